This is an optimization exercise on Yosys and OpenROAD, whose aim is small area and a short achievable clock period, not a production implementation.
RTL that was checked went through simulation tests only; none was proved equivalent to the original.
Runs are listed by start time; runs that overlapped did not see each other's results, and the first one shown may already differ from the original design.
Not every run is shown, and edits may drop behaviour that the tests do not exercise.
No functional check of the RTL was part of runs 3, 4, 6 to 8 and 10 to 12.
No activity file was given, so power comes from the tool's default toggle rates.

==> design/flow/config.mk <==
export PLATFORM = sky130hd
export DESIGN_NAME = game_top
export DESIGN_NICKNAME = game_top
export VERILOG_FILES = /design/flow/design.v
export SDC_FILE = /design/flow/constraint.sdc
export NUM_CORES = 4
export LEC_CHECK = 0
export CAP_MARGIN = 20
export CORE_MARGIN = 2
export CORE_UTILIZATION = 40
export PLACE_DENSITY = 0.6
export SLEW_MARGIN = 20
==> design/flow/constraint.sdc <==
create_clock -name core_clock -period 30.0 [get_ports {clk}]
set_input_delay 6.0000 -clock core_clock [delete_from_list [all_inputs] [get_ports {clk}]]
set_output_delay 6.0000 -clock core_clock [all_outputs]
set_load 0.01 [all_outputs]
==> design/flow/design.v <==
module seven_segment_array_driver (
    input wire clk,
    input wire rst_n,
    input wire [31:0] display_data,  
    input wire [7:0] dot_point,      
    output reg [7:0] seg_com,        
    output reg [7:0] seg_data        
);
    parameter SCAN_DIV = 5000;  
    reg [15:0] scan_cnt;
    reg [2:0] digit_sel;
    reg [3:0] hex_val;
    reg dp_val;
    always @(posedge clk or negedge rst_n) begin
        if (!rst_n) begin
            scan_cnt <= 0;
            digit_sel <= 0;
        end else begin
            if (scan_cnt >= SCAN_DIV) begin
                scan_cnt <= 0;
                digit_sel <= digit_sel + 1;
            end else begin
                scan_cnt <= scan_cnt + 1;
            end
        end
    end
    always @(*) begin
        case (digit_sel)
            3'd0: begin seg_com = 8'b11111110; hex_val = display_data[3:0];   dp_val = dot_point[0]; end
            3'd1: begin seg_com = 8'b11111101; hex_val = display_data[7:4];   dp_val = dot_point[1]; end
            3'd2: begin seg_com = 8'b11111011; hex_val = display_data[11:8];  dp_val = dot_point[2]; end
            3'd3: begin seg_com = 8'b11110111; hex_val = display_data[15:12]; dp_val = dot_point[3]; end
            3'd4: begin seg_com = 8'b11101111; hex_val = display_data[19:16]; dp_val = dot_point[4]; end
            3'd5: begin seg_com = 8'b11011111; hex_val = display_data[23:20]; dp_val = dot_point[5]; end
            3'd6: begin seg_com = 8'b10111111; hex_val = display_data[27:24]; dp_val = dot_point[6]; end
            3'd7: begin seg_com = 8'b01111111; hex_val = display_data[31:28]; dp_val = dot_point[7]; end
            default: begin seg_com = 8'b11111111; hex_val = 4'h0; dp_val = 0; end
        endcase
    end
    always @(*) begin
        case (hex_val)
            4'h0: seg_data = 8'b11111100;  
            4'h1: seg_data = 8'b01100000;  
            4'h2: seg_data = 8'b11011010;  
            4'h3: seg_data = 8'b11110010;  
            4'h4: seg_data = 8'b01100110;  
            4'h5: seg_data = 8'b10110110;  
            4'h6: seg_data = 8'b10111110;  
            4'h7: seg_data = 8'b11100000;  
            4'h8: seg_data = 8'b11111110;  
            4'h9: seg_data = 8'b11110110;  
            4'hA: seg_data = 8'b11101110;  
            4'hB: seg_data = 8'b00010000;  
            4'hC: seg_data = 8'b10011100;  
            4'hD: seg_data = 8'b01111010;  
            4'hE: seg_data = 8'b10011110;  
            4'hF: seg_data = 8'b10001110;  
            default: seg_data = 8'b00000000;
        endcase
        if (dp_val) begin
            seg_data[0] = 1'b1;
        end
    end
endmodule
module adc_interface (
    input  wire clk,
    input  wire rst,          
    input  wire adc_data_in,  
    output reg  adc_cs_n,     
    output reg  adc_sclk,     
    output reg  adc_din,      
    output reg [7:0] dial_value,  
    output reg [7:0] cds_value    
);
    parameter integer CLK_DIV = 2500;
    reg [15:0] clk_cnt;
    reg sck_rise_en;  
    reg sck_fall_en;  
    always @(posedge clk or posedge rst) begin
        if (rst) begin
            clk_cnt     <= 0;
            adc_sclk    <= 0;
            sck_rise_en <= 0;
            sck_fall_en <= 0;
        end else begin
            sck_rise_en <= 0;
            sck_fall_en <= 0;
            if (clk_cnt >= (CLK_DIV - 1)) begin
                clk_cnt  <= 0;
                adc_sclk <= ~adc_sclk;
                if (adc_sclk == 0) sck_rise_en <= 1;  
                else               sck_fall_en <= 1;  
            end else begin
                clk_cnt <= clk_cnt + 1;
            end
        end
    end
    localparam S_IDLE  = 2'd0;
    localparam S_TRANS = 2'd1;
    localparam S_DONE  = 2'd2;
    reg [1:0] state;
    reg [4:0] bit_cnt;
    reg [2:0] channel_addr;
    reg [2:0] prev_addr;
    reg [15:0] shift_in;
    always @(posedge clk or posedge rst) begin
        if (rst) begin
            state        <= S_IDLE;
            adc_cs_n     <= 1;
            adc_din      <= 0;
            bit_cnt      <= 0;
            channel_addr <= 0;
            prev_addr    <= 0;
            shift_in     <= 0;
            dial_value   <= 0;
            cds_value    <= 0;
        end else begin
            case (state)
                S_IDLE: begin
                    adc_cs_n <= 1;
                    if (sck_fall_en) begin  
                        adc_cs_n <= 0;
                        bit_cnt  <= 0;
                        state    <= S_TRANS;
                    end
                end
                S_TRANS: begin
                    if (sck_rise_en) begin  
                        if (bit_cnt >= 1 && bit_cnt <= 16) begin
                            shift_in <= {shift_in[14:0], adc_data_in};
                        end
                        case (bit_cnt)
                            0:  adc_din <= 1'b1;             
                            1:  adc_din <= 1'b0;             
                            2:  adc_din <= 1'b0;             
                            3:  adc_din <= channel_addr[2];  
                            4:  adc_din <= channel_addr[1];  
                            5:  adc_din <= channel_addr[0];  
                            6:  adc_din <= 1'b1;             
                            7:  adc_din <= 1'b1;             
                            8:  adc_din <= 1'b0;             
                            9:  adc_din <= 1'b0;             
                            10: adc_din <= 1'b1;             
                            11: adc_din <= 1'b1;             
                            default: adc_din <= 1'b0;
                        endcase
                        bit_cnt <= bit_cnt + 1;
                        if (bit_cnt == 16) begin
                            state    <= S_DONE;
                            adc_cs_n <= 1;
                        end
                    end
                end
                S_DONE: begin
                    if (prev_addr == 0)      cds_value  <= shift_in[11:4];  
                    else if (prev_addr == 1) dial_value <= shift_in[11:4];  
                    prev_addr <= channel_addr;
                    channel_addr <= (channel_addr == 0) ? 1 : 0;
                    state <= S_IDLE;
                end
            endcase
        end
    end
endmodule
module dip_switch_driver (
    input wire clk,
    input wire rst_n,
    input wire [7:0] dip_in,
    output reg [7:0] dip_out
);
    parameter CNTR_WIDTH = 20; 
    reg [7:0] dip_sync_0;
    reg [7:0] dip_sync_1;
    always @(posedge clk or negedge rst_n) begin
        if (!rst_n) begin
            dip_sync_0 <= 8'h00;
            dip_sync_1 <= 8'h00;
        end else begin
            dip_sync_0 <= dip_in;
            dip_sync_1 <= dip_sync_0;
        end
    end
    reg [CNTR_WIDTH-1:0] debounce_cnt;
    wire sample_tick;
    always @(posedge clk or negedge rst_n) begin
        if (!rst_n) begin
            debounce_cnt <= 0;
        end else begin
            debounce_cnt <= debounce_cnt + 1;
        end
    end
    assign sample_tick = (debounce_cnt == 0);
    always @(posedge clk or negedge rst_n) begin
        if (!rst_n) begin
            dip_out <= 8'h00;
        end else if (sample_tick) begin
            dip_out <= dip_sync_1;
        end
    end
endmodule
module led_array_driver (
    input  wire rst_n,         
    input  wire [7:0] led_data,  
    output wire [7:0] led_out    
);
    assign led_out = (!rst_n) ? 8'hFF : ~led_data;
endmodule
module keypad_parallel_driver (
    input wire clk,
    input wire rst_n,
    input wire [11:0] key_in,    
    output reg [3:0] key_value,  
    output reg key_valid         
);
    parameter CNT_MAX = 1000000; 
    wire [11:0] key_in_inv;
    wire [11:0] key_clean;
    reg [11:0] key_prev;
    assign key_in_inv = ~key_in; 
    genvar i;
    generate
        for (i = 0; i < 12; i = i + 1) begin : key_debounce
            reg [19:0] cnt;
            reg sync_0, sync_1;
            reg clean_reg;
            always @(posedge clk or negedge rst_n) begin
                if (!rst_n) begin
                    cnt <= 0; clean_reg <= 0; sync_0 <= 0; sync_1 <= 0;
                end else begin
                    sync_0 <= key_in_inv[i];
                    sync_1 <= sync_0;
                    if (sync_1 != clean_reg) begin
                        cnt <= cnt + 1;
                        if (cnt >= CNT_MAX) begin
                            clean_reg <= sync_1;
                            cnt <= 0;
                        end
                    end else begin
                        cnt <= 0;
                    end
                end
            end
            assign key_clean[i] = clean_reg;
        end
    endgenerate
    always @(posedge clk or negedge rst_n) begin
        if (!rst_n) begin
            key_prev <= 0; key_valid <= 0; key_value <= 0;
        end else begin
            key_prev <= key_clean; 
            key_valid <= 0;        
            if (key_clean[0] && !key_prev[0]) begin
                key_value <= 4'd1; key_valid <= 1;
            end else if (key_clean[1] && !key_prev[1]) begin
                key_value <= 4'd2; key_valid <= 1;
            end else if (key_clean[2] && !key_prev[2]) begin
                key_value <= 4'd3; key_valid <= 1;
            end else if (key_clean[3] && !key_prev[3]) begin
                key_value <= 4'd4; key_valid <= 1;
            end else if (key_clean[4] && !key_prev[4]) begin
                key_value <= 4'd5; key_valid <= 1;
            end else if (key_clean[5] && !key_prev[5]) begin
                key_value <= 4'd6; key_valid <= 1;
            end else if (key_clean[6] && !key_prev[6]) begin
                key_value <= 4'd7; key_valid <= 1;
            end else if (key_clean[7] && !key_prev[7]) begin
                key_value <= 4'd8; key_valid <= 1;
            end
            else if (key_clean[9] && !key_prev[9]) begin
                key_value <= 4'd10; key_valid <= 1;  
            end else if (key_clean[10] && !key_prev[10]) begin
                key_value <= 4'd0; key_valid <= 1;   
            end else if (key_clean[11] && !key_prev[11]) begin
                key_value <= 4'd11; key_valid <= 1;  
            end
        end
    end
endmodule
module rgb_led_driver (
    input  wire       clk,
    input  wire       rst_n,
    input  wire [2:0] color_sel,  
    input  wire       blink_en,   
    output wire [3:0] r_out,
    output wire [3:0] g_out,
    output wire [3:0] b_out
);
    parameter BLINK_MAX = 25000000; 
    reg [24:0] cnt;
    reg blink_state;
    reg mask; 
    always @(posedge clk or negedge rst_n) begin
        if(!rst_n) begin
            cnt <= 0;
            blink_state <= 1'b1;  
        end else begin
            if(cnt >= BLINK_MAX) begin
                cnt <= 0;
                blink_state <= ~blink_state;
            end else begin
                cnt <= cnt + 1;
            end
        end
    end
    always @(*) begin
        if (blink_en) mask = blink_state;
        else          mask = 1'b1;  
    end
    assign r_out = {4{ ~(color_sel[2] & mask) }};
    assign g_out = {4{ ~(color_sel[1] & mask) }};
    assign b_out = {4{ ~(color_sel[0] & mask) }};
endmodule
module servo_motor_driver (
    input wire clk,
    input wire rst_n,
    input wire [7:0] angle_val,  
    output reg servo_pwm
);
    parameter PWM_PERIOD = 1000000;  
    parameter MIN_WIDTH = 30000;
    parameter MAX_WIDTH = 120000;
    parameter ANGLE_STEP = 500;
    reg [19:0] cnt;
    reg [19:0] target_width;   
    reg [19:0] current_width;  
    always @(*) begin
        if (angle_val > 180) 
            target_width = MAX_WIDTH;
        else 
            target_width = MIN_WIDTH + (angle_val * ANGLE_STEP);
    end
    always @(posedge clk or negedge rst_n) begin
        if (!rst_n) begin
            cnt <= 0;
            servo_pwm <= 0;
            current_width <= MIN_WIDTH;  
        end else begin
            if (cnt >= PWM_PERIOD - 1) begin
                cnt <= 0;
                servo_pwm <= 1;  
                current_width <= target_width; 
            end else begin
                cnt <= cnt + 1;
                if (cnt < current_width) 
                    servo_pwm <= 1;
                else 
                    servo_pwm <= 0;
            end
        end
    end
endmodule
module single_seven_segment_driver (
    input  wire [3:0] hex_value,  
    input  wire       dp_in,      
    output reg  [7:0] seg_out     
);
    parameter ACTIVE_LOW = 1;
    reg [7:0] seg_decode;  
    always @(*) begin
        case(hex_value)
            4'h0: seg_decode = 8'b11111100;
            4'h1: seg_decode = 8'b01100000;
            4'h2: seg_decode = 8'b11011010;
            4'h3: seg_decode = 8'b11110010;
            4'h4: seg_decode = 8'b01100110;
            4'h5: seg_decode = 8'b10110110;
            4'h6: seg_decode = 8'b10111110;
            4'h7: seg_decode = 8'b11100000;
            4'h8: seg_decode = 8'b11111110;
            4'h9: seg_decode = 8'b11110110;
            4'hA: seg_decode = 8'b11101110;
            4'hB: seg_decode = 8'b00111110;
            4'hC: seg_decode = 8'b10011100;
            4'hD: seg_decode = 8'b01111010;
            4'hE: seg_decode = 8'b10011110;
            4'hF: seg_decode = 8'b10001110;
            default: seg_decode = 8'b00000000;
        endcase
        if(dp_in) seg_decode[0] = 1'b1;
        else      seg_decode[0] = 1'b0;
    end
    always @(*) begin
        if (ACTIVE_LOW) begin
            seg_out = ~seg_decode;
        end else begin
            seg_out = seg_decode;
        end
    end
endmodule
module step_motor_driver (
    input wire clk,
    input wire rst_n,
    input wire step_pulse,       
    input wire dir,              
    output reg [3:0] motor_phase  
);
    reg [1:0] step_idx;
    always @(posedge clk or negedge rst_n) begin
        if (!rst_n) begin
            step_idx <= 0;
            motor_phase <= 4'b0000;  
        end else begin
            if (step_pulse) begin
                if (dir == 0) step_idx <= step_idx + 1;
                else          step_idx <= step_idx - 1;
            end
            case (step_idx)
                2'b00: motor_phase <= 4'b1100;
                2'b01: motor_phase <= 4'b0110;
                2'b10: motor_phase <= 4'b0011;
                2'b11: motor_phase <= 4'b1001;
                default: motor_phase <= 4'b0000;
            endcase
        end
    end
endmodule
module text_lcd_driver (
    input  wire         clk,
    input  wire         rst_n,
    input  wire [127:0] line1_buffer,
    input  wire [127:0] line2_buffer,
    output reg          lcd_rs,
    output reg          lcd_rw,
    output reg          lcd_en,
    output reg  [7:0]   lcd_data
);
    parameter CNT_INIT  = 100000;
    parameter CNT_PULSE = 50;
    parameter CNT_EXEC  = 2500;
    reg [19:0] delay_cnt;
    reg [5:0]  char_idx;
    reg [3:0]  state;
    localparam S_INIT_WAIT = 0;
    localparam S_SET_DATA  = 1;
    localparam S_EN_HIGH   = 2;
    localparam S_EN_LOW    = 3;
    localparam S_WAIT_EXEC = 4;
    reg [3:0]  cmd_step;
    reg [7:0]  target_data;
    reg        target_rs;
    reg [19:0] wait_limit;
    wire [7:0] char_data [0:31];
    genvar i;
    generate
        for(i=0; i<16; i=i+1) begin : parsing
            assign char_data[i]    = line1_buffer[8*(15-i) +: 8];
            assign char_data[16+i] = line2_buffer[8*(15-i) +: 8];
        end
    endgenerate
    always @(posedge clk or negedge rst_n) begin
        if(!rst_n) begin
            state <= S_INIT_WAIT;
            cmd_step <= 0;
            char_idx <= 0;
            lcd_en <= 0;
            delay_cnt <= 0;
            lcd_rs <= 0; lcd_rw <= 0; lcd_data <= 0;
            target_rs <= 0; target_data <= 0;
        end else begin
            case(state)
                S_INIT_WAIT: begin
                    if(delay_cnt < CNT_INIT) delay_cnt <= delay_cnt + 1;
                    else begin
                        delay_cnt <= 0;
                        state <= S_SET_DATA;
                        cmd_step <= 0; 
                    end
                end
                S_SET_DATA: begin
                    lcd_rw <= 0;
                    case(cmd_step)
                        0: begin target_rs<=0; target_data<=8'h38; end
                        1: begin target_rs<=0; target_data<=8'h0C; end
                        2: begin target_rs<=0; target_data<=8'h01; end
                        3: begin target_rs<=0; target_data<=8'h06; end
                        4: begin
                            target_rs <= 0;
                            if(char_idx < 16) target_data <= 8'h80 + char_idx;
                            else              target_data <= 8'hC0 + (char_idx-16);
                        end
                        5: begin
                            target_rs <= 1;
                            target_data <= char_data[char_idx];
                        end
                    endcase
                    lcd_rs <= target_rs;
                    lcd_data <= target_data;
                    state <= S_EN_HIGH;
                    delay_cnt <= 0;
                end
                S_EN_HIGH: begin
                    lcd_en <= 1;
                    if(delay_cnt < CNT_PULSE) delay_cnt <= delay_cnt + 1;
                    else begin
                        delay_cnt <= 0;
                        state <= S_EN_LOW;
                    end
                end
                S_EN_LOW: begin
                    lcd_en <= 0;
                    state <= S_WAIT_EXEC;
                end
                S_WAIT_EXEC: begin
                    wait_limit = (cmd_step == 2) ? CNT_INIT : CNT_EXEC;
                    if(delay_cnt < wait_limit) delay_cnt <= delay_cnt + 1;
                    else begin
                        delay_cnt <= 0;
                        state <= S_SET_DATA;
                        if(cmd_step < 4) cmd_step <= cmd_step + 1;
                        else if(cmd_step == 4) cmd_step <= 5;
                        else begin
                            if(char_idx == 31) begin
                                char_idx <= 0;
                                cmd_step <= 4;
                            end else begin
                                char_idx <= char_idx + 1;
                                cmd_step <= 4;
                            end
                        end
                    end
                end
            endcase
        end
    end
endmodule
module game_timer (
    input wire clk,
    input wire rst_n,
    input wire game_enable,      
    input wire timer_reset,      
    input wire [3:0] stability,  
    output reg [15:0] time_bcd,  
    output reg time_out          
);
    parameter CLK_FREQ      = 50_000_000;
    parameter START_TIME_MM = 8'h05;  
    parameter START_TIME_SS = 8'h00;  
    parameter SIM_MODE      = 0; 
    reg [31:0] tick_cnt;
    reg [31:0] tick_limit;
    reg [7:0] min_val;  
    reg [7:0] sec_val;  
    parameter DIVIDER = (SIM_MODE) ? 1000 : 1;
    always @(*) begin
        case (stability)
            4'd9: tick_limit = 50_000_000 / DIVIDER;  
            4'd8: tick_limit = 47_222_222 / DIVIDER;
            4'd7: tick_limit = 44_444_444 / DIVIDER;
            4'd6: tick_limit = 41_666_666 / DIVIDER;
            4'd5: tick_limit = 38_888_888 / DIVIDER;
            4'd4: tick_limit = 36_111_111 / DIVIDER;
            4'd3: tick_limit = 33_333_333 / DIVIDER;  
            4'd2: tick_limit = 30_555_555 / DIVIDER;
            4'd1: tick_limit = 27_777_777 / DIVIDER;
            4'd0: tick_limit = 25_000_000 / DIVIDER;  
            default: tick_limit = 50_000_000 / DIVIDER;
        endcase
    end
    always @(posedge clk or negedge rst_n) begin
        if (!rst_n) begin
            min_val <= START_TIME_MM;
            sec_val <= START_TIME_SS;
            tick_cnt <= 0;
            time_out <= 0;
        end else begin
            time_out <= 0;  
            if (timer_reset) begin
                min_val <= START_TIME_MM;
                sec_val <= START_TIME_SS;
                tick_cnt <= 0;
            end 
            else if (game_enable) begin
                if (min_val != 0 || sec_val != 0) begin
                    if (tick_cnt >= tick_limit) begin
                        tick_cnt <= 0;
                        if (sec_val == 0) begin
                            sec_val <= 8'h59;
                            if (min_val != 0) begin
                                if (min_val[3:0] == 0) min_val <= min_val - 8'h07; 
                                else                   min_val <= min_val - 8'h01;
                            end
                        end else begin
                            if (sec_val[3:0] == 0) sec_val <= sec_val - 8'h07;
                            else                   sec_val <= sec_val - 8'h01;
                        end
                    end else begin
                        tick_cnt <= tick_cnt + 1;
                    end
                end else begin
                    time_out <= 1; 
                end
            end
        end
    end
    always @(*) begin
        time_bcd = {min_val, sec_val};
    end
endmodule
module main_fsm (
    input wire clk,
    input wire rst_n,
    input wire game_start_btn,
    input wire phase_clear,
    input wire time_out,
    input wire puzzle_fail,
    input wire event_fail,
    input wire puzzle_correct,
    output reg [2:0] current_state,
    output reg [3:0] stability,
    output reg game_enable,
    output reg timer_reset,
    output reg game_clear,
    output reg game_over
);
    localparam IDLE    = 3'd0;
    localparam PHASE1  = 3'd1;
    localparam PHASE2  = 3'd2;
    localparam PHASE3  = 3'd3;
    localparam PHASE4  = 3'd4;
    localparam SUCCESS = 3'd5;
    localparam FAIL    = 3'd6;
    reg [2:0] next_state;
    reg p_fail_prev, e_fail_prev, p_corr_prev;
    wire p_fail_edge, e_fail_edge, p_corr_edge;
    assign p_fail_edge = puzzle_fail & ~p_fail_prev;
    assign e_fail_edge = event_fail & ~e_fail_prev;
    assign p_corr_edge = puzzle_correct & ~p_corr_prev;
    always @(posedge clk or negedge rst_n) begin
        if (!rst_n) begin
            current_state <= IDLE;
            p_fail_prev <= 0; e_fail_prev <= 0; p_corr_prev <= 0;
        end else begin
            current_state <= next_state;
            p_fail_prev <= puzzle_fail;
            e_fail_prev <= event_fail;
            p_corr_prev <= puzzle_correct;
        end
    end
    always @(*) begin
        next_state = current_state;
        case (current_state)
            IDLE: if (game_start_btn) next_state = PHASE1;
            PHASE1: begin
                if (time_out) next_state = FAIL;  
                else if (phase_clear) next_state = PHASE2;
            end
            PHASE2: begin
                if (time_out) next_state = FAIL;
                else if (phase_clear) next_state = PHASE3;
            end
            PHASE3: begin
                if (time_out) next_state = FAIL;
                else if (phase_clear) next_state = PHASE4;
            end
            PHASE4: begin
                if (time_out) next_state = FAIL;
                else if (phase_clear) next_state = SUCCESS;
            end
            SUCCESS: begin end
            FAIL: begin end
            default: next_state = IDLE;
        endcase
    end
    always @(posedge clk or negedge rst_n) begin
        if (!rst_n) begin
            stability <= 4'd9;
        end else begin
            if (current_state == IDLE) begin
                stability <= 4'd9;
            end else if (game_enable) begin
                if ((p_fail_edge || e_fail_edge) && stability > 0)
                    stability <= stability - 1;  
                else if (p_corr_edge && stability < 9)
                    stability <= stability + 1;
            end
        end
    end
    always @(*) begin
        game_enable = 0;
        game_clear = 0;
        game_over = 0;
        timer_reset = 0;
        case (current_state)
            IDLE: timer_reset = 1;
            PHASE1, PHASE2, PHASE3, PHASE4: game_enable = 1;
            SUCCESS: game_clear = 1;
            FAIL:    game_over = 1;
        endcase
    end
endmodule
module random_event_generator (
    input wire clk,
    input wire rst_n,
    input wire [2:0] current_state,  
    input wire event_active,         
    output reg trig_ev1,             
    output reg trig_ev2              
);
    parameter MIN_TIME = 32'd250_000_000;  
    parameter MAX_TIME = 32'd750_000_000;  
    reg [31:0] timer_cnt;
    reg [31:0] target_time;
    reg [31:0] lfsr;
    wire feedback = lfsr[31] ^ lfsr[21] ^ lfsr[1] ^ lfsr[0];
    always @(posedge clk or negedge rst_n) begin
        if (!rst_n) begin
            lfsr <= 32'h1234_5678;  
            target_time <= MIN_TIME;
        end else begin
            lfsr <= {lfsr[30:0], feedback};
            if (trig_ev1 || trig_ev2) begin
                target_time <= MIN_TIME + (lfsr % (MAX_TIME - MIN_TIME));
            end
        end
    end
    always @(posedge clk or negedge rst_n) begin
        if (!rst_n) begin
            timer_cnt <= 0;
            trig_ev1 <= 0;
            trig_ev2 <= 0;
        end else begin
            trig_ev1 <= 0;  
            trig_ev2 <= 0;
            if ((current_state == 3'd1 || current_state == 3'd3 || current_state == 3'd4) 
                && !event_active) begin
                if (timer_cnt >= target_time) begin
                    timer_cnt <= 0;
                    if (lfsr[0]) trig_ev1 <= 1;
                    else         trig_ev2 <= 1;
                end else begin
                    timer_cnt <= timer_cnt + 1;
                end
            end else begin
            end
        end
    end
endmodule
module phase1_puzzle1 (
    input wire clk,
    input wire rst_n,
    input wire enable,
    input wire [7:0] dip_sw,      
    input wire key_valid,         
    input wire [3:0] key_value,   
    input wire [15:0] timer_data, 
    output reg [31:0] seg_data,   
    output reg [7:0] led_out,     
    output reg clear,             
    output reg fail,              
    output reg correct            
);
    localparam KEY_SUBMIT = 4'd0;   
    localparam KEY_STAR   = 4'd10;  
    localparam KEY_HASH   = 4'd11;  
    localparam TARGET_RESULT = 8'hFF;
    reg edit_mode; 
    reg [7:0] nums [0:8]; 
    reg [1:0] ops  [0:7];  
    reg [7:0] calc_result;
    integer i;
    always @(posedge clk or negedge rst_n) begin
        if (!rst_n) begin
            clear <= 0; fail <= 0; correct <= 0;
            edit_mode <= 0; 
            led_out <= 8'hFF; 
            nums[0] <= 8'h12; nums[1] <= 8'h34; nums[2] <= 8'h56; 
            nums[3] <= 8'h78; nums[4] <= 8'h9A; nums[5] <= 8'hBC;
            nums[6] <= 8'hDE; nums[7] <= 8'hF0; nums[8] <= 8'hAA;
            for (i=0; i<8; i=i+1) ops[i] <= 0; 
        end else if (enable) begin
            clear <= 0; fail <= 0; correct <= 0;
            if (key_valid) begin
                case (key_value)
                    KEY_SUBMIT: begin
                        if (calc_result == TARGET_RESULT) begin
                            clear <= 1; correct <= 1;
                        end else begin
                            fail <= 1; 
                        end
                        edit_mode <= 0; 
                        led_out <= 8'hFF;
                    end
                    KEY_STAR: begin
                        edit_mode <= ~edit_mode;
                        if (edit_mode == 0) led_out <= 8'h00; 
                        else                led_out <= 8'hFF; 
                    end
                    KEY_HASH: begin
                    end
                    default: begin
                        if (key_value >= 1 && key_value <= 8) begin
                            if (edit_mode == 0) begin
                                nums[key_value - 1] <= ~nums[key_value - 1];
                            end 
                        end
                    end
                endcase
            end
        end else begin
             clear <= 0; fail <= 0; correct <= 0;
        end
    end
    always @(*) begin
        calc_result = nums[0]; 
        for (i = 0; i < 8; i = i + 1) begin
            if (dip_sw[i]) begin 
                calc_result = calc_result | nums[i+1];
            end
        end
    end
    always @(*) begin
        seg_data = {
            3'd0, calc_result[7], 
            3'd0, calc_result[6],
            3'd0, calc_result[5],
            3'd0, calc_result[4],
            3'd0, calc_result[3],
            3'd0, calc_result[2],
            3'd0, calc_result[1],
            3'd0, calc_result[0]
        };
    end
endmodule
module phase1_puzzle2_dial (
    input wire clk,
    input wire rst_n,
    input wire enable,
    input wire [7:0] adc_dial_val,   
    input wire btn_click,            
    output reg [31:0] target_seg_data,  
    output reg [7:0] cursor_led,        
    output reg [7:0] servo_angle,       
    output reg clear,
    output reg fail
);
    parameter TIME_LIMIT_SEC = 3;       
    parameter CLK_FREQ = 50_000_000;    
    parameter MAX_TICK = TIME_LIMIT_SEC * CLK_FREQ; 
    localparam S_INIT = 0;
    localparam S_PLAY = 1;
    localparam S_DONE = 2;
    reg [1:0] state;
    reg [2:0] target_pos;    
    reg [2:0] current_pos;   
    reg [31:0] timer_cnt;    
    reg [15:0] lfsr_reg;
    wire feedback = lfsr_reg[15] ^ lfsr_reg[13] ^ lfsr_reg[12] ^ lfsr_reg[10];
    always @(posedge clk or negedge rst_n) begin
        if (!rst_n) begin
            lfsr_reg <= 16'hACE1;
            target_pos <= 0;
            state <= S_INIT;
            timer_cnt <= 0;
            clear <= 0; fail <= 0;
        end else begin
            lfsr_reg <= {lfsr_reg[14:0], feedback};
            clear <= 0; 
            fail <= 0;
            if (enable) begin
                case (state)
                    S_INIT: begin
                        target_pos <= lfsr_reg[2:0]; 
                        timer_cnt <= MAX_TICK;
                        state <= S_PLAY;
                    end
                    S_PLAY: begin
                        if (timer_cnt > 0) begin
                            timer_cnt <= timer_cnt - 1;
                            if (btn_click) begin
                                if (current_pos == target_pos) begin
                                    clear <= 1;
                                    state <= S_DONE; 
                                end else begin
                                    fail <= 1; 
                                    state <= S_INIT; 
                                end
                            end
                        end else begin
                            fail <= 1;
                            state <= S_INIT;
                        end
                    end
                    S_DONE: begin
                    end
                endcase
            end else begin
                state <= S_INIT;
            end
        end
    end
    always @(*) begin
        current_pos = adc_dial_val[7:5];  
        case (current_pos)
            3'd0: cursor_led = 8'b00000001;
            3'd1: cursor_led = 8'b00000010;
            3'd2: cursor_led = 8'b00000100;
            3'd3: cursor_led = 8'b00001000;
            3'd4: cursor_led = 8'b00010000;
            3'd5: cursor_led = 8'b00100000;
            3'd6: cursor_led = 8'b01000000;
            3'd7: cursor_led = 8'b10000000;
            default: cursor_led = 8'b00000000;
        endcase
        servo_angle = current_pos * 8'd25; 
    end
    always @(*) begin
        if (enable && state != S_DONE) begin
            target_seg_data = {8{4'hB}}; 
            case (target_pos)
                3'd0: target_seg_data[3:0]   = 4'h0;  
                3'd1: target_seg_data[7:4]   = 4'h0; 
                3'd2: target_seg_data[11:8]  = 4'h0; 
                3'd3: target_seg_data[15:12] = 4'h0; 
                3'd4: target_seg_data[19:16] = 4'h0; 
                3'd5: target_seg_data[23:20] = 4'h0; 
                3'd6: target_seg_data[27:24] = 4'h0; 
                3'd7: target_seg_data[31:28] = 4'h0;  
            endcase
        end else begin
            target_seg_data = 32'h00000000;
        end
    end
endmodule
module phase1_puzzle3 (
    input wire clk,
    input wire rst_n,
    input wire enable,
    input wire [7:0] dip_sw,         
    input wire btn_submit,           
    input wire [15:0] timer_data,    
    output reg [31:0] seg_data,      
    output reg [7:0] led_out,        
    output reg clear,                
    output reg fail                  
);
    localparam INITIAL_PATTERN = 8'h2B; 
    reg [7:0] dip_prev;
    reg puzzle_active;
    reg [7:0] next_led_out; 
    reg [7:0] switch_masks [0:7];
    integer i;
    always @(posedge clk or negedge rst_n) begin
        if (!rst_n) begin
            led_out <= INITIAL_PATTERN;
            dip_prev <= 0;
            clear <= 0; fail <= 0;
            puzzle_active <= 0;
            switch_masks[0] <= 8'b01001011;  
            switch_masks[1] <= 8'b00010110;  
            switch_masks[2] <= 8'b10101101;  
            switch_masks[3] <= 8'b01011010;  
            switch_masks[4] <= 8'b10110101;  
            switch_masks[5] <= 8'b11101101;  
            switch_masks[6] <= 8'b11010010;  
            switch_masks[7] <= 8'b10100100;  
        end else begin
            if (enable) begin
                clear <= 0; fail <= 0; 
                if (!puzzle_active) begin
                    led_out <= INITIAL_PATTERN;
                    dip_prev <= dip_sw; 
                    puzzle_active <= 1;
                end else begin
                    next_led_out = led_out; 
                    for (i = 0; i < 8; i = i + 1) begin
                        if (dip_sw[i] != dip_prev[i]) begin
                            next_led_out = next_led_out ^ switch_masks[i];
                        end
                    end
                    led_out <= next_led_out;
                    dip_prev <= dip_sw; 
                    if (btn_submit) begin
                        if (led_out == 8'h00) clear <= 1;
                        else                  fail <= 1;
                    end
                end
            end else begin
                puzzle_active <= 0;
                clear <= 0; fail <= 0;
            end
        end
    end
    always @(*) begin
        if (enable) begin
            seg_data = {timer_data, 16'hCAFE}; 
        end else begin
            seg_data = 32'h00000000;
        end
    end
endmodule
module phase1_final_click (
    input wire clk,
    input wire rst_n,
    input wire enable,
    input wire btn_click,
    output reg [31:0] seg_display,
    output reg motor_pulse,
    output reg clear
);
    reg [7:0] current_cnt;
    reg [7:0] target_cnt;
    reg target_set_flag;
    reg [15:0] lfsr_reg;
    wire feedback = lfsr_reg[15] ^ lfsr_reg[13] ^ lfsr_reg[12] ^ lfsr_reg[10];
    always @(posedge clk or negedge rst_n) begin
        if (!rst_n) begin
            lfsr_reg <= 16'hCAFE;
            target_cnt <= 8'd30;
            target_set_flag <= 0;
        end else begin
            lfsr_reg <= {lfsr_reg[14:0], feedback};
            if (enable) begin
                if (!target_set_flag) begin
                    target_cnt <= {3'b0, lfsr_reg[4:0]} + 8'd20;
                    target_set_flag <= 1;
                end
            end else begin
                target_set_flag <= 0;
            end
        end
    end
    always @(posedge clk or negedge rst_n) begin
        if (!rst_n) begin
            current_cnt <= 0; motor_pulse <= 0; clear <= 0;
        end else begin
            motor_pulse <= 0;
            if (enable) begin
                if (btn_click) begin
                    if (current_cnt < target_cnt) begin
                        current_cnt <= current_cnt + 1;
                        motor_pulse <= 1; 
                    end
                end
                if (current_cnt >= target_cnt) clear <= 1;
                else clear <= 0;
            end else begin
                current_cnt <= 0; clear <= 0;
            end
        end
    end
    function [11:0] bin2bcd(input [7:0] bin);
        integer i;
        begin
            bin2bcd = 0;
            for (i = 7; i >= 0; i = i - 1) begin
                if (bin2bcd[3:0] >= 5) bin2bcd[3:0] = bin2bcd[3:0] + 3;
                if (bin2bcd[7:4] >= 5) bin2bcd[7:4] = bin2bcd[7:4] + 3;
                if (bin2bcd[11:8] >= 5) bin2bcd[11:8] = bin2bcd[11:8] + 3;
                bin2bcd = {bin2bcd[10:0], bin[i]};
            end
        end
    endfunction
    reg [11:0] current_bcd;
    reg [11:0] target_bcd;
    always @(*) begin
        current_bcd = bin2bcd(current_cnt);
        target_bcd = bin2bcd(target_cnt);
        seg_display = 32'hFFFF_FFFF;
        seg_display[23:16] = 8'hFF;
        seg_display[15:8]  = 8'hFF;
        seg_display[31:28] = current_bcd[3:0];
        seg_display[27:24] = current_bcd[7:4];
        seg_display[7:4] = target_bcd[3:0];
        seg_display[3:0] = target_bcd[7:4];
    end
endmodule
module event1_overload (
    input wire clk,
    input wire rst_n,
    input wire event_start,          
    input wire [7:0] cds_value,      
    output reg [7:0] servo_angle,    
    output reg piezo_warn,           
    output reg event_success,        
    output reg event_fail,           
    output reg event_active          
);
    parameter DROP_MARGIN   = 8'd3;     
    parameter integer SERVO_STEP_PERIOD = 200_000;  
    parameter OVERLOAD_ANGLE = 8'd180;  
    parameter IDLE_ANGLE     = 8'd0;
    parameter BEEP_PERIOD = 12500000;
    localparam IDLE    = 2'b00;
    localparam WARNING = 2'b01; 
    localparam RESULT  = 2'b10;
    reg [1:0] state;
    reg [31:0] servo_step_cnt;        
    reg [24:0] beep_cnt;
    reg [7:0] ambient_level;          
    reg [7:0] live_cds_value;         
    wire drop_success;
    wire servo_reach_next;
    assign drop_success = (ambient_level > live_cds_value) &&
                          ((ambient_level - live_cds_value) >= DROP_MARGIN);
    assign servo_reach_next = (servo_angle >= OVERLOAD_ANGLE) ||
                              ((servo_angle == OVERLOAD_ANGLE - 1) && (servo_step_cnt >= SERVO_STEP_PERIOD));
    always @(posedge clk or negedge rst_n) begin
        if (!rst_n) begin
            state <= IDLE;
            event_success <= 0; event_fail <= 0; event_active <= 0;
            servo_angle <= IDLE_ANGLE; piezo_warn <= 0; beep_cnt <= 0;
            ambient_level <= 0; live_cds_value <= 0;
            servo_step_cnt <= 0;
        end else begin
            case (state)
                IDLE: begin
                    event_success <= 0; event_fail <= 0; event_active <= 0;
                    piezo_warn <= 0; beep_cnt <= 0;
                    servo_angle <= IDLE_ANGLE;
                    servo_step_cnt <= 0;
                    if (event_start) begin
                        state <= WARNING;
                        event_active <= 1;
                        ambient_level <= cds_value;
                        live_cds_value <= cds_value;
                        piezo_warn <= 1; 
                    end
                end
                WARNING: begin
                    live_cds_value <= cds_value;
                    if (beep_cnt >= BEEP_PERIOD) begin
                        beep_cnt <= 0;
                        piezo_warn <= ~piezo_warn;  
                    end else begin
                        beep_cnt <= beep_cnt + 1;
                    end
                    if (drop_success) begin
                        event_success <= 1;
                        state <= RESULT;
                    end else if (servo_reach_next) begin
                        servo_angle <= OVERLOAD_ANGLE;
                        servo_step_cnt <= 0;
                        event_fail <= 1;
                        state <= RESULT;
                    end else begin
                        if (servo_step_cnt >= SERVO_STEP_PERIOD) begin
                            servo_step_cnt <= 0;
                            servo_angle <= servo_angle + 1;
                        end else begin
                            servo_step_cnt <= servo_step_cnt + 1;
                        end
                    end
                end
                RESULT: begin
                    event_active <= 0; 
                    piezo_warn <= 0; 
                    servo_angle <= IDLE_ANGLE;
                    servo_step_cnt <= 0;
                    state <= IDLE;      
                end
                default: state <= IDLE;
            endcase
        end
    end
endmodule
module event2_danger (
    input wire clk,
    input wire rst_n,
    input wire event_start,           
    input wire btn_pressed,
    output reg [7:0] servo_angle,
    output reg [2:0] rgb_led,
    output reg event_success,
    output reg event_fail,
    output reg event_active
);
    parameter SWEEP_SPEED = 200_000; 
    parameter TIME_LIMIT = 250_000_000; 
    localparam SERVO_MAX   = 8'd180;
    localparam GRN_WIDTH   = 8'd40;    
    localparam YEL_MARGIN  = 8'd40;    
    localparam BASE_MIN    = YEL_MARGIN;
    localparam BASE_MAX    = SERVO_MAX - GRN_WIDTH - YEL_MARGIN;
    localparam RAND_SPAN   = BASE_MAX - BASE_MIN + 1;
    localparam COLOR_RED = 3'b110;   
    localparam COLOR_YEL = 3'b010;
    localparam COLOR_GRN = 3'b011;
    localparam COLOR_OFF = 3'b000;
    localparam IDLE   = 2'b00;
    localparam SCAN   = 2'b01; 
    localparam FINISH = 2'b10;
    reg [1:0] state;
    reg [31:0] move_cnt;
    reg [31:0] timer_cnt;
    reg direction;
    reg [7:0] rand_state;
    reg [7:0] green_start, green_end;
    reg [7:0] yel_low_start, yel_low_end;
    reg [7:0] yel_high_start, yel_high_end;
    wire [7:0] rand_next = {rand_state[6:0], rand_state[7] ^ rand_state[5] ^ rand_state[4] ^ rand_state[3]};
    wire [7:0] next_green_start = BASE_MIN + (rand_next % RAND_SPAN);
    wire [7:0] next_green_end   = next_green_start + GRN_WIDTH;
    wire [7:0] next_yel_low_start  = (next_green_start >= YEL_MARGIN) ? (next_green_start - YEL_MARGIN) : 8'd0;
    wire [7:0] next_yel_low_end    = next_green_start;
    wire [7:0] next_yel_high_start = next_green_end;
    wire [7:0] next_yel_high_end   = (next_green_end + YEL_MARGIN <= SERVO_MAX) ? (next_green_end + YEL_MARGIN) : SERVO_MAX;
    always @(posedge clk or negedge rst_n) begin
        if (!rst_n) begin
            state <= IDLE;
            servo_angle <= 0; rgb_led <= COLOR_OFF;
            event_success <= 0; event_fail <= 0; event_active <= 0;
            move_cnt <= 0; timer_cnt <= 0; direction <= 0;
            rand_state <= 8'hA5;
            green_start <= BASE_MIN;
            green_end <= BASE_MIN + GRN_WIDTH;
            yel_low_start <= (BASE_MIN >= YEL_MARGIN) ? (BASE_MIN - YEL_MARGIN) : 8'd0;
            yel_low_end <= BASE_MIN;
            yel_high_start <= BASE_MIN + GRN_WIDTH;
            yel_high_end <= ((BASE_MIN + GRN_WIDTH + YEL_MARGIN) <= SERVO_MAX) ? (BASE_MIN + GRN_WIDTH + YEL_MARGIN) : SERVO_MAX;
        end else begin
            case (state)
                IDLE: begin
                    event_success <= 0; event_fail <= 0; event_active <= 0;
                    rgb_led <= COLOR_OFF; move_cnt <= 0; timer_cnt <= 0;
                    if (event_start) begin
                        state <= SCAN;
                        event_active <= 1;
                        servo_angle <= 0;
                        direction <= 0;
                        rand_state <= rand_next;
                        green_start <= next_green_start;
                        green_end <= next_green_end;
                        yel_low_start <= next_yel_low_start;
                        yel_low_end <= next_yel_low_end;
                        yel_high_start <= next_yel_high_start;
                        yel_high_end <= next_yel_high_end;
                    end
                end
                SCAN: begin
                    if (move_cnt >= SWEEP_SPEED) begin
                        move_cnt <= 0;
                        if (direction == 0) begin 
                            if (servo_angle >= 180) direction <= 1;
                            else servo_angle <= servo_angle + 1;
                        end else begin
                            if (servo_angle <= 0) direction <= 0;
                            else servo_angle <= servo_angle - 1;
                        end
                    end else begin
                        move_cnt <= move_cnt + 1;
                    end
                    if (servo_angle < yel_low_start) rgb_led <= COLOR_RED;
                    else if (servo_angle < yel_low_end) rgb_led <= COLOR_YEL;
                    else if (servo_angle < green_end) rgb_led <= COLOR_GRN;
                    else if (servo_angle < yel_high_end) rgb_led <= COLOR_YEL;
                    else rgb_led <= COLOR_RED;
                    timer_cnt <= timer_cnt + 1;
                    if (timer_cnt >= TIME_LIMIT) begin
                        event_fail <= 1; 
                        state <= FINISH;
                    end else if (btn_pressed) begin
                        if ((servo_angle >= green_start) && (servo_angle < green_end)) event_success <= 1; 
                        else event_fail <= 1;
                        state <= FINISH;
                    end
                end
                FINISH: begin
                    event_active <= 0; rgb_led <= COLOR_OFF;
                    state <= IDLE;
                end
                default: state <= IDLE;
            endcase
        end
    end
endmodule
module game_top (
    input wire clk,              
    input wire [11:0] keypad_in, 
    input wire [7:0] dip_in,     
    input wire adc_data_in,      
    output wire [7:0] seg_com,   
    output wire [7:0] seg_data,  
    output wire [7:0] seg_single_data,
    output wire [7:0] led_out,   
    output wire [2:0] f_led1, f_led2, f_led3, f_led4,
    output wire lcd_rs, lcd_rw, lcd_en,
    output wire [7:0] lcd_data,
    output wire servo_pwm,        
    output wire [3:0] step_motor_phase, 
    output wire piezo_out,
    output wire adc_cs_n, adc_sclk, adc_din         
);
    wire sys_rst; 
    assign sys_rst = ~keypad_in[8];  
    wire [3:0] key_val;        
    wire key_pulse;            
    wire btn_main_action;
    assign btn_main_action = key_pulse && (key_val == 4'd0);
    wire btn_p4_action;
    assign btn_p4_action = key_pulse && (key_val == 4'd1);
    wire btn_event_action;
    assign btn_event_action = key_pulse && (key_val == 4'd11);
    wire [7:0] dip_sync;       
    wire [7:0] adc_dial_val;   
    wire [7:0] adc_cds_val;   
    wire [2:0] current_state;  
    wire [3:0] stability;      
    wire game_enable;          
    wire timer_reset_sig;      
    wire game_clear_sig;       
    wire game_over_sig;        
    wire time_out_sig;         
    wire [15:0] time_bcd;      
    wire p1_clear, p2_clear, p3_clear, p4_clear;
    wire p1_fail, p2_fail, p3_fail; 
    wire ev1_fail, ev2_fail;
    wire p_fail_sig, e_fail_sig;
    assign p_fail_sig = p1_fail | p2_fail | p3_fail;
    assign e_fail_sig = ev1_fail | ev2_fail;
    wire p_correct_sig;
    wire ev1_success, ev2_success;
    wire stability_recover_sig;
    assign stability_recover_sig = p_correct_sig | ev1_success | ev2_success;
    wire ev1_active, ev2_active; 
    wire is_event_running;
    assign is_event_running = ev1_active | ev2_active;
    wire auto_trig_ev1, auto_trig_ev2;
    reg [31:0] seg_display_data;
    reg [7:0] led_display_data;
    reg [7:0] servo_target_angle;
    reg [2:0] rgb_target_color;
    reg [127:0] lcd_line1; 
    reg [127:0] lcd_line2;
    wire [7:0] p1_led, p2_led, p3_led;
    wire [31:0] p1_seg, p2_seg, p3_seg, p4_seg;
    wire [7:0] p2_servo, ev1_servo, ev2_servo;
    wire p4_motor_pulse; 
    wire ev1_piezo;
    wire [2:0] ev2_rgb;
    wire [3:0] rgb_r_vec, rgb_g_vec, rgb_b_vec;
    dip_switch_driver #(.CNTR_WIDTH(4)) u_dip_driver (
        .clk(clk), .rst_n(~sys_rst), .dip_in(dip_in), .dip_out(dip_sync)
    );
    adc_interface #(.CLK_DIV(3)) u_adc_driver (
        .clk(clk), .rst(sys_rst),
        .adc_data_in(adc_data_in), .adc_cs_n(adc_cs_n), .adc_sclk(adc_sclk), .adc_din(adc_din),
        .dial_value(adc_dial_val), .cds_value(adc_cds_val)
    );
    keypad_parallel_driver #(.CNT_MAX(8)) u_keypad_driver (
        .clk(clk), .rst_n(~sys_rst), .key_in(keypad_in), .key_value(key_val), .key_valid(key_pulse)
    );
    random_event_generator #(.MIN_TIME(32'd1250), .MAX_TIME(32'd3750)) u_rand_gen (
        .clk(clk), .rst_n(~sys_rst),
        .current_state(current_state),
        .event_active(is_event_running),
        .trig_ev1(auto_trig_ev1),
        .trig_ev2(auto_trig_ev2)
    );
    main_fsm u_fsm (
        .clk(clk), .rst_n(~sys_rst),
        .game_start_btn(btn_main_action),
        .phase_clear(p1_clear | p2_clear | p3_clear | p4_clear),
        .time_out(time_out_sig),
        .puzzle_fail(p_fail_sig), .event_fail(e_fail_sig), .puzzle_correct(stability_recover_sig),
        .current_state(current_state), .stability(stability), .game_enable(game_enable),
        .timer_reset(timer_reset_sig), .game_clear(game_clear_sig), .game_over(game_over_sig)
    );
    game_timer #(.DIVIDER(200000)) u_timer (
        .clk(clk), .rst_n(~sys_rst),
        .game_enable(game_enable), .timer_reset(timer_reset_sig), .stability(stability),
        .time_bcd(time_bcd), .time_out(time_out_sig)
    );
    phase1_puzzle1 u_puzzle1 (
        .clk(clk), .rst_n(~sys_rst), 
        .enable(current_state == 3'd1),
        .dip_sw(dip_sync), .key_valid(key_pulse), .key_value(key_val),
        .timer_data(time_bcd),
        .led_out(p1_led), .seg_data(p1_seg), .clear(p1_clear), 
        .fail(p1_fail), 
        .correct(p_correct_sig)
    );
    phase1_puzzle2_dial #(.CLK_FREQ(250)) u_puzzle2 (
        .clk(clk), .rst_n(~sys_rst), 
        .enable(current_state == 3'd2),
        .adc_dial_val(adc_dial_val), 
        .btn_click(btn_main_action),     
        .target_seg_data(p2_seg), .cursor_led(p2_led), .servo_angle(p2_servo),
        .clear(p2_clear), 
        .fail(p2_fail) 
    );
    phase1_puzzle3 u_puzzle3 (
        .clk(clk), .rst_n(~sys_rst), 
        .enable(current_state == 3'd3),
        .dip_sw(dip_sync), 
        .btn_submit(btn_main_action), 
        .timer_data(time_bcd),    
        .seg_data(p3_seg), .led_out(p3_led), .clear(p3_clear), 
        .fail(p3_fail) 
    );
    phase1_final_click u_puzzle4 (
        .clk(clk), .rst_n(~sys_rst), 
        .enable(current_state == 3'd4),
        .btn_click(btn_p4_action),     
        .seg_display(p4_seg), .motor_pulse(p4_motor_pulse), .clear(p4_clear)
    );
    event1_overload #(.SERVO_STEP_PERIOD(1), .BEEP_PERIOD(62)) u_event1 (
        .clk(clk), .rst_n(~sys_rst), 
        .event_start(auto_trig_ev1), 
        .cds_value(adc_cds_val),
        .servo_angle(ev1_servo), .piezo_warn(ev1_piezo),
        .event_success(ev1_success), 
        .event_fail(ev1_fail), 
        .event_active(ev1_active)
    );
    event2_danger #(.SWEEP_SPEED(1), .TIME_LIMIT(1250)) u_event2 (
        .clk(clk), .rst_n(~sys_rst), 
        .event_start(auto_trig_ev2), 
        .btn_pressed(btn_event_action), 
        .servo_angle(ev2_servo), .rgb_led(ev2_rgb),
        .event_success(ev2_success), 
        .event_fail(ev2_fail), 
        .event_active(ev2_active)
    );
    always @(*) begin
        case (current_state)
            3'd1: seg_display_data = p1_seg; 
            3'd2: seg_display_data = p2_seg;
            3'd3: seg_display_data = p3_seg; 
            3'd4: seg_display_data = p4_seg;
            3'd5: seg_display_data = 32'h8888_8888;  
            3'd6: seg_display_data = 32'hDEAD_DEAD;  
            default: seg_display_data = 32'hFFFF_1d1E; 
        endcase
    end
    always @(*) begin
        case (current_state)
            3'd1: led_display_data = p1_led;
            3'd2: led_display_data = p2_led;
            3'd3: led_display_data = p3_led;
            default: led_display_data = 8'h00;
        endcase
    end
    always @(*) begin
        if (ev1_active)      servo_target_angle = ev1_servo;
        else if (ev2_active) servo_target_angle = ev2_servo;
        else if (current_state == 3'd2) servo_target_angle = p2_servo;
        else servo_target_angle = 8'd90;
    end
    always @(*) begin
        if (ev2_active) 
            rgb_target_color = ev2_rgb;
        else 
            rgb_target_color = 3'b000;
    end
    reg [127:0] lcd_timer_str;
    always @(*) begin
        lcd_timer_str = {
            8'h54, 8'h49, 8'h4D, 8'h45, 8'h3A, 8'h20,  
            (8'h30 + {4'b0, time_bcd[15:12]}),         
            (8'h30 + {4'b0, time_bcd[11:8]}),          
            8'h3A,                                     
            (8'h30 + {4'b0, time_bcd[7:4]}),           
            (8'h30 + {4'b0, time_bcd[3:0]}),           
            8'h20, 8'h20, 8'h20, 8'h20, 8'h20          
        };
    end
    always @(*) begin
        case (current_state)
            3'd0: begin lcd_line1 = "READY TO PLAY   "; lcd_line2 = lcd_timer_str; end
            3'd1: begin lcd_line1 = "PHASE 1: NUMBER "; lcd_line2 = lcd_timer_str; end
            3'd2: begin lcd_line1 = "PHASE 2: DIAL   "; lcd_line2 = lcd_timer_str; end
            3'd3: begin lcd_line1 = "PHASE 3: LOGIC  "; lcd_line2 = lcd_timer_str; end
            3'd4: begin lcd_line1 = "PHASE 4: CLICK  "; lcd_line2 = lcd_timer_str; end
            3'd5: begin lcd_line1 = "BOMB DEFUSED!   "; lcd_line2 = "YOU ARE SAFE :) "; end
            3'd6: begin lcd_line1 = "EXPLOSION !!!   "; lcd_line2 = "GAME OVER :(    "; end
            default: begin lcd_line1 = "FPGA BOMB GAME  "; lcd_line2 = "initializing... "; end
        endcase
    end
    seven_segment_array_driver #(.SCAN_DIV(4)) u_seg_driver (
        .clk(clk), .rst_n(~sys_rst),
        .display_data(seg_display_data), .dot_point(8'h00),
        .seg_com(seg_com), .seg_data(seg_data)
    );
    single_seven_segment_driver #(
        .ACTIVE_LOW(1'b0)
    ) u_single_seg (
        .hex_value(stability), .dp_in(1'b0), .seg_out(seg_single_data)
    );
    servo_motor_driver #(.PWM_PERIOD(2000), .MIN_WIDTH(60), .MAX_WIDTH(240), .ANGLE_STEP(1)) u_servo_driver (
        .clk(clk), .rst_n(~sys_rst),
        .angle_val(servo_target_angle), .servo_pwm(servo_pwm)
    );
    step_motor_driver u_step_driver (
        .clk(clk), .rst_n(~sys_rst),
        .step_pulse(p4_motor_pulse), .dir(1'b0), .motor_phase(step_motor_phase)
    );
    rgb_led_driver u_rgb_driver (
        .clk(clk), .rst_n(~sys_rst),
        .color_sel(rgb_target_color), .blink_en(1'b0), 
        .r_out(rgb_r_vec), .g_out(rgb_g_vec), .b_out(rgb_b_vec)
    );
    assign f_led1 = {rgb_b_vec[0], rgb_r_vec[0], rgb_g_vec[0]};
    assign f_led2 = {rgb_b_vec[1], rgb_r_vec[1], rgb_g_vec[1]};
    assign f_led3 = {rgb_b_vec[2], rgb_r_vec[2], rgb_g_vec[2]};
    assign f_led4 = {rgb_b_vec[3], rgb_r_vec[3], rgb_g_vec[3]};
    assign piezo_out = ev1_piezo; 
    led_array_driver u_led_driver (
        .rst_n(~sys_rst), .led_data(led_display_data), .led_out(led_out)
    );
    text_lcd_driver #(.CNT_INIT(200), .CNT_PULSE(2), .CNT_EXEC(8)) u_lcd_driver (
        .clk(clk), .rst_n(~sys_rst),
        .line1_buffer(lcd_line1), .line2_buffer(lcd_line2),
        .lcd_rs(lcd_rs), .lcd_rw(lcd_rw), .lcd_en(lcd_en), .lcd_data(lcd_data)
    );
endmodule
==> design/flow/run.sh <==
#!/bin/bash
# synth_recipe.tcl (not shown) runs the flow's synth.tcl, then flattens the netlist and writes it again
# the make line also repeats each setting of config.mk as NAME=value (left out here)
make -C /OpenROAD-flow-scripts/flow DESIGN_CONFIG=/design/flow/config.mk WORK_HOME=/design/flow/orfs CLKGATE_MAP_FILE= SYNTH_SCRIPT=/design/flow/synth_recipe.tcl finish
==> results.toml, run 1 <==
[min_path]
hold_class = "reg -> reg"
min-delay-start = "u_puzzle2.lfsr_reg[3]$_DFF_PN0_"

[clocking]
cts.clk_slew.worst_paths_ns = 0.06
cts_buffers = 110
h-tree-depth = 3
holdBufCountCts = 0
clockBufferDepth = 3
cts_tree = "done"
cts_setup_buffers = 0
clk-insertion-delay-late_ns = 0.74
cts_sinks = 1002
cts_resized = 0
cts_root_buffer = "clkbuf_16"

[global_routing]
grt_pass1_wl_mm = 228
grt_usage_pct = 18.5
grt_pass1_vias = 44118
grt_max_degree = 178
antenna_found_initial = 1
globalRouteOverflowTotal = 0

[floorplan]
rows = 138
dieArea_sq_mm = 0.146
start_util_pct = 40.3
die_y_um = 382
ios = 86
fp.dieW_um = 382
core_sq_mm = 0.142

[place]
io_buffers = 82
place_area_sq_mm = 0.0604
dp_hpwl_mm = 95.4
gp_congestion = 0.942
place_inst = 8047

[timing]
rsz0062_at_grt = "false"
fin_skew_ns = 0.0458
timing.fmax_mhz = 40.8
fin_setup_tns_ns = 0
hold_viol_final = 0
max_slew_margin_pct = 24.4
fin_crit_ns = 24.50
finalCritPeriodShare_pct = 81.7
drv_slew = 0
worst-slew-pin-transition_ns = 1.13
finalSetupViolations = 0

[final_layout]
layout_commonest_cell = "dfrtp_1"
antenna_cells = 0
ff_latch_area_sq_mm = 0.0252
top_regs = "u_keypad_driver.key_debounce.cnt: 220 flops, u_puzzle1.nums: 72 flops"
final_layout_size_suffix_gt1_share_pct = 9.98
fin_cells = 8255
syn_to_final_growth_pct = 12.6
nFillCells = 13520
top_register = "u_keypad_driver.key_debounce.cnt"
multi_input_area_sq_mm = 0.0306
layout_common_cells = "897 x dfrtp_1, 638 x nor2_1, 478 x nand2_1"
final_nets = 6530
final_area_sq_mm = 0.0644
largest_reg_flops = 220

[logic_synthesis]
ys_seq_area_share_pct = 44.1
syn_area_sq_mm = 0.0572
ys_async_sr_fraction_pct = 100
syn-mean-instance-area_sq_um = 9.40
ys_warn_count = 22
ys.flop_type = "dfrtp_1"
ys_types = 136
synth_edf_count = 0
netlist_instances = 6081
ys_seq_elements = 1002

[route]
viasPerCell = 5.48
drc = 0
drtPass1Iterations = 6
wl_mm = 137
post_drt_wl_per_cell_um = 16.5
drt-initial-drc-count = 3384
antenna_left = 0
num_vias = 45269

[critical_path]
startpoint = "u_rand_gen.lfsr[23]$_DFF_PN0_"
crit_fanout = 18
timing.rr.start = "u_rand_gen.lfsr[23]$_DFF_PN0_"
slowest_delay_ns = 0.85
critPathKind = "reg -> reg"
slowest_stage = "a41oi_1"
cp_common_cell = "o21ai_1"
start_kind = "flip-flop"
critPathArrivalTime_ns = 25.07
endpoint_kind = "flip-flop"
required_ns = 30.58

[power_and_ir_drop]
ir_drop_v = 0.0000520
leakage_nw = 27.8
p_total_w = 0.00410
powerDensity_mw_per_mm2 = 63.6

[outcome]
status = "complete, no violations"

[job]
drv_cap = 0
==> through the flow <==
step	setup slack, ns	hold slack, ns	util, %
CTS	5.41	0.317	45.4
floorplan	10.38	0.331	-
detailed placement	5.52	0.335	42.6
finish	5.50	0.335	45.4
global placement	6.12	0.332	42.6
global route	3.29	0.333	45.4
==> power by group <==
part	leakage [nW]	switching (W)	internal, W
combinational	13.2	0.000584	0.000402
clock	1.90	0.000579	0.000855
sequential	12.7	0.000145	0.00153
total	27.8	0.00131	0.00279
==> logic make-up (layout without fill, tap and decap cells) <==
family	Yosys count	count (layout)	synth area share, %
AO/OA/AOI/OAI	1530	1530	18.5
XOR/XNOR	344	344	5.40
adder cells (fa/ha/maj)	254	254	5.54
buffers and inverters	545	616	3.76
flip-flops	1002	1002	44.1
multiplexers	204	204	3.96
other	1	214	0.00656
AND/OR/NAND/NOR	2201	2201	18.8
==> cell type report <==
cell class | instances | area share [%]
clock buffers | 163 | 4.94
clock inverters | 45 | 1.17
inverters | 291 | 1.70
multi-input cells | 4747 | 47.6
flip-flops and latches | 1002 | 39.2
well taps | 1890 | 3.67
repair buffers | 117 | 1.73
==> synth_stat cells, types with 16 or more instances <==
library cell	count	area [sq um]
or3_1	46	288
a21boi_0	19	143
a211oi_1	64	480
nor3_1	158	791
buf_2	19	95.1
xor2_1	129	1130
a21oi_1	341	1710
nand3_1	198	991
o21a_1	45	338
o221ai_1	18	158
o31ai_1	29	218
dfstp_2	103	2710
and4_1	18	158
mux2_2	156	1760
nand2b_1	72	450
a21o_1	51	383
or4_1	30	225
nand4_1	82	513
nand2_1	478	1790
o22ai_1	57	357
a22o_1	22	193
a211o_1	22	193
buf_1	19	71.3
o21ai_1	32	160
o21ai_0	333	1670
and2_1	93	582
a31oi_1	75	469
a221oi_1	22	193
inv_1	287	1080
dfrtp_1	899	22500
or2_2	38	238
nor2_1	638	2390
and3_1	81	507
buf_4	16	120
a22oi_1	52	390
clkbuf_1	197	739
mux2i_1	43	430
nor2b_1	75	469
o211ai_1	48	360
nor4_1	129	807
xnor2_1	207	1810
ha_1	236	2950
==> per-layer routing <==
layer  wire [um]  GRT usage, %  part of all wire [%]
met5           0             0                     0
met4        3640          6.01                   2.7
met2       61500          29.3                    45
met1       64100          25.9                    47
met3        7350          2.83                   5.4
==> final timing paths <==
| path | endpoint | depth (start not counted) | slack, ns |
|---|---|---|---|
| max | u_rand_gen.target_time[9]$_DFFE_PN0P_ | 66 | 5.50 |
| min | u_puzzle2.lfsr_reg[4]$_DFF_PN0_ | 0 | 0.33 |
| max reg2reg | u_rand_gen.target_time[9]$_DFFE_PN0P_ | 66 | 5.50 |
| min reg2reg | u_puzzle2.lfsr_reg[4]$_DFF_PN0_ | 0 | 0.33 |
| max in group asynchronous | u_event1.ambient_level[7]$_DFFE_PN0P_ | 4 | 21.64 |
| min in group asynchronous | u_timer.tick_cnt[17]$_DFFE_PN0P_ | 1 | 5.23 |
==> worst max-delay path, delay by kind of cell (launching register included) <==
kind | cells | cell delay, ns
adders and majority gates | 2 | 0.71
AOI/OAI and AO/OA | 42 | 14.69
DFF | 1 | 0.60
and+or+nand+nor | 15 | 5.93
xor gates and xnor gates | 4 | 1.29
muxes | 3 | 1.10
==> run 2: changes to the inputs <==
==> design/flow/design.v (replaced) <==
module game_top (
    input wire clk,
    input wire [11:0] keypad_in,
    input wire [7:0] dip_in,
    input wire adc_data_in,
    output wire [7:0] seg_com,
    output wire [7:0] seg_data,
    output wire [7:0] seg_single_data,
    output wire [7:0] led_out,
    output wire [2:0] f_led1, f_led2, f_led3, f_led4,
    output wire lcd_rs, lcd_rw, lcd_en,
    output wire [7:0] lcd_data,
    output wire servo_pwm,
    output wire [3:0] step_motor_phase,
    output wire piezo_out,
    output wire adc_cs_n, adc_sclk, adc_din
);
    wire rst_n = keypad_in[8];    
    reg  [10:0] fc;
    wire        fc_end = (fc == 11'd1999);
    wire [10:0] fc_d   = fc_end ? 11'd0 : fc + 11'd1;
    wire [3:0]  f4     = fc[3:0];
    wire [3:0]  f4_d   = fc_d[3:0];
    reg  [7:0] dA, dD;
    wire [7:0] dA_d = (f4 == 4'd14) ? dip_in : dA;
    wire [7:0] dD_d = (f4 == 4'd1)  ? dA : dD;
    wire [7:0] dip_sw   = ((f4 == 4'd15) || (f4 == 4'd0)) ? dD : dA;
    wire [7:0] dip_sw_d = ((f4_d == 4'd15) || (f4_d == 4'd0)) ? dD_d : dA_d;
    wire [7:0] dip_tog  = (f4 == 4'd1) ? (dA ^ dD) : 8'd0;    
    localparam [3:0] KM1 = 4'd9, KM2A = 4'd10, KM2B = 4'd11;
    wire [10:0] kp;    
    genvar gi;
    generate
        for (gi = 0; gi < 11; gi = gi + 1) begin : kd
            localparam integer PIN = (gi < 8) ? gi : gi + 1;
            reg s0, s1, cl;
            reg [3:0] c;
            reg [3:0] c_d;
            reg cl_d;
            wire m = s1 ^ cl;
            always @(*) begin
                cl_d = cl;
                case (c)
                    4'd8: begin
                        if (m) begin c_d = KM1; cl_d = s1; end
                        else c_d = 4'd0;
                    end
                    KM1:  c_d = m ? KM2B : KM2A;
                    KM2A: c_d = m ? 4'd1 : 4'd0;
                    KM2B: c_d = m ? 4'd2 : 4'd0;
                    default: c_d = m ? c + 4'd1 : 4'd0;
                endcase
            end
            always @(posedge clk or negedge rst_n) begin
                if (!rst_n) begin
                    s0 <= 1'b0; s1 <= 1'b0; cl <= 1'b0; c <= 4'd0;
                end else begin
                    s0 <= ~keypad_in[PIN];
                    s1 <= s0;
                    cl <= cl_d;
                    c  <= c_d;
                end
            end
            assign kp[gi] = cl & ((c == KM2A) || (c == KM2B));
        end
    endgenerate
    wire [7:0] numk;
    assign numk[0] = kp[0];
    generate
        for (gi = 1; gi < 8; gi = gi + 1) begin : kpri
            assign numk[gi] = kp[gi] & ~(|kp[gi-1:0]);
        end
    endgenerate
    wire any_num = |kp[7:0];
    wire k_star  = kp[8] & ~any_num;
    wire k_zero  = kp[9] & ~any_num & ~kp[8];
    wire k_hash  = kp[10] & ~any_num & ~kp[8] & ~kp[9];
    wire k_one   = kp[0];
    reg [2:0] st;
    reg [3:0] stab;
    reg pfp, efp, pcp;
    reg [2:0] st_d;
    reg [3:0] stab_d;
    wire p1c, p2c, p3c, p4c, p1f, p2f, p3f, evs, evf, tout;
    wire phase_clear = p1c | p2c | p3c | p4c;
    wire p_fail = p1f | p2f | p3f;
    wire p_corr = p1c | evs;
    wire pfe = p_fail & ~pfp;
    wire efe = evf & ~efp;
    wire pce = p_corr & ~pcp;
    wire ge  = (st == 3'd1) || (st == 3'd2) || (st == 3'd3) || (st == 3'd4);
    always @(*) begin
        st_d = st;
        case (st)
            3'd0: if (k_zero) st_d = 3'd1;
            3'd1, 3'd2, 3'd3, 3'd4: begin
                if (tout) st_d = 3'd6;
                else if (phase_clear) st_d = st + 3'd1;
            end
            3'd5, 3'd6: st_d = st;
            default: st_d = 3'd0;
        endcase
        stab_d = stab;
        if (st == 3'd0) stab_d = 4'd9;
        else if (ge) begin
            if ((pfe || efe) && stab != 4'd0) stab_d = stab - 4'd1;
            else if (pce && stab < 4'd9) stab_d = stab + 4'd1;
        end
    end
    reg [7:0] tick;
    reg [2:0] mn, sh10;
    reg [3:0] so;
    reg       tout_r;
    reg [7:0] tick_d;
    reg [2:0] mn_d, sh10_d;
    reg [3:0] so_d;
    reg       tout_d;
    reg [7:0] tlim;
    assign tout = tout_r;
    always @(*) begin
        case (stab)
            4'd8: tlim = 8'd236;
            4'd7: tlim = 8'd222;
            4'd6: tlim = 8'd208;
            4'd5: tlim = 8'd194;
            4'd4: tlim = 8'd180;
            4'd3: tlim = 8'd166;
            4'd2: tlim = 8'd152;
            4'd1: tlim = 8'd138;
            4'd0: tlim = 8'd125;
            default: tlim = 8'd250;
        endcase
        tick_d = tick; mn_d = mn; sh10_d = sh10; so_d = so; tout_d = 1'b0;
        if (st == 3'd0) begin
            mn_d = 3'd5; sh10_d = 3'd0; so_d = 4'd0; tick_d = 8'd0;
        end else if (ge) begin
            if (mn != 3'd0 || sh10 != 3'd0 || so != 4'd0) begin
                if (tick >= tlim) begin
                    tick_d = 8'd0;
                    if (sh10 == 3'd0 && so == 4'd0) begin
                        sh10_d = 3'd5; so_d = 4'd9;
                        if (mn != 3'd0) mn_d = mn - 3'd1;
                    end else if (so == 4'd0) begin
                        sh10_d = sh10 - 3'd1; so_d = 4'd9;
                    end else begin
                        so_d = so - 4'd1;
                    end
                end else begin
                    tick_d = tick + 8'd1;
                end
            end else begin
                tout_d = 1'b1;
            end
        end
    end
    reg [7:0] inv;      
    reg edit, p1c_r, p1f_r;
    reg [7:0] inv_d;
    reg edit_d, p1c_d, p1f_d;
    assign p1c = p1c_r;
    assign p1f = p1f_r;
    wire en1 = (st == 3'd1);
    function [7:0] p1_calc(input [7:0] iv, input [7:0] dsw);
        reg [7:0] n0, n1, n2, n3, n4, n5, n6, n7;
        begin
            n0 = 8'h12 ^ {8{iv[0]}}; n1 = 8'h34 ^ {8{iv[1]}};
            n2 = 8'h56 ^ {8{iv[2]}}; n3 = 8'h78 ^ {8{iv[3]}};
            n4 = 8'h9A ^ {8{iv[4]}}; n5 = 8'hBC ^ {8{iv[5]}};
            n6 = 8'hDE ^ {8{iv[6]}}; n7 = 8'hF0 ^ {8{iv[7]}};
            p1_calc = n0 | (n1 & {8{dsw[0]}}) | (n2 & {8{dsw[1]}}) | (n3 & {8{dsw[2]}})
                         | (n4 & {8{dsw[3]}}) | (n5 & {8{dsw[4]}}) | (n6 & {8{dsw[5]}})
                         | (n7 & {8{dsw[6]}}) | (8'hAA & {8{dsw[7]}});
        end
    endfunction
    wire [7:0] calc = p1_calc(inv, dip_sw);
    always @(*) begin
        inv_d = inv; edit_d = edit; p1c_d = 1'b0; p1f_d = 1'b0;
        if (en1) begin
            if (k_zero) begin
                if (calc == 8'hFF) p1c_d = 1'b1;
                else p1f_d = 1'b1;
                edit_d = 1'b0;
            end else if (k_star) begin
                edit_d = ~edit;
            end else if (!edit) begin
                inv_d = inv ^ numk;
            end
        end
    end
    reg [15:0] l2;
    reg [2:0]  tpos;
    reg [1:0]  p2s;
    reg [9:0]  p2t;
    reg        p2c_r, p2f_r;
    reg [2:0]  tpos_d;
    reg [1:0]  p2s_d;
    reg [9:0]  p2t_d;
    reg        p2c_d, p2f_d;
    assign p2c = p2c_r;
    assign p2f = p2f_r;
    wire [15:0] l2_d = {l2[14:0], l2[15] ^ l2[13] ^ l2[12] ^ l2[10]};
    wire en2 = (st == 3'd2);
    reg  [2:0] dial;
    wire [2:0] pos = dial;
    always @(*) begin
        tpos_d = tpos; p2s_d = p2s; p2t_d = p2t; p2c_d = 1'b0; p2f_d = 1'b0;
        if (en2) begin
            case (p2s)
                2'd0: begin
                    tpos_d = l2[2:0];
                    p2t_d = 10'd750;
                    p2s_d = 2'd1;
                end
                2'd1: begin
                    if (p2t != 10'd0) begin
                        p2t_d = p2t - 10'd1;
                        if (k_zero) begin
                            if (pos == tpos) begin p2c_d = 1'b1; p2s_d = 2'd2; end
                            else begin p2f_d = 1'b1; p2s_d = 2'd0; end
                        end
                    end else begin
                        p2f_d = 1'b1; p2s_d = 2'd0;
                    end
                end
                default: ;
            endcase
        end else begin
            p2s_d = 2'd0;
        end
    end
    reg [7:0] p3l;
    reg p3a, p3c_r, p3f_r;
    reg [7:0] p3l_d;
    reg p3a_d, p3c_d, p3f_d;
    assign p3c = p3c_r;
    assign p3f = p3f_r;
    wire en3 = (st == 3'd3);
    wire [7:0] p3mask = ({8{dip_tog[0]}} & 8'b01001011) ^ ({8{dip_tog[1]}} & 8'b00010110)
                      ^ ({8{dip_tog[2]}} & 8'b10101101) ^ ({8{dip_tog[3]}} & 8'b01011010)
                      ^ ({8{dip_tog[4]}} & 8'b10110101) ^ ({8{dip_tog[5]}} & 8'b11101101)
                      ^ ({8{dip_tog[6]}} & 8'b11010010) ^ ({8{dip_tog[7]}} & 8'b10100100);
    always @(*) begin
        p3l_d = p3l; p3a_d = p3a; p3c_d = 1'b0; p3f_d = 1'b0;
        if (en3) begin
            if (!p3a) begin
                p3l_d = 8'h2B; p3a_d = 1'b1;
            end else begin
                p3l_d = p3l ^ p3mask;
                if (k_zero) begin
                    if (p3l == 8'h00) p3c_d = 1'b1;
                    else p3f_d = 1'b1;
                end
            end
        end else begin
            p3a_d = 1'b0;
        end
    end
    reg [3:0] l4d;               
    wire s4 = l2[0] ^ l2[2] ^ l2[3] ^ l2[4] ^ l2[5] ^ l2[8] ^ l2[11] ^ l2[12] ^ l2[14] ^ l2[15];
    wire [4:0] l4lo = {l4d, s4};
    reg [2:0] tt;  reg [3:0] to;        
    reg tflag;
    reg [2:0] ct;  reg [3:0] co;        
    reg mp, p4c_r;
    reg [2:0] tt_d; reg [3:0] to_d; reg tflag_d;
    reg [2:0] ct_d; reg [3:0] co_d; reg mp_d, p4c_d;
    assign p4c = p4c_r;
    wire en4 = (st == 3'd4);
    function [6:0] tgt_bcd(input [4:0] v);    
        begin
            if (v >= 5'd30)      begin tgt_bcd[6:4] = 3'd5; tgt_bcd[3:0] = v[3:0] - 4'd14; end
            else if (v >= 5'd20) begin tgt_bcd[6:4] = 3'd4; tgt_bcd[3:0] = v[3:0] - 4'd4; end
            else if (v >= 5'd10) begin tgt_bcd[6:4] = 3'd3; tgt_bcd[3:0] = v[3:0] - 4'd10; end
            else                 begin tgt_bcd[6:4] = 3'd2; tgt_bcd[3:0] = v[3:0]; end
        end
    endfunction
    wire cur_lt_tgt = (ct < tt) || ((ct == tt) && (co < to));
    always @(*) begin
        tt_d = tt; to_d = to; tflag_d = tflag;
        if (en4) begin
            if (!tflag) begin
                {tt_d, to_d} = tgt_bcd(l4lo);
                tflag_d = 1'b1;
            end
        end else begin
            tflag_d = 1'b0;
        end
        ct_d = ct; co_d = co; mp_d = 1'b0; p4c_d = 1'b0;
        if (en4) begin
            if (k_one && cur_lt_tgt) begin
                if (co == 4'd9) begin co_d = 4'd0; ct_d = ct + 3'd1; end
                else co_d = co + 4'd1;
                mp_d = 1'b1;
            end
            p4c_d = ~cur_lt_tgt;
        end else begin
            ct_d = 3'd0; co_d = 4'd0;
        end
    end
    reg [1:0] sidx;
    reg [3:0] mph;
    assign step_motor_phase = mph;
    reg [31:0] lf;
    reg [11:0] tc;
    reg [11:0] tg;        
    reg [4:0]  sc;
    reg tr1, tr2;
    wire [31:0] lf_d = {lf[30:0], lf[31] ^ lf[21] ^ lf[1] ^ lf[0]};
    wire trig = tr1 | tr2;
    wire [11:0] tg_in = trig ? 12'd1250 : tg;
    wire [12:0] ty = {tg_in, lf[31]};
    wire [12:0] tg_sub  = (ty >= 13'd5000) ? (ty - 13'd3750) : (ty - 13'd1250);
    wire [11:0] tg_step = tg_sub[11:0];
    wire [11:0] tg_d = (trig || sc != 5'd0) ? tg_step : tg;
    wire [4:0]  sc_d = trig ? 5'd1 : ((sc != 5'd0) ? sc + 5'd1 : 5'd0);
    reg  [2:0]  es;
    wire ev_act = (es != 3'd0);
    wire rq = ((st == 3'd1) || (st == 3'd3) || (st == 3'd4)) && !ev_act;
    wire tc_hit = (tc >= tg);
    wire [11:0] tc_d = rq ? (tc_hit ? 12'd0 : tc + 12'd1) : tc;
    wire tr1_d = rq & tc_hit & lf[0];
    wire tr2_d = rq & tc_hit & ~lf[0];
    localparam [2:0] E_IDLE = 3'd0, E_W1 = 3'd1, E_R1 = 3'd2, E_S2 = 3'd3, E_F2 = 3'd4;
    reg [10:0] T;
    reg [7:0]  sv;
    reg        dir;
    reg [7:0]  amb;
    reg [7:0]  rnd;
    reg        gok;
    reg        nR, nG, nB;      
    reg        pz;
    reg        evs_r, evf_r;
    reg [7:0]  cdsL;            
    assign evs = evs_r;
    assign evf = evf_r;
    reg [2:0]  es_d;
    reg [10:0] T_d;
    reg [7:0]  sv_d;
    reg        dir_d;
    reg [7:0]  amb_d;
    reg [7:0]  rnd_d;
    reg        gok_d;
    reg        nR_d, nG_d, nB_d;
    reg        pz_d;
    reg        evs_d, evf_d;
    wire [7:0] rnd_next = {rnd[6:0], rnd[7] ^ rnd[5] ^ rnd[4] ^ rnd[3]};
    wire [7:0] rmod = rnd % 8'd61;
    wire [5:0] gofs = gok ? rmod[5:0] : 6'd0;      
    wire [8:0] dz = {1'b0, sv} - {3'b000, gofs};
    wire z_red = dz[8] || (dz >= 9'd120);
    wire z_grn = !dz[8] && (dz >= 9'd40) && (dz < 9'd80);
    wire drop = (T != 11'd0) && ({1'b0, amb} >= ({1'b0, cdsL} + 9'd3));
    wire beep = (T == 11'd62) || (T == 11'd125) || (T == 11'd188) || (T == 11'd251) || (T == 11'd314);
    always @(*) begin
        es_d = es; T_d = T; sv_d = sv; dir_d = dir; amb_d = amb; rnd_d = rnd; gok_d = gok;
        nR_d = 1'b1; nG_d = 1'b1; nB_d = 1'b1; pz_d = pz; evs_d = evs_r; evf_d = evf_r;
        case (es)
            E_IDLE: begin
                evs_d = 1'b0; evf_d = 1'b0; pz_d = 1'b0; T_d = 11'd0; sv_d = 8'd0;
                if (tr1) begin
                    es_d = E_W1; pz_d = 1'b1;
                end else if (tr2) begin
                    es_d = E_S2; dir_d = 1'b0; rnd_d = rnd_next; gok_d = 1'b1;
                end
            end
            E_W1: begin
                T_d = T + 11'd1;
                if (beep) pz_d = ~pz;
                if (T == 11'd0) amb_d = cdsL;
                if (drop) begin
                    evs_d = 1'b1; es_d = E_R1;
                end else if ((sv == 8'd179) && T[0]) begin
                    sv_d = 8'd180; evf_d = 1'b1; es_d = E_R1;
                end else if (T[0]) begin
                    sv_d = sv + 8'd1;
                end
            end
            E_R1: begin
                es_d = E_IDLE; pz_d = 1'b0; sv_d = 8'd0;
            end
            E_S2: begin
                if (T[0]) begin
                    if (!dir) begin
                        if (sv >= 8'd180) dir_d = 1'b1;
                        else sv_d = sv + 8'd1;
                    end else begin
                        if (sv == 8'd0) dir_d = 1'b0;
                        else sv_d = sv - 8'd1;
                    end
                end
                nR_d = ~z_red;
                nG_d = 1'b0;
                nB_d = ~z_grn;
                T_d = T + 11'd1;
                if (T >= 11'd1250) begin
                    evf_d = 1'b1; es_d = E_F2;
                end else if (k_hash) begin
                    if (z_grn) evs_d = 1'b1;
                    else evf_d = 1'b1;
                    es_d = E_F2;
                end
            end
            E_F2: begin
                es_d = E_IDLE;
            end
            default: es_d = E_IDLE;
        endcase
    end
    assign f_led1 = {nB, nR, nG};
    assign f_led2 = {nB, nR, nG};
    assign f_led3 = {nB, nR, nG};
    assign f_led4 = {nB, nR, nG};
    assign piezo_out = pz;
    reg [1:0] ac;
    reg       sclk_r;
    reg [4:0] bc;
    reg       chan, prv, csn, din_r;
    reg [7:0] shr;
    reg [4:0] bc_d;
    reg       din_d;
    wire rise = (ac == 2'd0) && sclk_r;
    wire fall = (ac == 2'd0) && !sclk_r;
    wire [1:0] ac_d = (ac == 2'd2) ? 2'd0 : ac + 2'd1;
    wire sclk_d = (ac == 2'd2) ? ~sclk_r : sclk_r;
    wire in_tr = (bc <= 5'd16);
    always @(*) begin
        bc_d = bc;
        if (bc == 5'd20) bc_d = 5'd19;
        else if (bc == 5'd19) begin if (fall) bc_d = 5'd0; end
        else if (bc == 5'd17) bc_d = 5'd18;
        else if (bc == 5'd18) bc_d = 5'd19;
        else if (in_tr && rise) bc_d = bc + 5'd1;
        din_d = din_r;
        if (in_tr && rise) begin
            case (bc)
                5'd0: din_d = 1'b1;
                5'd5: din_d = chan;
                5'd6, 5'd7, 5'd10, 5'd11: din_d = 1'b1;
                default: din_d = 1'b0;
            endcase
        end
    end
    wire csn_d = !(bc_d <= 5'd16);
    wire sh_en = rise && (bc >= 5'd5) && (bc <= 5'd12);
    assign adc_cs_n = csn;
    assign adc_sclk = sclk_r;
    assign adc_din  = din_r;
    reg [7:0] sang;
    reg       pwm;
    wire [7:0] p2_servo = {pos, 4'b0} + {1'b0, pos, 3'b0} + {5'b0, pos};
    wire [7:0] servo_tgt = ev_act ? sv : (en2 ? p2_servo : 8'd90);
    wire pwm_d = fc_end ? 1'b1 : ({1'b0, fc} < ({4'b0, sang} + 12'd60));
    assign servo_pwm = pwm;
    reg [2:0] s5;
    reg [7:0] scom;
    wire s5_adv = (s5 >= 3'd4);
    wire [2:0] s5_d = s5_adv ? 3'd0 : s5 + 3'd1;
    wire [7:0] scom_d = s5_adv ? {scom[6:0], scom[7]} : scom;
    assign seg_com = scom;
    function [7:0] hex7(input [3:0] h);
        case (h)
            4'h0: hex7 = 8'hFC; 4'h1: hex7 = 8'h60; 4'h2: hex7 = 8'hDA; 4'h3: hex7 = 8'hF2;
            4'h4: hex7 = 8'h66; 4'h5: hex7 = 8'hB6; 4'h6: hex7 = 8'hBE; 4'h7: hex7 = 8'hE0;
            4'h8: hex7 = 8'hFE; 4'h9: hex7 = 8'hF6; 4'hA: hex7 = 8'hEE; 4'hB: hex7 = 8'h10;
            4'hC: hex7 = 8'h9C; 4'hD: hex7 = 8'h7A; 4'hE: hex7 = 8'h9E; default: hex7 = 8'h8E;
        endcase
    endfunction
    wire [7:0] calc_d = p1_calc(inv_d, dip_sw_d);
    reg  [31:0] disp_d;
    always @(*) begin
        case (st_d)
            3'd1: disp_d = {3'd0, calc_d[7], 3'd0, calc_d[6], 3'd0, calc_d[5], 3'd0, calc_d[4],
                            3'd0, calc_d[3], 3'd0, calc_d[2], 3'd0, calc_d[1], 3'd0, calc_d[0]};
            3'd2: begin
                if (p2s_d == 2'd2) disp_d = 32'h0000_0000;
                else begin
                    disp_d = 32'hBBBB_BBBB;
                    disp_d[tpos_d*4 +: 4] = 4'h0;
                end
            end
            3'd3: disp_d = {4'h0, 1'b0, mn_d, 1'b0, sh10_d, so_d, 16'hCAFE};
            3'd4: disp_d = {co_d, 1'b0, ct_d, 16'hFFFF, to_d, 1'b0, tt_d};
            3'd5: disp_d = 32'h8888_8888;
            3'd6: disp_d = 32'hDEAD_DEAD;
            default: disp_d = 32'hFFFF_1D1E;
        endcase
    end
    reg [3:0] hex_d;
    integer di;
    always @(*) begin
        hex_d = 4'h0;
        for (di = 0; di < 8; di = di + 1)
            if (!scom_d[di]) hex_d = hex_d | disp_d[di*4 +: 4];
    end
    wire [7:0] segd_d = hex7(hex_d);
    reg  [7:0] segd;
    assign seg_data = segd;
    reg [6:0] ssd;
    wire [7:0] ssd_full = hex7(stab_d);
    assign seg_single_data = {ssd, 1'b0};
    reg [7:0] ledr;
    reg [7:0] led_d;
    always @(*) begin
        case (st_d)
            3'd1: led_d = edit_d ? 8'hFF : 8'h00;
            3'd2: led_d = ~(8'd1 << dial_d);
            3'd3: led_d = ~p3l_d;
            default: led_d = 8'hFF;
        endcase
    end
    assign led_out = ledr;
    reg [2:0] ls;
    reg [7:0] dcnt;
    reg [2:0] cmd;
    reg [4:0] cidx;
    reg       trs, lrs, len;
    reg [7:0] tdat, ldat;
    reg [2:0] ls_d;
    reg [7:0] dcnt_d;
    reg [2:0] cmd_d;
    reg [4:0] cidx_d;
    reg       trs_d, lrs_d, len_d;
    reg [7:0] tdat_d, ldat_d;
    assign lcd_rs = lrs;
    assign lcd_rw = 1'b0;
    assign lcd_en = len;
    assign lcd_data = ldat;
    function [7:0] lcd_char(input [2:0] s, input [4:0] idx, input [2:0] m1, input [2:0] s10, input [3:0] s1);
        begin
            lcd_char = 8'h20;
            case ({s, idx})
                {3'd0, 5'd0}: lcd_char = 8'h52;
                {3'd0, 5'd1}: lcd_char = 8'h45;
                {3'd0, 5'd2}: lcd_char = 8'h41;
                {3'd0, 5'd3}: lcd_char = 8'h44;
                {3'd0, 5'd4}: lcd_char = 8'h59;
                {3'd0, 5'd6}: lcd_char = 8'h54;
                {3'd0, 5'd7}: lcd_char = 8'h4F;
                {3'd0, 5'd9}: lcd_char = 8'h50;
                {3'd0, 5'd10}: lcd_char = 8'h4C;
                {3'd0, 5'd11}: lcd_char = 8'h41;
                {3'd0, 5'd12}: lcd_char = 8'h59;
                {3'd0, 5'd16}: lcd_char = 8'h54;
                {3'd0, 5'd17}: lcd_char = 8'h49;
                {3'd0, 5'd18}: lcd_char = 8'h4D;
                {3'd0, 5'd19}: lcd_char = 8'h45;
                {3'd0, 5'd20}: lcd_char = 8'h3A;
                {3'd0, 5'd22}: lcd_char = 8'h30;
                {3'd0, 5'd23}: lcd_char = {5'b00110, m1};
                {3'd0, 5'd24}: lcd_char = 8'h3A;
                {3'd0, 5'd25}: lcd_char = {5'b00110, s10};
                {3'd0, 5'd26}: lcd_char = {4'h3, s1};
                {3'd1, 5'd0}: lcd_char = 8'h50;
                {3'd1, 5'd1}: lcd_char = 8'h48;
                {3'd1, 5'd2}: lcd_char = 8'h41;
                {3'd1, 5'd3}: lcd_char = 8'h53;
                {3'd1, 5'd4}: lcd_char = 8'h45;
                {3'd1, 5'd6}: lcd_char = 8'h31;
                {3'd1, 5'd7}: lcd_char = 8'h3A;
                {3'd1, 5'd9}: lcd_char = 8'h4E;
                {3'd1, 5'd10}: lcd_char = 8'h55;
                {3'd1, 5'd11}: lcd_char = 8'h4D;
                {3'd1, 5'd12}: lcd_char = 8'h42;
                {3'd1, 5'd13}: lcd_char = 8'h45;
                {3'd1, 5'd14}: lcd_char = 8'h52;
                {3'd1, 5'd16}: lcd_char = 8'h54;
                {3'd1, 5'd17}: lcd_char = 8'h49;
                {3'd1, 5'd18}: lcd_char = 8'h4D;
                {3'd1, 5'd19}: lcd_char = 8'h45;
                {3'd1, 5'd20}: lcd_char = 8'h3A;
                {3'd1, 5'd22}: lcd_char = 8'h30;
                {3'd1, 5'd23}: lcd_char = {5'b00110, m1};
                {3'd1, 5'd24}: lcd_char = 8'h3A;
                {3'd1, 5'd25}: lcd_char = {5'b00110, s10};
                {3'd1, 5'd26}: lcd_char = {4'h3, s1};
                {3'd2, 5'd0}: lcd_char = 8'h50;
                {3'd2, 5'd1}: lcd_char = 8'h48;
                {3'd2, 5'd2}: lcd_char = 8'h41;
                {3'd2, 5'd3}: lcd_char = 8'h53;
                {3'd2, 5'd4}: lcd_char = 8'h45;
                {3'd2, 5'd6}: lcd_char = 8'h32;
                {3'd2, 5'd7}: lcd_char = 8'h3A;
                {3'd2, 5'd9}: lcd_char = 8'h44;
                {3'd2, 5'd10}: lcd_char = 8'h49;
                {3'd2, 5'd11}: lcd_char = 8'h41;
                {3'd2, 5'd12}: lcd_char = 8'h4C;
                {3'd2, 5'd16}: lcd_char = 8'h54;
                {3'd2, 5'd17}: lcd_char = 8'h49;
                {3'd2, 5'd18}: lcd_char = 8'h4D;
                {3'd2, 5'd19}: lcd_char = 8'h45;
                {3'd2, 5'd20}: lcd_char = 8'h3A;
                {3'd2, 5'd22}: lcd_char = 8'h30;
                {3'd2, 5'd23}: lcd_char = {5'b00110, m1};
                {3'd2, 5'd24}: lcd_char = 8'h3A;
                {3'd2, 5'd25}: lcd_char = {5'b00110, s10};
                {3'd2, 5'd26}: lcd_char = {4'h3, s1};
                {3'd3, 5'd0}: lcd_char = 8'h50;
                {3'd3, 5'd1}: lcd_char = 8'h48;
                {3'd3, 5'd2}: lcd_char = 8'h41;
                {3'd3, 5'd3}: lcd_char = 8'h53;
                {3'd3, 5'd4}: lcd_char = 8'h45;
                {3'd3, 5'd6}: lcd_char = 8'h33;
                {3'd3, 5'd7}: lcd_char = 8'h3A;
                {3'd3, 5'd9}: lcd_char = 8'h4C;
                {3'd3, 5'd10}: lcd_char = 8'h4F;
                {3'd3, 5'd11}: lcd_char = 8'h47;
                {3'd3, 5'd12}: lcd_char = 8'h49;
                {3'd3, 5'd13}: lcd_char = 8'h43;
                {3'd3, 5'd16}: lcd_char = 8'h54;
                {3'd3, 5'd17}: lcd_char = 8'h49;
                {3'd3, 5'd18}: lcd_char = 8'h4D;
                {3'd3, 5'd19}: lcd_char = 8'h45;
                {3'd3, 5'd20}: lcd_char = 8'h3A;
                {3'd3, 5'd22}: lcd_char = 8'h30;
                {3'd3, 5'd23}: lcd_char = {5'b00110, m1};
                {3'd3, 5'd24}: lcd_char = 8'h3A;
                {3'd3, 5'd25}: lcd_char = {5'b00110, s10};
                {3'd3, 5'd26}: lcd_char = {4'h3, s1};
                {3'd4, 5'd0}: lcd_char = 8'h50;
                {3'd4, 5'd1}: lcd_char = 8'h48;
                {3'd4, 5'd2}: lcd_char = 8'h41;
                {3'd4, 5'd3}: lcd_char = 8'h53;
                {3'd4, 5'd4}: lcd_char = 8'h45;
                {3'd4, 5'd6}: lcd_char = 8'h34;
                {3'd4, 5'd7}: lcd_char = 8'h3A;
                {3'd4, 5'd9}: lcd_char = 8'h43;
                {3'd4, 5'd10}: lcd_char = 8'h4C;
                {3'd4, 5'd11}: lcd_char = 8'h49;
                {3'd4, 5'd12}: lcd_char = 8'h43;
                {3'd4, 5'd13}: lcd_char = 8'h4B;
                {3'd4, 5'd16}: lcd_char = 8'h54;
                {3'd4, 5'd17}: lcd_char = 8'h49;
                {3'd4, 5'd18}: lcd_char = 8'h4D;
                {3'd4, 5'd19}: lcd_char = 8'h45;
                {3'd4, 5'd20}: lcd_char = 8'h3A;
                {3'd4, 5'd22}: lcd_char = 8'h30;
                {3'd4, 5'd23}: lcd_char = {5'b00110, m1};
                {3'd4, 5'd24}: lcd_char = 8'h3A;
                {3'd4, 5'd25}: lcd_char = {5'b00110, s10};
                {3'd4, 5'd26}: lcd_char = {4'h3, s1};
                {3'd5, 5'd0}: lcd_char = 8'h42;
                {3'd5, 5'd1}: lcd_char = 8'h4F;
                {3'd5, 5'd2}: lcd_char = 8'h4D;
                {3'd5, 5'd3}: lcd_char = 8'h42;
                {3'd5, 5'd5}: lcd_char = 8'h44;
                {3'd5, 5'd6}: lcd_char = 8'h45;
                {3'd5, 5'd7}: lcd_char = 8'h46;
                {3'd5, 5'd8}: lcd_char = 8'h55;
                {3'd5, 5'd9}: lcd_char = 8'h53;
                {3'd5, 5'd10}: lcd_char = 8'h45;
                {3'd5, 5'd11}: lcd_char = 8'h44;
                {3'd5, 5'd12}: lcd_char = 8'h21;
                {3'd5, 5'd16}: lcd_char = 8'h59;
                {3'd5, 5'd17}: lcd_char = 8'h4F;
                {3'd5, 5'd18}: lcd_char = 8'h55;
                {3'd5, 5'd20}: lcd_char = 8'h41;
                {3'd5, 5'd21}: lcd_char = 8'h52;
                {3'd5, 5'd22}: lcd_char = 8'h45;
                {3'd5, 5'd24}: lcd_char = 8'h53;
                {3'd5, 5'd25}: lcd_char = 8'h41;
                {3'd5, 5'd26}: lcd_char = 8'h46;
                {3'd5, 5'd27}: lcd_char = 8'h45;
                {3'd5, 5'd29}: lcd_char = 8'h3A;
                {3'd5, 5'd30}: lcd_char = 8'h29;
                {3'd6, 5'd0}: lcd_char = 8'h45;
                {3'd6, 5'd1}: lcd_char = 8'h58;
                {3'd6, 5'd2}: lcd_char = 8'h50;
                {3'd6, 5'd3}: lcd_char = 8'h4C;
                {3'd6, 5'd4}: lcd_char = 8'h4F;
                {3'd6, 5'd5}: lcd_char = 8'h53;
                {3'd6, 5'd6}: lcd_char = 8'h49;
                {3'd6, 5'd7}: lcd_char = 8'h4F;
                {3'd6, 5'd8}: lcd_char = 8'h4E;
                {3'd6, 5'd10}: lcd_char = 8'h21;
                {3'd6, 5'd11}: lcd_char = 8'h21;
                {3'd6, 5'd12}: lcd_char = 8'h21;
                {3'd6, 5'd16}: lcd_char = 8'h47;
                {3'd6, 5'd17}: lcd_char = 8'h41;
                {3'd6, 5'd18}: lcd_char = 8'h4D;
                {3'd6, 5'd19}: lcd_char = 8'h45;
                {3'd6, 5'd21}: lcd_char = 8'h4F;
                {3'd6, 5'd22}: lcd_char = 8'h56;
                {3'd6, 5'd23}: lcd_char = 8'h45;
                {3'd6, 5'd24}: lcd_char = 8'h52;
                {3'd6, 5'd26}: lcd_char = 8'h3A;
                {3'd6, 5'd27}: lcd_char = 8'h28;
                {3'd7, 5'd0}: lcd_char = 8'h46;
                {3'd7, 5'd1}: lcd_char = 8'h50;
                {3'd7, 5'd2}: lcd_char = 8'h47;
                {3'd7, 5'd3}: lcd_char = 8'h41;
                {3'd7, 5'd5}: lcd_char = 8'h42;
                {3'd7, 5'd6}: lcd_char = 8'h4F;
                {3'd7, 5'd7}: lcd_char = 8'h4D;
                {3'd7, 5'd8}: lcd_char = 8'h42;
                {3'd7, 5'd10}: lcd_char = 8'h47;
                {3'd7, 5'd11}: lcd_char = 8'h41;
                {3'd7, 5'd12}: lcd_char = 8'h4D;
                {3'd7, 5'd13}: lcd_char = 8'h45;
                {3'd7, 5'd16}: lcd_char = 8'h69;
                {3'd7, 5'd17}: lcd_char = 8'h6E;
                {3'd7, 5'd18}: lcd_char = 8'h69;
                {3'd7, 5'd19}: lcd_char = 8'h74;
                {3'd7, 5'd20}: lcd_char = 8'h69;
                {3'd7, 5'd21}: lcd_char = 8'h61;
                {3'd7, 5'd22}: lcd_char = 8'h6C;
                {3'd7, 5'd23}: lcd_char = 8'h69;
                {3'd7, 5'd24}: lcd_char = 8'h7A;
                {3'd7, 5'd25}: lcd_char = 8'h69;
                {3'd7, 5'd26}: lcd_char = 8'h6E;
                {3'd7, 5'd27}: lcd_char = 8'h67;
                {3'd7, 5'd28}: lcd_char = 8'h2E;
                {3'd7, 5'd29}: lcd_char = 8'h2E;
                {3'd7, 5'd30}: lcd_char = 8'h2E;
                default: lcd_char = 8'h20;
            endcase
        end
    endfunction
    always @(*) begin
        ls_d = ls; dcnt_d = dcnt; cmd_d = cmd; cidx_d = cidx;
        trs_d = trs; lrs_d = lrs; len_d = len; tdat_d = tdat; ldat_d = ldat;
        case (ls)
            3'd0: begin
                if (dcnt < 8'd200) dcnt_d = dcnt + 8'd1;
                else begin dcnt_d = 8'd0; ls_d = 3'd1; cmd_d = 3'd0; end
            end
            3'd1: begin
                case (cmd)
                    3'd0: begin trs_d = 1'b0; tdat_d = 8'h38; end
                    3'd1: begin trs_d = 1'b0; tdat_d = 8'h0C; end
                    3'd2: begin trs_d = 1'b0; tdat_d = 8'h01; end
                    3'd3: begin trs_d = 1'b0; tdat_d = 8'h06; end
                    3'd4: begin trs_d = 1'b0; tdat_d = {1'b1, cidx[4], 2'b00, cidx[3:0]}; end
                    3'd5: begin trs_d = 1'b1; tdat_d = lcd_char(st, cidx, mn, sh10, so); end
                    default: ;
                endcase
                lrs_d = trs; ldat_d = tdat;
                ls_d = 3'd2; dcnt_d = 8'd0;
            end
            3'd2: begin
                len_d = 1'b1;
                if (dcnt < 8'd2) dcnt_d = dcnt + 8'd1;
                else begin dcnt_d = 8'd0; ls_d = 3'd3; end
            end
            3'd3: begin
                len_d = 1'b0; ls_d = 3'd4;
            end
            3'd4: begin
                if (dcnt < ((cmd == 3'd2) ? 8'd200 : 8'd8)) dcnt_d = dcnt + 8'd1;
                else begin
                    dcnt_d = 8'd0; ls_d = 3'd1;
                    if (cmd < 3'd4) cmd_d = cmd + 3'd1;
                    else if (cmd == 3'd4) cmd_d = 3'd5;
                    else begin cidx_d = cidx + 5'd1; cmd_d = 3'd4; end
                end
            end
            default: ;
        endcase
    end
    wire [2:0] dial_d = (bc == 5'd17 && prv) ? shr[7:5] : dial;
    always @(posedge clk or negedge rst_n) begin
        if (!rst_n) begin
            fc <= 11'd0;
            dA <= 8'd0; dD <= 8'd0;
            st <= 3'd0; stab <= 4'd9; pfp <= 1'b0; efp <= 1'b0; pcp <= 1'b0;
            tick <= 8'd0; mn <= 3'd5; sh10 <= 3'd0; so <= 4'd0; tout_r <= 1'b0;
            inv <= 8'd0; edit <= 1'b0; p1c_r <= 1'b0; p1f_r <= 1'b0;
            l2 <= 16'hACE1; tpos <= 3'd0; p2s <= 2'd0; p2t <= 10'd0; p2c_r <= 1'b0; p2f_r <= 1'b0;
            p3l <= 8'h2B; p3a <= 1'b0; p3c_r <= 1'b0; p3f_r <= 1'b0;
            l4d <= 4'b1111; tt <= 3'd3; to <= 4'd0; tflag <= 1'b0; ct <= 3'd0; co <= 4'd0;
            mp <= 1'b0; p4c_r <= 1'b0;
            sidx <= 2'd0; mph <= 4'b0000;
            lf <= 32'h1234_5678; tc <= 12'd0; tg <= 12'd1250; sc <= 5'd0; tr1 <= 1'b0; tr2 <= 1'b0;
            es <= E_IDLE; T <= 11'd0; sv <= 8'd0; dir <= 1'b0; amb <= 8'd0; rnd <= 8'hA5; gok <= 1'b0;
            nR <= 1'b1; nG <= 1'b1; nB <= 1'b1; pz <= 1'b0; evs_r <= 1'b0; evf_r <= 1'b0;
            ac <= 2'd0; sclk_r <= 1'b0; bc <= 5'd20; chan <= 1'b0; prv <= 1'b0; csn <= 1'b1; din_r <= 1'b0;
            dial <= 3'd0; cdsL <= 8'd0;
            sang <= 8'd0; pwm <= 1'b0;
            s5 <= 3'd0; scom <= 8'hFE; segd <= 8'h9E; ssd <= 7'h7B; ledr <= 8'hFF;
            ls <= 3'd0; dcnt <= 8'd0; cmd <= 3'd0; cidx <= 5'd0;
            trs <= 1'b0; lrs <= 1'b0; len <= 1'b0; tdat <= 8'd0; ldat <= 8'd0;
        end else begin
            fc <= fc_d;
            dA <= dA_d; dD <= dD_d;
            st <= st_d; stab <= stab_d; pfp <= p_fail; efp <= evf; pcp <= p_corr;
            tick <= tick_d; mn <= mn_d; sh10 <= sh10_d; so <= so_d; tout_r <= tout_d;
            inv <= inv_d; edit <= edit_d; p1c_r <= p1c_d; p1f_r <= p1f_d;
            l2 <= l2_d; tpos <= tpos_d; p2s <= p2s_d; p2t <= p2t_d; p2c_r <= p2c_d; p2f_r <= p2f_d;
            p3l <= p3l_d; p3a <= p3a_d; p3c_r <= p3c_d; p3f_r <= p3f_d;
            l4d <= {l4d[2:0], s4}; tt <= tt_d; to <= to_d; tflag <= tflag_d; ct <= ct_d; co <= co_d;
            mp <= mp_d; p4c_r <= p4c_d;
            if (mp) sidx <= sidx + 2'd1;
            case (sidx)
                2'b00: mph <= 4'b1100;
                2'b01: mph <= 4'b0110;
                2'b10: mph <= 4'b0011;
                default: mph <= 4'b1001;
            endcase
            lf <= lf_d; tc <= tc_d; tg <= tg_d; sc <= sc_d; tr1 <= tr1_d; tr2 <= tr2_d;
            es <= es_d; T <= T_d; sv <= sv_d; dir <= dir_d; amb <= amb_d; rnd <= rnd_d; gok <= gok_d;
            nR <= nR_d; nG <= nG_d; nB <= nB_d; pz <= pz_d; evs_r <= evs_d; evf_r <= evf_d;
            ac <= ac_d; sclk_r <= sclk_d; bc <= bc_d; csn <= csn_d; din_r <= din_d;
            if (bc == 5'd18) begin
                chan <= ~chan; prv <= chan;
                if (!prv) cdsL <= shr;
            end
            dial <= dial_d;
            if (fc_end) sang <= servo_tgt;
            pwm <= pwm_d;
            s5 <= s5_d; scom <= scom_d; segd <= segd_d; ssd <= ssd_full[7:1]; ledr <= led_d;
            ls <= ls_d; dcnt <= dcnt_d; cmd <= cmd_d; cidx <= cidx_d;
            trs <= trs_d; lrs <= lrs_d; len <= len_d; tdat <= tdat_d; ldat <= ldat_d;
        end
    end
    always @(posedge clk) begin
        if (sh_en) shr <= {shr[6:0], adc_data_in};
    end
endmodule
==> run 2 against run 1 <==
  * Total power is 59% lower
  * Combinational power is 67% lower
  * Largest power group unchanged
  * Synthesized area is 54% lower
  * Design area is 53% lower
  * Register-to-register slack better by 18 ns
  * Critical path depth fell by 52
  * Die area is 53% lower
==> results.toml, run 2 <==
[place]
gp_congestion = 0.912
place_area_sq_mm = 0.0281
dp_hpwl_mm = 50.3
place_inst = 3730
io_buffers = 82

[critical_path]
critPathArrivalTime_ns = 9.88
endpoint_kind = "flip-flop"
required_ns = 30.51
start_kind = "input pin"
crit_fanout = 5
critPathKind = "in -> reg"

[global_routing]
grt_max_degree = 119
grt_pass1_vias = 21436
globalRouteOverflowTotal = 0
grt_usage_pct = 20.2
grt_pass1_wl_mm = 113
antenna_found_initial = 0

[logic_synthesis]
ys_warn_count = 1
syn-mean-instance-area_sq_um = 9.26
synth_top_cell_area_share_pct = 33.1
netlist_top_cells_count = "351 x dfrtp_1, 305 x nand2_1, 233 x nor2_1, 202 x o21ai_0, 185 x ha_1"
synth_compound_area_share_pct = 17.3
synth_xor_area_share_pct = 4.61
ys_types = 108
yosysMostFrequentCell = "dfrtp_1"
ys.flop_type = "dfrtp_1"
synth_adder_area_share_pct = 8.96
netlist_instances = 2863
muxShareOfSynthArea_pct = 4.74
synth_top_family_by_area = "simple AND/OR/NAND/NOR gates"
ys_seq_elements = 435
synth-simple-area-share_pct = 18.6
yosysTopAreaCell = "dfrtp_1"
synth_edf_count = 8
ys_seq_area_share_pct = 41.6
ys_async_sr_fraction_pct = 98.2
ys_top_cells_by_area = "dfrtp_1 33%, ha_1 8.7%, dfstp_2 7.5%"
syn_area_sq_mm = 0.0265

[route]
post_drt_wl_per_cell_um = 17.9
num_vias = 21673
drtPass1Iterations = 6
drc = 0
antenna_left = 0
viasPerCell = 5.66
drt-initial-drc-count = 1766
wl_mm = 68.7

[timing]
fin_setup_tns_ns = 0
worst-slew-pin-transition_ns = 1.04
fin_skew_ns = 0.0224
finalCritPeriodShare_pct = 31.2
timing.fmax_mhz = 107
finalSetupViolations = 0
max_slew_margin_pct = 30.9
rsz0062_at_grt = "false"
hold_viol_final = 0
fin_crit_ns = 9.37
drv_slew = 0

[job]
drv_cap = 0

[clocking]
cts_resized = 0
clk-insertion-delay-late_ns = 0.61
holdBufCountCts = 0
cts_sinks = 435
clockBufferDepth = 3
cts_tree = "done"
cts.clk_slew.worst_paths_ns = 0.06
cts_setup_buffers = 0
cts_buffers = 52
h-tree-depth = 2
cts_root_buffer = "clkbuf_16"

[floorplan]
ios = 86
fp.dieW_um = 261
die_y_um = 261
rows = 94
dieArea_sq_mm = 0.0683
core_sq_mm = 0.0656
start_util_pct = 40.4

[final_layout]
top_register = "kd.c"
layout_common_cells = "351 x dfrtp_1, 305 x nand2_1, 233 x nor2_1"
layout_commonest_cell = "dfrtp_1"
largest_reg_flops = 44
antenna_cells = 0
final_area_sq_mm = 0.0300
final_layout_size_suffix_gt1_share_pct = 10.5
final_nets = 3131
syn_to_final_growth_pct = 13.0
fin_cells = 3829
top_regs = "kd.c: 44 flops, lf: 32 flops, l2: 16 flops"

[outcome]
status = "complete, no violations"

[power_and_ir_drop]
leakage_nw = 13.3
ir_drop_v = 0.0000451
p_total_w = 0.00167
powerDensity_mw_per_mm2 = 55.8

[min_path]
hold_class = "reg -> reg"
run 2: changes by cell type in the layout (fill, tap and decap cells not counted), moves of 82 or more:
cell,delta
inv_1,-118
nor3_1,-99
nand3_1,-108
xor2_1,-82
nor2_1,-405
o21ai_0,-131
nor4_1,-90
a21oi_1,-180
conb_1,-211
xnor2_1,-119
dfrtp_1,-546
mux2_2,-88
nand2_1,-173
run 2: report_power, final:
| group | switching (W) | internal (W) | total [W] |
|---|---|---|---|
| combinational | 0.000195 | 0.000126 | 0.000321 |
| sequential | 0.0000511 | 0.000631 | 0.000682 |
| clock | 0.000258 | 0.000410 | 0.000668 |
run 2: worst paths after layout:
check / startpoint / endpoint / slack (ns) / depth (start not counted)
hold reg to reg: lf[5]$_DFF_PN1_ / lf[6]$_DFF_PN1_ / 0.34 / 0
setup / recovery: dip_in[3] / segd[4]$_DFF_PN1_ / 20.63 / 14
min in group asynchronous: keypad_in[8] / din_r$_DFFE_PN0P_ / 5.46 / 1
max in group asynchronous: keypad_in[8] / ldat[3]$_DFFE_PN0P_ / 22.38 / 3
setup reg to reg: st[2]$_DFF_PN0_ / segd[4]$_DFF_PN1_ / 23.26 / 17
hold / removal: lf[5]$_DFF_PN1_ / lf[6]$_DFF_PN1_ / 0.34 / 0
run 2: stage by stage:
step	hold WS, ns	utilization [%]	setup slack (ns)
5_1_grt	0.343	45.6	20.44
2_1_floorplan	0.331	-	21.45
6_report	0.344	45.6	20.63
3_5_place_dp	0.336	42.8	20.08
3_3_place_gp	0.333	42.8	20.34
4_1_cts	0.338	45.6	20.70
run 2: layout make-up:
class / instances / area, sq um
Sequential cell: 435 / 11000
Clock inverter: 25 / 328
Fill cell: 6300 / 35700
Tap cell: 864 / 1080
Clock buffer: 73 / 1500
Inverter: 176 / 661
Multi-Input combinational cell: 2154 / 14400
Timing Repair Buffer: 102 / 973
run 2: cell families after synthesis:
kind of cell / count (synthesis)
buffers and inverters: 276
AOI/OAI and AO/OA: 706
xor gates and xnor gates: 137
DFF: 435
other: 1
and+or+nand+nor: 1003
muxes: 117
adders and majority gates: 188
run 2: per-layer routing:
layer | part of all wire [%] | track usage, % | routed length (um)
met5 | 0 | 0 | 0
met1 | 46 | 27.6 | 31400
met4 | 2.7 | 6.11 | 1850
met2 | 46 | 32.9 | 31900
met3 | 5.1 | 3.25 | 3510
run 2: critical path, stage by stage:
cell	delay, ns
clkdlybuf4s50_1	0.44
mux2_2	0.29
o221a_2	0.25
a31oi_1	0.24
or3_1	0.20
nand4_1	0.14
o311ai_0	0.46
o2111ai_1	0.21
nor4_1	0.36
nand3_1	0.39
ha_1	0.44
inv_1	0.05
mux2_2	0.26
o21ai_0	0.14
==> run 3: changes to the inputs <==
--- a/design/flow/design.v
+++ b/design/flow/design.v
@@ -25,43 +25,53 @@
     wire [7:0] dA_d = (f4 == 4'd14) ? dip_in : dA;
     wire [7:0] dD_d = (f4 == 4'd1)  ? dA : dD;
     wire [7:0] dip_sw   = ((f4 == 4'd15) || (f4 == 4'd0)) ? dD : dA;
-    wire [7:0] dip_sw_d = ((f4_d == 4'd15) || (f4_d == 4'd0)) ? dD_d : dA_d;
+    wire [7:0] dip_sw_d = ((f4_d == 4'd15) || (f4_d == 4'd0)) ? dD_d : dA;
     wire [7:0] dip_tog  = (f4 == 4'd1) ? (dA ^ dD) : 8'd0;    
-    localparam [3:0] KM1 = 4'd9, KM2A = 4'd10, KM2B = 4'd11;
+    localparam [3:0] KM1 = 4'd9, KM20 = 4'd10, KM21 = 4'd11, KM30 = 4'd12, KM31 = 4'd13, KM32 = 4'd14;
     wire [10:0] kp;    
     genvar gi;
     generate
         for (gi = 0; gi < 11; gi = gi + 1) begin : kd
             localparam integer PIN = (gi < 8) ? gi : gi + 1;
-            reg s0, s1, cl;
+            reg s0, cl;
             reg [3:0] c;
             reg [3:0] c_d;
             reg cl_d;
-            wire m = s1 ^ cl;
+            wire m = s0 ^ cl;
             always @(*) begin
                 cl_d = cl;
                 case (c)
+                    4'd0: c_d = m ? 4'd1 : 4'd0;
+                    4'd1: c_d = m ? 4'd2 : 4'd0;
+                    4'd2: c_d = m ? 4'd3 : 4'd0;
+                    4'd3: c_d = m ? 4'd4 : 4'd0;
+                    4'd4: c_d = m ? 4'd5 : 4'd0;
+                    4'd5: c_d = m ? 4'd6 : 4'd0;
+                    4'd6: c_d = m ? 4'd7 : 4'd0;
+                    4'd7: c_d = m ? 4'd8 : 4'd0;
                     4'd8: begin
-                        if (m) begin c_d = KM1; cl_d = s1; end
+                        if (m) begin c_d = KM1; cl_d = s0; end
                         else c_d = 4'd0;
                     end
-                    KM1:  c_d = m ? KM2B : KM2A;
-                    KM2A: c_d = m ? 4'd1 : 4'd0;
-                    KM2B: c_d = m ? 4'd2 : 4'd0;
-                    default: c_d = m ? c + 4'd1 : 4'd0;
+                    KM1:  c_d = m ? KM21 : KM20;
+                    KM20: c_d = m ? KM31 : KM30;
+                    KM21: c_d = m ? KM32 : KM30;
+                    KM30: c_d = m ? 4'd1 : 4'd0;
+                    KM31: c_d = m ? 4'd2 : 4'd0;
+                    KM32: c_d = m ? 4'd3 : 4'd0;
+                    default: c_d = 4'd0;
                 endcase
             end
             always @(posedge clk or negedge rst_n) begin
                 if (!rst_n) begin
-                    s0 <= 1'b0; s1 <= 1'b0; cl <= 1'b0; c <= 4'd0;
+                    s0 <= 1'b0; cl <= 1'b0; c <= 4'd0;
                 end else begin
                     s0 <= ~keypad_in[PIN];
-                    s1 <= s0;
                     cl <= cl_d;
                     c  <= c_d;
                 end
             end
-            assign kp[gi] = cl & ((c == KM2A) || (c == KM2B));
+            assign kp[gi] = cl & ((c == KM30) || (c == KM31) || (c == KM32));
         end
     endgenerate
     wire [7:0] numk;
@@ -449,7 +459,10 @@
     reg       pwm;
     wire [7:0] p2_servo = {pos, 4'b0} + {1'b0, pos, 3'b0} + {5'b0, pos};
     wire [7:0] servo_tgt = ev_act ? sv : (en2 ? p2_servo : 8'd90);
-    wire pwm_d = fc_end ? 1'b1 : ({1'b0, fc} < ({4'b0, sang} + 12'd60));
+    wire fc_lt60 = (fc < 11'd60);
+    wire sang_nz = (sang != 8'd0);
+    wire [7:0] sang_d = fc_end ? servo_tgt : ((!fc_lt60 && sang_nz) ? sang - 8'd1 : sang);
+    wire pwm_d = fc_end | fc_lt60 | sang_nz;
     assign servo_pwm = pwm;
     reg [2:0] s5;
     reg [7:0] scom;
@@ -457,46 +470,55 @@
     wire [2:0] s5_d = s5_adv ? 3'd0 : s5 + 3'd1;
     wire [7:0] scom_d = s5_adv ? {scom[6:0], scom[7]} : scom;
     assign seg_com = scom;
-    function [7:0] hex7(input [3:0] h);
-        case (h)
-            4'h0: hex7 = 8'hFC; 4'h1: hex7 = 8'h60; 4'h2: hex7 = 8'hDA; 4'h3: hex7 = 8'hF2;
-            4'h4: hex7 = 8'h66; 4'h5: hex7 = 8'hB6; 4'h6: hex7 = 8'hBE; 4'h7: hex7 = 8'hE0;
-            4'h8: hex7 = 8'hFE; 4'h9: hex7 = 8'hF6; 4'hA: hex7 = 8'hEE; 4'hB: hex7 = 8'h10;
-            4'hC: hex7 = 8'h9C; 4'hD: hex7 = 8'h7A; 4'hE: hex7 = 8'h9E; default: hex7 = 8'h8E;
-        endcase
+    function [7:0] bcd7(input [3:0] v);
+        reg A, B, C, D;
+        begin
+            {A, B, C, D} = v;
+            bcd7[7] = A | C | (B & D) | (~B & ~D);
+            bcd7[6] = ~B | (~C & ~D) | (C & D);
+            bcd7[5] = B | ~C | D;
+            bcd7[4] = A | (~B & ~D) | (C & ~D) | (B & ~C & D) | (~B & C);
+            bcd7[3] = (~B & ~D) | (C & ~D);
+            bcd7[2] = A | (~C & ~D) | (B & ~C) | (B & ~D);
+            bcd7[1] = A | (B & ~C) | (~B & C) | (C & ~D);
+            bcd7[0] = 1'b0;
+        end
     endfunction
     wire [7:0] calc_d = p1_calc(inv_d, dip_sw_d);
-    reg  [31:0] disp_d;
+    wire [7:0] dsel = ~scom_d;           
+    reg  [3:0] bcd_in;
+    reg        use_bcd;
+    reg  [7:0] seg_const;
+    wire       p2_zero = (p2s_d == 2'd2) || dsel[tpos_d];
     always @(*) begin
+        bcd_in = 4'd0; use_bcd = 1'b0;
         case (st_d)
-            3'd1: disp_d = {3'd0, calc_d[7], 3'd0, calc_d[6], 3'd0, calc_d[5], 3'd0, calc_d[4],
-                            3'd0, calc_d[3], 3'd0, calc_d[2], 3'd0, calc_d[1], 3'd0, calc_d[0]};
-            3'd2: begin
-                if (p2s_d == 2'd2) disp_d = 32'h0000_0000;
-                else begin
-                    disp_d = 32'hBBBB_BBBB;
-                    disp_d[tpos_d*4 +: 4] = 4'h0;
-                end
+            3'd3: begin
+                use_bcd = |dsel[6:4];
+                bcd_in = ({4{dsel[6]}} & {1'b0, mn_d}) | ({4{dsel[5]}} & {1'b0, sh10_d}) | ({4{dsel[4]}} & so_d);
             end
-            3'd3: disp_d = {4'h0, 1'b0, mn_d, 1'b0, sh10_d, so_d, 16'hCAFE};
-            3'd4: disp_d = {co_d, 1'b0, ct_d, 16'hFFFF, to_d, 1'b0, tt_d};
-            3'd5: disp_d = 32'h8888_8888;
-            3'd6: disp_d = 32'hDEAD_DEAD;
-            default: disp_d = 32'hFFFF_1D1E;
+            3'd4: begin
+                use_bcd = dsel[7] | dsel[6] | dsel[1] | dsel[0];
+                bcd_in = ({4{dsel[7]}} & co_d) | ({4{dsel[6]}} & {1'b0, ct_d})
+                       | ({4{dsel[1]}} & to_d) | ({4{dsel[0]}} & {1'b0, tt_d});
+            end
+            default: ;
+        endcase
+        case (st_d)
+            3'd1: seg_const = (|(calc_d & dsel)) ? 8'h60 : 8'hFC;
+            3'd2: seg_const = p2_zero ? 8'hFC : 8'h10;
+            3'd3: seg_const = dsel[7] ? 8'hFC : dsel[3] ? 8'h9C : dsel[2] ? 8'hEE : dsel[1] ? 8'h8E : 8'h9E;
+            3'd4: seg_const = 8'h8E;
+            3'd5: seg_const = 8'hFE;
+            3'd6: seg_const = (dsel[6] | dsel[2]) ? 8'h9E : (dsel[5] | dsel[1]) ? 8'hEE : 8'h7A;
+            default: seg_const = (|dsel[7:4]) ? 8'h8E : (dsel[3] | dsel[1]) ? 8'h60 : dsel[2] ? 8'h7A : 8'h9E;
         endcase
     end
-    reg [3:0] hex_d;
-    integer di;
-    always @(*) begin
-        hex_d = 4'h0;
-        for (di = 0; di < 8; di = di + 1)
-            if (!scom_d[di]) hex_d = hex_d | disp_d[di*4 +: 4];
-    end
-    wire [7:0] segd_d = hex7(hex_d);
+    wire [7:0] segd_d = use_bcd ? bcd7(bcd_in) : seg_const;
     reg  [7:0] segd;
     assign seg_data = segd;
     reg [6:0] ssd;
-    wire [7:0] ssd_full = hex7(stab_d);
+    wire [7:0] ssd_full = bcd7(stab_d);
     assign seg_single_data = {ssd, 1'b0};
     reg [7:0] ledr;
     reg [7:0] led_d;
@@ -762,18 +784,17 @@
             fc <= 11'd0;
             dA <= 8'd0; dD <= 8'd0;
             st <= 3'd0; stab <= 4'd9; pfp <= 1'b0; efp <= 1'b0; pcp <= 1'b0;
-            tick <= 8'd0; mn <= 3'd5; sh10 <= 3'd0; so <= 4'd0; tout_r <= 1'b0;
             inv <= 8'd0; edit <= 1'b0; p1c_r <= 1'b0; p1f_r <= 1'b0;
-            l2 <= 16'hACE1; tpos <= 3'd0; p2s <= 2'd0; p2t <= 10'd0; p2c_r <= 1'b0; p2f_r <= 1'b0;
+            l2 <= 16'hACE1; tpos <= 3'd0; p2s <= 2'd0; p2c_r <= 1'b0; p2f_r <= 1'b0;
             p3l <= 8'h2B; p3a <= 1'b0; p3c_r <= 1'b0; p3f_r <= 1'b0;
             l4d <= 4'b1111; tt <= 3'd3; to <= 4'd0; tflag <= 1'b0; ct <= 3'd0; co <= 4'd0;
             mp <= 1'b0; p4c_r <= 1'b0;
             sidx <= 2'd0; mph <= 4'b0000;
             lf <= 32'h1234_5678; tc <= 12'd0; tg <= 12'd1250; sc <= 5'd0; tr1 <= 1'b0; tr2 <= 1'b0;
-            es <= E_IDLE; T <= 11'd0; sv <= 8'd0; dir <= 1'b0; amb <= 8'd0; rnd <= 8'hA5; gok <= 1'b0;
+            es <= E_IDLE; rnd <= 8'hA5; gok <= 1'b0;
             nR <= 1'b1; nG <= 1'b1; nB <= 1'b1; pz <= 1'b0; evs_r <= 1'b0; evf_r <= 1'b0;
             ac <= 2'd0; sclk_r <= 1'b0; bc <= 5'd20; chan <= 1'b0; prv <= 1'b0; csn <= 1'b1; din_r <= 1'b0;
-            dial <= 3'd0; cdsL <= 8'd0;
+            dial <= 3'd0;
             sang <= 8'd0; pwm <= 1'b0;
             s5 <= 3'd0; scom <= 8'hFE; segd <= 8'h9E; ssd <= 7'h7B; ledr <= 8'hFF;
             ls <= 3'd0; dcnt <= 8'd0; cmd <= 3'd0; cidx <= 5'd0;
@@ -782,9 +803,8 @@
             fc <= fc_d;
             dA <= dA_d; dD <= dD_d;
             st <= st_d; stab <= stab_d; pfp <= p_fail; efp <= evf; pcp <= p_corr;
-            tick <= tick_d; mn <= mn_d; sh10 <= sh10_d; so <= so_d; tout_r <= tout_d;
             inv <= inv_d; edit <= edit_d; p1c_r <= p1c_d; p1f_r <= p1f_d;
-            l2 <= l2_d; tpos <= tpos_d; p2s <= p2s_d; p2t <= p2t_d; p2c_r <= p2c_d; p2f_r <= p2f_d;
+            l2 <= l2_d; tpos <= tpos_d; p2s <= p2s_d; p2c_r <= p2c_d; p2f_r <= p2f_d;
             p3l <= p3l_d; p3a <= p3a_d; p3c_r <= p3c_d; p3f_r <= p3f_d;
             l4d <= {l4d[2:0], s4}; tt <= tt_d; to <= to_d; tflag <= tflag_d; ct <= ct_d; co <= co_d;
             mp <= mp_d; p4c_r <= p4c_d;
@@ -796,15 +816,14 @@
                 default: mph <= 4'b1001;
             endcase
             lf <= lf_d; tc <= tc_d; tg <= tg_d; sc <= sc_d; tr1 <= tr1_d; tr2 <= tr2_d;
-            es <= es_d; T <= T_d; sv <= sv_d; dir <= dir_d; amb <= amb_d; rnd <= rnd_d; gok <= gok_d;
+            es <= es_d; rnd <= rnd_d; gok <= gok_d;
             nR <= nR_d; nG <= nG_d; nB <= nB_d; pz <= pz_d; evs_r <= evs_d; evf_r <= evf_d;
             ac <= ac_d; sclk_r <= sclk_d; bc <= bc_d; csn <= csn_d; din_r <= din_d;
             if (bc == 5'd18) begin
                 chan <= ~chan; prv <= chan;
-                if (!prv) cdsL <= shr;
             end
             dial <= dial_d;
-            if (fc_end) sang <= servo_tgt;
+            sang <= sang_d;
             pwm <= pwm_d;
             s5 <= s5_d; scom <= scom_d; segd <= segd_d; ssd <= ssd_full[7:1]; ledr <= led_d;
             ls <= ls_d; dcnt <= dcnt_d; cmd <= cmd_d; cidx <= cidx_d;
@@ -813,5 +832,9 @@
     end
     always @(posedge clk) begin
         if (sh_en) shr <= {shr[6:0], adc_data_in};
+        if (bc == 5'd18 && !prv) cdsL <= shr;
+        tick <= tick_d; mn <= mn_d; sh10 <= sh10_d; so <= so_d; tout_r <= tout_d;
+        p2t <= p2t_d;
+        T <= T_d; sv <= sv_d; dir <= dir_d; amb <= amb_d;
     end
 endmodule
--- a/design/flow/config.mk
+++ b/design/flow/config.mk
@@ -5,6 +5,7 @@
 export SDC_FILE = /design/flow/constraint.sdc
 export NUM_CORES = 4
 export LEC_CHECK = 0
+export ABC_AREA = 1
 export CAP_MARGIN = 20
 export CORE_MARGIN = 2
 export CORE_UTILIZATION = 40
==> run 3 against run 2 <==
  * Sequential power rose by 2%
  * Die area fell by 6.0%
  * Maximum frequency rose by 21%
  * Setup slack improved by 1.6 ns
  * Critical path depth fell by 11
  * Register-to-register slack improved by 1.5 ns
  * Utilization rose by 0.17 points
  * Sequential cell count fell by 11
  * Routed wire length fell by 15%
  * Critical endpoint is now fc[5]$_DFF_PN0_
  * Largest cell class unchanged
  * Largest power group unchanged
==> results.toml, run 3 <==
[critical_path]
crit_family = "buffers and inverters"
cp_cell_sequence = "buf_8 > buf_4 > buf_12"
required_ns = 30.56
crit_fanout = 175
critPathArrivalTime_ns = 8.33
critPathKind = "in -> async"
endpoint_kind = "asynchronous set/reset pin"
cp_num_buf_inv = 3
slowest_stage = "buf_4"
slowest_delay_ns = 0.74
start_kind = "input pin"

[power_and_ir_drop]
p_comb_share_pct = 20.1
p_int_w = 0.00111
seqPwrFrac_pct = 43.1
switching_share_pct = 31.2
leakage_nw = 13.2
p_switching_w = 0.000505
powerDensity_mw_per_mm2 = 57.3
power.share.clock_pct = 36.8
ir_drop_v = 0.0000408

[clocking]
cts.clk_slew.worst_paths_ns = 0.06
cts_tree = "done"
cts_root_buffer = "clkbuf_16"
cts_buffers = 50
cts_sinks = 424
cts_resized = 0
cts_setup_buffers = 0
clockBufferDepth = 3
h-tree-depth = 2
clk-insertion-delay-late_ns = 0.60
holdBufCountCts = 0

[global_routing]
busiest_layer = "met2"
grt_pass1_wl_mm = 97.5
grt_max_degree = 176
globalRouteOverflowTotal = 0
antenna_found_initial = 0
use_met2_pct = 29.3
met3_usage_pct = 2.26
grt_usage_pct = 18.5
grt_pass1_vias = 19279
grt.met1_usage_pct = 26.1

[floorplan]
rows = 91
core_sq_mm = 0.0616
ios = 86
fp.dieW_um = 253
start_util_pct = 40.4
dieArea_sq_mm = 0.0643
die_y_um = 253

[logic_synthesis]
ys_top_cells_by_area = "dfrtp_1 28%, nand2_1 8.7%, inv_1 8.1%"
ys.flop_type = "dfrtp_1"
synth_top_cell_area_share_pct = 27.8
ys_seq_area_share_pct = 43.7
yosysTopAreaCell = "dfrtp_1"
ys_types = 77
ys_async_sr_fraction_pct = 82.8
syn_area_sq_mm = 0.0249
ys_warn_count = 1
synth_edf_count = 54
netlist_top_cells_count = "577 x nand2_1, 535 x inv_1, 365 x nor2_1, 277 x dfrtp_1, 200 x o21ai_0"
ys_seq_elements = 424
netlist_instances = 3137
syn-mean-instance-area_sq_um = 7.94
yosysMostFrequentCell = "nand2_1"

[timing]
drv_slew = 0
fin_setup_tns_ns = 0
hold_viol_final = 0
fin_crit_ns = 7.77
rsz0062_at_grt = "false"
hold_slack_ns = 0.345
worst-slew-pin-transition_ns = 1.05
finalCritPeriodShare_pct = 25.9
max_slew_margin_pct = 29.0
fin_skew_ns = 0.0162
timing.fmax_mhz = 129
finalSetupViolations = 0

[final_layout]
nFillCells = 6011
largest_reg_flops = 44
layout_common_cells = "577 x nand2_1, 535 x inv_1, 365 x nor2_1"
layout_commonest_cell = "nand2_1"
final_layout_size_suffix_gt1_share_pct = 7.47
final_area_sq_mm = 0.0282
top_register = "kd.c"
final_nets = 3377
top_regs = "kd.c: 44 flops, lf: 32 flops, l2: 16 flops"
final_util_pct = 45.8
antenna_cells = 0
syn_to_final_growth_pct = 13.3
fin_cells = 4117

[route]
drtPass1Iterations = 6
viasPerCell = 5.00
drt-initial-drc-count = 1344
post_drt_wl_per_cell_um = 14.2
antenna_left = 0
drc = 0
num_vias = 20589
wl_mm = 58.6

[place]
io_buffers = 82
gp_congestion = 0.976
dp_hpwl_mm = 43.8
place_area_sq_mm = 0.0266
place_inst = 4023

[outcome]
status = "complete, no violations"

[job]
drv_cap = 0

[min_path]
hold_class = "reg -> reg"
[run 3: changes by cell type in the layout (fill, tap and decap cells not counted), sizes merged, moves of 71 or more]
cell	change
inv	+370
nand3	+80
nor2	+143
nand2	+292
ha	-71
dfrtp	-74
[run 3: power groups by stage]
stage | registers [W] | logic [W] | clock network, W
after floorplan | 0.000688 | 0.000247 | 0
after global placement | 0.000705 | 0.000323 | 0
after detailed placement | 0.000705 | 0.000326 | 0
after CTS | 0.000696 | 0.000327 | 0.000617
after global routing | 0.000705 | 0.000374 | 0.000639
final | 0.000696 | 0.000324 | 0.000595
[run 3: cells by family after synthesis]
family	share of synthesized area, %
compound gates	13.2
xor+xnor	3.96
fa+ha+maj	5.97
buf+inv	9.29
flops	43.7
mux	0.357
other cells	0.0151
simple gates	23.5
[run 3: worst reg2reg max path: cells and delay by family (launching register included)]
kind,cells,cell delay (ns)
adders and majority gates,4,0.93
and+or+nand+nor,13,1.50
xor gates and xnor gates,1,0.22
AOI/OAI and AO/OA,9,1.76
DFF,1,0.59
buffers and inverters,2,0.15
[run 3: area by class of cell]
cell class | instances | area, sq um | area share (%)
clock buffers | 70 | 1430 | 5.06
clock inverters | 24 | 189 | 0.669
repair buffers | 91 | 906 | 3.21
well taps | 837 | 1050 | 3.71
multi-input cells | 2123 | 11700 | 41.5
flip-flops and latches | 424 | 10900 | 38.5
inverters | 548 | 2060 | 7.30
[run 3: metrics by stage]
step                      setup WS (ns)  power [W]
final                             22.23    0.00162
after global routing              21.78    0.00172
after CTS                         22.16    0.00164
after detailed placement          21.51    0.00103
after global placement            21.51    0.00103
after floorplan                   23.36   0.000935
[run 3: path summary, 6_finish.rpt]
check	start	depth (start not counted)	to	slack, ns
worst max-delay path	keypad_in[8]	3	fc[5]$_DFF_PN0_	22.23
worst min-delay path	lf[15]$_DFF_PN0_	0	lf[16]$_DFF_PN0_	0.34
worst max register to register	rnd[5]$_DFFE_PN1P_	29	evf_r$_DFFE_PN0P_	24.73
worst min register to register	lf[15]$_DFF_PN0_	0	lf[16]$_DFF_PN0_	0.34
max in group core_clock	scom[6]$_DFF_PN1_	1	seg_com[6]	22.32
min in group asynchronous	keypad_in[8]	1	ssd[2]$_DFF_PN0_	5.50
[run 3: metal layers]
metal,routed length (um),vias to the layer above
met4,1720,0
met5,0,-
met1,28200,9535
li1,-,10492
met2,26100,449
met3,2630,113
==> run 4: changes to the inputs <==
--- a/design/flow/config.mk
+++ b/design/flow/config.mk
@@ -9,5 +9,7 @@
 export CAP_MARGIN = 20
 export CORE_MARGIN = 2
 export CORE_UTILIZATION = 40
+export CTS_BUF_LIST = sky130_fd_sc_hd__clkbuf_4
+export CTS_CLUSTER_SIZE = 30
 export PLACE_DENSITY = 0.6
 export SLEW_MARGIN = 20
==> run 4 against run 3 <==
  * Still clean on timing, DRC and antenna
  * Clock skew is 0.067 ns higher
  * First-iteration DRC count shrank 5.2%
  * Sequential share of layout area up 0.060 points
  * Register-to-register slack is essentially flat
  * Cell count is 3.3% higher
  * Maximum frequency shrank 2.7%
==> results.toml, run 4 <==
[route]
num_vias = 21079
antenna_left = 0
viasPerCell = 4.96
drt-initial-drc-count = 1274
post_drt_wl_per_cell_um = 14.0
drtPass1Iterations = 6
wl_met1_mm = 28.3
drc = 0
wl_mm = 59.4
top_layer = "met4"
dr_wl_met3_mm = 3.03
routed-wl-met2_mm = 26.3

[critical_path]
endpoint_kind = "primary output"
critPathArrivalTime_ns = 1.98
critPathKind = "reg -> out"
crit_fanout = 4
slowest_stage = "dfstp_2"
slowest_delay_ns = 0.55
start_kind = "flip-flop"
crit_family = "flip-flops"
required_ns = 24.00
cp_num_buf_inv = 1
cp_cell_sequence = "clkdlybuf4s50_1"

[logic_synthesis]
syn-mean-instance-area_sq_um = 7.94
netlist_instances = 3137
ys_seq_area_share_pct = 43.7
syn_area_sq_mm = 0.0249
ys_async_sr_fraction_pct = 82.8
synth_edf_count = 54
synth_top_cell_area_share_pct = 27.8
netlist_top_cells_count = "577 x nand2_1, 535 x inv_1, 365 x nor2_1, 277 x dfrtp_1, 200 x o21ai_0"
ys_top_cells_by_area = "dfrtp_1 28%, nand2_1 8.7%, inv_1 8.1%"
ys_types = 77
ys_warn_count = 1
yosysMostFrequentCell = "nand2_1"
ys.flop_type = "dfrtp_1"
yosysTopAreaCell = "dfrtp_1"
ys_seq_elements = 424

[power_and_ir_drop]
p_comb_share_pct = 20.8
p_switching_w = 0.000516
seqPwrFrac_pct = 44.6
powerDensity_mw_per_mm2 = 55.4
power.share.clock_pct = 34.6
p_int_w = 0.00105
switching_share_pct = 33.0
ir_drop_v = 0.0000301
leakage_nw = 13.4

[clocking]
cts_tree = "done"
cts.clk_slew.worst_paths_ns = 0.06
cts_sinks = 424
cts_resized = 0
cts_buffers = 119
h-tree-depth = 3
cts_setup_buffers = 0
clockBufferDepth = 3
holdBufCountCts = 0
clk-insertion-delay-late_ns = 0.90
cts_root_buffer = "clkbuf_4"

[timing]
fin_skew_ns = 0.0834
timing.fmax_mhz = 125
finalCritPeriodShare_pct = 26.6
hold_viol_final = 0
finalSetupViolations = 0
fin_crit_ns = 7.98
rsz0062_at_grt = "false"
max_slew_margin_pct = 24.8
worst-slew-pin-transition_ns = 1.12
fin_setup_tns_ns = 0
drv_slew = 0

[floorplan]
start_util_pct = 40.4
dieArea_sq_mm = 0.0643
fp.dieW_um = 253
ios = 86
die_y_um = 253
core_sq_mm = 0.0616
rows = 91

[final_layout]
fin_cells = 4252
final_nets = 3446
syn_to_final_growth_pct = 13.2
layout_common_cells = "577 x nand2_1, 535 x inv_1, 365 x nor2_1"
largest_reg_flops = 44
top_register = "kd.c"
top_regs = "kd.c: 44 flops, lf: 32 flops, l2: 16 flops"
layout_commonest_cell = "nand2_1"
final_layout_size_suffix_gt1_share_pct = 10.6

[place]
dp_hpwl_mm = 43.8
place_inst = 4023
gp_congestion = 0.976
io_buffers = 82

[outcome]
status = "complete, no violations"

[global_routing]
grt_max_degree = 176
antenna_found_initial = 2
grt_pass1_vias = 19941
globalRouteOverflowTotal = 0
grt_usage_pct = 18.8
grt_pass1_wl_mm = 98.8

[job]
drv_cap = 0

[min_path]
hold_class = "reg -> reg"
-- run 4: cell types whose count changed in the layout (fill, tap and decap cells not counted), sizes merged --
cell,change
clkbuf,+111
clkinvlp,-3
inv,+3
bufinv,-1
diode,+4
clkinv,+21
-- run 4: metrics by stage --
step	hold WS, ns	cell area (sq um)	setup slack (ns)	utilization (%)	total power, W
finish	0.315	28200	22.02	45.7	0.00156
detailed placement	0.336	26600	21.51	43.2	0.00103
CTS	0.321	28200	21.91	45.7	0.00159
floorplan	0.331	24900	23.36	-	0.000935
global route	0.328	28200	21.87	45.7	0.00167
global placement	0.334	26600	21.51	43.2	0.00103
-- run 4: cells by family (layout without fill, tap and decap cells) --
family / Yosys count / in the layout / share of synthesized area (%)
AND/OR/NAND/NOR: 1334 / 1334 / 23.5
buffers and inverters: 592 / 864 / 9.29
other: 1 / 7 / 0.0151
multiplexers: 8 / 8 / 0.357
XOR/XNOR: 110 / 110 / 3.96
adder cells (fa/ha/maj): 117 / 117 / 5.97
AO/OA/AOI/OAI: 551 / 551 / 13.2
flip-flops: 424 / 424 / 43.7
-- run 4: cell type report --
cell class | count | area [sq um]
Sequential cell | 424 | 10900
Fill cell | 6131 | 33400
Multi-Input combinational cell | 2123 | 11700
Tap cell | 837 | 1050
Clock buffer | 181 | 1360
Antenna cell | 4 | 10.0
Inverter | 548 | 2060
Timing Repair Buffer | 91 | 906
Clock inverter | 44 | 204
-- run 4: worst paths after layout --
kind / start / slack (ns) / endpoint / cells past startpoint
min: l2[10]$_DFF_PN1_ / 0.32 / l2[11]$_DFF_PN1_ / 0
min reg2reg: l2[10]$_DFF_PN1_ / 0.32 / l2[11]$_DFF_PN1_ / 0
min in group asynchronous: keypad_in[8] / 5.20 / ssd[2]$_DFF_PN0_ / 1
max reg2reg: rnd[7]$_DFFE_PN1P_ / 24.72 / evf_r$_DFFE_PN0P_ / 29
max in group asynchronous: keypad_in[8] / 22.38 / kd[0].cl$_DFFE_PN0P_ / 3
max: nB$_DFF_PN1_ / 22.02 / f_led3[2] / 1
-- run 4: metal layers --
metal / global-route usage, % / vias to the layer above
met5: 0 / -
met4: 7.44 / 0
met2: 29.4 / 509
li1: - / 10717
met3: 3.68 / 132
met1: 25.6 / 9721
-- run 4: power by group through the flow --
stage / logic [W] / clock network (W) / registers, W
final: 0.000325 / 0.000540 / 0.000696
after floorplan: 0.000247 / 0 / 0.000688
after detailed placement: 0.000326 / 0 / 0.000705
after global placement: 0.000323 / 0 / 0.000705
after CTS: 0.000327 / 0.000565 / 0.000695
after global routing: 0.000374 / 0.000595 / 0.000705
==> run 5: changes to the inputs <==
--- a/design/flow/design.v
+++ b/design/flow/design.v
@@ -182,12 +182,13 @@
                          | (n7 & {8{dsw[6]}}) | (8'hAA & {8{dsw[7]}});
         end
     endfunction
-    wire [7:0] calc = p1_calc(inv, dip_sw);
+    reg  calc_ok;       
+    wire [7:0] calc_d;
     always @(*) begin
         inv_d = inv; edit_d = edit; p1c_d = 1'b0; p1f_d = 1'b0;
         if (en1) begin
             if (k_zero) begin
-                if (calc == 8'hFF) p1c_d = 1'b1;
+                if (calc_ok) p1c_d = 1'b1;
                 else p1f_d = 1'b1;
                 edit_d = 1'b0;
             end else if (k_star) begin
@@ -311,23 +312,22 @@
     reg [3:0] mph;
     assign step_motor_phase = mph;
     reg [31:0] lf;
-    reg [11:0] tc;
-    reg [11:0] tg;        
+    reg [12:0] tcm;
+    reg [11:0] tg;
     reg [4:0]  sc;
     reg tr1, tr2;
     wire [31:0] lf_d = {lf[30:0], lf[31] ^ lf[21] ^ lf[1] ^ lf[0]};
     wire trig = tr1 | tr2;
-    wire [11:0] tg_in = trig ? 12'd1250 : tg;
-    wire [12:0] ty = {tg_in, lf[31]};
-    wire [12:0] tg_sub  = (ty >= 13'd5000) ? (ty - 13'd3750) : (ty - 13'd1250);
-    wire [11:0] tg_step = tg_sub[11:0];
+    wire [12:0] ty = {tg & {12{~trig}}, lf[31]};       
+    wire [13:0] ty_sub = {1'b0, ty} - 14'd2500;
+    wire [11:0] tg_step = ty_sub[13] ? ty[11:0] : ty_sub[11:0];
     wire [11:0] tg_d = (trig || sc != 5'd0) ? tg_step : tg;
     wire [4:0]  sc_d = trig ? 5'd1 : ((sc != 5'd0) ? sc + 5'd1 : 5'd0);
     reg  [2:0]  es;
     wire ev_act = (es != 3'd0);
     wire rq = ((st == 3'd1) || (st == 3'd3) || (st == 3'd4)) && !ev_act;
-    wire tc_hit = (tc >= tg);
-    wire [11:0] tc_d = rq ? (tc_hit ? 12'd0 : tc + 12'd1) : tc;
+    wire tc_hit = !tcm[12] && (tcm[11:0] >= tg);
+    wire [12:0] tcm_d = rq ? (tc_hit ? 13'h1B1E : tcm + 13'd1) : tcm;
     wire tr1_d = rq & tc_hit & lf[0];
     wire tr2_d = rq & tc_hit & ~lf[0];
     localparam [2:0] E_IDLE = 3'd0, E_W1 = 3'd1, E_R1 = 3'd2, E_S2 = 3'd3, E_F2 = 3'd4;
@@ -354,7 +354,9 @@
     reg        pz_d;
     reg        evs_d, evf_d;
     wire [7:0] rnd_next = {rnd[6:0], rnd[7] ^ rnd[5] ^ rnd[4] ^ rnd[3]};
-    wire [7:0] rmod = rnd % 8'd61;
+    wire [6:0] rm_s = {1'b0, rnd[5:0]} + {3'b0, rnd[7:6], 1'b0} + {5'b0, rnd[7:6]};
+    wire [6:0] rm_t = rm_s - 7'd61;
+    wire [7:0] rmod = {1'b0, (rm_s >= 7'd61) ? rm_t : rm_s};
     wire [5:0] gofs = gok ? rmod[5:0] : 6'd0;      
     wire [8:0] dz = {1'b0, sv} - {3'b000, gofs};
     wire z_red = dz[8] || (dz >= 9'd120);
@@ -402,7 +404,7 @@
                 nG_d = 1'b0;
                 nB_d = ~z_grn;
                 T_d = T + 11'd1;
-                if (T >= 11'd1250) begin
+                if (T == 11'd1250) begin
                     evf_d = 1'b1; es_d = E_F2;
                 end else if (k_hash) begin
                     if (z_grn) evs_d = 1'b1;
@@ -484,7 +486,7 @@
             bcd7[0] = 1'b0;
         end
     endfunction
-    wire [7:0] calc_d = p1_calc(inv_d, dip_sw_d);
+    assign calc_d = p1_calc(inv_d, dip_sw_d);
     wire [7:0] dsel = ~scom_d;           
     reg  [3:0] bcd_in;
     reg        use_bcd;
@@ -706,33 +708,28 @@
                 {3'd6, 5'd24}: lcd_char = 8'h52;
                 {3'd6, 5'd26}: lcd_char = 8'h3A;
                 {3'd6, 5'd27}: lcd_char = 8'h28;
-                {3'd7, 5'd0}: lcd_char = 8'h46;
-                {3'd7, 5'd1}: lcd_char = 8'h50;
-                {3'd7, 5'd2}: lcd_char = 8'h47;
-                {3'd7, 5'd3}: lcd_char = 8'h41;
-                {3'd7, 5'd5}: lcd_char = 8'h42;
-                {3'd7, 5'd6}: lcd_char = 8'h4F;
-                {3'd7, 5'd7}: lcd_char = 8'h4D;
-                {3'd7, 5'd8}: lcd_char = 8'h42;
-                {3'd7, 5'd10}: lcd_char = 8'h47;
-                {3'd7, 5'd11}: lcd_char = 8'h41;
-                {3'd7, 5'd12}: lcd_char = 8'h4D;
-                {3'd7, 5'd13}: lcd_char = 8'h45;
-                {3'd7, 5'd16}: lcd_char = 8'h69;
-                {3'd7, 5'd17}: lcd_char = 8'h6E;
-                {3'd7, 5'd18}: lcd_char = 8'h69;
-                {3'd7, 5'd19}: lcd_char = 8'h74;
-                {3'd7, 5'd20}: lcd_char = 8'h69;
-                {3'd7, 5'd21}: lcd_char = 8'h61;
-                {3'd7, 5'd22}: lcd_char = 8'h6C;
-                {3'd7, 5'd23}: lcd_char = 8'h69;
-                {3'd7, 5'd24}: lcd_char = 8'h7A;
-                {3'd7, 5'd25}: lcd_char = 8'h69;
-                {3'd7, 5'd26}: lcd_char = 8'h6E;
-                {3'd7, 5'd27}: lcd_char = 8'h67;
-                {3'd7, 5'd28}: lcd_char = 8'h2E;
-                {3'd7, 5'd29}: lcd_char = 8'h2E;
-                {3'd7, 5'd30}: lcd_char = 8'h2E;
+                {3'd7, 5'd0}: lcd_char = 8'h50;
+                {3'd7, 5'd1}: lcd_char = 8'h48;
+                {3'd7, 5'd2}: lcd_char = 8'h41;
+                {3'd7, 5'd3}: lcd_char = 8'h53;
+                {3'd7, 5'd4}: lcd_char = 8'h45;
+                {3'd7, 5'd6}: lcd_char = 8'h33;
+                {3'd7, 5'd7}: lcd_char = 8'h3A;
+                {3'd7, 5'd9}: lcd_char = 8'h4C;
+                {3'd7, 5'd10}: lcd_char = 8'h4F;
+                {3'd7, 5'd11}: lcd_char = 8'h47;
+                {3'd7, 5'd12}: lcd_char = 8'h49;
+                {3'd7, 5'd13}: lcd_char = 8'h43;
+                {3'd7, 5'd16}: lcd_char = 8'h54;
+                {3'd7, 5'd17}: lcd_char = 8'h49;
+                {3'd7, 5'd18}: lcd_char = 8'h4D;
+                {3'd7, 5'd19}: lcd_char = 8'h45;
+                {3'd7, 5'd20}: lcd_char = 8'h3A;
+                {3'd7, 5'd22}: lcd_char = 8'h30;
+                {3'd7, 5'd23}: lcd_char = {5'b00110, m1};
+                {3'd7, 5'd24}: lcd_char = 8'h3A;
+                {3'd7, 5'd25}: lcd_char = {5'b00110, s10};
+                {3'd7, 5'd26}: lcd_char = {4'h3, s1};
                 default: lcd_char = 8'h20;
             endcase
         end
@@ -784,13 +781,13 @@
             fc <= 11'd0;
             dA <= 8'd0; dD <= 8'd0;
             st <= 3'd0; stab <= 4'd9; pfp <= 1'b0; efp <= 1'b0; pcp <= 1'b0;
-            inv <= 8'd0; edit <= 1'b0; p1c_r <= 1'b0; p1f_r <= 1'b0;
+            inv <= 8'd0; calc_ok <= 1'b0; edit <= 1'b0; p1c_r <= 1'b0; p1f_r <= 1'b0;
             l2 <= 16'hACE1; tpos <= 3'd0; p2s <= 2'd0; p2c_r <= 1'b0; p2f_r <= 1'b0;
             p3l <= 8'h2B; p3a <= 1'b0; p3c_r <= 1'b0; p3f_r <= 1'b0;
             l4d <= 4'b1111; tt <= 3'd3; to <= 4'd0; tflag <= 1'b0; ct <= 3'd0; co <= 4'd0;
             mp <= 1'b0; p4c_r <= 1'b0;
             sidx <= 2'd0; mph <= 4'b0000;
-            lf <= 32'h1234_5678; tc <= 12'd0; tg <= 12'd1250; sc <= 5'd0; tr1 <= 1'b0; tr2 <= 1'b0;
+            lf <= 32'h1234_5678; tcm <= 13'h1B1E; tg <= 12'd0; sc <= 5'd0; tr1 <= 1'b0; tr2 <= 1'b0;
             es <= E_IDLE; rnd <= 8'hA5; gok <= 1'b0;
             nR <= 1'b1; nG <= 1'b1; nB <= 1'b1; pz <= 1'b0; evs_r <= 1'b0; evf_r <= 1'b0;
             ac <= 2'd0; sclk_r <= 1'b0; bc <= 5'd20; chan <= 1'b0; prv <= 1'b0; csn <= 1'b1; din_r <= 1'b0;
@@ -803,7 +800,7 @@
             fc <= fc_d;
             dA <= dA_d; dD <= dD_d;
             st <= st_d; stab <= stab_d; pfp <= p_fail; efp <= evf; pcp <= p_corr;
-            inv <= inv_d; edit <= edit_d; p1c_r <= p1c_d; p1f_r <= p1f_d;
+            inv <= inv_d; calc_ok <= &calc_d; edit <= edit_d; p1c_r <= p1c_d; p1f_r <= p1f_d;
             l2 <= l2_d; tpos <= tpos_d; p2s <= p2s_d; p2c_r <= p2c_d; p2f_r <= p2f_d;
             p3l <= p3l_d; p3a <= p3a_d; p3c_r <= p3c_d; p3f_r <= p3f_d;
             l4d <= {l4d[2:0], s4}; tt <= tt_d; to <= to_d; tflag <= tflag_d; ct <= ct_d; co <= co_d;
@@ -815,7 +812,7 @@
                 2'b10: mph <= 4'b0011;
                 default: mph <= 4'b1001;
             endcase
-            lf <= lf_d; tc <= tc_d; tg <= tg_d; sc <= sc_d; tr1 <= tr1_d; tr2 <= tr2_d;
+            lf <= lf_d; tcm <= tcm_d; tg <= tg_d; sc <= sc_d; tr1 <= tr1_d; tr2 <= tr2_d;
             es <= es_d; rnd <= rnd_d; gok <= gok_d;
             nR <= nR_d; nG <= nG_d; nB <= nB_d; pz <= pz_d; evs_r <= evs_d; evf_r <= evf_d;
             ac <= ac_d; sclk_r <= sclk_d; bc <= bc_d; csn <= csn_d; din_r <= din_d;
==> design/flow/config.mk (replaced) <==
export PLATFORM = sky130hd
export DESIGN_NAME = game_top
export DESIGN_NICKNAME = game_top
export VERILOG_FILES = /design/flow/design.v
export SDC_FILE = /design/flow/constraint.sdc
export NUM_CORES = 4
export LEC_CHECK = 0
export CAP_MARGIN = 20
export CORE_MARGIN = 2
export CORE_UTILIZATION = 40
export PLACE_DENSITY = 0.6
export SLEW_MARGIN = 20
==> run 5 against run 4 <==
  * Hold slack improved by 0.029 ns
  * Maximum frequency increased by 2.6%
  * Total power rose by 4.1%
  * Clock skew fell by 0.053 ns
  * Critical path type unchanged
==> results.toml, run 5 <==
[global_routing]
grt_pass1_vias = 18191
grt_pass1_wl_mm = 94.6
globalRouteOverflowTotal = 0
antenna_found_initial = 1
grt_usage_pct = 18.4
grt_max_degree = 182

[logic_synthesis]
synth_edf_count = 54
yosysMostFrequentCell = "dfrtp_1"
ys_types = 103
netlist_instances = 2522
ys_seq_elements = 426
syn-mean-instance-area_sq_um = 9.52
ys.flop_type = "dfrtp_1"
ys_top_cells_by_area = "dfrtp_1 29%, dfstp_2 8.4%, edfxtp_1 6.8%"
yosysTopAreaCell = "dfrtp_1"
netlist_top_cells_count = "276 x dfrtp_1, 245 x nor2_1, 240 x nand2_1, 165 x o21ai_0, 150 x inv_1"
ys_seq_area_share_pct = 45.5
synth_top_cell_area_share_pct = 28.8
ys_async_sr_fraction_pct = 82.9
ys_warn_count = 1
syn_area_sq_mm = 0.0240

[critical_path]
r2r_slack_ns = 24.08
required_ns = 24.00
timing.rr.start = "rnd[7]$_DFFE_PN1P_"
ff2ff_path_depth = 25
slowest_delay_ns = 0.63
endpoint_kind = "primary output"
critPathArrivalTime_ns = 1.78
crit_fanout = 3
slowest_stage = "clkdlybuf4s50_1"
critPathKind = "reg -> out"
start_kind = "flip-flop"
cp_cell_sequence = "clkdlybuf4s50_1"
r2r-end = "evs_r$_DFFE_PN0P_"
cp_num_buf_inv = 1
crit_family = "buffers and inverters"

[floorplan]
die_y_um = 249
rows = 89
dieArea_sq_mm = 0.0620
fp.dieW_um = 249
ios = 86
core_sq_mm = 0.0591
start_util_pct = 40.6

[job]
drv_cap = 0

[place]
io_buffers = 82
dp_hpwl_mm = 41.3
place_area_sq_mm = 0.0255
gp_congestion = 0.907

[timing]
max_slew_margin_pct = 34.9
fin_crit_ns = 7.78
finalSetupViolations = 0
worst-slew-pin-transition_ns = 0.973
timing.fmax_mhz = 129
rsz0062_at_grt = "false"
hold_slack_ns = 0.344
fin_setup_tns_ns = 0
drv_slew = 0
hold_viol_final = 0
finalCritPeriodShare_pct = 25.9
fin_skew_ns = 0.0308

[final_layout]
ff_latch_area_sq_mm = 0.0109
final_area_sq_mm = 0.0272
layout_common_cells = "276 x dfrtp_1, 245 x nor2_1, 240 x nand2_1"
top_register = "kd.c"
final_nets = 2720
antenna_cells = 0
syn_to_final_growth_pct = 13.5
top_regs = "kd.c: 44 flops, lf: 32 flops, l2: 16 flops"
largest_reg_flops = 44
final_layout_size_suffix_gt1_share_pct = 10.8
layout_commonest_cell = "dfrtp_1"
nFillCells = 5486
multi_input_area_sq_mm = 0.0121

[clocking]
clk-insertion-delay-late_ns = 0.61
holdBufCountCts = 0
cts_buffers = 51
h-tree-depth = 2
cts_setup_buffers = 0
cts_root_buffer = "clkbuf_16"
cts.clk_slew.worst_paths_ns = 0.06
cts_resized = 0
cts_tree = "done"
cts_sinks = 426
clockBufferDepth = 3

[route]
drtPass1Iterations = 5
drc = 0
viasPerCell = 5.54
num_vias = 18797
antenna_left = 0
post_drt_wl_per_cell_um = 16.9
drt-initial-drc-count = 1373
wl_mm = 57.5

[power_and_ir_drop]
p_total_w = 0.00163
leakage_nw = 11.6
powerDensity_mw_per_mm2 = 59.7
ir_drop_v = 0.0000426

[min_path]
whs_path_depth = 0
min_to = "lf[16]$_DFF_PN0_"
hold_class = "reg -> reg"
min-delay-start = "lf[15]$_DFF_PN0_"

[outcome]
status = "complete, no violations"
[run 5: cell types whose count changed in the layout (fill, tap and decap cells not counted), moves of 25 or more]
| cell | delta |
|---|---|
| clkinv_1 | -33 |
| nand2_1 | -337 |
| mux2_2 | +46 |
| nor2b_1 | +49 |
| nor2_1 | -120 |
| o21ai_0 | -35 |
| nand3_1 | -90 |
| nand2b_1 | +37 |
| o211ai_1 | -25 |
| xnor2_1 | +54 |
| inv_1 | -385 |
| clkbuf_4 | -181 |
| mux2i_1 | +35 |
| clkbuf_16 | +52 |
[run 5: worst max path at each step]
stage | cells after the start | startpoint | to | slack [ns]
floorplan | 1 | nG$_DFF_PN1_ | f_led1[0] | 23.36
global placement | 2 | keypad_in[8] | lf[11]$_DFF_PN0_ | 22.39
detailed placement | 2 | keypad_in[8] | lf[11]$_DFF_PN0_ | 22.34
CTS | 1 | scom[1]$_DFF_PN1_ | seg_com[1] | 22.16
global route | 1 | scom[2]$_DFF_PN1_ | seg_com[2] | 22.15
finish | 1 | scom[2]$_DFF_PN1_ | seg_com[2] | 22.22
[run 5: layout make-up]
| cell class | count | area share, % |
|---|---|---|
| Inverter | 153 | 2.11 |
| Sequential cell | 426 | 40.1 |
| Tap cell | 773 | 3.55 |
| Multi-Input combinational cell | 1846 | 44.3 |
| Clock buffer | 74 | 5.59 |
| Clock inverter | 22 | 0.716 |
| Timing Repair Buffer | 102 | 3.63 |
[run 5: layer usage]
metal	global-route usage (%)	wire length (um)	vias up
li1	-	-	9065
met1	25.3	26600	9133
met2	28.9	25800	473
met3	2.94	2940	126
met4	7.84	2110	0
met5	0	0	-
[run 5: kinds of logic (layout without fill, tap and decap cells)]
family                   Yosys count  in the layout  synth area share, %
other                              1              3               0.0156
AND/OR/NAND/NOR                  908            908                 18.7
multiplexers                      90             90                 4.08
AO/OA/AOI/OAI                    566            566                 15.2
XOR/XNOR                         156            156                 5.75
flip-flops                       426            426                 45.5
buffers and inverters            252            351                 4.25
adder cells (fa/ha/maj)          123            123                 6.49
[run 5: metrics by stage]
stage               util, %  setup WS (ns)  cells
global route           46.1          22.15   3396
finish                 46.1          22.22   3396
detailed placement     43.2          22.34   3300
global placement       43.2          22.39   3300
CTS                    46.1          22.16   3396
floorplan                 -          23.36   2524
[run 5: where the power goes]
group	internal, W	switching (W)
Sequential	0.000643	0.0000643
Clock	0.000370	0.000249
Combinational	0.000123	0.000175
## Run 6: large edit since run 5, in outline
design/flow/design.v: 837 -> 19149 lines; modules unchanged: 0
  game_top: edited, 837 -> 19149 lines, shown in part
==> module game_top as of run 6, first 86 of 19149 lines <==
module game_top(clk, keypad_in, dip_in, adc_data_in, seg_com, seg_data, seg_single_data, led_out, f_led1, f_led2, f_led3, f_led4, lcd_rs, lcd_rw, lcd_en, lcd_data, servo_pwm, step_motor_phase, piezo_out, adc_cs_n, adc_sclk
, adc_din);
  input clk;
  wire clk;
  input [11:0] keypad_in;
  wire [11:0] keypad_in;
  input [7:0] dip_in;
  wire [7:0] dip_in;
  input adc_data_in;
  wire adc_data_in;
  output [7:0] seg_com;
  reg [7:0] seg_com;
  output [7:0] seg_data;
  wire [7:0] seg_data;
  output [7:0] seg_single_data;
  wire [7:0] seg_single_data;
  output [7:0] led_out;
  reg [7:0] led_out;
  output [2:0] f_led1;
  wire [2:0] f_led1;
  output [2:0] f_led2;
  wire [2:0] f_led2;
  output [2:0] f_led3;
  wire [2:0] f_led3;
  output [2:0] f_led4;
  wire [2:0] f_led4;
  output lcd_rs;
  reg lcd_rs;
  output lcd_rw;
  wire lcd_rw;
  output lcd_en;
  reg lcd_en;
  output [7:0] lcd_data;
  reg [7:0] lcd_data;
  output servo_pwm;
  reg servo_pwm;
  output [3:0] step_motor_phase;
  reg [3:0] step_motor_phase;
  output piezo_out;
  reg piezo_out;
  output adc_cs_n;
  reg adc_cs_n;
  output adc_sclk;
  reg adc_sclk;
  output adc_din;
  reg adc_din;
  wire _00000_;
  wire _00001_;
  wire _00002_;
  wire _00003_;
  wire _00004_;
  wire _00005_;
  wire _00006_;
  wire _00007_;
  wire _00008_;
  wire _00009_;
  wire _00010_;
  wire _00011_;
  wire _00012_;
  wire _00013_;
  wire _00014_;
  wire _00015_;
  wire _00016_;
  wire _00017_;
  wire _00018_;
  wire _00019_;
  wire _00020_;
  wire _00021_;
  wire _00022_;
  wire _00023_;
  wire _00024_;
  wire _00025_;
  wire _00026_;
  wire _00027_;
  wire _00028_;
  wire _00029_;
  wire _00030_;
  wire _00031_;
  wire _00032_;
  wire _00033_;
  wire _00034_;
  wire _00035_;
  wire _00036_;
  wire _00037_;
  wire _00038_;
  wire _00039_;
removed: design/flow/run.sh
==> design/flow/flow/run.sh (new file) <==
#!/bin/bash
# Layout flow: the standard ORFS flow (standard.sh, unchanged synthesis, floorplan,
# power grid, placement, CTS, routing), with three settings passed to make:
#  - port buffers are buf_2 cells;
#  - clock tree synthesis inserts no dummy loads;
#  - repair_timing aims for a setup slack of 22.5 ns at the design's 30 ns clock,
#    so that the paths that set the achieved period are sized and buffered.
# All tool output goes to flow_standard.log here (ORFS's per-step logs are in orfs/logs).
set -uo pipefail
bash standard.sh finish \
  "BUFFER_PORTS_ARGS=-buffer_cell sky130_fd_sc_hd__buf_2" \
  "CTS_ARGS=-sink_clustering_enable -repair_clock_nets -dont_use_dummy_load" \
  "SETUP_SLACK_MARGIN=22.5" > flow_standard.log 2>&1
==> design/flow/standard.sh (new file) <==
#!/bin/bash
# synth_recipe.tcl (not shown) runs the flow's synth.tcl, then flattens the netlist and writes it again
# the make line also repeats each setting of config.mk as NAME=value (left out here)
make -C /OpenROAD-flow-scripts/flow DESIGN_CONFIG=/design/flow/config.mk WORK_HOME=/design/flow/orfs CLKGATE_MAP_FILE= SYNTH_SCRIPT=/design/flow/synth_recipe.tcl "${@:-finish}"
--- a/design/flow/config.mk
+++ b/design/flow/config.mk
@@ -5,6 +5,7 @@
 export SDC_FILE = /design/flow/constraint.sdc
 export NUM_CORES = 4
 export LEC_CHECK = 0
+export ABC_AREA = 1
 export CAP_MARGIN = 20
 export CORE_MARGIN = 2
 export CORE_UTILIZATION = 40
==> run 6 against run 5 <==
  * Still clean on timing, DRC and antenna
  * Clock power down about 20%
  * Design area fell by 9.2%
  * Setup slack improved by 0.53 ns
  * Synthesized area shrank 6.5%
  * Register-to-register slack improved by 0.10 ns
  * Clock skew is 0.052 ns higher
  * Maximum frequency is 7.3% higher
  * Critical path type unchanged
==> results.toml, run 6 <==
[outcome]
status = "complete, no violations"

[logic_synthesis]
synth_top_family_by_area = "simple AND/OR/NAND/NOR gates"
ys.flop_type = "dfrtp_1"
synth_compound_area_share_pct = 13.0
muxShareOfSynthArea_pct = 0.240
ys_seq_area_share_pct = 48.7
ys_seq_elements = 426
synth_edf_count = 54
ys_top_cells_by_area = "dfrtp_1 31%, dfstp_2 9.0%, nand2_1 8.3%"
netlist_top_cells_count = "497 x nand2_1, 466 x inv_1, 316 x nor2_1, 276 x dfrtp_1, 177 x o21ai_0"
synth-simple-area-share_pct = 21.4
yosysMostFrequentCell = "nand2_1"
syn-mean-instance-area_sq_um = 8.25
synth_xor_area_share_pct = 2.58
ys_warn_count = 1
yosysTopAreaCell = "dfrtp_1"
ys_async_sr_fraction_pct = 82.9
ys_types = 76
syn_area_sq_mm = 0.0224
synth_top_cell_area_share_pct = 30.8
synth_adder_area_share_pct = 4.28
netlist_instances = 2718

[clocking]
clk-insertion-delay-late_ns = 0.61
clockBufferDepth = 3
cts_setup_buffers = 0
cts_buffers = 48
h-tree-depth = 2
cts.clk_slew.worst_paths_ns = 0.06
cts_sinks = 426
cts_resized = 0
holdBufCountCts = 0
cts_root_buffer = "clkbuf_16"
cts_tree = "done"

[critical_path]
required_ns = 24.00
crit_fanout = 4
slowest_stage = "dfstp_2"
endpoint_kind = "primary output"
critPathKind = "reg -> out"
slowest_delay_ns = 0.54
crit_family = "flip-flops"
start_kind = "flip-flop"
cp_cell_sequence = "buf_2"
critPathArrivalTime_ns = 1.25
cp_num_buf_inv = 1

[final_layout]
antenna_cells = 0
syn_to_final_growth_pct = 10.3
final_nets = 2897
layout_common_cells = "497 x nand2_1, 466 x inv_1, 315 x nor2_1"
layout_commonest_cell = "nand2_1"
final_layout_size_suffix_gt1_share_pct = 10.8

[timing]
fin_setup_tns_ns = 0
setup_ws_ns = 22.75
drv_slew = 0
max_slew_margin_pct = 34.1
fin_crit_ns = 7.25
fin_skew_ns = 0.0832
timing.fmax_mhz = 138
finalSetupViolations = 0
worst-slew-pin-transition_ns = 0.985
rsz0062_at_grt = "false"
hold_viol_final = 0
finalCritPeriodShare_pct = 24.2

[route]
num_vias = 17872
viasPerCell = 5.04
drt-initial-drc-count = 1215
drc = 0
wl_mm = 52.8
antenna_left = 0
post_drt_wl_per_cell_um = 14.9
drtPass1Iterations = 7

[place]
io_buffers = 82
gp_congestion = 0.914
dp_hpwl_mm = 39.4
place_ws_ns = 22.04

[global_routing]
globalRouteOverflowTotal = 0
grt_pass1_vias = 17580
grt_max_degree = 136
grt_usage_pct = 18.6
grt_pass1_wl_mm = 87.8
antenna_found_initial = 0

[floorplan]
ios = 86
start_util_pct = 40.6
die_y_um = 241
fp.dieW_um = 241
dieArea_sq_mm = 0.0580
core_sq_mm = 0.0553
rows = 86

[power_and_ir_drop]
p_total_w = 0.00140
leakage_nw = 11.8
powerDensity_mw_per_mm2 = 56.8
ir_drop_v = 0.0000506

[min_path]
hold_class = "reg -> reg"

[job]
drv_cap = 0
==> run 6: per-stage QoR <==
stage | cell area, sq um | hold slack [ns] | util [%] | std cells
global route | 24700 | 0.350 | 44.7 | 3548
global placement | 23500 | 0.332 | 42.5 | 3499
finish | 24700 | 0.347 | 44.7 | 3548
floorplan | 22400 | 0.331 | - | 2720
CTS | 24700 | 0.348 | 44.6 | 3547
detailed placement | 23500 | 0.336 | 42.5 | 3499
==> run 6: cell families (layout without fill, tap and decap cells) <==
group,Yosys count,after routing
xor+xnor,66,66
other cells,1,3
flops,426,426
mux,5,5
compound gates,499,499
buf+inv,545,625
simple gates,1102,1102
fa+ha+maj,74,74
==> run 6: report_power, final <==
part	total, W	internal (W)	switching (W)
logic	0.000216	0.0000792	0.000136
registers	0.000695	0.000643	0.0000520
clock network	0.000493	0.000279	0.000215
==> run 6: cell type report <==
| cell class | instances | area [sq um] |
|---|---|---|
| flip-flops and latches | 426 | 10900 |
| fillers | 5411 | 30600 |
| multi-input cells | 1749 | 9330 |
| clock buffers | 48 | 1200 |
| well taps | 748 | 936 |
| inverters | 487 | 1830 |
| repair buffers | 90 | 504 |
==> run 6: path summary, 6_finish.rpt <==
check,startpoint,to,slack [ns],cells past startpoint
setup / recovery,nG$_DFF_PN1_,f_led2[0],22.75,1
hold / removal,lf[30]$_DFF_PN0_,lf[31]$_DFF_PN0_,0.35,0
setup reg to reg,flip-flop,evs$_DFF_PN0_,24.18,29
hold reg to reg,lf[30]$_DFF_PN0_,lf[31]$_DFF_PN0_,0.35,0
max in group asynchronous,keypad_in[8],seg_data_reg[6]$_DFF_PN0_,22.94,3
min in group asynchronous,keypad_in[8],kd[8].s0$_DFF_PN0_,5.30,1
==> run 6: per-layer routing <==
| layer | GRT usage (%) | up-vias | routed length (um) | part of all wire (%) |
|---|---|---|---|---|
| li1 | - | 8969 | - | - |
| met1 | 25.0 | 8433 | 24700 | 47 |
| met2 | 30.8 | 370 | 24400 | 46 |
| met3 | 2.69 | 100 | 2220 | 4.2 |
| met4 | 6.58 | 0 | 1510 | 2.8 |
| met5 | 0 | - | 0 | 0 |
==> run 7: changes to the inputs <==
==> design/flow/run.sh (new file) <==
#!/bin/bash
# synth_recipe.tcl (not shown) runs the flow's synth.tcl, then flattens the netlist and writes it again
# the make line also repeats each setting of config.mk as NAME=value (left out here)
make -C /OpenROAD-flow-scripts/flow DESIGN_CONFIG=/design/flow/config.mk WORK_HOME=/design/flow/orfs CLKGATE_MAP_FILE= SYNTH_SCRIPT=/design/flow/synth_recipe.tcl finish
removed: design/flow/flow/run.sh
removed: design/flow/standard.sh
==> run 7 against run 6 <==
  * Still clean
  * Design area is 3.8% higher
  * Sequential cell count stayed put
  * Register-to-register slack worse by 0.04 ns
  * Maximum frequency is 6.4% lower
  * Synthesized cell count stayed put
  * Sequential share of layout area is 1.6 points lower
  * Synthesized area stayed put
  * Largest power group unchanged
==> results.toml, run 7 <==
[route]
drtPass1Iterations = 6
num_vias = 18037
drc = 0
drt-initial-drc-count = 1381
antenna_left = 0
wl_mm = 54.0
post_drt_wl_per_cell_um = 15.0
viasPerCell = 5.02

[logic_synthesis]
synth_edf_count = 54
syn_area_sq_mm = 0.0224
synth_top_cell_area_share_pct = 30.8
netlist_top_cells_count = "497 x nand2_1, 466 x inv_1, 316 x nor2_1, 276 x dfrtp_1, 177 x o21ai_0"
ys_types = 76
ys_seq_area_share_pct = 48.7
ys_warn_count = 1
syn-mean-instance-area_sq_um = 8.25
yosysTopAreaCell = "dfrtp_1"
netlist_instances = 2718
ys_top_cells_by_area = "dfrtp_1 31%, dfstp_2 9.0%, nand2_1 8.3%"
ys_async_sr_fraction_pct = 82.9
yosysMostFrequentCell = "nand2_1"
ys.flop_type = "dfrtp_1"
ys_seq_elements = 426

[global_routing]
globalRouteOverflowTotal = 0
grt_max_degree = 76
grt_pass1_wl_mm = 89.0
antenna_found_initial = 3
grt_pass1_vias = 17621
grt_usage_pct = 19.0

[clocking]
cts_buffers = 48
clk-insertion-delay-late_ns = 0.61
cts_resized = 0
clockBufferDepth = 3
cts_tree = "done"
cts_setup_buffers = 0
cts_sinks = 426
holdBufCountCts = 0
cts.clk_slew.worst_paths_ns = 0.06
h-tree-depth = 2
cts_root_buffer = "clkbuf_16"

[critical_path]
cp_num_buf_inv = 1
slowest_stage = "dfstp_2"
slowest_delay_ns = 0.57
critPathKind = "reg -> out"
cp_cell_sequence = "clkdlybuf4s50_1"
start_kind = "flip-flop"
required_ns = 24.00
crit_family = "flip-flops"
crit_fanout = 3
endpoint_kind = "primary output"
critPathArrivalTime_ns = 1.74

[final_layout]
multi_input_area_sq_mm = 0.00933
layout_commonest_cell = "nand2_1"
nFillCells = 5394
antenna_cells = 0
syn_to_final_growth_pct = 14.5
fin_cells = 3590
final_nets = 2897
ff_latch_area_sq_mm = 0.0109
layout_common_cells = "497 x nand2_1, 466 x inv_1, 315 x nor2_1"
final_layout_size_suffix_gt1_share_pct = 8.90

[floorplan]
ios = 86
dieArea_sq_mm = 0.0580
die_y_um = 241
rows = 86
fp.dieW_um = 241
start_util_pct = 40.6
core_sq_mm = 0.0553

[timing]
worst-slew-pin-transition_ns = 0.984
setup_ws_ns = 22.26
hold_viol_final = 0
hold_slack_ns = 0.349
max_slew_margin_pct = 33.7
timing.fmax_mhz = 129
drv_slew = 0
rsz0062_at_grt = "false"
finalCritPeriodShare_pct = 25.8
finalSetupViolations = 0
fin_setup_tns_ns = 0
fin_skew_ns = 0.0184
fin_crit_ns = 7.74

[place]
gp_congestion = 0.921
dp_hpwl_mm = 40.2
io_buffers = 82
place_ws_ns = 21.60
place_inst = 3500

[outcome]
status = "complete, no violations"

[power_and_ir_drop]
ir_drop_v = 0.0000453
leakage_nw = 12.1
powerDensity_mw_per_mm2 = 60.6

[job]
drv_cap = 0

[min_path]
hold_class = "reg -> reg"
## run 7: final timing paths
path	cells past startpoint	slack, ns	endpoint	start
hold / removal	0	0.35	lf[31]$_DFF_PN0_	lf[30]$_DFF_PN0_
min in group asynchronous	1	5.32	adc_sclk$_DFF_PN0_	keypad_in[8]
hold reg to reg	0	0.35	lf[31]$_DFF_PN0_	lf[30]$_DFF_PN0_
max in group asynchronous	3	22.41	ls[2]$_DFF_PN0_	keypad_in[8]
setup / recovery	1	22.26	seg_com[1]	seg_com[1]$_DFF_PN1_
setup reg to reg	29	24.14	evs$_DFF_PN0_	flip-flop
## run 7: kinds of logic after synthesis
family	count (synthesis)	synth area share, %
compound gates	499	13.0
xor+xnor	66	2.58
fa+ha+maj	74	4.28
buf+inv	545	9.75
flops	426	48.7
mux	5	0.240
other cells	1	0.0167
simple gates	1102	21.4
## run 7: area by class of cell
class                           count  area share (%)
Clock inverter                     27            1.43
Tap cell                          748            3.65
Timing Repair Buffer               90            3.45
Multi-Input combinational cell   1749            36.3
Inverter                          487            7.13
Sequential cell                   426            42.6
Clock buffer                       63            5.42
## run 7: metrics by stage
step	total power, W	util [%]	instance area [sq um]
finish	0.00156	46.4	25700
CTS	0.00157	46.4	25700
floorplan	0.000853	-	22400
detailed placement	0.000922	43.2	23900
global route	0.00165	46.4	25700
global placement	0.000908	43.2	23900
## run 7: metal layers
layer  up-vias  global-route usage [%]  wire length [um]
met2       400                    31.9             25300
met3        70                    3.53              2690
met5         -                       0                 0
li1       8992                       -                 -
met4         0                    4.92              1140
met1      8575                    25.4             24900
## run 7: report_power, final
group	total (W)	internal, W	switching (W)
Clock	0.000642	0.000390	0.000252
Sequential	0.000695	0.000643	0.0000518
Combinational	0.000219	0.0000811	0.000138
## Run 8: large edit since run 7, in outline
design/flow/design.v: 19149 -> 18652 lines; modules unchanged: 0
  game_top: edited, 19149 -> 18652 lines, shown in part
==> module game_top as of run 8, first 86 of 18652 lines <==
module game_top(clk, keypad_in, dip_in, adc_data_in, seg_com, seg_data, seg_single_data, led_out, f_led1, f_led2, f_led3, f_led4, lcd_rs, lcd_rw, lcd_en, lcd_data, servo_pwm, step_motor_phase, piezo_out, adc_cs_n, adc_sclk
, adc_din);
  input clk;
  wire clk;
  input [11:0] keypad_in;
  wire [11:0] keypad_in;
  input [7:0] dip_in;
  wire [7:0] dip_in;
  input adc_data_in;
  wire adc_data_in;
  output [7:0] seg_com;
  reg [7:0] seg_com;
  output [7:0] seg_data;
  wire [7:0] seg_data;
  output [7:0] seg_single_data;
  wire [7:0] seg_single_data;
  output [7:0] led_out;
  reg [7:0] led_out;
  output [2:0] f_led1;
  wire [2:0] f_led1;
  output [2:0] f_led2;
  wire [2:0] f_led2;
  output [2:0] f_led3;
  wire [2:0] f_led3;
  output [2:0] f_led4;
  wire [2:0] f_led4;
  output lcd_rs;
  reg lcd_rs;
  output lcd_rw;
  wire lcd_rw;
  output lcd_en;
  reg lcd_en;
  output [7:0] lcd_data;
  reg [7:0] lcd_data;
  output servo_pwm;
  reg servo_pwm;
  output [3:0] step_motor_phase;
  reg [3:0] step_motor_phase;
  output piezo_out;
  reg piezo_out;
  output adc_cs_n;
  reg adc_cs_n;
  output adc_sclk;
  reg adc_sclk;
  output adc_din;
  reg adc_din;
  wire _00000_;
  wire _00001_;
  wire _00002_;
  wire _00003_;
  wire _00004_;
  wire _00005_;
  wire _00006_;
  wire _00007_;
  wire _00008_;
  wire _00009_;
  wire _00010_;
  wire _00011_;
  wire _00012_;
  wire _00013_;
  wire _00014_;
  wire _00015_;
  wire _00016_;
  wire _00017_;
  wire _00018_;
  wire _00019_;
  wire _00020_;
  wire _00021_;
  wire _00022_;
  wire _00023_;
  wire _00024_;
  wire _00025_;
  wire _00026_;
  wire _00027_;
  wire _00028_;
  wire _00029_;
  wire _00030_;
  wire _00031_;
  wire _00032_;
  wire _00033_;
  wire _00034_;
  wire _00035_;
  wire _00036_;
  wire _00037_;
  wire _00038_;
  wire _00039_;
removed: design/flow/run.sh
==> design/flow/flow/run.sh (new file) <==
#!/bin/bash
# Layout flow: the standard ORFS flow (standard.sh, unchanged synthesis, floorplan,
# power grid, placement, CTS, routing), with three settings passed to make:
#  - port buffers are buf_2 cells;
#  - clock tree synthesis inserts no dummy loads;
#  - repair_timing aims for a setup slack of 24 ns at the design's 30 ns clock,
#    so that the paths that set the achieved period are sized and buffered.
# All tool output goes to flow_standard.log here (ORFS's per-step logs are in orfs/logs).
set -uo pipefail
bash standard.sh finish \
  "BUFFER_PORTS_ARGS=-buffer_cell sky130_fd_sc_hd__buf_2" \
  "CTS_ARGS=-sink_clustering_enable -repair_clock_nets -dont_use_dummy_load" \
  "SETUP_SLACK_MARGIN=24" > flow_standard.log 2>&1
==> design/flow/standard.sh (new file) <==
#!/bin/bash
# synth_recipe.tcl (not shown) runs the flow's synth.tcl, then flattens the netlist and writes it again
# the make line also repeats each setting of config.mk as NAME=value (left out here)
make -C /OpenROAD-flow-scripts/flow DESIGN_CONFIG=/design/flow/config.mk WORK_HOME=/design/flow/orfs CLKGATE_MAP_FILE= SYNTH_SCRIPT=/design/flow/synth_recipe.tcl "${@:-finish}"
==> run 8 against run 7 <==
  * Total power grew 4.8%
  * Hold slack lost 0.024 ns
  * Combinational power grew 77%
  * Critical endpoint is now f_led4[0]
  * Non-clock buffer count grew 25
  * Sequential cell count grew 1
  * Maximum frequency grew 7.0%
  * Design area shrank 1.5%
  * Setup slack gained 0.50 ns
  * Critical path depth is the same
  * Clock power shrank 21%
  * First-iteration DRC count shrank 6.8%
  * Via count shrank 0.92%
==> results.toml, run 8 <==
[outcome]
status = "complete, no violations"

[clocking]
clk-insertion-delay-late_ns = 0.58
cts_root_buffer = "clkbuf_16"
clockBufferDepth = 3
holdBufCountCts = 0
cts_buffers = 50
cts.clk_slew.worst_paths_ns = 0.05
cts_sinks = 427
h-tree-depth = 2
cts_tree = "done"

[critical_path]
required_ns = 24.00
critPathArrivalTime_ns = 1.24
endpoint_kind = "primary output"
cp_cell_sequence = "buf_2"
cp_num_buf_inv = 1
crit_fanout = 4
critPathKind = "reg -> out"
cp.depth = 1
slowest_stage = "dfstp_2"
slowest_delay_ns = 0.53
crit_family = "flip-flops"
ff2ff_path_depth = 33
start_kind = "flip-flop"

[route]
drt-initial-drc-count = 1287
post_drt_wl_per_cell_um = 15.8
viasPerCell = 5.15
drc = 0
num_vias = 17871
antenna_left = 0
wl_mm = 54.7
drtPass1Iterations = 5

[final_layout]
antenna_cells = 0
final_nets = 2859
final_area_sq_mm = 0.0253
final_layout_size_suffix_gt1_share_pct = 13.2
layout_common_cells = "467 x inv_1, 457 x nand2_1, 310 x nor2_1"
layout_commonest_cell = "inv_1"
syn_to_final_growth_pct = 14.2

[timing]
fin_crit_ns = 7.24
rsz0062_at_grt = "true"
drv_slew = 0
worst-slew-pin-transition_ns = 0.988
fin_setup_tns_ns = 0
setup_ws_ns = 22.76
finalSetupViolations = 0
hold_viol_final = 0
max_slew_margin_pct = 33.4
finalCritPeriodShare_pct = 24.1
timing.fmax_mhz = 138
fin_skew_ns = 0.0408

[global_routing]
grt_pass1_vias = 17621
use_met2_pct = 32.5
globalRouteOverflowTotal = 0
grt.met1_usage_pct = 26.3
grt_max_degree = 39
busiest_layer = "met2"
antenna_found_initial = 0
met3_usage_pct = 2.75
grt_usage_pct = 19.5
grt_pass1_wl_mm = 90.4

[place]
io_buffers = 82
place_area_sq_mm = 0.0233
place_ws_ns = 21.62
gp_congestion = 0.907
dp_hpwl_mm = 39.2

[logic_synthesis]
syn-mean-instance-area_sq_um = 8.35
synth_edf_count = 55
yosysMostFrequentCell = "inv_1"
ys_top_cells_by_area = "dfrtp_1 31%, dfstp_2 9.4%, inv_1 8.1%"
syn_area_sq_mm = 0.0221
synth_top_family_by_area = "simple AND/OR/NAND/NOR gates"
ys_warn_count = 1
ys_seq_elements = 427
ys_seq_area_share_pct = 49.5
netlist_instances = 2652
synth_top_cell_area_share_pct = 31.0
ys_types = 63
synth_adder_area_share_pct = 4.07
synth-simple-area-share_pct = 20.9
ys.flop_type = "dfrtp_1"
ys_async_sr_fraction_pct = 82.7
netlist_top_cells_count = "478 x inv_1, 457 x nand2_1, 317 x nor2_1, 274 x dfrtp_1, 159 x o21ai_0"
synth_compound_area_share_pct = 12.8
synth_xor_area_share_pct = 2.37
yosysTopAreaCell = "dfrtp_1"
muxShareOfSynthArea_pct = 0.407

[job]
drv_cap = 0

[power_and_ir_drop]
leakage_nw = 12.0
ir_drop_v = 0.0000621
powerDensity_mw_per_mm2 = 64.5

[floorplan]
dieArea_sq_mm = 0.0572
die_y_um = 239
rows = 86
ios = 86
start_util_pct = 40.3
core_sq_mm = 0.0549
fp.dieW_um = 239

[min_path]
whs_path_depth = 0
hold_class = "reg -> reg"
==> run 8: cell count changes after synthesis, moves of 6 or more <==
cell / before / now
o22ai_1: 40 / 48
nand2_1: 497 / 457
nor3_1: 62 / 44
o21ai_1: 18 / 12
nor4_1: 14 / 21
nand3_2: 3 / 10
nand2_2: 7 / 13
inv_1: 466 / 478
o21ai_0: 177 / 159
nand4_1: 46 / 28
nand3_1: 95 / 110
o211ai_1: 13 / 20
inv_2: 15 / 21
a21oi_1: 146 / 126
==> run 8: metrics by stage <==
stage	util [%]	instances	hold WS, ns	power, W
2_1_floorplan	-	2654	0.331	0.00101
3_3_place_gp	42.4	3395	0.336	0.00110
3_5_place_dp	42.4	3395	0.336	0.00112
4_1_cts	45.9	3465	0.317	0.00165
5_1_grt	46.1	3470	0.318	0.00174
6_report	46.1	3470	0.325	0.00163
==> run 8: logic make-up (layout without fill, tap and decap cells) <==
family,Yosys count,after routing
muxes,8,8
adders and majority gates,69,69
DFF,427,427
xor gates and xnor gates,60,60
other,1,3
AOI/OAI and AO/OA,476,476
and+or+nand+nor,1057,1057
buffers and inverters,554,666
==> run 8: final cells by class <==
| type | instances | area [sq um] |
|---|---|---|
| fillers | 5178 | 29600 |
| flip-flops and latches | 427 | 11000 |
| multi-input cells | 1673 | 9040 |
| inverters | 501 | 1910 |
| clock buffers | 50 | 1250 |
| repair buffers | 115 | 1240 |
| well taps | 704 | 881 |
==> run 8: final timing paths <==
check	slack, ns	start	end
max	22.76	nG$_DFF_PN1_	f_led4[0]
min	0.32	lf[30]$_DFF_PN0_	lf[31]$_DFF_PN0_
max reg2reg	24.63	flip-flop	evf$_DFF_PN0_
min reg2reg	0.32	lf[30]$_DFF_PN0_	lf[31]$_DFF_PN0_
max in group asynchronous	24.06	keypad_in[8]	tcm[0]$_DFF_PN0_
min in group asynchronous	5.39	keypad_in[8]	p3l[7]$_DFF_PN0_
==> run 8: worst reg2reg max path: cells and delay by family, from the launching register on <==
family | cells | cell delay [ns]
simple gates | 14 | 1.51
flops | 1 | 0.42
xor+xnor | 1 | 0.31
compound gates | 4 | 0.54
buf+inv | 6 | 0.35
fa+ha+maj | 8 | 2.13
==> run 8: repair_timing <==
item                                    4_1_cts  5_1_grt
endpoints found under the setup margin      341       81
gates resized for setup                      52        9
gates cloned                                  9        2
setup buffers                                11        3
endpoints found under the hold margin         0        0
==> run 8: report_power, final <==
group / switching [W] / leakage [nW] / internal (W)
sequential: 0.0000652 / 5.15 / 0.000672
combinational: 0.000245 / 6.28 / 0.000142
clock: 0.000216 / 0.616 / 0.000290
total: 0.000527 / 12.0 / 0.00110
==> run 8: per-layer routing <==
| metal | share of wire [%] | vias up |
|---|---|---|
| li1 | - | 8799 |
| met1 | 46 | 8528 |
| met2 | 47 | 440 |
| met3 | 4.5 | 104 |
| met4 | 2.6 | 0 |
| met5 | 0 | - |
## Run 9: large edit since run 8, in outline
design/flow/design.v: 18652 -> 18046 lines; modules unchanged: 0
  game_top: edited, 18652 -> 18046 lines, shown in part
==> module game_top as of run 9, first 86 of 18046 lines <==
module game_top(clk, keypad_in, dip_in, adc_data_in, seg_com, seg_data, seg_single_data, led_out, f_led1, f_led2, f_led3, f_led4, lcd_rs, lcd_rw, lcd_en, lcd_data, servo_pwm, step_motor_phase, piezo_out, adc_cs_n, adc_sclk
, adc_din);
  input clk;
  wire clk;
  input [11:0] keypad_in;
  wire [11:0] keypad_in;
  input [7:0] dip_in;
  wire [7:0] dip_in;
  input adc_data_in;
  wire adc_data_in;
  output [7:0] seg_com;
  reg [7:0] seg_com;
  output [7:0] seg_data;
  wire [7:0] seg_data;
  output [7:0] seg_single_data;
  wire [7:0] seg_single_data;
  output [7:0] led_out;
  reg [7:0] led_out;
  output [2:0] f_led1;
  wire [2:0] f_led1;
  output [2:0] f_led2;
  wire [2:0] f_led2;
  output [2:0] f_led3;
  wire [2:0] f_led3;
  output [2:0] f_led4;
  wire [2:0] f_led4;
  output lcd_rs;
  reg lcd_rs;
  output lcd_rw;
  wire lcd_rw;
  output lcd_en;
  reg lcd_en;
  output [7:0] lcd_data;
  reg [7:0] lcd_data;
  output servo_pwm;
  reg servo_pwm;
  output [3:0] step_motor_phase;
  reg [3:0] step_motor_phase;
  output piezo_out;
  reg piezo_out;
  output adc_cs_n;
  reg adc_cs_n;
  output adc_sclk;
  reg adc_sclk;
  output adc_din;
  reg adc_din;
  wire _00000_;
  wire _00001_;
  wire _00002_;
  wire _00003_;
  wire _00004_;
  wire _00005_;
  wire _00006_;
  wire _00007_;
  wire _00008_;
  wire _00009_;
  wire _00010_;
  wire _00011_;
  wire _00012_;
  wire _00013_;
  wire _00014_;
  wire _00015_;
  wire _00016_;
  wire _00017_;
  wire _00018_;
  wire _00019_;
  wire _00020_;
  wire _00021_;
  wire _00022_;
  wire _00023_;
  wire _00024_;
  wire _00025_;
  wire _00026_;
  wire _00027_;
  wire _00028_;
  wire _00029_;
  wire _00030_;
  wire _00031_;
  wire _00032_;
  wire _00033_;
  wire _00034_;
  wire _00035_;
  wire _00036_;
  wire _00037_;
  wire _00038_;
  wire _00039_;
==> design/flow/flow/run.sh (replaced) <==
#!/bin/bash
# Layout flow: the standard ORFS flow (standard.sh, unchanged synthesis, floorplan,
# power grid, placement, CTS, routing), with three settings passed to make:
#  - port buffers are buf_2 cells;
#  - clock tree synthesis inserts no dummy loads;
#  - repair_timing aims for a setup slack of 22.5 ns at the design's 30 ns clock,
#    so that the paths that set the achieved period are sized and buffered.
# All tool output goes to flow_standard.log here (ORFS's per-step logs are in orfs/logs).
set -uo pipefail
bash standard.sh finish \
  "BUFFER_PORTS_ARGS=-buffer_cell sky130_fd_sc_hd__buf_2" \
  "CTS_ARGS=-sink_clustering_enable -repair_clock_nets -dont_use_dummy_load" \
  "SETUP_SLACK_MARGIN=22.5" > flow_standard.log 2>&1
==> run 9 against run 8 <==
  * Die area shrank 1.1%
  * Synthesized area shrank 1.1%
  * Clock skew grew 0.030 ns
  * Via count shrank 2.7%
  * Setup slack lost 0.0051 ns
  * Utilization shrank 1.3 points
  * Largest cell class unchanged
  * Synthesized cell count shrank 0.94%
  * Sequential power grew 4.2%
  * Critical path type unchanged
  * Highest routed layer unchanged
  * Clock power shrank 1%
  * Still clean
  * Design area shrank 4.5%
==> results.toml, run 9 <==
[logic_synthesis]
netlist_top_cells_count = "516 x nand2_1, 430 x inv_1, 291 x nor2_1, 274 x dfrtp_1, 164 x o21ai_0"
yosysTopAreaCell = "dfrtp_1"
ys_async_sr_fraction_pct = 82.7
ys_types = 74
synth_edf_count = 55
yosysMostFrequentCell = "nand2_1"
ys.flop_type = "dfrtp_1"
netlist_instances = 2627
ys_seq_area_share_pct = 50.1
ys_warn_count = 1
synth_top_cell_area_share_pct = 31.3
syn_area_sq_mm = 0.0219
syn-mean-instance-area_sq_um = 8.33
ys_seq_elements = 427
ys_top_cells_by_area = "dfrtp_1 31%, dfstp_2 9.5%, nand2_1 8.8%"

[floorplan]
rows = 85
ios = 86
dieArea_sq_mm = 0.0566
fp.dieW_um = 238
core_sq_mm = 0.0539
die_y_um = 238
start_util_pct = 40.6

[timing]
finalSetupViolations = 0
finalCritPeriodShare_pct = 24.2
fin_setup_tns_ns = 0
drv_slew = 0
fin_crit_ns = 7.25
hold_viol_final = 0
worst-slew-pin-transition_ns = 0.972
setup_ws_ns = 22.75
fin_skew_ns = 0.0705
rsz0062_at_grt = "false"
max_slew_margin_pct = 34.7
timing.fmax_mhz = 138

[final_layout]
layout_common_cells = "516 x nand2_1, 430 x inv_1, 291 x nor2_1"
final_layout_size_suffix_gt1_share_pct = 12.0
antenna_cells = 0
final_nets = 2787
layout_commonest_cell = "nand2_1"
syn_to_final_growth_pct = 10.2

[clocking]
cts_sinks = 427
clockBufferDepth = 3
clk-insertion-delay-late_ns = 0.59
cts_setup_buffers = 0
cts_tree = "done"
h-tree-depth = 2
holdBufCountCts = 0
cts.clk_slew.worst_paths_ns = 0.05
cts_buffers = 49
cts_root_buffer = "clkbuf_16"

[route]
routed-wl-met2_mm = 23.2
post_drt_wl_per_cell_um = 15.2
wl_mm = 51.8
top_layer = "met4"
num_vias = 17387
drt-initial-drc-count = 1197
drc = 0
viasPerCell = 5.11
drtPass1Iterations = 5
wl_met1_mm = 24.5
dr_wl_met3_mm = 2.61
antenna_left = 0

[critical_path]
r2r-end = "tcm[11]$_DFF_PN1_"
cp_num_buf_inv = 1
critPathKind = "reg -> out"
startpoint = "seg_com[2]$_DFF_PN1_"
critPathCapture = "seg_com[2]"
r2r_slack_ns = 25.50
timing.rr.start = "st[1]$_DFF_PN0_"
crit_fanout = 3
start_kind = "flip-flop"
cp_cell_sequence = "buf_2"
crit_family = "flip-flops"
required_ns = 24.00
critPathArrivalTime_ns = 1.25
cp.depth = 1
slowest_delay_ns = 0.53
slowest_stage = "dfstp_2"
endpoint_kind = "primary output"
ff2ff_path_depth = 20

[power_and_ir_drop]
p_int_w = 0.00117
switching_share_pct = 37.2
power.share.clock_pct = 26.8
seqPwrFrac_pct = 41.1
p_comb_share_pct = 32.1
powerDensity_mw_per_mm2 = 77.4
ir_drop_v = 0.0000473
p_switching_w = 0.000696
leakage_nw = 11.9

[place]
gp_congestion = 0.914
place_ws_ns = 21.37
dp_hpwl_mm = 38.2
io_buffers = 82

[job]
drv_cap = 0

[global_routing]
globalRouteOverflowTotal = 0
grt_max_degree = 156
grt_pass1_vias = 16832
grt_usage_pct = 18.5
grt_pass1_wl_mm = 85.2
antenna_found_initial = 0

[min_path]
hold_class = "reg -> reg"

[outcome]
status = "complete, no violations"
## run 9: cell types whose count changed in the layout (fill, tap and decap cells not counted), sizes merged, moves of 19 or more
cell | before | now
a21oi | 130 | 111
buf | 106 | 86
inv | 499 | 447
nand2 | 471 | 529
nand3 | 120 | 150
nor2 | 335 | 308
## run 9: worst min-delay path by stage
stage | to | startpoint | cells past startpoint | slack (ns)
global route | lf[6]$_DFF_PN1_ | lf[5]$_DFF_PN1_ | 0 | 0.29
global placement | lf[31]$_DFF_PN0_ | lf[30]$_DFF_PN0_ | 0 | 0.34
floorplan | lf[16]$_DFF_PN0_ | lf[15]$_DFF_PN0_ | 0 | 0.33
detailed placement | lf[16]$_DFF_PN0_ | lf[15]$_DFF_PN0_ | 0 | 0.34
CTS | lf[6]$_DFF_PN1_ | lf[5]$_DFF_PN1_ | 0 | 0.31
finish | lf[6]$_DFF_PN1_ | lf[5]$_DFF_PN1_ | 0 | 0.30
## run 9: final cells by class
type	instances	area [sq um]
multi-input cells	1691	8880
inverters	454	1710
clock buffers	49	1230
fillers	5224	29800
flip-flops and latches	427	11000
repair buffers	86	483
well taps	696	871
## run 9: power groups by stage
stage / Clock [W] / Sequential [W] / Combinational [W]
3_3_place_gp: 0 / 0.000773 / 0.000588
5_1_grt: 0.000539 / 0.000780 / 0.000684
2_1_floorplan: 0 / 0.000757 / 0.000442
3_5_place_dp: 0 / 0.000777 / 0.000598
6_report: 0.000500 / 0.000768 / 0.000601
4_1_cts: 0.000516 / 0.000768 / 0.000603
## run 9: logic make-up after synthesis
group,synth area share [%]
simple gates,22.2
buf+inv,9.41
compound gates,11.8
xor+xnor,2.67
other cells,0.0171
mux,0.606
flops,50.1
fa+ha+maj,3.20
## run 9: timing repair
action	in CTS	in global routing
resized for setup	3	1
setup endpoints to repair	83	83
endpoints found under the hold margin	0	0
## run 9: per-layer routing
layer  vias to the layer above  global-route usage [%]
li1                       8623                       -
met1                      8262                    25.4
met2                       399                    29.7
met3                       103                    3.11
met4                         0                    6.23
met5                         -                       0
## run 9: stage by stage
| step | power, W | instance area [sq um] | hold slack (ns) | util (%) | std cells |
|---|---|---|---|---|---|
| 3_5_place_dp | 0.00137 | 22900 | 0.336 | 42.4 | 3354 |
| 5_1_grt | 0.00200 | 24100 | 0.294 | 44.8 | 3403 |
| 4_1_cts | 0.00189 | 24100 | 0.306 | 44.7 | 3403 |
| 3_3_place_gp | 0.00136 | 22900 | 0.335 | 42.4 | 3354 |
| 2_1_floorplan | 0.00120 | 21900 | 0.331 | - | 2629 |
| 6_report | 0.00187 | 24100 | 0.305 | 44.8 | 3403 |
==> run 10: too many edits to list; what changed since run 9 <==
design/flow/design.v: 18046 -> 18621 lines; modules unchanged: 0
  game_top: edited, 18046 -> 18621 lines, shown in part
==> module game_top, changes in run 10, first 96 of 18459 lines <==
@@ -9,13 +9,13 @@
   input adc_data_in;
   wire adc_data_in;
   output [7:0] seg_com;
-  reg [7:0] seg_com;
+  wire [7:0] seg_com;
   output [7:0] seg_data;
   wire [7:0] seg_data;
   output [7:0] seg_single_data;
   wire [7:0] seg_single_data;
   output [7:0] led_out;
-  reg [7:0] led_out;
+  wire [7:0] led_out;
   output [2:0] f_led1;
   wire [2:0] f_led1;
   output [2:0] f_led2;
@@ -39,7 +39,7 @@
   output piezo_out;
   reg piezo_out;
   output adc_cs_n;
-  reg adc_cs_n;
+  wire adc_cs_n;
   output adc_sclk;
   reg adc_sclk;
   output adc_din;
@@ -1816,7 +1816,7 @@
   wire _01769_;
   wire _01770_;
   wire _01771_;
-  wire [7:0] _01772_;
+  wire _01772_;
   wire _01773_;
   wire _01774_;
   wire _01775_;
@@ -1941,7 +1941,7 @@
   wire _01894_;
   wire _01895_;
   wire _01896_;
-  wire _01897_;
+  wire [7:0] _01897_;
   wire _01898_;
   wire _01899_;
   wire _01900_;
@@ -8244,6 +8244,285 @@
   wire _08197_;
   wire _08198_;
   wire _08199_;
+  wire _08200_;
+  wire _08201_;
+  wire _08202_;
+  wire _08203_;
+  wire _08204_;
+  wire _08205_;
+  wire _08206_;
+  wire _08207_;
+  wire _08208_;
+  wire _08209_;
+  wire _08210_;
+  wire _08211_;
+  wire _08212_;
+  wire _08213_;
+  wire _08214_;
+  wire _08215_;
+  wire _08216_;
+  wire _08217_;
+  wire _08218_;
+  wire _08219_;
+  wire _08220_;
+  wire _08221_;
+  wire _08222_;
+  wire _08223_;
+  wire _08224_;
+  wire _08225_;
+  wire _08226_;
+  wire _08227_;
+  wire _08228_;
+  wire _08229_;
+  wire _08230_;
+  wire _08231_;
+  wire _08232_;
+  wire _08233_;
+  wire _08234_;
+  wire _08235_;
+  wire _08236_;
+  wire _08237_;
+  wire _08238_;
+  wire _08239_;
+  wire _08240_;
+  wire _08241_;
+  wire _08242_;
+  wire _08243_;
+  wire _08244_;
+  wire _08245_;
+  wire _08246_;
+  wire _08247_;
+  wire _08248_;
==> run 10 against run 9 <==
  * Clock power fell by 2%
  * Register-to-register slack got worse by 1.2 ns
  * Total power fell by 25%
  * Sequential cell count did not move
  * Critical endpoint is now seg_com[0]
==> results.toml, run 10 <==
[logic_synthesis]
netlist_top_cells_count = "487 x inv_1, 459 x nand2_1, 303 x dfrtp_1, 301 x nor2_1, 178 x o21ai_0"
synth_edf_count = 55
ys_seq_elements = 427
ys.flop_type = "dfrtp_1"
ys_warn_count = 1
ys_top_cells_by_area = "dfrtp_1 35%, inv_1 8.3%, nand2_1 7.8%"
synth_top_cell_area_share_pct = 34.5
netlist_instances = 2662
syn-mean-instance-area_sq_um = 8.25
ys_seq_area_share_pct = 49.8
yosysTopAreaCell = "dfrtp_1"
yosysMostFrequentCell = "inv_1"
ys_async_sr_fraction_pct = 82.7
syn_area_sq_mm = 0.0220
ys_types = 71

[critical_path]
critPathArrivalTime_ns = 1.27
crit_family = "flip-flops"
critPathKind = "reg -> out"
cp_cell_sequence = "inv_1 > buf_2"
slowest_delay_ns = 0.53
crit_fanout = 3
endpoint_kind = "primary output"
start_kind = "flip-flop"
slowest_stage = "dfstp_2"
required_ns = 24.00
cp_num_buf_inv = 2

[clocking]
h-tree-depth = 2
cts_sinks = 427
clockBufferDepth = 3
cts_buffers = 48
clk-insertion-delay-late_ns = 0.58
holdBufCountCts = 0
cts.clk_slew.worst_paths_ns = 0.06
cts_root_buffer = "clkbuf_16"
cts_tree = "done"

[power_and_ir_drop]
p_switching_w = 0.000400
leakage_nw = 11.7
switching_share_pct = 28.6
p_comb_share_pct = 15.8
seqPwrFrac_pct = 49.2
p_int_w = 0.000999
ir_drop_v = 0.0000469
powerDensity_mw_per_mm2 = 57.7
power.share.clock_pct = 35.0

[route]
antenna_left = 0
wl_mm = 50.9
drc = 0
drt-initial-drc-count = 1159
drtPass1Iterations = 5
post_drt_wl_per_cell_um = 14.8
num_vias = 17525
viasPerCell = 5.09

[final_layout]
syn_to_final_growth_pct = 10.5
final_nets = 2841
antenna_cells = 0
layout_common_cells = "487 x inv_1, 459 x nand2_1, 303 x dfrtp_1"
final_layout_size_suffix_gt1_share_pct = 9.42
nFillCells = 5271
layout_commonest_cell = "inv_1"

[global_routing]
grt_max_degree = 160
antenna_found_initial = 4
grt_pass1_wl_mm = 84.8
grt_usage_pct = 18.3
globalRouteOverflowTotal = 0
grt_pass1_vias = 16975

[outcome]
status = "complete, no violations"

[timing]
timing.fmax_mhz = 138
fin_setup_tns_ns = 0
fin_crit_ns = 7.27
max_slew_margin_pct = 35.2
finalCritPeriodShare_pct = 24.2
drv_slew = 0
worst-slew-pin-transition_ns = 0.970
hold_viol_final = 0
finalSetupViolations = 0
fin_skew_ns = 0.0318
hold_slack_ns = 0.345
rsz0062_at_grt = "false"

[floorplan]
dieArea_sq_mm = 0.0568
ios = 86
die_y_um = 238
rows = 85
start_util_pct = 40.6
core_sq_mm = 0.0540
fp.dieW_um = 238

[job]
drv_cap = 0

[place]
dp_hpwl_mm = 37.7
io_buffers = 82
gp_congestion = 0.945

[min_path]
hold_class = "reg -> reg"
==> run 10: changes by cell type in the layout (fill, tap and decap cells not counted), sizes merged, moves of 16 or more <==
cell,delta
xnor2,+18
or2,-16
nand3,-37
dfrtp,+29
xor2,-21
nand2,-63
dfstp,-29
nor3,+17
o22ai,+22
a21oi,+22
inv,+63
==> run 10: per-stage QoR <==
stage / setup slack (ns) / util, % / instance area (sq um) / cells / power (W)
after floorplan: 23.33 / - / 22000 / 2664 / 0.000849
after global placement: 21.60 / 42.6 / 23000 / 3396 / 0.000907
after detailed placement: 21.53 / 42.6 / 23000 / 3396 / 0.000918
after CTS: 22.51 / 44.8 / 24200 / 3444 / 0.00142
after global routing: 22.66 / 44.9 / 24300 / 3445 / 0.00149
final: 22.73 / 44.9 / 24300 / 3445 / 0.00140
==> run 10: cell families (layout without fill, tap and decap cells) <==
logic type / Yosys count / count (layout) / synth area share, %
AOI/OAI and AO/OA: 491 / 491 / 13.0
muxes: 3 / 3 / 0.148
DFF: 427 / 427 / 49.8
buffers and inverters: 563 / 648 / 10.1
xor gates and xnor gates: 63 / 63 / 2.51
and+or+nand+nor: 1045 / 1045 / 20.4
adders and majority gates: 69 / 69 / 4.09
other: 1 / 3 / 0.0171
==> run 10: area by class of cell <==
class / count / area (sq um) / area share [%]
sequential: 427 / 10900 / 45.1
tap: 696 / 871 / 3.59
inverter: 513 / 1930 / 7.94
multi-input combinational: 1674 / 8830 / 36.4
timing repair buffer: 87 / 502 / 2.07
clock buffer: 48 / 1200 / 4.95
==> run 10: what timing repair did <==
item | in CTS | in global routing
resized for setup | 2 | 0
setup buffers | 0 | 0
endpoints found under the setup margin | 69 | 0
==> run 10: worst paths after layout <==
path	start	to	slack (ns)	cells past startpoint
worst max-delay path	sdig[0]$_DFF_PN1_	seg_com[0]	22.73	2
worst min-delay path	lf[22]$_DFF_PN0_	lf[23]$_DFF_PN0_	0.34	0
worst max register to register	flip-flop	evf$_DFF_PN0_	24.30	29
worst min register to register	lf[22]$_DFF_PN0_	lf[23]$_DFF_PN0_	0.34	0
max in group asynchronous	keypad_in[8]	ls[0]$_DFF_PN0_	22.95	3
min in group asynchronous	keypad_in[8]	kd[7].c[3]$_DFF_PN0_	5.33	1
==> run 10: routing by layer <==
metal | vias up | global-route usage, % | routed length (um)
met5 | - | 0 | 21
li1 | 8774 | - | -
met2 | 383 | 29.3 | 23100
met4 | 4 | 6.02 | 1400
met3 | 89 | 3.69 | 2670
met1 | 8275 | 24.7 | 23800
==> run 10: worst reg2reg max path: cells and delay by family (launching register included) <==
family / cells / cell delay (ns)
adders and majority gates: 9 / 2.93
and+or+nand+nor: 13 / 1.45
AOI/OAI and AO/OA: 4 / 0.58
DFF: 1 / 0.43
buffers and inverters: 3 / 0.19
==> run 10: power by group through the flow <==
stage / Clock [W] / Sequential [W] / Combinational [W]
6_report: 0.000490 / 0.000688 / 0.000221
5_1_grt: 0.000533 / 0.000695 / 0.000258
4_1_cts: 0.000510 / 0.000687 / 0.000222
3_5_place_dp: 0 / 0.000697 / 0.000221
3_3_place_gp: 0 / 0.000695 / 0.000212
2_1_floorplan: 0 / 0.000684 / 0.000165
==> run 11: too many edits to list; what changed since run 10 <==
design/flow/design.v: 18621 -> 18901 lines; modules unchanged: 0
  game_top: edited, 18621 -> 18901 lines, shown in part
==> module game_top, changes in run 11, first 104 of 18896 lines <==
@@ -1941,7 +1941,7 @@
   wire _01894_;
   wire _01895_;
   wire _01896_;
-  wire [7:0] _01897_;
+  wire _01897_;
   wire _01898_;
   wire _01899_;
   wire _01900_;
@@ -1992,7 +1992,7 @@
   wire _01945_;
   wire _01946_;
   wire _01947_;
-  wire _01948_;
+  wire [7:0] _01948_;
   wire _01949_;
   wire _01950_;
   wire _01951_;
@@ -8523,6 +8523,150 @@
   wire _08476_;
   wire _08477_;
   wire _08478_;
+  wire _08479_;
+  wire _08480_;
+  wire _08481_;
+  wire _08482_;
+  wire _08483_;
+  wire _08484_;
+  wire _08485_;
+  wire _08486_;
+  wire _08487_;
+  wire _08488_;
+  wire _08489_;
+  wire _08490_;
+  wire _08491_;
+  wire _08492_;
+  wire _08493_;
+  wire _08494_;
+  wire _08495_;
+  wire _08496_;
+  wire _08497_;
+  wire _08498_;
+  wire _08499_;
+  wire _08500_;
+  wire _08501_;
+  wire _08502_;
+  wire _08503_;
+  wire _08504_;
+  wire _08505_;
+  wire _08506_;
+  wire _08507_;
+  wire _08508_;
+  wire _08509_;
+  wire _08510_;
+  wire _08511_;
+  wire _08512_;
+  wire _08513_;
+  wire _08514_;
+  wire _08515_;
+  wire _08516_;
+  wire _08517_;
+  wire _08518_;
+  wire _08519_;
+  wire _08520_;
+  wire _08521_;
+  wire _08522_;
+  wire _08523_;
+  wire _08524_;
+  wire _08525_;
+  wire _08526_;
+  wire _08527_;
+  wire _08528_;
+  wire _08529_;
+  wire _08530_;
+  wire _08531_;
+  wire _08532_;
+  wire _08533_;
+  wire _08534_;
+  wire _08535_;
+  wire _08536_;
+  wire _08537_;
+  wire _08538_;
+  wire _08539_;
+  wire _08540_;
+  wire _08541_;
+  wire _08542_;
+  wire _08543_;
+  wire _08544_;
+  wire _08545_;
+  wire _08546_;
+  wire _08547_;
+  wire _08548_;
+  wire _08549_;
+  wire _08550_;
+  wire _08551_;
+  wire _08552_;
+  wire _08553_;
+  wire _08554_;
+  wire _08555_;
+  wire _08556_;
+  wire _08557_;
+  wire _08558_;
+  wire _08559_;
+  wire _08560_;
==> run 11 against run 10 <==
  * Highest routed layer is now met4
  * Still clean on timing, DRC and antenna
  * Critical path type unchanged
  * Via count grew 0.65%
  * Cell count is 2.4% higher
  * First-iteration DRC count is the same
  * Maximum frequency rose by 1.3%
  * Synthesized area increased by 1.9%
  * Count of clock-buffer cells in the layout rose by 1
  * Global-route usage fell by 0.35 points
  * Sequential share of layout area fell by 0.71 points
  * Setup slack better by 0.092 ns
  * Non-clock buffer count grew 1
  * Synthesized cell count is 0.86% higher
==> results.toml, run 11 <==
[outcome]
status = "complete, no violations"

[logic_synthesis]
ys_seq_elements = 435
ys_top_cells_by_area = "dfrtp_1 31%, edfxtp_1 8.1%, inv_1 8.0%"
syn-mean-instance-area_sq_um = 8.33
synth_top_cell_area_share_pct = 31.0
netlist_top_cells_count = "474 x inv_1, 440 x nand2_1, 316 x nor2_1, 277 x dfrtp_1, 155 x o21ai_0"
ys_types = 82
ys_async_sr_fraction_pct = 74.5
ys_seq_area_share_pct = 49.1
synth_edf_count = 60
yosysTopAreaCell = "dfrtp_1"
syn_area_sq_mm = 0.0224
ys.flop_type = "dfrtp_1"
yosysMostFrequentCell = "inv_1"
ys_warn_count = 1
netlist_instances = 2685

[final_layout]
layout_common_cells = "474 x inv_1, 440 x nand2_1, 316 x nor2_1"
final_layout_size_suffix_gt1_share_pct = 11.8
layout_commonest_cell = "inv_1"
final_nets = 2863
final_area_sq_mm = 0.0248
antenna_cells = 0
syn_to_final_growth_pct = 10.8

[place]
gp_congestion = 0.924
dp_hpwl_mm = 38.2
io_buffers = 82
place_area_sq_mm = 0.0235
place_ws_ns = 21.64

[power_and_ir_drop]
powerDensity_mw_per_mm2 = 51.9
ir_drop_v = 0.0000453
p_int_w = 0.000958
power.share.clock_pct = 38.9
p_comb_share_pct = 10.0
switching_share_pct = 25.6
leakage_nw = 11.9
p_total_w = 0.00129
seqPwrFrac_pct = 51.1
p_switching_w = 0.000329

[timing]
fin_setup_tns_ns = 0
rsz0062_at_grt = "false"
finalSetupViolations = 0
finalCritPeriodShare_pct = 23.9
drv_slew = 0
fin_crit_ns = 7.18
setup_ws_ns = 22.82
hold_viol_final = 0
timing.fmax_mhz = 139
fin_skew_ns = 0.0413
hold_slack_ns = 0.340
max_slew_margin_pct = 34.2
worst-slew-pin-transition_ns = 0.983

[job]
drv_cap = 0

[critical_path]
r2r_slack_ns = 24.43
endpoint_kind = "primary output"
crit_fanout = 2
ff2ff_path_depth = 30
start_kind = "flip-flop"
critPathArrivalTime_ns = 1.18
critPathKind = "reg -> out"
startpoint = "sdig_reg[5]$_DFF_PN0_"
required_ns = 24.00

[route]
num_vias = 17639
drtPass1Iterations = 5
drt-initial-drc-count = 1159
antenna_left = 0
post_drt_wl_per_cell_um = 14.5
drc = 0
wl_mm = 51.2
viasPerCell = 5.00

[floorplan]
dieArea_sq_mm = 0.0578
ios = 86
die_y_um = 241
fp.dieW_um = 241
start_util_pct = 40.5
rows = 86
core_sq_mm = 0.0552

[clocking]
cts.clk_slew.worst_paths_ns = 0.06
cts_sinks = 435
holdBufCountCts = 0
cts_buffers = 49
clockBufferDepth = 3
cts_tree = "done"
cts_root_buffer = "clkbuf_16"
cts_setup_buffers = 0
clk-insertion-delay-late_ns = 0.60
h-tree-depth = 2

[min_path]
min-delay-start = "lf[9]$_DFF_PN1_"
hold_class = "reg -> reg"
whs_path_depth = 0
min_to = "lf[10]$_DFF_PN1_"

[global_routing]
globalRouteOverflowTotal = 0
antenna_found_initial = 0
grt_pass1_vias = 17142
grt_pass1_wl_mm = 84.3
grt_max_degree = 163
grt_usage_pct = 17.9
run 11: changes by cell type after synthesis, sizes merged, moves of 9 or more:
cell / before / now
a21oi: 133 / 116
dfrtp: 303 / 277
xor2: 30 / 40
nand3: 113 / 124
nor2: 318 / 339
clkbuf: 23 / 14
dfxtp: 19 / 51
o22ai: 59 / 50
ha: 63 / 54
run 11: worst max-delay path, cell delays in order (launching register included):
cell	delay (ns)
dfrtp_1	0.37
inv_1	0.08
buf_2	0.13
run 11: how the worst max path moves through the flow:
stage                                 end  slack (ns)  cells after the start
2_1_floorplan                   f_led2[0]       23.39                      2
3_3_place_gp   asynchronous set/reset pin       21.67                      3
3_5_place_dp   asynchronous set/reset pin       21.64                      3
4_1_cts                   f4[0]$_DFF_PN0_       22.55                      3
5_1_grt        asynchronous set/reset pin       22.68                      3
6_report                       seg_com[5]       22.82                      2
run 11: cell families after synthesis:
logic type               after synthesis  share of synthesized area, %
AND/OR/NAND/NOR                     1083                          22.0
buffers and inverters                560                          9.90
AO/OA/AOI/OAI                        474                          12.5
flip-flops                           435                          49.1
XOR/XNOR                              66                          2.62
adder cells (fa/ha/maj)               61                          3.60
multiplexers                           5                         0.240
other                                  1                        0.0168
run 11: power groups by stage:
stage	registers, W	logic [W]	clock network, W
after floorplan	0.000661	0.0000964	0
after global placement	0.000665	0.000122	0
after detailed placement	0.000668	0.000128	0
after CTS	0.000657	0.000129	0.000519
after global routing	0.000662	0.000149	0.000542
final	0.000658	0.000128	0.000501
run 11: metal layers:
layer	GRT usage (%)	wire length, um	up-vias
met5	0	0	-
met1	23.0	22900	8273
met3	2.51	2220	118
met2	30.0	24000	402
li1	-	-	8846
met4	8.19	2090	0
run 11: area by class of cell:
type | instances | area [sq um]
fillers | 5300 | 30400
flip-flops and latches | 435 | 11000
multi-input cells | 1692 | 9180
inverters | 515 | 1940
clock buffers | 49 | 1230
well taps | 748 | 936
repair buffers | 88 | 507
run 11: per-stage QoR:
step	utilization (%)	cells
after floorplan	-	2687
after global placement	42.6	3477
after detailed placement	42.6	3477
after CTS	44.8	3526
after global routing	44.9	3527
final	44.9	3527
run 11: repair_timing:
item                                    CTS  global route
cloned                                    0             1
endpoints found under the setup margin   71            71
resized for setup                         1             1
==> run 12: changes to the inputs <==
==> design/flow/flow/run.sh (replaced) <==
#!/bin/bash
# Layout flow: the standard ORFS flow (standard.sh, unchanged synthesis, floorplan,
# power grid, placement, CTS, routing), with three settings passed to make:
#  - port buffers are buf_2 cells;
#  - clock tree synthesis inserts no dummy loads;
#  - repair_timing aims for a setup slack of 23.1 ns at the design's 30 ns clock,
#    so that the paths that set the achieved period are sized and buffered.
# All tool output goes to flow_standard.log here (ORFS's per-step logs are in orfs/logs).
set -uo pipefail
bash standard.sh finish \
  "BUFFER_PORTS_ARGS=-buffer_cell sky130_fd_sc_hd__buf_2" \
  "CTS_ARGS=-sink_clustering_enable -repair_clock_nets -dont_use_dummy_load" \
  "SETUP_SLACK_MARGIN=23.1" > flow_standard.log 2>&1
==> run 12 against run 11 <==
  * Cell count rose by 0.51%
  * Non-clock buffer count rose by 18
  * Via count rose by 0.23%
  * Utilization rose by 0.52 points
  * Design area rose by 1.2%
  * Sequential cell count did not move
  * Critical path depth did not move
  * Critical path type unchanged
  * Critical endpoint is now seg_com[2]
==> results.toml, run 12 <==
[power_and_ir_drop]
leakage_nw = 12.1
seqPwrFrac_pct = 51.1
power.share.clock_pct = 38.9
p_int_w = 0.000959
p_comb_share_pct = 10.0
switching_share_pct = 25.6
p_switching_w = 0.000329
powerDensity_mw_per_mm2 = 51.4
p_total_w = 0.00129
ir_drop_v = 0.0000451

[final_layout]
antenna_cells = 0
final_layout_size_suffix_gt1_share_pct = 12.6
ff_latch_area_sq_mm = 0.0110
nFillCells = 5281
layout_common_cells = "467 x inv_1, 440 x nand2_1, 316 x nor2_1"
multi_input_area_sq_mm = 0.00918
layout_commonest_cell = "inv_1"
final_nets = 2881
syn_to_final_growth_pct = 12.0

[logic_synthesis]
synth_edf_count = 60
synth-simple-area-share_pct = 22.0
syn-mean-instance-area_sq_um = 8.33
ys.flop_type = "dfrtp_1"
netlist_instances = 2685
ys_async_sr_fraction_pct = 74.5
ys_warn_count = 1
synth_xor_area_share_pct = 2.62
ys_types = 82
yosysTopAreaCell = "dfrtp_1"
synth_adder_area_share_pct = 3.60
synth_compound_area_share_pct = 12.5
muxShareOfSynthArea_pct = 0.240
synth_top_cell_area_share_pct = 31.0
yosysMostFrequentCell = "inv_1"
synth_top_family_by_area = "simple AND/OR/NAND/NOR gates"
syn_area_sq_mm = 0.0224
ys_top_cells_by_area = "dfrtp_1 31%, edfxtp_1 8.1%, inv_1 8.0%"
ys_seq_area_share_pct = 49.1
netlist_top_cells_count = "474 x inv_1, 440 x nand2_1, 316 x nor2_1, 277 x dfrtp_1, 155 x o21ai_0"
ys_seq_elements = 435

[clocking]
clk-insertion-delay-late_ns = 0.60
cts_sinks = 435
clockBufferDepth = 3
cts_root_buffer = "clkbuf_16"
cts.clk_slew.worst_paths_ns = 0.06
cts_tree = "done"
holdBufCountCts = 0
h-tree-depth = 2
cts_buffers = 49

[timing]
finalCritPeriodShare_pct = 23.9
hold_viol_final = 0
fin_setup_tns_ns = 0
drv_slew = 0
worst-slew-pin-transition_ns = 1.02
finalSetupViolations = 0
fin_skew_ns = 0.0384
rsz0062_at_grt = "true"
fin_crit_ns = 7.16
max_slew_margin_pct = 31.9
timing.fmax_mhz = 140

[global_routing]
grt_max_degree = 95
grt_pass1_vias = 17301
grt_usage_pct = 18.1
globalRouteOverflowTotal = 0
grt_pass1_wl_mm = 85.2
antenna_found_initial = 0

[route]
wl_mm = 51.5
antenna_left = 0
drc = 0
drt-initial-drc-count = 1065
post_drt_wl_per_cell_um = 14.5
num_vias = 17679
drtPass1Iterations = 5
viasPerCell = 4.99

[critical_path]
crit_fanout = 3
start_kind = "flip-flop"
cp_num_buf_inv = 2
critPathKind = "reg -> out"
crit_family = "flip-flops"
cp_cell_sequence = "inv_1 > buf_2"
critPathArrivalTime_ns = 1.16
slowest_delay_ns = 0.39
endpoint_kind = "primary output"
required_ns = 24.00
slowest_stage = "dfrtp_1"

[place]
gp_congestion = 0.924
io_buffers = 82
dp_hpwl_mm = 38.2

[job]
drv_cap = 0

[floorplan]
rows = 86
ios = 86
core_sq_mm = 0.0552
start_util_pct = 40.5
fp.dieW_um = 241
die_y_um = 241
dieArea_sq_mm = 0.0578

[outcome]
status = "complete, no violations"

[min_path]
hold_class = "reg -> reg"
run 12: cell counts after synthesis:
Identical to the previous run, type by type.
run 12: final timing paths:
path                                  startpoint               end  slack, ns  depth (start not counted)
max in group asynchronous           keypad_in[8]  fch[0]$_DFF_PN1_      23.37                          3
min reg2reg                      lf[9]$_DFF_PN1_  lf[10]$_DFF_PN1_       0.34                          0
max reg2reg                            flip-flop         flip-flop      24.46                         29
min in group asynchronous           keypad_in[8]      cB$_DFF_PN0_       5.38                          1
max                        sdig_reg[2]$_DFF_PN0_        seg_com[2]      22.84                          2
min                              lf[9]$_DFF_PN1_  lf[10]$_DFF_PN1_       0.34                          0
run 12: kinds of logic (layout without fill, tap and decap cells):
| kind of cell | Yosys count | in the layout |
|---|---|---|
| AOI/OAI and AO/OA | 474 | 474 |
| xor gates and xnor gates | 66 | 66 |
| buffers and inverters | 560 | 670 |
| other | 1 | 3 |
| muxes | 5 | 5 |
| adders and majority gates | 61 | 61 |
| and+or+nand+nor | 1083 | 1083 |
| DFF | 435 | 435 |
run 12: repair_timing:
| item | 4_1_cts | 5_1_grt |
|---|---|---|
| setup endpoints to repair | 132 | 129 |
| gates cloned | 1 | 0 |
| resized for setup | 18 | 15 |
| setup buffers | 13 | 5 |
run 12: metal layers:
metal	track usage (%)	share of wire [%]	vias up
met3	2.49	3.7	116
met1	23.1	45	8338
li1	-	-	8884
met2	30.5	47	341
met5	0	0	-
met4	8.41	4.0	0
run 12: layout make-up:
cell class	count	share of cell area, %
clock buffer	49	4.89
inverter	515	7.74
multi-input combinational	1692	36.6
sequential	435	43.8
tap	748	3.73
timing repair buffer	106	3.17
run 12: worst register-to-register path: cells and delay by family, from the launching register on:
kind                     cells  cell delay (ns)
buffers and inverters        7             0.43
adder cells (fa/ha/maj)      9             2.63
XOR/XNOR                     1             0.15
AND/OR/NAND/NOR              8             0.78
AO/OA/AOI/OAI                4             0.87
flip-flops                   1             0.41
run 12: stage by stage:
stage                     setup WS, ns  hold WS (ns)  cells  area (sq um)  util (%)
after floorplan                  23.39         0.331   2687         22400         -
after global placement           21.67         0.337   3477         23500      42.6
after detailed placement         21.64         0.335   3477         23500      42.6
after CTS                        22.81         0.338   3540         24900      45.2
after global routing             22.77         0.340   3545         25100      45.4
final                            22.84         0.339   3545         25100      45.4
run 12: power groups by stage:
stage | clock network (W) | logic, W | registers [W]
floorplan | 0 | 0.0000964 | 0.000661
global placement | 0 | 0.000122 | 0.000665
detailed placement | 0 | 0.000128 | 0.000668
CTS | 0.000519 | 0.000130 | 0.000657
global route | 0.000542 | 0.000150 | 0.000662
finish | 0.000501 | 0.000129 | 0.000658
==> run 13: too many edits to list; what changed since run 12 <==
design/flow/design.v: 18901 -> 17887 lines; modules unchanged: 0
  game_top: edited, 18901 -> 17887 lines, shown in part
==> module game_top as of run 13, first 86 of 17887 lines <==
module game_top(clk, keypad_in, dip_in, adc_data_in, seg_com, seg_data, seg_single_data, led_out, f_led1, f_led2, f_led3, f_led4, lcd_rs, lcd_rw, lcd_en, lcd_data, servo_pwm, step_motor_phase, piezo_out, adc_cs_n, adc_sclk
, adc_din);
  input clk;
  wire clk;
  input [11:0] keypad_in;
  wire [11:0] keypad_in;
  input [7:0] dip_in;
  wire [7:0] dip_in;
  input adc_data_in;
  wire adc_data_in;
  output [7:0] seg_com;
  wire [7:0] seg_com;
  output [7:0] seg_data;
  wire [7:0] seg_data;
  output [7:0] seg_single_data;
  wire [7:0] seg_single_data;
  output [7:0] led_out;
  wire [7:0] led_out;
  output [2:0] f_led1;
  wire [2:0] f_led1;
  output [2:0] f_led2;
  wire [2:0] f_led2;
  output [2:0] f_led3;
  wire [2:0] f_led3;
  output [2:0] f_led4;
  wire [2:0] f_led4;
  output lcd_rs;
  reg lcd_rs;
  output lcd_rw;
  wire lcd_rw;
  output lcd_en;
  reg lcd_en;
  output [7:0] lcd_data;
  reg [7:0] lcd_data;
  output servo_pwm;
  reg servo_pwm;
  output [3:0] step_motor_phase;
  reg [3:0] step_motor_phase;
  output piezo_out;
  reg piezo_out;
  output adc_cs_n;
  wire adc_cs_n;
  output adc_sclk;
  reg adc_sclk;
  output adc_din;
  reg adc_din;
  wire _00000_;
  wire _00001_;
  wire _00002_;
  wire _00003_;
  wire _00004_;
  wire _00005_;
  wire _00006_;
  wire _00007_;
  wire _00008_;
  wire _00009_;
  wire _00010_;
  wire _00011_;
  wire _00012_;
  wire _00013_;
  wire _00014_;
  wire _00015_;
  wire _00016_;
  wire _00017_;
  wire _00018_;
  wire _00019_;
  wire _00020_;
  wire _00021_;
  wire _00022_;
  wire _00023_;
  wire _00024_;
  wire _00025_;
  wire _00026_;
  wire _00027_;
  wire _00028_;
  wire _00029_;
  wire _00030_;
  wire _00031_;
  wire _00032_;
  wire _00033_;
  wire _00034_;
  wire _00035_;
  wire _00036_;
  wire _00037_;
  wire _00038_;
  wire _00039_;
==> design/flow/flow/run.sh (replaced) <==
#!/bin/bash
# Layout flow: the standard ORFS flow (standard.sh, unchanged synthesis, floorplan,
# power grid, placement, CTS, routing), with three settings passed to make:
#  - port buffers are buf_2 cells;
#  - clock tree synthesis inserts no dummy loads and uses clkbuf_4/clkbuf_8 cells;
#  - repair_timing aims for a setup slack of 22.5 ns at the design's 30 ns clock,
#    so that the paths that set the achieved period are sized and buffered.
# All tool output goes to flow_standard.log here (ORFS's per-step logs are in orfs/logs).
set -uo pipefail
bash standard.sh finish \
  "BUFFER_PORTS_ARGS=-buffer_cell sky130_fd_sc_hd__buf_2" \
  "CTS_ARGS=-sink_clustering_enable -repair_clock_nets -dont_use_dummy_load -buf_list {sky130_fd_sc_hd__clkbuf_4 sky130_fd_sc_hd__clkbuf_8}" \
  "SETUP_SLACK_MARGIN=22.5" > flow_standard.log 2>&1
==> run 13 against run 12 <==
  * Combinational power grew to 2.9 times the previous value
  * Cell count shrank 4.3%
  * Total power grew 22%
  * Utilization shrank 0.93 points
  * Die area shrank 3.0%
  * Sequential share of layout area grew 2.2 points
  * Still clean
  * Global-route usage is essentially flat
  * Count of clock-buffer cells in the layout grew 31
  * Synthesized cell count shrank 4.2%
  * Largest power group unchanged
  * Sequential cell count is the same
  * Synthesized area shrank 3.1%
  * Sequential power grew 13%
  * Largest cell class unchanged
==> results.toml, run 13 <==
[logic_synthesis]
synth_edf_count = 60
ys_seq_area_share_pct = 50.7
ys_seq_elements = 435
synth-simple-area-share_pct = 19.9
syn_area_sq_mm = 0.0217
ys_warn_count = 1
ys_async_sr_fraction_pct = 74.5
synth_xor_area_share_pct = 2.86
syn-mean-instance-area_sq_um = 8.43
synth_compound_area_share_pct = 12.3
synth_adder_area_share_pct = 3.91
ys_types = 75
synth_top_family_by_area = "simple AND/OR/NAND/NOR gates"
ys_top_cells_by_area = "dfrtp_1 32%, edfxtp_1 8.3%, inv_1 8.3%"
netlist_instances = 2573
muxShareOfSynthArea_pct = 0.519
yosysMostFrequentCell = "inv_1"
synth_top_cell_area_share_pct = 32.0
netlist_top_cells_count = "478 x inv_1, 433 x nand2_1, 298 x nor2_1, 277 x dfrtp_1, 174 x o21ai_0"
ys.flop_type = "dfrtp_1"
yosysTopAreaCell = "dfrtp_1"

[critical_path]
required_ns = 24.00
critPathArrivalTime_ns = 1.26
endpoint_kind = "primary output"
slowest_stage = "dfrtp_1"
start_kind = "flip-flop"
cp_num_buf_inv = 2
slowest_delay_ns = 0.39
crit_fanout = 2
crit_family = "flip-flops"
cp_cell_sequence = "inv_1 > buf_2"
critPathKind = "reg -> out"

[outcome]
status = "complete, no violations"

[power_and_ir_drop]
p_total_w = 0.00156
switching_share_pct = 33.4
p_switching_w = 0.000522
power.share.clock_pct = 28.9
ir_drop_v = 0.0000391
seqPwrFrac_pct = 47.3
powerDensity_mw_per_mm2 = 65.5
p_comb_share_pct = 23.8
leakage_nw = 11.4
p_int_w = 0.00104

[route]
antenna_left = 0
drtPass1Iterations = 7
post_drt_wl_per_cell_um = 14.7
drc = 0
viasPerCell = 5.03
drt-initial-drc-count = 867
wl_mm = 50.0
num_vias = 17075

[global_routing]
grt_max_degree = 165
antenna_found_initial = 1
grt_pass1_wl_mm = 82.8
globalRouteOverflowTotal = 0
grt_usage_pct = 18.1
grt_pass1_vias = 16667

[clocking]
holdBufCountCts = 0
cts_buffers = 80
cts_root_buffer = "clkbuf_8"
clockBufferDepth = 3
cts.clk_slew.worst_paths_ns = 0.06
clk-insertion-delay-late_ns = 0.67
h-tree-depth = 3
cts_tree = "done"
cts_sinks = 435

[floorplan]
ios = 86
dieArea_sq_mm = 0.0561
die_y_um = 237
fp.dieW_um = 237
rows = 85
start_util_pct = 40.4
core_sq_mm = 0.0537

[timing]
finalSetupViolations = 0
rsz0062_at_grt = "false"
timing.fmax_mhz = 138
hold_viol_final = 0
setup_ws_ns = 22.74
hold_slack_ns = 0.302
fin_skew_ns = 0.0863
worst-slew-pin-transition_ns = 0.881
fin_setup_tns_ns = 0
finalCritPeriodShare_pct = 24.2
drv_slew = 0
max_slew_margin_pct = 40.7
fin_crit_ns = 7.26

[place]
io_buffers = 82
place_inst = 3313
gp_congestion = 0.903
dp_hpwl_mm = 36.9
place_ws_ns = 21.63

[final_layout]
nFillCells = 5180
final_nets = 2787
multi_input_area_sq_mm = 0.00857
layout_commonest_cell = "inv_1"
fin_cells = 3394
final_layout_size_suffix_gt1_share_pct = 11.3
layout_common_cells = "478 x inv_1, 433 x nand2_1, 298 x nor2_1"
ff_latch_area_sq_mm = 0.0110
syn_to_final_growth_pct = 10.2

[min_path]
hold_class = "reg -> reg"

[job]
drv_cap = 0
[run 13: changes by cell type in the layout (fill, tap and decap cells not counted), moves of 19 or more]
cell,delta
clkbuf_8,+80
clkbuf_16,-49
nand3_1,-34
inv_2,-24
o21ai_1,-24
buf_2,+21
buf_6,-20
nand2_2,-19
o21ai_0,+19
[run 13: layer usage]
layer / vias up / share of wire (%) / global-route usage, %
li1: 8510 / - / -
met1: 8058 / 45 / 23.4
met2: 408 / 47 / 30.1
met3: 99 / 4.9 / 3.66
met4: 0 / 2.7 / 6.81
met5: - / 0 / 0
[run 13: worst reg2reg max path: cells and delay by family, from the launching register on]
family,cells,cell delay [ns]
AOI/OAI and AO/OA,6,0.89
adders and majority gates,6,1.54
buffers and inverters,6,0.45
DFF,1,0.56
and+or+nand+nor,12,1.42
[run 13: cell families after synthesis]
| kind of cell | after synthesis |
|---|---|
| flip-flops | 435 |
| adder cells (fa/ha/maj) | 66 |
| buffers and inverters | 545 |
| AND/OR/NAND/NOR | 987 |
| multiplexers | 10 |
| other | 1 |
| AO/OA/AOI/OAI | 460 |
| XOR/XNOR | 69 |
[run 13: timing repair]
action	in CTS	in global routing
cloned	0	0
resized for setup	1	1
setup endpoints to repair	64	14
pin swaps	0	0
buffers inserted	0	0
[run 13: path summary, 6_finish.rpt]
kind	start	end	slack (ns)	depth (start not counted)
min in group asynchronous	keypad_in[8]	asynchronous set/reset pin	5.38	1
max in group asynchronous	keypad_in[8]	kd[7].s0$_DFF_PN0_	22.92	3
setup / recovery	sdig_reg[1]$_DFF_PN0_	seg_com[1]	22.74	2
setup reg to reg	flip-flop	flip-flop	24.83	30
hold / removal	l2[6]$_DFF_PN1_	l2[7]$_DFF_PN1_	0.30	0
hold reg to reg	l2[6]$_DFF_PN1_	l2[7]$_DFF_PN1_	0.30	0
[run 13: final cells by class]
type / count / area share [%]
Sequential cell: 435 / 46.0
Multi-Input combinational cell: 1595 / 35.9
Timing Repair Buffer: 87 / 2.02
Antenna cell: 1 / 0.0105
Inverter: 500 / 7.87
Tap cell: 696 / 3.64
Clock buffer: 80 / 4.61
[run 13: through the flow]
step	area [sq um]	utilization, %
after detailed placement	22800	42.4
after CTS	23900	44.5
after global placement	22800	42.4
final	23900	44.5
after global routing	23900	44.5
after floorplan	21700	-
[run 13: power by group through the flow]
stage / clock network [W] / logic, W / registers [W]
floorplan: 0 / 0.000280 / 0.000734
CTS: 0.000473 / 0.000376 / 0.000741
global route: 0.000499 / 0.000427 / 0.000752
detailed placement: 0 / 0.000375 / 0.000751
finish: 0.000452 / 0.000372 / 0.000741
global placement: 0 / 0.000364 / 0.000748
==> run 14: changes to the inputs <==
==> design/flow/flow/run.sh (replaced) <==
#!/bin/bash
# Layout flow: the standard ORFS flow (standard.sh, unchanged synthesis, floorplan,
# power grid, placement, CTS, routing), with three settings passed to make:
#  - port buffers are buf_2 cells;
#  - clock tree synthesis inserts no dummy loads and uses sink clusters of up to 20;
#  - repair_timing aims for a setup slack of 22.5 ns at the design's 30 ns clock,
#    so that the paths that set the achieved period are sized and buffered.
# All tool output goes to flow_standard.log here (ORFS's per-step logs are in orfs/logs).
set -uo pipefail
bash standard.sh finish \
  "BUFFER_PORTS_ARGS=-buffer_cell sky130_fd_sc_hd__buf_2" \
  "CTS_ARGS=-sink_clustering_enable -repair_clock_nets -dont_use_dummy_load -sink_clustering_size 20 -sink_clustering_max_diameter 120" \
  "SETUP_SLACK_MARGIN=22.5" > flow_standard.log 2>&1
==> run 14 against run 13 <==
  * Still clean on timing, DRC and antenna
  * Sequential cell count unchanged
  * Maximum frequency increased by 0.97%
  * Sequential share of layout area increased by 0.89 points
  * Die area unchanged
  * Cell count shrank 1.6%
  * Routed wire length fell by 1.7%
  * Non-clock buffer count did not move
  * Design area shrank 1.9%
  * Critical path type unchanged
  * Critical endpoint is now f_led3[0]
  * Highest routed layer unchanged
==> results.toml, run 14 <==
[logic_synthesis]
netlist_top_cells_count = "478 x inv_1, 433 x nand2_1, 298 x nor2_1, 277 x dfrtp_1, 174 x o21ai_0"
synth_top_cell_area_share_pct = 32.0
ys_seq_elements = 435
ys.flop_type = "dfrtp_1"
ys_types = 75
yosysTopAreaCell = "dfrtp_1"
netlist_instances = 2573
ys_warn_count = 1
yosysMostFrequentCell = "inv_1"
syn-mean-instance-area_sq_um = 8.43
syn_area_sq_mm = 0.0217
ys_seq_area_share_pct = 50.7
ys_top_cells_by_area = "dfrtp_1 32%, edfxtp_1 8.3%, inv_1 8.3%"
ys_async_sr_fraction_pct = 74.5
synth_edf_count = 60

[route]
post_drt_wl_per_cell_um = 14.7
drt-initial-drc-count = 934
drc = 0
num_vias = 16819
wl_mm = 49.2
viasPerCell = 5.04
drtPass1Iterations = 5
antenna_left = 0

[clocking]
clk-insertion-delay-late_ns = 0.60
h-tree-depth = 1
holdBufCountCts = 0
clockBufferDepth = 3
cts_root_buffer = "clkbuf_16"
cts_buffers = 26
cts_sinks = 435
cts_tree = "done"
cts.clk_slew.worst_paths_ns = 0.09

[critical_path]
critPathArrivalTime_ns = 1.19
ff2ff_path_depth = 30
start_kind = "flip-flop"
endpoint_kind = "primary output"
critPathKind = "reg -> out"
required_ns = 24.00
crit_fanout = 4
r2r_slack_ns = 24.84

[global_routing]
antenna_found_initial = 0
globalRouteOverflowTotal = 0
grt_pass1_wl_mm = 81.6
grt_usage_pct = 17.6
grt_pass1_vias = 16285
grt_max_degree = 165

[timing]
finalSetupViolations = 0
fin_setup_tns_ns = 0
fin_skew_ns = 0.0617
finalCritPeriodShare_pct = 24.0
timing.fmax_mhz = 139
fin_crit_ns = 7.19
drv_slew = 0
max_slew_margin_pct = 38.9
rsz0062_at_grt = "false"
hold_viol_final = 0
worst-slew-pin-transition_ns = 0.908

[final_layout]
layout_commonest_cell = "inv_1"
final_area_sq_mm = 0.0234
final_nets = 2733
syn_to_final_growth_pct = 8.08
layout_common_cells = "478 x inv_1, 433 x nand2_1, 298 x nor2_1"
antenna_cells = 0
final_layout_size_suffix_gt1_share_pct = 9.46
nFillCells = 5213

[place]
dp_hpwl_mm = 36.9
io_buffers = 82
gp_congestion = 0.903
place_area_sq_mm = 0.0228

[floorplan]
core_sq_mm = 0.0537
dieArea_sq_mm = 0.0561
start_util_pct = 40.4
die_y_um = 237
ios = 86
fp.dieW_um = 237
rows = 85

[min_path]
min-delay-start = "lf[30]$_DFF_PN0_"
whs_path_depth = 0
min_to = "lf[31]$_DFF_PN0_"
hold_class = "reg -> reg"

[power_and_ir_drop]
powerDensity_mw_per_mm2 = 62.0
leakage_nw = 11.1
ir_drop_v = 0.0000336

[outcome]
status = "complete, no violations"

[job]
drv_cap = 0
[run 14: cell counts after synthesis]
Identical to the previous run, type by type.
[run 14: worst max-delay path by stage]
stage | endpoint | cells past startpoint | from | slack (ns)
3_5_place_dp | asynchronous set/reset pin | 3 | keypad_in[8] | 21.63
2_1_floorplan | f_led2[0] | 2 | cG$_DFF_PN0_ | 23.39
3_3_place_gp | kd[1].s0$_DFF_PN0_ | 3 | keypad_in[8] | 21.70
4_1_cts | kd[7].c[0]$_DFF_PN0_ | 3 | keypad_in[8] | 22.59
5_1_grt | kd[7].c[0]$_DFF_PN0_ | 3 | keypad_in[8] | 22.51
6_report | f_led3[0] | 2 | cG$_DFF_PN0_ | 22.81
[run 14: timing repair]
item	in CTS	in global routing
endpoints found under the setup margin	68	64
gates cloned	0	0
resized for setup	1	1
setup buffers	0	0
[run 14: through the flow]
step / total power [W] / std cells / setup slack [ns] / utilization (%) / hold slack [ns]
2_1_floorplan: 0.00101 / 2575 / 23.39 / - / 0.331
3_3_place_gp: 0.00111 / 3313 / 21.70 / 42.4 / 0.333
3_5_place_dp: 0.00113 / 3313 / 21.63 / 42.4 / 0.336
4_1_cts: 0.00148 / 3339 / 22.59 / 43.6 / 0.336
5_1_grt: 0.00156 / 3339 / 22.51 / 43.6 / 0.340
6_report: 0.00145 / 3339 / 22.81 / 43.6 / 0.344
[run 14: cell type report]
type	count	area, sq um	share of cell area [%]
clock buffer	26	651	2.78
inverter	500	1880	8.02
multi-input combinational	1595	8570	36.6
sequential	435	11000	46.9
tap	696	871	3.71
timing repair buffer	87	482	2.05
[run 14: per-layer routing]
layer,global-route usage (%),share of wire (%),up-vias
met5,0,0,-
met4,5.43,2.8,0
met3,1.92,3.5,87
met2,30.1,47,323
met1,23.6,47,7997
li1,-,-,8412
[run 14: kinds of logic after synthesis]
kind of cell / after synthesis / share of synthesized area (%)
AO/OA/AOI/OAI: 460 / 12.3
AND/OR/NAND/NOR: 987 / 19.9
multiplexers: 10 / 0.519
XOR/XNOR: 69 / 2.86
buffers and inverters: 545 / 9.86
flip-flops: 435 / 50.7
other: 1 / 0.0173
adder cells (fa/ha/maj): 66 / 3.91
[run 14: critical path, stage by stage (launching register included)]
cell	delay [ns]
dfrtp_1	0.36
inv_1	0.09
buf_2	0.14
[run 14: report_power, final]
part,internal (W),total [W],switching (W)
Combinational,0.000127,0.000372,0.000245
Sequential,0.000680,0.000739,0.0000587
Clock,0.000153,0.000343,0.000190
==> run 15: changes to the inputs <==
==> design/flow/flow/run.sh (replaced) <==
#!/bin/bash
# Layout flow: the standard ORFS flow (standard.sh, unchanged synthesis, floorplan,
# power grid, placement, CTS, routing), with three settings passed to make:
#  - port buffers are buf_2 cells;
#  - clock tree synthesis inserts no dummy loads and uses sink clusters of up to 25;
#  - repair_timing aims for a setup slack of 22.5 ns at the design's 30 ns clock,
#    so that the paths that set the achieved period are sized and buffered.
# All tool output goes to flow_standard.log here (ORFS's per-step logs are in orfs/logs).
set -uo pipefail
bash standard.sh finish \
  "BUFFER_PORTS_ARGS=-buffer_cell sky130_fd_sc_hd__buf_2" \
  "CTS_ARGS=-sink_clustering_enable -repair_clock_nets -dont_use_dummy_load -sink_clustering_size 25 -sink_clustering_max_diameter 150" \
  "SETUP_SLACK_MARGIN=22.5" > flow_standard.log 2>&1
==> run 15 against run 14 <==
  * Still clean on timing, DRC and antenna
  * Sequential cell count unchanged
  * Hold slack improved by 0.0017 ns
  * Combinational power hardly changed
  * Utilization shrank 0.19 points
  * First-iteration DRC count up 1.1%
  * Global-route usage decreased by 0.11 points
  * Clock power decreased by 9.3%
  * Non-clock buffer count up 1
  * Design area fell by 0.43%
  * Count of clock-buffer cells in the layout decreased by 5
  * Clock skew is 0.025 ns lower
  * Largest power group unchanged
==> results.toml, run 15 <==
[clocking]
cts_setup_buffers = 0
clockBufferDepth = 3
cts_tree = "done"
h-tree-depth = 1
cts.clk_slew.worst_paths_ns = 0.10
cts_buffers = 21
clk-insertion-delay-late_ns = 0.57
cts_sinks = 435
cts_root_buffer = "clkbuf_16"

[timing]
fin_skew_ns = 0.0368
worst-slew-pin-transition_ns = 0.883
finalCritPeriodShare_pct = 23.9
max_slew_margin_pct = 40.6
timing.fmax_mhz = 140
rsz0062_at_grt = "false"
fin_crit_ns = 7.16
drv_slew = 0
fin_setup_tns_ns = 0
finalSetupViolations = 0
hold_viol_final = 0

[logic_synthesis]
netlist_instances = 2573
ys_async_sr_fraction_pct = 74.5
ys_types = 75
synth_edf_count = 60
yosysTopAreaCell = "dfrtp_1"
ys_top_cells_by_area = "dfrtp_1 32%, edfxtp_1 8.3%, inv_1 8.3%"
synth_top_cell_area_share_pct = 32.0
yosysMostFrequentCell = "inv_1"
netlist_top_cells_count = "478 x inv_1, 433 x nand2_1, 298 x nor2_1, 277 x dfrtp_1, 174 x o21ai_0"
syn_area_sq_mm = 0.0217
syn-mean-instance-area_sq_um = 8.43
ys_seq_elements = 435
ys.flop_type = "dfrtp_1"
ys_warn_count = 1
ys_seq_area_share_pct = 50.7

[route]
post_drt_wl_per_cell_um = 14.8
viasPerCell = 5.02
drtPass1Iterations = 5
num_vias = 16749
antenna_left = 0
wl_mm = 49.2
drt-initial-drc-count = 944
drc = 0

[final_layout]
syn_to_final_growth_pct = 7.61
final_nets = 2729
layout_commonest_cell = "inv_1"
final_layout_size_suffix_gt1_share_pct = 9.32
layout_common_cells = "478 x inv_1, 433 x nand2_1, 298 x nor2_1"
final_util_pct = 43.5
antenna_cells = 0

[global_routing]
antenna_found_initial = 0
globalRouteOverflowTotal = 0
grt_pass1_vias = 16256
grt_max_degree = 165
grt_pass1_wl_mm = 81.2
grt_usage_pct = 17.5

[critical_path]
critPathKind = "reg -> out"
crit_fanout = 4
required_ns = 24.00
endpoint_kind = "primary output"
start_kind = "flip-flop"
critPathArrivalTime_ns = 1.16

[floorplan]
start_util_pct = 40.4
die_y_um = 237
fp.dieW_um = 237
dieArea_sq_mm = 0.0561
rows = 85
core_sq_mm = 0.0537
ios = 86

[power_and_ir_drop]
powerDensity_mw_per_mm2 = 61.0
leakage_nw = 11.1
p_total_w = 0.00142
ir_drop_v = 0.0000317

[place]
gp_congestion = 0.903
dp_hpwl_mm = 36.9
io_buffers = 82

[min_path]
hold_class = "reg -> reg"

[outcome]
status = "complete, no violations"

[job]
drv_cap = 0
==> run 15: cell count changes in the layout (fill, tap and decap cells not counted), sizes merged <==
| cell | delta |
|---|---|
| clkbuf | -4 |
==> run 15: critical path: stages, from the launching register on <==
cell and delay, ns:
dfrtp_1 0.37, inv_1 0.09, buf_2 0.14
==> run 15: what timing repair did <==
item,in CTS,in global routing
hold buffers,0,0
gates cloned,0,1
resized for setup,1,1
setup endpoints to repair,68,64
==> run 15: where the power goes <==
part	leakage (nW)	internal (W)	switching (W)
clock	0.259	0.000126	0.000185
sequential	5.16	0.000680	0.0000587
combinational	5.64	0.000128	0.000246
total	11.1	0.000933	0.000489
==> run 15: kinds of logic (layout without fill, tap and decap cells) <==
kind of cell,count (synthesis),after routing,synth area share (%)
muxes,10,10,0.519
DFF,435,435,50.7
adders and majority gates,66,66,3.91
buffers and inverters,545,609,9.86
AOI/OAI and AO/OA,460,460,12.3
and+or+nand+nor,987,987,19.9
other,1,3,0.0173
xor gates and xnor gates,69,69,2.86
==> run 15: stage by stage <==
| step | setup WS (ns) | std cells | area [sq um] | hold WS, ns |
|---|---|---|---|---|
| 2_1_floorplan | 23.39 | 2575 | 21700 | 0.331 |
| 3_3_place_gp | 21.70 | 3313 | 22800 | 0.333 |
| 3_5_place_dp | 21.63 | 3313 | 22800 | 0.336 |
| 4_1_cts | 22.56 | 3334 | 23300 | 0.342 |
| 5_1_grt | 22.75 | 3335 | 23300 | 0.350 |
| 6_report | 22.84 | 3335 | 23300 | 0.345 |
==> run 15: cell type report <==
class	instances	area, sq um
Inverter	500	1880
Timing Repair Buffer	88	507
Fill cell	5222	30400
Multi-Input combinational cell	1595	8570
Clock buffer	21	526
Sequential cell	435	11000
Tap cell	696	871
==> run 15: routing by layer <==
layer,vias to the layer above,global-route usage [%],wire [um]
li1,8404,-,-
met1,7914,23.5,22800
met2,347,29.9,23200
met3,84,1.99,1920
met4,0,4.95,1280
met5,-,0,0
==> run 15: final timing paths <==
check                           slack [ns]             start                    endpoint  cells past startpoint
min in group asynchronous             5.44      keypad_in[8]  asynchronous set/reset pin                      1
worst min register to register        0.35  lf[20]$_DFF_PN1_            lf[21]$_DFF_PN1_                      0
worst max register to register       24.83         flip-flop                   flip-flop                     30
max in group asynchronous            23.07      keypad_in[8]        kd[7].c[0]$_DFF_PN0_                      3
worst max-delay path                 22.84      cG$_DFF_PN0_                   f_led3[0]                      2
worst min-delay path                  0.35  lf[20]$_DFF_PN1_            lf[21]$_DFF_PN1_                      0
==> run 16: changes to the inputs <==
--- a/design/flow/config.mk
+++ b/design/flow/config.mk
@@ -8,6 +8,6 @@
 export ABC_AREA = 1
 export CAP_MARGIN = 20
 export CORE_MARGIN = 2
-export CORE_UTILIZATION = 40
-export PLACE_DENSITY = 0.6
+export CORE_UTILIZATION = 65
+export PLACE_DENSITY = 0.8
 export SLEW_MARGIN = 20
==> run 16 against run 15 <==
  * Non-clock buffer count fell by 1
  * Count of clock-buffer cells in the layout stayed put
  * Synthesized cell count unchanged
  * Synthesized area did not move
  * Still clean
  * Clock power is 3% lower
  * Critical path depth unchanged
  * Maximum frequency fell by 0.37%
  * Critical endpoint is now seg_com[3]
  * First-iteration DRC count is 31% higher
  * Critical path type unchanged
  * Die area is 38% lower
==> results.toml, run 16 <==
[clocking]
h-tree-depth = 1
cts_tree = "done"
cts_buffers = 21
cts_root_buffer = "clkbuf_16"
cts_resized = 0
cts_setup_buffers = 0
clk-insertion-delay-late_ns = 0.56
holdBufCountCts = 0
clockBufferDepth = 3
cts_sinks = 435
cts.clk_slew.worst_paths_ns = 0.11

[timing]
hold_viol_final = 0
fin_crit_ns = 7.19
max_slew_margin_pct = 34.8
fin_setup_tns_ns = 0
rsz0062_at_grt = "false"
finalSetupViolations = 0
fin_skew_ns = 0.0457
hold_slack_ns = 0.352
finalCritPeriodShare_pct = 24.0
drv_slew = 0
timing.fmax_mhz = 139
worst-slew-pin-transition_ns = 0.978

[power_and_ir_drop]
leakage_nw = 11.0
powerDensity_mw_per_mm2 = 61.9
switching_share_pct = 34.4
p_switching_w = 0.000488
p_total_w = 0.00142
p_int_w = 0.000933
p_comb_share_pct = 26.7
power.share.clock_pct = 21.2
ir_drop_v = 0.0000712
seqPwrFrac_pct = 52.1

[global_routing]
globalRouteOverflowTotal = 0
grt_pass1_wl_mm = 81.3
antenna_found_initial = 0
grt_max_degree = 105
grt_pass1_vias = 16920
grt_usage_pct = 28.2

[route]
antenna_left = 0
drc = 0
routed-wl-met2_mm = 23.7
dr_wl_met3_mm = 2.26
viasPerCell = 5.59
drt-initial-drc-count = 1235
wl_mm = 48.7
drtPass1Iterations = 6
post_drt_wl_per_cell_um = 15.8
top_layer = "met4"
wl_met1_mm = 20.8
num_vias = 17205

[floorplan]
core_sq_mm = 0.0327
die_y_um = 187
fp.dieW_um = 187
ios = 86
dieArea_sq_mm = 0.0348
rows = 66
start_util_pct = 66.3

[logic_synthesis]
synth_adder_area_share_pct = 3.91
synth_compound_area_share_pct = 12.3
muxShareOfSynthArea_pct = 0.519
ys_seq_elements = 435
synth-simple-area-share_pct = 19.9
ys_types = 75
yosysMostFrequentCell = "inv_1"
synth_xor_area_share_pct = 2.86
ys_seq_area_share_pct = 50.7
ys_top_cells_by_area = "dfrtp_1 32%, edfxtp_1 8.3%, inv_1 8.3%"
synth_edf_count = 60
yosysTopAreaCell = "dfrtp_1"
synth_top_family_by_area = "simple AND/OR/NAND/NOR gates"
ys_async_sr_fraction_pct = 74.5
netlist_instances = 2573
ys.flop_type = "dfrtp_1"
syn-mean-instance-area_sq_um = 8.43
synth_top_cell_area_share_pct = 32.0
ys_warn_count = 1
netlist_top_cells_count = "478 x inv_1, 433 x nand2_1, 298 x nor2_1, 277 x dfrtp_1, 174 x o21ai_0"
syn_area_sq_mm = 0.0217

[job]
drv_cap = 0

[critical_path]
ff2ff_path_depth = 30
start_kind = "flip-flop"
required_ns = 24.00
critPathArrivalTime_ns = 1.19
endpoint_kind = "primary output"
crit_fanout = 2
critPathKind = "reg -> out"

[final_layout]
layout_common_cells = "478 x inv_1, 433 x nand2_1, 298 x nor2_1"
layout_commonest_cell = "inv_1"
final_layout_size_suffix_gt1_share_pct = 9.33
antenna_cells = 0
final_util_pct = 70.3
final_nets = 2728
fin_cells = 3080
nFillCells = 2664
syn_to_final_growth_pct = 5.95

[place]
place_inst = 3059
io_buffers = 82
dp_hpwl_mm = 36.9
gp_congestion = 0.934

[min_path]
hold_class = "reg -> reg"
whs_path_depth = 0

[outcome]
status = "complete, no violations"
## run 16: cell counts after synthesis
Identical to the previous run, type by type.
## run 16: power groups by stage
stage,logic [W],registers (W),clock network [W]
after floorplan,0.000280,0.000734,0
after global placement,0.000354,0.000747,0
after detailed placement,0.000375,0.000751,0
after CTS,0.000377,0.000740,0.000309
after global routing,0.000428,0.000751,0.000328
final,0.000380,0.000741,0.000301
## run 16: critical path, stage by stage, from the launching register on
cell	delay [ns]
dfrtp_1	0.40
inv_1	0.09
buf_2	0.14
## run 16: area by class of cell
type	instances	area [sq um]	area share, %
flip-flops and latches	435	11000	47.8
multi-input cells	1595	8570	37.3
inverters	500	1880	8.18
well taps	442	553	2.41
clock buffers	21	526	2.29
repair buffers	87	458	1.99
## run 16: per-stage QoR
stage | setup WS [ns] | instance area, sq um
floorplan | 23.39 | 21700
global placement | 22.37 | 22400
detailed placement | 22.33 | 22400
CTS | 22.81 | 23000
global route | 22.68 | 23000
finish | 22.81 | 23000
## run 16: routing by layer
layer,global-route usage (%),vias up
li1,-,8396
met1,36.5,8183
met2,49.1,512
met3,3.05,114
met4,10.7,0
met5,0,-
## run 16: final timing paths
| check | from | slack [ns] | to |
|---|---|---|---|
| min reg2reg | lf[30]$_DFF_PN0_ | 0.35 | lf[31]$_DFF_PN0_ |
| min in group asynchronous | keypad_in[8] | 5.45 | asynchronous set/reset pin |
| max reg2reg | flip-flop | 24.70 | flip-flop |
| min | lf[30]$_DFF_PN0_ | 0.35 | lf[31]$_DFF_PN0_ |
| max | sdig_reg[3]$_DFF_PN0_ | 22.81 | seg_com[3] |
| max in group asynchronous | keypad_in[8] | 22.97 | lf[11]$_DFF_PN0_ |
## run 16: cells by family (layout without fill, tap and decap cells)
family / after synthesis / in the layout
simple gates: 987 / 987
buf+inv: 545 / 608
fa+ha+maj: 66 / 66
flops: 435 / 435
other cells: 1 / 3
compound gates: 460 / 460
xor+xnor: 69 / 69
mux: 10 / 10
--- run 17: outline of the changes from run 16 ---
design/flow/design.v: 17887 -> 17463 lines; modules unchanged: 0
  game_top: edited, 17887 -> 17463 lines, shown in part
==> module game_top as of run 17, first 86 of 17463 lines <==
module game_top(clk, keypad_in, dip_in, adc_data_in, seg_com, seg_data, seg_single_data, led_out, f_led1, f_led2, f_led3, f_led4, lcd_rs, lcd_rw, lcd_en, lcd_data, servo_pwm, step_motor_phase, piezo_out, adc_cs_n, adc_sclk
, adc_din);
  input clk;
  wire clk;
  input [11:0] keypad_in;
  wire [11:0] keypad_in;
  input [7:0] dip_in;
  wire [7:0] dip_in;
  input adc_data_in;
  wire adc_data_in;
  output [7:0] seg_com;
  wire [7:0] seg_com;
  output [7:0] seg_data;
  wire [7:0] seg_data;
  output [7:0] seg_single_data;
  wire [7:0] seg_single_data;
  output [7:0] led_out;
  wire [7:0] led_out;
  output [2:0] f_led1;
  wire [2:0] f_led1;
  output [2:0] f_led2;
  wire [2:0] f_led2;
  output [2:0] f_led3;
  wire [2:0] f_led3;
  output [2:0] f_led4;
  wire [2:0] f_led4;
  output lcd_rs;
  reg lcd_rs;
  output lcd_rw;
  wire lcd_rw;
  output lcd_en;
  reg lcd_en;
  output [7:0] lcd_data;
  reg [7:0] lcd_data;
  output servo_pwm;
  reg servo_pwm;
  output [3:0] step_motor_phase;
  reg [3:0] step_motor_phase;
  output piezo_out;
  reg piezo_out;
  output adc_cs_n;
  wire adc_cs_n;
  output adc_sclk;
  reg adc_sclk;
  output adc_din;
  reg adc_din;
  wire _00000_;
  wire _00001_;
  wire _00002_;
  wire _00003_;
  wire _00004_;
  wire _00005_;
  wire _00006_;
  wire _00007_;
  wire _00008_;
  wire _00009_;
  wire _00010_;
  wire _00011_;
  wire _00012_;
  wire _00013_;
  wire _00014_;
  wire _00015_;
  wire _00016_;
  wire _00017_;
  wire _00018_;
  wire _00019_;
  wire _00020_;
  wire _00021_;
  wire _00022_;
  wire _00023_;
  wire _00024_;
  wire _00025_;
  wire _00026_;
  wire _00027_;
  wire _00028_;
  wire _00029_;
  wire _00030_;
  wire _00031_;
  wire _00032_;
  wire _00033_;
  wire _00034_;
  wire _00035_;
  wire _00036_;
  wire _00037_;
  wire _00038_;
  wire _00039_;
--- a/design/flow/config.mk
+++ b/design/flow/config.mk
@@ -8,6 +8,6 @@
 export ABC_AREA = 1
 export CAP_MARGIN = 20
 export CORE_MARGIN = 2
-export CORE_UTILIZATION = 65
-export PLACE_DENSITY = 0.8
+export CORE_UTILIZATION = 40
+export PLACE_DENSITY = 0.6
 export SLEW_MARGIN = 20
==> run 17 against run 16 <==
  * Total power increased by 7.0%
  * Clock skew increased by 0.030 ns
  * Combinational power increased by 22%
  * Still clean on timing, DRC and antenna
  * Register-to-register slack improved by 0.74 ns
==> results.toml, run 17 <==
[critical_path]
crit_family = "flip-flops"
slowest_stage = "dfrtp_1"
critPathKind = "reg -> out"
endpoint_kind = "primary output"
start_kind = "flip-flop"
slowest_delay_ns = 0.38
critPathArrivalTime_ns = 1.15
r2r_slack_ns = 25.44
crit_fanout = 4
cp_num_buf_inv = 2
cp.depth = 2
required_ns = 24.00
cp_cell_sequence = "inv_1 > buf_2"
ff2ff_path_depth = 31
startpoint = "cG$_DFF_PN0_"

[final_layout]
final_area_sq_mm = 0.0230
final_layout_size_suffix_gt1_share_pct = 8.09
layout_common_cells = "505 x nand2_1, 485 x inv_1, 275 x nor2_1"
final_nets = 2765
layout_commonest_cell = "nand2_1"
syn_to_final_growth_pct = 7.52

[logic_synthesis]
syn_area_sq_mm = 0.0214
ys_warn_count = 1
ys_top_cells_by_area = "dfrtp_1 31%, nand2_1 8.9%, inv_1 8.5%"
synth-simple-area-share_pct = 20.9
synth_xor_area_share_pct = 2.70
synth_compound_area_share_pct = 12.6
ys.flop_type = "dfrtp_1"
yosysMostFrequentCell = "nand2_1"
netlist_instances = 2616
synth_top_cell_area_share_pct = 31.2
ys_async_sr_fraction_pct = 74.4
synth_edf_count = 54
synth_top_family_by_area = "simple AND/OR/NAND/NOR gates"
netlist_top_cells_count = "505 x nand2_1, 485 x inv_1, 275 x nor2_1, 267 x dfrtp_1, 186 x o21ai_0"
yosysTopAreaCell = "dfrtp_1"
ys_types = 66
muxShareOfSynthArea_pct = 0.368
ys_seq_elements = 425
synth_adder_area_share_pct = 3.45
ys_seq_area_share_pct = 49.9
syn-mean-instance-area_sq_um = 8.18

[clocking]
cts_setup_buffers = 0
cts_sinks = 425
h-tree-depth = 1
clk-insertion-delay-late_ns = 0.56
cts_resized = 0
cts_root_buffer = "clkbuf_16"
clockBufferDepth = 3
cts.clk_slew.worst_paths_ns = 0.10
holdBufCountCts = 0
cts_buffers = 21
cts_tree = "done"

[min_path]
min-delay-start = "l2[9]$_DFF_PN0_"
min_to = "l2[10]$_DFF_PN1_"
hold_class = "reg -> reg"
whs_path_depth = 0

[floorplan]
start_util_pct = 40.6
fp.dieW_um = 235
dieArea_sq_mm = 0.0554
core_sq_mm = 0.0528
die_y_um = 235
ios = 86
rows = 84

[power_and_ir_drop]
seqPwrFrac_pct = 49.7
switching_share_pct = 36.2
p_comb_share_pct = 30.5
powerDensity_mw_per_mm2 = 66.1
p_switching_w = 0.000551
leakage_nw = 11.2
ir_drop_v = 0.0000388
p_int_w = 0.000970
power.share.clock_pct = 19.8

[timing]
finalSetupViolations = 0
rsz0062_at_grt = "false"
fin_setup_tns_ns = 0
fin_skew_ns = 0.0761
finalCritPeriodShare_pct = 23.8
worst-slew-pin-transition_ns = 1.05
fin_crit_ns = 7.15
hold_viol_final = 0
drv_slew = 0
timing.fmax_mhz = 140
max_slew_margin_pct = 29.0

[route]
drtPass1Iterations = 5
num_vias = 17098
antenna_left = 0
wl_mm = 49.9
drt-initial-drc-count = 1470
post_drt_wl_per_cell_um = 14.8
drc = 0
viasPerCell = 5.07

[place]
io_buffers = 82
gp_congestion = 0.906
place_area_sq_mm = 0.0225
dp_hpwl_mm = 38.0

[global_routing]
globalRouteOverflowTotal = 0
grt_pass1_wl_mm = 82.3
antenna_found_initial = 2
grt_pass1_vias = 16186
grt_max_degree = 123
grt_usage_pct = 17.9

[job]
drv_cap = 0

[outcome]
status = "complete, no violations"
-- run 17: power by group through the flow --
stage,sequential [W],combinational (W),clock (W)
2_1_floorplan,0.000746,0.000348,0
3_3_place_gp,0.000765,0.000454,0
3_5_place_dp,0.000768,0.000465,0
4_1_cts,0.000757,0.000467,0.000318
5_1_grt,0.000771,0.000534,0.000337
6_report,0.000757,0.000464,0.000301
-- run 17: final cells by class --
cell class	count	area [sq um]
Sequential cell	425	10700
Multi-Input combinational cell	1649	8580
Timing Repair Buffer	91	488
Clock buffer	21	526
Inverter	496	1860
Tap cell	688	861
Fill cell	5212	29700
Antenna cell	1	2.50
-- run 17: logic make-up (layout without fill, tap and decap cells) --
family          after synthesis  after routing
simple gates               1054           1054
buf+inv                     544            608
compound gates              460            460
flops                       425            425
xor+xnor                     66             66
fa+ha+maj                    59             59
mux                           7              7
other cells                   1              4
-- run 17: worst max path at each step --
stage | endpoint
floorplan | f_led2[0]
global placement | lq[2]$_DFF_PN0_
detailed placement | asynchronous set/reset pin
CTS | f_led1[2]
global route | asynchronous set/reset pin
finish | f_led4[0]
-- run 17: per-stage QoR --
| step | total power [W] | setup slack [ns] | hold WS, ns | utilization (%) | instances |
|---|---|---|---|---|---|
| 2_1_floorplan | 0.00109 | 23.39 | 0.331 | - | 2618 |
| 3_3_place_gp | 0.00122 | 22.34 | 0.335 | 42.6 | 3349 |
| 3_5_place_dp | 0.00123 | 22.27 | 0.337 | 42.6 | 3349 |
| 4_1_cts | 0.00154 | 22.81 | 0.354 | 43.6 | 3370 |
| 5_1_grt | 0.00164 | 22.68 | 0.356 | 43.6 | 3370 |
| 6_report | 0.00152 | 22.85 | 0.350 | 43.6 | 3371 |
-- run 17: routing by layer --
| layer | up-vias | global-route usage, % | wire length [um] |
|---|---|---|---|
| met4 | 2 | 3.92 | 1020 |
| met2 | 421 | 28.7 | 22400 |
| met3 | 62 | 1.92 | 2260 |
| li1 | 8523 | - | - |
| met5 | - | 0 | 13 |
| met1 | 8090 | 26.1 | 24200 |
==> run 18: changes to the inputs <==
==> design/flow/flow/run.sh (replaced) <==
#!/bin/bash
# Layout flow: the standard ORFS flow (standard.sh, unchanged synthesis, floorplan,
# power grid, placement, CTS, routing), with three settings passed to make:
#  - port buffers are buf_2 cells;
#  - clock tree synthesis inserts no dummy loads and uses sink clusters of up to 20;
#  - repair_timing aims for a setup slack of 22.5 ns at the design's 30 ns clock,
#    so that the paths that set the achieved period are sized and buffered.
# All tool output goes to flow_standard.log here (ORFS's per-step logs are in orfs/logs).
set -uo pipefail
bash standard.sh finish \
  "BUFFER_PORTS_ARGS=-buffer_cell sky130_fd_sc_hd__buf_2" \
  "CTS_ARGS=-sink_clustering_enable -repair_clock_nets -dont_use_dummy_load -sink_clustering_size 20 -sink_clustering_max_diameter 120" \
  "SETUP_SLACK_MARGIN=22.5" > flow_standard.log 2>&1
==> run 18 against run 17 <==
  * Design area is 0.43% higher
  * Count of clock-buffer cells in the layout increased by 4
  * Sequential share of layout area is 0.20 points lower
  * Clock skew decreased by 0.027 ns
==> results.toml, run 18 <==
[global_routing]
grt_pass1_vias = 16270
grt_max_degree = 123
globalRouteOverflowTotal = 0
antenna_found_initial = 2
grt.met1_usage_pct = 26.0
met3_usage_pct = 2.08
grt_pass1_wl_mm = 82.4
use_met2_pct = 28.7
busiest_layer = "met2"
grt_usage_pct = 17.9

[place]
place_inst = 3349
gp_congestion = 0.906
io_buffers = 82
place_area_sq_mm = 0.0225
dp_hpwl_mm = 38.0

[critical_path]
slowest_delay_ns = 0.36
crit_family = "flip-flops"
critPathKind = "reg -> out"
critPathArrivalTime_ns = 1.17
required_ns = 24.00
crit_fanout = 4
cp_cell_sequence = "inv_1 > buf_2"
cp_num_buf_inv = 2
slowest_stage = "dfrtp_1"
endpoint_kind = "primary output"
start_kind = "flip-flop"

[power_and_ir_drop]
seqPwrFrac_pct = 48.8
switching_share_pct = 36.1
p_comb_share_pct = 29.9
powerDensity_mw_per_mm2 = 67.1
power.share.clock_pct = 21.3
ir_drop_v = 0.0000413
p_int_w = 0.000992
p_switching_w = 0.000559
leakage_nw = 11.2

[logic_synthesis]
yosysMostFrequentCell = "nand2_1"
syn_area_sq_mm = 0.0214
netlist_instances = 2616
netlist_top_cells_count = "505 x nand2_1, 485 x inv_1, 275 x nor2_1, 267 x dfrtp_1, 186 x o21ai_0"
muxShareOfSynthArea_pct = 0.368
ys_types = 66
ys_async_sr_fraction_pct = 74.4
synth_top_family_by_area = "simple AND/OR/NAND/NOR gates"
ys_warn_count = 1
ys_top_cells_by_area = "dfrtp_1 31%, nand2_1 8.9%, inv_1 8.5%"
synth-simple-area-share_pct = 20.9
ys.flop_type = "dfrtp_1"
synth_edf_count = 54
synth_xor_area_share_pct = 2.70
syn-mean-instance-area_sq_um = 8.18
ys_seq_elements = 425
synth_compound_area_share_pct = 12.6
synth_adder_area_share_pct = 3.45
yosysTopAreaCell = "dfrtp_1"
ys_seq_area_share_pct = 49.9
synth_top_cell_area_share_pct = 31.2

[route]
drc = 0
post_drt_wl_per_cell_um = 14.9
drt-initial-drc-count = 1494
num_vias = 17110
antenna_left = 0
wl_mm = 50.2
viasPerCell = 5.07
drtPass1Iterations = 6

[job]
drv_cap = 0

[clocking]
cts_root_buffer = "clkbuf_16"
cts.clk_slew.worst_paths_ns = 0.08
cts_sinks = 425
holdBufCountCts = 0
cts_tree = "done"
h-tree-depth = 1
clk-insertion-delay-late_ns = 0.57
cts_resized = 0
cts_buffers = 25
clockBufferDepth = 3
cts_setup_buffers = 0

[timing]
finalSetupViolations = 0
timing.fmax_mhz = 139
worst-slew-pin-transition_ns = 0.993
drv_slew = 0
rsz0062_at_grt = "false"
fin_setup_tns_ns = 0
hold_viol_final = 0
finalCritPeriodShare_pct = 23.9
max_slew_margin_pct = 33.1
fin_skew_ns = 0.0487
fin_crit_ns = 7.17

[floorplan]
rows = 84
dieArea_sq_mm = 0.0554
ios = 86
core_sq_mm = 0.0528
die_y_um = 235
fp.dieW_um = 235
start_util_pct = 40.6

[final_layout]
layout_common_cells = "505 x nand2_1, 485 x inv_1, 275 x nor2_1"
final_nets = 2769
final_area_sq_mm = 0.0231
layout_commonest_cell = "nand2_1"
final_layout_size_suffix_gt1_share_pct = 8.23
syn_to_final_growth_pct = 7.98
final_util_pct = 43.8
fin_cells = 3375

[min_path]
hold_class = "reg -> reg"

[outcome]
status = "complete, no violations"
[run 18: per-layer routing]
| metal | share of wire [%] | vias up |
|---|---|---|
| li1 | - | 8538 |
| met1 | 48 | 8089 |
| met2 | 45 | 422 |
| met3 | 5.0 | 59 |
| met4 | 1.8 | 2 |
| met5 | 0.026 | - |
[run 18: kinds of logic after synthesis]
| kind of cell | count (synthesis) |
|---|---|
| AND/OR/NAND/NOR | 1054 |
| buffers and inverters | 544 |
| AO/OA/AOI/OAI | 460 |
| flip-flops | 425 |
| XOR/XNOR | 66 |
| adder cells (fa/ha/maj) | 59 |
| multiplexers | 7 |
| other | 1 |
[run 18: area by class of cell]
| class | instances | area, sq um |
|---|---|---|
| clock buffers | 25 | 626 |
| fillers | 5193 | 29600 |
| multi-input cells | 1649 | 8580 |
| repair buffers | 91 | 488 |
| inverters | 496 | 1860 |
| flip-flops and latches | 425 | 10700 |
| diodes | 1 | 2.50 |
| well taps | 688 | 861 |
[run 18: path summary, 6_finish.rpt]
check	start	end	slack, ns	cells past startpoint
hold / removal	lf[15]$_DFF_PN0_	lf[16]$_DFF_PN0_	0.35	0
setup / recovery	cB$_DFF_PN0_	f_led1[2]	22.83	2
min in group asynchronous	keypad_in[8]	kd[6].c[1]$_DFF_PN0_	5.50	1
hold reg to reg	lf[15]$_DFF_PN0_	lf[16]$_DFF_PN0_	0.35	0
setup reg to reg	flip-flop	flip-flop	25.44	31
max in group asynchronous	keypad_in[8]	asynchronous set/reset pin	22.97	2
[run 18: power groups by stage]
stage	Sequential (W)	Clock, W	Combinational, W
after floorplan	0.000746	0	0.000348
after global placement	0.000765	0	0.000454
after detailed placement	0.000768	0	0.000465
after CTS	0.000757	0.000344	0.000467
after global routing	0.000771	0.000365	0.000534
final	0.000757	0.000331	0.000464
[run 18: worst reg2reg max path: cells and delay by family, from the launching register on]
family / cells / cell delay [ns]
fa+ha+maj: 3 / 0.59
xor+xnor: 1 / 0.21
compound gates: 4 / 0.64
flops: 1 / 0.61
simple gates: 19 / 1.98
buf+inv: 4 / 0.26
[run 18: stage by stage]
step / hold WS [ns] / setup WS, ns / total power, W
after floorplan: 0.331 / 23.39 / 0.00109
after global placement: 0.335 / 22.34 / 0.00122
after detailed placement: 0.337 / 22.27 / 0.00123
after CTS: 0.356 / 22.79 / 0.00157
after global routing: 0.367 / 22.67 / 0.00167
final: 0.354 / 22.83 / 0.00155
--- run 19: outline of the changes from run 18 ---
design/flow/design.v: 17463 -> 17553 lines; modules unchanged: 0
  game_top: edited, 17463 -> 17553 lines, shown in part
==> module game_top, changes in run 19, first 99 of 17234 lines <==
@@ -1803,7 +1803,7 @@
   wire _01756_;
   wire _01757_;
   wire _01758_;
-  wire _01759_;
+  wire [7:0] _01759_;
   wire _01760_;
   wire _01761_;
   wire _01762_;
@@ -1814,7 +1814,7 @@
   wire _01767_;
   wire _01768_;
   wire _01769_;
-  wire [7:0] _01770_;
+  wire _01770_;
   wire _01771_;
   wire _01772_;
   wire _01773_;
@@ -7958,7 +7958,61 @@
   wire _07911_;
   wire _07912_;
   wire _07913_;
-  reg [10:0] T;
+  wire _07914_;
+  wire _07915_;
+  wire _07916_;
+  wire _07917_;
+  wire _07918_;
+  wire _07919_;
+  wire _07920_;
+  wire _07921_;
+  wire _07922_;
+  wire _07923_;
+  wire _07924_;
+  wire _07925_;
+  wire _07926_;
+  wire _07927_;
+  wire _07928_;
+  wire _07929_;
+  wire _07930_;
+  wire _07931_;
+  wire _07932_;
+  wire _07933_;
+  wire _07934_;
+  wire _07935_;
+  wire _07936_;
+  wire _07937_;
+  wire _07938_;
+  wire _07939_;
+  wire _07940_;
+  wire _07941_;
+  wire _07942_;
+  wire _07943_;
+  wire _07944_;
+  wire _07945_;
+  wire _07946_;
+  wire _07947_;
+  wire _07948_;
+  wire _07949_;
+  wire _07950_;
+  wire _07951_;
+  wire _07952_;
+  wire _07953_;
+  wire _07954_;
+  wire _07955_;
+  wire _07956_;
+  wire _07957_;
+  wire _07958_;
+  wire _07959_;
+  wire _07960_;
+  wire _07961_;
+  wire _07962_;
+  wire _07963_;
+  wire _07964_;
+  wire _07965_;
+  wire _07966_;
+  wire _07967_;
+  wire _07968_;
   reg Tp;
   wire Tp_d;
   reg [1:0] ac;
@@ -8049,6 +8103,7 @@
   reg [15:0] l2;
   wire [15:0] l2_d;
   reg [3:0] l4d;
+  reg lap;
   reg [2:0] lcmd;
   reg [7:0] ledx;
   wire len_d;
@@ -8122,2753 +8177,2687 @@
   reg trs;
   reg [2:0] tt;
   wire [2:0] tt_d;
-  assign _00001_ = ~T[9];
-  assign _00000_ = ~es[0];
-  assign evf_d = _01771_ & _01772_;
-  assign _01771_ = ~es[2];
-  assign _01772_ = ~_00000_;
-  assign _00002_ = ~evf_d;
==> run 19 against run 18 <==
  * Sequential share of layout area rose by 0.28 points
  * Largest cell class unchanged
  * Highest routed layer unchanged
  * Design area shrank 3.2%
  * Still clean
  * Register-to-register slack gained 0.56 ns
  * Utilization shrank 0.11 points
  * Hold slack got worse by 0.069 ns
  * Synthesized cell count fell by 5.0%
  * First-iteration DRC count shrank 27%
==> results.toml, run 19 <==
[outcome]
status = "complete, no violations"

[clocking]
clk-insertion-delay-late_ns = 0.59
cts_buffers = 25
cts_root_buffer = "clkbuf_16"
holdBufCountCts = 0
cts_tree = "done"
h-tree-depth = 1
cts_setup_buffers = 0
clockBufferDepth = 3
cts.clk_slew.worst_paths_ns = 0.09
cts_sinks = 415

[critical_path]
required_ns = 24.00
critPathCapture = "f_led2[1]"
start_kind = "flip-flop"
r2r-end = "segx_reg[3]$_DFF_PN0_"
ff2ff_path_depth = 13
critPathKind = "reg -> out"
r2r_slack_ns = 26.00
endpoint_kind = "primary output"
crit_fanout = 4
critPathArrivalTime_ns = 1.17
startpoint = "cR$_DFF_PN0_"
timing.rr.start = "st[1]$_DFF_PN0_"

[logic_synthesis]
synth_top_cell_area_share_pct = 32.4
ys_top_cells_by_area = "dfrtp_1 32%, nand2_1 8.4%, inv_1 7.9%"
ys.flop_type = "dfrtp_1"
syn_area_sq_mm = 0.0206
ys_seq_area_share_pct = 50.4
ys_async_sr_fraction_pct = 76.1
ys_warn_count = 1
ys_types = 74
syn-mean-instance-area_sq_um = 8.31
yosysMostFrequentCell = "nand2_1"
synth_edf_count = 46
ys_seq_elements = 415
netlist_instances = 2485
yosysTopAreaCell = "dfrtp_1"
netlist_top_cells_count = "462 x nand2_1, 437 x inv_1, 282 x nor2_1, 267 x dfrtp_1, 183 x o21ai_0"

[place]
dp_hpwl_mm = 37.1
place_area_sq_mm = 0.0217
place_inst = 3211
io_buffers = 82
gp_congestion = 0.938

[global_routing]
grt_pass1_wl_mm = 81.1
globalRouteOverflowTotal = 0
grt_max_degree = 167
antenna_found_initial = 1
grt_usage_pct = 18.6
grt_pass1_vias = 16068

[final_layout]
final_area_sq_mm = 0.0224
final_nets = 2633
layout_common_cells = "462 x nand2_1, 437 x inv_1, 282 x nor2_1"
final_util_pct = 43.7
ff_latch_area_sq_mm = 0.0104
multi_input_area_sq_mm = 0.00832
nFillCells = 4986
layout_commonest_cell = "nand2_1"
final_layout_size_suffix_gt1_share_pct = 8.29
syn_to_final_growth_pct = 8.35
fin_cells = 3238

[route]
drt-initial-drc-count = 1097
drtPass1Iterations = 7
wl_mm = 49.0
antenna_left = 0
num_vias = 16499
drc = 0
viasPerCell = 5.10
post_drt_wl_per_cell_um = 15.1

[timing]
fin_skew_ns = 0.0679
hold_viol_final = 0
fin_setup_tns_ns = 0
max_slew_margin_pct = 40.3
finalCritPeriodShare_pct = 23.9
worst-slew-pin-transition_ns = 0.886
timing.fmax_mhz = 140
finalSetupViolations = 0
fin_crit_ns = 7.17
rsz0062_at_grt = "false"
drv_slew = 0

[power_and_ir_drop]
ir_drop_v = 0.0000360
powerDensity_mw_per_mm2 = 66.6
p_total_w = 0.00149
leakage_nw = 10.9

[floorplan]
core_sq_mm = 0.0512
start_util_pct = 40.3
rows = 83
ios = 86
die_y_um = 231
dieArea_sq_mm = 0.0535
fp.dieW_um = 231

[job]
drv_cap = 0

[min_path]
hold_class = "reg -> reg"
## run 19: cell types whose count changed in the layout (fill, tap and decap cells not counted), sizes merged, moves of 8 or more
| cell | change |
|---|---|
| edfxtp | -8 |
| inv | -48 |
| nand2 | -43 |
| nand3 | -18 |
| nand4 | -10 |
## run 19: cells by family (layout without fill, tap and decap cells)
group	Yosys count	in the layout	share of synthesized area [%]
mux	11	11	0.594
compound gates	463	463	13.2
buf+inv	488	557	9.34
flops	415	415	50.4
fa+ha+maj	53	53	3.25
simple gates	988	988	20.4
xor+xnor	66	66	2.80
other cells	1	5	0.0182
## run 19: layer usage
metal	wire [um]	vias up	share of wire (%)	track usage, %
li1	-	8186	-	-
met5	13	-	0.027	0
met4	1190	2	2.4	5.40
met1	23000	7821	47	26.0
met3	2550	80	5.2	2.28
met2	22200	410	45	30.3
## run 19: layout make-up
class | instances | area share (%)
sequential | 415 | 46.5
multi-input combinational | 1584 | 37.2
inverter | 445 | 7.48
tap | 680 | 3.80
clock buffer | 25 | 2.80
timing repair buffer | 87 | 2.17
antenna | 2 | 0.0224
## run 19: metrics by stage
stage | hold WS [ns] | setup WS [ns]
after CTS | 0.291 | 22.60
after detailed placement | 0.336 | 21.67
after floorplan | 0.331 | 23.39
after global placement | 0.333 | 21.71
final | 0.285 | 22.83
after global routing | 0.296 | 22.58
## run 19: worst max-delay path, cell delays in order (launching register included)
cell,delay (ns)
dfrtp_1,0.36
inv_1,0.08
buf_2,0.13
## run 19: worst min path at each step
| stage | to | start | slack, ns | cells past startpoint |
|---|---|---|---|---|
| floorplan | lf[16]$_DFF_PN0_ | lf[15]$_DFF_PN0_ | 0.33 | 0 |
| global placement | lf[17]$_DFF_PN0_ | lf[16]$_DFF_PN0_ | 0.33 | 0 |
| detailed placement | lf[31]$_DFF_PN0_ | lf[30]$_DFF_PN0_ | 0.34 | 0 |
| CTS | lf[27]$_DFF_PN0_ | lf[26]$_DFF_PN0_ | 0.29 | 0 |
| global route | lf[27]$_DFF_PN0_ | lf[26]$_DFF_PN0_ | 0.30 | 0 |
| finish | lf[27]$_DFF_PN0_ | lf[26]$_DFF_PN0_ | 0.29 | 0 |
## run 19: report_power, final
part / internal [W] / total (W) / switching, W
clock: 0.000148 / 0.000329 / 0.000181
combinational: 0.000145 / 0.000423 / 0.000278
sequential: 0.000670 / 0.000738 / 0.0000685
total: 0.000962 / 0.00149 / 0.000527
## run 19: timing repair
item | in CTS | in global routing
cloned | 0 | 0
gates resized for setup | 1 | 3
endpoints found under the setup margin | 79 | 79
--- run 20: outline of the changes from run 19 ---
design/flow/design.v: 17553 -> 17312 lines; modules unchanged: 0
  game_top: edited, 17553 -> 17312 lines, shown in part
==> module game_top as of run 20, first 86 of 17312 lines <==
module game_top(clk, keypad_in, dip_in, adc_data_in, seg_com, seg_data, seg_single_data, led_out, f_led1, f_led2, f_led3, f_led4, lcd_rs, lcd_rw, lcd_en, lcd_data, servo_pwm, step_motor_phase, piezo_out, adc_cs_n, adc_sclk
, adc_din);
  input clk;
  wire clk;
  input [11:0] keypad_in;
  wire [11:0] keypad_in;
  input [7:0] dip_in;
  wire [7:0] dip_in;
  input adc_data_in;
  wire adc_data_in;
  output [7:0] seg_com;
  wire [7:0] seg_com;
  output [7:0] seg_data;
  wire [7:0] seg_data;
  output [7:0] seg_single_data;
  wire [7:0] seg_single_data;
  output [7:0] led_out;
  wire [7:0] led_out;
  output [2:0] f_led1;
  wire [2:0] f_led1;
  output [2:0] f_led2;
  wire [2:0] f_led2;
  output [2:0] f_led3;
  wire [2:0] f_led3;
  output [2:0] f_led4;
  wire [2:0] f_led4;
  output lcd_rs;
  reg lcd_rs;
  output lcd_rw;
  wire lcd_rw;
  output lcd_en;
  reg lcd_en;
  output [7:0] lcd_data;
  reg [7:0] lcd_data;
  output servo_pwm;
  reg servo_pwm;
  output [3:0] step_motor_phase;
  reg [3:0] step_motor_phase;
  output piezo_out;
  reg piezo_out;
  output adc_cs_n;
  wire adc_cs_n;
  output adc_sclk;
  reg adc_sclk;
  output adc_din;
  reg adc_din;
  wire _00000_;
  wire _00001_;
  wire _00002_;
  wire _00003_;
  wire _00004_;
  wire _00005_;
  wire _00006_;
  wire _00007_;
  wire _00008_;
  wire _00009_;
  wire _00010_;
  wire _00011_;
  wire _00012_;
  wire _00013_;
  wire _00014_;
  wire _00015_;
  wire _00016_;
  wire _00017_;
  wire _00018_;
  wire _00019_;
  wire _00020_;
  wire _00021_;
  wire _00022_;
  wire _00023_;
  wire _00024_;
  wire _00025_;
  wire _00026_;
  wire _00027_;
  wire _00028_;
  wire _00029_;
  wire _00030_;
  wire _00031_;
  wire _00032_;
  wire _00033_;
  wire _00034_;
  wire _00035_;
  wire _00036_;
  wire _00037_;
  wire _00038_;
  wire _00039_;
==> run 20 against run 19 <==
  * Still clean
  * Die area fell by 1.2%
  * Critical path depth stayed put
  * Design area down 1.4%
  * Synthesized cell count fell by 1.3%
  * Setup slack better by 0.012 ns
  * Utilization rose by 0.16 points
  * Largest power group unchanged
==> results.toml, run 20 <==
[clocking]
cts.clk_slew.worst_paths_ns = 0.08
clockBufferDepth = 3
cts_resized = 2
cts_root_buffer = "clkbuf_16"
h-tree-depth = 1
clk-insertion-delay-late_ns = 0.56
holdBufCountCts = 0
cts_sinks = 410
cts_tree = "done"
cts_setup_buffers = 0
cts_buffers = 24

[critical_path]
critPathKind = "reg -> out"
slowest_stage = "dfrtp_1"
start_kind = "flip-flop"
crit_fanout = 4
critPathArrivalTime_ns = 1.16
cp_cell_sequence = "inv_1 > buf_2"
slowest_delay_ns = 0.36
required_ns = 24.00
endpoint_kind = "primary output"

[logic_synthesis]
ys_seq_area_share_pct = 50.4
ys_top_cells_by_area = "dfrtp_1 32%, nand2_1 8.0%, inv_1 7.8%"
yosysTopAreaCell = "dfrtp_1"
netlist_top_cells_count = "435 x nand2_1, 423 x inv_1, 277 x nor2_1, 264 x dfrtp_1, 183 x o21ai_0"
ys.flop_type = "dfrtp_1"
synth_top_cell_area_share_pct = 32.4
syn-mean-instance-area_sq_um = 8.32
netlist_instances = 2452
syn_area_sq_mm = 0.0204
synth_edf_count = 45
ys_warn_count = 1
yosysMostFrequentCell = "nand2_1"
ys_types = 63
ys_seq_elements = 410
ys_async_sr_fraction_pct = 76.1

[power_and_ir_drop]
ir_drop_v = 0.0000389
leakage_nw = 10.5
powerDensity_mw_per_mm2 = 67.9

[place]
place_ws_ns = 21.56
dp_hpwl_mm = 36.1
gp_congestion = 0.948
io_buffers = 82
place_inst = 3166
place_area_sq_mm = 0.0214

[global_routing]
grt_max_degree = 116
globalRouteOverflowTotal = 0
grt_usage_pct = 18.2
grt_pass1_vias = 15757
grt_pass1_wl_mm = 79.5
antenna_found_initial = 2

[timing]
worst-slew-pin-transition_ns = 1.03
setup_ws_ns = 22.84
fin_skew_ns = 0.0192
fin_setup_tns_ns = 0
drv_slew = 0
fin_crit_ns = 7.16
hold_viol_final = 0
timing.fmax_mhz = 140
finalCritPeriodShare_pct = 23.9
max_slew_margin_pct = 30.4
rsz0062_at_grt = "false"
finalSetupViolations = 0

[final_layout]
syn_to_final_growth_pct = 8.14
nFillCells = 4960
final_nets = 2591
final_layout_size_suffix_gt1_share_pct = 8.74
layout_commonest_cell = "nand2_1"
layout_common_cells = "435 x nand2_1, 423 x inv_1, 277 x nor2_1"
final_area_sq_mm = 0.0221
fin_cells = 3191

[route]
num_vias = 16232
post_drt_wl_per_cell_um = 15.0
drc = 0
drt-initial-drc-count = 1322
viasPerCell = 5.09
wl_mm = 47.9
antenna_left = 0
drtPass1Iterations = 5

[floorplan]
dieArea_sq_mm = 0.0528
start_util_pct = 40.6
core_sq_mm = 0.0503
rows = 82
die_y_um = 230
fp.dieW_um = 230
ios = 86

[min_path]
hold_class = "reg -> reg"

[job]
drv_cap = 0

[outcome]
status = "complete, no violations"
run 20: kinds of logic (layout without fill, tap and decap cells):
kind of cell | Yosys count | in the layout | share of synthesized area, %
simple gates | 939 | 939 | 19.5
buf+inv | 484 | 548 | 9.36
compound gates | 483 | 483 | 13.9
flops | 410 | 410 | 50.4
xor+xnor | 74 | 74 | 3.18
fa+ha+maj | 49 | 49 | 3.01
mux | 12 | 12 | 0.650
other cells | 1 | 4 | 0.0184
run 20: final timing paths:
check                                     start                   end  slack [ns]  cells past startpoint
setup / recovery                   cB$_DFF_PN0_             f_led3[2]       22.84                      2
hold / removal                 lf[15]$_DFF_PN0_      lf[16]$_DFF_PN0_        0.36                      0
setup reg to reg           kd[5].c[2]$_DFF_PN0_     ledx[2]$_DFF_PN0_       25.95                     17
hold reg to reg                lf[15]$_DFF_PN0_      lf[16]$_DFF_PN0_        0.36                      0
max in group asynchronous          keypad_in[8]  ssx_reg[5]$_DFF_PN0_       23.00                      3
min in group asynchronous          keypad_in[8]     adc_din$_DFF_PN0_        5.42                      1
run 20: power by group:
group	internal (W)	total [W]	switching, W	leakage [nW]
combinational	0.000148	0.000460	0.000312	5.32
sequential	0.000651	0.000715	0.0000635	4.86
clock	0.000142	0.000322	0.000180	0.296
total	0.000941	0.00150	0.000556	10.5
run 20: per-layer routing:
| layer | vias to the layer above | track usage [%] | wire length, um |
|---|---|---|---|
| met1 | 7663 | 25.7 | 23200 |
| met4 | 0 | 4.62 | 993 |
| met2 | 404 | 29.5 | 21300 |
| met5 | - | 0 | 0 |
| li1 | 8093 | - | - |
| met3 | 72 | 2.38 | 2350 |
run 20: critical path, delay by kind of cell (launching register included):
kind | cells | cell delay [ns]
DFF | 1 | 0.36
buffers and inverters | 2 | 0.23
run 20: metrics by stage:
stage               util [%]  hold slack (ns)  power [W]
floorplan                  -            0.331    0.00104
global placement        42.6            0.336    0.00117
detailed placement      42.6            0.337    0.00118
CTS                     43.8            0.357    0.00151
global route            43.9            0.360    0.00161
finish                  43.9            0.357    0.00150
run 20: cell type report:
| cell class | count | area [sq um] | area share, % |
|---|---|---|---|
| clock buffer | 24 | 601 | 2.72 |
| inverter | 437 | 1640 | 7.44 |
| timing repair buffer | 87 | 470 | 2.13 |
| tap | 672 | 841 | 3.81 |
| antenna | 1 | 2.50 | 0.0113 |
| multi-input combinational | 1560 | 8220 | 37.3 |
| sequential | 410 | 10300 | 46.6 |
==> run 21: changes to the inputs <==
==> design/flow/flow/run.sh (replaced) <==
#!/bin/bash
# Layout flow: the standard ORFS flow (standard.sh, unchanged synthesis, floorplan,
# power grid, placement, CTS, routing), with three settings passed to make:
#  - port buffers are buf_2 cells;
#  - clock tree synthesis inserts no dummy loads and uses sink clusters of up to 25;
#  - repair_timing aims for a setup slack of 22.5 ns at the design's 30 ns clock,
#    so that the paths that set the achieved period are sized and buffered.
# All tool output goes to flow_standard.log here (ORFS's per-step logs are in orfs/logs).
set -uo pipefail
bash standard.sh finish \
  "BUFFER_PORTS_ARGS=-buffer_cell sky130_fd_sc_hd__buf_2" \
  "CTS_ARGS=-sink_clustering_enable -repair_clock_nets -dont_use_dummy_load -sink_clustering_size 25 -sink_clustering_max_diameter 150" \
  "SETUP_SLACK_MARGIN=22.5" > flow_standard.log 2>&1
==> run 21 against run 20 <==
  * First-iteration DRC count down 0.98%
  * Clock skew up 0.0021 ns
  * Routed wire length down 0.15%
  * Largest power group unchanged
  * Design area down 0.46%
  * Critical endpoint unchanged
  * Total power down 1.9%
==> results.toml, run 21 <==
[outcome]
status = "complete, no violations"

[place]
dp_hpwl_mm = 36.1
place_inst = 3166
io_buffers = 82
gp_congestion = 0.948

[final_layout]
fin_cells = 3186
nFillCells = 4955
syn_to_final_growth_pct = 7.63
layout_common_cells = "435 x nand2_1, 423 x inv_1, 277 x nor2_1"
antenna_cells = 0
layout_commonest_cell = "nand2_1"
final_nets = 2587
final_layout_size_suffix_gt1_share_pct = 8.59

[route]
post_drt_wl_per_cell_um = 15.0
drtPass1Iterations = 5
drc = 0
viasPerCell = 5.10
antenna_left = 0
num_vias = 16248
drt-initial-drc-count = 1309
wl_mm = 47.8

[logic_synthesis]
ys_warn_count = 1
synth_edf_count = 45
ys_seq_area_share_pct = 50.4
syn_area_sq_mm = 0.0204
syn-mean-instance-area_sq_um = 8.32
synth_top_cell_area_share_pct = 32.4
ys_types = 63
netlist_top_cells_count = "435 x nand2_1, 423 x inv_1, 277 x nor2_1, 264 x dfrtp_1, 183 x o21ai_0"
ys_top_cells_by_area = "dfrtp_1 32%, nand2_1 8.0%, inv_1 7.8%"
netlist_instances = 2452
yosysMostFrequentCell = "nand2_1"
yosysTopAreaCell = "dfrtp_1"
ys_async_sr_fraction_pct = 76.1
ys_seq_elements = 410
ys.flop_type = "dfrtp_1"

[global_routing]
grt_usage_pct = 18.2
grt_max_degree = 116
antenna_found_initial = 2
globalRouteOverflowTotal = 0
grt_pass1_wl_mm = 79.5
grt_pass1_vias = 15776

[critical_path]
required_ns = 24.00
timing.rr.start = "kd[5].c[2]$_DFF_PN0_"
cp.depth = 2
crit_family = "flip-flops"
cp_num_buf_inv = 2
crit_fanout = 4
start_kind = "flip-flop"
slowest_stage = "dfrtp_1"
critPathArrivalTime_ns = 1.14
critPathKind = "reg -> out"
cp_cell_sequence = "inv_1 > buf_2"
r2r-end = "ledx[3]$_DFF_PN0_"
endpoint_kind = "primary output"
r2r_slack_ns = 25.90
slowest_delay_ns = 0.37
ff2ff_path_depth = 15

[floorplan]
die_y_um = 230
core_sq_mm = 0.0503
rows = 82
fp.dieW_um = 230
dieArea_sq_mm = 0.0528
start_util_pct = 40.6
ios = 86

[clocking]
cts.clk_slew.worst_paths_ns = 0.09
clockBufferDepth = 3
cts_buffers = 20
cts_root_buffer = "clkbuf_16"
cts_tree = "done"
h-tree-depth = 1
cts_setup_buffers = 0
cts_sinks = 410
clk-insertion-delay-late_ns = 0.55
holdBufCountCts = 0

[power_and_ir_drop]
ir_drop_v = 0.0000390
leakage_nw = 10.4
powerDensity_mw_per_mm2 = 66.9
p_total_w = 0.00147

[timing]
finalCritPeriodShare_pct = 23.8
fin_skew_ns = 0.0214
max_slew_margin_pct = 32.6
fin_crit_ns = 7.14
hold_slack_ns = 0.358
finalSetupViolations = 0
rsz0062_at_grt = "false"
fin_setup_tns_ns = 0
hold_viol_final = 0
timing.fmax_mhz = 140
drv_slew = 0
worst-slew-pin-transition_ns = 1.00

[job]
drv_cap = 0

[min_path]
min-delay-start = "lf[15]$_DFF_PN0_"
whs_path_depth = 0
min_to = "lf[16]$_DFF_PN0_"
hold_class = "reg -> reg"
[run 21: kinds of logic after synthesis]
family	count (synthesis)	share of synthesized area, %
XOR/XNOR	74	3.18
other	1	0.0184
multiplexers	12	0.650
AND/OR/NAND/NOR	939	19.5
adder cells (fa/ha/maj)	49	3.01
flip-flops	410	50.4
buffers and inverters	484	9.36
AO/OA/AOI/OAI	483	13.9
[run 21: timing repair]
action,CTS,global route
gates resized for setup,2,1
setup endpoints to repair,70,43
hold endpoints to repair,0,0
[run 21: routing by layer]
layer,GRT usage [%],wire (um),up-vias
li1,-,-,8084
met1,25.9,22800,7627
met2,29.5,21200,462
met3,2.01,2580,75
met4,4.82,1160,0
met5,0,0,-
[run 21: worst reg2reg max path: stages (launching register included)]
cell,delay (ns)
dfrtp_1,0.39
inv_1,0.08
o21a_1,0.18
nand3_1,0.15
nand2_1,0.10
nor2_1,0.13
nand2_1,0.07
nor3_1,0.69
nand2_1,0.22
nand2_1,0.18
nand2_1,0.15
a21oi_1,0.42
inv_1,0.14
nand2_1,0.19
o21ai_0,0.21
nor3_1,0.62
[run 21: worst max-delay path by stage]
stage	slack, ns	endpoint	startpoint
global placement	21.61	ssx_reg[4]$_DFF_PN0_	keypad_in[8]
floorplan	23.39	f_led2[0]	cG$_DFF_PN0_
global route	22.70	cidx[3]$_DFF_PN0_	keypad_in[8]
detailed placement	21.56	ssx_reg[4]$_DFF_PN0_	keypad_in[8]
CTS	22.67	asynchronous set/reset pin	keypad_in[8]
finish	22.86	f_led3[2]	cB$_DFF_PN0_
[run 21: layout make-up]
type	instances	area, sq um	area share (%)
Clock buffer	20	500	2.28
Inverter	437	1640	7.47
Multi-Input combinational cell	1560	8220	37.4
Sequential cell	410	10300	46.8
Tap cell	672	841	3.83
Timing Repair Buffer	87	470	2.14
[run 21: stage by stage]
| step | setup WS, ns | cell area (sq um) | util, % |
|---|---|---|---|
| floorplan | 23.39 | 20400 | - |
| global placement | 21.61 | 21400 | 42.6 |
| detailed placement | 21.56 | 21400 | 42.6 |
| CTS | 22.67 | 21900 | 43.6 |
| global route | 22.70 | 21900 | 43.7 |
| finish | 22.86 | 21900 | 43.7 |
[run 21: where the power goes]
part	internal, W	total, W	switching (W)
Sequential	0.000651	0.000715	0.0000638
Clock	0.000120	0.000294	0.000174
Combinational	0.000148	0.000459	0.000311
Total	0.000919	0.00147	0.000549
## Run 22: large edit since run 21, in outline
design/flow/design.v: 17312 -> 17936 lines; modules unchanged: 0
  game_top: edited, 17312 -> 17936 lines, shown in part
==> module game_top, changes in run 22, first 104 of 17871 lines <==
@@ -1807,7 +1807,7 @@
   wire _01760_;
   wire _01761_;
   wire _01762_;
-  wire [7:0] _01763_;
+  wire _01763_;
   wire _01764_;
   wire _01765_;
   wire _01766_;
@@ -1871,7 +1871,7 @@
   wire _01824_;
   wire _01825_;
   wire _01826_;
-  wire _01827_;
+  wire [7:0] _01827_;
   wire _01828_;
   wire _01829_;
   wire _01830_;
@@ -7904,8 +7904,282 @@
   wire _07857_;
   wire _07858_;
   wire _07859_;
+  wire _07860_;
+  wire _07861_;
+  wire _07862_;
+  wire _07863_;
+  wire _07864_;
+  wire _07865_;
+  wire _07866_;
+  wire _07867_;
+  wire _07868_;
+  wire _07869_;
+  wire _07870_;
+  wire _07871_;
+  wire _07872_;
+  wire _07873_;
+  wire _07874_;
+  wire _07875_;
+  wire _07876_;
+  wire _07877_;
+  wire _07878_;
+  wire _07879_;
+  wire _07880_;
+  wire _07881_;
+  wire _07882_;
+  wire _07883_;
+  wire _07884_;
+  wire _07885_;
+  wire _07886_;
+  wire _07887_;
+  wire _07888_;
+  wire _07889_;
+  wire _07890_;
+  wire _07891_;
+  wire _07892_;
+  wire _07893_;
+  wire _07894_;
+  wire _07895_;
+  wire _07896_;
+  wire _07897_;
+  wire _07898_;
+  wire _07899_;
+  wire _07900_;
+  wire _07901_;
+  wire _07902_;
+  wire _07903_;
+  wire _07904_;
+  wire _07905_;
+  wire _07906_;
+  wire _07907_;
+  wire _07908_;
+  wire _07909_;
+  wire _07910_;
+  wire _07911_;
+  wire _07912_;
+  wire _07913_;
+  wire _07914_;
+  wire _07915_;
+  wire _07916_;
+  wire _07917_;
+  wire _07918_;
+  wire _07919_;
+  wire _07920_;
+  wire _07921_;
+  wire _07922_;
+  wire _07923_;
+  wire _07924_;
+  wire _07925_;
+  wire _07926_;
+  wire _07927_;
+  wire _07928_;
+  wire _07929_;
+  wire _07930_;
+  wire _07931_;
+  wire _07932_;
+  wire _07933_;
+  wire _07934_;
+  wire _07935_;
+  wire _07936_;
+  wire _07937_;
+  wire _07938_;
+  wire _07939_;
+  wire _07940_;
+  wire _07941_;
==> run 22 against run 21 <==
  * Design area up 3.1%
  * Sequential cell count fell by 8
  * Register-to-register slack got worse by 1.1 ns
  * Sequential share of layout area is 2.1 points lower
  * Largest cell class unchanged
  * Clock skew is 0.036 ns higher
  * First-iteration DRC count grew 17%
  * Synthesized cell count up 6.8%
  * Setup slack got worse by 0.0068 ns
  * Still clean
  * Total power down 0.20%
  * Cell count increased by 5.6%
==> results.toml, run 22 <==
[timing]
hold_viol_final = 0
finalCritPeriodShare_pct = 23.8
timing.fmax_mhz = 140
finalSetupViolations = 0
max_slew_margin_pct = 34.2
fin_skew_ns = 0.0572
worst-slew-pin-transition_ns = 0.962
rsz0062_at_grt = "false"
fin_setup_tns_ns = 0
drv_slew = 0
fin_crit_ns = 7.15

[logic_synthesis]
ys_types = 68
yosysTopAreaCell = "dfrtp_1"
netlist_instances = 2618
syn-mean-instance-area_sq_um = 8.05
yosysMostFrequentCell = "nand2_1"
syn_area_sq_mm = 0.0211
ys_async_sr_fraction_pct = 100
netlist_top_cells_count = "498 x nand2_1, 468 x inv_1, 350 x dfrtp_1, 286 x nor2_1, 197 x o21ai_0"
ys_warn_count = 1
synth_top_cell_area_share_pct = 41.6
ys_top_cells_by_area = "dfrtp_1 42%, nand2_1 8.9%, inv_1 8.3%"
ys.flop_type = "dfrtp_1"
ys_seq_area_share_pct = 48.0
ys_seq_elements = 402
synth_edf_count = 0

[route]
drt-initial-drc-count = 1526
drtPass1Iterations = 6
viasPerCell = 5.11
antenna_left = 0
drc = 0
wl_mm = 51.1
num_vias = 17184
post_drt_wl_per_cell_um = 15.2

[critical_path]
critPathArrivalTime_ns = 1.15
slowest_stage = "dfrtp_1"
cp_num_buf_inv = 2
start_kind = "flip-flop"
crit_family = "flip-flops"
cp_cell_sequence = "inv_1 > buf_2"
startpoint = "sdig_reg[7]$_DFF_PN0_"
slowest_delay_ns = 0.41
endpoint_kind = "primary output"
required_ns = 24.00
crit_fanout = 3
critPathKind = "reg -> out"

[floorplan]
dieArea_sq_mm = 0.0545
fp.dieW_um = 234
ios = 86
rows = 84
die_y_um = 234
core_sq_mm = 0.0523
start_util_pct = 40.3

[clocking]
clockBufferDepth = 3
h-tree-depth = 1
cts_tree = "done"
cts_buffers = 20
cts_setup_buffers = 0
cts_root_buffer = "clkbuf_16"
clk-insertion-delay-late_ns = 0.57
cts_sinks = 402
cts.clk_slew.worst_paths_ns = 0.09

[final_layout]
final_util_pct = 43.2
layout_common_cells = "498 x nand2_1, 468 x inv_1, 350 x dfrtp_1"
fin_cells = 3363
final_layout_size_suffix_gt1_share_pct = 8.90
layout_commonest_cell = "nand2_1"
syn_to_final_growth_pct = 7.40
final_nets = 2765

[global_routing]
globalRouteOverflowTotal = 0
grt_pass1_wl_mm = 82.9
grt_usage_pct = 18.7
grt_max_degree = 119
grt_pass1_vias = 16115
antenna_found_initial = 2

[place]
io_buffers = 82
gp_congestion = 0.905
dp_hpwl_mm = 38.8
place_inst = 3340

[min_path]
hold_class = "reg -> reg"
min-delay-start = "lf[3]$_DFF_PN1_"

[power_and_ir_drop]
powerDensity_mw_per_mm2 = 64.7
leakage_nw = 11.3
p_total_w = 0.00147
ir_drop_v = 0.0000410

[outcome]
status = "complete, no violations"

[job]
drv_cap = 0
## run 22: changes by cell type after synthesis, moves of 22 or more
cell and change:
edfxtp_1 -45, dfxtp_1 -53, nor3_1 +22, nand2_1 +63
inv_1 +45, dfrtp_1 +86
## run 22: metrics by stage
step	hold WS, ns	area (sq um)	setup slack (ns)
6_report	0.307	22600	22.85
5_1_grt	0.294	22600	22.65
4_1_cts	0.303	22600	22.68
3_5_place_dp	0.338	22100	21.60
3_3_place_gp	0.338	22100	21.64
2_1_floorplan	0.331	21100	23.39
## run 22: area by class of cell
| type | instances | area, sq um |
|---|---|---|
| Timing Repair Buffer | 89 | 502 |
| Inverter | 485 | 1820 |
| Antenna cell | 1 | 2.50 |
| Tap cell | 688 | 861 |
| Multi-Input combinational cell | 1678 | 8820 |
| Fill cell | 5215 | 29700 |
| Clock buffer | 20 | 500 |
| Sequential cell | 402 | 10100 |
## run 22: final timing paths
check	to	slack (ns)	cells past startpoint
min reg2reg	lf[4]$_DFF_PN1_	0.31	0
max in group asynchronous	asynchronous set/reset pin	22.95	3
min in group asynchronous	asynchronous set/reset pin	5.40	1
min	lf[4]$_DFF_PN1_	0.31	0
max	seg_com[7]	22.85	2
max reg2reg	evf$_DFF_PN0_	24.81	22
## run 22: power by group
part           total [W]  switching (W)  internal [W]
clock network   0.000288       0.000168      0.000120
registers       0.000697      0.0000704      0.000627
logic           0.000480       0.000320      0.000160
## run 22: cells by family after synthesis
family,share of synthesized area [%]
xor+xnor,2.24
mux,0.261
buf+inv,10.1
flops,48.0
simple gates,21.8
fa+ha+maj,4.08
other cells,0.0178
compound gates,13.4
## run 22: repair_timing
| action | 4_1_cts | 5_1_grt |
|---|---|---|
| gates resized for setup | 2 | 1 |
| setup endpoints to repair | 65 | 34 |
| hold buffers | 0 | 0 |
## run 22: per-layer routing
metal	vias to the layer above	GRT usage, %	routed length, um
li1	8507	-	-
met1	8159	27.1	24500
met2	444	30.2	23200
met3	74	1.86	2180
met4	0	4.49	1180
met5	-	0	0
## run 22: worst reg2reg max path: cells and delay by family, from the launching register on
kind / cells / cell delay, ns
buf+inv: 5 / 0.46
compound gates: 8 / 1.91
flops: 1 / 0.59
simple gates: 5 / 0.66
fa+ha+maj: 4 / 1.46
==> run 23: changes to the inputs <==
==> design/flow/design.v: back to that of run 20 <==
--- a/design/flow/flow/run.sh
+++ b/design/flow/flow/run.sh
@@ -9,5 +9,5 @@
 set -uo pipefail
 bash standard.sh finish \
   "BUFFER_PORTS_ARGS=-buffer_cell sky130_fd_sc_hd__buf_2" \
-  "CTS_ARGS=-sink_clustering_enable -repair_clock_nets -dont_use_dummy_load -sink_clustering_size 25 -sink_clustering_max_diameter 150" \
+  "CTS_ARGS=-sink_clustering_enable -repair_clock_nets -dont_use_dummy_load -sink_clustering_size 25 -sink_clustering_max_diameter 150 -distance_between_buffers 300 -branching_point_buffers_distance 300" \
   "SETUP_SLACK_MARGIN=22.5" > flow_standard.log 2>&1
==> run 23 against run 22 <==
  * Highest routed layer unchanged
  * Count of clock-buffer cells in the layout unchanged
  * Design area fell by 3.0%
  * Combinational power fell by 4.4%
  * Synthesized cell count fell by 6.3%
  * Critical endpoint is now f_led3[2]
  * Global-route usage fell by 0.58 points
  * Still clean
  * Largest power group unchanged
  * Die area decreased by 3.2%
==> results.toml, run 23 <==
[route]
drt-initial-drc-count = 1309
drc = 0
drtPass1Iterations = 5
antenna_left = 0
wl_mm = 47.8
post_drt_wl_per_cell_um = 15.0
num_vias = 16248
viasPerCell = 5.10

[global_routing]
grt_max_degree = 116
globalRouteOverflowTotal = 0
grt_pass1_vias = 15776
grt_pass1_wl_mm = 79.5
antenna_found_initial = 2
grt_usage_pct = 18.2

[floorplan]
ios = 86
rows = 82
start_util_pct = 40.6
die_y_um = 230
fp.dieW_um = 230
core_sq_mm = 0.0503
dieArea_sq_mm = 0.0528

[timing]
drv_slew = 0
fin_crit_ns = 7.14
finalSetupViolations = 0
rsz0062_at_grt = "false"
finalCritPeriodShare_pct = 23.8
hold_slack_ns = 0.358
worst-slew-pin-transition_ns = 1.00
hold_viol_final = 0
fin_skew_ns = 0.0214
timing.fmax_mhz = 140
max_slew_margin_pct = 32.6
fin_setup_tns_ns = 0

[clocking]
cts_root_buffer = "clkbuf_16"
h-tree-depth = 1
cts_tree = "done"
clockBufferDepth = 3
clk-insertion-delay-late_ns = 0.55
cts.clk_slew.worst_paths_ns = 0.09
cts_buffers = 20
cts_sinks = 410

[place]
dp_hpwl_mm = 36.1
place_area_sq_mm = 0.0214
gp_congestion = 0.948
io_buffers = 82

[logic_synthesis]
ys_warn_count = 1
yosysTopAreaCell = "dfrtp_1"
synth_top_cell_area_share_pct = 32.4
ys_types = 63
netlist_instances = 2452
netlist_top_cells_count = "435 x nand2_1, 423 x inv_1, 277 x nor2_1, 264 x dfrtp_1, 183 x o21ai_0"
ys.flop_type = "dfrtp_1"
ys_seq_elements = 410
synth_edf_count = 45
syn-mean-instance-area_sq_um = 8.32
ys_seq_area_share_pct = 50.4
yosysMostFrequentCell = "nand2_1"
syn_area_sq_mm = 0.0204
ys_top_cells_by_area = "dfrtp_1 32%, nand2_1 8.0%, inv_1 7.8%"
ys_async_sr_fraction_pct = 76.1

[final_layout]
layout_commonest_cell = "nand2_1"
nFillCells = 4955
final_area_sq_mm = 0.0219
antenna_cells = 0
syn_to_final_growth_pct = 7.63
ff_latch_area_sq_mm = 0.0103
final_layout_size_suffix_gt1_share_pct = 8.59
multi_input_area_sq_mm = 0.00822
layout_common_cells = "435 x nand2_1, 423 x inv_1, 277 x nor2_1"
final_nets = 2587

[critical_path]
critPathKind = "reg -> out"
start_kind = "flip-flop"
ff2ff_path_depth = 15
required_ns = 24.00
r2r-end = "ledx[3]$_DFF_PN0_"
timing.rr.start = "kd[5].c[2]$_DFF_PN0_"
crit_fanout = 4
endpoint_kind = "primary output"
critPathArrivalTime_ns = 1.14
r2r_slack_ns = 25.90

[min_path]
hold_class = "reg -> reg"
min_to = "lf[16]$_DFF_PN0_"
whs_path_depth = 0
min-delay-start = "lf[15]$_DFF_PN0_"

[outcome]
status = "complete, no violations"

[power_and_ir_drop]
powerDensity_mw_per_mm2 = 66.9
leakage_nw = 10.4
ir_drop_v = 0.0000390
p_total_w = 0.00147

[job]
drv_cap = 0
==> run 23: final cells by class <==
| type | instances | area share [%] |
|---|---|---|
| Clock buffer | 20 | 2.28 |
| Inverter | 437 | 7.47 |
| Multi-Input combinational cell | 1560 | 37.4 |
| Tap cell | 672 | 3.83 |
| Timing Repair Buffer | 87 | 2.14 |
| Sequential cell | 410 | 46.8 |
==> run 23: repair_timing <==
| action | 4_1_cts | 5_1_grt |
|---|---|---|
| endpoints found under the hold margin | 0 | 0 |
| setup endpoints to repair | 70 | 43 |
| hold buffers | 0 | 0 |
| buffers inserted | 0 | 0 |
| gates resized for setup | 2 | 1 |
| pin swaps | 0 | 0 |
==> run 23: worst max path at each step <==
stage,startpoint,endpoint,slack (ns),cells past startpoint
2_1_floorplan,cG$_DFF_PN0_,f_led2[0],23.39,2
3_3_place_gp,keypad_in[8],ssx_reg[4]$_DFF_PN0_,21.61,3
5_1_grt,keypad_in[8],cidx[3]$_DFF_PN0_,22.70,3
3_5_place_dp,keypad_in[8],ssx_reg[4]$_DFF_PN0_,21.56,3
4_1_cts,keypad_in[8],asynchronous set/reset pin,22.67,3
6_report,cB$_DFF_PN0_,f_led3[2],22.86,2
==> run 23: cells by family (layout without fill, tap and decap cells) <==
group           Yosys count  in the layout  share of synthesized area, %
xor+xnor                 74             74                          3.18
simple gates            939            939                          19.5
flops                   410            410                          50.4
buf+inv                 484            544                          9.36
fa+ha+maj                49             49                          3.01
compound gates          483            483                          13.9
mux                      12             12                         0.650
other cells               1              3                        0.0184
==> run 23: per-layer routing <==
layer	vias to the layer above	part of all wire [%]	track usage [%]
met3	75	5.4	2.01
met2	462	44	29.5
met4	0	2.4	4.82
met5	-	0	0
met1	7627	48	25.9
li1	8084	-	-
==> run 23: power breakdown <==
| part | switching [W] | total [W] | internal [W] |
|---|---|---|---|
| clock | 0.000174 | 0.000294 | 0.000120 |
| combinational | 0.000311 | 0.000459 | 0.000148 |
| sequential | 0.0000638 | 0.000715 | 0.000651 |
| total | 0.000549 | 0.00147 | 0.000919 |
==> run 23: through the flow <==
stage / setup slack (ns) / util (%) / instances
detailed placement: 21.56 / 42.6 / 3166
finish: 22.86 / 43.7 / 3186
floorplan: 23.39 / - / 2454
global placement: 21.61 / 42.6 / 3166
global route: 22.70 / 43.7 / 3186
CTS: 22.67 / 43.6 / 3186
==> run 23: critical path: stages, from the launching register on <==
cell	delay, ns
dfrtp_1	0.37
inv_1	0.09
buf_2	0.14
==> run 24: changes to the inputs <==
==> design/flow/flow/run.sh (replaced) <==
#!/bin/bash
# Layout flow: the standard ORFS flow (standard.sh, unchanged synthesis, floorplan,
# power grid, placement, CTS, routing), with three settings passed to make:
#  - port buffers are buf_4 cells;
#  - clock tree synthesis inserts no dummy loads and uses sink clusters of up to 25;
#  - repair_timing aims for a setup slack of 22.5 ns at the design's 30 ns clock,
#    so that the paths that set the achieved period are sized and buffered.
# All tool output goes to flow_standard.log here (ORFS's per-step logs are in orfs/logs).
set -uo pipefail
bash standard.sh finish \
  "BUFFER_PORTS_ARGS=-buffer_cell sky130_fd_sc_hd__buf_4" \
  "CTS_ARGS=-sink_clustering_enable -repair_clock_nets -dont_use_dummy_load -sink_clustering_size 25 -sink_clustering_max_diameter 150" \
  "SETUP_SLACK_MARGIN=22.5" > flow_standard.log 2>&1
==> run 24 against run 23 <==
  * Maximum frequency decreased by 0.37%
  * Design area increased by 1.1%
  * Register-to-register slack improved by 0.07 ns
  * Count of clock-buffer cells in the layout unchanged
  * Die area unchanged
  * Cell count about the same
  * Sequential cell count unchanged
  * Global-route usage increased by 0.15 points
==> results.toml, run 24 <==
[final_layout]
final_util_pct = 44.1
syn_to_final_growth_pct = 8.83
antenna_cells = 0
layout_commonest_cell = "nand2_1"
layout_common_cells = "435 x nand2_1, 423 x inv_1, 277 x nor2_1"
nFillCells = 4961
final_layout_size_suffix_gt1_share_pct = 8.70
fin_cells = 3189
final_nets = 2590

[timing]
hold_viol_final = 0
drv_slew = 0
fin_skew_ns = 0.0417
hold_slack_ns = 0.317
rsz0062_at_grt = "false"
finalSetupViolations = 0
fin_crit_ns = 7.17
max_slew_margin_pct = 37.2
finalCritPeriodShare_pct = 23.9
worst-slew-pin-transition_ns = 0.934
fin_setup_tns_ns = 0
timing.fmax_mhz = 140

[critical_path]
required_ns = 24.00
start_kind = "flip-flop"
timing.rr.start = "kd[5].c[2]$_DFF_PN0_"
endpoint_kind = "primary output"
crit_fanout = 4
r2r-end = "ledx[5]$_DFF_PN0_"
critPathArrivalTime_ns = 1.17
ff2ff_path_depth = 15
r2r_slack_ns = 25.97
critPathKind = "reg -> out"

[power_and_ir_drop]
ir_drop_v = 0.0000294
leakage_nw = 10.5
powerDensity_mw_per_mm2 = 66.4

[place]
dp_hpwl_mm = 36.6
place_inst = 3168
io_buffers = 82
gp_congestion = 0.917

[min_path]
min_to = "lf[10]$_DFF_PN1_"
whs_path_depth = 0
min-delay-start = "lf[9]$_DFF_PN1_"
hold_class = "reg -> reg"

[logic_synthesis]
synth_top_family_by_area = "simple AND/OR/NAND/NOR gates"
muxShareOfSynthArea_pct = 0.650
ys_types = 63
yosysTopAreaCell = "dfrtp_1"
ys.flop_type = "dfrtp_1"
syn-mean-instance-area_sq_um = 8.32
ys_warn_count = 1
ys_seq_area_share_pct = 50.4
netlist_instances = 2452
synth-simple-area-share_pct = 19.5
synth_compound_area_share_pct = 13.9
synth_top_cell_area_share_pct = 32.4
ys_async_sr_fraction_pct = 76.1
ys_top_cells_by_area = "dfrtp_1 32%, nand2_1 8.0%, inv_1 7.8%"
synth_adder_area_share_pct = 3.01
ys_seq_elements = 410
synth_xor_area_share_pct = 3.18
yosysMostFrequentCell = "nand2_1"
syn_area_sq_mm = 0.0204
netlist_top_cells_count = "435 x nand2_1, 423 x inv_1, 277 x nor2_1, 264 x dfrtp_1, 183 x o21ai_0"
synth_edf_count = 45

[route]
viasPerCell = 5.09
drt-initial-drc-count = 1175
post_drt_wl_per_cell_um = 15.1
num_vias = 16222
dr_wl_met3_mm = 2.18
routed-wl-met2_mm = 22.1
drtPass1Iterations = 6
drc = 0
wl_mm = 48.2
antenna_left = 0
wl_met1_mm = 23.0
top_layer = "met4"

[global_routing]
grt_usage_pct = 18.3
grt_max_degree = 86
grt_pass1_vias = 15825
grt_pass1_wl_mm = 79.9
antenna_found_initial = 4
globalRouteOverflowTotal = 0

[job]
drv_cap = 0

[clocking]
h-tree-depth = 1
clockBufferDepth = 3
cts_tree = "done"
cts_setup_buffers = 0
clk-insertion-delay-late_ns = 0.55
cts_buffers = 20
cts_sinks = 410
cts_root_buffer = "clkbuf_16"
cts.clk_slew.worst_paths_ns = 0.10

[floorplan]
rows = 82
core_sq_mm = 0.0503
ios = 86
dieArea_sq_mm = 0.0528
fp.dieW_um = 230
start_util_pct = 40.6
die_y_um = 230

[outcome]
status = "complete, no violations"
==> run 24: cell counts after synthesis <==
Identical to the previous run, type by type.
==> run 24: layer usage <==
metal	track usage [%]	vias to the layer above
met5	0	-
met4	4.58	0
met3	1.75	61
met2	30.1	383
met1	26.0	7697
li1	-	8081
==> run 24: worst max-delay path by stage <==
| stage | from | to | slack (ns) | cells past startpoint |
|---|---|---|---|---|
| after floorplan | cG$_DFF_PN0_ | f_led2[0] | 23.39 | 2 |
| after global placement | keypad_in[8] | l2[8]$_DFF_PN0_ | 21.59 | 3 |
| after detailed placement | keypad_in[8] | l2[8]$_DFF_PN0_ | 21.52 | 3 |
| after CTS | keypad_in[8] | l2[8]$_DFF_PN0_ | 22.70 | 3 |
| after global routing | keypad_in[8] | l2[12]$_DFF_PN0_ | 22.61 | 3 |
| final | cR$_DFF_PN0_ | f_led4[1] | 22.83 | 2 |
==> run 24: critical path: stages, from the launching register on <==
cell and delay, ns:
dfrtp_1 0.38, inv_1 0.11, buf_4 0.14
==> run 24: through the flow <==
| stage | setup WS [ns] | instance area, sq um | total power, W |
|---|---|---|---|
| finish | 22.83 | 22200 | 0.00147 |
| global placement | 21.59 | 21600 | 0.00118 |
| detailed placement | 21.52 | 21600 | 0.00119 |
| CTS | 22.70 | 22200 | 0.00149 |
| floorplan | 23.39 | 20400 | 0.00104 |
| global route | 22.61 | 22200 | 0.00158 |
==> run 24: logic make-up after synthesis <==
logic type | Yosys count
and+or+nand+nor | 939
buffers and inverters | 484
AOI/OAI and AO/OA | 483
DFF | 410
xor gates and xnor gates | 74
adders and majority gates | 49
muxes | 12
other | 1
==> run 24: cell type report <==
type | count | area, sq um | share of cell area [%]
tap | 672 | 841 | 3.79
multi-input combinational | 1560 | 8220 | 37.0
sequential | 410 | 10300 | 46.3
timing repair buffer | 90 | 714 | 3.22
clock buffer | 20 | 500 | 2.26
inverter | 437 | 1640 | 7.39
==> run 24: power by group <==
| part | switching [W] | internal (W) |
|---|---|---|
| clock | 0.000171 | 0.000120 |
| sequential | 0.0000649 | 0.000651 |
| combinational | 0.000313 | 0.000155 |
==> run 24: repair_timing <==
action                                  CTS  global route
hold buffers                              0             0
endpoints found under the setup margin   66             7
gates resized for setup                   2             2
cloned                                    0             0
==> run 25: changes to the inputs <==
==> design/flow/flow/run.sh (replaced) <==
#!/bin/bash
# Layout flow: the standard ORFS flow (standard.sh, unchanged synthesis, floorplan,
# power grid, placement, CTS, routing), with three settings passed to make:
#  - port buffers are buf_2 cells;
#  - clock tree synthesis inserts no dummy loads and uses sink clusters of up to 25;
#  - repair_timing aims for a setup slack of 22.5 ns at the design's 30 ns clock,
#    so that the paths that set the achieved period are sized and buffered.
# All tool output goes to flow_standard.log here (ORFS's per-step logs are in orfs/logs).
set -uo pipefail
bash standard.sh finish \
  "BUFFER_PORTS_ARGS=-buffer_cell sky130_fd_sc_hd__buf_2" \
  "CTS_ARGS=-sink_clustering_enable -repair_clock_nets -dont_use_dummy_load -sink_clustering_size 25 -sink_clustering_max_diameter 150 -buf_list {sky130_fd_sc_hd__clkbuf_8 sky130_fd_sc_hd__clkbuf_16}" \
  "SETUP_SLACK_MARGIN=22.5" > flow_standard.log 2>&1
==> run 25 against run 24 <==
  * Critical endpoint is now f_led3[2]
  * Register-to-register slack lost 0.07 ns
  * Setup slack gained 0.027 ns
  * Maximum frequency grew 0.38%
  * Clock skew shrank 0.020 ns
  * Die area is the same
  * First-iteration DRC count grew 11%
  * Still clean
  * Non-clock buffer count shrank 3
  * Sequential share of layout area grew 0.51 points
  * Sequential cell count is the same
  * Count of clock-buffer cells in the layout is the same
  * Global-route usage shrank 0.15 points
  * Highest routed layer unchanged
==> results.toml, run 25 <==
[global_routing]
met3_usage_pct = 2.01
grt_usage_pct = 18.2
grt_max_degree = 116
use_met2_pct = 29.5
grt_pass1_vias = 15776
grt_pass1_wl_mm = 79.5
antenna_found_initial = 2
busiest_layer = "met2"
globalRouteOverflowTotal = 0
grt.met1_usage_pct = 25.9

[power_and_ir_drop]
p_total_w = 0.00147
ir_drop_v = 0.0000390
powerDensity_mw_per_mm2 = 66.9
leakage_nw = 10.4

[timing]
drv_slew = 0
fin_skew_ns = 0.0214
rsz0062_at_grt = "false"
worst-slew-pin-transition_ns = 1.00
fin_setup_tns_ns = 0
hold_viol_final = 0
finalCritPeriodShare_pct = 23.8
fin_crit_ns = 7.14
max_slew_margin_pct = 32.6
finalSetupViolations = 0
timing.fmax_mhz = 140

[final_layout]
final_util_pct = 43.7
antenna_cells = 0
layout_commonest_cell = "nand2_1"
layout_common_cells = "435 x nand2_1, 423 x inv_1, 277 x nor2_1"
final_nets = 2587
syn_to_final_growth_pct = 7.63
final_layout_size_suffix_gt1_share_pct = 8.59
nFillCells = 4955
final_area_sq_mm = 0.0219

[logic_synthesis]
ys_top_cells_by_area = "dfrtp_1 32%, nand2_1 8.0%, inv_1 7.8%"
ys_warn_count = 1
ys_async_sr_fraction_pct = 76.1
syn_area_sq_mm = 0.0204
netlist_top_cells_count = "435 x nand2_1, 423 x inv_1, 277 x nor2_1, 264 x dfrtp_1, 183 x o21ai_0"
syn-mean-instance-area_sq_um = 8.32
ys.flop_type = "dfrtp_1"
synth_top_cell_area_share_pct = 32.4
ys_seq_area_share_pct = 50.4
yosysTopAreaCell = "dfrtp_1"
netlist_instances = 2452
ys_types = 63
yosysMostFrequentCell = "nand2_1"
ys_seq_elements = 410
synth_edf_count = 45

[critical_path]
critPathArrivalTime_ns = 1.14
crit_fanout = 4
required_ns = 24.00
start_kind = "flip-flop"
ff2ff_path_depth = 15
critPathKind = "reg -> out"
endpoint_kind = "primary output"

[clocking]
h-tree-depth = 1
clockBufferDepth = 3
clk-insertion-delay-late_ns = 0.55
cts_sinks = 410
cts_setup_buffers = 0
cts_root_buffer = "clkbuf_16"
cts_tree = "done"
cts_buffers = 20
cts.clk_slew.worst_paths_ns = 0.09

[floorplan]
ios = 86
core_sq_mm = 0.0503
die_y_um = 230
fp.dieW_um = 230
start_util_pct = 40.6
dieArea_sq_mm = 0.0528
rows = 82

[route]
wl_mm = 47.8
antenna_left = 0
drtPass1Iterations = 5
post_drt_wl_per_cell_um = 15.0
viasPerCell = 5.10
drt-initial-drc-count = 1309
drc = 0
num_vias = 16248

[outcome]
status = "complete, no violations"

[job]
drv_cap = 0

[place]
dp_hpwl_mm = 36.1
place_area_sq_mm = 0.0214
io_buffers = 82
gp_congestion = 0.948

[min_path]
whs_path_depth = 0
hold_class = "reg -> reg"
[run 25: cell counts after synthesis]
Identical to the previous run, type by type.
[run 25: worst paths after layout]
kind / start / to / slack [ns]
worst min-delay path: lf[15]$_DFF_PN0_ / lf[16]$_DFF_PN0_ / 0.36
worst max-delay path: cB$_DFF_PN0_ / f_led3[2] / 22.86
max in group asynchronous: keypad_in[8] / asynchronous set/reset pin / 22.98
worst max register to register: kd[5].c[2]$_DFF_PN0_ / ledx[3]$_DFF_PN0_ / 25.90
worst min register to register: lf[15]$_DFF_PN0_ / lf[16]$_DFF_PN0_ / 0.36
min in group asynchronous: keypad_in[8] / adc_din$_DFF_PN0_ / 5.42
[run 25: stage by stage]
stage               hold WS (ns)  cells  setup slack, ns
floorplan                  0.331   2454            23.39
global placement           0.336   3166            21.61
detailed placement         0.337   3166            21.56
CTS                        0.360   3186            22.67
global route               0.368   3186            22.70
finish                     0.358   3186            22.86
[run 25: cells by family (layout without fill, tap and decap cells)]
group	count (synthesis)	count (layout)	synth area share (%)
AOI/OAI and AO/OA	483	483	13.9
xor gates and xnor gates	74	74	3.18
adders and majority gates	49	49	3.01
buffers and inverters	484	544	9.36
DFF	410	410	50.4
muxes	12	12	0.650
other	1	3	0.0184
and+or+nand+nor	939	939	19.5
[run 25: cell type report]
class                           instances  area, sq um  share of cell area (%)
Clock buffer                           20          500                    2.28
Inverter                              437         1640                    7.47
Multi-Input combinational cell       1560         8220                    37.4
Sequential cell                       410        10300                    46.8
Tap cell                              672          841                    3.83
Timing Repair Buffer                   87          470                    2.14
[run 25: critical path: stages, from the launching register on]
cell,delay (ns)
dfrtp_1,0.37
inv_1,0.09
buf_2,0.14
[run 25: power by group]
part	leakage, nW	internal, W	switching (W)
Clock	0.246	0.000120	0.000174
Sequential	4.86	0.000651	0.0000638
Combinational	5.32	0.000148	0.000311
Total	10.4	0.000919	0.000549
[run 25: timing repair]
action / 4_1_cts / 5_1_grt
pin swaps: 0 / 0
hold buffers: 0 / 0
resized for setup: 2 / 1
endpoints found under the setup margin: 70 / 43
[run 25: metal layers]
metal  wire length (um)  part of all wire, %  vias to the layer above
met5                  0                    0                        -
met4               1160                  2.4                        0
met3               2580                  5.4                       75
met2              21200                   44                      462
met1              22800                   48                     7627
li1                   -                    -                     8084

afterwards: timing with drivers on the ports:
In the flow no input, the clock included, has a driving cell. The finished layouts below were timed again as built, in two steps. Step 1 sets driving cells, clkbuf_16 on the clock port and buf_2 on the other inputs (assumed; they add their load-dependent delay and slew). Step 2 times the ports against the registers' clock, not the clock port: input delays grow and output delays shrink by t, the midpoint of the rising clock arrivals with the driver on. Slacks: ideal ports / drivers / drivers and shift; pairs: ideal ports / drivers.
run	shift t [ns]	slack for setup (ns)	clock arrival spread, ns	worst data-port slew with drivers (ns)
run 1	0.800	5.502 / 5.502 / 5.502	0.051 / 0.052	0.06
run 2	0.653	20.633 / 20.665 / 20.012	0.022 / 0.023	0.05
run 3	0.649	22.234 / 22.248 / 21.599	0.019 / 0.020	0.05
run 4	0.915	22.021 / 21.966 / 21.472	0.088 / 0.089	0.05
run 5	0.651	22.223 / 22.165 / 22.393	0.031 / 0.031	0.05
run 6	0.621	22.750 / 22.693 / 22.328	0.084 / 0.084	0.05
run 7	0.658	22.256 / 22.198 / 21.762	0.019 / 0.018	0.05
run 8	0.619	22.760 / 22.701 / 23.270	0.045 / 0.045	0.24
run 9	0.616	22.755 / 22.699 / 22.239	0.072 / 0.072	0.06
run 10	0.619	22.730 / 22.676 / 22.336	0.032 / 0.031	0.05
run 11	0.626	22.822 / 22.766 / 22.386	0.054 / 0.054	0.05
run 12	0.625	22.845 / 22.789 / 22.740	0.055 / 0.055	0.06
run 13	0.682	22.744 / 22.687 / 22.248	0.089 / 0.089	0.05
run 14	0.625	22.814 / 22.756 / 22.285	0.066 / 0.067	0.05
run 15	0.605	22.842 / 22.784 / 22.467	0.037 / 0.037	0.05
run 16	0.594	22.815 / 22.761 / 22.378	0.046 / 0.046	0.05
run 17	0.573	22.850 / 22.797 / 22.416	0.078 / 0.078	0.06
run 18	0.607	22.831 / 22.775 / 22.363	0.051 / 0.050	0.06
run 19	0.613	22.832 / 22.779 / 22.315	0.068 / 0.069	0.05
run 20	0.615	22.844 / 22.785 / 22.387	0.020 / 0.021	0.06
run 21	0.599	22.859 / 22.801 / 22.374	0.025 / 0.024	0.06
run 22	0.599	22.852 / 22.793 / 22.327	0.058 / 0.057	0.07
run 23	0.599	22.859 / 22.801 / 22.374	0.025 / 0.024	0.06
run 24	0.590	22.832 / 22.773 / 22.310	0.044 / 0.044	0.06
run 25	0.599	22.859 / 22.801 / 22.374	0.025 / 0.024	0.06
After both steps setup and hold are still met in every run listed. The setup slack of run 3, which loses most, moves by +0.014 ns with the drivers and by -0.635 ns with both steps. Setup slack includes reset recovery checks.
